Context: an optimization exercise on an open-source flow, tuned for small area. The choices shown serve that exercise and are no tape-out recipe.
At most, simulation tests tie the RTL to the original design; equivalence was not proved.
Runs are listed by start time; runs that overlapped did not see each other's results, and the first one shown may already differ from the original design.
Not every run is shown, and edits may drop behaviour that the tests do not exercise.
Only the layout flow was run in runs 7, 9, 13, 27 and 28; the RTL was not checked for function there.

## flow/config.mk

```make
export PLATFORM = sky130hd
export DESIGN_NAME = alu
export DESIGN_NICKNAME = alu
export VERILOG_FILES = /design/flow/design.v
export SDC_FILE = /design/flow/constraint.sdc
export NUM_CORES = 4
export LEC_CHECK = 0
export CAP_MARGIN = 20
export CORE_MARGIN = 2
export CORE_UTILIZATION = 40
export SLEW_MARGIN = 20
```

## flow/constraint.sdc

```tcl
create_clock -name core_clock -period 12.0 [get_ports {i_clk}]
set_input_delay 2.4000 -clock core_clock [delete_from_list [all_inputs] [get_ports {i_clk}]]
set_output_delay 2.4000 -clock core_clock [all_outputs]
set_load 0.01 [all_outputs]
```

## flow/design.v

```verilog
module alu #(
	parameter DATA_WIDTH = 32,
	parameter INST_WIDTH = 4
)(
	input                   i_clk,
	input                   i_rst_n,
	input  [DATA_WIDTH-1:0] i_data_a,
	input  [DATA_WIDTH-1:0] i_data_b,
	input  [INST_WIDTH-1:0] i_inst,
	input                   i_valid,
	output [DATA_WIDTH-1:0] o_data,
	output                  o_overflow,
	output                  o_valid
);
	reg [DATA_WIDTH - 1:0] o_data_r, o_data_w;
	reg o_overflow_r, o_overflow_w;
	reg o_valid_r, o_valid_w;
	reg [2 * DATA_WIDTH - 1:0] o_mul_temp;
	integer i;
	assign o_data = o_data_r;
	assign o_overflow = o_overflow_r;
	assign o_valid = o_valid_r;
	always @(*) begin
		if (i_valid) begin
			case (i_inst)
				4'd0: begin
					o_data_w = i_data_a + i_data_b;
					if (i_data_a[DATA_WIDTH - 1] && i_data_b[DATA_WIDTH - 1] && ~o_data_w[DATA_WIDTH - 1]) begin
						o_overflow_w = 1;
					end
					else if (~i_data_a[DATA_WIDTH - 1] && ~i_data_b[DATA_WIDTH - 1] && o_data_w[DATA_WIDTH - 1]) begin
						o_overflow_w = 1;
					end
					else begin
						o_overflow_w = 0;
					end
					o_valid_w = 1;
				end
				4'd1: begin
					o_data_w = i_data_a - i_data_b;
					if (~i_data_a[DATA_WIDTH - 1] && i_data_b[DATA_WIDTH - 1] && o_data_w[DATA_WIDTH - 1]) begin
						o_overflow_w = 1;
					end
					else if (i_data_a[DATA_WIDTH - 1] && ~i_data_b[DATA_WIDTH - 1] && ~o_data_w[DATA_WIDTH - 1]) begin
						o_overflow_w = 1;
					end
					else begin
						o_overflow_w = 0;
					end
					o_valid_w = 1;
				end
				4'd2: begin
					o_data_w = i_data_a * i_data_b;
					if ((i_data_a[DATA_WIDTH - 1] == i_data_b[DATA_WIDTH - 1]) && o_data_w[DATA_WIDTH - 1]) begin
						o_overflow_w = 1;
					end
					else if ((i_data_a[DATA_WIDTH - 1] != i_data_b[DATA_WIDTH - 1]) && ~o_data_w[DATA_WIDTH - 1]) begin
						o_overflow_w = 1;
					end
					else begin
						o_overflow_w = 0;
					end
					o_valid_w = 1;
				end
				4'd3: begin
					if (~i_data_a[DATA_WIDTH - 1] && i_data_b[DATA_WIDTH - 1]) begin
						o_data_w = i_data_a;
					end
					else if (i_data_a[DATA_WIDTH - 1] && ~i_data_b[DATA_WIDTH - 1]) begin
						o_data_w = i_data_b;
					end
					else if (i_data_a > i_data_b) begin
						o_data_w = i_data_a;
					end
					else begin
						o_data_w = i_data_b;
					end
					o_overflow_w = 0;
					o_valid_w = 1;
				end
				4'd4: begin
					if (~i_data_a[DATA_WIDTH - 1] && i_data_b[DATA_WIDTH - 1]) begin
						o_data_w = i_data_b;
					end
					else if (i_data_a[DATA_WIDTH - 1] && ~i_data_b[DATA_WIDTH - 1]) begin
						o_data_w = i_data_a;
					end
					else if (i_data_a < i_data_b) begin
						o_data_w = i_data_a;
					end
					else begin
						o_data_w = i_data_b;
					end
					o_overflow_w = 0;
					o_valid_w = 1;
				end
				4'd5: begin
					{o_overflow_w, o_data_w} = i_data_a + i_data_b;
					o_valid_w = 1;
				end
				4'd6: begin
					o_data_w = i_data_a - i_data_b;
					if (i_data_a < i_data_b) begin
						o_overflow_w = 1;
					end
					else begin
						o_overflow_w = 0;
					end
					o_valid_w = 1;
				end
				4'd7: begin
					o_mul_temp = i_data_a * i_data_b;
					o_overflow_w = 0;
					for (i = DATA_WIDTH; i < 2 * DATA_WIDTH; i = i + 1) begin
						if (o_mul_temp[i]) begin
							o_overflow_w = 1;
						end
					end
					o_data_w = o_mul_temp[DATA_WIDTH - 1:0];
					o_valid_w = 1;
				end
				4'd8: begin
					if (i_data_a > i_data_b) begin
						o_data_w = i_data_a;
					end
					else begin
						o_data_w = i_data_b;
					end
					o_overflow_w = 0;
					o_valid_w = 1;
				end
				4'd9: begin
					if (i_data_a < i_data_b) begin
						o_data_w = i_data_a;
					end
					else begin
						o_data_w = i_data_b;
					end
					o_overflow_w = 0;
					o_valid_w = 1;
				end
				4'd10: begin
					o_data_w = i_data_a & i_data_b;
					o_overflow_w = 0;
					o_valid_w = 1;
				end
				4'd11: begin
					o_data_w = i_data_a | i_data_b;
					o_overflow_w = 0;
					o_valid_w = 1;
				end
				4'd12: begin
					o_data_w = (i_data_a & ~i_data_b) | (~i_data_a & i_data_b);
					o_overflow_w = 0;
					o_valid_w = 1;
				end
				4'd13: begin
					o_data_w = ~i_data_a;
					o_overflow_w = 0;
					o_valid_w = 1;
				end
				4'd14: begin
					for (i = 0; i < DATA_WIDTH; i = i + 1) begin
						o_data_w[i] = i_data_a[DATA_WIDTH - 1 - i];
					end
					o_overflow_w = 0;
					o_valid_w = 1;
				end
				default: begin
					o_overflow_w = 0;
					o_data_w = 0;
					o_valid_w = 1;
				end
			endcase
		end
		else begin
			o_overflow_w = 0;
			o_data_w = 0;
			o_valid_w = 0;
		end
	end
	always @(posedge i_clk or negedge i_rst_n) begin
		if (~i_rst_n) begin
			o_data_r <= 0;
			o_overflow_r <= 0;
			o_valid_r <= 0;
		end
		else begin
			o_data_r <= o_data_w;
			o_overflow_r <= o_overflow_w;
			o_valid_r <= o_valid_w;
		end
	end
endmodule
```

## flow/run.sh

```bash
#!/bin/bash
# synth_recipe.tcl (not shown) runs the flow's synth.tcl, then flattens the netlist and writes it again
# the make line also repeats each setting of config.mk as NAME=value (left out here)
make -C /OpenROAD-flow-scripts/flow DESIGN_CONFIG=/design/flow/config.mk WORK_HOME=/design/flow/orfs CLKGATE_MAP_FILE= SYNTH_SCRIPT=/design/flow/synth_recipe.tcl finish
```

==> results of run 1 <==
cell families after synthesis:
family / after synthesis / share of synthesized area [%]
flip-flops: 34 / 2.12
multiplexers: 10 / 0.256
AO/OA/AOI/OAI: 770 / 12.5
adder cells (fa/ha/maj): 1259 / 56.1
buffers and inverters: 1312 / 12.3
XOR/XNOR: 63 / 1.38
AND/OR/NAND/NOR: 1513 / 15.3
final timing paths:
check,startpoint,endpoint
worst max-delay path,i_data_b[20],o_overflow_r
max in group asynchronous,i_rst_n,o_data_r[20]
min in group core_clock,i_valid,o_valid_r
worst min-delay path,i_rst_n,o_data_r[31]
critical path: stages:
cell,delay [ns]
sky130_fd_sc_hd__clkdlybuf4s50_1,0.74
sky130_fd_sc_hd__inv_1,0.34
sky130_fd_sc_hd__buf_4,0.37
sky130_fd_sc_hd__nor2_1,0.13
sky130_fd_sc_hd__fa_1,0.55
sky130_fd_sc_hd__inv_1,0.05
sky130_fd_sc_hd__fa_1,0.46
sky130_fd_sc_hd__fa_1,0.51
sky130_fd_sc_hd__fa_1,0.57
sky130_fd_sc_hd__fa_1,0.46
sky130_fd_sc_hd__fa_1,0.52
sky130_fd_sc_hd__fa_1,0.43
sky130_fd_sc_hd__fa_1,0.49
sky130_fd_sc_hd__inv_1,0.05
sky130_fd_sc_hd__ha_1,0.40
sky130_fd_sc_hd__a21oi_1,0.30
sky130_fd_sc_hd__o21ai_0,0.32
sky130_fd_sc_hd__a21boi_1,0.55
sky130_fd_sc_hd__nor4_1,0.11
sky130_fd_sc_hd__nor3_1,0.16
sky130_fd_sc_hd__o211ai_1,0.14
sky130_fd_sc_hd__a41oi_1,0.20
sky130_fd_sc_hd__o2111ai_1,0.15
sky130_fd_sc_hd__or4_1,0.43
sky130_fd_sc_hd__nor4_1,0.27
sky130_fd_sc_hd__and4_1,0.23
sky130_fd_sc_hd__and4_1,0.29
sky130_fd_sc_hd__o22ai_1,0.11
stage by stage:
step	instances	util, %	hold slack [ns]
3_5_place_dp	6273	43.7	2.83
5_1_grt	6281	43.9	2.58
4_1_cts	6281	43.9	2.54
3_3_place_gp	6273	43.7	2.83
6_report	6285	43.9	2.53
2_1_floorplan	4961	-	2.10
timing repair:
action | CTS | global route
endpoints found under the hold margin | 0 | 0
endpoints found under the setup margin | 0 | 1
resized for setup | 0 | 1
hold buffers | 0 | 0
cell type report:
type | count | area share [%]
inverters | 994 | 8.53
well taps | 1298 | 3.71
repair buffers | 332 | 6.86
clock inverters | 3 | 0.157
clock buffers | 5 | 0.286
diodes | 4 | 0.0229
multi-input cells | 3615 | 78.5
flip-flops and latches | 34 | 1.94
sequential cells by signal, summed over array words and instances (netlist names):
| name | cells |
|---|---|
| o_data_r | 32 |
| o_overflow_r | 1 |
| o_valid_r | 1 |
cells in the mapped netlist, types with 30 or more instances:
master	instances	area share (%)
sky130_fd_sc_hd__inv_1	967	9.1
sky130_fd_sc_hd__nor2_1	929	8.7
sky130_fd_sc_hd__fa_1	898	45
sky130_fd_sc_hd__nand2_1	390	3.7
sky130_fd_sc_hd__ha_1	361	11
sky130_fd_sc_hd__clkbuf_1	249	2.3
sky130_fd_sc_hd__a21oi_1	222	2.8
sky130_fd_sc_hd__o21ai_0	159	2.0
sky130_fd_sc_hd__buf_1	61	0.57
sky130_fd_sc_hd__o221ai_1	43	0.94
sky130_fd_sc_hd__xnor2_1	39	0.85
sky130_fd_sc_hd__nor3_1	36	0.45
sky130_fd_sc_hd__dfrtp_1	34	2.1
sky130_fd_sc_hd__a31oi_1	30	0.47
metal layers:
metal / global-route usage [%] / up-vias / share of wire, %
li1: - / 15435 / -
met1: 41.1 / 18525 / 39
met2: 49.6 / 1945 / 45
met3: 6.66 / 430 / 9.9
met4: 15.7 / 2 / 6.3
met5: 0.284 / - / 0.011
layout by cell type, fill, tap and decap left out, types with 27 or more instances in the layout:
cell type                         Yosys  layout
sky130_fd_sc_hd__nand2_1            390     390
sky130_fd_sc_hd__xnor2_1             39      39
sky130_fd_sc_hd__o221ai_1            43      43
sky130_fd_sc_hd__buf_4                0     208
sky130_fd_sc_hd__nor2_1             929     927
sky130_fd_sc_hd__a21o_1              28      28
sky130_fd_sc_hd__o31ai_1             27      27
sky130_fd_sc_hd__clkdlybuf4s50_1      0     104
sky130_fd_sc_hd__fa_1               898     898
sky130_fd_sc_hd__a21oi_1            222     222
sky130_fd_sc_hd__inv_1              967     967
sky130_fd_sc_hd__ha_1               361     360
sky130_fd_sc_hd__nand4_1             28      28
sky130_fd_sc_hd__a31oi_1             30      30
sky130_fd_sc_hd__o21ai_0            159     158
sky130_fd_sc_hd__nor3_1              36      33
sky130_fd_sc_hd__a211oi_1            29      29
sky130_fd_sc_hd__dfrtp_1             34      34
sky130_fd_sc_hd__o22ai_1             29      29
==> flow_results.xml, run 1 <==
<?xml version="1.0" encoding="UTF-8"?>
<metrics>
  <group name="outcome">
    <metric name="outcome" unit="">finished clean</metric>
  </group>
  <group name="clocking">
    <metric name="clk_transition_reported_paths" unit="ns">0.05</metric>
    <metric name="cts_tree" unit="">done</metric>
    <metric name="cts_sinks" unit="">34</metric>
    <metric name="cts.htree.levels" unit="">2</metric>
    <metric name="cts_setup_buffers" unit="">0</metric>
    <metric name="cts-root-buf" unit="">sky130_fd_sc_hd__clkbuf_16</metric>
    <metric name="numCtsBuffers" unit="">5</metric>
    <metric name="cts_buffer_depth" unit="">2</metric>
  </group>
  <group name="timing">
    <metric name="final.min_clock_period" unit="ns">11.61</metric>
    <metric name="fmaxAchievable" unit="MHz">86.1</metric>
    <metric name="setup_ws" unit="ns">0.391</metric>
    <metric name="final.setup.tns" unit="ns">0</metric>
    <metric name="rsz0062_at_grt" unit="">no</metric>
    <metric name="setup_violations" unit="">0</metric>
    <metric name="timing.max_slew.rel_slack" unit="%">21.1</metric>
    <metric name="finalMaxSlewViolations" unit="">0</metric>
    <metric name="worst-slew-pin-transition" unit="ns">1.15</metric>
    <metric name="min_period_over_period" unit="%">96.7</metric>
    <metric name="finalHoldViolations" unit="">0</metric>
  </group>
  <group name="floorplanning">
    <metric name="floorplan_die_area" unit="sq um">103000</metric>
    <metric name="die-height" unit="um">321</metric>
    <metric name="ioPinCount" unit="">105</metric>
    <metric name="placeable_area" unit="sq um">99700</metric>
    <metric name="floorplan.die.width" unit="um">321</metric>
    <metric name="floorplan.initialDensity" unit="%">40.2</metric>
    <metric name="num_rows" unit="">116</metric>
  </group>
  <group name="finish">
    <metric name="multiInputGateArea" unit="sq um">34300</metric>
    <metric name="share_of_cells_above_drive_strength_1" unit="%">5.58</metric>
    <metric name="fill_count" unit="">10100</metric>
    <metric name="flow.area_growth_from_synthesis" unit="%">9.11</metric>
    <metric name="finalNetCount" unit="">6312</metric>
    <metric name="seq_area" unit="sq um">851</metric>
    <metric name="stdcell_area" unit="sq um">43800</metric>
  </group>
  <group name="global_routing">
    <metric name="grt_pass1_wl" unit="um">242000</metric>
    <metric name="grt_overflow_total" unit="">0</metric>
    <metric name="grt_pass1_vias" unit="">37654</metric>
    <metric name="grt_max_degree" unit="">63</metric>
    <metric name="grt.total_usage" unit="%">31.5</metric>
    <metric name="initial_antenna_violation_count" unit="">5</metric>
  </group>
  <group name="drt">
    <metric name="drt-total-wl" unit="um">160000</metric>
    <metric name="viasPerCell" unit="">5.78</metric>
    <metric name="drt_pass1_iterations" unit="">6</metric>
    <metric name="routed-via-count" unit="">36337</metric>
    <metric name="antenna_left" unit="">0</metric>
    <metric name="wire_per_inst" unit="um">25.5</metric>
    <metric name="drc_violation_count_after_routing" unit="">0</metric>
    <metric name="drt_iter0_markers" unit="">4192</metric>
  </group>
  <group name="placed_design">
    <metric name="io_buffer_count" unit="">104</metric>
    <metric name="place_hpwl" unit="um">129000</metric>
    <metric name="area_post_placement" unit="sq um">43600</metric>
    <metric name="place_congestion" unit="">1.07</metric>
    <metric name="preCtsSetupSlack" unit="ns">0.116</metric>
  </group>
  <group name="synthesis">
    <metric name="synth_cells" unit="">4961</metric>
    <metric name="mean_instance_size_in_the_synthesized_netlist" unit="sq um">8.08</metric>
    <metric name="netlist_area_pre_place" unit="sq um">40100</metric>
    <metric name="number_of_synthesized_flops_with_an_enable_pin" unit="">0</metric>
    <metric name="synth-seq-area-share" unit="%">2.12</metric>
    <metric name="syn_nets" unit="">6291</metric>
    <metric name="ys_seq_elements" unit="">34</metric>
    <metric name="postSynth.topFlopCell" unit="">sky130_fd_sc_hd__dfrtp_1</metric>
    <metric name="yosys_warnings" unit="">1</metric>
    <metric name="post_synth_num_cell_types" unit="">79</metric>
    <metric name="asyncSetResetFlopFracSynth" unit="%">100</metric>
  </group>
  <group name="setup_path">
    <metric name="crit_arrival" unit="ns">11.76</metric>
    <metric name="path_max_fanout" unit="">15</metric>
    <metric name="criticalPathCategory" unit="">in2reg</metric>
    <metric name="cp-end-kind" unit="">flip-flop</metric>
    <metric name="startpoint_type" unit="">primary input</metric>
    <metric name="timing.critical_path.required" unit="ns">12.15</metric>
  </group>
  <group name="min_path">
    <metric name="hold_class" unit="">in2async</metric>
  </group>
  <group name="run">
    <metric name="max-cap-violations" unit="">0</metric>
  </group>
</metrics>
Power of run 1 is not shown: default switching activity piles up to over one toggle a cycle in this logic, so the estimate is an artifact.
==> inputs of run 2 (changes only) <==
==> flow/design.v (replaced) <==
module alu #(
	parameter DATA_WIDTH = 32,
	parameter INST_WIDTH = 4
)(
	input                   i_clk,
	input                   i_rst_n,
	input  [DATA_WIDTH-1:0] i_data_a,
	input  [DATA_WIDTH-1:0] i_data_b,
	input  [INST_WIDTH-1:0] i_inst,
	input                   i_valid,
	output [DATA_WIDTH-1:0] o_data,
	output                  o_overflow,
	output                  o_valid
);
	wire [31:0] a = i_data_a;
	wire [31:0] b = i_data_b;
	wire [3:0]  op = i_inst;
	wire        sub = (op == 4'd1) | (op == 4'd3) | (op == 4'd4) | (op == 4'd6) | (op == 4'd8) | (op == 4'd9);
	wire [32:0] s   = {1'b0, a} + {1'b0, b ^ {32{sub}}} + {32'd0, sub};
	wire [31:0] sum = s[31:0];
	wire        cout = s[32];
	wire        bx   = b[31] ^ sub;
	wire        sovf = (a[31] == bx) & (sum[31] != a[31]);
	wire        lt_u = ~cout;               
	wire        lt_s = sum[31] ^ sovf;      
	wire [32:0] p = {1'b0, a} * {1'b0, b};
	wire [31:0] bsuf;   
	assign bsuf[31] = b[31];
	genvar k;
	generate
		for (k = 30; k >= 0; k = k - 1) begin : g_suf
			assign bsuf[k] = bsuf[k+1] | b[k];
		end
	endgenerate
	wire [30:0] big_t;
	generate
		for (k = 1; k < 32; k = k + 1) begin : g_big
			assign big_t[k-1] = a[k] & bsuf[32-k];
		end
	endgenerate
	wire umul_ov = p[32] | (|big_t);
	wire smul_ov = p[31] ^ a[31] ^ b[31];
	wire [31:0] rev;
	generate
		for (k = 0; k < 32; k = k + 1) begin : g_rev
			assign rev[k] = a[31-k];
		end
	endgenerate
	reg [31:0] d_w;
	reg        ov_w;
	always @(*) begin
		case (op)
			4'd0:  begin d_w = sum;          ov_w = sovf;    end
			4'd1:  begin d_w = sum;          ov_w = sovf;    end
			4'd2:  begin d_w = p[31:0];      ov_w = smul_ov; end
			4'd3:  begin d_w = lt_s ? b : a; ov_w = 1'b0;    end
			4'd4:  begin d_w = lt_s ? a : b; ov_w = 1'b0;    end
			4'd5:  begin d_w = sum;          ov_w = cout;    end
			4'd6:  begin d_w = sum;          ov_w = lt_u;    end
			4'd7:  begin d_w = p[31:0];      ov_w = umul_ov; end
			4'd8:  begin d_w = lt_u ? b : a; ov_w = 1'b0;    end
			4'd9:  begin d_w = lt_u ? a : b; ov_w = 1'b0;    end
			4'd10: begin d_w = a & b;        ov_w = 1'b0;    end
			4'd11: begin d_w = a | b;        ov_w = 1'b0;    end
			4'd12: begin d_w = a ^ b;        ov_w = 1'b0;    end
			4'd13: begin d_w = ~a;           ov_w = 1'b0;    end
			4'd14: begin d_w = rev;          ov_w = 1'b0;    end
			default: begin d_w = 32'd0;      ov_w = 1'b0;    end
		endcase
	end
	reg [31:0] o_data_r;
	reg        o_overflow_r;
	reg        o_valid_r;
	assign o_data = o_data_r;
	assign o_overflow = o_overflow_r;
	assign o_valid = o_valid_r;
	always @(posedge i_clk or negedge i_rst_n) begin
		if (~i_rst_n) begin
			o_data_r <= 32'd0;
			o_overflow_r <= 1'b0;
			o_valid_r <= 1'b0;
		end
		else begin
			o_data_r <= i_valid ? d_w : 32'd0;
			o_overflow_r <= i_valid & ov_w;
			o_valid_r <= i_valid;
		end
	end
endmodule
==> run 2 against run 1 <==
Still clean; non-clock buffer count down 135; routed wire length decreased by 37%; maximum frequency is 6.4% higher; clock-buffer cell count up 2; sequential share of layout area rose by 1.5 points; area after synthesis fell by 43%; final cell count shrank 43%; first-iteration DRC count decreased by 37%; critical path depth shrank 5; via count is 42% lower; critical endpoint unchanged.
==> flow_results.xml, run 2 <==
<?xml version="1.0" encoding="UTF-8"?>
<metrics>
  <group name="synthesis">
    <metric name="synthTopCellsByCount" unit="">sky130_fd_sc_hd__inv_1, sky130_fd_sc_hd__fa_1, sky130_fd_sc_hd__nand2_1</metric>
    <metric name="synth-seq-area-share" unit="%">3.74</metric>
    <metric name="synth_cells" unit="">2784</metric>
    <metric name="post_synth_main_area_contributors" unit="">sky130_fd_sc_hd__fa_1, sky130_fd_sc_hd__ha_1, sky130_fd_sc_hd__inv_1</metric>
    <metric name="postSynth.topFlopCell" unit="">sky130_fd_sc_hd__dfrtp_1</metric>
    <metric name="post-synth-top-area-cell" unit="">sky130_fd_sc_hd__fa_1</metric>
    <metric name="asyncSetResetFlopFracSynth" unit="%">100</metric>
    <metric name="post_synth_num_cell_types" unit="">77</metric>
    <metric name="number_of_synthesized_flops_with_an_enable_pin" unit="">0</metric>
    <metric name="yosys_warnings" unit="">1</metric>
    <metric name="netlist_area_pre_place" unit="sq um">22800</metric>
    <metric name="yosysMostFrequentCell" unit="">sky130_fd_sc_hd__inv_1</metric>
    <metric name="syn_nets" unit="">3513</metric>
    <metric name="yosys.area.top_type_share" unit="%">38.6</metric>
    <metric name="ys_seq_elements" unit="">34</metric>
    <metric name="mean_instance_size_in_the_synthesized_netlist" unit="sq um">8.18</metric>
  </group>
  <group name="timing">
    <metric name="finalHoldViolations" unit="">0</metric>
    <metric name="worst-slew-pin-transition" unit="ns">1.16</metric>
    <metric name="final.setup.tns" unit="ns">0</metric>
    <metric name="setup_ws" unit="ns">1.09</metric>
    <metric name="finalMaxSlewViolations" unit="">0</metric>
    <metric name="min_period_over_period" unit="%">90.9</metric>
    <metric name="final.min_clock_period" unit="ns">10.91</metric>
    <metric name="rsz0062_at_grt" unit="">no</metric>
    <metric name="fmaxAchievable" unit="MHz">91.7</metric>
    <metric name="setup_violations" unit="">0</metric>
    <metric name="timing.max_slew.rel_slack" unit="%">22.3</metric>
  </group>
  <group name="setup_path">
    <metric name="crit_path_cell_trace" unit="">clkdlybuf4s50_1 &gt; inv_1 &gt; buf_4 &gt; nor2_1 &gt; fa_1 &gt; inv_1 &gt; fa_1 &gt; fa_1 &gt; inv_1 &gt; fa_1 &gt; fa_1 &gt; fa_1 &gt; fa_1 &gt; ha_1 &gt; nand2_1 &gt; nor2_1 &gt; nand4_1 &gt; a21oi_1 &gt; a21oi_1 &gt; a211oi_1 &gt; nor3_1 &gt; nor4b_1 &gt; o22ai_1</metric>
    <metric name="critical_path.slowest_cell" unit="">sky130_fd_sc_hd__inv_1</metric>
    <metric name="worst-path-buf-inv" unit="">5</metric>
    <metric name="startpoint_type" unit="">primary input</metric>
    <metric name="criticalPathCategory" unit="">in2reg</metric>
    <metric name="cp-end-kind" unit="">flip-flop</metric>
    <metric name="crit_arrival" unit="ns">11.06</metric>
    <metric name="cpMostUsedCell" unit="">sky130_fd_sc_hd__fa_1</metric>
    <metric name="path_max_fanout" unit="">18</metric>
    <metric name="timing.critical_path.required" unit="ns">12.16</metric>
    <metric name="slowest_delay" unit="ns">0.79</metric>
    <metric name="crit_family" unit="">adder cells</metric>
  </group>
  <group name="clocking">
    <metric name="cts_tree" unit="">done</metric>
    <metric name="cts_setup_buffers" unit="">0</metric>
    <metric name="cts_hold_buf" unit="">0</metric>
    <metric name="cts_resized" unit="">0</metric>
    <metric name="cts_sinks" unit="">34</metric>
    <metric name="numCtsBuffers" unit="">5</metric>
    <metric name="cts-root-buf" unit="">sky130_fd_sc_hd__clkbuf_16</metric>
    <metric name="cts.htree.levels" unit="">2</metric>
    <metric name="clk_transition_reported_paths" unit="ns">0.06</metric>
    <metric name="cts_buffer_depth" unit="">2</metric>
  </group>
  <group name="global_routing">
    <metric name="grt_overflow_total" unit="">0</metric>
    <metric name="grt_pass1_vias" unit="">21961</metric>
    <metric name="grt_pass1_wl" unit="um">148000</metric>
    <metric name="grt_max_degree" unit="">35</metric>
    <metric name="grt.total_usage" unit="%">34.5</metric>
    <metric name="initial_antenna_violation_count" unit="">1</metric>
  </group>
  <group name="placed_design">
    <metric name="preCtsSetupSlack" unit="ns">1.04</metric>
    <metric name="place_congestion" unit="">1.03</metric>
    <metric name="place_hpwl" unit="um">78500</metric>
    <metric name="io_buffer_count" unit="">104</metric>
  </group>
  <group name="drt">
    <metric name="drt_iter0_markers" unit="">2637</metric>
    <metric name="wire_per_inst" unit="um">28.1</metric>
    <metric name="drc_violation_count_after_routing" unit="">0</metric>
    <metric name="viasPerCell" unit="">5.89</metric>
    <metric name="drt-total-wl" unit="um">101000</metric>
    <metric name="antenna_left" unit="">0</metric>
    <metric name="routed-via-count" unit="">21139</metric>
    <metric name="drt_pass1_iterations" unit="">7</metric>
  </group>
  <group name="floorplanning">
    <metric name="floorplan.initialDensity" unit="%">40.4</metric>
    <metric name="ioPinCount" unit="">105</metric>
    <metric name="floorplan_die_area" unit="sq um">58800</metric>
    <metric name="floorplan.die.width" unit="um">243</metric>
    <metric name="die-height" unit="um">243</metric>
    <metric name="num_rows" unit="">87</metric>
    <metric name="placeable_area" unit="sq um">56400</metric>
  </group>
  <group name="finish">
    <metric name="max_flop_register" unit="">o_data_r</metric>
    <metric name="share_of_cells_above_drive_strength_1" unit="%">4.56</metric>
    <metric name="commonest_non_fill_non_tap_cell_in_the_layout" unit="">sky130_fd_sc_hd__inv_1</metric>
    <metric name="flow.area_growth_from_synthesis" unit="%">10.1</metric>
    <metric name="finalNetCount" unit="">3557</metric>
    <metric name="reg_top3" unit="">o_data_r x32, o_overflow_r x1, o_valid_r x1</metric>
    <metric name="mostFrequentLayoutCells" unit="">sky130_fd_sc_hd__inv_1, sky130_fd_sc_hd__fa_1, sky130_fd_sc_hd__nand2_1</metric>
    <metric name="largest_register_ff_count" unit="">32</metric>
  </group>
  <group name="run">
    <metric name="max-cap-violations" unit="">0</metric>
  </group>
  <group name="outcome">
    <metric name="outcome" unit="">finished clean</metric>
  </group>
  <group name="min_path">
    <metric name="hold_class" unit="">in2async</metric>
  </group>
</metrics>
==> run 2: cell types whose count changed after synthesis, moves of 74 or more <==
cell / previous run / this run
sky130_fd_sc_hd__nor2_1: 929 / 285
sky130_fd_sc_hd__fa_1: 898 / 439
sky130_fd_sc_hd__inv_1: 967 / 534
sky130_fd_sc_hd__ha_1: 361 / 219
sky130_fd_sc_hd__a21oi_1: 222 / 92
sky130_fd_sc_hd__clkbuf_1: 249 / 125
sky130_fd_sc_hd__o21ai_0: 159 / 58
sky130_fd_sc_hd__xnor2_1: 39 / 113
==> run 2: routing by layer <==
metal	part of all wire, %	global-route usage (%)	vias up
met5	0	0	-
met4	6.2	17.4	0
met1	40	46.6	10745
li1	-	-	8803
met3	10	5.59	297
met2	44	53.5	1294
==> run 2: kinds of logic after synthesis <==
logic type | after synthesis | synth area share, %
simple gates | 825 | 15.2
flops | 34 | 3.74
mux | 24 | 1.09
compound gates | 399 | 12.3
fa+ha+maj | 658 | 50.6
xor+xnor | 135 | 5.25
buf+inv | 709 | 11.8
==> run 2: per-stage QoR <==
step / instance area, sq um / cells / utilization [%] / hold WS (ns)
6_report: 25100 / 3586 / 44.5 / 2.27
5_1_grt: 25100 / 3585 / 44.4 / 2.33
4_1_cts: 25100 / 3585 / 44.4 / 2.29
3_5_place_dp: 24900 / 3577 / 44.2 / 2.61
3_3_place_gp: 24900 / 3576 / 44.1 / 2.59
2_1_floorplan: 22800 / 2784 / - / 2.10
==> run 2: how the worst max path moves through the flow <==
| stage | startpoint | end | cells after the start |
|---|---|---|---|
| 3_5_place_dp | i_data_b[1] | o_overflow_r | 23 |
| 5_1_grt | i_data_a[8] | o_overflow_r | 26 |
| 2_1_floorplan | i_data_b[2] | o_overflow_r | 27 |
| 4_1_cts | i_data_b[1] | o_overflow_r | 23 |
| 3_3_place_gp | i_data_a[8] | o_overflow_r | 26 |
| 6_report | i_data_b[1] | o_overflow_r | 23 |
==> run 2: final cells by class <==
type / count / area [sq um]
Timing Repair Buffer: 197 / 1780
Clock buffer: 7 / 143
Multi-Input combinational cell: 2041 / 19300
Clock inverter: 1 / 5.00
Sequential cell: 34 / 851
Inverter: 549 / 2060
Antenna cell: 1 / 2.50
Tap cell: 756 / 946
Fill cell: 5750 / 31300
Power of run 2 is left out for the same reason.
==> run 3: too many edits to list; what changed since run 2 <==
flow/design.v: 89 -> 1639 lines; modules unchanged: 0
  alu: edited, 89 -> 90 lines
  mul33: new, 1549 lines, shown in part
==> module alu, changes in run 3 <==
@@ -25,3 +25,4 @@
 	wire        lt_s = sum[31] ^ sovf;      
-	wire [32:0] p = {1'b0, a} * {1'b0, b};
+	wire [32:0] p;
+	mul33 u_mul (.a(a), .b(b), .p(p));
 	wire [31:0] bsuf;   
==> module mul33 as of run 3, first 60 of 1549 lines <==
module mul33 (input [31:0] a, input [31:0] b, output [32:0] p);
	wire pp_0_0 = a[0] & b[0];
	wire pp_0_1 = a[0] & b[1];
	wire pp_0_2 = a[0] & b[2];
	wire pp_0_3 = a[0] & b[3];
	wire pp_0_4 = a[0] & b[4];
	wire pp_0_5 = a[0] & b[5];
	wire pp_0_6 = a[0] & b[6];
	wire pp_0_7 = a[0] & b[7];
	wire pp_0_8 = a[0] & b[8];
	wire pp_0_9 = a[0] & b[9];
	wire pp_0_10 = a[0] & b[10];
	wire pp_0_11 = a[0] & b[11];
	wire pp_0_12 = a[0] & b[12];
	wire pp_0_13 = a[0] & b[13];
	wire pp_0_14 = a[0] & b[14];
	wire pp_0_15 = a[0] & b[15];
	wire pp_0_16 = a[0] & b[16];
	wire pp_0_17 = a[0] & b[17];
	wire pp_0_18 = a[0] & b[18];
	wire pp_0_19 = a[0] & b[19];
	wire pp_0_20 = a[0] & b[20];
	wire pp_0_21 = a[0] & b[21];
	wire pp_0_22 = a[0] & b[22];
	wire pp_0_23 = a[0] & b[23];
	wire pp_0_24 = a[0] & b[24];
	wire pp_0_25 = a[0] & b[25];
	wire pp_0_26 = a[0] & b[26];
	wire pp_0_27 = a[0] & b[27];
	wire pp_0_28 = a[0] & b[28];
	wire pp_0_29 = a[0] & b[29];
	wire pp_0_30 = a[0] & b[30];
	wire pp_0_31 = a[0] & b[31];
	wire pp_1_0 = a[1] & b[0];
	wire pp_1_1 = a[1] & b[1];
	wire pp_1_2 = a[1] & b[2];
	wire pp_1_3 = a[1] & b[3];
	wire pp_1_4 = a[1] & b[4];
	wire pp_1_5 = a[1] & b[5];
	wire pp_1_6 = a[1] & b[6];
	wire pp_1_7 = a[1] & b[7];
	wire pp_1_8 = a[1] & b[8];
	wire pp_1_9 = a[1] & b[9];
	wire pp_1_10 = a[1] & b[10];
	wire pp_1_11 = a[1] & b[11];
	wire pp_1_12 = a[1] & b[12];
	wire pp_1_13 = a[1] & b[13];
	wire pp_1_14 = a[1] & b[14];
	wire pp_1_15 = a[1] & b[15];
	wire pp_1_16 = a[1] & b[16];
	wire pp_1_17 = a[1] & b[17];
	wire pp_1_18 = a[1] & b[18];
	wire pp_1_19 = a[1] & b[19];
	wire pp_1_20 = a[1] & b[20];
	wire pp_1_21 = a[1] & b[21];
	wire pp_1_22 = a[1] & b[22];
	wire pp_1_23 = a[1] & b[23];
	wire pp_1_24 = a[1] & b[24];
	wire pp_1_25 = a[1] & b[25];
	wire pp_1_26 = a[1] & b[26];
==> run 3 against run 2 <==
Highest routed layer is now met5; still clean; first-iteration DRC count down 14%; critical path type unchanged; area after synthesis down 7.3%; via count down 6.5%; critical endpoint unchanged; maximum frequency up 2.4%; critical path depth up 2.
==> flow_results.xml, run 3 <==
<?xml version="1.0" encoding="UTF-8"?>
<metrics>
  <group name="global_routing">
    <metric name="grt.total_usage" unit="%">34.9</metric>
    <metric name="grt_pass1_vias" unit="">20764</metric>
    <metric name="initial_antenna_violation_count" unit="">4</metric>
    <metric name="grt_pass1_wl" unit="um">137000</metric>
    <metric name="grt_max_degree" unit="">35</metric>
    <metric name="grt_overflow_total" unit="">0</metric>
  </group>
  <group name="synthesis">
    <metric name="number_of_synthesized_flops_with_an_enable_pin" unit="">0</metric>
    <metric name="synth_cells" unit="">2572</metric>
    <metric name="synthTopCellsByCount" unit="">sky130_fd_sc_hd__inv_1, sky130_fd_sc_hd__nor2_1, sky130_fd_sc_hd__fa_1</metric>
    <metric name="ys_seq_elements" unit="">34</metric>
    <metric name="yosys_warnings" unit="">1</metric>
    <metric name="synth-seq-area-share" unit="%">4.03</metric>
    <metric name="post-synth-top-area-cell" unit="">sky130_fd_sc_hd__fa_1</metric>
    <metric name="yosysMostFrequentCell" unit="">sky130_fd_sc_hd__inv_1</metric>
    <metric name="syn_nets" unit="">3236</metric>
    <metric name="mean_instance_size_in_the_synthesized_netlist" unit="sq um">8.20</metric>
    <metric name="postSynth.topFlopCell" unit="">sky130_fd_sc_hd__dfrtp_1</metric>
    <metric name="netlist_area_pre_place" unit="sq um">21100</metric>
    <metric name="asyncSetResetFlopFracSynth" unit="%">100</metric>
    <metric name="yosys.area.top_type_share" unit="%">42.5</metric>
    <metric name="post_synth_num_cell_types" unit="">71</metric>
    <metric name="post_synth_main_area_contributors" unit="">sky130_fd_sc_hd__fa_1, sky130_fd_sc_hd__inv_1, sky130_fd_sc_hd__ha_1</metric>
  </group>
  <group name="floorplanning">
    <metric name="num_rows" unit="">84</metric>
    <metric name="floorplan_die_area" unit="sq um">54600</metric>
    <metric name="floorplan.die.width" unit="um">234</metric>
    <metric name="die-height" unit="um">234</metric>
    <metric name="ioPinCount" unit="">105</metric>
    <metric name="floorplan.initialDensity" unit="%">40.3</metric>
    <metric name="placeable_area" unit="sq um">52300</metric>
  </group>
  <group name="placed_design">
    <metric name="io_buffer_count" unit="">104</metric>
    <metric name="place_congestion" unit="">1.01</metric>
    <metric name="place_hpwl" unit="um">71000</metric>
    <metric name="preCtsSetupSlack" unit="ns">1.19</metric>
    <metric name="area_post_placement" unit="sq um">23000</metric>
  </group>
  <group name="finish">
    <metric name="finalNetCount" unit="">3276</metric>
    <metric name="share_of_cells_above_drive_strength_1" unit="%">4.25</metric>
    <metric name="multiInputGateArea" unit="sq um">17700</metric>
    <metric name="reg_top3" unit="">o_data_r x32, o_overflow_r x1, o_valid_r x1</metric>
    <metric name="commonest_non_fill_non_tap_cell_in_the_layout" unit="">sky130_fd_sc_hd__inv_1</metric>
    <metric name="seq_area" unit="sq um">851</metric>
    <metric name="stdcell_area" unit="sq um">23200</metric>
    <metric name="max_flop_register" unit="">o_data_r</metric>
    <metric name="fill_count" unit="">5236</metric>
    <metric name="largest_register_ff_count" unit="">32</metric>
    <metric name="flow.area_growth_from_synthesis" unit="%">9.92</metric>
    <metric name="mostFrequentLayoutCells" unit="">sky130_fd_sc_hd__inv_1, sky130_fd_sc_hd__nor2_1, sky130_fd_sc_hd__fa_1</metric>
  </group>
  <group name="setup_path">
    <metric name="cpMostUsedCell" unit="">sky130_fd_sc_hd__fa_1</metric>
    <metric name="path_max_fanout" unit="">10</metric>
    <metric name="critical_path.slowest_cell" unit="">sky130_fd_sc_hd__clkdlybuf4s50_1</metric>
    <metric name="cp-end-kind" unit="">flip-flop</metric>
    <metric name="crit_start" unit="">i_data_b[3]</metric>
    <metric name="crit_arrival" unit="ns">10.82</metric>
    <metric name="slowest_delay" unit="ns">0.77</metric>
    <metric name="startpoint_type" unit="">primary input</metric>
    <metric name="criticalPathCategory" unit="">in2reg</metric>
    <metric name="timing.critical_path.required" unit="ns">12.18</metric>
    <metric name="crit_path_end" unit="">o_overflow_r</metric>
  </group>
  <group name="clocking">
    <metric name="cts-root-buf" unit="">sky130_fd_sc_hd__clkbuf_16</metric>
    <metric name="cts_sinks" unit="">34</metric>
    <metric name="cts_resized" unit="">0</metric>
    <metric name="numCtsBuffers" unit="">5</metric>
    <metric name="clk_transition_reported_paths" unit="ns">0.06</metric>
    <metric name="cts.htree.levels" unit="">2</metric>
    <metric name="cts_setup_buffers" unit="">0</metric>
    <metric name="cts_buffer_depth" unit="">2</metric>
    <metric name="cts_tree" unit="">done</metric>
    <metric name="cts_hold_buf" unit="">0</metric>
  </group>
  <group name="timing">
    <metric name="timing.max_slew.rel_slack" unit="%">26.0</metric>
    <metric name="fin_hold_ws" unit="ns">2.54</metric>
    <metric name="final.setup.tns" unit="ns">0</metric>
    <metric name="setup_violations" unit="">0</metric>
    <metric name="finalHoldViolations" unit="">0</metric>
    <metric name="worst-slew-pin-transition" unit="ns">1.10</metric>
    <metric name="final.min_clock_period" unit="ns">10.65</metric>
    <metric name="finalMaxSlewViolations" unit="">0</metric>
    <metric name="rsz0062_at_grt" unit="">no</metric>
    <metric name="setup_ws" unit="ns">1.35</metric>
    <metric name="fmaxAchievable" unit="MHz">93.9</metric>
    <metric name="min_period_over_period" unit="%">88.7</metric>
  </group>
  <group name="outcome">
    <metric name="outcome" unit="">finished clean</metric>
  </group>
  <group name="run">
    <metric name="max-cap-violations" unit="">0</metric>
  </group>
  <group name="drt">
    <metric name="drt_iter0_markers" unit="">2262</metric>
    <metric name="antenna_left" unit="">0</metric>
    <metric name="wire_per_inst" unit="um">28.3</metric>
    <metric name="viasPerCell" unit="">5.98</metric>
    <metric name="drt_pass1_iterations" unit="">8</metric>
    <metric name="drc_violation_count_after_routing" unit="">0</metric>
    <metric name="routed-via-count" unit="">19756</metric>
    <metric name="drt-total-wl" unit="um">93400</metric>
  </group>
  <group name="min_path">
    <metric name="hold_class" unit="">in2async</metric>
  </group>
</metrics>
## run 3: cell types whose count changed in the layout (fill, tap and decap cells not counted), moves of 14 or more
cell                       before  now
sky130_fd_sc_hd__nand2_1      405  173
sky130_fd_sc_hd__nor2_1       285  477
sky130_fd_sc_hd__ha_1         219  145
sky130_fd_sc_hd__inv_1        534  514
sky130_fd_sc_hd__a21oi_1       92   74
sky130_fd_sc_hd__a22oi_1       15   32
sky130_fd_sc_hd__buf_4         90   76
sky130_fd_sc_hd__o21ai_0       57   71
sky130_fd_sc_hd__o221ai_1      18    4
## run 3: cell families after synthesis
| family | share of synthesized area (%) |
|---|---|
| buffers and inverters | 12.3 |
| adder cells (fa/ha/maj) | 51.1 |
| XOR/XNOR | 5.52 |
| AND/OR/NAND/NOR | 14.6 |
| AO/OA/AOI/OAI | 11.8 |
| flip-flops | 4.03 |
| multiplexers | 0.617 |
## run 3: worst min path at each step
stage,start,end,slack (ns),cells past startpoint
6_report,i_rst_n,o_data_r[6],2.54,2
2_1_floorplan,i_rst_n,o_data_r[0],2.10,0
3_5_place_dp,i_rst_n,o_data_r[31],2.86,2
5_1_grt,i_rst_n,o_data_r[12],2.58,2
3_3_place_gp,i_rst_n,o_data_r[31],2.85,2
4_1_cts,i_rst_n,o_data_r[31],2.56,2
## run 3: per-layer routing
metal	share of wire, %	track usage, %	vias to the layer above	wire (um)
li1	-	-	7989	-
met1	38	44.9	9975	35100
met2	44	53.6	1389	40700
met3	12	7.89	397	10800
met4	7.3	20.9	6	6800
met5	0.044	0	-	41
## run 3: worst max-delay path, delay by kind of cell
kind / cells / cell delay [ns]
AND/OR/NAND/NOR: 2 / 0.26
XOR/XNOR: 1 / 0.19
AO/OA/AOI/OAI: 7 / 2.44
buffers and inverters: 3 / 1.24
adder cells (fa/ha/maj): 12 / 4.30
## run 3: cell type report
class	count	area share [%]
antenna	1	0.0108
clock buffer	7	0.615
clock inverter	1	0.0216
inverter	542	8.77
multi-input combinational	1849	76.2
sequential	34	3.67
tap	688	3.71
timing repair buffer	180	6.95
## run 3: metrics by stage
stage          utilization, %  instances
5_1_grt                  44.3       3301
3_3_place_gp             44.0       3293
6_report                 44.3       3302
2_1_floorplan               -       2572
4_1_cts                  44.3       3301
3_5_place_dp             44.0       3293
Power of run 3 is left out for the same reason.
==> inputs of run 4 (changes only) <==
==> flow/flow/run.sh (new file) <==
#!/bin/bash
# Standard synthesis, then a polarity clean-up of the synthesized netlist
# (flow/fixpol.py: removes the inverters Yosys's full-adder extraction leaves
# between full adders), then the standard layout from floorplan on.
set -euo pipefail
R=orfs/results/sky130hd/alu/base
bash standard.sh synth > synth.log 2>&1
cp $R/1_2_yosys.v 1_2_yosys.standard.v
python3 flow/fixpol.py 1_2_yosys.standard.v $R/1_2_yosys.v > fixpol.log 2>&1
rm -f $R/1_synth.odb $R/1_synth.sdc
bash standard.sh finish > layout.log 2>&1
==> flow/flow/fixpol.py (new file) <==
#!/usr/bin/env python3
"""Polarity clean-up of a flat Yosys netlist of sky130_fd_sc_hd cells.

Yosys's extract_fa picks the polarity of each full adder it finds on its own,
so a multiplier tree comes out with an inverter between many pairs of full
adders.  A full adder is self-dual (inverting all three inputs inverts both
outputs), and many simple gates have a De Morgan dual (nand2 <-> nor2 with
inverted inputs, a21oi <-> o21ai, xor2 <-> xnor2, ...).  This script removes
the inverters, chooses for every such cell whether to use it as is or as its
dual so as to need as few inverters as possible, and puts back one inverter
per net whose opposite polarity is still needed.  Registers, ports and every
other cell are kept as they are.

usage: fixpol.py IN.v OUT.v [LIB]
"""
import re
import sys
import random
import collections

P = "sky130_fd_sc_hd__"
OUT_PINS = {"X", "Y", "SUM", "COUT", "Q", "Q_N", "HI", "LO"}

# dual bases: flipping the cell inverts its outputs; inv_in says whether its
# inputs must be inverted too
DUAL = {}
def _pair(a, b, inv_in=True):
    DUAL[a] = (b, inv_in)
    DUAL[b] = (a, inv_in)
for a, b in [("nand2", "nor2"), ("nand3", "nor3"), ("nand4", "nor4"),
             ("and2", "or2"), ("and3", "or3"),
             ("a21oi", "o21ai"), ("a21o", "o21a"), ("a22oi", "o22ai"),
             ("a22o", "o22a"), ("a211oi", "o211ai"), ("a31oi", "o31ai"),
             ("a221oi", "o221ai"), ("a2111oi", "o2111ai"), ("a311oi", "o311ai"),
             ("a41oi", "o41ai"), ("a32oi", "o32ai")]:
    _pair(a, b)
_pair("xor2", "xnor2", inv_in=False)
DUAL["fa"] = ("fa", True)
DUAL["maj3"] = ("maj3", True)


def lib_cells(lib):
    txt = open(lib).read()
    return set(re.findall(r'cell \("' + P + r'(\w+)"\)', txt))


def split_type(t):
    m = re.fullmatch(P + r"(\w+?)_(\d+)", t)
    return (m.group(1), int(m.group(2))) if m else (None, None)


def main():
    src, dst = sys.argv[1], sys.argv[2]
    lib = sys.argv[3] if len(sys.argv) > 3 else \
        "/OpenROAD-flow-scripts/flow/platforms/sky130hd/lib/sky130_fd_sc_hd__tt_025C_1v80.lib"
    have = lib_cells(lib)
    txt = open(src).read()
    if re.search(r"^\s*assign\b", txt, re.M):
        sys.exit("fixpol: netlist has assign statements, not handled")
    mods = re.findall(r"^module\b", txt, re.M)
    if len(mods) != 1:
        sys.exit("fixpol: expected one module")
    head_end = None
    cell_re = re.compile(r"^  (" + P + r"\w+)\s+(\S+)\s*\((.*?)\);\n", re.S | re.M)
    cells = []
    spans = []
    for m in cell_re.finditer(txt):
        pins = [(p, n.strip()) for p, n in re.findall(r"\.(\w+)\(([^()]*)\)", m.group(3))]
        cells.append([m.group(1), m.group(2), pins])
        spans.append((m.start(), m.end()))
    # everything that is not a cell stays (header, wire declarations, endmodule)
    first, last = spans[0][0], spans[-1][1]
    between = txt[first:last]
    rest = cell_re.sub("", between)
    if rest.strip():
        sys.exit("fixpol: unexpected text between cells: " + rest.strip()[:200])
    head, tail = txt[:first], txt[last:]
    ports = set()
    for m in re.finditer(r"^\s*(input|output)\s+(\[\d+:\d+\]\s+)?(\S+);", head, re.M):
        rng, name = m.group(2), m.group(3)
        if rng:
            hi, lo = map(int, re.findall(r"\d+", rng))
            for i in range(min(hi, lo), max(hi, lo) + 1):
                ports.add(f"{name}[{i}]")
        ports.add(name)

    # inverters that can go
    inv_of = {}
    removed = set()
    for i, (t, n, pins) in enumerate(cells):
        base, _ = split_type(t)
        if base in ("inv", "clkinv"):
            d = dict(pins)
            if d["Y"] not in ports:
                inv_of[d["Y"]] = d["A"]
                removed.add(i)
    def root(net):
        k = 0
        seen = 0
        while net in inv_of:
            net = inv_of[net]
            k ^= 1
            seen += 1
            assert seen < 1000
        return net, k

    driver = {}
    for i, (t, n, pins) in enumerate(cells):
        if i in removed:
            continue
        for p, net in pins:
            if p in OUT_PINS:
                driver[net] = i
    flippable = {}
    for i, (t, n, pins) in enumerate(cells):
        if i in removed:
            continue
        base, drive = split_type(t)
        if base in DUAL:
            dual = DUAL[base][0]
            ok = any(f"{dual}_{d}" in have for d in (drive, 1, 2, 0, 4))
            if ok and not any(p in OUT_PINS and net in ports for p, net in pins):
                flippable[i] = DUAL[base][1]
    # consumers: list of (cell, pin index, root, k)
    cons = []
    cons_of_root = collections.defaultdict(list)
    cons_of_cell = collections.defaultdict(list)
    for i, (t, n, pins) in enumerate(cells):
        if i in removed:
            continue
        for j, (p, net) in enumerate(pins):
            if p in OUT_PINS:
                continue
            if not re.fullmatch(r"[\\A-Za-z_][^ ]*|\\\S+", net):
                continue  # constant
            r, k = root(net)
            ci = len(cons)
            cons.append((i, j, r, k))
            cons_of_root[r].append(ci)
            cons_of_cell[i].append(ci)
    flip = collections.defaultdict(int)

    def need(ci):
        i, j, r, k = cons[ci]
        want = k ^ (flip[i] if flippable.get(i, False) else 0)
        d = driver.get(r)
        have_p = flip[d] if d is not None and d in flippable else 0
        return want ^ have_p

    def root_cost(r):
        return 1 if any(need(ci) for ci in cons_of_root[r]) else 0

    def out_roots(i):
        return [net for p, net in cells[i][2] if p in OUT_PINS]

    def affected(i):
        rs = set(out_roots(i))
        if flippable.get(i, False):
            rs.update(cons[ci][2] for ci in cons_of_cell[i])
        return rs

    roots = set(cons[ci][2] for ci in range(len(cons)))
    total = sum(root_cost(r) for r in roots)
    print(f"fixpol: {len(cells)} cells, {len(removed)} inverters removed, "
          f"{len(flippable)} flippable, inverters needed before: {total}")
    rng = random.Random(1)
    order = list(flippable)
    improved = True
    passes = 0
    while improved and passes < 50:
        improved = False
        passes += 1
        rng.shuffle(order)
        for i in order:
            rs = affected(i)
            before = sum(root_cost(r) for r in rs)
            flip[i] ^= 1
            after = sum(root_cost(r) for r in rs)
            if after < before:
                total += after - before
                improved = True
            else:
                flip[i] ^= 1
    total = sum(root_cost(r) for r in roots)
    nflip = sum(1 for i in flippable if flip[i])
    print(f"fixpol: {passes} passes, {nflip} cells flipped, inverters needed after: {total}")

    # emit
    invnet = {}
    newcells = []
    for i, (t, n, pins) in enumerate(cells):
        if i in removed:
            continue
        if flip[i] and i in flippable:
            base, drive = split_type(t)
            dual = DUAL[base][0]
            for d in (drive, 1, 2, 0, 4):
                if f"{dual}_{d}" in have:
                    t = f"{P}{dual}_{d}"
                    break
        newpins = []
        for j, (p, net) in enumerate(pins):
            if p not in OUT_PINS and re.fullmatch(r"[\\A-Za-z_][^ ]*|\\\S+", net):
                r, k = root(net)
                want = k ^ (flip[i] if flippable.get(i, False) else 0)
                d = driver.get(r)
                hp = flip[d] if d is not None and d in flippable else 0
                if want ^ hp:
                    if r not in invnet:
                        invnet[r] = f"_pinv{len(invnet)}_"
                    net = invnet[r]
                else:
                    net = r
            newpins.append((p, net))
        newcells.append((t, n, newpins))
    for r, w in invnet.items():
        newcells.append((P + "inv_1", f"{w}i", [("A", r), ("Y", w)]))
    # drop declarations of nets no longer used
    used = set()
    for t, n, pins in newcells:
        used.update(net for p, net in pins)
    def keep_decl(m):
        name = m.group(1)
        return m.group(0) if (name in used or name in ports or "[" in m.group(0)) else ""
    head2 = re.sub(r"^  wire (\S+);\n", keep_decl, head, flags=re.M)
    head2 += "".join(f"  wire {w};\n" for w in invnet.values())
    body = []
    for t, n, pins in newcells:
        esc = lambda x: x + " " if x.startswith("\\") else x
        body.append(f"  {t} {esc(n)} (\n" + ",\n".join(f"    .{p}({esc(net)})" for p, net in pins) + "\n  );\n")
    open(dst, "w").write(head2 + "".join(body) + tail)
    print(f"fixpol: wrote {dst}: {len(newcells)} cells")


if __name__ == "__main__":
    main()
==> flow/standard.sh (new file) <==
#!/bin/bash
# synth_recipe.tcl (not shown) runs the flow's synth.tcl, then flattens the netlist and writes it again
# the make line also repeats each setting of config.mk as NAME=value (left out here)
make -C /OpenROAD-flow-scripts/flow DESIGN_CONFIG=/design/flow/config.mk WORK_HOME=/design/flow/orfs CLKGATE_MAP_FILE= SYNTH_SCRIPT=/design/flow/synth_recipe.tcl "${@:-finish}"
removed: flow/run.sh
==> run 4 against run 3 <==
Clock-buffer cell count unchanged; routed wire length down 2.8%; final cell count down 12%; first-iteration DRC count up 6.5%; synthesized cell count down 15%; core utilization up 0.28 points; sequential share of layout area up 0.25 points; non-clock buffer count up 1; critical path type unchanged; critical endpoint unchanged; cell area down 6.3%; via count down 7.7%; area after synthesis down 6.8%.
==> flow_results.xml, run 4 <==
<?xml version="1.0" encoding="UTF-8"?>
<metrics>
  <group name="finish">
    <metric name="finalNonFillerCells" unit="">2898</metric>
    <metric name="largest_register_ff_count" unit="">32</metric>
    <metric name="reg_top3" unit="">o_data_r x32, o_overflow_r x1, o_valid_r x1</metric>
    <metric name="commonest_non_fill_non_tap_cell_in_the_layout" unit="">sky130_fd_sc_hd__nor2_1</metric>
    <metric name="max_flop_register" unit="">o_data_r</metric>
    <metric name="share_of_cells_above_drive_strength_1" unit="%">4.88</metric>
    <metric name="finalNetCount" unit="">2896</metric>
    <metric name="flow.area_growth_from_synthesis" unit="%">10.5</metric>
    <metric name="mostFrequentLayoutCells" unit="">sky130_fd_sc_hd__nor2_1, sky130_fd_sc_hd__fa_1, sky130_fd_sc_hd__nand2_1</metric>
  </group>
  <group name="drt">
    <metric name="drt-total-wl" unit="um">90800</metric>
    <metric name="drt_iter0_markers" unit="">2408</metric>
    <metric name="viasPerCell" unit="">6.29</metric>
    <metric name="drt_pass1_iterations" unit="">7</metric>
    <metric name="antenna_left" unit="">0</metric>
    <metric name="routed-via-count" unit="">18226</metric>
    <metric name="wire_per_inst" unit="um">31.3</metric>
    <metric name="drc_violation_count_after_routing" unit="">0</metric>
  </group>
  <group name="timing">
    <metric name="fmaxAchievable" unit="MHz">94.8</metric>
    <metric name="timing.max_slew.rel_slack" unit="%">22.5</metric>
    <metric name="final.setup.tns" unit="ns">0</metric>
    <metric name="finalHoldViolations" unit="">0</metric>
    <metric name="finalMaxSlewViolations" unit="">0</metric>
    <metric name="final.min_clock_period" unit="ns">10.55</metric>
    <metric name="fin_hold_ws" unit="ns">2.28</metric>
    <metric name="rsz0062_at_grt" unit="">no</metric>
    <metric name="worst-slew-pin-transition" unit="ns">1.16</metric>
    <metric name="setup_violations" unit="">0</metric>
    <metric name="setup_ws" unit="ns">1.45</metric>
    <metric name="min_period_over_period" unit="%">87.9</metric>
  </group>
  <group name="clocking">
    <metric name="cts_sinks" unit="">34</metric>
    <metric name="cts_setup_buffers" unit="">0</metric>
    <metric name="cts.htree.levels" unit="">2</metric>
    <metric name="cts_hold_buf" unit="">0</metric>
    <metric name="cts_resized" unit="">0</metric>
    <metric name="cts-root-buf" unit="">sky130_fd_sc_hd__clkbuf_16</metric>
    <metric name="cts_buffer_depth" unit="">2</metric>
    <metric name="cts_tree" unit="">done</metric>
    <metric name="clk_transition_reported_paths" unit="ns">0.06</metric>
    <metric name="numCtsBuffers" unit="">5</metric>
  </group>
  <group name="setup_path">
    <metric name="crit_path_end" unit="">o_overflow_r</metric>
    <metric name="crit_arrival" unit="ns">10.73</metric>
    <metric name="path_max_fanout" unit="">19</metric>
    <metric name="crit_start" unit="">i_data_a[1]</metric>
    <metric name="timing.critical_path.required" unit="ns">12.19</metric>
    <metric name="startpoint_type" unit="">primary input</metric>
    <metric name="criticalPathCategory" unit="">in2reg</metric>
    <metric name="cp-end-kind" unit="">flip-flop</metric>
  </group>
  <group name="placed_design">
    <metric name="place_congestion" unit="">1.01</metric>
    <metric name="place_hpwl" unit="um">69100</metric>
    <metric name="dpl.cell_count" unit="">2889</metric>
    <metric name="preCtsSetupSlack" unit="ns">1.29</metric>
    <metric name="io_buffer_count" unit="">104</metric>
  </group>
  <group name="synthesis">
    <metric name="mean_instance_size_in_the_synthesized_netlist" unit="sq um">8.98</metric>
    <metric name="netlist_area_pre_place" unit="sq um">19700</metric>
    <metric name="syn_nets" unit="">2855</metric>
    <metric name="synth_cells" unit="">2191</metric>
    <metric name="yosys_warnings" unit="">1</metric>
  </group>
  <group name="global_routing">
    <metric name="grt_max_degree" unit="">35</metric>
    <metric name="grt_pass1_vias" unit="">19396</metric>
    <metric name="grt.total_usage" unit="%">36.7</metric>
    <metric name="grt_pass1_wl" unit="um">133000</metric>
    <metric name="initial_antenna_violation_count" unit="">1</metric>
    <metric name="grt_overflow_total" unit="">0</metric>
  </group>
  <group name="run">
    <metric name="max-cap-violations" unit="">0</metric>
  </group>
  <group name="min_path">
    <metric name="hold_class" unit="">in2async</metric>
  </group>
  <group name="outcome">
    <metric name="outcome" unit="">finished clean</metric>
  </group>
  <group name="floorplanning">
    <metric name="num_rows" unit="">81</metric>
    <metric name="placeable_area" unit="sq um">48700</metric>
    <metric name="floorplan_die_area" unit="sq um">51000</metric>
    <metric name="die-height" unit="um">226</metric>
    <metric name="ioPinCount" unit="">105</metric>
    <metric name="floorplan.initialDensity" unit="%">40.3</metric>
    <metric name="floorplan.die.width" unit="um">226</metric>
  </group>
</metrics>
run 4: worst min-delay path by stage:
stage	slack (ns)	endpoint	depth (start not counted)	startpoint
3_5_place_dp	2.61	o_data_r[0]	1	i_rst_n
6_report	2.28	o_data_r[3]	1	i_rst_n
2_1_floorplan	2.10	o_data_r[0]	0	i_rst_n
3_3_place_gp	2.59	o_data_r[0]	1	i_rst_n
4_1_cts	2.29	o_data_r[30]	1	i_rst_n
5_1_grt	2.33	o_data_r[4]	1	i_rst_n
run 4: layout make-up:
type	instances	area [sq um]
antenna	1	2.50
sequential	34	851
multi-input combinational	1849	17700
fill	4790	27000
clock buffer	7	143
inverter	161	604
timing repair buffer	181	1610
clock inverter	1	5.00
tap	664	831
run 4: layer usage:
metal	vias up	share of wire (%)	global-route usage, %
met5	-	0.014	0
met4	2	7.7	22.8
met3	374	11	7.81
met2	1379	44	55.6
met1	9252	37	47.9
li1	7219	-	-
run 4: worst max-delay path: stages:
cell and delay, ns:
sky130_fd_sc_hd__clkdlybuf4s50_1 0.40, sky130_fd_sc_hd__buf_4 0.19, sky130_fd_sc_hd__inv_1 0.54, sky130_fd_sc_hd__buf_4 0.34, sky130_fd_sc_hd__nor2_1 0.07, sky130_fd_sc_hd__ha_1 0.22
sky130_fd_sc_hd__fa_1 0.39, sky130_fd_sc_hd__fa_1 0.41, sky130_fd_sc_hd__fa_1 0.40, sky130_fd_sc_hd__fa_1 0.43, sky130_fd_sc_hd__fa_1 0.40, sky130_fd_sc_hd__fa_1 0.40
sky130_fd_sc_hd__fa_1 0.40, sky130_fd_sc_hd__fa_1 0.39, sky130_fd_sc_hd__fa_1 0.38, sky130_fd_sc_hd__inv_1 0.08, sky130_fd_sc_hd__fa_1 0.18, sky130_fd_sc_hd__fa_1 0.21
sky130_fd_sc_hd__nor2b_1 0.07, sky130_fd_sc_hd__o31ai_1 0.36, sky130_fd_sc_hd__a21o_1 0.22, sky130_fd_sc_hd__o21bai_1 0.15, sky130_fd_sc_hd__o221a_2 0.32, sky130_fd_sc_hd__a211oi_1 0.58
sky130_fd_sc_hd__xnor2_1 0.17, sky130_fd_sc_hd__a311o_1 0.39, sky130_fd_sc_hd__a41o_1 0.24
run 4: through the flow:
| step | cell area [sq um] | util, % |
|---|---|---|
| 3_5_place_dp | 21600 | 44.3 |
| 4_1_cts | 21700 | 44.6 |
| 3_3_place_gp | 21600 | 44.3 |
| 5_1_grt | 21700 | 44.6 |
| 2_1_floorplan | 19700 | - |
| 6_report | 21700 | 44.6 |
Power of run 4 is not shown: the default activity estimate is doubtful for this run.
==> inputs of run 5 (changes only) <==
--- a/flow/flow/fixpol.py
+++ b/flow/flow/fixpol.py
@@ -94,3 +94,8 @@
             if d["Y"] not in ports:
-                inv_of[d["Y"]] = d["A"]
+                inv_of[d["Y"]] = (d["A"], 1)
+                removed.add(i)
+        elif base in ("buf", "clkbuf"):
+            d = dict(pins)
+            if d["X"] not in ports:
+                inv_of[d["X"]] = (d["A"], 0)
                 removed.add(i)
@@ -100,4 +105,4 @@
         while net in inv_of:
-            net = inv_of[net]
-            k ^= 1
+            net, kk = inv_of[net]
+            k ^= kk
             seen += 1
@@ -167,9 +172,25 @@
     order = list(flippable)
-    improved = True
-    passes = 0
-    while improved and passes < 50:
-        improved = False
-        passes += 1
-        rng.shuffle(order)
-        for i in order:
+
+    def greedy():
+        passes = 0
+        improved = True
+        while improved and passes < 50:
+            improved = False
+            passes += 1
+            rng.shuffle(order)
+            for i in order:
+                rs = affected(i)
+                before = sum(root_cost(r) for r in rs)
+                flip[i] ^= 1
+                after = sum(root_cost(r) for r in rs)
+                if after < before:
+                    improved = True
+                else:
+                    flip[i] ^= 1
+
+    def anneal(steps, t0):
+        cur = sum(root_cost(r) for r in roots)
+        for s in range(steps):
+            t = t0 * (1 - s / steps) + 1e-3
+            i = order[rng.randrange(len(order))]
             rs = affected(i)
@@ -178,10 +199,26 @@
             after = sum(root_cost(r) for r in rs)
-            if after < before:
-                total += after - before
-                improved = True
+            d = after - before
+            if d <= 0 or rng.random() < pow(2.718, -d / t):
+                cur += d
             else:
                 flip[i] ^= 1
+
+    starts = {"none": lambda i: 0, "all": lambda i: 1,
+              "fa": lambda i: 1 if split_type(cells[i][0])[0] == "fa" else 0}
+    best = None
+    for name, f0 in starts.items():
+        for i in flippable:
+            flip[i] = f0(i)
+        greedy()
+        anneal(40 * len(order), 1.0)
+        greedy()
+        c = sum(root_cost(r) for r in roots)
+        print(f"fixpol: start {name}: {c} inverters")
+        if best is None or c < best[0]:
+            best = (c, {i: flip[i] for i in flippable})
+    for i in flippable:
+        flip[i] = best[1][i]
     total = sum(root_cost(r) for r in roots)
     nflip = sum(1 for i in flippable if flip[i])
-    print(f"fixpol: {passes} passes, {nflip} cells flipped, inverters needed after: {total}")
+    print(f"fixpol: {nflip} cells flipped, inverters needed after: {total}")
 
==> run 5 against run 4 <==
Critical path depth is the same; synthesized cell count shrank 9.6%; core utilization grew 1.5 points; area after synthesis shrank 4.1%; sequential share of layout area is essentially flat; setup slack lost 0.18 ns; clock-buffer cell count is the same; die area shrank 4.0%; non-clock buffer count grew 3; critical endpoint unchanged; largest cell class unchanged.
==> flow_results.xml, run 5 <==
<?xml version="1.0" encoding="UTF-8"?>
<metrics>
  <group name="finish">
    <metric name="share_of_cells_above_drive_strength_1" unit="%">5.11</metric>
    <metric name="max_flop_register" unit="">o_data_r</metric>
    <metric name="largest_register_ff_count" unit="">32</metric>
    <metric name="reg_top3" unit="">o_data_r x32, o_overflow_r x1, o_valid_r x1</metric>
    <metric name="final_core_utilization" unit="%">46.1</metric>
    <metric name="finalNonFillerCells" unit="">2780</metric>
    <metric name="mostFrequentLayoutCells" unit="">sky130_fd_sc_hd__nor2_1, sky130_fd_sc_hd__fa_1, sky130_fd_sc_hd__ha_1</metric>
    <metric name="commonest_non_fill_non_tap_cell_in_the_layout" unit="">sky130_fd_sc_hd__nor2_1</metric>
    <metric name="flow.area_growth_from_synthesis" unit="%">13.8</metric>
    <metric name="fill_count" unit="">4530</metric>
    <metric name="finalNetCount" unit="">2835</metric>
  </group>
  <group name="clocking">
    <metric name="cts_tree" unit="">done</metric>
    <metric name="numCtsBuffers" unit="">5</metric>
    <metric name="cts_resized" unit="">0</metric>
    <metric name="cts_buffer_depth" unit="">2</metric>
    <metric name="cts_sinks" unit="">34</metric>
    <metric name="cts_setup_buffers" unit="">0</metric>
    <metric name="cts.htree.levels" unit="">2</metric>
    <metric name="cts_hold_buf" unit="">0</metric>
    <metric name="clk_transition_reported_paths" unit="ns">0.07</metric>
    <metric name="cts-root-buf" unit="">sky130_fd_sc_hd__clkbuf_16</metric>
  </group>
  <group name="placed_design">
    <metric name="io_buffer_count" unit="">104</metric>
    <metric name="dpl.cell_count" unit="">2769</metric>
    <metric name="place_congestion" unit="">0.992</metric>
    <metric name="place_hpwl" unit="um">66100</metric>
  </group>
  <group name="setup_path">
    <metric name="timing.critical_path.required" unit="ns">12.20</metric>
    <metric name="cp-end-kind" unit="">flip-flop</metric>
    <metric name="criticalPathCategory" unit="">in2reg</metric>
    <metric name="crit_cells" unit="">27</metric>
    <metric name="cpMostUsedCell" unit="">sky130_fd_sc_hd__fa_1</metric>
    <metric name="startpoint_type" unit="">primary input</metric>
    <metric name="crit_family" unit="">adder cells</metric>
    <metric name="critical_path.slowest_cell" unit="">sky130_fd_sc_hd__clkdlybuf4s50_1</metric>
    <metric name="worst-path-buf-inv" unit="">4</metric>
    <metric name="path_max_fanout" unit="">14</metric>
    <metric name="crit_arrival" unit="ns">10.92</metric>
    <metric name="slowest_delay" unit="ns">0.52</metric>
  </group>
  <group name="floorplanning">
    <metric name="ioPinCount" unit="">105</metric>
    <metric name="num_rows" unit="">79</metric>
    <metric name="floorplan_die_area" unit="sq um">48900</metric>
    <metric name="floorplan.initialDensity" unit="%">40.5</metric>
    <metric name="floorplan.die.width" unit="um">221</metric>
    <metric name="die-height" unit="um">221</metric>
    <metric name="placeable_area" unit="sq um">46600</metric>
  </group>
  <group name="run">
    <metric name="max-cap-violations" unit="">0</metric>
  </group>
  <group name="timing">
    <metric name="timing.max_slew.rel_slack" unit="%">28.1</metric>
    <metric name="setup_violations" unit="">0</metric>
    <metric name="worst-slew-pin-transition" unit="ns">1.08</metric>
    <metric name="final.setup.tns" unit="ns">0</metric>
    <metric name="final.min_clock_period" unit="ns">10.73</metric>
    <metric name="rsz0062_at_grt" unit="">no</metric>
    <metric name="fmaxAchievable" unit="MHz">93.2</metric>
    <metric name="fin_hold_ws" unit="ns">2.26</metric>
    <metric name="min_period_over_period" unit="%">89.4</metric>
    <metric name="finalHoldViolations" unit="">0</metric>
    <metric name="finalMaxSlewViolations" unit="">0</metric>
  </group>
  <group name="synthesis">
    <metric name="syn_nets" unit="">2644</metric>
    <metric name="mean_instance_size_in_the_synthesized_netlist" unit="sq um">9.53</metric>
    <metric name="synth_cells" unit="">1980</metric>
    <metric name="yosys_warnings" unit="">1</metric>
    <metric name="netlist_area_pre_place" unit="sq um">18900</metric>
  </group>
  <group name="drt">
    <metric name="drt_pass1_iterations" unit="">6</metric>
    <metric name="wire_per_inst" unit="um">30.8</metric>
    <metric name="antenna_left" unit="">0</metric>
    <metric name="viasPerCell" unit="">6.32</metric>
    <metric name="drt_iter0_markers" unit="">1992</metric>
    <metric name="drc_violation_count_after_routing" unit="">0</metric>
    <metric name="routed-via-count" unit="">17578</metric>
    <metric name="drt-total-wl" unit="um">85600</metric>
  </group>
  <group name="global_routing">
    <metric name="grt_pass1_vias" unit="">18591</metric>
    <metric name="grt_overflow_total" unit="">0</metric>
    <metric name="grt_pass1_wl" unit="um">126000</metric>
    <metric name="grt.total_usage" unit="%">35.3</metric>
    <metric name="grt_max_degree" unit="">35</metric>
    <metric name="initial_antenna_violation_count" unit="">2</metric>
  </group>
  <group name="outcome">
    <metric name="outcome" unit="">finished clean</metric>
  </group>
  <group name="min_path">
    <metric name="hold_class" unit="">in2async</metric>
  </group>
</metrics>
[run 5: layout make-up]
cell class	instances	area, sq um	share of cell area [%]
multi-input cells	1849	17700	82.4
flip-flops and latches	34	851	3.96
diodes	1	2.50	0.0117
clock inverters	1	5.00	0.0233
clock buffers	7	143	0.664
repair buffers	184	1660	7.75
inverters	97	364	1.70
well taps	607	759	3.54
[run 5: routing by layer]
metal	part of all wire, %	track usage, %	up-vias
li1	-	-	7098
met1	38	45.3	9024
met2	44	54.4	1183
met3	12	10.3	269
met4	6.3	17.7	4
met5	0.022	0	-
[run 5: worst max-delay path by stage]
stage | slack, ns | start | endpoint
after detailed placement | 1.01 | i_data_b[0] | o_overflow_r
after floorplan | 2.25 | i_data_a[0] | o_overflow_r
after CTS | 1.33 | i_data_b[0] | o_overflow_r
after global routing | 0.82 | i_data_b[0] | o_overflow_r
final | 1.27 | i_data_b[0] | o_overflow_r
after global placement | 1.07 | i_data_b[0] | o_overflow_r
[run 5: per-stage QoR]
stage          instance area [sq um]  worst slack [ns]
2_1_floorplan                  18900              2.25
3_3_place_gp                   21300              1.07
3_5_place_dp                   21300              1.01
4_1_cts                        21400              1.33
5_1_grt                        21500             0.824
6_report                       21500              1.27
Power of run 5 is not shown: the default activity estimate is doubtful for this run.
==> inputs of run 6 (changes only) <==
--- a/flow/flow/run.sh
+++ b/flow/flow/run.sh
@@ -3,3 +3,5 @@
 # (flow/fixpol.py: removes the inverters Yosys's full-adder extraction leaves
-# between full adders), then the standard layout from floorplan on.
+# between full adders, choosing De Morgan duals of gates where that needs
+# fewer inverters), then the standard layout from floorplan on, with the
+# port buffers made of the smallest buffer.
 set -euo pipefail
@@ -10,2 +12,3 @@
 rm -f $R/1_synth.odb $R/1_synth.sdc
+export BUFFER_PORTS_ARGS="-buffer_cell sky130_fd_sc_hd__buf_1"
 bash standard.sh finish > layout.log 2>&1
--- a/flow/flow/fixpol.py
+++ b/flow/flow/fixpol.py
@@ -37,2 +37,4 @@
 _pair("xor2", "xnor2", inv_in=False)
+XORS = {"xor2", "xnor2"}
+OUTPIN = {"xor2": "X", "xnor2": "Y"}   # inputs take either polarity; the type absorbs it
 DUAL["fa"] = ("fa", True)
@@ -43,3 +45,15 @@
     txt = open(lib).read()
-    return set(re.findall(r'cell \("' + P + r'(\w+)"\)', txt))
+    area = {}
+    for m in re.finditer(r'cell \("' + P + r'(\w+)"\)\s*\{(.*?)\n\s*area\s*:\s*([\d.]+)', txt, re.S):
+        area[m.group(1)] = float(m.group(3))
+    return area
+
+
+def dual_type(t, have):
+    base, drive = split_type(t)
+    dual = DUAL[base][0]
+    for d in (drive, 1, 2, 0, 4):
+        if f"{dual}_{d}" in have:
+            return f"{P}{dual}_{d}"
+    return None
 
@@ -147,4 +161,8 @@
 
+    isxor = {i for i in flippable if split_type(cells[i][0])[0] in XORS}
+
     def need(ci):
         i, j, r, k = cons[ci]
+        if i in isxor:
+            return 0
         want = k ^ (flip[i] if flippable.get(i, False) else 0)
@@ -173,2 +191,11 @@
 
+    INV_AREA = have["inv_1"]
+    adelta = {}
+    for i in flippable:
+        t = cells[i][0]
+        adelta[i] = 0.0 if i in isxor else have[dual_type(t, have)[len(P):]] - have[t[len(P):]]
+
+    def cellcost(i):
+        return adelta[i] if flip[i] else 0.0
+
     def greedy():
@@ -181,25 +208,42 @@
             for i in order:
-                rs = affected(i)
-                before = sum(root_cost(r) for r in rs)
-                flip[i] ^= 1
-                after = sum(root_cost(r) for r in rs)
-                if after < before:
+                if try_move([i], 0):
                     improved = True
-                else:
-                    flip[i] ^= 1
+
+    # group moves: all flippable consumers of one root, flipped together
+    groups = []
+    for r in roots:
+        g = sorted(set(cons[ci][0] for ci in cons_of_root[r] if flippable.get(cons[ci][0], False)))
+        if len(g) > 1:
+            groups.append(g)
+
+    def try_move(cellset, t):
+        rs = set()
+        for i in cellset:
+            rs |= affected(i)
+        before = INV_AREA * sum(root_cost(r) for r in rs) + sum(cellcost(i) for i in cellset)
+        for i in cellset:
+            flip[i] ^= 1
+        after = INV_AREA * sum(root_cost(r) for r in rs) + sum(cellcost(i) for i in cellset)
+        d = after - before
+        if d < -1e-6 or (t > 0 and rng.random() < pow(2.718, -d / t)):
+            return True
+        for i in cellset:
+            flip[i] ^= 1
+        return False
 
     def anneal(steps, t0):
-        cur = sum(root_cost(r) for r in roots)
         for s in range(steps):
             t = t0 * (1 - s / steps) + 1e-3
-            i = order[rng.randrange(len(order))]
-            rs = affected(i)
-            before = sum(root_cost(r) for r in rs)
-            flip[i] ^= 1
-            after = sum(root_cost(r) for r in rs)
-            d = after - before
-            if d <= 0 or rng.random() < pow(2.718, -d / t):
-                cur += d
+            if groups and rng.random() < 0.3:
+                try_move(groups[rng.randrange(len(groups))], t)
             else:
-                flip[i] ^= 1
+                try_move([order[rng.randrange(len(order))]], t)
+
+    def greedy_groups():
+        improved = True
+        while improved:
+            improved = False
+            for g in groups:
+                if try_move(g, 0):
+                    improved = True
 
@@ -212,6 +256,9 @@
         greedy()
-        anneal(40 * len(order), 1.0)
+        greedy_groups()
+        anneal(40 * len(order), 4.0)
         greedy()
-        c = sum(root_cost(r) for r in roots)
-        print(f"fixpol: start {name}: {c} inverters")
+        greedy_groups()
+        greedy()
+        c = INV_AREA * sum(root_cost(r) for r in roots) + sum(cellcost(i) for i in flippable)
+        print(f"fixpol: start {name}: {sum(root_cost(r) for r in roots)} inverters, cost {c:.1f}")
         if best is None or c < best[0]:
@@ -230,9 +277,17 @@
             continue
-        if flip[i] and i in flippable:
-            base, drive = split_type(t)
-            dual = DUAL[base][0]
-            for d in (drive, 1, 2, 0, 4):
-                if f"{dual}_{d}" in have:
-                    t = f"{P}{dual}_{d}"
-                    break
+        tog = flip[i] if i in flippable else 0
+        if i in isxor:
+            for j, (p, net) in enumerate(pins):
+                if p not in OUT_PINS and re.fullmatch(r"[\\A-Za-z_][^ ]*|\\\S+", net):
+                    r, k = root(net)
+                    d = driver.get(r)
+                    hp = flip[d] if d is not None and d in flippable else 0
+                    tog ^= k ^ hp
+        if tog and i in flippable:
+            t0 = t
+            t = dual_type(t, have)
+            # xor2 drives X, xnor2 drives Y
+            po, pn = OUTPIN.get(split_type(t0)[0]), OUTPIN.get(split_type(t)[0])
+            if po != pn:
+                pins = [(pn if p == po else p, net) for p, net in pins]
         newpins = []
@@ -244,3 +299,3 @@
                 hp = flip[d] if d is not None and d in flippable else 0
-                if want ^ hp:
+                if (want ^ hp) and i not in isxor:
                     if r not in invnet:
==> run 6 against run 5 <==
Clock-buffer cell count decreased by 2; global-route usage decreased by 1.8 points; non-clock buffer count decreased by 18; largest cell class unchanged; highest routed layer unchanged.
==> flow_results.xml, run 6 <==
<?xml version="1.0" encoding="UTF-8"?>
<metrics>
  <group name="outcome">
    <metric name="outcome" unit="">finished clean</metric>
  </group>
  <group name="synthesis">
    <metric name="synth_cells" unit="">1969</metric>
    <metric name="mean_instance_size_in_the_synthesized_netlist" unit="sq um">9.56</metric>
    <metric name="syn_nets" unit="">2633</metric>
    <metric name="yosys_warnings" unit="">1</metric>
    <metric name="netlist_area_pre_place" unit="sq um">18800</metric>
  </group>
  <group name="finish">
    <metric name="finalNetCount" unit="">2806</metric>
    <metric name="max_flop_register" unit="">o_data_r</metric>
    <metric name="fill_count" unit="">4523</metric>
    <metric name="final_core_utilization" unit="%">44.4</metric>
    <metric name="insertedDiodeCount" unit="">0</metric>
    <metric name="share_of_cells_above_drive_strength_1" unit="%">4.34</metric>
    <metric name="commonest_non_fill_non_tap_cell_in_the_layout" unit="">sky130_fd_sc_hd__nor2_1</metric>
    <metric name="mostFrequentLayoutCells" unit="">sky130_fd_sc_hd__nor2_1, sky130_fd_sc_hd__fa_1, sky130_fd_sc_hd__ha_1</metric>
    <metric name="flow.area_growth_from_synthesis" unit="%">9.65</metric>
    <metric name="reg_top3" unit="">o_data_r x32, o_overflow_r x1, o_valid_r x1</metric>
    <metric name="largest_register_ff_count" unit="">32</metric>
  </group>
  <group name="clocking">
    <metric name="cts_hold_buf" unit="">0</metric>
    <metric name="numCtsBuffers" unit="">5</metric>
    <metric name="cts_buffer_depth" unit="">2</metric>
    <metric name="cts_sinks" unit="">34</metric>
    <metric name="cts_setup_buffers" unit="">0</metric>
    <metric name="cts_resized" unit="">0</metric>
    <metric name="cts.htree.levels" unit="">2</metric>
    <metric name="clk_transition_reported_paths" unit="ns">0.07</metric>
    <metric name="cts_tree" unit="">done</metric>
    <metric name="cts-root-buf" unit="">sky130_fd_sc_hd__clkbuf_16</metric>
  </group>
  <group name="setup_path">
    <metric name="timing.critical_path.required" unit="ns">12.20</metric>
    <metric name="crit_start" unit="">i_data_b[3]</metric>
    <metric name="cp-end-kind" unit="">flip-flop</metric>
    <metric name="crit_path_end" unit="">o_overflow_r</metric>
    <metric name="criticalPathCategory" unit="">in2reg</metric>
    <metric name="path_max_fanout" unit="">18</metric>
    <metric name="crit_arrival" unit="ns">10.92</metric>
    <metric name="startpoint_type" unit="">primary input</metric>
  </group>
  <group name="drt">
    <metric name="antenna_left" unit="">0</metric>
    <metric name="wire_per_inst" unit="um">29.6</metric>
    <metric name="viasPerCell" unit="">6.33</metric>
    <metric name="drt_pass1_iterations" unit="">8</metric>
    <metric name="drc_violation_count_after_routing" unit="">0</metric>
    <metric name="drt_iter0_markers" unit="">2236</metric>
    <metric name="routed-via-count" unit="">17408</metric>
    <metric name="drt-total-wl" unit="um">81400</metric>
  </group>
  <group name="floorplanning">
    <metric name="num_rows" unit="">79</metric>
    <metric name="placeable_area" unit="sq um">46500</metric>
    <metric name="floorplan_die_area" unit="sq um">48800</metric>
    <metric name="ioPinCount" unit="">105</metric>
    <metric name="floorplan.die.width" unit="um">221</metric>
    <metric name="die-height" unit="um">221</metric>
    <metric name="floorplan.initialDensity" unit="%">40.5</metric>
  </group>
  <group name="timing">
    <metric name="finalMaxSlewViolations" unit="">0</metric>
    <metric name="final.min_clock_period" unit="ns">10.72</metric>
    <metric name="timing.max_slew.rel_slack" unit="%">25.2</metric>
    <metric name="final.setup.tns" unit="ns">0</metric>
    <metric name="setup_violations" unit="">0</metric>
    <metric name="worst-slew-pin-transition" unit="ns">1.12</metric>
    <metric name="min_period_over_period" unit="%">89.3</metric>
    <metric name="fmaxAchievable" unit="MHz">93.3</metric>
    <metric name="setup_ws" unit="ns">1.28</metric>
    <metric name="finalHoldViolations" unit="">0</metric>
    <metric name="rsz0062_at_grt" unit="">no</metric>
    <metric name="fin_hold_ws" unit="ns">2.24</metric>
  </group>
  <group name="run">
    <metric name="max-cap-violations" unit="">0</metric>
  </group>
  <group name="placed_design">
    <metric name="preCtsSetupSlack" unit="ns">1.14</metric>
    <metric name="place_congestion" unit="">1.00</metric>
    <metric name="io_buffer_count" unit="">104</metric>
    <metric name="place_hpwl" unit="um">62200</metric>
  </group>
  <group name="global_routing">
    <metric name="grt_overflow_total" unit="">0</metric>
    <metric name="grt_max_degree" unit="">35</metric>
    <metric name="initial_antenna_violation_count" unit="">1</metric>
    <metric name="grt_pass1_wl" unit="um">121000</metric>
    <metric name="grt_pass1_vias" unit="">18263</metric>
    <metric name="grt.total_usage" unit="%">33.5</metric>
  </group>
  <group name="min_path">
    <metric name="hold_class" unit="">in2async</metric>
  </group>
</metrics>
run 6: final cells by class:
cell class	count	area (sq um)	share of cell area [%]
clock buffer	5	125	0.606
sequential	34	851	4.12
clock inverter	3	45.0	0.218
multi-input combinational	1849	17700	85.7
inverter	86	323	1.56
timing repair buffer	166	857	4.15
tap	607	759	3.68
run 6: through the flow:
stage / area [sq um] / cells
floorplan: 18800 / 1969
global placement: 20500 / 2742
detailed placement: 20500 / 2742
CTS: 20600 / 2750
global route: 20600 / 2750
finish: 20600 / 2750
run 6: per-layer routing:
| layer | GRT usage (%) | vias up | share of wire [%] |
|---|---|---|---|
| met5 | 0 | - | 0.026 |
| met4 | 17.4 | 2 | 6.6 |
| met3 | 9.99 | 299 | 13 |
| met2 | 50.6 | 1287 | 43 |
| met1 | 43.5 | 8770 | 37 |
| li1 | - | 7050 | - |
run 6: worst max-delay path, stage by stage:
cell and delay [ns]:
sky130_fd_sc_hd__buf_1 0.19, sky130_fd_sc_hd__inv_1 0.47, sky130_fd_sc_hd__buf_4 0.38, sky130_fd_sc_hd__nor2_1 0.09, sky130_fd_sc_hd__fa_1 0.52, sky130_fd_sc_hd__fa_1 0.44
sky130_fd_sc_hd__fa_1 0.48, sky130_fd_sc_hd__fa_1 0.45, sky130_fd_sc_hd__fa_1 0.41, sky130_fd_sc_hd__fa_1 0.43, sky130_fd_sc_hd__fa_1 0.41, sky130_fd_sc_hd__fa_1 0.42
sky130_fd_sc_hd__fa_1 0.40, sky130_fd_sc_hd__fa_1 0.40, sky130_fd_sc_hd__fa_1 0.43, sky130_fd_sc_hd__fa_1 0.42, sky130_fd_sc_hd__inv_1 0.08, sky130_fd_sc_hd__nor2b_1 0.05
sky130_fd_sc_hd__o2111ai_1 0.23, sky130_fd_sc_hd__a31oi_1 0.24, sky130_fd_sc_hd__o21ai_1 0.29, sky130_fd_sc_hd__a31oi_1 0.16, sky130_fd_sc_hd__a21o_1 0.21, sky130_fd_sc_hd__a21oi_1 0.29
sky130_fd_sc_hd__xor2_1 0.11, sky130_fd_sc_hd__o41a_1 0.32, sky130_fd_sc_hd__a41o_1 0.21
run 6: worst min-delay path by stage:
| stage | endpoint | cells past startpoint | startpoint | slack (ns) |
|---|---|---|---|---|
| floorplan | o_data_r[0] | 0 | i_rst_n | 2.10 |
| global placement | o_data_r[17] | 1 | i_rst_n | 2.62 |
| detailed placement | o_data_r[17] | 1 | i_rst_n | 2.64 |
| CTS | o_data_r[2] | 1 | i_rst_n | 2.33 |
| global route | o_data_r[5] | 1 | i_rst_n | 2.31 |
| finish | o_data_r[2] | 1 | i_rst_n | 2.24 |
Power of run 6 is not shown: the default activity estimate is doubtful for this run.
==> inputs of run 7 (changes only) <==
==> flow/design.v (replaced) <==
module alu #(
	parameter DATA_WIDTH = 32,
	parameter INST_WIDTH = 4
)(
	input                   i_clk,
	input                   i_rst_n,
	input  [DATA_WIDTH-1:0] i_data_a,
	input  [DATA_WIDTH-1:0] i_data_b,
	input  [INST_WIDTH-1:0] i_inst,
	input                   i_valid,
	output [DATA_WIDTH-1:0] o_data,
	output                  o_overflow,
	output                  o_valid
);
	wire [31:0] a = i_data_a;
	wire [31:0] b = i_data_b;
	wire [3:0]  op = i_inst;
	wire        sub = (op == 4'd1) | (op == 4'd3) | (op == 4'd4) | (op == 4'd6) | (op == 4'd8) | (op == 4'd9);
	wire [31:0] bxx = b ^ {32{sub}};
	wire rs0 = a[0] ^ bxx[0] ^ sub;
	wire rc0 = (a[0] & bxx[0]) | (a[0] & sub) | (bxx[0] & sub);
	wire rs1 = a[1] ^ bxx[1] ^ rc0;
	wire rc1 = (a[1] & bxx[1]) | (a[1] & rc0) | (bxx[1] & rc0);
	wire rs2 = a[2] ^ bxx[2] ^ rc1;
	wire rc2 = (a[2] & bxx[2]) | (a[2] & rc1) | (bxx[2] & rc1);
	wire rs3 = a[3] ^ bxx[3] ^ rc2;
	wire rc3 = (a[3] & bxx[3]) | (a[3] & rc2) | (bxx[3] & rc2);
	wire rs4 = a[4] ^ bxx[4] ^ rc3;
	wire rc4 = (a[4] & bxx[4]) | (a[4] & rc3) | (bxx[4] & rc3);
	wire rs5 = a[5] ^ bxx[5] ^ rc4;
	wire rc5 = (a[5] & bxx[5]) | (a[5] & rc4) | (bxx[5] & rc4);
	wire rs6 = a[6] ^ bxx[6] ^ rc5;
	wire rc6 = (a[6] & bxx[6]) | (a[6] & rc5) | (bxx[6] & rc5);
	wire rs7 = a[7] ^ bxx[7] ^ rc6;
	wire rc7 = (a[7] & bxx[7]) | (a[7] & rc6) | (bxx[7] & rc6);
	wire [24:0] rhi = {1'b0, a[31:8]} + {1'b0, bxx[31:8]} + rc7;
	wire [32:0] s = {rhi, rs7, rs6, rs5, rs4, rs3, rs2, rs1, rs0};
	wire [31:0] sum = s[31:0];
	wire        cout = s[32];
	wire        bx   = b[31] ^ sub;
	wire        sovf = (a[31] == bx) & (sum[31] != a[31]);
	wire        lt_u = ~cout;               
	wire        lt_s = sum[31] ^ sovf;      
	wire [32:0] p;
	mul33 u_mul (.a(a), .b(b), .p(p));
	wire [31:0] bsuf;   
	assign bsuf[31] = b[31];
	genvar k;
	generate
		for (k = 30; k >= 0; k = k - 1) begin : g_suf
			assign bsuf[k] = bsuf[k+1] | b[k];
		end
	endgenerate
	wire [30:0] big_t;
	generate
		for (k = 1; k < 32; k = k + 1) begin : g_big
			assign big_t[k-1] = a[k] & bsuf[32-k];
		end
	endgenerate
	wire umul_ov = p[32] | (|big_t);
	wire smul_ov = p[31] ^ a[31] ^ b[31];
	wire [31:0] rev;
	generate
		for (k = 0; k < 32; k = k + 1) begin : g_rev
			assign rev[k] = a[31-k];
		end
	endgenerate
	reg [31:0] d_w;
	reg        ov_w;
	always @(*) begin
		case (op)
			4'd0:  begin d_w = sum;          ov_w = sovf;    end
			4'd1:  begin d_w = sum;          ov_w = sovf;    end
			4'd2:  begin d_w = p[31:0];      ov_w = smul_ov; end
			4'd3:  begin d_w = lt_s ? b : a; ov_w = 1'b0;    end
			4'd4:  begin d_w = lt_s ? a : b; ov_w = 1'b0;    end
			4'd5:  begin d_w = sum;          ov_w = cout;    end
			4'd6:  begin d_w = sum;          ov_w = lt_u;    end
			4'd7:  begin d_w = p[31:0];      ov_w = umul_ov; end
			4'd8:  begin d_w = lt_u ? b : a; ov_w = 1'b0;    end
			4'd9:  begin d_w = lt_u ? a : b; ov_w = 1'b0;    end
			4'd10: begin d_w = a & b;        ov_w = 1'b0;    end
			4'd11: begin d_w = a | b;        ov_w = 1'b0;    end
			4'd12: begin d_w = a ^ b;        ov_w = 1'b0;    end
			4'd13: begin d_w = ~a;           ov_w = 1'b0;    end
			4'd14: begin d_w = rev;          ov_w = 1'b0;    end
			default: begin d_w = 32'd0;      ov_w = 1'b0;    end
		endcase
	end
	reg [31:0] o_data_r;
	reg        o_overflow_r;
	reg        o_valid_r;
	assign o_data = o_data_r;
	assign o_overflow = o_overflow_r;
	assign o_valid = o_valid_r;
	always @(posedge i_clk or negedge i_rst_n) begin
		if (~i_rst_n) begin
			o_data_r <= 32'd0;
			o_overflow_r <= 1'b0;
			o_valid_r <= 1'b0;
		end
		else begin
			o_data_r <= i_valid ? d_w : 32'd0;
			o_overflow_r <= i_valid & ov_w;
			o_valid_r <= i_valid;
		end
	end
endmodule
module mul33 (input [31:0] a, input [31:0] b, output [32:0] p);
	wire bo0 = b[0] ^ 1'b0;
	wire bt0 = (b[1] & ~b[0] & ~1'b0) | (~b[1] & b[0] & 1'b0);
	wire bn0 = b[1];
	wire pp_0_0 = ((bo0 & a[0])) ^ bn0;
	wire pp_0_1;
	bpp u_pp_0_1 (.one(bo0), .two(bt0), .neg(bn0), .aj(a[1]), .aj1(a[0]), .y(pp_0_1));
	wire pp_0_2;
	bpp u_pp_0_2 (.one(bo0), .two(bt0), .neg(bn0), .aj(a[2]), .aj1(a[1]), .y(pp_0_2));
	wire pp_0_3;
	bpp u_pp_0_3 (.one(bo0), .two(bt0), .neg(bn0), .aj(a[3]), .aj1(a[2]), .y(pp_0_3));
	wire pp_0_4;
	bpp u_pp_0_4 (.one(bo0), .two(bt0), .neg(bn0), .aj(a[4]), .aj1(a[3]), .y(pp_0_4));
	wire pp_0_5;
	bpp u_pp_0_5 (.one(bo0), .two(bt0), .neg(bn0), .aj(a[5]), .aj1(a[4]), .y(pp_0_5));
	wire pp_0_6;
	bpp u_pp_0_6 (.one(bo0), .two(bt0), .neg(bn0), .aj(a[6]), .aj1(a[5]), .y(pp_0_6));
	wire pp_0_7;
	bpp u_pp_0_7 (.one(bo0), .two(bt0), .neg(bn0), .aj(a[7]), .aj1(a[6]), .y(pp_0_7));
	wire pp_0_8;
	bpp u_pp_0_8 (.one(bo0), .two(bt0), .neg(bn0), .aj(a[8]), .aj1(a[7]), .y(pp_0_8));
	wire pp_0_9;
	bpp u_pp_0_9 (.one(bo0), .two(bt0), .neg(bn0), .aj(a[9]), .aj1(a[8]), .y(pp_0_9));
	wire pp_0_10;
	bpp u_pp_0_10 (.one(bo0), .two(bt0), .neg(bn0), .aj(a[10]), .aj1(a[9]), .y(pp_0_10));
	wire pp_0_11;
	bpp u_pp_0_11 (.one(bo0), .two(bt0), .neg(bn0), .aj(a[11]), .aj1(a[10]), .y(pp_0_11));
	wire pp_0_12;
	bpp u_pp_0_12 (.one(bo0), .two(bt0), .neg(bn0), .aj(a[12]), .aj1(a[11]), .y(pp_0_12));
	wire pp_0_13;
	bpp u_pp_0_13 (.one(bo0), .two(bt0), .neg(bn0), .aj(a[13]), .aj1(a[12]), .y(pp_0_13));
	wire pp_0_14;
	bpp u_pp_0_14 (.one(bo0), .two(bt0), .neg(bn0), .aj(a[14]), .aj1(a[13]), .y(pp_0_14));
	wire pp_0_15;
	bpp u_pp_0_15 (.one(bo0), .two(bt0), .neg(bn0), .aj(a[15]), .aj1(a[14]), .y(pp_0_15));
	wire pp_0_16;
	bpp u_pp_0_16 (.one(bo0), .two(bt0), .neg(bn0), .aj(a[16]), .aj1(a[15]), .y(pp_0_16));
	wire pp_0_17;
	bpp u_pp_0_17 (.one(bo0), .two(bt0), .neg(bn0), .aj(a[17]), .aj1(a[16]), .y(pp_0_17));
	wire pp_0_18;
	bpp u_pp_0_18 (.one(bo0), .two(bt0), .neg(bn0), .aj(a[18]), .aj1(a[17]), .y(pp_0_18));
	wire pp_0_19;
	bpp u_pp_0_19 (.one(bo0), .two(bt0), .neg(bn0), .aj(a[19]), .aj1(a[18]), .y(pp_0_19));
	wire pp_0_20;
	bpp u_pp_0_20 (.one(bo0), .two(bt0), .neg(bn0), .aj(a[20]), .aj1(a[19]), .y(pp_0_20));
	wire pp_0_21;
	bpp u_pp_0_21 (.one(bo0), .two(bt0), .neg(bn0), .aj(a[21]), .aj1(a[20]), .y(pp_0_21));
	wire pp_0_22;
	bpp u_pp_0_22 (.one(bo0), .two(bt0), .neg(bn0), .aj(a[22]), .aj1(a[21]), .y(pp_0_22));
	wire pp_0_23;
	bpp u_pp_0_23 (.one(bo0), .two(bt0), .neg(bn0), .aj(a[23]), .aj1(a[22]), .y(pp_0_23));
	wire pp_0_24;
	bpp u_pp_0_24 (.one(bo0), .two(bt0), .neg(bn0), .aj(a[24]), .aj1(a[23]), .y(pp_0_24));
	wire pp_0_25;
	bpp u_pp_0_25 (.one(bo0), .two(bt0), .neg(bn0), .aj(a[25]), .aj1(a[24]), .y(pp_0_25));
	wire pp_0_26;
	bpp u_pp_0_26 (.one(bo0), .two(bt0), .neg(bn0), .aj(a[26]), .aj1(a[25]), .y(pp_0_26));
	wire pp_0_27;
	bpp u_pp_0_27 (.one(bo0), .two(bt0), .neg(bn0), .aj(a[27]), .aj1(a[26]), .y(pp_0_27));
	wire pp_0_28;
	bpp u_pp_0_28 (.one(bo0), .two(bt0), .neg(bn0), .aj(a[28]), .aj1(a[27]), .y(pp_0_28));
	wire pp_0_29;
	bpp u_pp_0_29 (.one(bo0), .two(bt0), .neg(bn0), .aj(a[29]), .aj1(a[28]), .y(pp_0_29));
	wire pp_0_30;
	bpp u_pp_0_30 (.one(bo0), .two(bt0), .neg(bn0), .aj(a[30]), .aj1(a[29]), .y(pp_0_30));
	wire pp_0_31;
	bpp u_pp_0_31 (.one(bo0), .two(bt0), .neg(bn0), .aj(a[31]), .aj1(a[30]), .y(pp_0_31));
	wire pp_0_32 = ((bt0 & a[31])) ^ bn0;
	wire bo1 = b[2] ^ b[1];
	wire bt1 = (b[3] & ~b[2] & ~b[1]) | (~b[3] & b[2] & b[1]);
	wire bn1 = b[3];
	wire pp_1_0 = ((bo1 & a[0])) ^ bn1;
	wire pp_1_1;
	bpp u_pp_1_1 (.one(bo1), .two(bt1), .neg(bn1), .aj(a[1]), .aj1(a[0]), .y(pp_1_1));
	wire pp_1_2;
	bpp u_pp_1_2 (.one(bo1), .two(bt1), .neg(bn1), .aj(a[2]), .aj1(a[1]), .y(pp_1_2));
	wire pp_1_3;
	bpp u_pp_1_3 (.one(bo1), .two(bt1), .neg(bn1), .aj(a[3]), .aj1(a[2]), .y(pp_1_3));
	wire pp_1_4;
	bpp u_pp_1_4 (.one(bo1), .two(bt1), .neg(bn1), .aj(a[4]), .aj1(a[3]), .y(pp_1_4));
	wire pp_1_5;
	bpp u_pp_1_5 (.one(bo1), .two(bt1), .neg(bn1), .aj(a[5]), .aj1(a[4]), .y(pp_1_5));
	wire pp_1_6;
	bpp u_pp_1_6 (.one(bo1), .two(bt1), .neg(bn1), .aj(a[6]), .aj1(a[5]), .y(pp_1_6));
	wire pp_1_7;
	bpp u_pp_1_7 (.one(bo1), .two(bt1), .neg(bn1), .aj(a[7]), .aj1(a[6]), .y(pp_1_7));
	wire pp_1_8;
	bpp u_pp_1_8 (.one(bo1), .two(bt1), .neg(bn1), .aj(a[8]), .aj1(a[7]), .y(pp_1_8));
	wire pp_1_9;
	bpp u_pp_1_9 (.one(bo1), .two(bt1), .neg(bn1), .aj(a[9]), .aj1(a[8]), .y(pp_1_9));
	wire pp_1_10;
	bpp u_pp_1_10 (.one(bo1), .two(bt1), .neg(bn1), .aj(a[10]), .aj1(a[9]), .y(pp_1_10));
	wire pp_1_11;
	bpp u_pp_1_11 (.one(bo1), .two(bt1), .neg(bn1), .aj(a[11]), .aj1(a[10]), .y(pp_1_11));
	wire pp_1_12;
	bpp u_pp_1_12 (.one(bo1), .two(bt1), .neg(bn1), .aj(a[12]), .aj1(a[11]), .y(pp_1_12));
	wire pp_1_13;
	bpp u_pp_1_13 (.one(bo1), .two(bt1), .neg(bn1), .aj(a[13]), .aj1(a[12]), .y(pp_1_13));
	wire pp_1_14;
	bpp u_pp_1_14 (.one(bo1), .two(bt1), .neg(bn1), .aj(a[14]), .aj1(a[13]), .y(pp_1_14));
	wire pp_1_15;
	bpp u_pp_1_15 (.one(bo1), .two(bt1), .neg(bn1), .aj(a[15]), .aj1(a[14]), .y(pp_1_15));
	wire pp_1_16;
	bpp u_pp_1_16 (.one(bo1), .two(bt1), .neg(bn1), .aj(a[16]), .aj1(a[15]), .y(pp_1_16));
	wire pp_1_17;
	bpp u_pp_1_17 (.one(bo1), .two(bt1), .neg(bn1), .aj(a[17]), .aj1(a[16]), .y(pp_1_17));
	wire pp_1_18;
	bpp u_pp_1_18 (.one(bo1), .two(bt1), .neg(bn1), .aj(a[18]), .aj1(a[17]), .y(pp_1_18));
	wire pp_1_19;
	bpp u_pp_1_19 (.one(bo1), .two(bt1), .neg(bn1), .aj(a[19]), .aj1(a[18]), .y(pp_1_19));
	wire pp_1_20;
	bpp u_pp_1_20 (.one(bo1), .two(bt1), .neg(bn1), .aj(a[20]), .aj1(a[19]), .y(pp_1_20));
	wire pp_1_21;
	bpp u_pp_1_21 (.one(bo1), .two(bt1), .neg(bn1), .aj(a[21]), .aj1(a[20]), .y(pp_1_21));
	wire pp_1_22;
	bpp u_pp_1_22 (.one(bo1), .two(bt1), .neg(bn1), .aj(a[22]), .aj1(a[21]), .y(pp_1_22));
	wire pp_1_23;
	bpp u_pp_1_23 (.one(bo1), .two(bt1), .neg(bn1), .aj(a[23]), .aj1(a[22]), .y(pp_1_23));
	wire pp_1_24;
	bpp u_pp_1_24 (.one(bo1), .two(bt1), .neg(bn1), .aj(a[24]), .aj1(a[23]), .y(pp_1_24));
	wire pp_1_25;
	bpp u_pp_1_25 (.one(bo1), .two(bt1), .neg(bn1), .aj(a[25]), .aj1(a[24]), .y(pp_1_25));
	wire pp_1_26;
	bpp u_pp_1_26 (.one(bo1), .two(bt1), .neg(bn1), .aj(a[26]), .aj1(a[25]), .y(pp_1_26));
	wire pp_1_27;
	bpp u_pp_1_27 (.one(bo1), .two(bt1), .neg(bn1), .aj(a[27]), .aj1(a[26]), .y(pp_1_27));
	wire pp_1_28;
	bpp u_pp_1_28 (.one(bo1), .two(bt1), .neg(bn1), .aj(a[28]), .aj1(a[27]), .y(pp_1_28));
	wire pp_1_29;
	bpp u_pp_1_29 (.one(bo1), .two(bt1), .neg(bn1), .aj(a[29]), .aj1(a[28]), .y(pp_1_29));
	wire pp_1_30;
	bpp u_pp_1_30 (.one(bo1), .two(bt1), .neg(bn1), .aj(a[30]), .aj1(a[29]), .y(pp_1_30));
	wire bo2 = b[4] ^ b[3];
	wire bt2 = (b[5] & ~b[4] & ~b[3]) | (~b[5] & b[4] & b[3]);
	wire bn2 = b[5];
	wire pp_2_0 = ((bo2 & a[0])) ^ bn2;
	wire pp_2_1;
	bpp u_pp_2_1 (.one(bo2), .two(bt2), .neg(bn2), .aj(a[1]), .aj1(a[0]), .y(pp_2_1));
	wire pp_2_2;
	bpp u_pp_2_2 (.one(bo2), .two(bt2), .neg(bn2), .aj(a[2]), .aj1(a[1]), .y(pp_2_2));
	wire pp_2_3;
	bpp u_pp_2_3 (.one(bo2), .two(bt2), .neg(bn2), .aj(a[3]), .aj1(a[2]), .y(pp_2_3));
	wire pp_2_4;
	bpp u_pp_2_4 (.one(bo2), .two(bt2), .neg(bn2), .aj(a[4]), .aj1(a[3]), .y(pp_2_4));
	wire pp_2_5;
	bpp u_pp_2_5 (.one(bo2), .two(bt2), .neg(bn2), .aj(a[5]), .aj1(a[4]), .y(pp_2_5));
	wire pp_2_6;
	bpp u_pp_2_6 (.one(bo2), .two(bt2), .neg(bn2), .aj(a[6]), .aj1(a[5]), .y(pp_2_6));
	wire pp_2_7;
	bpp u_pp_2_7 (.one(bo2), .two(bt2), .neg(bn2), .aj(a[7]), .aj1(a[6]), .y(pp_2_7));
	wire pp_2_8;
	bpp u_pp_2_8 (.one(bo2), .two(bt2), .neg(bn2), .aj(a[8]), .aj1(a[7]), .y(pp_2_8));
	wire pp_2_9;
	bpp u_pp_2_9 (.one(bo2), .two(bt2), .neg(bn2), .aj(a[9]), .aj1(a[8]), .y(pp_2_9));
	wire pp_2_10;
	bpp u_pp_2_10 (.one(bo2), .two(bt2), .neg(bn2), .aj(a[10]), .aj1(a[9]), .y(pp_2_10));
	wire pp_2_11;
	bpp u_pp_2_11 (.one(bo2), .two(bt2), .neg(bn2), .aj(a[11]), .aj1(a[10]), .y(pp_2_11));
	wire pp_2_12;
	bpp u_pp_2_12 (.one(bo2), .two(bt2), .neg(bn2), .aj(a[12]), .aj1(a[11]), .y(pp_2_12));
	wire pp_2_13;
	bpp u_pp_2_13 (.one(bo2), .two(bt2), .neg(bn2), .aj(a[13]), .aj1(a[12]), .y(pp_2_13));
	wire pp_2_14;
	bpp u_pp_2_14 (.one(bo2), .two(bt2), .neg(bn2), .aj(a[14]), .aj1(a[13]), .y(pp_2_14));
	wire pp_2_15;
	bpp u_pp_2_15 (.one(bo2), .two(bt2), .neg(bn2), .aj(a[15]), .aj1(a[14]), .y(pp_2_15));
	wire pp_2_16;
	bpp u_pp_2_16 (.one(bo2), .two(bt2), .neg(bn2), .aj(a[16]), .aj1(a[15]), .y(pp_2_16));
	wire pp_2_17;
	bpp u_pp_2_17 (.one(bo2), .two(bt2), .neg(bn2), .aj(a[17]), .aj1(a[16]), .y(pp_2_17));
	wire pp_2_18;
	bpp u_pp_2_18 (.one(bo2), .two(bt2), .neg(bn2), .aj(a[18]), .aj1(a[17]), .y(pp_2_18));
	wire pp_2_19;
	bpp u_pp_2_19 (.one(bo2), .two(bt2), .neg(bn2), .aj(a[19]), .aj1(a[18]), .y(pp_2_19));
	wire pp_2_20;
	bpp u_pp_2_20 (.one(bo2), .two(bt2), .neg(bn2), .aj(a[20]), .aj1(a[19]), .y(pp_2_20));
	wire pp_2_21;
	bpp u_pp_2_21 (.one(bo2), .two(bt2), .neg(bn2), .aj(a[21]), .aj1(a[20]), .y(pp_2_21));
	wire pp_2_22;
	bpp u_pp_2_22 (.one(bo2), .two(bt2), .neg(bn2), .aj(a[22]), .aj1(a[21]), .y(pp_2_22));
	wire pp_2_23;
	bpp u_pp_2_23 (.one(bo2), .two(bt2), .neg(bn2), .aj(a[23]), .aj1(a[22]), .y(pp_2_23));
	wire pp_2_24;
	bpp u_pp_2_24 (.one(bo2), .two(bt2), .neg(bn2), .aj(a[24]), .aj1(a[23]), .y(pp_2_24));
	wire pp_2_25;
	bpp u_pp_2_25 (.one(bo2), .two(bt2), .neg(bn2), .aj(a[25]), .aj1(a[24]), .y(pp_2_25));
	wire pp_2_26;
	bpp u_pp_2_26 (.one(bo2), .two(bt2), .neg(bn2), .aj(a[26]), .aj1(a[25]), .y(pp_2_26));
	wire pp_2_27;
	bpp u_pp_2_27 (.one(bo2), .two(bt2), .neg(bn2), .aj(a[27]), .aj1(a[26]), .y(pp_2_27));
	wire pp_2_28;
	bpp u_pp_2_28 (.one(bo2), .two(bt2), .neg(bn2), .aj(a[28]), .aj1(a[27]), .y(pp_2_28));
	wire bo3 = b[6] ^ b[5];
	wire bt3 = (b[7] & ~b[6] & ~b[5]) | (~b[7] & b[6] & b[5]);
	wire bn3 = b[7];
	wire pp_3_0 = ((bo3 & a[0])) ^ bn3;
	wire pp_3_1;
	bpp u_pp_3_1 (.one(bo3), .two(bt3), .neg(bn3), .aj(a[1]), .aj1(a[0]), .y(pp_3_1));
	wire pp_3_2;
	bpp u_pp_3_2 (.one(bo3), .two(bt3), .neg(bn3), .aj(a[2]), .aj1(a[1]), .y(pp_3_2));
	wire pp_3_3;
	bpp u_pp_3_3 (.one(bo3), .two(bt3), .neg(bn3), .aj(a[3]), .aj1(a[2]), .y(pp_3_3));
	wire pp_3_4;
	bpp u_pp_3_4 (.one(bo3), .two(bt3), .neg(bn3), .aj(a[4]), .aj1(a[3]), .y(pp_3_4));
	wire pp_3_5;
	bpp u_pp_3_5 (.one(bo3), .two(bt3), .neg(bn3), .aj(a[5]), .aj1(a[4]), .y(pp_3_5));
	wire pp_3_6;
	bpp u_pp_3_6 (.one(bo3), .two(bt3), .neg(bn3), .aj(a[6]), .aj1(a[5]), .y(pp_3_6));
	wire pp_3_7;
	bpp u_pp_3_7 (.one(bo3), .two(bt3), .neg(bn3), .aj(a[7]), .aj1(a[6]), .y(pp_3_7));
	wire pp_3_8;
	bpp u_pp_3_8 (.one(bo3), .two(bt3), .neg(bn3), .aj(a[8]), .aj1(a[7]), .y(pp_3_8));
	wire pp_3_9;
	bpp u_pp_3_9 (.one(bo3), .two(bt3), .neg(bn3), .aj(a[9]), .aj1(a[8]), .y(pp_3_9));
	wire pp_3_10;
	bpp u_pp_3_10 (.one(bo3), .two(bt3), .neg(bn3), .aj(a[10]), .aj1(a[9]), .y(pp_3_10));
	wire pp_3_11;
	bpp u_pp_3_11 (.one(bo3), .two(bt3), .neg(bn3), .aj(a[11]), .aj1(a[10]), .y(pp_3_11));
	wire pp_3_12;
	bpp u_pp_3_12 (.one(bo3), .two(bt3), .neg(bn3), .aj(a[12]), .aj1(a[11]), .y(pp_3_12));
	wire pp_3_13;
	bpp u_pp_3_13 (.one(bo3), .two(bt3), .neg(bn3), .aj(a[13]), .aj1(a[12]), .y(pp_3_13));
	wire pp_3_14;
	bpp u_pp_3_14 (.one(bo3), .two(bt3), .neg(bn3), .aj(a[14]), .aj1(a[13]), .y(pp_3_14));
	wire pp_3_15;
	bpp u_pp_3_15 (.one(bo3), .two(bt3), .neg(bn3), .aj(a[15]), .aj1(a[14]), .y(pp_3_15));
	wire pp_3_16;
	bpp u_pp_3_16 (.one(bo3), .two(bt3), .neg(bn3), .aj(a[16]), .aj1(a[15]), .y(pp_3_16));
	wire pp_3_17;
	bpp u_pp_3_17 (.one(bo3), .two(bt3), .neg(bn3), .aj(a[17]), .aj1(a[16]), .y(pp_3_17));
	wire pp_3_18;
	bpp u_pp_3_18 (.one(bo3), .two(bt3), .neg(bn3), .aj(a[18]), .aj1(a[17]), .y(pp_3_18));
	wire pp_3_19;
	bpp u_pp_3_19 (.one(bo3), .two(bt3), .neg(bn3), .aj(a[19]), .aj1(a[18]), .y(pp_3_19));
	wire pp_3_20;
	bpp u_pp_3_20 (.one(bo3), .two(bt3), .neg(bn3), .aj(a[20]), .aj1(a[19]), .y(pp_3_20));
	wire pp_3_21;
	bpp u_pp_3_21 (.one(bo3), .two(bt3), .neg(bn3), .aj(a[21]), .aj1(a[20]), .y(pp_3_21));
	wire pp_3_22;
	bpp u_pp_3_22 (.one(bo3), .two(bt3), .neg(bn3), .aj(a[22]), .aj1(a[21]), .y(pp_3_22));
	wire pp_3_23;
	bpp u_pp_3_23 (.one(bo3), .two(bt3), .neg(bn3), .aj(a[23]), .aj1(a[22]), .y(pp_3_23));
	wire pp_3_24;
	bpp u_pp_3_24 (.one(bo3), .two(bt3), .neg(bn3), .aj(a[24]), .aj1(a[23]), .y(pp_3_24));
	wire pp_3_25;
	bpp u_pp_3_25 (.one(bo3), .two(bt3), .neg(bn3), .aj(a[25]), .aj1(a[24]), .y(pp_3_25));
	wire pp_3_26;
	bpp u_pp_3_26 (.one(bo3), .two(bt3), .neg(bn3), .aj(a[26]), .aj1(a[25]), .y(pp_3_26));
	wire bo4 = b[8] ^ b[7];
	wire bt4 = (b[9] & ~b[8] & ~b[7]) | (~b[9] & b[8] & b[7]);
	wire bn4 = b[9];
	wire pp_4_0 = ((bo4 & a[0])) ^ bn4;
	wire pp_4_1;
	bpp u_pp_4_1 (.one(bo4), .two(bt4), .neg(bn4), .aj(a[1]), .aj1(a[0]), .y(pp_4_1));
	wire pp_4_2;
	bpp u_pp_4_2 (.one(bo4), .two(bt4), .neg(bn4), .aj(a[2]), .aj1(a[1]), .y(pp_4_2));
	wire pp_4_3;
	bpp u_pp_4_3 (.one(bo4), .two(bt4), .neg(bn4), .aj(a[3]), .aj1(a[2]), .y(pp_4_3));
	wire pp_4_4;
	bpp u_pp_4_4 (.one(bo4), .two(bt4), .neg(bn4), .aj(a[4]), .aj1(a[3]), .y(pp_4_4));
	wire pp_4_5;
	bpp u_pp_4_5 (.one(bo4), .two(bt4), .neg(bn4), .aj(a[5]), .aj1(a[4]), .y(pp_4_5));
	wire pp_4_6;
	bpp u_pp_4_6 (.one(bo4), .two(bt4), .neg(bn4), .aj(a[6]), .aj1(a[5]), .y(pp_4_6));
	wire pp_4_7;
	bpp u_pp_4_7 (.one(bo4), .two(bt4), .neg(bn4), .aj(a[7]), .aj1(a[6]), .y(pp_4_7));
	wire pp_4_8;
	bpp u_pp_4_8 (.one(bo4), .two(bt4), .neg(bn4), .aj(a[8]), .aj1(a[7]), .y(pp_4_8));
	wire pp_4_9;
	bpp u_pp_4_9 (.one(bo4), .two(bt4), .neg(bn4), .aj(a[9]), .aj1(a[8]), .y(pp_4_9));
	wire pp_4_10;
	bpp u_pp_4_10 (.one(bo4), .two(bt4), .neg(bn4), .aj(a[10]), .aj1(a[9]), .y(pp_4_10));
	wire pp_4_11;
	bpp u_pp_4_11 (.one(bo4), .two(bt4), .neg(bn4), .aj(a[11]), .aj1(a[10]), .y(pp_4_11));
	wire pp_4_12;
	bpp u_pp_4_12 (.one(bo4), .two(bt4), .neg(bn4), .aj(a[12]), .aj1(a[11]), .y(pp_4_12));
	wire pp_4_13;
	bpp u_pp_4_13 (.one(bo4), .two(bt4), .neg(bn4), .aj(a[13]), .aj1(a[12]), .y(pp_4_13));
	wire pp_4_14;
	bpp u_pp_4_14 (.one(bo4), .two(bt4), .neg(bn4), .aj(a[14]), .aj1(a[13]), .y(pp_4_14));
	wire pp_4_15;
	bpp u_pp_4_15 (.one(bo4), .two(bt4), .neg(bn4), .aj(a[15]), .aj1(a[14]), .y(pp_4_15));
	wire pp_4_16;
	bpp u_pp_4_16 (.one(bo4), .two(bt4), .neg(bn4), .aj(a[16]), .aj1(a[15]), .y(pp_4_16));
	wire pp_4_17;
	bpp u_pp_4_17 (.one(bo4), .two(bt4), .neg(bn4), .aj(a[17]), .aj1(a[16]), .y(pp_4_17));
	wire pp_4_18;
	bpp u_pp_4_18 (.one(bo4), .two(bt4), .neg(bn4), .aj(a[18]), .aj1(a[17]), .y(pp_4_18));
	wire pp_4_19;
	bpp u_pp_4_19 (.one(bo4), .two(bt4), .neg(bn4), .aj(a[19]), .aj1(a[18]), .y(pp_4_19));
	wire pp_4_20;
	bpp u_pp_4_20 (.one(bo4), .two(bt4), .neg(bn4), .aj(a[20]), .aj1(a[19]), .y(pp_4_20));
	wire pp_4_21;
	bpp u_pp_4_21 (.one(bo4), .two(bt4), .neg(bn4), .aj(a[21]), .aj1(a[20]), .y(pp_4_21));
	wire pp_4_22;
	bpp u_pp_4_22 (.one(bo4), .two(bt4), .neg(bn4), .aj(a[22]), .aj1(a[21]), .y(pp_4_22));
	wire pp_4_23;
	bpp u_pp_4_23 (.one(bo4), .two(bt4), .neg(bn4), .aj(a[23]), .aj1(a[22]), .y(pp_4_23));
	wire pp_4_24;
	bpp u_pp_4_24 (.one(bo4), .two(bt4), .neg(bn4), .aj(a[24]), .aj1(a[23]), .y(pp_4_24));
	wire bo5 = b[10] ^ b[9];
	wire bt5 = (b[11] & ~b[10] & ~b[9]) | (~b[11] & b[10] & b[9]);
	wire bn5 = b[11];
	wire pp_5_0 = ((bo5 & a[0])) ^ bn5;
	wire pp_5_1;
	bpp u_pp_5_1 (.one(bo5), .two(bt5), .neg(bn5), .aj(a[1]), .aj1(a[0]), .y(pp_5_1));
	wire pp_5_2;
	bpp u_pp_5_2 (.one(bo5), .two(bt5), .neg(bn5), .aj(a[2]), .aj1(a[1]), .y(pp_5_2));
	wire pp_5_3;
	bpp u_pp_5_3 (.one(bo5), .two(bt5), .neg(bn5), .aj(a[3]), .aj1(a[2]), .y(pp_5_3));
	wire pp_5_4;
	bpp u_pp_5_4 (.one(bo5), .two(bt5), .neg(bn5), .aj(a[4]), .aj1(a[3]), .y(pp_5_4));
	wire pp_5_5;
	bpp u_pp_5_5 (.one(bo5), .two(bt5), .neg(bn5), .aj(a[5]), .aj1(a[4]), .y(pp_5_5));
	wire pp_5_6;
	bpp u_pp_5_6 (.one(bo5), .two(bt5), .neg(bn5), .aj(a[6]), .aj1(a[5]), .y(pp_5_6));
	wire pp_5_7;
	bpp u_pp_5_7 (.one(bo5), .two(bt5), .neg(bn5), .aj(a[7]), .aj1(a[6]), .y(pp_5_7));
	wire pp_5_8;
	bpp u_pp_5_8 (.one(bo5), .two(bt5), .neg(bn5), .aj(a[8]), .aj1(a[7]), .y(pp_5_8));
	wire pp_5_9;
	bpp u_pp_5_9 (.one(bo5), .two(bt5), .neg(bn5), .aj(a[9]), .aj1(a[8]), .y(pp_5_9));
	wire pp_5_10;
	bpp u_pp_5_10 (.one(bo5), .two(bt5), .neg(bn5), .aj(a[10]), .aj1(a[9]), .y(pp_5_10));
	wire pp_5_11;
	bpp u_pp_5_11 (.one(bo5), .two(bt5), .neg(bn5), .aj(a[11]), .aj1(a[10]), .y(pp_5_11));
	wire pp_5_12;
	bpp u_pp_5_12 (.one(bo5), .two(bt5), .neg(bn5), .aj(a[12]), .aj1(a[11]), .y(pp_5_12));
	wire pp_5_13;
	bpp u_pp_5_13 (.one(bo5), .two(bt5), .neg(bn5), .aj(a[13]), .aj1(a[12]), .y(pp_5_13));
	wire pp_5_14;
	bpp u_pp_5_14 (.one(bo5), .two(bt5), .neg(bn5), .aj(a[14]), .aj1(a[13]), .y(pp_5_14));
	wire pp_5_15;
	bpp u_pp_5_15 (.one(bo5), .two(bt5), .neg(bn5), .aj(a[15]), .aj1(a[14]), .y(pp_5_15));
	wire pp_5_16;
	bpp u_pp_5_16 (.one(bo5), .two(bt5), .neg(bn5), .aj(a[16]), .aj1(a[15]), .y(pp_5_16));
	wire pp_5_17;
	bpp u_pp_5_17 (.one(bo5), .two(bt5), .neg(bn5), .aj(a[17]), .aj1(a[16]), .y(pp_5_17));
	wire pp_5_18;
	bpp u_pp_5_18 (.one(bo5), .two(bt5), .neg(bn5), .aj(a[18]), .aj1(a[17]), .y(pp_5_18));
	wire pp_5_19;
	bpp u_pp_5_19 (.one(bo5), .two(bt5), .neg(bn5), .aj(a[19]), .aj1(a[18]), .y(pp_5_19));
	wire pp_5_20;
	bpp u_pp_5_20 (.one(bo5), .two(bt5), .neg(bn5), .aj(a[20]), .aj1(a[19]), .y(pp_5_20));
	wire pp_5_21;
	bpp u_pp_5_21 (.one(bo5), .two(bt5), .neg(bn5), .aj(a[21]), .aj1(a[20]), .y(pp_5_21));
	wire pp_5_22;
	bpp u_pp_5_22 (.one(bo5), .two(bt5), .neg(bn5), .aj(a[22]), .aj1(a[21]), .y(pp_5_22));
	wire bo6 = b[12] ^ b[11];
	wire bt6 = (b[13] & ~b[12] & ~b[11]) | (~b[13] & b[12] & b[11]);
	wire bn6 = b[13];
	wire pp_6_0 = ((bo6 & a[0])) ^ bn6;
	wire pp_6_1;
	bpp u_pp_6_1 (.one(bo6), .two(bt6), .neg(bn6), .aj(a[1]), .aj1(a[0]), .y(pp_6_1));
	wire pp_6_2;
	bpp u_pp_6_2 (.one(bo6), .two(bt6), .neg(bn6), .aj(a[2]), .aj1(a[1]), .y(pp_6_2));
	wire pp_6_3;
	bpp u_pp_6_3 (.one(bo6), .two(bt6), .neg(bn6), .aj(a[3]), .aj1(a[2]), .y(pp_6_3));
	wire pp_6_4;
	bpp u_pp_6_4 (.one(bo6), .two(bt6), .neg(bn6), .aj(a[4]), .aj1(a[3]), .y(pp_6_4));
	wire pp_6_5;
	bpp u_pp_6_5 (.one(bo6), .two(bt6), .neg(bn6), .aj(a[5]), .aj1(a[4]), .y(pp_6_5));
	wire pp_6_6;
	bpp u_pp_6_6 (.one(bo6), .two(bt6), .neg(bn6), .aj(a[6]), .aj1(a[5]), .y(pp_6_6));
	wire pp_6_7;
	bpp u_pp_6_7 (.one(bo6), .two(bt6), .neg(bn6), .aj(a[7]), .aj1(a[6]), .y(pp_6_7));
	wire pp_6_8;
	bpp u_pp_6_8 (.one(bo6), .two(bt6), .neg(bn6), .aj(a[8]), .aj1(a[7]), .y(pp_6_8));
	wire pp_6_9;
	bpp u_pp_6_9 (.one(bo6), .two(bt6), .neg(bn6), .aj(a[9]), .aj1(a[8]), .y(pp_6_9));
	wire pp_6_10;
	bpp u_pp_6_10 (.one(bo6), .two(bt6), .neg(bn6), .aj(a[10]), .aj1(a[9]), .y(pp_6_10));
	wire pp_6_11;
	bpp u_pp_6_11 (.one(bo6), .two(bt6), .neg(bn6), .aj(a[11]), .aj1(a[10]), .y(pp_6_11));
	wire pp_6_12;
	bpp u_pp_6_12 (.one(bo6), .two(bt6), .neg(bn6), .aj(a[12]), .aj1(a[11]), .y(pp_6_12));
	wire pp_6_13;
	bpp u_pp_6_13 (.one(bo6), .two(bt6), .neg(bn6), .aj(a[13]), .aj1(a[12]), .y(pp_6_13));
	wire pp_6_14;
	bpp u_pp_6_14 (.one(bo6), .two(bt6), .neg(bn6), .aj(a[14]), .aj1(a[13]), .y(pp_6_14));
	wire pp_6_15;
	bpp u_pp_6_15 (.one(bo6), .two(bt6), .neg(bn6), .aj(a[15]), .aj1(a[14]), .y(pp_6_15));
	wire pp_6_16;
	bpp u_pp_6_16 (.one(bo6), .two(bt6), .neg(bn6), .aj(a[16]), .aj1(a[15]), .y(pp_6_16));
	wire pp_6_17;
	bpp u_pp_6_17 (.one(bo6), .two(bt6), .neg(bn6), .aj(a[17]), .aj1(a[16]), .y(pp_6_17));
	wire pp_6_18;
	bpp u_pp_6_18 (.one(bo6), .two(bt6), .neg(bn6), .aj(a[18]), .aj1(a[17]), .y(pp_6_18));
	wire pp_6_19;
	bpp u_pp_6_19 (.one(bo6), .two(bt6), .neg(bn6), .aj(a[19]), .aj1(a[18]), .y(pp_6_19));
	wire pp_6_20;
	bpp u_pp_6_20 (.one(bo6), .two(bt6), .neg(bn6), .aj(a[20]), .aj1(a[19]), .y(pp_6_20));
	wire bo7 = b[14] ^ b[13];
	wire bt7 = (b[15] & ~b[14] & ~b[13]) | (~b[15] & b[14] & b[13]);
	wire bn7 = b[15];
	wire pp_7_0 = ((bo7 & a[0])) ^ bn7;
	wire pp_7_1;
	bpp u_pp_7_1 (.one(bo7), .two(bt7), .neg(bn7), .aj(a[1]), .aj1(a[0]), .y(pp_7_1));
	wire pp_7_2;
	bpp u_pp_7_2 (.one(bo7), .two(bt7), .neg(bn7), .aj(a[2]), .aj1(a[1]), .y(pp_7_2));
	wire pp_7_3;
	bpp u_pp_7_3 (.one(bo7), .two(bt7), .neg(bn7), .aj(a[3]), .aj1(a[2]), .y(pp_7_3));
	wire pp_7_4;
	bpp u_pp_7_4 (.one(bo7), .two(bt7), .neg(bn7), .aj(a[4]), .aj1(a[3]), .y(pp_7_4));
	wire pp_7_5;
	bpp u_pp_7_5 (.one(bo7), .two(bt7), .neg(bn7), .aj(a[5]), .aj1(a[4]), .y(pp_7_5));
	wire pp_7_6;
	bpp u_pp_7_6 (.one(bo7), .two(bt7), .neg(bn7), .aj(a[6]), .aj1(a[5]), .y(pp_7_6));
	wire pp_7_7;
	bpp u_pp_7_7 (.one(bo7), .two(bt7), .neg(bn7), .aj(a[7]), .aj1(a[6]), .y(pp_7_7));
	wire pp_7_8;
	bpp u_pp_7_8 (.one(bo7), .two(bt7), .neg(bn7), .aj(a[8]), .aj1(a[7]), .y(pp_7_8));
	wire pp_7_9;
	bpp u_pp_7_9 (.one(bo7), .two(bt7), .neg(bn7), .aj(a[9]), .aj1(a[8]), .y(pp_7_9));
	wire pp_7_10;
	bpp u_pp_7_10 (.one(bo7), .two(bt7), .neg(bn7), .aj(a[10]), .aj1(a[9]), .y(pp_7_10));
	wire pp_7_11;
	bpp u_pp_7_11 (.one(bo7), .two(bt7), .neg(bn7), .aj(a[11]), .aj1(a[10]), .y(pp_7_11));
	wire pp_7_12;
	bpp u_pp_7_12 (.one(bo7), .two(bt7), .neg(bn7), .aj(a[12]), .aj1(a[11]), .y(pp_7_12));
	wire pp_7_13;
	bpp u_pp_7_13 (.one(bo7), .two(bt7), .neg(bn7), .aj(a[13]), .aj1(a[12]), .y(pp_7_13));
	wire pp_7_14;
	bpp u_pp_7_14 (.one(bo7), .two(bt7), .neg(bn7), .aj(a[14]), .aj1(a[13]), .y(pp_7_14));
	wire pp_7_15;
	bpp u_pp_7_15 (.one(bo7), .two(bt7), .neg(bn7), .aj(a[15]), .aj1(a[14]), .y(pp_7_15));
	wire pp_7_16;
	bpp u_pp_7_16 (.one(bo7), .two(bt7), .neg(bn7), .aj(a[16]), .aj1(a[15]), .y(pp_7_16));
	wire pp_7_17;
	bpp u_pp_7_17 (.one(bo7), .two(bt7), .neg(bn7), .aj(a[17]), .aj1(a[16]), .y(pp_7_17));
	wire pp_7_18;
	bpp u_pp_7_18 (.one(bo7), .two(bt7), .neg(bn7), .aj(a[18]), .aj1(a[17]), .y(pp_7_18));
	wire bo8 = b[16] ^ b[15];
	wire bt8 = (b[17] & ~b[16] & ~b[15]) | (~b[17] & b[16] & b[15]);
	wire bn8 = b[17];
	wire pp_8_0 = ((bo8 & a[0])) ^ bn8;
	wire pp_8_1;
	bpp u_pp_8_1 (.one(bo8), .two(bt8), .neg(bn8), .aj(a[1]), .aj1(a[0]), .y(pp_8_1));
	wire pp_8_2;
	bpp u_pp_8_2 (.one(bo8), .two(bt8), .neg(bn8), .aj(a[2]), .aj1(a[1]), .y(pp_8_2));
	wire pp_8_3;
	bpp u_pp_8_3 (.one(bo8), .two(bt8), .neg(bn8), .aj(a[3]), .aj1(a[2]), .y(pp_8_3));
	wire pp_8_4;
	bpp u_pp_8_4 (.one(bo8), .two(bt8), .neg(bn8), .aj(a[4]), .aj1(a[3]), .y(pp_8_4));
	wire pp_8_5;
	bpp u_pp_8_5 (.one(bo8), .two(bt8), .neg(bn8), .aj(a[5]), .aj1(a[4]), .y(pp_8_5));
	wire pp_8_6;
	bpp u_pp_8_6 (.one(bo8), .two(bt8), .neg(bn8), .aj(a[6]), .aj1(a[5]), .y(pp_8_6));
	wire pp_8_7;
	bpp u_pp_8_7 (.one(bo8), .two(bt8), .neg(bn8), .aj(a[7]), .aj1(a[6]), .y(pp_8_7));
	wire pp_8_8;
	bpp u_pp_8_8 (.one(bo8), .two(bt8), .neg(bn8), .aj(a[8]), .aj1(a[7]), .y(pp_8_8));
	wire pp_8_9;
	bpp u_pp_8_9 (.one(bo8), .two(bt8), .neg(bn8), .aj(a[9]), .aj1(a[8]), .y(pp_8_9));
	wire pp_8_10;
	bpp u_pp_8_10 (.one(bo8), .two(bt8), .neg(bn8), .aj(a[10]), .aj1(a[9]), .y(pp_8_10));
	wire pp_8_11;
	bpp u_pp_8_11 (.one(bo8), .two(bt8), .neg(bn8), .aj(a[11]), .aj1(a[10]), .y(pp_8_11));
	wire pp_8_12;
	bpp u_pp_8_12 (.one(bo8), .two(bt8), .neg(bn8), .aj(a[12]), .aj1(a[11]), .y(pp_8_12));
	wire pp_8_13;
	bpp u_pp_8_13 (.one(bo8), .two(bt8), .neg(bn8), .aj(a[13]), .aj1(a[12]), .y(pp_8_13));
	wire pp_8_14;
	bpp u_pp_8_14 (.one(bo8), .two(bt8), .neg(bn8), .aj(a[14]), .aj1(a[13]), .y(pp_8_14));
	wire pp_8_15;
	bpp u_pp_8_15 (.one(bo8), .two(bt8), .neg(bn8), .aj(a[15]), .aj1(a[14]), .y(pp_8_15));
	wire pp_8_16;
	bpp u_pp_8_16 (.one(bo8), .two(bt8), .neg(bn8), .aj(a[16]), .aj1(a[15]), .y(pp_8_16));
	wire bo9 = b[18] ^ b[17];
	wire bt9 = (b[19] & ~b[18] & ~b[17]) | (~b[19] & b[18] & b[17]);
	wire bn9 = b[19];
	wire pp_9_0 = ((bo9 & a[0])) ^ bn9;
	wire pp_9_1;
	bpp u_pp_9_1 (.one(bo9), .two(bt9), .neg(bn9), .aj(a[1]), .aj1(a[0]), .y(pp_9_1));
	wire pp_9_2;
	bpp u_pp_9_2 (.one(bo9), .two(bt9), .neg(bn9), .aj(a[2]), .aj1(a[1]), .y(pp_9_2));
	wire pp_9_3;
	bpp u_pp_9_3 (.one(bo9), .two(bt9), .neg(bn9), .aj(a[3]), .aj1(a[2]), .y(pp_9_3));
	wire pp_9_4;
	bpp u_pp_9_4 (.one(bo9), .two(bt9), .neg(bn9), .aj(a[4]), .aj1(a[3]), .y(pp_9_4));
	wire pp_9_5;
	bpp u_pp_9_5 (.one(bo9), .two(bt9), .neg(bn9), .aj(a[5]), .aj1(a[4]), .y(pp_9_5));
	wire pp_9_6;
	bpp u_pp_9_6 (.one(bo9), .two(bt9), .neg(bn9), .aj(a[6]), .aj1(a[5]), .y(pp_9_6));
	wire pp_9_7;
	bpp u_pp_9_7 (.one(bo9), .two(bt9), .neg(bn9), .aj(a[7]), .aj1(a[6]), .y(pp_9_7));
	wire pp_9_8;
	bpp u_pp_9_8 (.one(bo9), .two(bt9), .neg(bn9), .aj(a[8]), .aj1(a[7]), .y(pp_9_8));
	wire pp_9_9;
	bpp u_pp_9_9 (.one(bo9), .two(bt9), .neg(bn9), .aj(a[9]), .aj1(a[8]), .y(pp_9_9));
	wire pp_9_10;
	bpp u_pp_9_10 (.one(bo9), .two(bt9), .neg(bn9), .aj(a[10]), .aj1(a[9]), .y(pp_9_10));
	wire pp_9_11;
	bpp u_pp_9_11 (.one(bo9), .two(bt9), .neg(bn9), .aj(a[11]), .aj1(a[10]), .y(pp_9_11));
	wire pp_9_12;
	bpp u_pp_9_12 (.one(bo9), .two(bt9), .neg(bn9), .aj(a[12]), .aj1(a[11]), .y(pp_9_12));
	wire pp_9_13;
	bpp u_pp_9_13 (.one(bo9), .two(bt9), .neg(bn9), .aj(a[13]), .aj1(a[12]), .y(pp_9_13));
	wire pp_9_14;
	bpp u_pp_9_14 (.one(bo9), .two(bt9), .neg(bn9), .aj(a[14]), .aj1(a[13]), .y(pp_9_14));
	wire bo10 = b[20] ^ b[19];
	wire bt10 = (b[21] & ~b[20] & ~b[19]) | (~b[21] & b[20] & b[19]);
	wire bn10 = b[21];
	wire pp_10_0 = ((bo10 & a[0])) ^ bn10;
	wire pp_10_1;
	bpp u_pp_10_1 (.one(bo10), .two(bt10), .neg(bn10), .aj(a[1]), .aj1(a[0]), .y(pp_10_1));
	wire pp_10_2;
	bpp u_pp_10_2 (.one(bo10), .two(bt10), .neg(bn10), .aj(a[2]), .aj1(a[1]), .y(pp_10_2));
	wire pp_10_3;
	bpp u_pp_10_3 (.one(bo10), .two(bt10), .neg(bn10), .aj(a[3]), .aj1(a[2]), .y(pp_10_3));
	wire pp_10_4;
	bpp u_pp_10_4 (.one(bo10), .two(bt10), .neg(bn10), .aj(a[4]), .aj1(a[3]), .y(pp_10_4));
	wire pp_10_5;
	bpp u_pp_10_5 (.one(bo10), .two(bt10), .neg(bn10), .aj(a[5]), .aj1(a[4]), .y(pp_10_5));
	wire pp_10_6;
	bpp u_pp_10_6 (.one(bo10), .two(bt10), .neg(bn10), .aj(a[6]), .aj1(a[5]), .y(pp_10_6));
	wire pp_10_7;
	bpp u_pp_10_7 (.one(bo10), .two(bt10), .neg(bn10), .aj(a[7]), .aj1(a[6]), .y(pp_10_7));
	wire pp_10_8;
	bpp u_pp_10_8 (.one(bo10), .two(bt10), .neg(bn10), .aj(a[8]), .aj1(a[7]), .y(pp_10_8));
	wire pp_10_9;
	bpp u_pp_10_9 (.one(bo10), .two(bt10), .neg(bn10), .aj(a[9]), .aj1(a[8]), .y(pp_10_9));
	wire pp_10_10;
	bpp u_pp_10_10 (.one(bo10), .two(bt10), .neg(bn10), .aj(a[10]), .aj1(a[9]), .y(pp_10_10));
	wire pp_10_11;
	bpp u_pp_10_11 (.one(bo10), .two(bt10), .neg(bn10), .aj(a[11]), .aj1(a[10]), .y(pp_10_11));
	wire pp_10_12;
	bpp u_pp_10_12 (.one(bo10), .two(bt10), .neg(bn10), .aj(a[12]), .aj1(a[11]), .y(pp_10_12));
	wire bo11 = b[22] ^ b[21];
	wire bt11 = (b[23] & ~b[22] & ~b[21]) | (~b[23] & b[22] & b[21]);
	wire bn11 = b[23];
	wire pp_11_0 = ((bo11 & a[0])) ^ bn11;
	wire pp_11_1;
	bpp u_pp_11_1 (.one(bo11), .two(bt11), .neg(bn11), .aj(a[1]), .aj1(a[0]), .y(pp_11_1));
	wire pp_11_2;
	bpp u_pp_11_2 (.one(bo11), .two(bt11), .neg(bn11), .aj(a[2]), .aj1(a[1]), .y(pp_11_2));
	wire pp_11_3;
	bpp u_pp_11_3 (.one(bo11), .two(bt11), .neg(bn11), .aj(a[3]), .aj1(a[2]), .y(pp_11_3));
	wire pp_11_4;
	bpp u_pp_11_4 (.one(bo11), .two(bt11), .neg(bn11), .aj(a[4]), .aj1(a[3]), .y(pp_11_4));
	wire pp_11_5;
	bpp u_pp_11_5 (.one(bo11), .two(bt11), .neg(bn11), .aj(a[5]), .aj1(a[4]), .y(pp_11_5));
	wire pp_11_6;
	bpp u_pp_11_6 (.one(bo11), .two(bt11), .neg(bn11), .aj(a[6]), .aj1(a[5]), .y(pp_11_6));
	wire pp_11_7;
	bpp u_pp_11_7 (.one(bo11), .two(bt11), .neg(bn11), .aj(a[7]), .aj1(a[6]), .y(pp_11_7));
	wire pp_11_8;
	bpp u_pp_11_8 (.one(bo11), .two(bt11), .neg(bn11), .aj(a[8]), .aj1(a[7]), .y(pp_11_8));
	wire pp_11_9;
	bpp u_pp_11_9 (.one(bo11), .two(bt11), .neg(bn11), .aj(a[9]), .aj1(a[8]), .y(pp_11_9));
	wire pp_11_10;
	bpp u_pp_11_10 (.one(bo11), .two(bt11), .neg(bn11), .aj(a[10]), .aj1(a[9]), .y(pp_11_10));
	wire bo12 = b[24] ^ b[23];
	wire bt12 = (b[25] & ~b[24] & ~b[23]) | (~b[25] & b[24] & b[23]);
	wire bn12 = b[25];
	wire pp_12_0 = ((bo12 & a[0])) ^ bn12;
	wire pp_12_1;
	bpp u_pp_12_1 (.one(bo12), .two(bt12), .neg(bn12), .aj(a[1]), .aj1(a[0]), .y(pp_12_1));
	wire pp_12_2;
	bpp u_pp_12_2 (.one(bo12), .two(bt12), .neg(bn12), .aj(a[2]), .aj1(a[1]), .y(pp_12_2));
	wire pp_12_3;
	bpp u_pp_12_3 (.one(bo12), .two(bt12), .neg(bn12), .aj(a[3]), .aj1(a[2]), .y(pp_12_3));
	wire pp_12_4;
	bpp u_pp_12_4 (.one(bo12), .two(bt12), .neg(bn12), .aj(a[4]), .aj1(a[3]), .y(pp_12_4));
	wire pp_12_5;
	bpp u_pp_12_5 (.one(bo12), .two(bt12), .neg(bn12), .aj(a[5]), .aj1(a[4]), .y(pp_12_5));
	wire pp_12_6;
	bpp u_pp_12_6 (.one(bo12), .two(bt12), .neg(bn12), .aj(a[6]), .aj1(a[5]), .y(pp_12_6));
	wire pp_12_7;
	bpp u_pp_12_7 (.one(bo12), .two(bt12), .neg(bn12), .aj(a[7]), .aj1(a[6]), .y(pp_12_7));
	wire pp_12_8;
	bpp u_pp_12_8 (.one(bo12), .two(bt12), .neg(bn12), .aj(a[8]), .aj1(a[7]), .y(pp_12_8));
	wire bo13 = b[26] ^ b[25];
	wire bt13 = (b[27] & ~b[26] & ~b[25]) | (~b[27] & b[26] & b[25]);
	wire bn13 = b[27];
	wire pp_13_0 = ((bo13 & a[0])) ^ bn13;
	wire pp_13_1;
	bpp u_pp_13_1 (.one(bo13), .two(bt13), .neg(bn13), .aj(a[1]), .aj1(a[0]), .y(pp_13_1));
	wire pp_13_2;
	bpp u_pp_13_2 (.one(bo13), .two(bt13), .neg(bn13), .aj(a[2]), .aj1(a[1]), .y(pp_13_2));
	wire pp_13_3;
	bpp u_pp_13_3 (.one(bo13), .two(bt13), .neg(bn13), .aj(a[3]), .aj1(a[2]), .y(pp_13_3));
	wire pp_13_4;
	bpp u_pp_13_4 (.one(bo13), .two(bt13), .neg(bn13), .aj(a[4]), .aj1(a[3]), .y(pp_13_4));
	wire pp_13_5;
	bpp u_pp_13_5 (.one(bo13), .two(bt13), .neg(bn13), .aj(a[5]), .aj1(a[4]), .y(pp_13_5));
	wire pp_13_6;
	bpp u_pp_13_6 (.one(bo13), .two(bt13), .neg(bn13), .aj(a[6]), .aj1(a[5]), .y(pp_13_6));
	wire bo14 = b[28] ^ b[27];
	wire bt14 = (b[29] & ~b[28] & ~b[27]) | (~b[29] & b[28] & b[27]);
	wire bn14 = b[29];
	wire pp_14_0 = ((bo14 & a[0])) ^ bn14;
	wire pp_14_1;
	bpp u_pp_14_1 (.one(bo14), .two(bt14), .neg(bn14), .aj(a[1]), .aj1(a[0]), .y(pp_14_1));
	wire pp_14_2;
	bpp u_pp_14_2 (.one(bo14), .two(bt14), .neg(bn14), .aj(a[2]), .aj1(a[1]), .y(pp_14_2));
	wire pp_14_3;
	bpp u_pp_14_3 (.one(bo14), .two(bt14), .neg(bn14), .aj(a[3]), .aj1(a[2]), .y(pp_14_3));
	wire pp_14_4;
	bpp u_pp_14_4 (.one(bo14), .two(bt14), .neg(bn14), .aj(a[4]), .aj1(a[3]), .y(pp_14_4));
	wire bo15 = b[30] ^ b[29];
	wire bt15 = (b[31] & ~b[30] & ~b[29]) | (~b[31] & b[30] & b[29]);
	wire bn15 = b[31];
	wire pp_15_0 = ((bo15 & a[0])) ^ bn15;
	wire pp_15_1;
	bpp u_pp_15_1 (.one(bo15), .two(bt15), .neg(bn15), .aj(a[1]), .aj1(a[0]), .y(pp_15_1));
	wire pp_15_2;
	bpp u_pp_15_2 (.one(bo15), .two(bt15), .neg(bn15), .aj(a[2]), .aj1(a[1]), .y(pp_15_2));
	wire bo16 = 1'b0 ^ b[31];
	wire bt16 = (1'b0 & ~1'b0 & ~b[31]) | (~1'b0 & 1'b0 & b[31]);
	wire bn16 = 1'b0;
	wire pp_16_0 = ((bo16 & a[0])) ^ bn16;
	wire hs1 = pp_0_24 ^ pp_1_22;
	wire hc2 = pp_0_24 & pp_1_22;
	wire hs3 = pp_0_25 ^ pp_1_23;
	wire hc4 = pp_0_25 & pp_1_23;
	wire fs5 = pp_0_26 ^ pp_1_24 ^ pp_2_22;
	wire fc6 = (pp_0_26 & pp_1_24) | (pp_0_26 & pp_2_22) | (pp_1_24 & pp_2_22);
	wire hs7 = pp_3_20 ^ pp_4_18;
	wire hc8 = pp_3_20 & pp_4_18;
	wire fs9 = pp_0_27 ^ pp_1_25 ^ pp_2_23;
	wire fc10 = (pp_0_27 & pp_1_25) | (pp_0_27 & pp_2_23) | (pp_1_25 & pp_2_23);
	wire hs11 = pp_3_21 ^ pp_4_19;
	wire hc12 = pp_3_21 & pp_4_19;
	wire fs13 = pp_0_28 ^ pp_1_26 ^ pp_2_24;
	wire fc14 = (pp_0_28 & pp_1_26) | (pp_0_28 & pp_2_24) | (pp_1_26 & pp_2_24);
	wire fs15 = pp_3_22 ^ pp_4_20 ^ pp_5_18;
	wire fc16 = (pp_3_22 & pp_4_20) | (pp_3_22 & pp_5_18) | (pp_4_20 & pp_5_18);
	wire hs17 = pp_6_16 ^ pp_7_14;
	wire hc18 = pp_6_16 & pp_7_14;
	wire fs19 = pp_0_29 ^ pp_1_27 ^ pp_2_25;
	wire fc20 = (pp_0_29 & pp_1_27) | (pp_0_29 & pp_2_25) | (pp_1_27 & pp_2_25);
	wire fs21 = pp_3_23 ^ pp_4_21 ^ pp_5_19;
	wire fc22 = (pp_3_23 & pp_4_21) | (pp_3_23 & pp_5_19) | (pp_4_21 & pp_5_19);
	wire hs23 = pp_6_17 ^ pp_7_15;
	wire hc24 = pp_6_17 & pp_7_15;
	wire fs25 = pp_0_30 ^ pp_1_28 ^ pp_2_26;
	wire fc26 = (pp_0_30 & pp_1_28) | (pp_0_30 & pp_2_26) | (pp_1_28 & pp_2_26);
	wire fs27 = pp_3_24 ^ pp_4_22 ^ pp_5_20;
	wire fc28 = (pp_3_24 & pp_4_22) | (pp_3_24 & pp_5_20) | (pp_4_22 & pp_5_20);
	wire fs29 = pp_6_18 ^ pp_7_16 ^ pp_8_14;
	wire fc30 = (pp_6_18 & pp_7_16) | (pp_6_18 & pp_8_14) | (pp_7_16 & pp_8_14);
	wire hs31 = pp_9_12 ^ pp_10_10;
	wire hc32 = pp_9_12 & pp_10_10;
	wire fs33 = pp_0_31 ^ pp_1_29 ^ pp_2_27;
	wire fc34 = (pp_0_31 & pp_1_29) | (pp_0_31 & pp_2_27) | (pp_1_29 & pp_2_27);
	wire fs35 = pp_3_25 ^ pp_4_23 ^ pp_5_21;
	wire fc36 = (pp_3_25 & pp_4_23) | (pp_3_25 & pp_5_21) | (pp_4_23 & pp_5_21);
	wire fs37 = pp_6_19 ^ pp_7_17 ^ pp_8_15;
	wire fc38 = (pp_6_19 & pp_7_17) | (pp_6_19 & pp_8_15) | (pp_7_17 & pp_8_15);
	wire hs39 = pp_9_13 ^ pp_10_11;
	wire hc40 = pp_9_13 & pp_10_11;
	wire hs41 = pp_0_16 ^ pp_1_14;
	wire hc42 = pp_0_16 & pp_1_14;
	wire hs43 = pp_0_17 ^ pp_1_15;
	wire hc44 = pp_0_17 & pp_1_15;
	wire fs45 = pp_0_18 ^ pp_1_16 ^ pp_2_14;
	wire fc46 = (pp_0_18 & pp_1_16) | (pp_0_18 & pp_2_14) | (pp_1_16 & pp_2_14);
	wire hs47 = pp_3_12 ^ pp_4_10;
	wire hc48 = pp_3_12 & pp_4_10;
	wire fs49 = pp_0_19 ^ pp_1_17 ^ pp_2_15;
	wire fc50 = (pp_0_19 & pp_1_17) | (pp_0_19 & pp_2_15) | (pp_1_17 & pp_2_15);
	wire hs51 = pp_3_13 ^ pp_4_11;
	wire hc52 = pp_3_13 & pp_4_11;
	wire fs53 = pp_0_20 ^ pp_1_18 ^ pp_2_16;
	wire fc54 = (pp_0_20 & pp_1_18) | (pp_0_20 & pp_2_16) | (pp_1_18 & pp_2_16);
	wire fs55 = pp_3_14 ^ pp_4_12 ^ pp_5_10;
	wire fc56 = (pp_3_14 & pp_4_12) | (pp_3_14 & pp_5_10) | (pp_4_12 & pp_5_10);
	wire hs57 = pp_6_8 ^ pp_7_6;
	wire hc58 = pp_6_8 & pp_7_6;
	wire fs59 = pp_0_21 ^ pp_1_19 ^ pp_2_17;
	wire fc60 = (pp_0_21 & pp_1_19) | (pp_0_21 & pp_2_17) | (pp_1_19 & pp_2_17);
	wire fs61 = pp_3_15 ^ pp_4_13 ^ pp_5_11;
	wire fc62 = (pp_3_15 & pp_4_13) | (pp_3_15 & pp_5_11) | (pp_4_13 & pp_5_11);
	wire hs63 = pp_6_9 ^ pp_7_7;
	wire hc64 = pp_6_9 & pp_7_7;
	wire fs65 = pp_0_22 ^ pp_1_20 ^ pp_2_18;
	wire fc66 = (pp_0_22 & pp_1_20) | (pp_0_22 & pp_2_18) | (pp_1_20 & pp_2_18);
	wire fs67 = pp_3_16 ^ pp_4_14 ^ pp_5_12;
	wire fc68 = (pp_3_16 & pp_4_14) | (pp_3_16 & pp_5_12) | (pp_4_14 & pp_5_12);
	wire fs69 = pp_6_10 ^ pp_7_8 ^ pp_8_6;
	wire fc70 = (pp_6_10 & pp_7_8) | (pp_6_10 & pp_8_6) | (pp_7_8 & pp_8_6);
	wire hs71 = pp_9_4 ^ pp_10_2;
	wire hc72 = pp_9_4 & pp_10_2;
	wire fs73 = pp_0_23 ^ pp_1_21 ^ pp_2_19;
	wire fc74 = (pp_0_23 & pp_1_21) | (pp_0_23 & pp_2_19) | (pp_1_21 & pp_2_19);
	wire fs75 = pp_3_17 ^ pp_4_15 ^ pp_5_13;
	wire fc76 = (pp_3_17 & pp_4_15) | (pp_3_17 & pp_5_13) | (pp_4_15 & pp_5_13);
	wire fs77 = pp_6_11 ^ pp_7_9 ^ pp_8_7;
	wire fc78 = (pp_6_11 & pp_7_9) | (pp_6_11 & pp_8_7) | (pp_7_9 & pp_8_7);
	wire hs79 = pp_9_5 ^ pp_10_3;
	wire hc80 = pp_9_5 & pp_10_3;
	wire fs81 = pp_2_20 ^ pp_3_18 ^ pp_4_16;
	wire fc82 = (pp_2_20 & pp_3_18) | (pp_2_20 & pp_4_16) | (pp_3_18 & pp_4_16);
	wire fs83 = pp_5_14 ^ pp_6_12 ^ pp_7_10;
	wire fc84 = (pp_5_14 & pp_6_12) | (pp_5_14 & pp_7_10) | (pp_6_12 & pp_7_10);
	wire fs85 = pp_8_8 ^ pp_9_6 ^ pp_10_4;
	wire fc86 = (pp_8_8 & pp_9_6) | (pp_8_8 & pp_10_4) | (pp_9_6 & pp_10_4);
	wire fs87 = pp_11_2 ^ pp_12_0 ^ bn12;
	wire fc88 = (pp_11_2 & pp_12_0) | (pp_11_2 & bn12) | (pp_12_0 & bn12);
	wire fs89 = pp_2_21 ^ pp_3_19 ^ pp_4_17;
	wire fc90 = (pp_2_21 & pp_3_19) | (pp_2_21 & pp_4_17) | (pp_3_19 & pp_4_17);
	wire fs91 = pp_5_15 ^ pp_6_13 ^ pp_7_11;
	wire fc92 = (pp_5_15 & pp_6_13) | (pp_5_15 & pp_7_11) | (pp_6_13 & pp_7_11);
	wire fs93 = pp_8_9 ^ pp_9_7 ^ pp_10_5;
	wire fc94 = (pp_8_9 & pp_9_7) | (pp_8_9 & pp_10_5) | (pp_9_7 & pp_10_5);
	wire fs95 = pp_11_3 ^ pp_12_1 ^ hc2;
	wire fc96 = (pp_11_3 & pp_12_1) | (pp_11_3 & hc2) | (pp_12_1 & hc2);
	wire fs97 = pp_5_16 ^ pp_6_14 ^ pp_7_12;
	wire fc98 = (pp_5_16 & pp_6_14) | (pp_5_16 & pp_7_12) | (pp_6_14 & pp_7_12);
	wire fs99 = pp_8_10 ^ pp_9_8 ^ pp_10_6;
	wire fc100 = (pp_8_10 & pp_9_8) | (pp_8_10 & pp_10_6) | (pp_9_8 & pp_10_6);
	wire fs101 = pp_11_4 ^ pp_12_2 ^ pp_13_0;
	wire fc102 = (pp_11_4 & pp_12_2) | (pp_11_4 & pp_13_0) | (pp_12_2 & pp_13_0);
	wire fs103 = bn13 ^ hc4 ^ fs5;
	wire fc104 = (bn13 & hc4) | (bn13 & fs5) | (hc4 & fs5);
	wire fs105 = pp_5_17 ^ pp_6_15 ^ pp_7_13;
	wire fc106 = (pp_5_17 & pp_6_15) | (pp_5_17 & pp_7_13) | (pp_6_15 & pp_7_13);
	wire fs107 = pp_8_11 ^ pp_9_9 ^ pp_10_7;
	wire fc108 = (pp_8_11 & pp_9_9) | (pp_8_11 & pp_10_7) | (pp_9_9 & pp_10_7);
	wire fs109 = pp_11_5 ^ pp_12_3 ^ pp_13_1;
	wire fc110 = (pp_11_5 & pp_12_3) | (pp_11_5 & pp_13_1) | (pp_12_3 & pp_13_1);
	wire fs111 = fc6 ^ hc8 ^ fs9;
	wire fc112 = (fc6 & hc8) | (fc6 & fs9) | (hc8 & fs9);
	wire fs113 = pp_8_12 ^ pp_9_10 ^ pp_10_8;
	wire fc114 = (pp_8_12 & pp_9_10) | (pp_8_12 & pp_10_8) | (pp_9_10 & pp_10_8);
	wire fs115 = pp_11_6 ^ pp_12_4 ^ pp_13_2;
	wire fc116 = (pp_11_6 & pp_12_4) | (pp_11_6 & pp_13_2) | (pp_12_4 & pp_13_2);
	wire fs117 = pp_14_0 ^ bn14 ^ fc10;
	wire fc118 = (pp_14_0 & bn14) | (pp_14_0 & fc10) | (bn14 & fc10);
	wire fs119 = hc12 ^ fs13 ^ fs15;
	wire fc120 = (hc12 & fs13) | (hc12 & fs15) | (fs13 & fs15);
	wire fs121 = pp_8_13 ^ pp_9_11 ^ pp_10_9;
	wire fc122 = (pp_8_13 & pp_9_11) | (pp_8_13 & pp_10_9) | (pp_9_11 & pp_10_9);
	wire fs123 = pp_11_7 ^ pp_12_5 ^ pp_13_3;
	wire fc124 = (pp_11_7 & pp_12_5) | (pp_11_7 & pp_13_3) | (pp_12_5 & pp_13_3);
	wire fs125 = pp_14_1 ^ fc14 ^ fc16;
	wire fc126 = (pp_14_1 & fc14) | (pp_14_1 & fc16) | (fc14 & fc16);
	wire fs127 = hc18 ^ fs19 ^ fs21;
	wire fc128 = (hc18 & fs19) | (hc18 & fs21) | (fs19 & fs21);
	wire fs129 = pp_11_8 ^ pp_12_6 ^ pp_13_4;
	wire fc130 = (pp_11_8 & pp_12_6) | (pp_11_8 & pp_13_4) | (pp_12_6 & pp_13_4);
	wire fs131 = pp_14_2 ^ pp_15_0 ^ bn15;
	wire fc132 = (pp_14_2 & pp_15_0) | (pp_14_2 & bn15) | (pp_15_0 & bn15);
	wire fs133 = fc20 ^ fc22 ^ hc24;
	wire fc134 = (fc20 & fc22) | (fc20 & hc24) | (fc22 & hc24);
	wire fs135 = fs25 ^ fs27 ^ fs29;
	wire fc136 = (fs25 & fs27) | (fs25 & fs29) | (fs27 & fs29);
	wire fs137 = pp_11_9 ^ pp_12_7 ^ pp_13_5;
	wire fc138 = (pp_11_9 & pp_12_7) | (pp_11_9 & pp_13_5) | (pp_12_7 & pp_13_5);
	wire fs139 = pp_14_3 ^ pp_15_1 ^ fc26;
	wire fc140 = (pp_14_3 & pp_15_1) | (pp_14_3 & fc26) | (pp_15_1 & fc26);
	wire fs141 = fc28 ^ fc30 ^ hc32;
	wire fc142 = (fc28 & fc30) | (fc28 & hc32) | (fc30 & hc32);
	wire fs143 = fs33 ^ fs35 ^ fs37;
	wire fc144 = (fs33 & fs35) | (fs33 & fs37) | (fs35 & fs37);
	wire hs145 = pp_0_10 ^ pp_1_8;
	wire hc146 = pp_0_10 & pp_1_8;
	wire hs147 = pp_0_11 ^ pp_1_9;
	wire hc148 = pp_0_11 & pp_1_9;
	wire fs149 = pp_0_12 ^ pp_1_10 ^ pp_2_8;
	wire fc150 = (pp_0_12 & pp_1_10) | (pp_0_12 & pp_2_8) | (pp_1_10 & pp_2_8);
	wire hs151 = pp_3_6 ^ pp_4_4;
	wire hc152 = pp_3_6 & pp_4_4;
	wire fs153 = pp_0_13 ^ pp_1_11 ^ pp_2_9;
	wire fc154 = (pp_0_13 & pp_1_11) | (pp_0_13 & pp_2_9) | (pp_1_11 & pp_2_9);
	wire hs155 = pp_3_7 ^ pp_4_5;
	wire hc156 = pp_3_7 & pp_4_5;
	wire fs157 = pp_0_14 ^ pp_1_12 ^ pp_2_10;
	wire fc158 = (pp_0_14 & pp_1_12) | (pp_0_14 & pp_2_10) | (pp_1_12 & pp_2_10);
	wire fs159 = pp_3_8 ^ pp_4_6 ^ pp_5_4;
	wire fc160 = (pp_3_8 & pp_4_6) | (pp_3_8 & pp_5_4) | (pp_4_6 & pp_5_4);
	wire hs161 = pp_6_2 ^ pp_7_0;
	wire hc162 = pp_6_2 & pp_7_0;
	wire fs163 = pp_0_15 ^ pp_1_13 ^ pp_2_11;
	wire fc164 = (pp_0_15 & pp_1_13) | (pp_0_15 & pp_2_11) | (pp_1_13 & pp_2_11);
	wire fs165 = pp_3_9 ^ pp_4_7 ^ pp_5_5;
	wire fc166 = (pp_3_9 & pp_4_7) | (pp_3_9 & pp_5_5) | (pp_4_7 & pp_5_5);
	wire hs167 = pp_6_3 ^ pp_7_1;
	wire hc168 = pp_6_3 & pp_7_1;
	wire fs169 = pp_2_12 ^ pp_3_10 ^ pp_4_8;
	wire fc170 = (pp_2_12 & pp_3_10) | (pp_2_12 & pp_4_8) | (pp_3_10 & pp_4_8);
	wire fs171 = pp_5_6 ^ pp_6_4 ^ pp_7_2;
	wire fc172 = (pp_5_6 & pp_6_4) | (pp_5_6 & pp_7_2) | (pp_6_4 & pp_7_2);
	wire fs173 = pp_8_0 ^ bn8 ^ hs41;
	wire fc174 = (pp_8_0 & bn8) | (pp_8_0 & hs41) | (bn8 & hs41);
	wire fs175 = pp_2_13 ^ pp_3_11 ^ pp_4_9;
	wire fc176 = (pp_2_13 & pp_3_11) | (pp_2_13 & pp_4_9) | (pp_3_11 & pp_4_9);
	wire fs177 = pp_5_7 ^ pp_6_5 ^ pp_7_3;
	wire fc178 = (pp_5_7 & pp_6_5) | (pp_5_7 & pp_7_3) | (pp_6_5 & pp_7_3);
	wire fs179 = pp_8_1 ^ hc42 ^ hs43;
	wire fc180 = (pp_8_1 & hc42) | (pp_8_1 & hs43) | (hc42 & hs43);
	wire fs181 = pp_5_8 ^ pp_6_6 ^ pp_7_4;
	wire fc182 = (pp_5_8 & pp_6_6) | (pp_5_8 & pp_7_4) | (pp_6_6 & pp_7_4);
	wire fs183 = pp_8_2 ^ pp_9_0 ^ bn9;
	wire fc184 = (pp_8_2 & pp_9_0) | (pp_8_2 & bn9) | (pp_9_0 & bn9);
	wire fs185 = hc44 ^ fs45 ^ hs47;
	wire fc186 = (hc44 & fs45) | (hc44 & hs47) | (fs45 & hs47);
	wire fs187 = pp_5_9 ^ pp_6_7 ^ pp_7_5;
	wire fc188 = (pp_5_9 & pp_6_7) | (pp_5_9 & pp_7_5) | (pp_6_7 & pp_7_5);
	wire fs189 = pp_8_3 ^ pp_9_1 ^ fc46;
	wire fc190 = (pp_8_3 & pp_9_1) | (pp_8_3 & fc46) | (pp_9_1 & fc46);
	wire fs191 = hc48 ^ fs49 ^ hs51;
	wire fc192 = (hc48 & fs49) | (hc48 & hs51) | (fs49 & hs51);
	wire fs193 = pp_8_4 ^ pp_9_2 ^ pp_10_0;
	wire fc194 = (pp_8_4 & pp_9_2) | (pp_8_4 & pp_10_0) | (pp_9_2 & pp_10_0);
	wire fs195 = bn10 ^ fc50 ^ hc52;
	wire fc196 = (bn10 & fc50) | (bn10 & hc52) | (fc50 & hc52);
	wire fs197 = fs53 ^ fs55 ^ hs57;
	wire fc198 = (fs53 & fs55) | (fs53 & hs57) | (fs55 & hs57);
	wire fs199 = pp_8_5 ^ pp_9_3 ^ pp_10_1;
	wire fc200 = (pp_8_5 & pp_9_3) | (pp_8_5 & pp_10_1) | (pp_9_3 & pp_10_1);
	wire fs201 = fc54 ^ fc56 ^ hc58;
	wire fc202 = (fc54 & fc56) | (fc54 & hc58) | (fc56 & hc58);
	wire fs203 = fs59 ^ fs61 ^ hs63;
	wire fc204 = (fs59 & fs61) | (fs59 & hs63) | (fs61 & hs63);
	wire fs205 = pp_11_0 ^ bn11 ^ fc60;
	wire fc206 = (pp_11_0 & bn11) | (pp_11_0 & fc60) | (bn11 & fc60);
	wire fs207 = fc62 ^ hc64 ^ fs65;
	wire fc208 = (fc62 & hc64) | (fc62 & fs65) | (hc64 & fs65);
	wire fs209 = fs67 ^ fs69 ^ hs71;
	wire fc210 = (fs67 & fs69) | (fs67 & hs71) | (fs69 & hs71);
	wire fs211 = pp_11_1 ^ fc66 ^ fc68;
	wire fc212 = (pp_11_1 & fc66) | (pp_11_1 & fc68) | (fc66 & fc68);
	wire fs213 = fc70 ^ hc72 ^ fs73;
	wire fc214 = (fc70 & hc72) | (fc70 & fs73) | (hc72 & fs73);
	wire fs215 = fs75 ^ fs77 ^ hs79;
	wire fc216 = (fs75 & fs77) | (fs75 & hs79) | (fs77 & hs79);
	wire fs217 = hs1 ^ fc74 ^ fc76;
	wire fc218 = (hs1 & fc74) | (hs1 & fc76) | (fc74 & fc76);
	wire fs219 = fc78 ^ hc80 ^ fs81;
	wire fc220 = (fc78 & hc80) | (fc78 & fs81) | (hc80 & fs81);
	wire fs221 = fs83 ^ fs85 ^ fs87;
	wire fc222 = (fs83 & fs85) | (fs83 & fs87) | (fs85 & fs87);
	wire fs223 = hs3 ^ fc82 ^ fc84;
	wire fc224 = (hs3 & fc82) | (hs3 & fc84) | (fc82 & fc84);
	wire fs225 = fc86 ^ fc88 ^ fs89;
	wire fc226 = (fc86 & fc88) | (fc86 & fs89) | (fc88 & fs89);
	wire fs227 = fs91 ^ fs93 ^ fs95;
	wire fc228 = (fs91 & fs93) | (fs91 & fs95) | (fs93 & fs95);
	wire fs229 = hs7 ^ fc90 ^ fc92;
	wire fc230 = (hs7 & fc90) | (hs7 & fc92) | (fc90 & fc92);
	wire fs231 = fc94 ^ fc96 ^ fs97;
	wire fc232 = (fc94 & fc96) | (fc94 & fs97) | (fc96 & fs97);
	wire fs233 = fs99 ^ fs101 ^ fs103;
	wire fc234 = (fs99 & fs101) | (fs99 & fs103) | (fs101 & fs103);
	wire fs235 = hs11 ^ fc98 ^ fc100;
	wire fc236 = (hs11 & fc98) | (hs11 & fc100) | (fc98 & fc100);
	wire fs237 = fc102 ^ fc104 ^ fs105;
	wire fc238 = (fc102 & fc104) | (fc102 & fs105) | (fc104 & fs105);
	wire fs239 = fs107 ^ fs109 ^ fs111;
	wire fc240 = (fs107 & fs109) | (fs107 & fs111) | (fs109 & fs111);
	wire fs241 = hs17 ^ fc106 ^ fc108;
	wire fc242 = (hs17 & fc106) | (hs17 & fc108) | (fc106 & fc108);
	wire fs243 = fc110 ^ fc112 ^ fs113;
	wire fc244 = (fc110 & fc112) | (fc110 & fs113) | (fc112 & fs113);
	wire fs245 = fs115 ^ fs117 ^ fs119;
	wire fc246 = (fs115 & fs117) | (fs115 & fs119) | (fs117 & fs119);
	wire fs247 = hs23 ^ fc114 ^ fc116;
	wire fc248 = (hs23 & fc114) | (hs23 & fc116) | (fc114 & fc116);
	wire fs249 = fc118 ^ fc120 ^ fs121;
	wire fc250 = (fc118 & fc120) | (fc118 & fs121) | (fc120 & fs121);
	wire fs251 = fs123 ^ fs125 ^ fs127;
	wire fc252 = (fs123 & fs125) | (fs123 & fs127) | (fs125 & fs127);
	wire fs253 = hs31 ^ fc122 ^ fc124;
	wire fc254 = (hs31 & fc122) | (hs31 & fc124) | (fc122 & fc124);
	wire fs255 = fc126 ^ fc128 ^ fs129;
	wire fc256 = (fc126 & fc128) | (fc126 & fs129) | (fc128 & fs129);
	wire fs257 = fs131 ^ fs133 ^ fs135;
	wire fc258 = (fs131 & fs133) | (fs131 & fs135) | (fs133 & fs135);
	wire fs259 = hs39 ^ fc130 ^ fc132;
	wire fc260 = (hs39 & fc130) | (hs39 & fc132) | (fc130 & fc132);
	wire fs261 = fc134 ^ fc136 ^ fs137;
	wire fc262 = (fc134 & fc136) | (fc134 & fs137) | (fc136 & fs137);
	wire fs263 = fs139 ^ fs141 ^ fs143;
	wire fc264 = (fs139 & fs141) | (fs139 & fs143) | (fs141 & fs143);
	wire hs265 = pp_0_6 ^ pp_1_4;
	wire hc266 = pp_0_6 & pp_1_4;
	wire hs267 = pp_0_7 ^ pp_1_5;
	wire hc268 = pp_0_7 & pp_1_5;
	wire fs269 = pp_0_8 ^ pp_1_6 ^ pp_2_4;
	wire fc270 = (pp_0_8 & pp_1_6) | (pp_0_8 & pp_2_4) | (pp_1_6 & pp_2_4);
	wire hs271 = pp_3_2 ^ pp_4_0;
	wire hc272 = pp_3_2 & pp_4_0;
	wire fs273 = pp_0_9 ^ pp_1_7 ^ pp_2_5;
	wire fc274 = (pp_0_9 & pp_1_7) | (pp_0_9 & pp_2_5) | (pp_1_7 & pp_2_5);
	wire hs275 = pp_3_3 ^ pp_4_1;
	wire hc276 = pp_3_3 & pp_4_1;
	wire fs277 = pp_2_6 ^ pp_3_4 ^ pp_4_2;
	wire fc278 = (pp_2_6 & pp_3_4) | (pp_2_6 & pp_4_2) | (pp_3_4 & pp_4_2);
	wire fs279 = pp_5_0 ^ bn5 ^ hs145;
	wire fc280 = (pp_5_0 & bn5) | (pp_5_0 & hs145) | (bn5 & hs145);
	wire fs281 = pp_2_7 ^ pp_3_5 ^ pp_4_3;
	wire fc282 = (pp_2_7 & pp_3_5) | (pp_2_7 & pp_4_3) | (pp_3_5 & pp_4_3);
	wire fs283 = pp_5_1 ^ hc146 ^ hs147;
	wire fc284 = (pp_5_1 & hc146) | (pp_5_1 & hs147) | (hc146 & hs147);
	wire fs285 = pp_5_2 ^ pp_6_0 ^ bn6;
	wire fc286 = (pp_5_2 & pp_6_0) | (pp_5_2 & bn6) | (pp_6_0 & bn6);
	wire fs287 = hc148 ^ fs149 ^ hs151;
	wire fc288 = (hc148 & fs149) | (hc148 & hs151) | (fs149 & hs151);
	wire fs289 = pp_5_3 ^ pp_6_1 ^ fc150;
	wire fc290 = (pp_5_3 & pp_6_1) | (pp_5_3 & fc150) | (pp_6_1 & fc150);
	wire fs291 = hc152 ^ fs153 ^ hs155;
	wire fc292 = (hc152 & fs153) | (hc152 & hs155) | (fs153 & hs155);
	wire fs293 = bn7 ^ fc154 ^ hc156;
	wire fc294 = (bn7 & fc154) | (bn7 & hc156) | (fc154 & hc156);
	wire fs295 = fs157 ^ fs159 ^ hs161;
	wire fc296 = (fs157 & fs159) | (fs157 & hs161) | (fs159 & hs161);
	wire fs297 = fc158 ^ fc160 ^ hc162;
	wire fc298 = (fc158 & fc160) | (fc158 & hc162) | (fc160 & hc162);
	wire fs299 = fs163 ^ fs165 ^ hs167;
	wire fc300 = (fs163 & fs165) | (fs163 & hs167) | (fs165 & hs167);
	wire fs301 = fc164 ^ fc166 ^ hc168;
	wire fc302 = (fc164 & fc166) | (fc164 & hc168) | (fc166 & hc168);
	wire fs303 = fs169 ^ fs171 ^ fs173;
	wire fc304 = (fs169 & fs171) | (fs169 & fs173) | (fs171 & fs173);
	wire fs305 = fc170 ^ fc172 ^ fc174;
	wire fc306 = (fc170 & fc172) | (fc170 & fc174) | (fc172 & fc174);
	wire fs307 = fs175 ^ fs177 ^ fs179;
	wire fc308 = (fs175 & fs177) | (fs175 & fs179) | (fs177 & fs179);
	wire fs309 = fc176 ^ fc178 ^ fc180;
	wire fc310 = (fc176 & fc178) | (fc176 & fc180) | (fc178 & fc180);
	wire fs311 = fs181 ^ fs183 ^ fs185;
	wire fc312 = (fs181 & fs183) | (fs181 & fs185) | (fs183 & fs185);
	wire fs313 = fc182 ^ fc184 ^ fc186;
	wire fc314 = (fc182 & fc184) | (fc182 & fc186) | (fc184 & fc186);
	wire fs315 = fs187 ^ fs189 ^ fs191;
	wire fc316 = (fs187 & fs189) | (fs187 & fs191) | (fs189 & fs191);
	wire fs317 = fc188 ^ fc190 ^ fc192;
	wire fc318 = (fc188 & fc190) | (fc188 & fc192) | (fc190 & fc192);
	wire fs319 = fs193 ^ fs195 ^ fs197;
	wire fc320 = (fs193 & fs195) | (fs193 & fs197) | (fs195 & fs197);
	wire fs321 = fc194 ^ fc196 ^ fc198;
	wire fc322 = (fc194 & fc196) | (fc194 & fc198) | (fc196 & fc198);
	wire fs323 = fs199 ^ fs201 ^ fs203;
	wire fc324 = (fs199 & fs201) | (fs199 & fs203) | (fs201 & fs203);
	wire fs325 = fc200 ^ fc202 ^ fc204;
	wire fc326 = (fc200 & fc202) | (fc200 & fc204) | (fc202 & fc204);
	wire fs327 = fs205 ^ fs207 ^ fs209;
	wire fc328 = (fs205 & fs207) | (fs205 & fs209) | (fs207 & fs209);
	wire fs329 = fc206 ^ fc208 ^ fc210;
	wire fc330 = (fc206 & fc208) | (fc206 & fc210) | (fc208 & fc210);
	wire fs331 = fs211 ^ fs213 ^ fs215;
	wire fc332 = (fs211 & fs213) | (fs211 & fs215) | (fs213 & fs215);
	wire fs333 = fc212 ^ fc214 ^ fc216;
	wire fc334 = (fc212 & fc214) | (fc212 & fc216) | (fc214 & fc216);
	wire fs335 = fs217 ^ fs219 ^ fs221;
	wire fc336 = (fs217 & fs219) | (fs217 & fs221) | (fs219 & fs221);
	wire fs337 = fc218 ^ fc220 ^ fc222;
	wire fc338 = (fc218 & fc220) | (fc218 & fc222) | (fc220 & fc222);
	wire fs339 = fs223 ^ fs225 ^ fs227;
	wire fc340 = (fs223 & fs225) | (fs223 & fs227) | (fs225 & fs227);
	wire fs341 = fc224 ^ fc226 ^ fc228;
	wire fc342 = (fc224 & fc226) | (fc224 & fc228) | (fc226 & fc228);
	wire fs343 = fs229 ^ fs231 ^ fs233;
	wire fc344 = (fs229 & fs231) | (fs229 & fs233) | (fs231 & fs233);
	wire fs345 = fc230 ^ fc232 ^ fc234;
	wire fc346 = (fc230 & fc232) | (fc230 & fc234) | (fc232 & fc234);
	wire fs347 = fs235 ^ fs237 ^ fs239;
	wire fc348 = (fs235 & fs237) | (fs235 & fs239) | (fs237 & fs239);
	wire fs349 = fc236 ^ fc238 ^ fc240;
	wire fc350 = (fc236 & fc238) | (fc236 & fc240) | (fc238 & fc240);
	wire fs351 = fs241 ^ fs243 ^ fs245;
	wire fc352 = (fs241 & fs243) | (fs241 & fs245) | (fs243 & fs245);
	wire fs353 = fc242 ^ fc244 ^ fc246;
	wire fc354 = (fc242 & fc244) | (fc242 & fc246) | (fc244 & fc246);
	wire fs355 = fs247 ^ fs249 ^ fs251;
	wire fc356 = (fs247 & fs249) | (fs247 & fs251) | (fs249 & fs251);
	wire fs357 = fc248 ^ fc250 ^ fc252;
	wire fc358 = (fc248 & fc250) | (fc248 & fc252) | (fc250 & fc252);
	wire fs359 = fs253 ^ fs255 ^ fs257;
	wire fc360 = (fs253 & fs255) | (fs253 & fs257) | (fs255 & fs257);
	wire fs361 = fc254 ^ fc256 ^ fc258;
	wire fc362 = (fc254 & fc256) | (fc254 & fc258) | (fc256 & fc258);
	wire fs363 = fs259 ^ fs261 ^ fs263;
	wire fc364 = (fs259 & fs261) | (fs259 & fs263) | (fs261 & fs263);
	wire hs365 = pp_0_4 ^ pp_1_2;
	wire hc366 = pp_0_4 & pp_1_2;
	wire hs367 = pp_0_5 ^ pp_1_3;
	wire hc368 = pp_0_5 & pp_1_3;
	wire fs369 = pp_2_2 ^ pp_3_0 ^ bn3;
	wire fc370 = (pp_2_2 & pp_3_0) | (pp_2_2 & bn3) | (pp_3_0 & bn3);
	wire fs371 = pp_2_3 ^ pp_3_1 ^ hc266;
	wire fc372 = (pp_2_3 & pp_3_1) | (pp_2_3 & hc266) | (pp_3_1 & hc266);
	wire fs373 = bn4 ^ hc268 ^ fs269;
	wire fc374 = (bn4 & hc268) | (bn4 & fs269) | (hc268 & fs269);
	wire fs375 = fc270 ^ hc272 ^ fs273;
	wire fc376 = (fc270 & hc272) | (fc270 & fs273) | (hc272 & fs273);
	wire fs377 = fc274 ^ hc276 ^ fs277;
	wire fc378 = (fc274 & hc276) | (fc274 & fs277) | (hc276 & fs277);
	wire fs379 = fc278 ^ fc280 ^ fs281;
	wire fc380 = (fc278 & fc280) | (fc278 & fs281) | (fc280 & fs281);
	wire fs381 = fc282 ^ fc284 ^ fs285;
	wire fc382 = (fc282 & fc284) | (fc282 & fs285) | (fc284 & fs285);
	wire fs383 = fc286 ^ fc288 ^ fs289;
	wire fc384 = (fc286 & fc288) | (fc286 & fs289) | (fc288 & fs289);
	wire fs385 = fc290 ^ fc292 ^ fs293;
	wire fc386 = (fc290 & fc292) | (fc290 & fs293) | (fc292 & fs293);
	wire fs387 = fc294 ^ fc296 ^ fs297;
	wire fc388 = (fc294 & fc296) | (fc294 & fs297) | (fc296 & fs297);
	wire fs389 = fc298 ^ fc300 ^ fs301;
	wire fc390 = (fc298 & fc300) | (fc298 & fs301) | (fc300 & fs301);
	wire fs391 = fc302 ^ fc304 ^ fs305;
	wire fc392 = (fc302 & fc304) | (fc302 & fs305) | (fc304 & fs305);
	wire fs393 = fc306 ^ fc308 ^ fs309;
	wire fc394 = (fc306 & fc308) | (fc306 & fs309) | (fc308 & fs309);
	wire fs395 = fc310 ^ fc312 ^ fs313;
	wire fc396 = (fc310 & fc312) | (fc310 & fs313) | (fc312 & fs313);
	wire fs397 = fc314 ^ fc316 ^ fs317;
	wire fc398 = (fc314 & fc316) | (fc314 & fs317) | (fc316 & fs317);
	wire fs399 = fc318 ^ fc320 ^ fs321;
	wire fc400 = (fc318 & fc320) | (fc318 & fs321) | (fc320 & fs321);
	wire fs401 = fc322 ^ fc324 ^ fs325;
	wire fc402 = (fc322 & fc324) | (fc322 & fs325) | (fc324 & fs325);
	wire fs403 = fc326 ^ fc328 ^ fs329;
	wire fc404 = (fc326 & fc328) | (fc326 & fs329) | (fc328 & fs329);
	wire fs405 = fc330 ^ fc332 ^ fs333;
	wire fc406 = (fc330 & fc332) | (fc330 & fs333) | (fc332 & fs333);
	wire fs407 = fc334 ^ fc336 ^ fs337;
	wire fc408 = (fc334 & fc336) | (fc334 & fs337) | (fc336 & fs337);
	wire fs409 = fc338 ^ fc340 ^ fs341;
	wire fc410 = (fc338 & fc340) | (fc338 & fs341) | (fc340 & fs341);
	wire fs411 = fc342 ^ fc344 ^ fs345;
	wire fc412 = (fc342 & fc344) | (fc342 & fs345) | (fc344 & fs345);
	wire fs413 = fc346 ^ fc348 ^ fs349;
	wire fc414 = (fc346 & fc348) | (fc346 & fs349) | (fc348 & fs349);
	wire fs415 = fc350 ^ fc352 ^ fs353;
	wire fc416 = (fc350 & fc352) | (fc350 & fs353) | (fc352 & fs353);
	wire fs417 = fc354 ^ fc356 ^ fs357;
	wire fc418 = (fc354 & fc356) | (fc354 & fs357) | (fc356 & fs357);
	wire fs419 = fc358 ^ fc360 ^ fs361;
	wire fc420 = (fc358 & fc360) | (fc358 & fs361) | (fc360 & fs361);
	wire hs421 = pp_0_2 ^ pp_1_0;
	wire hc422 = pp_0_2 & pp_1_0;
	wire hs423 = pp_0_3 ^ pp_1_1;
	wire hc424 = pp_0_3 & pp_1_1;
	wire fs425 = pp_2_0 ^ bn2 ^ hs365;
	wire fc426 = (pp_2_0 & bn2) | (pp_2_0 & hs365) | (bn2 & hs365);
	wire fs427 = pp_2_1 ^ hc366 ^ hs367;
	wire fc428 = (pp_2_1 & hc366) | (pp_2_1 & hs367) | (hc366 & hs367);
	wire fs429 = hs265 ^ hc368 ^ fs369;
	wire fc430 = (hs265 & hc368) | (hs265 & fs369) | (hc368 & fs369);
	wire fs431 = hs267 ^ fc370 ^ fs371;
	wire fc432 = (hs267 & fc370) | (hs267 & fs371) | (fc370 & fs371);
	wire fs433 = hs271 ^ fc372 ^ fs373;
	wire fc434 = (hs271 & fc372) | (hs271 & fs373) | (fc372 & fs373);
	wire fs435 = hs275 ^ fc374 ^ fs375;
	wire fc436 = (hs275 & fc374) | (hs275 & fs375) | (fc374 & fs375);
	wire fs437 = fs279 ^ fc376 ^ fs377;
	wire fc438 = (fs279 & fc376) | (fs279 & fs377) | (fc376 & fs377);
	wire fs439 = fs283 ^ fc378 ^ fs379;
	wire fc440 = (fs283 & fc378) | (fs283 & fs379) | (fc378 & fs379);
	wire fs441 = fs287 ^ fc380 ^ fs381;
	wire fc442 = (fs287 & fc380) | (fs287 & fs381) | (fc380 & fs381);
	wire fs443 = fs291 ^ fc382 ^ fs383;
	wire fc444 = (fs291 & fc382) | (fs291 & fs383) | (fc382 & fs383);
	wire fs445 = fs295 ^ fc384 ^ fs385;
	wire fc446 = (fs295 & fc384) | (fs295 & fs385) | (fc384 & fs385);
	wire fs447 = fs299 ^ fc386 ^ fs387;
	wire fc448 = (fs299 & fc386) | (fs299 & fs387) | (fc386 & fs387);
	wire fs449 = fs303 ^ fc388 ^ fs389;
	wire fc450 = (fs303 & fc388) | (fs303 & fs389) | (fc388 & fs389);
	wire fs451 = fs307 ^ fc390 ^ fs391;
	wire fc452 = (fs307 & fc390) | (fs307 & fs391) | (fc390 & fs391);
	wire fs453 = fs311 ^ fc392 ^ fs393;
	wire fc454 = (fs311 & fc392) | (fs311 & fs393) | (fc392 & fs393);
	wire fs455 = fs315 ^ fc394 ^ fs395;
	wire fc456 = (fs315 & fc394) | (fs315 & fs395) | (fc394 & fs395);
	wire fs457 = fs319 ^ fc396 ^ fs397;
	wire fc458 = (fs319 & fc396) | (fs319 & fs397) | (fc396 & fs397);
	wire fs459 = fs323 ^ fc398 ^ fs399;
	wire fc460 = (fs323 & fc398) | (fs323 & fs399) | (fc398 & fs399);
	wire fs461 = fs327 ^ fc400 ^ fs401;
	wire fc462 = (fs327 & fc400) | (fs327 & fs401) | (fc400 & fs401);
	wire fs463 = fs331 ^ fc402 ^ fs403;
	wire fc464 = (fs331 & fc402) | (fs331 & fs403) | (fc402 & fs403);
	wire fs465 = fs335 ^ fc404 ^ fs405;
	wire fc466 = (fs335 & fc404) | (fs335 & fs405) | (fc404 & fs405);
	wire fs467 = fs339 ^ fc406 ^ fs407;
	wire fc468 = (fs339 & fc406) | (fs339 & fs407) | (fc406 & fs407);
	wire fs469 = fs343 ^ fc408 ^ fs409;
	wire fc470 = (fs343 & fc408) | (fs343 & fs409) | (fc408 & fs409);
	wire fs471 = fs347 ^ fc410 ^ fs411;
	wire fc472 = (fs347 & fc410) | (fs347 & fs411) | (fc410 & fs411);
	wire fs473 = fs351 ^ fc412 ^ fs413;
	wire fc474 = (fs351 & fc412) | (fs351 & fs413) | (fc412 & fs413);
	wire fs475 = fs355 ^ fc414 ^ fs415;
	wire fc476 = (fs355 & fc414) | (fs355 & fs415) | (fc414 & fs415);
	wire fs477 = fs359 ^ fc416 ^ fs417;
	wire fc478 = (fs359 & fc416) | (fs359 & fs417) | (fc416 & fs417);
	wire fs479 = fs363 ^ fc418 ^ fs419;
	wire fc480 = (fs363 & fc418) | (fs363 & fs419) | (fc418 & fs419);
	wire hs481 = pp_0_0 ^ bn0;
	wire hc482 = pp_0_0 & bn0;
	wire hs483 = pp_0_1 ^ hc482;
	wire hc484 = pp_0_1 & hc482;
	wire fs485 = bn1 ^ hs421 ^ hc484;
	wire fc486 = (bn1 & hs421) | (bn1 & hc484) | (hs421 & hc484);
	wire fs487 = hc422 ^ hs423 ^ fc486;
	wire fc488 = (hc422 & hs423) | (hc422 & fc486) | (hs423 & fc486);
	wire fs489 = hc424 ^ fs425 ^ fc488;
	wire fc490 = (hc424 & fs425) | (hc424 & fc488) | (fs425 & fc488);
	wire fs491 = fc426 ^ fs427 ^ fc490;
	wire fc492 = (fc426 & fs427) | (fc426 & fc490) | (fs427 & fc490);
	wire fs493 = fc428 ^ fs429 ^ fc492;
	wire fc494 = (fc428 & fs429) | (fc428 & fc492) | (fs429 & fc492);
	wire fs495 = fc430 ^ fs431 ^ fc494;
	wire fc496 = (fc430 & fs431) | (fc430 & fc494) | (fs431 & fc494);
	wire fs497 = fc432 ^ fs433 ^ fc496;
	wire fc498 = (fc432 & fs433) | (fc432 & fc496) | (fs433 & fc496);
	wire fs499 = fc434 ^ fs435 ^ fc498;
	wire fc500 = (fc434 & fs435) | (fc434 & fc498) | (fs435 & fc498);
	wire fs501 = fc436 ^ fs437 ^ fc500;
	wire fc502 = (fc436 & fs437) | (fc436 & fc500) | (fs437 & fc500);
	wire fs503 = fc438 ^ fs439 ^ fc502;
	wire fc504 = (fc438 & fs439) | (fc438 & fc502) | (fs439 & fc502);
	wire [19:0] fx = {fc478, fc476, fc474, fc472, fc470, fc468, fc466, fc464, fc462, fc460, fc458, fc456, fc454, fc452, fc450, fc448, fc446, fc444, fc442, fc440};
	wire [19:0] fy = {fs479, fs477, fs475, fs473, fs471, fs469, fs467, fs465, fs463, fs461, fs459, fs457, fs455, fs453, fs451, fs449, fs447, fs445, fs443, fs441};
	wire [20:0] fsum = fx + fy + fc504;
	assign p[0] = hs481;
	assign p[1] = hs483;
	assign p[2] = fs485;
	assign p[3] = fs487;
	assign p[4] = fs489;
	assign p[5] = fs491;
	assign p[6] = fs493;
	assign p[7] = fs495;
	assign p[8] = fs497;
	assign p[9] = fs499;
	assign p[10] = fs501;
	assign p[11] = fs503;
	assign p[12] = fsum[0];
	assign p[13] = fsum[1];
	assign p[14] = fsum[2];
	assign p[15] = fsum[3];
	assign p[16] = fsum[4];
	assign p[17] = fsum[5];
	assign p[18] = fsum[6];
	assign p[19] = fsum[7];
	assign p[20] = fsum[8];
	assign p[21] = fsum[9];
	assign p[22] = fsum[10];
	assign p[23] = fsum[11];
	assign p[24] = fsum[12];
	assign p[25] = fsum[13];
	assign p[26] = fsum[14];
	assign p[27] = fsum[15];
	assign p[28] = fsum[16];
	assign p[29] = fsum[17];
	assign p[30] = fsum[18];
	assign p[31] = fsum[19];
	assign p[32] = (pp_0_32 ^ pp_1_30 ^ pp_2_28 ^ pp_3_26 ^ pp_4_24 ^ pp_5_22 ^ pp_6_20 ^ pp_7_18 ^ pp_8_16 ^ pp_9_14 ^ pp_10_12 ^ pp_11_10 ^ pp_12_8 ^ pp_13_6 ^ pp_14_4 ^ pp_15_2 ^ pp_16_0 ^ bn16 ^ fc34 ^ fc36 ^ fc38 ^ hc40 ^ fc138 ^ fc140 ^ fc142 ^ fc144 ^ fc260 ^ fc262 ^ fc264 ^ fc362 ^ fc364 ^ fc420 ^ fc480 ^ fsum[20]);
endmodule
module bpp (input one, input two, input neg, input aj, input aj1, output y);
	assign y = ((one & aj) | (two & aj1)) ^ neg;
endmodule
--- a/flow/flow/run.sh
+++ b/flow/flow/run.sh
@@ -4,3 +4,4 @@
 # between full adders, choosing De Morgan duals of gates where that needs
-# fewer inverters), then the standard layout from floorplan on, with the
+# fewer inverters, and setting every gate to its smallest drive, which the
+# resizer sizes up where timing needs it), then the standard layout from floorplan on, with the
 # port buffers made of the smallest buffer.
@@ -10,3 +11,3 @@
 cp $R/1_2_yosys.v 1_2_yosys.standard.v
-python3 flow/fixpol.py 1_2_yosys.standard.v $R/1_2_yosys.v > fixpol.log 2>&1
+python3 flow/fixpol.py 1_2_yosys.standard.v $R/1_2_yosys.v --downsize > fixpol.log 2>&1
 rm -f $R/1_synth.odb $R/1_synth.sdc
--- a/flow/flow/fixpol.py
+++ b/flow/flow/fixpol.py
@@ -67,3 +67,4 @@
     src, dst = sys.argv[1], sys.argv[2]
-    lib = sys.argv[3] if len(sys.argv) > 3 else \
+    args = [a for a in sys.argv[3:] if not a.startswith("--")]
+    lib = args[0] if args else \
         "/OpenROAD-flow-scripts/flow/platforms/sky130hd/lib/sky130_fd_sc_hd__tt_025C_1v80.lib"
@@ -184,3 +185,3 @@
 
-    roots = set(cons[ci][2] for ci in range(len(cons)))
+    roots = sorted(set(cons[ci][2] for ci in range(len(cons))))
     total = sum(root_cost(r) for r in roots)
@@ -189,3 +190,3 @@
     rng = random.Random(1)
-    order = list(flippable)
+    order = sorted(flippable)
 
@@ -307,2 +308,22 @@
         newcells.append((t, n, newpins))
+    if "--downsize" in sys.argv:
+        # smallest drive of each combinational cell; the resizer sizes up where timing needs it
+        small = {}
+        for name in have:
+            m = re.fullmatch(r"(\w+?)_(\d+)", name)
+            if m:
+                b, d = m.group(1), int(m.group(2))
+                if b not in small or d < small[b]:
+                    small[b] = d
+        out = []
+        nd = 0
+        for t, n, pins in newcells:
+            base, drive = split_type(t)
+            if base and not base.startswith(("df", "conb", "tap", "fill", "decap", "clk", "dly", "lpflow", "probe")) \
+                    and small.get(base, drive) < drive:
+                t = f"{P}{base}_{small[base]}"
+                nd += 1
+            out.append((t, n, pins))
+        newcells = out
+        print(f"fixpol: {nd} cells set to their smallest drive")
     for r, w in invnet.items():
--- a/flow/config.mk
+++ b/flow/config.mk
@@ -11 +11,3 @@
 export SLEW_MARGIN = 20
+export SYNTH_HIERARCHICAL = 1
+export SYNTH_MINIMUM_KEEP_SIZE = 0
==> run 7 against run 6 <==
Via count is 1.5% lower; first-iteration DRC count is 8.2% higher; die area is 12% lower; critical endpoint unchanged; still clean; clock-buffer cell count is 3 higher; global-route usage is 2.2 points higher; non-clock buffer count is 54 higher.
==> flow_results.xml, run 7 <==
<?xml version="1.0" encoding="UTF-8"?>
<metrics>
  <group name="outcome">
    <metric name="outcome" unit="">finished clean</metric>
  </group>
  <group name="timing">
    <metric name="setup_ws" unit="ns">0.393</metric>
    <metric name="fmaxAchievable" unit="MHz">86.2</metric>
    <metric name="finalHoldViolations" unit="">0</metric>
    <metric name="final.min_clock_period" unit="ns">11.61</metric>
    <metric name="finalMaxSlewViolations" unit="">0</metric>
    <metric name="min_period_over_period" unit="%">96.7</metric>
    <metric name="worst-slew-pin-transition" unit="ns">0.945</metric>
    <metric name="setup_violations" unit="">0</metric>
    <metric name="timing.max_slew.rel_slack" unit="%">36.5</metric>
  </group>
  <group name="global_routing">
    <metric name="initial_antenna_violation_count" unit="">2</metric>
    <metric name="grt.total_usage" unit="%">35.7</metric>
    <metric name="grt_max_degree" unit="">36</metric>
    <metric name="grt_overflow_total" unit="">0</metric>
    <metric name="grt_pass1_vias" unit="">17075</metric>
    <metric name="grt_pass1_wl" unit="um">111000</metric>
  </group>
  <group name="finish">
    <metric name="max_flop_register" unit="">o_data_r</metric>
    <metric name="fill_count" unit="">3961</metric>
    <metric name="finalNetCount" unit="">2432</metric>
    <metric name="flow.area_growth_from_synthesis" unit="%">13.3</metric>
    <metric name="final_core_utilization" unit="%">45.8</metric>
    <metric name="mostFrequentLayoutCells" unit="">sky130_fd_sc_hd__fa_1, sky130_fd_sc_hd__xnor2_1, sky130_fd_sc_hd__xor2_1</metric>
    <metric name="commonest_non_fill_non_tap_cell_in_the_layout" unit="">sky130_fd_sc_hd__fa_1</metric>
    <metric name="multiInputGateArea" unit="sq um">15200</metric>
    <metric name="reg_top3" unit="">o_data_r x32, o_overflow_r x1, o_valid_r x1</metric>
    <metric name="largest_register_ff_count" unit="">32</metric>
    <metric name="seq_area" unit="sq um">851</metric>
    <metric name="share_of_cells_above_drive_strength_1" unit="%">7.34</metric>
  </group>
  <group name="clocking">
    <metric name="cts_tree" unit="">done</metric>
    <metric name="cts.htree.levels" unit="">2</metric>
    <metric name="numCtsBuffers" unit="">5</metric>
    <metric name="cts_buffer_depth" unit="">2</metric>
    <metric name="cts_sinks" unit="">34</metric>
    <metric name="cts-root-buf" unit="">sky130_fd_sc_hd__clkbuf_16</metric>
    <metric name="clk_transition_reported_paths" unit="ns">0.06</metric>
  </group>
  <group name="drt">
    <metric name="drc_violation_count_after_routing" unit="">0</metric>
    <metric name="drt-total-wl" unit="um">76600</metric>
    <metric name="viasPerCell" unit="">6.76</metric>
    <metric name="drt_pass1_iterations" unit="">9</metric>
    <metric name="drt_iter0_markers" unit="">2419</metric>
    <metric name="antenna_left" unit="">0</metric>
    <metric name="routed-via-count" unit="">17151</metric>
    <metric name="wire_per_inst" unit="um">30.2</metric>
  </group>
  <group name="setup_path">
    <metric name="worst-path-buf-inv" unit="">4</metric>
    <metric name="timing.critical_path.required" unit="ns">12.17</metric>
    <metric name="criticalPathCategory" unit="">in2reg</metric>
    <metric name="startpoint_type" unit="">primary input</metric>
    <metric name="cp-end-kind" unit="">flip-flop</metric>
    <metric name="crit_family" unit="">adder cells</metric>
    <metric name="critical_path.slowest_cell" unit="">sky130_fd_sc_hd__fa_1</metric>
    <metric name="cpMostUsedCell" unit="">sky130_fd_sc_hd__fa_1</metric>
    <metric name="slowest_delay" unit="ns">0.51</metric>
    <metric name="path_max_fanout" unit="">10</metric>
    <metric name="crit_arrival" unit="ns">11.78</metric>
  </group>
  <group name="run">
    <metric name="max-cap-violations" unit="">0</metric>
  </group>
  <group name="floorplanning">
    <metric name="ioPinCount" unit="">105</metric>
    <metric name="placeable_area" unit="sq um">40600</metric>
    <metric name="floorplan.die.width" unit="um">207</metric>
    <metric name="floorplan_die_area" unit="sq um">42700</metric>
    <metric name="floorplan.initialDensity" unit="%">40.4</metric>
    <metric name="die-height" unit="um">207</metric>
    <metric name="num_rows" unit="">74</metric>
  </group>
  <group name="placed_design">
    <metric name="place_congestion" unit="">1.03</metric>
    <metric name="place_hpwl" unit="um">57400</metric>
    <metric name="io_buffer_count" unit="">104</metric>
    <metric name="preCtsSetupSlack" unit="ns">0.156</metric>
  </group>
  <group name="min_path">
    <metric name="hold_class" unit="">in2async</metric>
  </group>
  <group name="synthesis">
    <metric name="syn_nets" unit="">2205</metric>
    <metric name="synth_cells" unit="">1775</metric>
    <metric name="yosys_warnings" unit="">7</metric>
    <metric name="mean_instance_size_in_the_synthesized_netlist" unit="sq um">9.26</metric>
    <metric name="netlist_area_pre_place" unit="sq um">16400</metric>
  </group>
</metrics>
==> run 7: per-stage QoR <==
step / instance area (sq um) / setup TNS (ns) / hold slack (ns) / instances
2_1_floorplan: 16400 / 0 / 2.10 / 1775
3_3_place_gp: 18400 / 0 / 2.56 / 2527
3_5_place_dp: 18400 / 0 / 2.57 / 2527
4_1_cts: 18600 / 0 / 2.28 / 2535
5_1_grt: 18600 / -0.0343 / 2.33 / 2535
6_report: 18600 / 0 / 2.24 / 2538
==> run 7: final timing paths <==
kind / startpoint / cells after the start / end
max: i_data_b[1] / 34 / o_overflow_r
min in group core_clock: i_valid / 1 / o_valid_r
max in group asynchronous: i_rst_n / 1 / o_data_r[0]
min: i_rst_n / 1 / o_data_r[19]
==> run 7: repair_timing <==
item / in CTS / in global routing
gates resized for setup: 0 / 2
hold buffers: 0 / 0
setup endpoints to repair: 0 / 1
setup buffers: 0 / 0
==> run 7: cell type report <==
| type | instances | share of cell area, % |
|---|---|---|
| Multi-Input combinational cell | 1638 | 81.9 |
| Inverter | 103 | 2.08 |
| Timing Repair Buffer | 220 | 6.92 |
| Clock buffer | 8 | 0.894 |
| Antenna cell | 3 | 0.0403 |
| Sequential cell | 34 | 4.57 |
| Tap cell | 532 | 3.58 |
==> run 7: layer usage <==
| metal | track usage (%) | up-vias | part of all wire, % |
|---|---|---|---|
| li1 | - | 7092 | - |
| met1 | 46.7 | 8398 | 38 |
| met2 | 53.9 | 1356 | 43 |
| met3 | 8.82 | 303 | 12 |
| met4 | 19.9 | 2 | 6.3 |
| met5 | 0 | - | 0.023 |
Power of run 7 is not shown: default switching activity piles up to over one toggle a cycle in this logic, so the estimate is an artifact.
==> inputs of run 8 (changes only) <==
--- a/flow/design.v
+++ b/flow/design.v
@@ -18,21 +18,3 @@
 	wire        sub = (op == 4'd1) | (op == 4'd3) | (op == 4'd4) | (op == 4'd6) | (op == 4'd8) | (op == 4'd9);
-	wire [31:0] bxx = b ^ {32{sub}};
-	wire rs0 = a[0] ^ bxx[0] ^ sub;
-	wire rc0 = (a[0] & bxx[0]) | (a[0] & sub) | (bxx[0] & sub);
-	wire rs1 = a[1] ^ bxx[1] ^ rc0;
-	wire rc1 = (a[1] & bxx[1]) | (a[1] & rc0) | (bxx[1] & rc0);
-	wire rs2 = a[2] ^ bxx[2] ^ rc1;
-	wire rc2 = (a[2] & bxx[2]) | (a[2] & rc1) | (bxx[2] & rc1);
-	wire rs3 = a[3] ^ bxx[3] ^ rc2;
-	wire rc3 = (a[3] & bxx[3]) | (a[3] & rc2) | (bxx[3] & rc2);
-	wire rs4 = a[4] ^ bxx[4] ^ rc3;
-	wire rc4 = (a[4] & bxx[4]) | (a[4] & rc3) | (bxx[4] & rc3);
-	wire rs5 = a[5] ^ bxx[5] ^ rc4;
-	wire rc5 = (a[5] & bxx[5]) | (a[5] & rc4) | (bxx[5] & rc4);
-	wire rs6 = a[6] ^ bxx[6] ^ rc5;
-	wire rc6 = (a[6] & bxx[6]) | (a[6] & rc5) | (bxx[6] & rc5);
-	wire rs7 = a[7] ^ bxx[7] ^ rc6;
-	wire rc7 = (a[7] & bxx[7]) | (a[7] & rc6) | (bxx[7] & rc6);
-	wire [24:0] rhi = {1'b0, a[31:8]} + {1'b0, bxx[31:8]} + rc7;
-	wire [32:0] s = {rhi, rs7, rs6, rs5, rs4, rs3, rs2, rs1, rs0};
+	wire [32:0] s   = {1'b0, a} + {1'b0, b ^ {32{sub}}} + {32'd0, sub};
 	wire [31:0] sum = s[31:0];
==> run 8 against run 7 <==
Critical path depth did not move; non-clock buffer count fell by 10; hold slack improved by 0.014 ns.
==> flow_results.xml, run 8 <==
<?xml version="1.0" encoding="UTF-8"?>
<metrics>
  <group name="timing">
    <metric name="fmaxAchievable" unit="MHz">85.6</metric>
    <metric name="final.min_clock_period" unit="ns">11.69</metric>
    <metric name="fin_hold_ws" unit="ns">2.26</metric>
    <metric name="timing.max_slew.rel_slack" unit="%">16.4</metric>
    <metric name="setup_violations" unit="">0</metric>
    <metric name="finalMaxSlewViolations" unit="">0</metric>
    <metric name="worst-slew-pin-transition" unit="ns">1.25</metric>
    <metric name="finalHoldViolations" unit="">0</metric>
    <metric name="min_period_over_period" unit="%">97.4</metric>
  </group>
  <group name="setup_path">
    <metric name="cp-end-kind" unit="">flip-flop</metric>
    <metric name="critical_path.slowest_cell" unit="">sky130_fd_sc_hd__fa_1</metric>
    <metric name="startpoint_type" unit="">primary input</metric>
    <metric name="slowest_delay" unit="ns">0.48</metric>
    <metric name="criticalPathCategory" unit="">in2reg</metric>
    <metric name="cpMostUsedCell" unit="">sky130_fd_sc_hd__fa_1</metric>
    <metric name="crit_arrival" unit="ns">11.87</metric>
    <metric name="timing.critical_path.required" unit="ns">12.18</metric>
    <metric name="path_max_fanout" unit="">7</metric>
  </group>
  <group name="clocking">
    <metric name="cts_hold_buf" unit="">0</metric>
    <metric name="cts.htree.levels" unit="">2</metric>
    <metric name="cts_sinks" unit="">34</metric>
    <metric name="cts_buffer_depth" unit="">2</metric>
    <metric name="cts-root-buf" unit="">sky130_fd_sc_hd__clkbuf_16</metric>
    <metric name="cts_tree" unit="">done</metric>
    <metric name="numCtsBuffers" unit="">5</metric>
    <metric name="clk_transition_reported_paths" unit="ns">0.06</metric>
  </group>
  <group name="finish">
    <metric name="stdcell_area" unit="sq um">18800</metric>
    <metric name="reg_top3" unit="">o_data_r x32, o_overflow_r x1, o_valid_r x1</metric>
    <metric name="flow.area_growth_from_synthesis" unit="%">12.3</metric>
    <metric name="largest_register_ff_count" unit="">32</metric>
    <metric name="finalNonFillerCells" unit="">2591</metric>
    <metric name="max_flop_register" unit="">o_data_r</metric>
    <metric name="fill_count" unit="">4230</metric>
    <metric name="commonest_non_fill_non_tap_cell_in_the_layout" unit="">sky130_fd_sc_hd__xnor2_1</metric>
    <metric name="finalNetCount" unit="">2480</metric>
    <metric name="mostFrequentLayoutCells" unit="">sky130_fd_sc_hd__xnor2_1, sky130_fd_sc_hd__fa_1, sky130_fd_sc_hd__xor2_1</metric>
    <metric name="final_core_utilization" unit="%">45.2</metric>
    <metric name="share_of_cells_above_drive_strength_1" unit="%">6.58</metric>
  </group>
  <group name="global_routing">
    <metric name="grt_max_degree" unit="">35</metric>
    <metric name="initial_antenna_violation_count" unit="">2</metric>
    <metric name="grt_pass1_vias" unit="">17439</metric>
    <metric name="grt.total_usage" unit="%">35.9</metric>
    <metric name="grt_overflow_total" unit="">0</metric>
    <metric name="grt_pass1_wl" unit="um">116000</metric>
  </group>
  <group name="synthesis">
    <metric name="syn_nets" unit="">2263</metric>
    <metric name="synth_cells" unit="">1833</metric>
    <metric name="yosys_warnings" unit="">7</metric>
    <metric name="netlist_area_pre_place" unit="sq um">16800</metric>
    <metric name="mean_instance_size_in_the_synthesized_netlist" unit="sq um">9.15</metric>
  </group>
  <group name="drt">
    <metric name="antenna_left" unit="">0</metric>
    <metric name="drt-total-wl" unit="um">79900</metric>
    <metric name="routed-via-count" unit="">17517</metric>
    <metric name="drt_pass1_iterations" unit="">19</metric>
    <metric name="drt_iter0_markers" unit="">2521</metric>
    <metric name="viasPerCell" unit="">6.76</metric>
    <metric name="drc_violation_count_after_routing" unit="">0</metric>
    <metric name="wire_per_inst" unit="um">30.9</metric>
  </group>
  <group name="placed_design">
    <metric name="place_hpwl" unit="um">59800</metric>
    <metric name="io_buffer_count" unit="">104</metric>
    <metric name="dpl.cell_count" unit="">2580</metric>
    <metric name="area_post_placement" unit="sq um">18700</metric>
    <metric name="place_congestion" unit="">1.01</metric>
  </group>
  <group name="outcome">
    <metric name="outcome" unit="">finished clean</metric>
  </group>
  <group name="min_path">
    <metric name="hold_class" unit="">in2async</metric>
  </group>
  <group name="floorplanning">
    <metric name="die-height" unit="um">209</metric>
    <metric name="floorplan.die.width" unit="um">209</metric>
    <metric name="placeable_area" unit="sq um">41700</metric>
    <metric name="floorplan.initialDensity" unit="%">40.2</metric>
    <metric name="ioPinCount" unit="">105</metric>
    <metric name="floorplan_die_area" unit="sq um">43600</metric>
    <metric name="num_rows" unit="">75</metric>
  </group>
  <group name="run">
    <metric name="max-cap-violations" unit="">0</metric>
  </group>
</metrics>
[run 8: cell count changes in the layout (fill, tap and decap cells not counted), sizes merged, moves of 15 or more]
cell	delta
a221o	-17
nor2	+16
a22oi	+41
a21oi	-15
a221oi	+32
o22ai	-38
[run 8: worst max path at each step]
stage | startpoint | to | slack [ns]
floorplan | i_data_b[2] | o_overflow_r | 0.01
global placement | i_data_b[1] | o_overflow_r | 0.11
detailed placement | i_data_b[2] | o_overflow_r | -0.02
CTS | i_data_b[2] | o_overflow_r | 0.25
global route | i_data_b[2] | o_overflow_r | -0.002
finish | i_data_b[2] | o_overflow_r | 0.31
[run 8: per-layer routing]
layer	global-route usage, %	vias to the layer above	share of wire (%)
li1	-	7279	-
met5	0	-	0
met1	46.8	8605	38
met4	18.2	0	6.0
met3	11.6	314	14
met2	53.4	1319	42
[run 8: worst max-delay path: cells and delay by family]
| kind | cells | cell delay [ns] |
|---|---|---|
| buf+inv | 3 | 0.39 |
| fa+ha+maj | 12 | 5.40 |
| compound gates | 12 | 2.43 |
| simple gates | 5 | 0.90 |
| xor+xnor | 2 | 0.36 |
[run 8: timing repair]
item                                    in CTS  in global routing
setup buffers                                0                  2
endpoints found under the setup margin       0                  1
resized for setup                            0                  4
[run 8: per-stage QoR]
stage,setup WS [ns],TNS (ns)
after floorplan,0.0149,0
after global placement,0.115,0
after detailed placement,-0.0185,-0.0185
after CTS,0.251,0
after global routing,-0.00181,-0.00181
final,0.313,0
[run 8: cell type report]
class / count / area (sq um) / share of cell area (%)
flip-flops and latches: 34 / 851 / 4.52
well taps: 539 / 674 / 3.58
repair buffers: 210 / 1200 / 6.38
diodes: 1 / 2.50 / 0.0133
multi-input cells: 1695 / 15600 / 82.7
clock buffers: 7 / 143 / 0.757
clock inverters: 1 / 5.00 / 0.0266
inverters: 104 / 390 / 2.07
Power of run 8 is left out for the same reason.
==> inputs of run 9 (changes only) <==
--- a/flow/design.v
+++ b/flow/design.v
@@ -18,3 +18,21 @@
 	wire        sub = (op == 4'd1) | (op == 4'd3) | (op == 4'd4) | (op == 4'd6) | (op == 4'd8) | (op == 4'd9);
-	wire [32:0] s   = {1'b0, a} + {1'b0, b ^ {32{sub}}} + {32'd0, sub};
+	wire [31:0] bxx = b ^ {32{sub}};
+	wire rs0 = a[0] ^ bxx[0] ^ sub;
+	wire rc0 = (a[0] & bxx[0]) | (a[0] & sub) | (bxx[0] & sub);
+	wire rs1 = a[1] ^ bxx[1] ^ rc0;
+	wire rc1 = (a[1] & bxx[1]) | (a[1] & rc0) | (bxx[1] & rc0);
+	wire rs2 = a[2] ^ bxx[2] ^ rc1;
+	wire rc2 = (a[2] & bxx[2]) | (a[2] & rc1) | (bxx[2] & rc1);
+	wire rs3 = a[3] ^ bxx[3] ^ rc2;
+	wire rc3 = (a[3] & bxx[3]) | (a[3] & rc2) | (bxx[3] & rc2);
+	wire rs4 = a[4] ^ bxx[4] ^ rc3;
+	wire rc4 = (a[4] & bxx[4]) | (a[4] & rc3) | (bxx[4] & rc3);
+	wire rs5 = a[5] ^ bxx[5] ^ rc4;
+	wire rc5 = (a[5] & bxx[5]) | (a[5] & rc4) | (bxx[5] & rc4);
+	wire rs6 = a[6] ^ bxx[6] ^ rc5;
+	wire rc6 = (a[6] & bxx[6]) | (a[6] & rc5) | (bxx[6] & rc5);
+	wire rs7 = a[7] ^ bxx[7] ^ rc6;
+	wire rc7 = (a[7] & bxx[7]) | (a[7] & rc6) | (bxx[7] & rc6);
+	wire [24:0] rhi = {1'b0, a[31:8]} + {1'b0, bxx[31:8]} + rc7;
+	wire [32:0] s = {rhi, rs7, rs6, rs5, rs4, rs3, rs2, rs1, rs0};
 	wire [31:0] sum = s[31:0];
--- a/flow/config.mk
+++ b/flow/config.mk
@@ -10,2 +10,4 @@
 export CORE_UTILIZATION = 40
+export CTS_BUF_LIST = sky130_fd_sc_hd__clkbuf_4
+export GPL_TIMING_DRIVEN = 0
 export SLEW_MARGIN = 20
==> run 9 against run 8 <==
Largest cell class unchanged; routed wire length decreased by 9.4%; still clean; core utilization up 0.75 points; final cell count decreased by 4.4%; maximum frequency about the same; first-iteration DRC count is 9.7% lower; hold slack worse by 0.16 ns; setup slack better by 0.0081 ns; flip-flop and latch count did not move; non-clock buffer count fell by 52; sequential share of layout area is essentially flat; global-route usage is 2.0 points lower; cell area decreased by 0.84%.
==> flow_results.xml, run 9 <==
<?xml version="1.0" encoding="UTF-8"?>
<metrics>
  <group name="finish">
    <metric name="fill_count" unit="">3947</metric>
    <metric name="max_flop_register" unit="">o_data_r</metric>
    <metric name="seq_area" unit="sq um">851</metric>
    <metric name="mostFrequentLayoutCells" unit="">sky130_fd_sc_hd__fa_1, sky130_fd_sc_hd__xnor2_1, sky130_fd_sc_hd__xor2_1</metric>
    <metric name="share_of_cells_above_drive_strength_1" unit="%">7.16</metric>
    <metric name="finalNetCount" unit="">2372</metric>
    <metric name="commonest_non_fill_non_tap_cell_in_the_layout" unit="">sky130_fd_sc_hd__fa_1</metric>
    <metric name="reg_top3" unit="">o_data_r x32, o_overflow_r x1, o_valid_r x1</metric>
    <metric name="largest_register_ff_count" unit="">32</metric>
    <metric name="multiInputGateArea" unit="sq um">15400</metric>
    <metric name="flow.area_growth_from_synthesis" unit="%">13.7</metric>
  </group>
  <group name="synthesis">
    <metric name="yosys_warnings" unit="">7</metric>
    <metric name="syn_nets" unit="">2205</metric>
    <metric name="mean_instance_size_in_the_synthesized_netlist" unit="sq um">9.26</metric>
    <metric name="synth_cells" unit="">1775</metric>
    <metric name="netlist_area_pre_place" unit="sq um">16400</metric>
  </group>
  <group name="timing">
    <metric name="final.min_clock_period" unit="ns">11.68</metric>
    <metric name="finalHoldViolations" unit="">0</metric>
    <metric name="setup_violations" unit="">0</metric>
    <metric name="timing.max_slew.rel_slack" unit="%">17.2</metric>
    <metric name="fmaxAchievable" unit="MHz">85.6</metric>
    <metric name="final.setup.tns" unit="ns">0</metric>
    <metric name="worst-slew-pin-transition" unit="ns">1.24</metric>
    <metric name="min_period_over_period" unit="%">97.3</metric>
    <metric name="finalMaxSlewViolations" unit="">0</metric>
    <metric name="rsz0062_at_grt" unit="">no</metric>
  </group>
  <group name="drt">
    <metric name="drt_pass1_iterations" unit="">9</metric>
    <metric name="drt-total-wl" unit="um">72500</metric>
    <metric name="drc_violation_count_after_routing" unit="">0</metric>
    <metric name="viasPerCell" unit="">6.79</metric>
    <metric name="wire_per_inst" unit="um">29.3</metric>
    <metric name="drt_iter0_markers" unit="">2276</metric>
    <metric name="antenna_left" unit="">0</metric>
    <metric name="routed-via-count" unit="">16818</metric>
  </group>
  <group name="global_routing">
    <metric name="initial_antenna_violation_count" unit="">3</metric>
    <metric name="grt_pass1_vias" unit="">17073</metric>
    <metric name="grt_max_degree" unit="">35</metric>
    <metric name="grt_overflow_total" unit="">0</metric>
    <metric name="grt_pass1_wl" unit="um">108000</metric>
    <metric name="grt.total_usage" unit="%">34.0</metric>
  </group>
  <group name="floorplanning">
    <metric name="placeable_area" unit="sq um">40600</metric>
    <metric name="floorplan.die.width" unit="um">207</metric>
    <metric name="die-height" unit="um">207</metric>
    <metric name="num_rows" unit="">74</metric>
    <metric name="floorplan_die_area" unit="sq um">42700</metric>
    <metric name="ioPinCount" unit="">105</metric>
    <metric name="floorplan.initialDensity" unit="%">40.4</metric>
  </group>
  <group name="clocking">
    <metric name="cts_tree" unit="">done</metric>
    <metric name="clk_transition_reported_paths" unit="ns">0.12</metric>
    <metric name="cts-root-buf" unit="">sky130_fd_sc_hd__clkbuf_4</metric>
    <metric name="cts_hold_buf" unit="">0</metric>
    <metric name="numCtsBuffers" unit="">5</metric>
    <metric name="cts_sinks" unit="">34</metric>
    <metric name="cts.htree.levels" unit="">2</metric>
    <metric name="cts_buffer_depth" unit="">2</metric>
  </group>
  <group name="placed_design">
    <metric name="io_buffer_count" unit="">104</metric>
    <metric name="place_hpwl" unit="um">53300</metric>
    <metric name="place_congestion" unit="">0.947</metric>
  </group>
  <group name="setup_path">
    <metric name="path_max_fanout" unit="">23</metric>
    <metric name="cpMostUsedCell" unit="">sky130_fd_sc_hd__fa_1</metric>
    <metric name="critical_path.slowest_cell" unit="">sky130_fd_sc_hd__fa_1</metric>
    <metric name="criticalPathCategory" unit="">in2reg</metric>
    <metric name="timing.critical_path.required" unit="ns">12.26</metric>
    <metric name="startpoint_type" unit="">primary input</metric>
    <metric name="crit_arrival" unit="ns">11.94</metric>
    <metric name="slowest_delay" unit="ns">0.50</metric>
    <metric name="cp-end-kind" unit="">flip-flop</metric>
  </group>
  <group name="outcome">
    <metric name="outcome" unit="">finished clean</metric>
  </group>
  <group name="min_path">
    <metric name="hold_class" unit="">in2async</metric>
  </group>
  <group name="run">
    <metric name="max-cap-violations" unit="">0</metric>
  </group>
</metrics>
==> run 9: worst paths after layout <==
| check | startpoint | depth (start not counted) | slack (ns) | to |
|---|---|---|---|---|
| setup / recovery | i_data_b[1] | 33 | 0.32 | o_overflow_r |
| hold / removal | i_rst_n | 1 | 2.10 | o_data_r[24] |
| max in group asynchronous | i_rst_n | 1 | 9.40 | o_data_r[23] |
| min in group core_clock | i_valid | 1 | 2.26 | o_valid_r |
==> run 9: final cells by class <==
cell class              instances  area share [%]
diodes                          3          0.0402
clock buffers                   5           0.201
clock inverters                 2          0.0536
inverters                     103            2.29
multi-input cells            1638            82.7
flip-flops and latches         34            4.55
well taps                     532            3.56
repair buffers                158            6.57
repair inverters                2          0.0536
==> run 9: what timing repair did <==
action	in CTS	in global routing
cloned	2	0
pin swaps	2	3
setup buffers	18	0
resized for setup	37	9
setup endpoints to repair	12	1
==> run 9: layer usage <==
metal	vias to the layer above	part of all wire (%)	track usage (%)	routed length (um)
li1	6979	-	-	-
met1	8258	38	43.5	27400
met2	1280	44	53.1	31700
met3	301	12	7.46	8610
met4	0	6.6	18.9	4760
met5	-	0	0	0
==> run 9: worst max-delay path: cells and delay by family <==
kind	cells	cell delay (ns)
buf+inv	3	0.52
compound gates	9	1.77
fa+ha+maj	13	5.77
simple gates	6	1.07
xor+xnor	2	0.38
==> run 9: through the flow <==
step / std cells / hold WS (ns) / area, sq um / utilization (%) / worst slack (ns)
final: 2477 / 2.10 / 18700 / 46.0 / 0.321
after global routing: 2476 / 2.14 / 18700 / 46.0 / 0.0243
after CTS: 2474 / 2.11 / 18600 / 45.8 / 0.0355
after detailed placement: 2447 / 2.51 / 18300 / 45.0 / -2.21
after global placement: 2411 / 2.59 / 17500 / 43.0 / -5.18
after floorplan: 1775 / 2.10 / 16400 / - / 0.281
Power of run 9 is left out for the same reason.
==> inputs of run 10 (changes only) <==
--- a/flow/design.v
+++ b/flow/design.v
@@ -67,24 +67,27 @@
 	endgenerate
-	reg [31:0] d_w;
-	reg        ov_w;
-	always @(*) begin
-		case (op)
-			4'd0:  begin d_w = sum;          ov_w = sovf;    end
-			4'd1:  begin d_w = sum;          ov_w = sovf;    end
-			4'd2:  begin d_w = p[31:0];      ov_w = smul_ov; end
-			4'd3:  begin d_w = lt_s ? b : a; ov_w = 1'b0;    end
-			4'd4:  begin d_w = lt_s ? a : b; ov_w = 1'b0;    end
-			4'd5:  begin d_w = sum;          ov_w = cout;    end
-			4'd6:  begin d_w = sum;          ov_w = lt_u;    end
-			4'd7:  begin d_w = p[31:0];      ov_w = umul_ov; end
-			4'd8:  begin d_w = lt_u ? b : a; ov_w = 1'b0;    end
-			4'd9:  begin d_w = lt_u ? a : b; ov_w = 1'b0;    end
-			4'd10: begin d_w = a & b;        ov_w = 1'b0;    end
-			4'd11: begin d_w = a | b;        ov_w = 1'b0;    end
-			4'd12: begin d_w = a ^ b;        ov_w = 1'b0;    end
-			4'd13: begin d_w = ~a;           ov_w = 1'b0;    end
-			4'd14: begin d_w = rev;          ov_w = 1'b0;    end
-			default: begin d_w = 32'd0;      ov_w = 1'b0;    end
-		endcase
-	end
+	wire is_max_min = (op == 4'd3) | (op == 4'd4) | (op == 4'd8) | (op == 4'd9);
+	wire pick_b = ((op == 4'd3) & lt_s) | ((op == 4'd4) & ~lt_s) |
+	              ((op == 4'd8) & lt_u) | ((op == 4'd9) & ~lt_u);
+	wire pick_a = is_max_min & ~pick_b;
+	wire op_and = (op == 4'd10);
+	wire op_or  = (op == 4'd11);
+	wire op_xor = (op == 4'd12);
+	wire op_not = (op == 4'd13);
+	wire [3:0] lut;    
+	assign lut[0] = i_valid & op_not;
+	assign lut[1] = i_valid & (pick_b | op_or | op_xor | op_not);
+	assign lut[2] = i_valid & (pick_a | op_or | op_xor);
+	assign lut[3] = i_valid & (pick_a | pick_b | op_and | op_or);
+	wire sel_sum = i_valid & ((op == 4'd0) | (op == 4'd1) | (op == 4'd5) | (op == 4'd6));
+	wire sel_mul = i_valid & ((op == 4'd2) | (op == 4'd7));
+	wire sel_rev = i_valid & (op == 4'd14);
+	wire [31:0] d_w;
+	generate
+		for (k = 0; k < 32; k = k + 1) begin : g_out
+			assign d_w[k] = lut[{a[k], b[k]}] | (sel_sum & sum[k]) | (sel_mul & p[k]) | (sel_rev & a[31-k]);
+		end
+	endgenerate
+	wire ov_w = i_valid & (((op == 4'd0) | (op == 4'd1)) & sovf |
+	                      (op == 4'd5) & cout | (op == 4'd6) & lt_u |
+	                      (op == 4'd2) & smul_ov | (op == 4'd7) & umul_ov);
 	reg [31:0] o_data_r;
@@ -102,4 +105,4 @@
 		else begin
-			o_data_r <= i_valid ? d_w : 32'd0;
-			o_overflow_r <= i_valid & ov_w;
+			o_data_r <= d_w;
+			o_overflow_r <= ov_w;
 			o_valid_r <= i_valid;
--- a/flow/config.mk
+++ b/flow/config.mk
@@ -10,4 +10,2 @@
 export CORE_UTILIZATION = 40
-export CTS_BUF_LIST = sky130_fd_sc_hd__clkbuf_4
-export GPL_TIMING_DRIVEN = 0
 export SLEW_MARGIN = 20
==> run 10 against run 9 <==
Still clean on timing, DRC and antenna; final cell count fell by 2.9%; routed wire length fell by 3.1%; core utilization rose by 0.11 points; cell area fell by 6.9%; sequential share of layout area rose by 0.34 points; non-clock buffer count rose by 47; global-route usage rose by 1.6 points; critical path depth rose by 1; highest routed layer unchanged.
==> flow_results.xml, run 10 <==
<?xml version="1.0" encoding="UTF-8"?>
<metrics>
  <group name="setup_path">
    <metric name="path_max_fanout" unit="">5</metric>
    <metric name="cpMostUsedCell" unit="">sky130_fd_sc_hd__fa_1</metric>
    <metric name="crit_start" unit="">i_data_b[1]</metric>
    <metric name="critical_path.slowest_cell" unit="">sky130_fd_sc_hd__fa_1</metric>
    <metric name="timing.critical_path.required" unit="ns">12.17</metric>
    <metric name="crit_path_end" unit="">o_overflow_r</metric>
    <metric name="slowest_delay" unit="ns">0.49</metric>
    <metric name="criticalPathCategory" unit="">in2reg</metric>
    <metric name="crit_arrival" unit="ns">11.53</metric>
    <metric name="startpoint_type" unit="">primary input</metric>
    <metric name="cp-end-kind" unit="">flip-flop</metric>
  </group>
  <group name="global_routing">
    <metric name="grt.total_usage" unit="%">35.5</metric>
    <metric name="grt_overflow_total" unit="">0</metric>
    <metric name="grt_max_degree" unit="">35</metric>
    <metric name="initial_antenna_violation_count" unit="">0</metric>
    <metric name="grt_pass1_wl" unit="um">103000</metric>
    <metric name="grt_pass1_vias" unit="">15761</metric>
  </group>
  <group name="finish">
    <metric name="fill_count" unit="">3724</metric>
    <metric name="stdcell_area" unit="sq um">17400</metric>
    <metric name="reg_top3" unit="">o_data_r x32, o_overflow_r x1, o_valid_r x1</metric>
    <metric name="finalNetCount" unit="">2259</metric>
    <metric name="largest_register_ff_count" unit="">32</metric>
    <metric name="commonest_non_fill_non_tap_cell_in_the_layout" unit="">sky130_fd_sc_hd__fa_1</metric>
    <metric name="share_of_cells_above_drive_strength_1" unit="%">6.97</metric>
    <metric name="final_core_utilization" unit="%">46.1</metric>
    <metric name="max_flop_register" unit="">o_data_r</metric>
    <metric name="mostFrequentLayoutCells" unit="">sky130_fd_sc_hd__fa_1, sky130_fd_sc_hd__xnor2_1, sky130_fd_sc_hd__xor2_1</metric>
    <metric name="flow.area_growth_from_synthesis" unit="%">13.1</metric>
  </group>
  <group name="drt">
    <metric name="antenna_left" unit="">0</metric>
    <metric name="routed-via-count" unit="">15659</metric>
    <metric name="viasPerCell" unit="">6.51</metric>
    <metric name="drc_violation_count_after_routing" unit="">0</metric>
    <metric name="drt_pass1_iterations" unit="">8</metric>
    <metric name="wire_per_inst" unit="um">29.2</metric>
    <metric name="drt-total-wl" unit="um">70200</metric>
    <metric name="drt_iter0_markers" unit="">1903</metric>
  </group>
  <group name="timing">
    <metric name="rsz0062_at_grt" unit="">no</metric>
    <metric name="worst-slew-pin-transition" unit="ns">0.979</metric>
    <metric name="timing.max_slew.rel_slack" unit="%">34.8</metric>
    <metric name="setup_violations" unit="">0</metric>
    <metric name="finalMaxSlewViolations" unit="">0</metric>
    <metric name="fmaxAchievable" unit="MHz">88.0</metric>
    <metric name="final.min_clock_period" unit="ns">11.36</metric>
    <metric name="min_period_over_period" unit="%">94.6</metric>
    <metric name="finalHoldViolations" unit="">0</metric>
    <metric name="final.setup.tns" unit="ns">0</metric>
  </group>
  <group name="min_path">
    <metric name="hold_class" unit="">in2async</metric>
  </group>
  <group name="placed_design">
    <metric name="area_post_placement" unit="sq um">17200</metric>
    <metric name="io_buffer_count" unit="">104</metric>
    <metric name="place_hpwl" unit="um">53200</metric>
    <metric name="place_congestion" unit="">0.965</metric>
  </group>
  <group name="floorplanning">
    <metric name="ioPinCount" unit="">105</metric>
    <metric name="num_rows" unit="">71</metric>
    <metric name="floorplan.die.width" unit="um">200</metric>
    <metric name="floorplan_die_area" unit="sq um">40000</metric>
    <metric name="floorplan.initialDensity" unit="%">40.7</metric>
    <metric name="die-height" unit="um">200</metric>
    <metric name="placeable_area" unit="sq um">37800</metric>
  </group>
  <group name="synthesis">
    <metric name="syn_nets" unit="">2047</metric>
    <metric name="synth_cells" unit="">1681</metric>
    <metric name="mean_instance_size_in_the_synthesized_netlist" unit="sq um">9.15</metric>
    <metric name="netlist_area_pre_place" unit="sq um">15400</metric>
    <metric name="yosys_warnings" unit="">7</metric>
  </group>
  <group name="clocking">
    <metric name="cts.htree.levels" unit="">2</metric>
    <metric name="cts_tree" unit="">done</metric>
    <metric name="cts_sinks" unit="">34</metric>
    <metric name="cts-root-buf" unit="">sky130_fd_sc_hd__clkbuf_16</metric>
    <metric name="cts_buffer_depth" unit="">2</metric>
    <metric name="cts_setup_buffers" unit="">0</metric>
    <metric name="numCtsBuffers" unit="">5</metric>
    <metric name="clk_transition_reported_paths" unit="ns">0.06</metric>
  </group>
  <group name="outcome">
    <metric name="outcome" unit="">finished clean</metric>
  </group>
  <group name="run">
    <metric name="max-cap-violations" unit="">0</metric>
  </group>
</metrics>
==> run 10: cell types whose count changed in the layout (fill, tap and decap cells not counted), moves of 25 or more <==
cell / previous run / this run
sky130_fd_sc_hd__o21ai_0: 41 / 70
sky130_fd_sc_hd__o22ai_1: 166 / 126
sky130_fd_sc_hd__a21oi_1: 84 / 53
sky130_fd_sc_hd__ha_1: 138 / 74
sky130_fd_sc_hd__nor2_1: 71 / 46
sky130_fd_sc_hd__a22oi_1: 131 / 157
sky130_fd_sc_hd__buf_4: 27 / 101
==> run 10: repair_timing <==
| action | in CTS | in global routing |
|---|---|---|
| hold buffers | 0 | 0 |
| gates resized for setup | 0 | 8 |
| endpoints found under the setup margin | 0 | 1 |
==> run 10: critical path: cells and delay by family <==
| family | cells | cell delay (ns) |
|---|---|---|
| buf+inv | 3 | 0.28 |
| xor+xnor | 2 | 0.36 |
| compound gates | 11 | 1.89 |
| fa+ha+maj | 13 | 5.75 |
| simple gates | 5 | 0.84 |
==> run 10: cell type report <==
| class | instances | area (sq um) | share of cell area, % |
|---|---|---|---|
| Clock buffer | 7 | 143 | 0.820 |
| Sequential cell | 34 | 851 | 4.89 |
| Antenna cell | 1 | 2.50 | 0.0144 |
| Clock inverter | 1 | 5.00 | 0.0288 |
| Inverter | 96 | 360 | 2.07 |
| Multi-Input combinational cell | 1551 | 14200 | 81.8 |
| Tap cell | 511 | 639 | 3.68 |
| Timing Repair Buffer | 205 | 1160 | 6.69 |
==> run 10: worst min-delay path by stage <==
| stage | to | slack (ns) | cells past startpoint |
|---|---|---|---|
| final | o_data_r[30] | 2.23 | 1 |
| after floorplan | o_data_r[0] | 2.10 | 0 |
| after global placement | o_data_r[30] | 2.55 | 1 |
| after global routing | o_data_r[30] | 2.31 | 1 |
| after detailed placement | o_data_r[30] | 2.57 | 1 |
| after CTS | o_data_r[30] | 2.26 | 1 |
==> run 10: metrics by stage <==
stage	hold slack [ns]	worst slack, ns	std cells
finish	2.23	0.642	2406
global route	2.31	0.0796	2405
CTS	2.26	0.299	2405
detailed placement	2.57	0.0408	2397
global placement	2.55	0.112	2397
floorplan	2.10	0.0943	1681
==> run 10: layer usage <==
metal | part of all wire [%] | vias to the layer above | global-route usage (%)
met2 | 45 | 1012 | 57.2
met3 | 9.6 | 197 | 5.58
met5 | 0 | - | 0
met4 | 5.0 | 0 | 15.9
met1 | 40 | 7807 | 47.2
li1 | - | 6643 | -
Power of run 10 is left out for the same reason.
==> inputs of run 11 (changes only) <==
--- a/flow/flow/run.sh
+++ b/flow/flow/run.sh
@@ -4,4 +4,3 @@
 # between full adders, choosing De Morgan duals of gates where that needs
-# fewer inverters, and setting every gate to its smallest drive, which the
-# resizer sizes up where timing needs it), then the standard layout from floorplan on, with the
+# fewer inverters), then the standard layout from floorplan on, with the
 # port buffers made of the smallest buffer.
@@ -11,3 +10,3 @@
 cp $R/1_2_yosys.v 1_2_yosys.standard.v
-python3 flow/fixpol.py 1_2_yosys.standard.v $R/1_2_yosys.v --downsize > fixpol.log 2>&1
+python3 flow/fixpol.py 1_2_yosys.standard.v $R/1_2_yosys.v > fixpol.log 2>&1
 rm -f $R/1_synth.odb $R/1_synth.sdc
==> run 11 against run 10 <==
First-iteration DRC count shrank 3.6%; core utilization shrank 0.36 points; global-route usage shrank 4.0 points; area after synthesis grew 11%; non-clock buffer count grew 3; cell area grew 10%; routed wire length is essentially flat; setup slack lost 0.10 ns; critical path depth is the same; via count grew 0.33%; critical path type unchanged; largest cell class unchanged; highest routed layer unchanged.
==> flow_results.xml, run 11 <==
<?xml version="1.0" encoding="UTF-8"?>
<metrics>
  <group name="finish">
    <metric name="share_of_cells_above_drive_strength_1" unit="%">24.5</metric>
    <metric name="commonest_non_fill_non_tap_cell_in_the_layout" unit="">sky130_fd_sc_hd__fa_1</metric>
    <metric name="mostFrequentLayoutCells" unit="">sky130_fd_sc_hd__fa_1, sky130_fd_sc_hd__xnor2_1, sky130_fd_sc_hd__xor2_1</metric>
    <metric name="flow.area_growth_from_synthesis" unit="%">12.4</metric>
    <metric name="largest_register_ff_count" unit="">32</metric>
    <metric name="reg_top3" unit="">o_data_r x32, o_overflow_r x1, o_valid_r x1</metric>
    <metric name="finalNetCount" unit="">2262</metric>
    <metric name="insertedDiodeCount" unit="">0</metric>
    <metric name="final_core_utilization" unit="%">45.7</metric>
    <metric name="max_flop_register" unit="">o_data_r</metric>
  </group>
  <group name="synthesis">
    <metric name="synth_cells" unit="">1681</metric>
    <metric name="mean_instance_size_in_the_synthesized_netlist" unit="sq um">10.2</metric>
    <metric name="syn_nets" unit="">2047</metric>
    <metric name="yosys_warnings" unit="">7</metric>
    <metric name="netlist_area_pre_place" unit="sq um">17100</metric>
  </group>
  <group name="placed_design">
    <metric name="preCtsSetupSlack" unit="ns">0.0889</metric>
    <metric name="place_congestion" unit="">0.970</metric>
    <metric name="io_buffer_count" unit="">104</metric>
    <metric name="place_hpwl" unit="um">53700</metric>
  </group>
  <group name="floorplanning">
    <metric name="floorplan.initialDensity" unit="%">40.7</metric>
    <metric name="floorplan_die_area" unit="sq um">44400</metric>
    <metric name="ioPinCount" unit="">105</metric>
    <metric name="num_rows" unit="">75</metric>
    <metric name="floorplan.die.width" unit="um">211</metric>
    <metric name="placeable_area" unit="sq um">42000</metric>
    <metric name="die-height" unit="um">211</metric>
  </group>
  <group name="drt">
    <metric name="wire_per_inst" unit="um">28.8</metric>
    <metric name="drc_violation_count_after_routing" unit="">0</metric>
    <metric name="viasPerCell" unit="">6.45</metric>
    <metric name="routed-via-count" unit="">15711</metric>
    <metric name="drt_iter0_markers" unit="">1834</metric>
    <metric name="antenna_left" unit="">0</metric>
    <metric name="drt-total-wl" unit="um">70200</metric>
    <metric name="drt_pass1_iterations" unit="">7</metric>
  </group>
  <group name="timing">
    <metric name="worst-slew-pin-transition" unit="ns">1.14</metric>
    <metric name="setup_violations" unit="">0</metric>
    <metric name="setup_ws" unit="ns">0.542</metric>
    <metric name="rsz0062_at_grt" unit="">no</metric>
    <metric name="timing.max_slew.rel_slack" unit="%">23.7</metric>
    <metric name="final.min_clock_period" unit="ns">11.46</metric>
    <metric name="min_period_over_period" unit="%">95.5</metric>
    <metric name="finalHoldViolations" unit="">0</metric>
    <metric name="finalMaxSlewViolations" unit="">0</metric>
    <metric name="final.setup.tns" unit="ns">0</metric>
    <metric name="fmaxAchievable" unit="MHz">87.3</metric>
  </group>
  <group name="setup_path">
    <metric name="crit_path_end" unit="">o_overflow_r</metric>
    <metric name="path_max_fanout" unit="">5</metric>
    <metric name="timing.critical_path.required" unit="ns">12.16</metric>
    <metric name="crit_start" unit="">i_data_b[1]</metric>
    <metric name="critical_path.slowest_cell" unit="">sky130_fd_sc_hd__fa_1</metric>
    <metric name="slowest_delay" unit="ns">0.50</metric>
    <metric name="startpoint_type" unit="">primary input</metric>
    <metric name="criticalPathCategory" unit="">in2reg</metric>
    <metric name="cpMostUsedCell" unit="">sky130_fd_sc_hd__fa_1</metric>
    <metric name="cp-end-kind" unit="">flip-flop</metric>
    <metric name="crit_arrival" unit="ns">11.62</metric>
  </group>
  <group name="clocking">
    <metric name="cts-root-buf" unit="">sky130_fd_sc_hd__clkbuf_16</metric>
    <metric name="cts_tree" unit="">done</metric>
    <metric name="cts.htree.levels" unit="">2</metric>
    <metric name="cts_hold_buf" unit="">0</metric>
    <metric name="clk_transition_reported_paths" unit="ns">0.06</metric>
    <metric name="cts_sinks" unit="">34</metric>
    <metric name="numCtsBuffers" unit="">5</metric>
    <metric name="cts_setup_buffers" unit="">0</metric>
    <metric name="cts_buffer_depth" unit="">2</metric>
    <metric name="cts_resized" unit="">0</metric>
  </group>
  <group name="min_path">
    <metric name="hold_class" unit="">in2async</metric>
  </group>
  <group name="global_routing">
    <metric name="grt_pass1_vias" unit="">15837</metric>
    <metric name="grt_max_degree" unit="">35</metric>
    <metric name="grt.total_usage" unit="%">31.5</metric>
    <metric name="initial_antenna_violation_count" unit="">2</metric>
    <metric name="grt_pass1_wl" unit="um">104000</metric>
    <metric name="grt_overflow_total" unit="">0</metric>
  </group>
  <group name="outcome">
    <metric name="outcome" unit="">finished clean</metric>
  </group>
  <group name="run">
    <metric name="max-cap-violations" unit="">0</metric>
  </group>
</metrics>
[run 11: worst max-delay path: cells and delay by family]
| kind | cells | cell delay (ns) |
|---|---|---|
| buf+inv | 3 | 0.34 |
| compound gates | 11 | 1.81 |
| simple gates | 5 | 0.74 |
| xor+xnor | 2 | 0.36 |
| fa+ha+maj | 13 | 5.96 |
[run 11: metrics by stage]
stage | cells | hold WS [ns] | area [sq um]
finish | 2436 | 2.24 | 19200
global route | 2436 | 2.31 | 19200
CTS | 2436 | 2.27 | 19200
detailed placement | 2428 | 2.57 | 19100
global placement | 2428 | 2.56 | 19100
floorplan | 1681 | 2.10 | 17100
[run 11: per-layer routing]
metal,GRT usage [%],up-vias,part of all wire (%)
met3,5.47,190,9.4
met5,0,-,0
met1,42.6,7921,41
met2,50.5,943,45
met4,12.0,0,4.4
li1,-,6657,-
[run 11: worst min path at each step]
stage              endpoint  startpoint  depth (start not counted)
3_5_place_dp   o_data_r[27]     i_rst_n                          1
4_1_cts        o_data_r[25]     i_rst_n                          1
3_3_place_gp   o_data_r[30]     i_rst_n                          1
6_report       o_data_r[25]     i_rst_n                          1
2_1_floorplan   o_data_r[0]     i_rst_n                          0
5_1_grt        o_data_r[25]     i_rst_n                          1
[run 11: area by class of cell]
| cell class | count | area (sq um) |
|---|---|---|
| fillers | 4071 | 22800 |
| inverters | 96 | 360 |
| flip-flops and latches | 34 | 851 |
| clock buffers | 6 | 139 |
| repair buffers | 208 | 1200 |
| multi-input cells | 1551 | 16000 |
| well taps | 539 | 674 |
| clock inverters | 2 | 12.5 |
Power of run 11 is left out for the same reason.
==> inputs of run 12 (changes only) <==
--- a/flow/flow/run.sh
+++ b/flow/flow/run.sh
@@ -4,3 +4,4 @@
 # between full adders, choosing De Morgan duals of gates where that needs
-# fewer inverters), then the standard layout from floorplan on, with the
+# fewer inverters, and setting every gate to its smallest drive, which the
+# resizer sizes up where timing needs it), then the standard layout from floorplan on, with the
 # port buffers made of the smallest buffer.
@@ -10,3 +11,3 @@
 cp $R/1_2_yosys.v 1_2_yosys.standard.v
-python3 flow/fixpol.py 1_2_yosys.standard.v $R/1_2_yosys.v > fixpol.log 2>&1
+python3 flow/fixpol.py 1_2_yosys.standard.v $R/1_2_yosys.v --downsize > fixpol.log 2>&1
 rm -f $R/1_synth.odb $R/1_synth.sdc
--- a/flow/config.mk
+++ b/flow/config.mk
@@ -7,6 +7,6 @@
 export LEC_CHECK = 0
-export CAP_MARGIN = 20
+export CAP_MARGIN = 0
 export CORE_MARGIN = 2
 export CORE_UTILIZATION = 40
-export SLEW_MARGIN = 20
+export SLEW_MARGIN = 0
 export SYNTH_HIERARCHICAL = 1
==> run 12 against run 11 <==
Still clean; hold slack lost 0.0026 ns; sequential share of layout area grew 0.46 points; cell area shrank 9.5%; maximum frequency grew 0.88%.
==> flow_results.xml, run 12 <==
<?xml version="1.0" encoding="UTF-8"?>
<metrics>
  <group name="floorplanning">
    <metric name="die-height" unit="um">200</metric>
    <metric name="floorplan_die_area" unit="sq um">40000</metric>
    <metric name="floorplan.die.width" unit="um">200</metric>
    <metric name="num_rows" unit="">71</metric>
    <metric name="floorplan.initialDensity" unit="%">40.7</metric>
    <metric name="placeable_area" unit="sq um">37800</metric>
    <metric name="ioPinCount" unit="">105</metric>
  </group>
  <group name="timing">
    <metric name="finalHoldViolations" unit="">0</metric>
    <metric name="min_period_over_period" unit="%">94.6</metric>
    <metric name="timing.max_slew.rel_slack" unit="%">34.8</metric>
    <metric name="finalMaxSlewViolations" unit="">0</metric>
    <metric name="worst-slew-pin-transition" unit="ns">0.979</metric>
    <metric name="rsz0062_at_grt" unit="">no</metric>
    <metric name="setup_violations" unit="">0</metric>
    <metric name="final.setup.tns" unit="ns">0</metric>
    <metric name="final.min_clock_period" unit="ns">11.36</metric>
    <metric name="fmaxAchievable" unit="MHz">88.0</metric>
  </group>
  <group name="synthesis">
    <metric name="mean_instance_size_in_the_synthesized_netlist" unit="sq um">9.15</metric>
    <metric name="synth_cells" unit="">1681</metric>
    <metric name="yosys_warnings" unit="">7</metric>
    <metric name="netlist_area_pre_place" unit="sq um">15400</metric>
    <metric name="syn_nets" unit="">2047</metric>
  </group>
  <group name="setup_path">
    <metric name="cp-end-kind" unit="">flip-flop</metric>
    <metric name="path_max_fanout" unit="">5</metric>
    <metric name="timing.critical_path.required" unit="ns">12.17</metric>
    <metric name="startpoint_type" unit="">primary input</metric>
    <metric name="slowest_delay" unit="ns">0.49</metric>
    <metric name="critical_path.slowest_cell" unit="">sky130_fd_sc_hd__fa_1</metric>
    <metric name="crit_arrival" unit="ns">11.53</metric>
    <metric name="criticalPathCategory" unit="">in2reg</metric>
    <metric name="cpMostUsedCell" unit="">sky130_fd_sc_hd__fa_1</metric>
  </group>
  <group name="drt">
    <metric name="drc_violation_count_after_routing" unit="">0</metric>
    <metric name="viasPerCell" unit="">6.51</metric>
    <metric name="drt-total-wl" unit="um">70200</metric>
    <metric name="drt_pass1_iterations" unit="">8</metric>
    <metric name="antenna_left" unit="">0</metric>
    <metric name="wire_per_inst" unit="um">29.2</metric>
    <metric name="routed-via-count" unit="">15659</metric>
    <metric name="drt_iter0_markers" unit="">1903</metric>
  </group>
  <group name="global_routing">
    <metric name="grt.met3_usage" unit="%">5.58</metric>
    <metric name="grt_pass1_wl" unit="um">103000</metric>
    <metric name="grt_overflow_total" unit="">0</metric>
    <metric name="grt_pass1_vias" unit="">15761</metric>
    <metric name="met1_usage" unit="%">47.2</metric>
    <metric name="global_route.usage.met2" unit="%">57.2</metric>
    <metric name="grt_max_degree" unit="">35</metric>
    <metric name="initial_antenna_violation_count" unit="">0</metric>
    <metric name="most_utilized_layer_in_the_global_route_result" unit="">met2</metric>
    <metric name="grt.total_usage" unit="%">35.5</metric>
  </group>
  <group name="clocking">
    <metric name="cts.htree.levels" unit="">2</metric>
    <metric name="cts_hold_buf" unit="">0</metric>
    <metric name="cts_tree" unit="">done</metric>
    <metric name="cts_setup_buffers" unit="">0</metric>
    <metric name="numCtsBuffers" unit="">5</metric>
    <metric name="cts_buffer_depth" unit="">2</metric>
    <metric name="clk_transition_reported_paths" unit="ns">0.06</metric>
    <metric name="cts-root-buf" unit="">sky130_fd_sc_hd__clkbuf_16</metric>
    <metric name="cts_sinks" unit="">34</metric>
  </group>
  <group name="finish">
    <metric name="reg_top3" unit="">o_data_r x32, o_overflow_r x1, o_valid_r x1</metric>
    <metric name="largest_register_ff_count" unit="">32</metric>
    <metric name="mostFrequentLayoutCells" unit="">sky130_fd_sc_hd__fa_1, sky130_fd_sc_hd__xnor2_1, sky130_fd_sc_hd__xor2_1</metric>
    <metric name="finalNetCount" unit="">2259</metric>
    <metric name="max_flop_register" unit="">o_data_r</metric>
    <metric name="flow.area_growth_from_synthesis" unit="%">13.1</metric>
    <metric name="share_of_cells_above_drive_strength_1" unit="%">6.97</metric>
    <metric name="commonest_non_fill_non_tap_cell_in_the_layout" unit="">sky130_fd_sc_hd__fa_1</metric>
  </group>
  <group name="placed_design">
    <metric name="place_congestion" unit="">0.965</metric>
    <metric name="place_hpwl" unit="um">53200</metric>
    <metric name="io_buffer_count" unit="">104</metric>
  </group>
  <group name="outcome">
    <metric name="outcome" unit="">finished clean</metric>
  </group>
  <group name="min_path">
    <metric name="hold_class" unit="">in2async</metric>
  </group>
  <group name="run">
    <metric name="max-cap-violations" unit="">0</metric>
  </group>
</metrics>
## run 12: final cells by class
| cell class | count | area, sq um |
|---|---|---|
| Inverter | 96 | 360 |
| Sequential cell | 34 | 851 |
| Multi-Input combinational cell | 1551 | 14200 |
| Tap cell | 511 | 639 |
| Antenna cell | 1 | 2.50 |
| Timing Repair Buffer | 205 | 1160 |
| Clock buffer | 7 | 143 |
| Clock inverter | 1 | 5.00 |
| Fill cell | 3724 | 20400 |
## run 12: timing repair
item	4_1_cts	5_1_grt
setup endpoints to repair	0	1
hold endpoints to repair	0	0
gates resized for setup	0	8
## run 12: path summary, 6_finish.rpt
path / startpoint / to / slack, ns / cells after the start
worst min-delay path: i_rst_n / o_data_r[30] / 2.23 / 1
max in group asynchronous: i_rst_n / o_data_r[15] / 9.18 / 1
min in group core_clock: i_valid / o_valid_r / 2.36 / 1
worst max-delay path: i_data_b[1] / o_overflow_r / 0.64 / 34
## run 12: worst max-delay path: cells and delay by family
kind,cells,cell delay [ns]
adder cells (fa/ha/maj),13,5.75
XOR/XNOR,2,0.36
AND/OR/NAND/NOR,5,0.84
AO/OA/AOI/OAI,11,1.89
buffers and inverters,3,0.28
## run 12: per-layer routing
layer | wire [um] | part of all wire, %
met5 | 0 | 0
met4 | 3510 | 5.0
met3 | 6760 | 9.6
met2 | 31800 | 45
met1 | 28200 | 40
## run 12: stage by stage
step,hold WS [ns],setup WS [ns],util [%],cells,instance area [sq um]
after floorplan,2.10,0.0943,-,1681,15400
after global placement,2.55,0.112,45.6,2397,17200
after detailed placement,2.57,0.0408,45.6,2397,17200
after CTS,2.26,0.299,46.0,2405,17400
after global routing,2.31,0.0796,46.1,2405,17400
final,2.23,0.642,46.1,2406,17400
Power of run 12 is left out for the same reason.
==> inputs of run 13 (changes only) <==
--- a/flow/design.v
+++ b/flow/design.v
@@ -35,4 +35,159 @@
 	wire rc7 = (a[7] & bxx[7]) | (a[7] & rc6) | (bxx[7] & rc6);
-	wire [24:0] rhi = {1'b0, a[31:8]} + {1'b0, bxx[31:8]} + rc7;
-	wire [32:0] s = {rhi, rs7, rs6, rs5, rs4, rs3, rs2, rs1, rs0};
+	wire akg0 = a[8] & bxx[8];
+	wire akp0 = a[8] ^ bxx[8];
+	wire akg1 = a[9] & bxx[9];
+	wire akp1 = a[9] ^ bxx[9];
+	wire akg2 = a[10] & bxx[10];
+	wire akp2 = a[10] ^ bxx[10];
+	wire akg3 = a[11] & bxx[11];
+	wire akp3 = a[11] ^ bxx[11];
+	wire akg4 = a[12] & bxx[12];
+	wire akp4 = a[12] ^ bxx[12];
+	wire akg5 = a[13] & bxx[13];
+	wire akp5 = a[13] ^ bxx[13];
+	wire akg6 = a[14] & bxx[14];
+	wire akp6 = a[14] ^ bxx[14];
+	wire akg7 = a[15] & bxx[15];
+	wire akp7 = a[15] ^ bxx[15];
+	wire akg8 = a[16] & bxx[16];
+	wire akp8 = a[16] ^ bxx[16];
+	wire akg9 = a[17] & bxx[17];
+	wire akp9 = a[17] ^ bxx[17];
+	wire akg10 = a[18] & bxx[18];
+	wire akp10 = a[18] ^ bxx[18];
+	wire akg11 = a[19] & bxx[19];
+	wire akp11 = a[19] ^ bxx[19];
+	wire akg12 = a[20] & bxx[20];
+	wire akp12 = a[20] ^ bxx[20];
+	wire akg13 = a[21] & bxx[21];
+	wire akp13 = a[21] ^ bxx[21];
+	wire akg14 = a[22] & bxx[22];
+	wire akp14 = a[22] ^ bxx[22];
+	wire akg15 = a[23] & bxx[23];
+	wire akp15 = a[23] ^ bxx[23];
+	wire akg16 = a[24] & bxx[24];
+	wire akp16 = a[24] ^ bxx[24];
+	wire akg17 = a[25] & bxx[25];
+	wire akp17 = a[25] ^ bxx[25];
+	wire akg18 = a[26] & bxx[26];
+	wire akp18 = a[26] ^ bxx[26];
+	wire akg19 = a[27] & bxx[27];
+	wire akp19 = a[27] ^ bxx[27];
+	wire akg20 = a[28] & bxx[28];
+	wire akp20 = a[28] ^ bxx[28];
+	wire akg21 = a[29] & bxx[29];
+	wire akp21 = a[29] ^ bxx[29];
+	wire akg22 = a[30] & bxx[30];
+	wire akp22 = a[30] ^ bxx[30];
+	wire akg23 = a[31] & bxx[31];
+	wire akp23 = a[31] ^ bxx[31];
+	wire akG1 = akg0 | (akp0 & rc7);
+	wire akP1 = akp0 & 1'b0;
+	wire akG2 = akg2 | (akp2 & akg1);
+	wire akP2 = akp2 & akp1;
+	wire akG3 = akg4 | (akp4 & akg3);
+	wire akP3 = akp4 & akp3;
+	wire akG4 = akg6 | (akp6 & akg5);
+	wire akP4 = akp6 & akp5;
+	wire akG5 = akg8 | (akp8 & akg7);
+	wire akP5 = akp8 & akp7;
+	wire akG6 = akg10 | (akp10 & akg9);
+	wire akP6 = akp10 & akp9;
+	wire akG7 = akg12 | (akp12 & akg11);
+	wire akP7 = akp12 & akp11;
+	wire akG8 = akg14 | (akp14 & akg13);
+	wire akP8 = akp14 & akp13;
+	wire akG9 = akg16 | (akp16 & akg15);
+	wire akP9 = akp16 & akp15;
+	wire akG10 = akg18 | (akp18 & akg17);
+	wire akP10 = akp18 & akp17;
+	wire akG11 = akg20 | (akp20 & akg19);
+	wire akP11 = akp20 & akp19;
+	wire akG12 = akg22 | (akp22 & akg21);
+	wire akP12 = akp22 & akp21;
+	wire akG13 = akG2 | (akP2 & akG1);
+	wire akP13 = akP2 & akP1;
+	wire akG14 = akG4 | (akP4 & akG3);
+	wire akP14 = akP4 & akP3;
+	wire akG15 = akG6 | (akP6 & akG5);
+	wire akP15 = akP6 & akP5;
+	wire akG16 = akG8 | (akP8 & akG7);
+	wire akP16 = akP8 & akP7;
+	wire akG17 = akG10 | (akP10 & akG9);
+	wire akP17 = akP10 & akP9;
+	wire akG18 = akG12 | (akP12 & akG11);
+	wire akP18 = akP12 & akP11;
+	wire akG19 = akG14 | (akP14 & akG13);
+	wire akP19 = akP14 & akP13;
+	wire akG20 = akG16 | (akP16 & akG15);
+	wire akP20 = akP16 & akP15;
+	wire akG21 = akG18 | (akP18 & akG17);
+	wire akP21 = akP18 & akP17;
+	wire akG22 = akG20 | (akP20 & akG19);
+	wire akP22 = akP20 & akP19;
+	wire akG23 = akG21 | (akP21 & akG22);
+	wire akP23 = akP21 & akP22;
+	wire akG24 = akG15 | (akP15 & akG19);
+	wire akP24 = akP15 & akP19;
+	wire akG25 = akG17 | (akP17 & akG22);
+	wire akP25 = akP17 & akP22;
+	wire akG26 = akG3 | (akP3 & akG13);
+	wire akP26 = akP3 & akP13;
+	wire akG27 = akG5 | (akP5 & akG19);
+	wire akP27 = akP5 & akP19;
+	wire akG28 = akG7 | (akP7 & akG24);
+	wire akP28 = akP7 & akP24;
+	wire akG29 = akG9 | (akP9 & akG22);
+	wire akP29 = akP9 & akP22;
+	wire akG30 = akG11 | (akP11 & akG25);
+	wire akP30 = akP11 & akP25;
+	wire akG31 = akg1 | (akp1 & akG1);
+	wire akP31 = akp1 & akP1;
+	wire akG32 = akg3 | (akp3 & akG13);
+	wire akP32 = akp3 & akP13;
+	wire akG33 = akg5 | (akp5 & akG26);
+	wire akP33 = akp5 & akP26;
+	wire akG34 = akg7 | (akp7 & akG19);
+	wire akP34 = akp7 & akP19;
+	wire akG35 = akg9 | (akp9 & akG27);
+	wire akP35 = akp9 & akP27;
+	wire akG36 = akg11 | (akp11 & akG24);
+	wire akP36 = akp11 & akP24;
+	wire akG37 = akg13 | (akp13 & akG28);
+	wire akP37 = akp13 & akP28;
+	wire akG38 = akg15 | (akp15 & akG22);
+	wire akP38 = akp15 & akP22;
+	wire akG39 = akg17 | (akp17 & akG29);
+	wire akP39 = akp17 & akP29;
+	wire akG40 = akg19 | (akp19 & akG25);
+	wire akP40 = akp19 & akP25;
+	wire akG41 = akg21 | (akp21 & akG30);
+	wire akP41 = akp21 & akP30;
+	wire akG42 = akg23 | (akp23 & akG23);
+	wire akP42 = akp23 & akP23;
+	wire aks0 = akp0 ^ rc7;
+	wire aks1 = akp1 ^ akG1;
+	wire aks2 = akp2 ^ akG31;
+	wire aks3 = akp3 ^ akG13;
+	wire aks4 = akp4 ^ akG32;
+	wire aks5 = akp5 ^ akG26;
+	wire aks6 = akp6 ^ akG33;
+	wire aks7 = akp7 ^ akG19;
+	wire aks8 = akp8 ^ akG34;
+	wire aks9 = akp9 ^ akG27;
+	wire aks10 = akp10 ^ akG35;
+	wire aks11 = akp11 ^ akG24;
+	wire aks12 = akp12 ^ akG36;
+	wire aks13 = akp13 ^ akG28;
+	wire aks14 = akp14 ^ akG37;
+	wire aks15 = akp15 ^ akG22;
+	wire aks16 = akp16 ^ akG38;
+	wire aks17 = akp17 ^ akG29;
+	wire aks18 = akp18 ^ akG39;
+	wire aks19 = akp19 ^ akG25;
+	wire aks20 = akp20 ^ akG40;
+	wire aks21 = akp21 ^ akG30;
+	wire aks22 = akp22 ^ akG41;
+	wire aks23 = akp23 ^ akG23;
+	wire [32:0] s = {akG42, aks23, aks22, aks21, aks20, aks19, aks18, aks17, aks16, aks15, aks14, aks13, aks12, aks11, aks10, aks9, aks8, aks7, aks6, aks5, aks4, aks3, aks2, aks1, aks0, rs7, rs6, rs5, rs4, rs3, rs2, rs1, rs0};
 	wire [31:0] sum = s[31:0];
@@ -1229,3 +1384,131 @@
 	wire [19:0] fy = {fs479, fs477, fs475, fs473, fs471, fs469, fs467, fs465, fs463, fs461, fs459, fs457, fs455, fs453, fs451, fs449, fs447, fs445, fs443, fs441};
-	wire [20:0] fsum = fx + fy + fc504;
+	wire mkg0 = fc440 & fs441;
+	wire mkp0 = fc440 ^ fs441;
+	wire mkg1 = fc442 & fs443;
+	wire mkp1 = fc442 ^ fs443;
+	wire mkg2 = fc444 & fs445;
+	wire mkp2 = fc444 ^ fs445;
+	wire mkg3 = fc446 & fs447;
+	wire mkp3 = fc446 ^ fs447;
+	wire mkg4 = fc448 & fs449;
+	wire mkp4 = fc448 ^ fs449;
+	wire mkg5 = fc450 & fs451;
+	wire mkp5 = fc450 ^ fs451;
+	wire mkg6 = fc452 & fs453;
+	wire mkp6 = fc452 ^ fs453;
+	wire mkg7 = fc454 & fs455;
+	wire mkp7 = fc454 ^ fs455;
+	wire mkg8 = fc456 & fs457;
+	wire mkp8 = fc456 ^ fs457;
+	wire mkg9 = fc458 & fs459;
+	wire mkp9 = fc458 ^ fs459;
+	wire mkg10 = fc460 & fs461;
+	wire mkp10 = fc460 ^ fs461;
+	wire mkg11 = fc462 & fs463;
+	wire mkp11 = fc462 ^ fs463;
+	wire mkg12 = fc464 & fs465;
+	wire mkp12 = fc464 ^ fs465;
+	wire mkg13 = fc466 & fs467;
+	wire mkp13 = fc466 ^ fs467;
+	wire mkg14 = fc468 & fs469;
+	wire mkp14 = fc468 ^ fs469;
+	wire mkg15 = fc470 & fs471;
+	wire mkp15 = fc470 ^ fs471;
+	wire mkg16 = fc472 & fs473;
+	wire mkp16 = fc472 ^ fs473;
+	wire mkg17 = fc474 & fs475;
+	wire mkp17 = fc474 ^ fs475;
+	wire mkg18 = fc476 & fs477;
+	wire mkp18 = fc476 ^ fs477;
+	wire mkg19 = fc478 & fs479;
+	wire mkp19 = fc478 ^ fs479;
+	wire mkG1 = mkg0 | (mkp0 & fc504);
+	wire mkP1 = mkp0 & 1'b0;
+	wire mkG2 = mkg2 | (mkp2 & mkg1);
+	wire mkP2 = mkp2 & mkp1;
+	wire mkG3 = mkg4 | (mkp4 & mkg3);
+	wire mkP3 = mkp4 & mkp3;
+	wire mkG4 = mkg6 | (mkp6 & mkg5);
+	wire mkP4 = mkp6 & mkp5;
+	wire mkG5 = mkg8 | (mkp8 & mkg7);
+	wire mkP5 = mkp8 & mkp7;
+	wire mkG6 = mkg10 | (mkp10 & mkg9);
+	wire mkP6 = mkp10 & mkp9;
+	wire mkG7 = mkg12 | (mkp12 & mkg11);
+	wire mkP7 = mkp12 & mkp11;
+	wire mkG8 = mkg14 | (mkp14 & mkg13);
+	wire mkP8 = mkp14 & mkp13;
+	wire mkG9 = mkg16 | (mkp16 & mkg15);
+	wire mkP9 = mkp16 & mkp15;
+	wire mkG10 = mkg18 | (mkp18 & mkg17);
+	wire mkP10 = mkp18 & mkp17;
+	wire mkG11 = mkG2 | (mkP2 & mkG1);
+	wire mkP11 = mkP2 & mkP1;
+	wire mkG12 = mkG4 | (mkP4 & mkG3);
+	wire mkP12 = mkP4 & mkP3;
+	wire mkG13 = mkG6 | (mkP6 & mkG5);
+	wire mkP13 = mkP6 & mkP5;
+	wire mkG14 = mkG8 | (mkP8 & mkG7);
+	wire mkP14 = mkP8 & mkP7;
+	wire mkG15 = mkG10 | (mkP10 & mkG9);
+	wire mkP15 = mkP10 & mkP9;
+	wire mkG16 = mkG12 | (mkP12 & mkG11);
+	wire mkP16 = mkP12 & mkP11;
+	wire mkG17 = mkG14 | (mkP14 & mkG13);
+	wire mkP17 = mkP14 & mkP13;
+	wire mkG18 = mkG17 | (mkP17 & mkG16);
+	wire mkP18 = mkP17 & mkP16;
+	wire mkG19 = mkG13 | (mkP13 & mkG16);
+	wire mkP19 = mkP13 & mkP16;
+	wire mkG20 = mkG15 | (mkP15 & mkG18);
+	wire mkP20 = mkP15 & mkP18;
+	wire mkG21 = mkG3 | (mkP3 & mkG11);
+	wire mkP21 = mkP3 & mkP11;
+	wire mkG22 = mkG5 | (mkP5 & mkG16);
+	wire mkP22 = mkP5 & mkP16;
+	wire mkG23 = mkG7 | (mkP7 & mkG19);
+	wire mkP23 = mkP7 & mkP19;
+	wire mkG24 = mkG9 | (mkP9 & mkG18);
+	wire mkP24 = mkP9 & mkP18;
+	wire mkG25 = mkg1 | (mkp1 & mkG1);
+	wire mkP25 = mkp1 & mkP1;
+	wire mkG26 = mkg3 | (mkp3 & mkG11);
+	wire mkP26 = mkp3 & mkP11;
+	wire mkG27 = mkg5 | (mkp5 & mkG21);
+	wire mkP27 = mkp5 & mkP21;
+	wire mkG28 = mkg7 | (mkp7 & mkG16);
+	wire mkP28 = mkp7 & mkP16;
+	wire mkG29 = mkg9 | (mkp9 & mkG22);
+	wire mkP29 = mkp9 & mkP22;
+	wire mkG30 = mkg11 | (mkp11 & mkG19);
+	wire mkP30 = mkp11 & mkP19;
+	wire mkG31 = mkg13 | (mkp13 & mkG23);
+	wire mkP31 = mkp13 & mkP23;
+	wire mkG32 = mkg15 | (mkp15 & mkG18);
+	wire mkP32 = mkp15 & mkP18;
+	wire mkG33 = mkg17 | (mkp17 & mkG24);
+	wire mkP33 = mkp17 & mkP24;
+	wire mkG34 = mkg19 | (mkp19 & mkG20);
+	wire mkP34 = mkp19 & mkP20;
+	wire mks0 = mkp0 ^ fc504;
+	wire mks1 = mkp1 ^ mkG1;
+	wire mks2 = mkp2 ^ mkG25;
+	wire mks3 = mkp3 ^ mkG11;
+	wire mks4 = mkp4 ^ mkG26;
+	wire mks5 = mkp5 ^ mkG21;
+	wire mks6 = mkp6 ^ mkG27;
+	wire mks7 = mkp7 ^ mkG16;
+	wire mks8 = mkp8 ^ mkG28;
+	wire mks9 = mkp9 ^ mkG22;
+	wire mks10 = mkp10 ^ mkG29;
+	wire mks11 = mkp11 ^ mkG19;
+	wire mks12 = mkp12 ^ mkG30;
+	wire mks13 = mkp13 ^ mkG23;
+	wire mks14 = mkp14 ^ mkG31;
+	wire mks15 = mkp15 ^ mkG18;
+	wire mks16 = mkp16 ^ mkG32;
+	wire mks17 = mkp17 ^ mkG24;
+	wire mks18 = mkp18 ^ mkG33;
+	wire mks19 = mkp19 ^ mkG20;
+	wire [20:0] fsum = {mkG34, mks19, mks18, mks17, mks16, mks15, mks14, mks13, mks12, mks11, mks10, mks9, mks8, mks7, mks6, mks5, mks4, mks3, mks2, mks1, mks0};
 	assign p[0] = hs481;
--- a/flow/config.mk
+++ b/flow/config.mk
@@ -7,6 +7,6 @@
 export LEC_CHECK = 0
-export CAP_MARGIN = 0
+export CAP_MARGIN = 20
 export CORE_MARGIN = 2
 export CORE_UTILIZATION = 40
-export SLEW_MARGIN = 0
+export SLEW_MARGIN = 20
 export SYNTH_HIERARCHICAL = 1
==> run 13 against run 12 <==
Routed wire length fell by 0.48%; sequential share of layout area hardly changed; final cell count fell by 0.75%; die area decreased by 1.6%; still clean; clock-buffer cell count unchanged; critical path type unchanged.
==> flow_results.xml, run 13 <==
<?xml version="1.0" encoding="UTF-8"?>
<metrics>
  <group name="finish">
    <metric name="stdcell_area" unit="sq um">17600</metric>
    <metric name="flow.area_growth_from_synthesis" unit="%">16.0</metric>
    <metric name="commonest_non_fill_non_tap_cell_in_the_layout" unit="">sky130_fd_sc_hd__fa_1</metric>
    <metric name="reg_top3" unit="">o_data_r x32, o_overflow_r x1, o_valid_r x1</metric>
    <metric name="insertedDiodeCount" unit="">0</metric>
    <metric name="finalNetCount" unit="">2262</metric>
    <metric name="max_flop_register" unit="">o_data_r</metric>
    <metric name="mostFrequentLayoutCells" unit="">sky130_fd_sc_hd__fa_1, sky130_fd_sc_hd__xor2_1, sky130_fd_sc_hd__xnor2_1</metric>
    <metric name="share_of_cells_above_drive_strength_1" unit="%">10.2</metric>
    <metric name="largest_register_ff_count" unit="">32</metric>
  </group>
  <group name="clocking">
    <metric name="cts_sinks" unit="">34</metric>
    <metric name="numCtsBuffers" unit="">5</metric>
    <metric name="cts-root-buf" unit="">sky130_fd_sc_hd__clkbuf_16</metric>
    <metric name="cts_buffer_depth" unit="">2</metric>
    <metric name="cts_hold_buf" unit="">0</metric>
    <metric name="cts_tree" unit="">done</metric>
    <metric name="cts.htree.levels" unit="">2</metric>
    <metric name="clk_transition_reported_paths" unit="ns">0.06</metric>
  </group>
  <group name="drt">
    <metric name="drt_pass1_iterations" unit="">6</metric>
    <metric name="wire_per_inst" unit="um">29.3</metric>
    <metric name="drt_iter0_markers" unit="">1994</metric>
    <metric name="routed-via-count" unit="">15438</metric>
    <metric name="viasPerCell" unit="">6.46</metric>
    <metric name="antenna_left" unit="">0</metric>
    <metric name="drc_violation_count_after_routing" unit="">0</metric>
    <metric name="drt-total-wl" unit="um">69900</metric>
  </group>
  <group name="setup_path">
    <metric name="slowest_delay" unit="ns">0.42</metric>
    <metric name="crit_arrival" unit="ns">11.79</metric>
    <metric name="crit_cells" unit="">40</metric>
    <metric name="cpMostUsedCell" unit="">sky130_fd_sc_hd__fa_2</metric>
    <metric name="timing.critical_path.required" unit="ns">12.17</metric>
    <metric name="critical_path.slowest_cell" unit="">sky130_fd_sc_hd__fa_2</metric>
    <metric name="startpoint_type" unit="">primary input</metric>
    <metric name="worst-path-buf-inv" unit="">4</metric>
    <metric name="crit_family" unit="">adder cells</metric>
    <metric name="cp-end-kind" unit="">flip-flop</metric>
    <metric name="criticalPathCategory" unit="">in2reg</metric>
    <metric name="path_max_fanout" unit="">8</metric>
  </group>
  <group name="timing">
    <metric name="min_period_over_period" unit="%">96.8</metric>
    <metric name="final.min_clock_period" unit="ns">11.62</metric>
    <metric name="rsz0062_at_grt" unit="">no</metric>
    <metric name="setup_violations" unit="">0</metric>
    <metric name="timing.max_slew.rel_slack" unit="%">12.1</metric>
    <metric name="final.setup.tns" unit="ns">0</metric>
    <metric name="worst-slew-pin-transition" unit="ns">1.31</metric>
    <metric name="finalHoldViolations" unit="">0</metric>
    <metric name="finalMaxSlewViolations" unit="">0</metric>
    <metric name="fmaxAchievable" unit="MHz">86.1</metric>
  </group>
  <group name="global_routing">
    <metric name="grt_max_degree" unit="">35</metric>
    <metric name="grt_overflow_total" unit="">0</metric>
    <metric name="initial_antenna_violation_count" unit="">1</metric>
    <metric name="grt_pass1_wl" unit="um">103000</metric>
    <metric name="grt_pass1_vias" unit="">15443</metric>
    <metric name="grt.total_usage" unit="%">36.0</metric>
  </group>
  <group name="placed_design">
    <metric name="place_hpwl" unit="um">53600</metric>
    <metric name="place_congestion" unit="">1.05</metric>
    <metric name="area_post_placement" unit="sq um">17300</metric>
    <metric name="io_buffer_count" unit="">104</metric>
  </group>
  <group name="floorplanning">
    <metric name="die-height" unit="um">199</metric>
    <metric name="ioPinCount" unit="">105</metric>
    <metric name="placeable_area" unit="sq um">37500</metric>
    <metric name="floorplan.initialDensity" unit="%">40.4</metric>
    <metric name="floorplan_die_area" unit="sq um">39400</metric>
    <metric name="floorplan.die.width" unit="um">199</metric>
    <metric name="num_rows" unit="">71</metric>
  </group>
  <group name="min_path">
    <metric name="hold_class" unit="">in2async</metric>
  </group>
  <group name="synthesis">
    <metric name="yosys_warnings" unit="">7</metric>
    <metric name="netlist_area_pre_place" unit="sq um">15100</metric>
    <metric name="synth_cells" unit="">1624</metric>
    <metric name="syn_nets" unit="">2009</metric>
    <metric name="mean_instance_size_in_the_synthesized_netlist" unit="sq um">9.32</metric>
  </group>
  <group name="run">
    <metric name="max-cap-violations" unit="">0</metric>
  </group>
  <group name="outcome">
    <metric name="outcome" unit="">finished clean</metric>
  </group>
</metrics>
==> run 13: timing repair <==
action / in CTS / in global routing
buffers inserted: 0 / 2
gates resized for setup: 11 / 10
pin swaps: 2 / 9
cloned: 0 / 0
setup endpoints to repair: 1 / 1
==> run 13: metal layers <==
| metal | routed length, um | global-route usage, % | vias up |
|---|---|---|---|
| met3 | 8370 | 7.71 | 241 |
| met1 | 27400 | 48.7 | 7666 |
| met4 | 4180 | 19.5 | 0 |
| met2 | 29900 | 53.8 | 1119 |
| met5 | 0 | 0 | - |
| li1 | - | - | 6412 |
==> run 13: metrics by stage <==
step	setup WS, ns	hold WS, ns	util [%]	instances
5_1_grt	0.0260	2.30	46.8	2388
3_5_place_dp	-0.736	2.57	46.2	2379
4_1_cts	0.0365	2.25	46.7	2386
3_3_place_gp	-0.720	2.56	46.2	2379
6_report	0.380	2.21	46.8	2388
2_1_floorplan	0.0398	2.10	-	1624
==> run 13: how the worst max path moves through the flow <==
stage,from,to,slack (ns)
finish,i_data_b[2],o_overflow_r,0.38
global route,i_data_b[2],o_overflow_r,0.03
CTS,i_data_b[1],o_overflow_r,0.04
detailed placement,i_data_b[2],o_overflow_r,-0.74
global placement,i_data_b[2],o_overflow_r,-0.72
floorplan,i_data_b[2],o_overflow_r,0.04
==> run 13: area by class of cell <==
cell class	instances	area [sq um]
clock buffers	7	133
fillers	3735	19900
inverters	116	438
multi-input cells	1474	14000
flip-flops and latches	34	851
well taps	511	639
repair buffers	246	1500
Power of run 13 is left out for the same reason.
==> inputs of run 14 (changes only) <==
==> flow/design.v: back to that of run 10 <==
--- a/flow/config.mk
+++ b/flow/config.mk
@@ -7,6 +7,7 @@
 export LEC_CHECK = 0
-export CAP_MARGIN = 20
+export CAP_MARGIN = 0
 export CORE_MARGIN = 2
 export CORE_UTILIZATION = 40
-export SLEW_MARGIN = 20
+export GPL_TIMING_DRIVEN = 0
+export SLEW_MARGIN = 0
 export SYNTH_HIERARCHICAL = 1
==> run 14 against run 13 <==
Core utilization decreased by 0.68 points; via count increased by 1.9%; die area increased by 1.6%; setup slack got worse by 0.052 ns; critical endpoint unchanged; area after synthesis increased by 1.6%; highest routed layer is now met5; now fails the layout checks on capacitance limit, slew limit; final cell count decreased by 1.7%.
==> flow_results.xml, run 14 <==
<?xml version="1.0" encoding="UTF-8"?>
<metrics>
  <group name="outcome">
    <metric name="outcome" unit="">failed layout checks</metric>
    <metric name="violations" unit="">capacitance limit, slew limit</metric>
  </group>
  <group name="setup_path">
    <metric name="cpMostUsedCell" unit="">sky130_fd_sc_hd__fa_2</metric>
    <metric name="slowest_delay" unit="ns">0.77</metric>
    <metric name="crit_family" unit="">adder cells</metric>
    <metric name="critical_path.slowest_cell" unit="">sky130_fd_sc_hd__o21ai_2</metric>
    <metric name="cp-end-kind" unit="">flip-flop</metric>
    <metric name="startpoint_type" unit="">primary input</metric>
    <metric name="timing.critical_path.required" unit="ns">12.15</metric>
    <metric name="worst-path-buf-inv" unit="">4</metric>
    <metric name="criticalPathCategory" unit="">in2reg</metric>
    <metric name="crit_arrival" unit="ns">11.83</metric>
    <metric name="path_max_fanout" unit="">31</metric>
    <metric name="crit_start" unit="">i_data_b[5]</metric>
  </group>
  <group name="synthesis">
    <metric name="syn_nets" unit="">2047</metric>
    <metric name="netlist_area_pre_place" unit="sq um">15400</metric>
    <metric name="synth_cells" unit="">1681</metric>
    <metric name="mean_instance_size_in_the_synthesized_netlist" unit="sq um">9.15</metric>
    <metric name="yosys_warnings" unit="">7</metric>
  </group>
  <group name="floorplanning">
    <metric name="floorplan.die.width" unit="um">200</metric>
    <metric name="floorplan.initialDensity" unit="%">40.7</metric>
    <metric name="die-height" unit="um">200</metric>
    <metric name="placeable_area" unit="sq um">37800</metric>
    <metric name="floorplan_die_area" unit="sq um">40000</metric>
    <metric name="num_rows" unit="">71</metric>
    <metric name="ioPinCount" unit="">105</metric>
  </group>
  <group name="finish">
    <metric name="final_core_utilization" unit="%">46.2</metric>
    <metric name="flow.area_growth_from_synthesis" unit="%">13.3</metric>
    <metric name="max_flop_register" unit="">o_data_r</metric>
    <metric name="share_of_cells_above_drive_strength_1" unit="%">6.32</metric>
    <metric name="mostFrequentLayoutCells" unit="">sky130_fd_sc_hd__fa_1, sky130_fd_sc_hd__xnor2_1, sky130_fd_sc_hd__xor2_1</metric>
    <metric name="commonest_non_fill_non_tap_cell_in_the_layout" unit="">sky130_fd_sc_hd__fa_1</metric>
    <metric name="reg_top3" unit="">o_data_r x32, o_overflow_r x1, o_valid_r x1</metric>
    <metric name="finalNetCount" unit="">2201</metric>
    <metric name="largest_register_ff_count" unit="">32</metric>
  </group>
  <group name="drt">
    <metric name="viasPerCell" unit="">6.70</metric>
    <metric name="antenna_left" unit="">0</metric>
    <metric name="drt-total-wl" unit="um">66600</metric>
    <metric name="wire_per_inst" unit="um">28.4</metric>
    <metric name="drt_pass1_iterations" unit="">6</metric>
    <metric name="routed-via-count" unit="">15736</metric>
    <metric name="drc_violation_count_after_routing" unit="">0</metric>
    <metric name="drt_iter0_markers" unit="">1979</metric>
  </group>
  <group name="min_path">
    <metric name="hold_class" unit="">in2async</metric>
  </group>
  <group name="clocking">
    <metric name="numCtsBuffers" unit="">5</metric>
    <metric name="cts_sinks" unit="">34</metric>
    <metric name="cts_hold_buf" unit="">0</metric>
    <metric name="clk_transition_reported_paths" unit="ns">0.06</metric>
    <metric name="cts_tree" unit="">done</metric>
    <metric name="cts.htree.levels" unit="">2</metric>
    <metric name="cts_buffer_depth" unit="">2</metric>
    <metric name="cts-root-buf" unit="">sky130_fd_sc_hd__clkbuf_16</metric>
  </group>
  <group name="timing">
    <metric name="timing.max_slew.rel_slack" unit="%">-3.50</metric>
    <metric name="fmaxAchievable" unit="MHz">85.7</metric>
    <metric name="worst-slew-pin-transition" unit="ns">1.55</metric>
    <metric name="rsz0062_at_grt" unit="">no</metric>
    <metric name="fin_hold_ws" unit="ns">2.18</metric>
    <metric name="final.min_clock_period" unit="ns">11.67</metric>
    <metric name="finalHoldViolations" unit="">0</metric>
    <metric name="finalMaxSlewViolations" unit="">12</metric>
    <metric name="setup_violations" unit="">0</metric>
    <metric name="min_period_over_period" unit="%">97.3</metric>
    <metric name="final.setup.tns" unit="ns">0</metric>
  </group>
  <group name="global_routing">
    <metric name="grt_pass1_vias" unit="">15946</metric>
    <metric name="grt_max_degree" unit="">35</metric>
    <metric name="grt_overflow_total" unit="">0</metric>
    <metric name="grt_pass1_wl" unit="um">99400</metric>
    <metric name="initial_antenna_violation_count" unit="">2</metric>
    <metric name="grt.total_usage" unit="%">33.6</metric>
  </group>
  <group name="placed_design">
    <metric name="place_congestion" unit="">0.950</metric>
    <metric name="io_buffer_count" unit="">104</metric>
    <metric name="place_hpwl" unit="um">47800</metric>
  </group>
  <group name="run">
    <metric name="max-cap-violations" unit="">1</metric>
  </group>
</metrics>
[run 14: cell types whose count changed in the layout (fill, tap and decap cells not counted), sizes merged, moves of 12 or more]
cell,change
fa,-20
o211ai,-17
o21ai,-12
a22oi,+12
xnor2,+26
nand3b,+20
inv,-28
nor2,+14
nand3,+13
buf,-94
xor2,-13
o31ai,+12
[run 14: worst max path at each step]
stage	end	slack, ns	cells after the start
2_1_floorplan	o_overflow_r	0.09	33
3_3_place_gp	o_overflow_r	-5.02	35
3_5_place_dp	o_overflow_r	-2.98	34
4_1_cts	o_overflow_r	0.04	37
5_1_grt	o_overflow_r	0.004	37
6_report	o_overflow_r	0.33	32
[run 14: what timing repair did]
| action | 4_1_cts | 5_1_grt |
|---|---|---|
| pin swaps | 6 | 5 |
| buffers inserted | 18 | 1 |
| endpoints found under the setup margin | 15 | 1 |
| cloned | 3 | 0 |
| gates resized for setup | 51 | 4 |
[run 14: layout make-up]
cell class | instances | area [sq um]
Tap cell | 511 | 639
Timing Repair inverter | 2 | 10.0
Clock inverter | 1 | 5.00
Multi-Input combinational cell | 1551 | 14400
Inverter | 96 | 390
Clock buffer | 7 | 143
Timing Repair Buffer | 145 | 982
Sequential cell | 34 | 851
Fill cell | 3732 | 20300
Antenna cell | 1 | 2.50
[run 14: per-stage QoR]
step | cells | setup WS [ns] | area [sq um]
after floorplan | 1681 | 0.0943 | 15400
after global placement | 2296 | -5.02 | 16400
after detailed placement | 2317 | -2.98 | 16900
after CTS | 2346 | 0.0435 | 17400
after global routing | 2347 | 0.00404 | 17400
final | 2348 | 0.329 | 17400
[run 14: routing by layer]
| metal | track usage [%] | up-vias | routed length [um] |
|---|---|---|---|
| met4 | 16.9 | 2 | 3580 |
| met1 | 43.9 | 7802 | 25800 |
| met3 | 7.34 | 259 | 7830 |
| met5 | 0 | - | 13 |
| li1 | - | 6555 | - |
| met2 | 52.5 | 1118 | 29400 |
Power of run 14 is left out for the same reason.
==> inputs of run 15 (changes only) <==
--- a/flow/flow/run.sh
+++ b/flow/flow/run.sh
@@ -14,2 +14,4 @@
 export BUFFER_PORTS_ARGS="-buffer_cell sky130_fd_sc_hd__buf_1"
+# the resizer buffers high-fanout nets with the smaller buffers
+export DONT_USE_CELLS="sky130_fd_sc_hd__buf_4 sky130_fd_sc_hd__buf_6 sky130_fd_sc_hd__buf_8 sky130_fd_sc_hd__buf_12 sky130_fd_sc_hd__buf_16"
 bash standard.sh finish > layout.log 2>&1
--- a/flow/config.mk
+++ b/flow/config.mk
@@ -7,7 +7,6 @@
 export LEC_CHECK = 0
-export CAP_MARGIN = 0
+export CAP_MARGIN = 20
 export CORE_MARGIN = 2
 export CORE_UTILIZATION = 40
-export GPL_TIMING_DRIVEN = 0
-export SLEW_MARGIN = 0
+export SLEW_MARGIN = 20
 export SYNTH_HIERARCHICAL = 1
==> run 15 against run 14 <==
The run now finishes clean; via count is 0.49% lower; hold slack better by 0.051 ns; routed wire length is 5.4% higher; flip-flop and latch count stayed put; core utilization is 0.079 points lower; clock-buffer cell count stayed put; first-iteration DRC count is 3.8% lower; final cell count is 2.5% higher; synthesized cell count stayed put; critical path depth is 2 higher.
==> flow_results.xml, run 15 <==
<?xml version="1.0" encoding="UTF-8"?>
<metrics>
  <group name="timing">
    <metric name="min_period_over_period" unit="%">94.6</metric>
    <metric name="fmaxAchievable" unit="MHz">88.0</metric>
    <metric name="timing.max_slew.rel_slack" unit="%">34.8</metric>
    <metric name="rsz0062_at_grt" unit="">no</metric>
    <metric name="final.setup.tns" unit="ns">0</metric>
    <metric name="finalMaxSlewViolations" unit="">0</metric>
    <metric name="final.min_clock_period" unit="ns">11.36</metric>
    <metric name="finalHoldViolations" unit="">0</metric>
    <metric name="setup_violations" unit="">0</metric>
    <metric name="worst-slew-pin-transition" unit="ns">0.979</metric>
  </group>
  <group name="placed_design">
    <metric name="place_hpwl" unit="um">53200</metric>
    <metric name="place_congestion" unit="">0.965</metric>
    <metric name="io_buffer_count" unit="">104</metric>
  </group>
  <group name="setup_path">
    <metric name="cp-end-kind" unit="">flip-flop</metric>
    <metric name="crit_arrival" unit="ns">11.53</metric>
    <metric name="criticalPathCategory" unit="">in2reg</metric>
    <metric name="path_max_fanout" unit="">5</metric>
    <metric name="startpoint_type" unit="">primary input</metric>
    <metric name="timing.critical_path.required" unit="ns">12.17</metric>
    <metric name="critical_path.slowest_cell" unit="">sky130_fd_sc_hd__fa_1</metric>
    <metric name="slowest_delay" unit="ns">0.49</metric>
    <metric name="cpMostUsedCell" unit="">sky130_fd_sc_hd__fa_1</metric>
  </group>
  <group name="clocking">
    <metric name="clk_transition_reported_paths" unit="ns">0.06</metric>
    <metric name="cts_hold_buf" unit="">0</metric>
    <metric name="cts_setup_buffers" unit="">0</metric>
    <metric name="numCtsBuffers" unit="">5</metric>
    <metric name="cts_sinks" unit="">34</metric>
    <metric name="cts_tree" unit="">done</metric>
    <metric name="cts_buffer_depth" unit="">2</metric>
    <metric name="cts_resized" unit="">0</metric>
    <metric name="cts-root-buf" unit="">sky130_fd_sc_hd__clkbuf_16</metric>
    <metric name="cts.htree.levels" unit="">2</metric>
  </group>
  <group name="drt">
    <metric name="antenna_left" unit="">0</metric>
    <metric name="drc_violation_count_after_routing" unit="">0</metric>
    <metric name="drt_pass1_iterations" unit="">8</metric>
    <metric name="drt_iter0_markers" unit="">1903</metric>
    <metric name="viasPerCell" unit="">6.51</metric>
    <metric name="drt-total-wl" unit="um">70200</metric>
    <metric name="wire_per_inst" unit="um">29.2</metric>
    <metric name="routed-via-count" unit="">15659</metric>
  </group>
  <group name="finish">
    <metric name="max_flop_register" unit="">o_data_r</metric>
    <metric name="mostFrequentLayoutCells" unit="">sky130_fd_sc_hd__fa_1, sky130_fd_sc_hd__xnor2_1, sky130_fd_sc_hd__xor2_1</metric>
    <metric name="share_of_cells_above_drive_strength_1" unit="%">6.97</metric>
    <metric name="flow.area_growth_from_synthesis" unit="%">13.1</metric>
    <metric name="reg_top3" unit="">o_data_r x32, o_overflow_r x1, o_valid_r x1</metric>
    <metric name="commonest_non_fill_non_tap_cell_in_the_layout" unit="">sky130_fd_sc_hd__fa_1</metric>
    <metric name="fill_count" unit="">3724</metric>
    <metric name="largest_register_ff_count" unit="">32</metric>
    <metric name="finalNetCount" unit="">2259</metric>
  </group>
  <group name="global_routing">
    <metric name="initial_antenna_violation_count" unit="">0</metric>
    <metric name="grt_pass1_wl" unit="um">103000</metric>
    <metric name="grt_max_degree" unit="">35</metric>
    <metric name="grt_pass1_vias" unit="">15761</metric>
    <metric name="grt_overflow_total" unit="">0</metric>
    <metric name="grt.total_usage" unit="%">35.5</metric>
  </group>
  <group name="run">
    <metric name="max-cap-violations" unit="">0</metric>
  </group>
  <group name="floorplanning">
    <metric name="floorplan.initialDensity" unit="%">40.7</metric>
    <metric name="floorplan_die_area" unit="sq um">40000</metric>
    <metric name="placeable_area" unit="sq um">37800</metric>
    <metric name="die-height" unit="um">200</metric>
    <metric name="num_rows" unit="">71</metric>
    <metric name="floorplan.die.width" unit="um">200</metric>
    <metric name="ioPinCount" unit="">105</metric>
  </group>
  <group name="synthesis">
    <metric name="yosys_warnings" unit="">7</metric>
    <metric name="syn_nets" unit="">2047</metric>
    <metric name="mean_instance_size_in_the_synthesized_netlist" unit="sq um">9.15</metric>
    <metric name="synth_cells" unit="">1681</metric>
    <metric name="netlist_area_pre_place" unit="sq um">15400</metric>
  </group>
  <group name="outcome">
    <metric name="outcome" unit="">finished clean</metric>
  </group>
  <group name="min_path">
    <metric name="hold_class" unit="">in2async</metric>
  </group>
</metrics>
==> run 15: routing by layer <==
layer	vias up	global-route usage (%)	routed length (um)
met2	1012	57.2	31800
met3	197	5.58	6760
met5	-	0	0
li1	6643	-	-
met4	0	15.9	3510
met1	7807	47.2	28200
==> run 15: path summary, 6_finish.rpt <==
| kind | endpoint | from | cells past startpoint | slack, ns |
|---|---|---|---|---|
| worst max-delay path | o_overflow_r | i_data_b[1] | 34 | 0.64 |
| worst min-delay path | o_data_r[30] | i_rst_n | 1 | 2.23 |
| max in group asynchronous | o_data_r[15] | i_rst_n | 1 | 9.18 |
| min in group core_clock | o_valid_r | i_valid | 1 | 2.36 |
==> run 15: final cells by class <==
type / instances / area [sq um] / area share [%]
Inverter: 96 / 360 / 2.07
Clock buffer: 7 / 143 / 0.820
Clock inverter: 1 / 5.00 / 0.0288
Multi-Input combinational cell: 1551 / 14200 / 81.8
Tap cell: 511 / 639 / 3.68
Timing Repair Buffer: 205 / 1160 / 6.69
Antenna cell: 1 / 2.50 / 0.0144
Sequential cell: 34 / 851 / 4.89
==> run 15: stage by stage <==
step	instances	util (%)	setup WS, ns	hold slack, ns	area (sq um)
final	2406	46.1	0.642	2.23	17400
after global routing	2405	46.1	0.0796	2.31	17400
after CTS	2405	46.0	0.299	2.26	17400
after detailed placement	2397	45.6	0.0408	2.57	17200
after global placement	2397	45.6	0.112	2.55	17200
after floorplan	1681	-	0.0943	2.10	15400
==> run 15: worst max-delay path: cells and delay by family <==
family,cells,cell delay [ns]
adder cells (fa/ha/maj),13,5.75
AO/OA/AOI/OAI,11,1.89
AND/OR/NAND/NOR,5,0.84
XOR/XNOR,2,0.36
buffers and inverters,3,0.28
Power of run 15 is left out for the same reason.
==> inputs of run 16 (changes only) <==
--- a/flow/flow/run.sh
+++ b/flow/flow/run.sh
@@ -14,4 +14,2 @@
 export BUFFER_PORTS_ARGS="-buffer_cell sky130_fd_sc_hd__buf_1"
-# the resizer buffers high-fanout nets with the smaller buffers
-export DONT_USE_CELLS="sky130_fd_sc_hd__buf_4 sky130_fd_sc_hd__buf_6 sky130_fd_sc_hd__buf_8 sky130_fd_sc_hd__buf_12 sky130_fd_sc_hd__buf_16"
 bash standard.sh finish > layout.log 2>&1
--- a/flow/flow/fixpol.py
+++ b/flow/flow/fixpol.py
@@ -249,2 +249,12 @@
                     improved = True
+            # every cell of one kind (as it currently stands) flipped together
+            kinds = collections.defaultdict(list)
+            for i in order:
+                base = split_type(cells[i][0])[0]
+                if flip[i]:
+                    base = DUAL[base][0]
+                kinds[base].append(i)
+            for base in sorted(kinds):
+                if len(kinds[base]) > 1 and try_move(kinds[base], 0):
+                    improved = True
 
@@ -317,2 +327,11 @@
                     small[b] = d
+        fo_lim = 10 ** 9
+        for a in sys.argv:
+            if a.startswith("--downsize-fo="):
+                fo_lim = int(a.split("=")[1])
+        fanout = collections.Counter()
+        for t, n, pins in newcells:
+            for p, net in pins:
+                if p not in OUT_PINS:
+                    fanout[net] += 1
         out = []
@@ -321,2 +340,5 @@
             base, drive = split_type(t)
+            if any(p in OUT_PINS and fanout[net] >= fo_lim for p, net in pins):
+                out.append((t, n, pins))
+                continue
             if base and not base.startswith(("df", "conb", "tap", "fill", "decap", "clk", "dly", "lpflow", "probe")) \
==> run 16 against run 15 <==
Still clean; routed wire length is 6.8% lower; setup slack worse by 0.071 ns; final cell count is 2.3% lower; via count decreased by 2.1%; core utilization barely moved; global-route usage shrank 2.4 points; non-clock buffer count unchanged; hold slack got worse by 0.021 ns; critical path type unchanged; critical endpoint unchanged; largest cell class unchanged.
==> flow_results.xml, run 16 <==
<?xml version="1.0" encoding="UTF-8"?>
<metrics>
  <group name="drt">
    <metric name="antenna_left" unit="">0</metric>
    <metric name="top_layer" unit="">met5</metric>
    <metric name="drt-total-wl" unit="um">65400</metric>
    <metric name="detailroute.wirelength.met2" unit="um">29800</metric>
    <metric name="drt_iter0_markers" unit="">1789</metric>
    <metric name="met3_wirelength" unit="um">7120</metric>
    <metric name="routed-via-count" unit="">15324</metric>
    <metric name="viasPerCell" unit="">6.52</metric>
    <metric name="wirelength_met1" unit="um">25700</metric>
    <metric name="drc_violation_count_after_routing" unit="">0</metric>
    <metric name="wire_per_inst" unit="um">27.8</metric>
    <metric name="drt_pass1_iterations" unit="">6</metric>
  </group>
  <group name="clocking">
    <metric name="numCtsBuffers" unit="">5</metric>
    <metric name="clk_transition_reported_paths" unit="ns">0.06</metric>
    <metric name="cts_sinks" unit="">34</metric>
    <metric name="cts.htree.levels" unit="">2</metric>
    <metric name="cts_tree" unit="">done</metric>
    <metric name="cts_setup_buffers" unit="">0</metric>
    <metric name="cts_buffer_depth" unit="">2</metric>
    <metric name="cts-root-buf" unit="">sky130_fd_sc_hd__clkbuf_16</metric>
  </group>
  <group name="outcome">
    <metric name="outcome" unit="">finished clean</metric>
  </group>
  <group name="timing">
    <metric name="setup_violations" unit="">0</metric>
    <metric name="fmaxAchievable" unit="MHz">87.5</metric>
    <metric name="worst-slew-pin-transition" unit="ns">1.16</metric>
    <metric name="rsz0062_at_grt" unit="">no</metric>
    <metric name="min_period_over_period" unit="%">95.2</metric>
    <metric name="finalHoldViolations" unit="">0</metric>
    <metric name="finalMaxSlewViolations" unit="">0</metric>
    <metric name="final.min_clock_period" unit="ns">11.43</metric>
    <metric name="final.setup.tns" unit="ns">0</metric>
    <metric name="timing.max_slew.rel_slack" unit="%">22.8</metric>
  </group>
  <group name="placed_design">
    <metric name="place_congestion" unit="">0.928</metric>
    <metric name="io_buffer_count" unit="">104</metric>
    <metric name="place_hpwl" unit="um">48500</metric>
  </group>
  <group name="finish">
    <metric name="finalNetCount" unit="">2207</metric>
    <metric name="insertedDiodeCount" unit="">0</metric>
    <metric name="mostFrequentLayoutCells" unit="">sky130_fd_sc_hd__xnor2_1, sky130_fd_sc_hd__a22oi_1, sky130_fd_sc_hd__fa_1</metric>
    <metric name="share_of_cells_above_drive_strength_1" unit="%">7.88</metric>
    <metric name="flow.area_growth_from_synthesis" unit="%">13.4</metric>
    <metric name="commonest_non_fill_non_tap_cell_in_the_layout" unit="">sky130_fd_sc_hd__xnor2_1</metric>
    <metric name="max_flop_register" unit="">o_data_r</metric>
    <metric name="largest_register_ff_count" unit="">32</metric>
    <metric name="reg_top3" unit="">o_data_r x32, o_overflow_r x1, o_valid_r x1</metric>
  </group>
  <group name="setup_path">
    <metric name="worst-path-buf-inv" unit="">1</metric>
    <metric name="critical_path.slowest_cell" unit="">sky130_fd_sc_hd__fa_1</metric>
    <metric name="slowest_delay" unit="ns">0.50</metric>
    <metric name="path_max_fanout" unit="">5</metric>
    <metric name="cpMostUsedCell" unit="">sky130_fd_sc_hd__fa_1</metric>
    <metric name="crit_family" unit="">adder cells</metric>
    <metric name="criticalPathCategory" unit="">in2reg</metric>
    <metric name="crit_arrival" unit="ns">11.61</metric>
    <metric name="cp-end-kind" unit="">flip-flop</metric>
    <metric name="startpoint_type" unit="">primary input</metric>
    <metric name="timing.critical_path.required" unit="ns">12.19</metric>
  </group>
  <group name="min_path">
    <metric name="hold_class" unit="">in2async</metric>
  </group>
  <group name="floorplanning">
    <metric name="floorplan.die.width" unit="um">200</metric>
    <metric name="placeable_area" unit="sq um">37800</metric>
    <metric name="floorplan_die_area" unit="sq um">39900</metric>
    <metric name="floorplan.initialDensity" unit="%">40.6</metric>
    <metric name="ioPinCount" unit="">105</metric>
    <metric name="die-height" unit="um">200</metric>
    <metric name="num_rows" unit="">71</metric>
  </group>
  <group name="synthesis">
    <metric name="synth_cells" unit="">1629</metric>
    <metric name="syn_nets" unit="">1995</metric>
    <metric name="netlist_area_pre_place" unit="sq um">15300</metric>
    <metric name="yosys_warnings" unit="">7</metric>
    <metric name="mean_instance_size_in_the_synthesized_netlist" unit="sq um">9.42</metric>
  </group>
  <group name="global_routing">
    <metric name="grt_max_degree" unit="">35</metric>
    <metric name="grt_overflow_total" unit="">0</metric>
    <metric name="grt_pass1_vias" unit="">15360</metric>
    <metric name="grt.total_usage" unit="%">33.1</metric>
    <metric name="initial_antenna_violation_count" unit="">3</metric>
    <metric name="grt_pass1_wl" unit="um">97500</metric>
  </group>
  <group name="run">
    <metric name="max-cap-violations" unit="">0</metric>
  </group>
</metrics>
[run 16: layout make-up]
class,instances,area [sq um]
Timing Repair Buffer,205,1180
Fill cell,3736,20400
Multi-Input combinational cell,1551,14400
Inverter,44,165
Sequential cell,34,851
Clock buffer,6,139
Tap cell,511,639
[run 16: worst max path at each step]
stage / startpoint / to / cells after the start
2_1_floorplan: i_data_b[3] / o_overflow_r / 32
3_3_place_gp: i_data_b[1] / o_overflow_r / 32
3_5_place_dp: i_data_b[1] / o_overflow_r / 32
4_1_cts: i_data_b[1] / o_overflow_r / 32
5_1_grt: i_data_b[1] / o_overflow_r / 32
6_report: i_data_b[1] / o_overflow_r / 32
[run 16: what timing repair did]
action / CTS / global route
hold buffers: 0 / 0
resized for setup: 0 / 3
setup endpoints to repair: 0 / 1
endpoints found under the hold margin: 0 / 0
[run 16: per-stage QoR]
stage	instance area [sq um]	hold slack [ns]	cells	setup slack (ns)	utilization [%]
finish	17400	2.21	2351	0.571	46.1
global route	17400	2.29	2351	0.103	46.1
CTS	17400	2.25	2351	0.326	46.0
detailed placement	17200	2.58	2345	0.00987	45.7
global placement	17200	2.57	2345	0.0689	45.7
floorplan	15400	2.10	1629	0.341	-
[run 16: layer usage]
layer	vias up	GRT usage [%]
met1	7611	44.1
met3	181	6.62
met4	6	13.8
met5	-	0
met2	996	52.7
li1	6530	-
Power of run 16 is left out for the same reason.
==> inputs of run 17 (changes only) <==
--- a/flow/config.mk
+++ b/flow/config.mk
@@ -10,2 +10,5 @@
 export CORE_UTILIZATION = 40
+export CTS_BUF_LIST = sky130_fd_sc_hd__clkbuf_8
+export CTS_CLUSTER_DIAMETER = 300
+export CTS_CLUSTER_SIZE = 40
 export SLEW_MARGIN = 20
==> run 17 against run 16 <==
Critical endpoint unchanged; still clean on timing, DRC and antenna; setup slack lost 0.16 ns; core utilization decreased by 0.18 points; cell area shrank 0.38%; critical path type unchanged; first-iteration DRC count up 1.3%; global-route usage is essentially flat; non-clock buffer count unchanged.
==> flow_results.xml, run 17 <==
<?xml version="1.0" encoding="UTF-8"?>
<metrics>
  <group name="floorplanning">
    <metric name="die-height" unit="um">200</metric>
    <metric name="num_rows" unit="">71</metric>
    <metric name="ioPinCount" unit="">105</metric>
    <metric name="floorplan.die.width" unit="um">200</metric>
    <metric name="floorplan.initialDensity" unit="%">40.6</metric>
    <metric name="floorplan_die_area" unit="sq um">39900</metric>
    <metric name="placeable_area" unit="sq um">37800</metric>
  </group>
  <group name="finish">
    <metric name="flow.area_growth_from_synthesis" unit="%">12.9</metric>
    <metric name="insertedDiodeCount" unit="">0</metric>
    <metric name="stdcell_area" unit="sq um">17300</metric>
    <metric name="final_core_utilization" unit="%">45.9</metric>
    <metric name="share_of_cells_above_drive_strength_1" unit="%">7.83</metric>
    <metric name="max_flop_register" unit="">o_data_r</metric>
    <metric name="fill_count" unit="">3748</metric>
    <metric name="commonest_non_fill_non_tap_cell_in_the_layout" unit="">sky130_fd_sc_hd__xnor2_1</metric>
    <metric name="mostFrequentLayoutCells" unit="">sky130_fd_sc_hd__xnor2_1, sky130_fd_sc_hd__a22oi_1, sky130_fd_sc_hd__fa_1</metric>
    <metric name="finalNetCount" unit="">2207</metric>
    <metric name="largest_register_ff_count" unit="">32</metric>
    <metric name="reg_top3" unit="">o_data_r x32, o_overflow_r x1, o_valid_r x1</metric>
  </group>
  <group name="setup_path">
    <metric name="cpMostUsedCell" unit="">sky130_fd_sc_hd__fa_1</metric>
    <metric name="critical_path.slowest_cell" unit="">sky130_fd_sc_hd__fa_1</metric>
    <metric name="path_max_fanout" unit="">5</metric>
    <metric name="crit_cells" unit="">32</metric>
    <metric name="timing.critical_path.required" unit="ns">12.21</metric>
    <metric name="startpoint_type" unit="">primary input</metric>
    <metric name="worst-path-buf-inv" unit="">1</metric>
    <metric name="cp-end-kind" unit="">flip-flop</metric>
    <metric name="crit_arrival" unit="ns">11.80</metric>
    <metric name="criticalPathCategory" unit="">in2reg</metric>
    <metric name="slowest_delay" unit="ns">0.50</metric>
    <metric name="crit_family" unit="">adder cells</metric>
  </group>
  <group name="timing">
    <metric name="worst-slew-pin-transition" unit="ns">1.16</metric>
    <metric name="setup_violations" unit="">0</metric>
    <metric name="final.min_clock_period" unit="ns">11.59</metric>
    <metric name="rsz0062_at_grt" unit="">no</metric>
    <metric name="fmaxAchievable" unit="MHz">86.3</metric>
    <metric name="finalHoldViolations" unit="">0</metric>
    <metric name="min_period_over_period" unit="%">96.6</metric>
    <metric name="finalMaxSlewViolations" unit="">0</metric>
    <metric name="final.setup.tns" unit="ns">0</metric>
    <metric name="timing.max_slew.rel_slack" unit="%">22.8</metric>
  </group>
  <group name="drt">
    <metric name="drt_pass1_iterations" unit="">8</metric>
    <metric name="routed-via-count" unit="">15313</metric>
    <metric name="viasPerCell" unit="">6.51</metric>
    <metric name="antenna_left" unit="">0</metric>
    <metric name="drt_iter0_markers" unit="">1813</metric>
    <metric name="drt-total-wl" unit="um">65500</metric>
    <metric name="drc_violation_count_after_routing" unit="">0</metric>
    <metric name="wire_per_inst" unit="um">27.9</metric>
  </group>
  <group name="outcome">
    <metric name="outcome" unit="">finished clean</metric>
  </group>
  <group name="synthesis">
    <metric name="yosys_warnings" unit="">7</metric>
    <metric name="synth_cells" unit="">1629</metric>
    <metric name="mean_instance_size_in_the_synthesized_netlist" unit="sq um">9.42</metric>
    <metric name="syn_nets" unit="">1995</metric>
    <metric name="netlist_area_pre_place" unit="sq um">15300</metric>
  </group>
  <group name="run">
    <metric name="max-cap-violations" unit="">0</metric>
  </group>
  <group name="global_routing">
    <metric name="grt.total_usage" unit="%">33.1</metric>
    <metric name="grt_pass1_wl" unit="um">97500</metric>
    <metric name="grt_overflow_total" unit="">0</metric>
    <metric name="grt_max_degree" unit="">35</metric>
    <metric name="initial_antenna_violation_count" unit="">3</metric>
    <metric name="grt_pass1_vias" unit="">15365</metric>
  </group>
  <group name="clocking">
    <metric name="cts_hold_buf" unit="">0</metric>
    <metric name="clk_transition_reported_paths" unit="ns">0.07</metric>
    <metric name="cts.htree.levels" unit="">2</metric>
    <metric name="cts-root-buf" unit="">sky130_fd_sc_hd__clkbuf_8</metric>
    <metric name="numCtsBuffers" unit="">5</metric>
    <metric name="cts_sinks" unit="">34</metric>
    <metric name="cts_buffer_depth" unit="">2</metric>
    <metric name="cts_tree" unit="">done</metric>
  </group>
  <group name="placed_design">
    <metric name="io_buffer_count" unit="">104</metric>
    <metric name="place_congestion" unit="">0.928</metric>
    <metric name="place_hpwl" unit="um">48500</metric>
    <metric name="area_post_placement" unit="sq um">17200</metric>
  </group>
  <group name="min_path">
    <metric name="hold_class" unit="">in2async</metric>
  </group>
</metrics>
run 17: cell types whose count changed in the layout (fill, tap and decap cells not counted):
cell and delta:
sky130_fd_sc_hd__buf_4 +1, sky130_fd_sc_hd__buf_6 -1, sky130_fd_sc_hd__clkbuf_16 -5, sky130_fd_sc_hd__clkbuf_8 +5, sky130_fd_sc_hd__o221ai_1 +1, sky130_fd_sc_hd__o221ai_2 -1
run 17: cell type report:
class,count,area [sq um],share of cell area (%)
Clock buffer,6,82.6,0.477
Sequential cell,34,851,4.91
Inverter,44,165,0.953
Multi-Input combinational cell,1551,14400,83.2
Tap cell,511,639,3.69
Timing Repair Buffer,205,1180,6.80
run 17: worst paths after layout:
kind	slack (ns)	from	endpoint
worst max-delay path	0.41	i_data_b[1]	o_overflow_r
max in group asynchronous	9.22	i_rst_n	o_data_r[12]
worst min-delay path	2.18	i_rst_n	o_data_r[27]
min in group core_clock	2.30	i_valid	o_valid_r
run 17: metal layers:
metal | global-route usage (%) | part of all wire (%) | vias to the layer above
met5 | 0 | 0.056 | -
met4 | 14.0 | 4.5 | 6
met3 | 6.79 | 11 | 201
met2 | 52.7 | 45 | 999
met1 | 44.0 | 39 | 7574
li1 | - | - | 6533
run 17: repair_timing:
item | 4_1_cts | 5_1_grt
endpoints found under the setup margin | 0 | 1
hold endpoints to repair | 0 | 0
setup buffers | 0 | 0
resized for setup | 0 | 1
run 17: stage by stage:
step	instances	setup slack (ns)	hold WS (ns)
detailed placement	2345	0.00987	2.58
floorplan	1629	0.341	2.10
global route	2351	0.00256	2.25
CTS	2351	0.361	2.22
finish	2351	0.412	2.18
global placement	2345	0.0689	2.57
Power of run 17 is left out for the same reason.
==> inputs of run 18 (changes only) <==
--- a/flow/flow/run.sh
+++ b/flow/flow/run.sh
@@ -6,3 +6,3 @@
 # resizer sizes up where timing needs it), then the standard layout from floorplan on, with the
-# port buffers made of the smallest buffer.
+# port buffers made of buf_4.
 set -euo pipefail
@@ -13,3 +13,3 @@
 rm -f $R/1_synth.odb $R/1_synth.sdc
-export BUFFER_PORTS_ARGS="-buffer_cell sky130_fd_sc_hd__buf_1"
+export BUFFER_PORTS_ARGS="-buffer_cell sky130_fd_sc_hd__buf_4"
 bash standard.sh finish > layout.log 2>&1
==> run 18 against run 17 <==
Largest cell class unchanged; global-route usage down 0.32 points; hold slack got worse by 0.16 ns; non-clock buffer count shrank 39; critical path type unchanged; cell area increased by 0.55%; area after synthesis did not move; first-iteration DRC count fell by 5.1%; routed wire length is 1.1% lower; via count fell by 1.0%; still clean on timing, DRC and antenna; setup slack improved by 0.076 ns; final cell count decreased by 1.6%.
==> flow_results.xml, run 18 <==
<?xml version="1.0" encoding="UTF-8"?>
<metrics>
  <group name="outcome">
    <metric name="outcome" unit="">finished clean</metric>
  </group>
  <group name="global_routing">
    <metric name="grt.total_usage" unit="%">32.8</metric>
    <metric name="grt_overflow_total" unit="">0</metric>
    <metric name="initial_antenna_violation_count" unit="">5</metric>
    <metric name="grt_pass1_wl" unit="um">97100</metric>
    <metric name="grt_pass1_vias" unit="">15346</metric>
    <metric name="grt_max_degree" unit="">38</metric>
  </group>
  <group name="setup_path">
    <metric name="slowest_delay" unit="ns">0.50</metric>
    <metric name="timing.critical_path.required" unit="ns">12.21</metric>
    <metric name="cpMostUsedCell" unit="">sky130_fd_sc_hd__fa_1</metric>
    <metric name="critical_path.slowest_cell" unit="">sky130_fd_sc_hd__fa_1</metric>
    <metric name="startpoint_type" unit="">primary input</metric>
    <metric name="criticalPathCategory" unit="">in2reg</metric>
    <metric name="worst-path-buf-inv" unit="">1</metric>
    <metric name="crit_family" unit="">adder cells</metric>
    <metric name="crit_arrival" unit="ns">11.72</metric>
    <metric name="path_max_fanout" unit="">5</metric>
    <metric name="cp-end-kind" unit="">flip-flop</metric>
  </group>
  <group name="clocking">
    <metric name="numCtsBuffers" unit="">5</metric>
    <metric name="cts-root-buf" unit="">sky130_fd_sc_hd__clkbuf_8</metric>
    <metric name="cts_buffer_depth" unit="">2</metric>
    <metric name="cts_sinks" unit="">34</metric>
    <metric name="clk_transition_reported_paths" unit="ns">0.07</metric>
    <metric name="cts_hold_buf" unit="">0</metric>
    <metric name="cts.htree.levels" unit="">2</metric>
    <metric name="cts_setup_buffers" unit="">0</metric>
    <metric name="cts_tree" unit="">done</metric>
  </group>
  <group name="floorplanning">
    <metric name="floorplan_die_area" unit="sq um">39900</metric>
    <metric name="die-height" unit="um">200</metric>
    <metric name="ioPinCount" unit="">105</metric>
    <metric name="num_rows" unit="">71</metric>
    <metric name="floorplan.die.width" unit="um">200</metric>
    <metric name="placeable_area" unit="sq um">37800</metric>
    <metric name="floorplan.initialDensity" unit="%">40.6</metric>
  </group>
  <group name="synthesis">
    <metric name="syn_nets" unit="">1995</metric>
    <metric name="synth_cells" unit="">1629</metric>
    <metric name="netlist_area_pre_place" unit="sq um">15300</metric>
    <metric name="yosys_warnings" unit="">7</metric>
    <metric name="mean_instance_size_in_the_synthesized_netlist" unit="sq um">9.42</metric>
  </group>
  <group name="timing">
    <metric name="min_period_over_period" unit="%">95.9</metric>
    <metric name="worst-slew-pin-transition" unit="ns">1.24</metric>
    <metric name="final.setup.tns" unit="ns">0</metric>
    <metric name="fin_hold_ws" unit="ns">2.01</metric>
    <metric name="rsz0062_at_grt" unit="">no</metric>
    <metric name="setup_ws" unit="ns">0.487</metric>
    <metric name="fmaxAchievable" unit="MHz">86.9</metric>
    <metric name="setup_violations" unit="">0</metric>
    <metric name="timing.max_slew.rel_slack" unit="%">16.8</metric>
    <metric name="finalMaxSlewViolations" unit="">0</metric>
    <metric name="final.min_clock_period" unit="ns">11.51</metric>
    <metric name="finalHoldViolations" unit="">0</metric>
  </group>
  <group name="drt">
    <metric name="drt_pass1_iterations" unit="">6</metric>
    <metric name="routed-via-count" unit="">15160</metric>
    <metric name="drt-total-wl" unit="um">64800</metric>
    <metric name="viasPerCell" unit="">6.55</metric>
    <metric name="drt_iter0_markers" unit="">1720</metric>
    <metric name="drc_violation_count_after_routing" unit="">0</metric>
    <metric name="antenna_left" unit="">0</metric>
    <metric name="wire_per_inst" unit="um">28.0</metric>
  </group>
  <group name="finish">
    <metric name="max_flop_register" unit="">o_data_r</metric>
    <metric name="largest_register_ff_count" unit="">32</metric>
    <metric name="finalNonFillerCells" unit="">2314</metric>
    <metric name="mostFrequentLayoutCells" unit="">sky130_fd_sc_hd__xnor2_1, sky130_fd_sc_hd__a22oi_1, sky130_fd_sc_hd__fa_1</metric>
    <metric name="commonest_non_fill_non_tap_cell_in_the_layout" unit="">sky130_fd_sc_hd__xnor2_1</metric>
    <metric name="share_of_cells_above_drive_strength_1" unit="%">10.5</metric>
    <metric name="finalNetCount" unit="">2168</metric>
    <metric name="flow.area_growth_from_synthesis" unit="%">13.6</metric>
    <metric name="reg_top3" unit="">o_data_r x32, o_overflow_r x1, o_valid_r x1</metric>
  </group>
  <group name="run">
    <metric name="max-cap-violations" unit="">0</metric>
  </group>
  <group name="placed_design">
    <metric name="io_buffer_count" unit="">104</metric>
    <metric name="dpl.cell_count" unit="">2306</metric>
    <metric name="preCtsSetupSlack" unit="ns">0.0220</metric>
    <metric name="place_hpwl" unit="um">46400</metric>
    <metric name="place_congestion" unit="">0.922</metric>
  </group>
  <group name="min_path">
    <metric name="hold_class" unit="">in2async</metric>
  </group>
</metrics>
[run 18: layout make-up]
class,count,area [sq um]
Inverter,44,165
Antenna cell,2,5.00
Multi-Input combinational cell,1551,14400
Tap cell,511,639
Timing Repair Buffer,166,1250
Fill cell,3635,20300
Sequential cell,34,851
Clock buffer,6,82.6
[run 18: layer usage]
layer  vias up  GRT usage [%]  share of wire (%)
met5         -              0              0.068
met1      7559           43.4                 40
met4         8           14.8                4.6
met3       182           6.54                 10
li1       6468              -                  -
met2       943           52.0                 45
[run 18: what timing repair did]
action / CTS / global route
resized for setup: 0 / 2
hold endpoints to repair: 0 / 0
setup endpoints to repair: 0 / 1
[run 18: how the worst max path moves through the flow]
stage                     start            to  slack (ns)  cells past startpoint
CTS                 i_data_b[1]  o_overflow_r        0.32                     32
floorplan           i_data_b[3]  o_overflow_r        0.34                     32
global placement    i_data_b[1]  o_overflow_r        0.08                     32
finish              i_data_b[1]  o_overflow_r        0.49                     32
detailed placement  i_data_b[1]  o_overflow_r        0.02                     32
global route        i_data_b[1]  o_overflow_r        0.09                     32
[run 18: per-stage QoR]
| stage | utilization [%] | area, sq um |
|---|---|---|
| finish | 46.1 | 17400 |
| global route | 46.1 | 17400 |
| global placement | 45.9 | 17300 |
| floorplan | - | 15400 |
| detailed placement | 45.9 | 17300 |
| CTS | 46.1 | 17400 |
Power of run 18 is left out for the same reason.
==> inputs of run 19 (changes only) <==
--- a/flow/flow/run.sh
+++ b/flow/flow/run.sh
@@ -6,3 +6,3 @@
 # resizer sizes up where timing needs it), then the standard layout from floorplan on, with the
-# port buffers made of buf_4.
+# port buffers made of buf_2.
 set -euo pipefail
@@ -13,3 +13,3 @@
 rm -f $R/1_synth.odb $R/1_synth.sdc
-export BUFFER_PORTS_ARGS="-buffer_cell sky130_fd_sc_hd__buf_4"
+export BUFFER_PORTS_ARGS="-buffer_cell sky130_fd_sc_hd__buf_2"
 bash standard.sh finish > layout.log 2>&1
==> run 19 against run 18 <==
Area after synthesis unchanged; global-route usage up 0.068 points; first-iteration DRC count up 3.1%; routed wire length up 0.84%.
==> flow_results.xml, run 19 <==
<?xml version="1.0" encoding="UTF-8"?>
<metrics>
  <group name="finish">
    <metric name="reg_top3" unit="">o_data_r x32, o_overflow_r x1, o_valid_r x1</metric>
    <metric name="largest_register_ff_count" unit="">32</metric>
    <metric name="multiInputGateArea" unit="sq um">14400</metric>
    <metric name="flow.area_growth_from_synthesis" unit="%">12.6</metric>
    <metric name="max_flop_register" unit="">o_data_r</metric>
    <metric name="fill_count" unit="">3673</metric>
    <metric name="mostFrequentLayoutCells" unit="">sky130_fd_sc_hd__xnor2_1, sky130_fd_sc_hd__a22oi_1, sky130_fd_sc_hd__fa_1</metric>
    <metric name="seq_area" unit="sq um">851</metric>
    <metric name="commonest_non_fill_non_tap_cell_in_the_layout" unit="">sky130_fd_sc_hd__xnor2_1</metric>
    <metric name="share_of_cells_above_drive_strength_1" unit="%">11.2</metric>
    <metric name="finalNetCount" unit="">2183</metric>
  </group>
  <group name="timing">
    <metric name="final.setup.tns" unit="ns">0</metric>
    <metric name="finalMaxSlewViolations" unit="">0</metric>
    <metric name="timing.max_slew.rel_slack" unit="%">24.9</metric>
    <metric name="finalHoldViolations" unit="">0</metric>
    <metric name="setup_violations" unit="">0</metric>
    <metric name="rsz0062_at_grt" unit="">no</metric>
    <metric name="final.min_clock_period" unit="ns">11.55</metric>
    <metric name="min_period_over_period" unit="%">96.3</metric>
    <metric name="worst-slew-pin-transition" unit="ns">1.12</metric>
    <metric name="fmaxAchievable" unit="MHz">86.6</metric>
  </group>
  <group name="drt">
    <metric name="wire_per_inst" unit="um">28.0</metric>
    <metric name="routed-via-count" unit="">15275</metric>
    <metric name="antenna_left" unit="">0</metric>
    <metric name="drt-total-wl" unit="um">65300</metric>
    <metric name="drt_iter0_markers" unit="">1774</metric>
    <metric name="drc_violation_count_after_routing" unit="">0</metric>
    <metric name="drt_pass1_iterations" unit="">8</metric>
    <metric name="viasPerCell" unit="">6.55</metric>
  </group>
  <group name="global_routing">
    <metric name="grt.total_usage" unit="%">32.9</metric>
    <metric name="grt_overflow_total" unit="">0</metric>
    <metric name="grt_pass1_wl" unit="um">97100</metric>
    <metric name="initial_antenna_violation_count" unit="">5</metric>
    <metric name="grt_max_degree" unit="">36</metric>
    <metric name="grt_pass1_vias" unit="">15167</metric>
  </group>
  <group name="setup_path">
    <metric name="crit_arrival" unit="ns">11.74</metric>
    <metric name="crit_family" unit="">adder cells</metric>
    <metric name="cpMostUsedCell" unit="">sky130_fd_sc_hd__fa_1</metric>
    <metric name="path_max_fanout" unit="">5</metric>
    <metric name="worst-path-buf-inv" unit="">2</metric>
    <metric name="cp-end-kind" unit="">flip-flop</metric>
    <metric name="slowest_delay" unit="ns">0.48</metric>
    <metric name="critical_path.slowest_cell" unit="">sky130_fd_sc_hd__fa_1</metric>
    <metric name="startpoint_type" unit="">primary input</metric>
    <metric name="timing.critical_path.required" unit="ns">12.18</metric>
    <metric name="criticalPathCategory" unit="">in2reg</metric>
  </group>
  <group name="placed_design">
    <metric name="io_buffer_count" unit="">104</metric>
    <metric name="place_hpwl" unit="um">48200</metric>
    <metric name="place_congestion" unit="">0.939</metric>
  </group>
  <group name="floorplanning">
    <metric name="die-height" unit="um">200</metric>
    <metric name="floorplan.initialDensity" unit="%">40.6</metric>
    <metric name="floorplan_die_area" unit="sq um">39900</metric>
    <metric name="ioPinCount" unit="">105</metric>
    <metric name="num_rows" unit="">71</metric>
    <metric name="floorplan.die.width" unit="um">200</metric>
    <metric name="placeable_area" unit="sq um">37800</metric>
  </group>
  <group name="clocking">
    <metric name="cts.htree.levels" unit="">2</metric>
    <metric name="cts_tree" unit="">done</metric>
    <metric name="cts_sinks" unit="">34</metric>
    <metric name="clk_transition_reported_paths" unit="ns">0.09</metric>
    <metric name="cts_buffer_depth" unit="">2</metric>
    <metric name="cts_hold_buf" unit="">0</metric>
    <metric name="cts-root-buf" unit="">sky130_fd_sc_hd__clkbuf_8</metric>
    <metric name="numCtsBuffers" unit="">5</metric>
  </group>
  <group name="synthesis">
    <metric name="mean_instance_size_in_the_synthesized_netlist" unit="sq um">9.42</metric>
    <metric name="synth_cells" unit="">1629</metric>
    <metric name="syn_nets" unit="">1995</metric>
    <metric name="netlist_area_pre_place" unit="sq um">15300</metric>
    <metric name="yosys_warnings" unit="">7</metric>
  </group>
  <group name="outcome">
    <metric name="outcome" unit="">finished clean</metric>
  </group>
  <group name="run">
    <metric name="max-cap-violations" unit="">0</metric>
  </group>
  <group name="min_path">
    <metric name="hold_class" unit="">in2async</metric>
  </group>
</metrics>
run 19: final timing paths:
check,depth (start not counted),start,to
min in group core_clock,1,i_valid,o_valid_r
max in group asynchronous,1,i_rst_n,o_data_r[17]
max,33,i_data_b[1],o_overflow_r
min,1,i_rst_n,o_data_r[27]
run 19: final cells by class:
| type | instances | share of cell area [%] |
|---|---|---|
| inverters | 44 | 0.956 |
| clock buffers | 6 | 0.478 |
| repair buffers | 181 | 6.36 |
| flip-flops and latches | 34 | 4.93 |
| multi-input cells | 1551 | 83.5 |
| clock inverters | 2 | 0.0724 |
| well taps | 511 | 3.70 |
| diodes | 3 | 0.0435 |
run 19: metal layers:
metal / part of all wire, % / wire length, um / vias to the layer above / GRT usage [%]
li1: - / - / 6500 / -
met1: 40 / 26400 / 7624 / 44.4
met2: 45 / 29200 / 965 / 51.3
met3: 11 / 7040 / 180 / 6.70
met4: 4.2 / 2750 / 6 / 14.1
met5: 0.052 / 34 / - / 0
run 19: what timing repair did:
action	in CTS	in global routing
endpoints found under the hold margin	0	0
setup buffers	0	0
setup endpoints to repair	0	1
resized for setup	0	2
run 19: metrics by stage:
step	cell area (sq um)	hold slack, ns	setup slack (ns)	instances	utilization, %
3_5_place_dp	17200	2.55	0.174	2321	45.5
6_report	17300	2.15	0.446	2332	45.7
3_3_place_gp	17200	2.53	0.189	2321	45.5
4_1_cts	17300	2.20	0.489	2329	45.7
2_1_floorplan	15400	2.10	0.341	1629	-
5_1_grt	17300	2.22	0.111	2330	45.7
Power of run 19 is left out for the same reason.
==> inputs of run 20 (changes only) <==
--- a/flow/config.mk
+++ b/flow/config.mk
@@ -13,2 +13,3 @@
 export CTS_CLUSTER_SIZE = 40
+export PLACE_DENSITY = 0.85
 export SLEW_MARGIN = 20
==> run 20 against run 19 <==
Still clean on timing, DRC and antenna; global-route usage down 1.4 points; clock-buffer cell count unchanged; final cell count down 0.69%; hold slack better by 0.027 ns; die area unchanged; core utilization down 0.30 points; routed wire length down 4.1%; critical path depth down 1; area after synthesis unchanged; maximum frequency down 0.22%; non-clock buffer count down 15; critical endpoint unchanged.
==> flow_results.xml, run 20 <==
<?xml version="1.0" encoding="UTF-8"?>
<metrics>
  <group name="timing">
    <metric name="setup_violations" unit="">0</metric>
    <metric name="setup_ws" unit="ns">0.421</metric>
    <metric name="final.min_clock_period" unit="ns">11.58</metric>
    <metric name="worst-slew-pin-transition" unit="ns">1.15</metric>
    <metric name="finalMaxSlewViolations" unit="">0</metric>
    <metric name="fmaxAchievable" unit="MHz">86.4</metric>
    <metric name="timing.max_slew.rel_slack" unit="%">22.9</metric>
    <metric name="finalHoldViolations" unit="">0</metric>
    <metric name="min_period_over_period" unit="%">96.5</metric>
  </group>
  <group name="global_routing">
    <metric name="initial_antenna_violation_count" unit="">5</metric>
    <metric name="grt_max_degree" unit="">35</metric>
    <metric name="grt.total_usage" unit="%">31.5</metric>
    <metric name="grt_pass1_vias" unit="">15694</metric>
    <metric name="grt_pass1_wl" unit="um">94800</metric>
    <metric name="grt_overflow_total" unit="">0</metric>
  </group>
  <group name="floorplanning">
    <metric name="ioPinCount" unit="">105</metric>
    <metric name="floorplan.die.width" unit="um">200</metric>
    <metric name="floorplan_die_area" unit="sq um">39900</metric>
    <metric name="die-height" unit="um">200</metric>
    <metric name="num_rows" unit="">71</metric>
    <metric name="floorplan.initialDensity" unit="%">40.6</metric>
    <metric name="placeable_area" unit="sq um">37800</metric>
  </group>
  <group name="drt">
    <metric name="wire_per_inst" unit="um">27.1</metric>
    <metric name="antenna_left" unit="">0</metric>
    <metric name="drt_iter0_markers" unit="">2295</metric>
    <metric name="drt_pass1_iterations" unit="">11</metric>
    <metric name="drt-total-wl" unit="um">62700</metric>
    <metric name="routed-via-count" unit="">15810</metric>
    <metric name="drc_violation_count_after_routing" unit="">0</metric>
    <metric name="viasPerCell" unit="">6.83</metric>
  </group>
  <group name="finish">
    <metric name="largest_register_ff_count" unit="">32</metric>
    <metric name="share_of_cells_above_drive_strength_1" unit="%">10.5</metric>
    <metric name="finalNonFillerCells" unit="">2316</metric>
    <metric name="finalNetCount" unit="">2168</metric>
    <metric name="commonest_non_fill_non_tap_cell_in_the_layout" unit="">sky130_fd_sc_hd__xnor2_1</metric>
    <metric name="flow.area_growth_from_synthesis" unit="%">11.9</metric>
    <metric name="reg_top3" unit="">o_data_r x32, o_overflow_r x1, o_valid_r x1</metric>
    <metric name="mostFrequentLayoutCells" unit="">sky130_fd_sc_hd__xnor2_1, sky130_fd_sc_hd__a22oi_1, sky130_fd_sc_hd__fa_1</metric>
    <metric name="stdcell_area" unit="sq um">17200</metric>
    <metric name="max_flop_register" unit="">o_data_r</metric>
  </group>
  <group name="clocking">
    <metric name="numCtsBuffers" unit="">5</metric>
    <metric name="cts_tree" unit="">done</metric>
    <metric name="clk_transition_reported_paths" unit="ns">0.09</metric>
    <metric name="cts.htree.levels" unit="">2</metric>
    <metric name="cts_setup_buffers" unit="">0</metric>
    <metric name="cts_sinks" unit="">34</metric>
    <metric name="cts_buffer_depth" unit="">2</metric>
    <metric name="cts-root-buf" unit="">sky130_fd_sc_hd__clkbuf_8</metric>
  </group>
  <group name="synthesis">
    <metric name="synth_cells" unit="">1629</metric>
    <metric name="yosys_warnings" unit="">7</metric>
    <metric name="syn_nets" unit="">1995</metric>
    <metric name="netlist_area_pre_place" unit="sq um">15300</metric>
    <metric name="mean_instance_size_in_the_synthesized_netlist" unit="sq um">9.42</metric>
  </group>
  <group name="run">
    <metric name="max-cap-violations" unit="">0</metric>
  </group>
  <group name="setup_path">
    <metric name="crit_arrival" unit="ns">11.76</metric>
    <metric name="crit_path_end" unit="">o_overflow_r</metric>
    <metric name="worst-path-buf-inv" unit="">1</metric>
    <metric name="startpoint_type" unit="">primary input</metric>
    <metric name="crit_family" unit="">adder cells</metric>
    <metric name="path_max_fanout" unit="">5</metric>
    <metric name="criticalPathCategory" unit="">in2reg</metric>
    <metric name="cpMostUsedCell" unit="">sky130_fd_sc_hd__fa_1</metric>
    <metric name="crit_cells" unit="">32</metric>
    <metric name="cp-end-kind" unit="">flip-flop</metric>
    <metric name="timing.critical_path.required" unit="ns">12.18</metric>
    <metric name="crit_start" unit="">i_data_b[1]</metric>
    <metric name="critical_path.slowest_cell" unit="">sky130_fd_sc_hd__fa_1</metric>
    <metric name="slowest_delay" unit="ns">0.49</metric>
  </group>
  <group name="placed_design">
    <metric name="dpl.cell_count" unit="">2306</metric>
    <metric name="preCtsSetupSlack" unit="ns">0.137</metric>
    <metric name="place_congestion" unit="">1.04</metric>
    <metric name="place_hpwl" unit="um">45700</metric>
    <metric name="area_post_placement" unit="sq um">17000</metric>
    <metric name="io_buffer_count" unit="">104</metric>
  </group>
  <group name="min_path">
    <metric name="hold_class" unit="">in2async</metric>
  </group>
  <group name="outcome">
    <metric name="outcome" unit="">finished clean</metric>
  </group>
</metrics>
-- run 20: worst min-delay path by stage --
stage	slack [ns]	from	depth (start not counted)	to
final	2.18	i_rst_n	1	o_data_r[27]
after global routing	2.25	i_rst_n	1	o_data_r[27]
after CTS	2.22	i_rst_n	1	o_data_r[27]
after detailed placement	2.55	i_rst_n	1	o_data_r[27]
after global placement	2.54	i_rst_n	1	o_data_r[27]
after floorplan	2.10	i_rst_n	0	o_data_r[0]
-- run 20: cell type report --
type,instances,area [sq um]
sequential,34,851
tap,511,639
clock buffer,6,82.6
clock inverter,2,8.76
timing repair buffer,166,986
multi-input combinational,1551,14400
inverter,44,165
antenna,2,5.00
fill,3584,20600
-- run 20: metrics by stage --
step           hold WS [ns]  TNS (ns)  util, %
4_1_cts                2.22         0     45.4
6_report               2.18         0     45.5
5_1_grt                2.25   -0.0614     45.4
2_1_floorplan          2.10         0        -
3_3_place_gp           2.54         0     45.1
3_5_place_dp           2.55         0     45.1
-- run 20: per-layer routing --
layer | global-route usage, % | vias to the layer above | share of wire (%)
met1 | 40.6 | 7607 | 36
li1 | - | 6462 | -
met4 | 15.9 | 8 | 5.8
met3 | 9.12 | 342 | 15
met2 | 48.1 | 1391 | 44
met5 | 0 | - | 0.075
-- run 20: what timing repair did --
| item | 4_1_cts | 5_1_grt |
|---|---|---|
| endpoints found under the setup margin | 0 | 1 |
| hold endpoints to repair | 0 | 0 |
| hold buffers | 0 | 0 |
| gates resized for setup | 0 | 3 |
Power of run 20 is left out for the same reason.
==> inputs of run 21 (changes only) <==
--- a/flow/config.mk
+++ b/flow/config.mk
@@ -13,3 +13,3 @@
 export CTS_CLUSTER_SIZE = 40
-export PLACE_DENSITY = 0.85
+export PLACE_DENSITY = 0.75
 export SLEW_MARGIN = 20
==> run 21 against run 20 <==
Area after synthesis is the same; core utilization up 0.060 points; largest cell class unchanged; final cell count is 0.22% higher; critical path depth increased by 2.
==> flow_results.xml, run 21 <==
<?xml version="1.0" encoding="UTF-8"?>
<metrics>
  <group name="drt">
    <metric name="drc_violation_count_after_routing" unit="">0</metric>
    <metric name="drt_pass1_iterations" unit="">9</metric>
    <metric name="routed-via-count" unit="">15544</metric>
    <metric name="drt_iter0_markers" unit="">2222</metric>
    <metric name="antenna_left" unit="">0</metric>
    <metric name="wire_per_inst" unit="um">27.1</metric>
    <metric name="drt-total-wl" unit="um">62900</metric>
    <metric name="viasPerCell" unit="">6.70</metric>
  </group>
  <group name="timing">
    <metric name="timing.max_slew.rel_slack" unit="%">23.7</metric>
    <metric name="worst-slew-pin-transition" unit="ns">1.14</metric>
    <metric name="min_period_over_period" unit="%">94.6</metric>
    <metric name="setup_violations" unit="">0</metric>
    <metric name="finalHoldViolations" unit="">0</metric>
    <metric name="final.min_clock_period" unit="ns">11.35</metric>
    <metric name="finalMaxSlewViolations" unit="">0</metric>
    <metric name="fmaxAchievable" unit="MHz">88.1</metric>
    <metric name="setup_ws" unit="ns">0.653</metric>
    <metric name="rsz0062_at_grt" unit="">no</metric>
    <metric name="final.setup.tns" unit="ns">0</metric>
  </group>
  <group name="placed_design">
    <metric name="place_congestion" unit="">0.976</metric>
    <metric name="io_buffer_count" unit="">104</metric>
    <metric name="place_hpwl" unit="um">46000</metric>
    <metric name="dpl.cell_count" unit="">2309</metric>
    <metric name="preCtsSetupSlack" unit="ns">0.148</metric>
  </group>
  <group name="finish">
    <metric name="mostFrequentLayoutCells" unit="">sky130_fd_sc_hd__xnor2_1, sky130_fd_sc_hd__a22oi_1, sky130_fd_sc_hd__fa_1</metric>
    <metric name="finalNetCount" unit="">2171</metric>
    <metric name="largest_register_ff_count" unit="">32</metric>
    <metric name="commonest_non_fill_non_tap_cell_in_the_layout" unit="">sky130_fd_sc_hd__xnor2_1</metric>
    <metric name="seq_area" unit="sq um">851</metric>
    <metric name="fill_count" unit="">3666</metric>
    <metric name="multiInputGateArea" unit="sq um">14400</metric>
    <metric name="reg_top3" unit="">o_data_r x32, o_overflow_r x1, o_valid_r x1</metric>
    <metric name="flow.area_growth_from_synthesis" unit="%">12.0</metric>
    <metric name="finalNonFillerCells" unit="">2321</metric>
    <metric name="share_of_cells_above_drive_strength_1" unit="%">10.6</metric>
    <metric name="max_flop_register" unit="">o_data_r</metric>
  </group>
  <group name="min_path">
    <metric name="hold_class" unit="">in2async</metric>
  </group>
  <group name="run">
    <metric name="max-cap-violations" unit="">0</metric>
  </group>
  <group name="clocking">
    <metric name="numCtsBuffers" unit="">5</metric>
    <metric name="clk_transition_reported_paths" unit="ns">0.08</metric>
    <metric name="cts_buffer_depth" unit="">2</metric>
    <metric name="cts_resized" unit="">0</metric>
    <metric name="cts_tree" unit="">done</metric>
    <metric name="cts.htree.levels" unit="">2</metric>
    <metric name="cts_setup_buffers" unit="">0</metric>
    <metric name="cts_hold_buf" unit="">0</metric>
    <metric name="cts-root-buf" unit="">sky130_fd_sc_hd__clkbuf_8</metric>
    <metric name="cts_sinks" unit="">34</metric>
  </group>
  <group name="setup_path">
    <metric name="cpMostUsedCell" unit="">sky130_fd_sc_hd__fa_1</metric>
    <metric name="slowest_delay" unit="ns">0.48</metric>
    <metric name="path_max_fanout" unit="">29</metric>
    <metric name="worst-path-buf-inv" unit="">3</metric>
    <metric name="crit_family" unit="">adder cells</metric>
    <metric name="startpoint_type" unit="">primary input</metric>
    <metric name="cp-end-kind" unit="">flip-flop</metric>
    <metric name="criticalPathCategory" unit="">in2reg</metric>
    <metric name="critical_path.slowest_cell" unit="">sky130_fd_sc_hd__fa_1</metric>
    <metric name="crit_arrival" unit="ns">11.53</metric>
    <metric name="timing.critical_path.required" unit="ns">12.18</metric>
  </group>
  <group name="global_routing">
    <metric name="grt_overflow_total" unit="">0</metric>
    <metric name="grt_pass1_wl" unit="um">95000</metric>
    <metric name="initial_antenna_violation_count" unit="">5</metric>
    <metric name="grt_pass1_vias" unit="">15613</metric>
    <metric name="grt.total_usage" unit="%">31.6</metric>
    <metric name="grt_max_degree" unit="">37</metric>
  </group>
  <group name="floorplanning">
    <metric name="floorplan_die_area" unit="sq um">39900</metric>
    <metric name="floorplan.die.width" unit="um">200</metric>
    <metric name="ioPinCount" unit="">105</metric>
    <metric name="floorplan.initialDensity" unit="%">40.6</metric>
    <metric name="die-height" unit="um">200</metric>
    <metric name="num_rows" unit="">71</metric>
    <metric name="placeable_area" unit="sq um">37800</metric>
  </group>
  <group name="outcome">
    <metric name="outcome" unit="">finished clean</metric>
  </group>
  <group name="synthesis">
    <metric name="mean_instance_size_in_the_synthesized_netlist" unit="sq um">9.42</metric>
    <metric name="netlist_area_pre_place" unit="sq um">15300</metric>
    <metric name="yosys_warnings" unit="">7</metric>
    <metric name="synth_cells" unit="">1629</metric>
    <metric name="syn_nets" unit="">1995</metric>
  </group>
</metrics>
run 21: cell type report:
class | count | area share [%]
Clock buffer | 6 | 0.481
Multi-Input combinational cell | 1551 | 83.9
Timing Repair Buffer | 169 | 5.87
Clock inverter | 2 | 0.0510
Antenna cell | 4 | 0.0583
Inverter | 44 | 0.961
Tap cell | 511 | 3.72
Sequential cell | 34 | 4.95
run 21: final timing paths:
kind                             start      endpoint  slack, ns  cells past startpoint
setup / recovery           i_data_b[1]  o_overflow_r       0.65                     34
hold / removal                 i_rst_n  o_data_r[27]       2.17                      1
max in group asynchronous      i_rst_n  o_data_r[11]       9.28                      1
min in group core_clock        i_valid     o_valid_r       2.30                      1
run 21: metrics by stage:
step / utilization (%) / hold WS, ns / cell area [sq um]
6_report: 45.5 / 2.17 / 17200
5_1_grt: 45.5 / 2.23 / 17200
4_1_cts: 45.5 / 2.20 / 17200
3_5_place_dp: 45.2 / 2.53 / 17100
3_3_place_gp: 45.2 / 2.52 / 17100
2_1_floorplan: - / 2.10 / 15400
run 21: per-layer routing:
layer	up-vias	GRT usage, %	share of wire (%)
met5	-	0	0.067
met4	8	14.3	4.7
met3	247	8.27	13
met2	1154	49.5	45
met1	7666	41.0	37
li1	6469	-	-
Power of run 21 is left out for the same reason.
==> inputs of run 22 (changes only) <==
--- a/flow/flow/fixpol.py
+++ b/flow/flow/fixpol.py
@@ -319,3 +319,2 @@
     if "--downsize" in sys.argv:
-        # smallest drive of each combinational cell; the resizer sizes up where timing needs it
         small = {}
@@ -325,3 +324,3 @@
                 b, d = m.group(1), int(m.group(2))
-                if b not in small or d < small[b]:
+                if b not in small or (have[name], -d) < (have[f"{b}_{small[b]}"], -small[b]):
                     small[b] = d
@@ -344,3 +343,3 @@
             if base and not base.startswith(("df", "conb", "tap", "fill", "decap", "clk", "dly", "lpflow", "probe")) \
-                    and small.get(base, drive) < drive:
+                    and small.get(base, drive) != drive and have[f"{base}_{small[base]}"] <= have[f"{base}_{drive}"]:
                 t = f"{P}{base}_{small[base]}"
@@ -351,3 +350,3 @@
     for r, w in invnet.items():
-        newcells.append((P + "inv_1", f"{w}i", [("A", r), ("Y", w)]))
+        newcells.append((P + ("inv_2" if "--downsize" in sys.argv else "inv_1"), f"{w}i", [("A", r), ("Y", w)]))
     # drop declarations of nets no longer used
--- a/flow/config.mk
+++ b/flow/config.mk
@@ -13,3 +13,3 @@
 export CTS_CLUSTER_SIZE = 40
-export PLACE_DENSITY = 0.75
+export PLACE_DENSITY = 0.85
 export SLEW_MARGIN = 20
==> run 22 against run 21 <==
Via count rose by 0.83%; global-route usage shrank 0.54 points; clock-buffer cell count is 1 lower; setup slack got worse by 0.18 ns; routed wire length decreased by 0.96%; sequential share of layout area about the same; area after synthesis unchanged; final cell count hardly changed; critical path type unchanged.
==> flow_results.xml, run 22 <==
<?xml version="1.0" encoding="UTF-8"?>
<metrics>
  <group name="floorplanning">
    <metric name="num_rows" unit="">71</metric>
    <metric name="die-height" unit="um">200</metric>
    <metric name="floorplan_die_area" unit="sq um">39900</metric>
    <metric name="ioPinCount" unit="">105</metric>
    <metric name="placeable_area" unit="sq um">37800</metric>
    <metric name="floorplan.initialDensity" unit="%">40.6</metric>
    <metric name="floorplan.die.width" unit="um">200</metric>
  </group>
  <group name="clocking">
    <metric name="cts-root-buf" unit="">sky130_fd_sc_hd__clkbuf_8</metric>
    <metric name="clk_transition_reported_paths" unit="ns">0.09</metric>
    <metric name="numCtsBuffers" unit="">5</metric>
    <metric name="cts_sinks" unit="">34</metric>
    <metric name="cts_tree" unit="">done</metric>
    <metric name="cts.htree.levels" unit="">2</metric>
    <metric name="cts_buffer_depth" unit="">2</metric>
    <metric name="cts_setup_buffers" unit="">0</metric>
    <metric name="cts_hold_buf" unit="">0</metric>
  </group>
  <group name="timing">
    <metric name="finalHoldViolations" unit="">0</metric>
    <metric name="final.setup.tns" unit="ns">0</metric>
    <metric name="worst-slew-pin-transition" unit="ns">1.10</metric>
    <metric name="finalMaxSlewViolations" unit="">0</metric>
    <metric name="min_period_over_period" unit="%">96.1</metric>
    <metric name="timing.max_slew.rel_slack" unit="%">26.7</metric>
    <metric name="final.min_clock_period" unit="ns">11.53</metric>
    <metric name="fmaxAchievable" unit="MHz">86.7</metric>
    <metric name="setup_violations" unit="">0</metric>
  </group>
  <group name="setup_path">
    <metric name="criticalPathCategory" unit="">in2reg</metric>
    <metric name="timing.critical_path.required" unit="ns">12.18</metric>
    <metric name="cpMostUsedCell" unit="">sky130_fd_sc_hd__fa_1</metric>
    <metric name="path_max_fanout" unit="">30</metric>
    <metric name="critical_path.slowest_cell" unit="">sky130_fd_sc_hd__fa_1</metric>
    <metric name="cp-end-kind" unit="">flip-flop</metric>
    <metric name="worst-path-buf-inv" unit="">2</metric>
    <metric name="slowest_delay" unit="ns">0.49</metric>
    <metric name="crit_arrival" unit="ns">11.71</metric>
    <metric name="crit_family" unit="">adder cells</metric>
    <metric name="startpoint_type" unit="">primary input</metric>
    <metric name="crit_cells" unit="">32</metric>
  </group>
  <group name="drt">
    <metric name="routed-via-count" unit="">15673</metric>
    <metric name="drt_pass1_iterations" unit="">7</metric>
    <metric name="drc_violation_count_after_routing" unit="">0</metric>
    <metric name="drt_iter0_markers" unit="">2286</metric>
    <metric name="viasPerCell" unit="">6.75</metric>
    <metric name="antenna_left" unit="">0</metric>
    <metric name="wire_per_inst" unit="um">26.8</metric>
    <metric name="drt-total-wl" unit="um">62300</metric>
  </group>
  <group name="synthesis">
    <metric name="synth_cells" unit="">1629</metric>
    <metric name="netlist_area_pre_place" unit="sq um">15300</metric>
    <metric name="yosys_warnings" unit="">7</metric>
    <metric name="syn_nets" unit="">1995</metric>
    <metric name="mean_instance_size_in_the_synthesized_netlist" unit="sq um">9.42</metric>
  </group>
  <group name="placed_design">
    <metric name="io_buffer_count" unit="">104</metric>
    <metric name="place_hpwl" unit="um">45500</metric>
    <metric name="place_congestion" unit="">1.00</metric>
  </group>
  <group name="global_routing">
    <metric name="initial_antenna_violation_count" unit="">8</metric>
    <metric name="grt_pass1_vias" unit="">15837</metric>
    <metric name="grt_overflow_total" unit="">0</metric>
    <metric name="grt_max_degree" unit="">37</metric>
    <metric name="grt_pass1_wl" unit="um">93800</metric>
    <metric name="grt.total_usage" unit="%">31.0</metric>
  </group>
  <group name="finish">
    <metric name="largest_register_ff_count" unit="">32</metric>
    <metric name="max_flop_register" unit="">o_data_r</metric>
    <metric name="flow.area_growth_from_synthesis" unit="%">12.2</metric>
    <metric name="finalNetCount" unit="">2169</metric>
    <metric name="mostFrequentLayoutCells" unit="">sky130_fd_sc_hd__xnor2_1, sky130_fd_sc_hd__a22oi_1, sky130_fd_sc_hd__fa_1</metric>
    <metric name="reg_top3" unit="">o_data_r x32, o_overflow_r x1, o_valid_r x1</metric>
    <metric name="share_of_cells_above_drive_strength_1" unit="%">13.7</metric>
    <metric name="commonest_non_fill_non_tap_cell_in_the_layout" unit="">sky130_fd_sc_hd__xnor2_1</metric>
  </group>
  <group name="run">
    <metric name="max-cap-violations" unit="">0</metric>
  </group>
  <group name="outcome">
    <metric name="outcome" unit="">finished clean</metric>
  </group>
  <group name="min_path">
    <metric name="hold_class" unit="">in2async</metric>
  </group>
</metrics>
run 22: final timing paths:
path	from	endpoint
max	i_data_b[2]	o_overflow_r
min	i_rst_n	o_data_r[22]
max in group asynchronous	i_rst_n	o_data_r[19]
min in group core_clock	i_valid	o_valid_r
run 22: per-stage QoR:
stage | instances | setup slack, ns | area, sq um | hold WS (ns) | util, %
2_1_floorplan | 1629 | 0.0254 | 15300 | 2.10 | -
3_3_place_gp | 2307 | 0.289 | 17100 | 2.53 | 45.2
3_5_place_dp | 2307 | 0.230 | 17100 | 2.54 | 45.2
4_1_cts | 2315 | 0.515 | 17200 | 2.21 | 45.5
5_1_grt | 2316 | -0.0213 | 17200 | 2.24 | 45.6
6_report | 2322 | 0.470 | 17200 | 2.18 | 45.6
run 22: cell type report:
type	instances	area [sq um]
fill	3591	20500
multi-input combinational	1551	14400
timing repair buffer	167	993
sequential	34	851
tap	511	639
inverter	44	165
clock buffer	5	68.8
clock inverter	3	68.8
antenna	7	17.5
run 22: layer usage:
| metal | wire length, um | part of all wire (%) | vias up | track usage (%) |
|---|---|---|---|---|
| met5 | 0 | 0 | - | 0 |
| met4 | 3020 | 4.9 | 0 | 13.8 |
| met3 | 10000 | 16 | 271 | 10.6 |
| met2 | 27100 | 43 | 1386 | 47.2 |
| met1 | 22200 | 36 | 7533 | 40.0 |
| li1 | - | - | 6483 | - |
run 22: what timing repair did:
action	4_1_cts	5_1_grt
resized for setup	0	1
endpoints found under the hold margin	0	0
setup endpoints to repair	0	1
Power of run 22 is left out for the same reason.
==> inputs of run 23 (changes only) <==
--- a/flow/config.mk
+++ b/flow/config.mk
@@ -13,3 +13,3 @@
 export CTS_CLUSTER_SIZE = 40
-export PLACE_DENSITY = 0.85
+export PLACE_DENSITY = 0.75
 export SLEW_MARGIN = 20
==> run 23 against run 22 <==
Hold slack improved by 0.0051 ns; synthesized cell count unchanged; still clean; critical path depth unchanged; via count decreased by 0.94%; final cell count decreased by 0.17%; critical endpoint unchanged; cell area decreased by 0.35%; area after synthesis unchanged.
==> flow_results.xml, run 23 <==
<?xml version="1.0" encoding="UTF-8"?>
<metrics>
  <group name="run">
    <metric name="max-cap-violations" unit="">0</metric>
  </group>
  <group name="finish">
    <metric name="finalNetCount" unit="">2169</metric>
    <metric name="reg_top3" unit="">o_data_r x32, o_overflow_r x1, o_valid_r x1</metric>
    <metric name="commonest_non_fill_non_tap_cell_in_the_layout" unit="">sky130_fd_sc_hd__xnor2_1</metric>
    <metric name="share_of_cells_above_drive_strength_1" unit="%">13.7</metric>
    <metric name="mostFrequentLayoutCells" unit="">sky130_fd_sc_hd__xnor2_1, sky130_fd_sc_hd__a22oi_1, sky130_fd_sc_hd__fa_1</metric>
    <metric name="max_flop_register" unit="">o_data_r</metric>
    <metric name="multiInputGateArea" unit="sq um">14400</metric>
    <metric name="largest_register_ff_count" unit="">32</metric>
    <metric name="flow.area_growth_from_synthesis" unit="%">11.8</metric>
    <metric name="seq_area" unit="sq um">851</metric>
    <metric name="fill_count" unit="">3627</metric>
  </group>
  <group name="floorplanning">
    <metric name="floorplan.die.width" unit="um">200</metric>
    <metric name="floorplan_die_area" unit="sq um">39900</metric>
    <metric name="ioPinCount" unit="">105</metric>
    <metric name="die-height" unit="um">200</metric>
    <metric name="floorplan.initialDensity" unit="%">40.6</metric>
    <metric name="placeable_area" unit="sq um">37800</metric>
    <metric name="num_rows" unit="">71</metric>
  </group>
  <group name="setup_path">
    <metric name="cp-end-kind" unit="">flip-flop</metric>
    <metric name="timing.critical_path.required" unit="ns">12.18</metric>
    <metric name="crit_family" unit="">adder cells</metric>
    <metric name="critical_path.slowest_cell" unit="">sky130_fd_sc_hd__fa_1</metric>
    <metric name="startpoint_type" unit="">primary input</metric>
    <metric name="slowest_delay" unit="ns">0.50</metric>
    <metric name="crit_arrival" unit="ns">11.63</metric>
    <metric name="worst-path-buf-inv" unit="">1</metric>
    <metric name="path_max_fanout" unit="">7</metric>
    <metric name="cpMostUsedCell" unit="">sky130_fd_sc_hd__fa_1</metric>
    <metric name="criticalPathCategory" unit="">in2reg</metric>
  </group>
  <group name="timing">
    <metric name="finalHoldViolations" unit="">0</metric>
    <metric name="final.setup.tns" unit="ns">0</metric>
    <metric name="fin_hold_ws" unit="ns">2.19</metric>
    <metric name="rsz0062_at_grt" unit="">no</metric>
    <metric name="final.min_clock_period" unit="ns">11.44</metric>
    <metric name="worst-slew-pin-transition" unit="ns">1.13</metric>
    <metric name="finalMaxSlewViolations" unit="">0</metric>
    <metric name="timing.max_slew.rel_slack" unit="%">24.8</metric>
    <metric name="min_period_over_period" unit="%">95.4</metric>
    <metric name="fmaxAchievable" unit="MHz">87.4</metric>
    <metric name="setup_violations" unit="">0</metric>
  </group>
  <group name="global_routing">
    <metric name="grt.total_usage" unit="%">31.3</metric>
    <metric name="grt_overflow_total" unit="">0</metric>
    <metric name="grt_max_degree" unit="">38</metric>
    <metric name="grt_pass1_vias" unit="">15511</metric>
    <metric name="initial_antenna_violation_count" unit="">6</metric>
    <metric name="grt_pass1_wl" unit="um">94200</metric>
  </group>
  <group name="drt">
    <metric name="drc_violation_count_after_routing" unit="">0</metric>
    <metric name="met3_wirelength" unit="um">8520</metric>
    <metric name="wirelength_met1" unit="um">23800</metric>
    <metric name="drt_iter0_markers" unit="">2247</metric>
    <metric name="drt_pass1_iterations" unit="">9</metric>
    <metric name="drt-total-wl" unit="um">62400</metric>
    <metric name="detailroute.wirelength.met2" unit="um">27400</metric>
    <metric name="antenna_left" unit="">0</metric>
    <metric name="wire_per_inst" unit="um">26.9</metric>
    <metric name="top_layer" unit="">met5</metric>
    <metric name="routed-via-count" unit="">15525</metric>
    <metric name="viasPerCell" unit="">6.70</metric>
  </group>
  <group name="synthesis">
    <metric name="netlist_area_pre_place" unit="sq um">15300</metric>
    <metric name="mean_instance_size_in_the_synthesized_netlist" unit="sq um">9.42</metric>
    <metric name="yosys_warnings" unit="">7</metric>
    <metric name="synth_cells" unit="">1629</metric>
    <metric name="syn_nets" unit="">1995</metric>
  </group>
  <group name="min_path">
    <metric name="hold_class" unit="">in2async</metric>
  </group>
  <group name="clocking">
    <metric name="cts_sinks" unit="">34</metric>
    <metric name="numCtsBuffers" unit="">5</metric>
    <metric name="cts_tree" unit="">done</metric>
    <metric name="clk_transition_reported_paths" unit="ns">0.08</metric>
    <metric name="cts-root-buf" unit="">sky130_fd_sc_hd__clkbuf_8</metric>
    <metric name="cts_hold_buf" unit="">0</metric>
    <metric name="cts_buffer_depth" unit="">2</metric>
    <metric name="cts_setup_buffers" unit="">0</metric>
    <metric name="cts.htree.levels" unit="">2</metric>
  </group>
  <group name="placed_design">
    <metric name="io_buffer_count" unit="">104</metric>
    <metric name="place_congestion" unit="">0.970</metric>
    <metric name="place_hpwl" unit="um">46200</metric>
  </group>
  <group name="outcome">
    <metric name="outcome" unit="">finished clean</metric>
  </group>
</metrics>
-- run 23: worst max-delay path by stage --
stage,depth (start not counted),slack (ns),endpoint,startpoint
2_1_floorplan,31,0.03,o_overflow_r,i_data_b[2]
3_3_place_gp,32,0.18,o_overflow_r,i_data_b[2]
3_5_place_dp,32,0.19,o_overflow_r,i_data_b[2]
4_1_cts,32,0.48,o_overflow_r,i_data_b[2]
5_1_grt,32,0.08,o_overflow_r,i_data_b[2]
6_report,32,0.56,o_overflow_r,i_data_b[2]
-- run 23: per-layer routing --
metal	GRT usage [%]	vias up
li1	-	6479
met1	43.0	7623
met2	48.6	1189
met3	6.30	232
met4	12.0	2
met5	0	-
-- run 23: per-stage QoR --
step / setup slack [ns] / utilization, % / std cells / instance area, sq um
after detailed placement: 0.191 / 45.2 / 2307 / 17100
final: 0.558 / 45.4 / 2318 / 17200
after global routing: 0.0817 / 45.4 / 2315 / 17200
after CTS: 0.482 / 45.4 / 2315 / 17100
after floorplan: 0.0254 / - / 1629 / 15300
after global placement: 0.179 / 45.2 / 2307 / 17100
-- run 23: repair_timing --
item                                    CTS  global route
endpoints found under the setup margin    0             1
hold endpoints to repair                  0             0
gates resized for setup                   0             2
-- run 23: final cells by class --
type	instances	area share (%)
multi-input cells	1551	84.0
inverters	44	0.963
repair buffers	167	5.79
flip-flops and latches	34	4.96
diodes	3	0.0438
clock inverters	3	0.102
clock buffers	5	0.401
well taps	511	3.73
Power of run 23 is left out for the same reason.
==> inputs of run 24 (changes only) <==
--- a/flow/config.mk
+++ b/flow/config.mk
@@ -9,3 +9,3 @@
 export CORE_MARGIN = 2
-export CORE_UTILIZATION = 40
+export CORE_UTILIZATION = 55
 export CTS_BUF_LIST = sky130_fd_sc_hd__clkbuf_8
==> run 24 against run 23 <==
Core utilization rose by 16 points; final cell count is 5.7% lower; cell area down 0.74%; synthesized cell count unchanged; maximum frequency fell by 0.62%; routed wire length is essentially flat; die area decreased by 27%; setup slack lost 0.072 ns; clock-buffer cell count grew 1; sequential share of layout area about the same; hold slack better by 0.00075 ns; global-route usage up 12 points; highest routed layer unchanged.
==> flow_results.xml, run 24 <==
<?xml version="1.0" encoding="UTF-8"?>
<metrics>
  <group name="run">
    <metric name="max-cap-violations" unit="">0</metric>
  </group>
  <group name="finish">
    <metric name="flow.area_growth_from_synthesis" unit="%">11.0</metric>
    <metric name="finalNetCount" unit="">2171</metric>
    <metric name="multiInputGateArea" unit="sq um">14400</metric>
    <metric name="mostFrequentLayoutCells" unit="">sky130_fd_sc_hd__xnor2_1, sky130_fd_sc_hd__a22oi_1, sky130_fd_sc_hd__fa_1</metric>
    <metric name="share_of_cells_above_drive_strength_1" unit="%">14.0</metric>
    <metric name="largest_register_ff_count" unit="">32</metric>
    <metric name="reg_top3" unit="">o_data_r x32, o_overflow_r x1, o_valid_r x1</metric>
    <metric name="seq_area" unit="sq um">851</metric>
    <metric name="max_flop_register" unit="">o_data_r</metric>
    <metric name="fill_count" unit="">2458</metric>
    <metric name="commonest_non_fill_non_tap_cell_in_the_layout" unit="">sky130_fd_sc_hd__xnor2_1</metric>
    <metric name="finalNonFillerCells" unit="">2185</metric>
  </group>
  <group name="timing">
    <metric name="finalHoldViolations" unit="">0</metric>
    <metric name="min_period_over_period" unit="%">95.9</metric>
    <metric name="worst-slew-pin-transition" unit="ns">1.13</metric>
    <metric name="fmaxAchievable" unit="MHz">86.9</metric>
    <metric name="timing.max_slew.rel_slack" unit="%">24.7</metric>
    <metric name="finalMaxSlewViolations" unit="">0</metric>
    <metric name="final.min_clock_period" unit="ns">11.51</metric>
    <metric name="setup_violations" unit="">0</metric>
  </group>
  <group name="synthesis">
    <metric name="synth_cells" unit="">1629</metric>
    <metric name="yosys_warnings" unit="">7</metric>
    <metric name="syn_nets" unit="">1995</metric>
    <metric name="mean_instance_size_in_the_synthesized_netlist" unit="sq um">9.42</metric>
    <metric name="netlist_area_pre_place" unit="sq um">15300</metric>
  </group>
  <group name="global_routing">
    <metric name="grt_pass1_wl" unit="um">94300</metric>
    <metric name="grt_max_degree" unit="">37</metric>
    <metric name="grt_overflow_total" unit="">0</metric>
    <metric name="initial_antenna_violation_count" unit="">3</metric>
    <metric name="grt.total_usage" unit="%">43.2</metric>
    <metric name="grt_pass1_vias" unit="">15708</metric>
  </group>
  <group name="setup_path">
    <metric name="cp-end-kind" unit="">flip-flop</metric>
    <metric name="cpMostUsedCell" unit="">sky130_fd_sc_hd__fa_1</metric>
    <metric name="slowest_delay" unit="ns">0.49</metric>
    <metric name="path_max_fanout" unit="">7</metric>
    <metric name="startpoint_type" unit="">primary input</metric>
    <metric name="crit_start" unit="">i_data_b[2]</metric>
    <metric name="timing.critical_path.required" unit="ns">12.20</metric>
    <metric name="crit_arrival" unit="ns">11.71</metric>
    <metric name="criticalPathCategory" unit="">in2reg</metric>
    <metric name="critical_path.slowest_cell" unit="">sky130_fd_sc_hd__fa_1</metric>
    <metric name="crit_path_end" unit="">o_overflow_r</metric>
  </group>
  <group name="drt">
    <metric name="routed-via-count" unit="">15619</metric>
    <metric name="drt_pass1_iterations" unit="">9</metric>
    <metric name="viasPerCell" unit="">7.15</metric>
    <metric name="drc_violation_count_after_routing" unit="">0</metric>
    <metric name="antenna_left" unit="">0</metric>
    <metric name="drt-total-wl" unit="um">62400</metric>
    <metric name="wire_per_inst" unit="um">28.6</metric>
    <metric name="drt_iter0_markers" unit="">2269</metric>
  </group>
  <group name="placed_design">
    <metric name="place_congestion" unit="">1.01</metric>
    <metric name="io_buffer_count" unit="">104</metric>
    <metric name="place_hpwl" unit="um">44500</metric>
    <metric name="dpl.cell_count" unit="">2176</metric>
  </group>
  <group name="clocking">
    <metric name="cts_buffer_depth" unit="">2</metric>
    <metric name="cts.htree.levels" unit="">2</metric>
    <metric name="cts_tree" unit="">done</metric>
    <metric name="cts-root-buf" unit="">sky130_fd_sc_hd__clkbuf_8</metric>
    <metric name="cts_resized" unit="">0</metric>
    <metric name="cts_hold_buf" unit="">0</metric>
    <metric name="numCtsBuffers" unit="">5</metric>
    <metric name="clk_transition_reported_paths" unit="ns">0.08</metric>
    <metric name="cts_setup_buffers" unit="">0</metric>
    <metric name="cts_sinks" unit="">34</metric>
  </group>
  <group name="floorplanning">
    <metric name="floorplan_die_area" unit="sq um">29200</metric>
    <metric name="floorplan.die.width" unit="um">171</metric>
    <metric name="num_rows" unit="">61</metric>
    <metric name="ioPinCount" unit="">105</metric>
    <metric name="placeable_area" unit="sq um">27600</metric>
    <metric name="floorplan.initialDensity" unit="%">55.5</metric>
    <metric name="die-height" unit="um">171</metric>
  </group>
  <group name="min_path">
    <metric name="hold_class" unit="">in2async</metric>
  </group>
  <group name="outcome">
    <metric name="outcome" unit="">finished clean</metric>
  </group>
</metrics>
[run 24: critical path: cells and delay by family]
family | cells | cell delay (ns)
fa+ha+maj | 13 | 5.96
compound gates | 10 | 1.93
simple gates | 5 | 0.64
xor+xnor | 3 | 0.56
buf+inv | 1 | 0.21
[run 24: worst min path at each step]
| stage | startpoint | endpoint | slack (ns) | depth (start not counted) |
|---|---|---|---|---|
| floorplan | i_rst_n | o_data_r[0] | 2.10 | 0 |
| finish | i_rst_n | o_data_r[31] | 2.19 | 1 |
| global placement | i_rst_n | o_data_r[31] | 2.55 | 1 |
| CTS | i_rst_n | o_data_r[31] | 2.21 | 1 |
| detailed placement | i_rst_n | o_data_r[0] | 2.55 | 1 |
| global route | i_rst_n | o_data_r[3] | 2.24 | 1 |
[run 24: metrics by stage]
stage | util [%] | hold slack (ns) | cell area [sq um] | setup WS, ns | TNS (ns)
2_1_floorplan | - | 2.10 | 15300 | 0.0254 | 0
5_1_grt | 61.6 | 2.24 | 17000 | -0.0718 | -0.0718
4_1_cts | 61.6 | 2.21 | 17000 | 0.325 | 0
3_5_place_dp | 61.2 | 2.55 | 16900 | 0.0177 | 0
6_report | 61.6 | 2.19 | 17000 | 0.486 | 0
3_3_place_gp | 61.2 | 2.55 | 16900 | 0.0499 | 0
[run 24: metal layers]
layer  GRT usage (%)  share of wire (%)  vias up
met2            66.0                 44     1278
met5               0              0.045        -
met1            55.9                 36     7550
met3            10.2                 14      310
met4            25.6                6.7        4
li1                -                  -     6477
[run 24: area by class of cell]
class	count	share of cell area, %
tap	378	2.78
timing repair buffer	169	5.92
antenna	1	0.0147
clock buffer	6	0.485
sequential	34	5.00
clock inverter	2	0.0514
inverter	44	0.970
multi-input combinational	1551	84.8
Power of run 24 is left out for the same reason.
==> inputs of run 25 (changes only) <==
--- a/flow/flow/run.sh
+++ b/flow/flow/run.sh
@@ -1,3 +1,3 @@
 #!/bin/bash
-# Standard synthesis, then a polarity clean-up of the synthesized netlist
+# Standard synthesis (adders mapped as Brent-Kung), then a polarity clean-up of the synthesized netlist
 # (flow/fixpol.py: removes the inverters Yosys's full-adder extraction leaves
@@ -9,3 +9,5 @@
 R=orfs/results/sky130hd/alu/base
-bash standard.sh synth > synth.log 2>&1
+# SYNTH_OPERATIONS_ARGS set (to a no-op) keeps ORFS from adding its Kogge-Stone
+# carry-lookahead map, so Yosys's own Brent-Kung map builds the adders
+bash standard.sh 'SYNTH_OPERATIONS_ARGS=-top alu' synth > synth.log 2>&1
 cp $R/1_2_yosys.v 1_2_yosys.standard.v
--- a/flow/config.mk
+++ b/flow/config.mk
@@ -9,3 +9,3 @@
 export CORE_MARGIN = 2
-export CORE_UTILIZATION = 55
+export CORE_UTILIZATION = 40
 export CTS_BUF_LIST = sky130_fd_sc_hd__clkbuf_8
==> run 25 against run 24 <==
Still clean on timing, DRC and antenna; synthesized cell count decreased by 5.1%; clock-buffer cell count decreased by 1; area after synthesis decreased by 1.4%; critical path type unchanged; largest cell class unchanged.
==> flow_results.xml, run 25 <==
<?xml version="1.0" encoding="UTF-8"?>
<metrics>
  <group name="setup_path">
    <metric name="criticalPathCategory" unit="">in2reg</metric>
    <metric name="crit_arrival" unit="ns">11.89</metric>
    <metric name="critical_path.slowest_cell" unit="">sky130_fd_sc_hd__or4b_2</metric>
    <metric name="path_max_fanout" unit="">6</metric>
    <metric name="slowest_delay" unit="ns">0.66</metric>
    <metric name="cp-end-kind" unit="">flip-flop</metric>
    <metric name="cpMostUsedCell" unit="">sky130_fd_sc_hd__fa_1</metric>
    <metric name="crit_family" unit="">adder cells</metric>
    <metric name="worst-path-buf-inv" unit="">1</metric>
    <metric name="startpoint_type" unit="">primary input</metric>
    <metric name="timing.critical_path.required" unit="ns">12.26</metric>
  </group>
  <group name="drt">
    <metric name="wire_per_inst" unit="um">28.1</metric>
    <metric name="drt_iter0_markers" unit="">2201</metric>
    <metric name="drt_pass1_iterations" unit="">7</metric>
    <metric name="drt-total-wl" unit="um">62700</metric>
    <metric name="routed-via-count" unit="">15202</metric>
    <metric name="viasPerCell" unit="">6.82</metric>
    <metric name="antenna_left" unit="">0</metric>
    <metric name="drc_violation_count_after_routing" unit="">0</metric>
  </group>
  <group name="timing">
    <metric name="rsz0062_at_grt" unit="">no</metric>
    <metric name="final.min_clock_period" unit="ns">11.63</metric>
    <metric name="finalMaxSlewViolations" unit="">0</metric>
    <metric name="finalHoldViolations" unit="">0</metric>
    <metric name="fmaxAchievable" unit="MHz">86.0</metric>
    <metric name="setup_violations" unit="">0</metric>
    <metric name="final.setup.tns" unit="ns">0</metric>
    <metric name="worst-slew-pin-transition" unit="ns">1.07</metric>
    <metric name="min_period_over_period" unit="%">96.9</metric>
    <metric name="timing.max_slew.rel_slack" unit="%">27.9</metric>
  </group>
  <group name="placed_design">
    <metric name="io_buffer_count" unit="">104</metric>
    <metric name="place_congestion" unit="">1.02</metric>
    <metric name="place_hpwl" unit="um">44600</metric>
  </group>
  <group name="finish">
    <metric name="finalNetCount" unit="">2100</metric>
    <metric name="fill_count" unit="">3608</metric>
    <metric name="share_of_cells_above_drive_strength_1" unit="%">15.3</metric>
    <metric name="largest_register_ff_count" unit="">32</metric>
    <metric name="commonest_non_fill_non_tap_cell_in_the_layout" unit="">sky130_fd_sc_hd__xnor2_1</metric>
    <metric name="reg_top3" unit="">o_data_r x32, o_overflow_r x1, o_valid_r x1</metric>
    <metric name="multiInputGateArea" unit="sq um">14100</metric>
    <metric name="mostFrequentLayoutCells" unit="">sky130_fd_sc_hd__xnor2_1, sky130_fd_sc_hd__fa_1, sky130_fd_sc_hd__a22oi_1</metric>
    <metric name="flow.area_growth_from_synthesis" unit="%">11.9</metric>
    <metric name="seq_area" unit="sq um">851</metric>
    <metric name="max_flop_register" unit="">o_data_r</metric>
  </group>
  <group name="clocking">
    <metric name="cts_hold_buf" unit="">0</metric>
    <metric name="clk_transition_reported_paths" unit="ns">0.09</metric>
    <metric name="numCtsBuffers" unit="">5</metric>
    <metric name="cts_setup_buffers" unit="">0</metric>
    <metric name="cts_sinks" unit="">34</metric>
    <metric name="cts-root-buf" unit="">sky130_fd_sc_hd__clkbuf_8</metric>
    <metric name="cts_buffer_depth" unit="">2</metric>
    <metric name="cts.htree.levels" unit="">2</metric>
    <metric name="cts_tree" unit="">done</metric>
    <metric name="cts_resized" unit="">0</metric>
  </group>
  <group name="floorplanning">
    <metric name="placeable_area" unit="sq um">37500</metric>
    <metric name="floorplan.die.width" unit="um">198</metric>
    <metric name="num_rows" unit="">71</metric>
    <metric name="floorplan_die_area" unit="sq um">39400</metric>
    <metric name="ioPinCount" unit="">105</metric>
    <metric name="floorplan.initialDensity" unit="%">40.4</metric>
    <metric name="die-height" unit="um">198</metric>
  </group>
  <group name="global_routing">
    <metric name="grt_pass1_vias" unit="">15564</metric>
    <metric name="grt_pass1_wl" unit="um">94000</metric>
    <metric name="grt.total_usage" unit="%">31.9</metric>
    <metric name="initial_antenna_violation_count" unit="">4</metric>
    <metric name="grt_max_degree" unit="">35</metric>
    <metric name="grt_overflow_total" unit="">0</metric>
  </group>
  <group name="synthesis">
    <metric name="synth_cells" unit="">1546</metric>
    <metric name="netlist_area_pre_place" unit="sq um">15100</metric>
    <metric name="mean_instance_size_in_the_synthesized_netlist" unit="sq um">9.79</metric>
    <metric name="yosys_warnings" unit="">7</metric>
    <metric name="syn_nets" unit="">1930</metric>
  </group>
  <group name="outcome">
    <metric name="outcome" unit="">finished clean</metric>
  </group>
  <group name="min_path">
    <metric name="hold_class" unit="">in2async</metric>
  </group>
  <group name="run">
    <metric name="max-cap-violations" unit="">0</metric>
  </group>
</metrics>
[run 25: cell types whose count changed in the layout (fill, tap and decap cells not counted), moves of 19 or more]
cell                       change
sky130_fd_sc_hd__a22oi_1      -46
sky130_fd_sc_hd__o22ai_1      +39
sky130_fd_sc_hd__o311ai_1     +28
sky130_fd_sc_hd__nand2_1      -25
sky130_fd_sc_hd__o21ai_1      -25
sky130_fd_sc_hd__inv_2        +24
sky130_fd_sc_hd__a221o_1      +21
sky130_fd_sc_hd__a31oi_1      -20
sky130_fd_sc_hd__fa_1         +20
sky130_fd_sc_hd__nand3b_1     -19
[run 25: routing by layer]
| layer | track usage, % | part of all wire (%) | routed length [um] | up-vias |
|---|---|---|---|---|
| met5 | 0 | 0.041 | 26 | - |
| met4 | 20.1 | 7.0 | 4400 | 4 |
| met3 | 8.66 | 14 | 8770 | 317 |
| met2 | 48.6 | 44 | 27500 | 1281 |
| met1 | 40.0 | 35 | 22000 | 7448 |
| li1 | - | - | - | 6152 |
[run 25: stage by stage]
step | hold slack, ns | area [sq um] | utilization (%) | instances | setup slack (ns)
after floorplan | 2.10 | 15100 | - | 1546 | 0.208
after global placement | 2.57 | 16800 | 44.8 | 2220 | 0.182
after detailed placement | 2.58 | 16800 | 44.8 | 2220 | 0.0459
after CTS | 2.25 | 16900 | 45.1 | 2228 | 0.350
after global routing | 2.27 | 16900 | 45.2 | 2230 | 0.0737
final | 2.22 | 16900 | 45.2 | 2230 | 0.371
[run 25: final cells by class]
class                   count  area share [%]
flip-flops and latches     34            5.03
inverters                  68            1.51
repair buffers            163            5.69
diodes                      2          0.0296
clock inverters             3           0.244
multi-input cells        1444            83.3
well taps                 511            3.78
clock buffers               5           0.407
[run 25: worst paths after layout]
| check | startpoint | endpoint | slack, ns | cells after the start |
|---|---|---|---|---|
| hold / removal | i_rst_n | o_data_r[28] | 2.22 | 1 |
| max in group asynchronous | i_rst_n | o_data_r[7] | 9.16 | 1 |
| setup / recovery | i_data_b[0] | o_overflow_r | 0.37 | 28 |
| min in group core_clock | i_valid | o_valid_r | 2.32 | 1 |
Power of run 25 is left out for the same reason.
==> inputs of run 26 (changes only) <==
--- a/flow/design.v
+++ b/flow/design.v
@@ -1219,13 +1219,5 @@
 	wire fc496 = (fc430 & fs431) | (fc430 & fc494) | (fs431 & fc494);
-	wire fs497 = fc432 ^ fs433 ^ fc496;
-	wire fc498 = (fc432 & fs433) | (fc432 & fc496) | (fs433 & fc496);
-	wire fs499 = fc434 ^ fs435 ^ fc498;
-	wire fc500 = (fc434 & fs435) | (fc434 & fc498) | (fs435 & fc498);
-	wire fs501 = fc436 ^ fs437 ^ fc500;
-	wire fc502 = (fc436 & fs437) | (fc436 & fc500) | (fs437 & fc500);
-	wire fs503 = fc438 ^ fs439 ^ fc502;
-	wire fc504 = (fc438 & fs439) | (fc438 & fc502) | (fs439 & fc502);
-	wire [19:0] fx = {fc478, fc476, fc474, fc472, fc470, fc468, fc466, fc464, fc462, fc460, fc458, fc456, fc454, fc452, fc450, fc448, fc446, fc444, fc442, fc440};
-	wire [19:0] fy = {fs479, fs477, fs475, fs473, fs471, fs469, fs467, fs465, fs463, fs461, fs459, fs457, fs455, fs453, fs451, fs449, fs447, fs445, fs443, fs441};
-	wire [20:0] fsum = fx + fy + fc504;
+	wire [23:0] fx = {fc478, fc476, fc474, fc472, fc470, fc468, fc466, fc464, fc462, fc460, fc458, fc456, fc454, fc452, fc450, fc448, fc446, fc444, fc442, fc440, fc438, fc436, fc434, fc432};
+	wire [23:0] fy = {fs479, fs477, fs475, fs473, fs471, fs469, fs467, fs465, fs463, fs461, fs459, fs457, fs455, fs453, fs451, fs449, fs447, fs445, fs443, fs441, fs439, fs437, fs435, fs433};
+	wire [24:0] fsum = fx + fy + fc496;
 	assign p[0] = hs481;
@@ -1238,27 +1230,27 @@
 	assign p[7] = fs495;
-	assign p[8] = fs497;
-	assign p[9] = fs499;
-	assign p[10] = fs501;
-	assign p[11] = fs503;
-	assign p[12] = fsum[0];
-	assign p[13] = fsum[1];
-	assign p[14] = fsum[2];
-	assign p[15] = fsum[3];
-	assign p[16] = fsum[4];
-	assign p[17] = fsum[5];
-	assign p[18] = fsum[6];
-	assign p[19] = fsum[7];
-	assign p[20] = fsum[8];
-	assign p[21] = fsum[9];
-	assign p[22] = fsum[10];
-	assign p[23] = fsum[11];
-	assign p[24] = fsum[12];
-	assign p[25] = fsum[13];
-	assign p[26] = fsum[14];
-	assign p[27] = fsum[15];
-	assign p[28] = fsum[16];
-	assign p[29] = fsum[17];
-	assign p[30] = fsum[18];
-	assign p[31] = fsum[19];
-	assign p[32] = (pp_0_32 ^ pp_1_30 ^ pp_2_28 ^ pp_3_26 ^ pp_4_24 ^ pp_5_22 ^ pp_6_20 ^ pp_7_18 ^ pp_8_16 ^ pp_9_14 ^ pp_10_12 ^ pp_11_10 ^ pp_12_8 ^ pp_13_6 ^ pp_14_4 ^ pp_15_2 ^ pp_16_0 ^ bn16 ^ fc34 ^ fc36 ^ fc38 ^ hc40 ^ fc138 ^ fc140 ^ fc142 ^ fc144 ^ fc260 ^ fc262 ^ fc264 ^ fc362 ^ fc364 ^ fc420 ^ fc480 ^ fsum[20]);
+	assign p[8] = fsum[0];
+	assign p[9] = fsum[1];
+	assign p[10] = fsum[2];
+	assign p[11] = fsum[3];
+	assign p[12] = fsum[4];
+	assign p[13] = fsum[5];
+	assign p[14] = fsum[6];
+	assign p[15] = fsum[7];
+	assign p[16] = fsum[8];
+	assign p[17] = fsum[9];
+	assign p[18] = fsum[10];
+	assign p[19] = fsum[11];
+	assign p[20] = fsum[12];
+	assign p[21] = fsum[13];
+	assign p[22] = fsum[14];
+	assign p[23] = fsum[15];
+	assign p[24] = fsum[16];
+	assign p[25] = fsum[17];
+	assign p[26] = fsum[18];
+	assign p[27] = fsum[19];
+	assign p[28] = fsum[20];
+	assign p[29] = fsum[21];
+	assign p[30] = fsum[22];
+	assign p[31] = fsum[23];
+	assign p[32] = (pp_0_32 ^ pp_1_30 ^ pp_2_28 ^ pp_3_26 ^ pp_4_24 ^ pp_5_22 ^ pp_6_20 ^ pp_7_18 ^ pp_8_16 ^ pp_9_14 ^ pp_10_12 ^ pp_11_10 ^ pp_12_8 ^ pp_13_6 ^ pp_14_4 ^ pp_15_2 ^ pp_16_0 ^ bn16 ^ fc34 ^ fc36 ^ fc38 ^ hc40 ^ fc138 ^ fc140 ^ fc142 ^ fc144 ^ fc260 ^ fc262 ^ fc264 ^ fc362 ^ fc364 ^ fc420 ^ fc480 ^ fsum[24]);
 endmodule
==> run 26 against run 25 <==
Still clean; final cell count fell by 0.31%; hold slack got worse by 0.00065 ns; synthesized cell count rose by 0.13%; non-clock buffer count fell by 7; routed wire length fell by 3.0%; area after synthesis rose by 0.30%; maximum frequency rose by 6.4%; sequential share of layout area barely moved; via count fell by 2.8%; critical path type unchanged; global-route usage fell by 0.80 points; cell area fell by 0.17%; flip-flop and latch count did not move.
==> flow_results.xml, run 26 <==
<?xml version="1.0" encoding="UTF-8"?>
<metrics>
  <group name="setup_path">
    <metric name="worst-path-buf-inv" unit="">2</metric>
    <metric name="startpoint_type" unit="">primary input</metric>
    <metric name="cp-end-kind" unit="">flip-flop</metric>
    <metric name="criticalPathCategory" unit="">in2reg</metric>
    <metric name="slowest_delay" unit="ns">0.82</metric>
    <metric name="cpMostUsedCell" unit="">sky130_fd_sc_hd__fa_1</metric>
    <metric name="crit_arrival" unit="ns">11.14</metric>
    <metric name="crit_family" unit="">adder cells</metric>
    <metric name="critical_path.slowest_cell" unit="">sky130_fd_sc_hd__mux2_2</metric>
    <metric name="path_max_fanout" unit="">32</metric>
    <metric name="timing.critical_path.required" unit="ns">12.22</metric>
  </group>
  <group name="placed_design">
    <metric name="place_congestion" unit="">0.966</metric>
    <metric name="dpl.cell_count" unit="">2215</metric>
    <metric name="place_hpwl" unit="um">44000</metric>
    <metric name="area_post_placement" unit="sq um">16800</metric>
    <metric name="io_buffer_count" unit="">104</metric>
  </group>
  <group name="clocking">
    <metric name="numCtsBuffers" unit="">5</metric>
    <metric name="cts_hold_buf" unit="">0</metric>
    <metric name="cts_setup_buffers" unit="">0</metric>
    <metric name="clk_transition_reported_paths" unit="ns">0.08</metric>
    <metric name="cts_buffer_depth" unit="">2</metric>
    <metric name="cts_tree" unit="">done</metric>
    <metric name="cts.htree.levels" unit="">2</metric>
    <metric name="cts_resized" unit="">0</metric>
    <metric name="cts_sinks" unit="">34</metric>
    <metric name="cts-root-buf" unit="">sky130_fd_sc_hd__clkbuf_8</metric>
  </group>
  <group name="timing">
    <metric name="fin_hold_ws" unit="ns">2.22</metric>
    <metric name="final.min_clock_period" unit="ns">10.93</metric>
    <metric name="setup_violations" unit="">0</metric>
    <metric name="finalMaxSlewViolations" unit="">0</metric>
    <metric name="timing.max_slew.rel_slack" unit="%">31.8</metric>
    <metric name="rsz0062_at_grt" unit="">no</metric>
    <metric name="worst-slew-pin-transition" unit="ns">1.02</metric>
    <metric name="min_period_over_period" unit="%">91.0</metric>
    <metric name="fmaxAchievable" unit="MHz">91.5</metric>
    <metric name="final.setup.tns" unit="ns">0</metric>
    <metric name="finalHoldViolations" unit="">0</metric>
  </group>
  <group name="floorplanning">
    <metric name="die-height" unit="um">199</metric>
    <metric name="placeable_area" unit="sq um">37500</metric>
    <metric name="ioPinCount" unit="">105</metric>
    <metric name="floorplan.die.width" unit="um">199</metric>
    <metric name="floorplan_die_area" unit="sq um">39500</metric>
    <metric name="num_rows" unit="">71</metric>
    <metric name="floorplan.initialDensity" unit="%">40.5</metric>
  </group>
  <group name="global_routing">
    <metric name="grt.total_usage" unit="%">31.1</metric>
    <metric name="most_utilized_layer_in_the_global_route_result" unit="">met2</metric>
    <metric name="grt_pass1_vias" unit="">15122</metric>
    <metric name="grt.met3_usage" unit="%">8.51</metric>
    <metric name="grt_pass1_wl" unit="um">92400</metric>
    <metric name="grt_max_degree" unit="">42</metric>
    <metric name="initial_antenna_violation_count" unit="">1</metric>
    <metric name="grt_overflow_total" unit="">0</metric>
    <metric name="global_route.usage.met2" unit="%">48.4</metric>
    <metric name="met1_usage" unit="%">39.3</metric>
  </group>
  <group name="drt">
    <metric name="viasPerCell" unit="">6.65</metric>
    <metric name="wire_per_inst" unit="um">27.4</metric>
    <metric name="drt_pass1_iterations" unit="">6</metric>
    <metric name="routed-via-count" unit="">14774</metric>
    <metric name="antenna_left" unit="">0</metric>
    <metric name="drt-total-wl" unit="um">60800</metric>
    <metric name="drt_iter0_markers" unit="">1810</metric>
    <metric name="drc_violation_count_after_routing" unit="">0</metric>
  </group>
  <group name="finish">
    <metric name="share_of_cells_above_drive_strength_1" unit="%">14.4</metric>
    <metric name="multiInputGateArea" unit="sq um">14200</metric>
    <metric name="finalNonFillerCells" unit="">2223</metric>
    <metric name="seq_area" unit="sq um">851</metric>
    <metric name="fill_count" unit="">3637</metric>
    <metric name="stdcell_area" unit="sq um">16900</metric>
    <metric name="commonest_non_fill_non_tap_cell_in_the_layout" unit="">sky130_fd_sc_hd__xnor2_1</metric>
    <metric name="flow.area_growth_from_synthesis" unit="%">11.4</metric>
    <metric name="finalNetCount" unit="">2097</metric>
    <metric name="mostFrequentLayoutCells" unit="">sky130_fd_sc_hd__xnor2_1, sky130_fd_sc_hd__a22oi_1, sky130_fd_sc_hd__fa_1</metric>
    <metric name="max_flop_register" unit="">o_data_r</metric>
    <metric name="largest_register_ff_count" unit="">32</metric>
    <metric name="reg_top3" unit="">o_data_r x32, o_overflow_r x1, o_valid_r x1</metric>
  </group>
  <group name="outcome">
    <metric name="outcome" unit="">finished clean</metric>
  </group>
  <group name="run">
    <metric name="max-cap-violations" unit="">0</metric>
  </group>
  <group name="synthesis">
    <metric name="syn_nets" unit="">1934</metric>
    <metric name="synth_cells" unit="">1548</metric>
    <metric name="netlist_area_pre_place" unit="sq um">15200</metric>
    <metric name="yosys_warnings" unit="">7</metric>
    <metric name="mean_instance_size_in_the_synthesized_netlist" unit="sq um">9.80</metric>
  </group>
  <group name="min_path">
    <metric name="hold_class" unit="">in2async</metric>
  </group>
</metrics>
run 26: final cells by class:
type	count	area share [%]
Multi-Input combinational cell	1452	83.9
Timing Repair Buffer	156	5.39
Sequential cell	34	5.03
Tap cell	511	3.78
Inverter	62	1.38
Clock buffer	5	0.407
Clock inverter	2	0.0444
Antenna cell	1	0.0148
run 26: metrics by stage:
step,setup WS [ns],utilization (%)
final,1.07,45.1
after global routing,0.663,45.1
after CTS,1.15,45.1
after detailed placement,0.831,44.8
after global placement,0.915,44.8
after floorplan,0.961,-
run 26: final timing paths:
| check | from | cells past startpoint | slack, ns | to |
|---|---|---|---|---|
| setup / recovery | i_inst[3] | 29 | 1.07 | o_data_r[0] |
| hold / removal | i_rst_n | 1 | 2.22 | o_data_r[31] |
| min in group core_clock | i_valid | 1 | 2.32 | o_valid_r |
| max in group asynchronous | i_rst_n | 1 | 9.19 | o_data_r[6] |
run 26: metal layers:
layer  wire length (um)  share of wire, %
met5                 13             0.021
met4               3300               5.4
met3               7070                12
met2              27700                46
met1              22700                37
Power of run 26 is left out for the same reason.
==> inputs of run 27 (changes only) <==
--- a/flow/design.v
+++ b/flow/design.v
@@ -35,4 +35,12 @@
 	wire rc7 = (a[7] & bxx[7]) | (a[7] & rc6) | (bxx[7] & rc6);
-	wire [24:0] rhi = {1'b0, a[31:8]} + {1'b0, bxx[31:8]} + rc7;
-	wire [32:0] s = {rhi, rs7, rs6, rs5, rs4, rs3, rs2, rs1, rs0};
+	wire rs8 = a[8] ^ bxx[8] ^ rc7;
+	wire rc8 = (a[8] & bxx[8]) | (a[8] & rc7) | (bxx[8] & rc7);
+	wire rs9 = a[9] ^ bxx[9] ^ rc8;
+	wire rc9 = (a[9] & bxx[9]) | (a[9] & rc8) | (bxx[9] & rc8);
+	wire rs10 = a[10] ^ bxx[10] ^ rc9;
+	wire rc10 = (a[10] & bxx[10]) | (a[10] & rc9) | (bxx[10] & rc9);
+	wire rs11 = a[11] ^ bxx[11] ^ rc10;
+	wire rc11 = (a[11] & bxx[11]) | (a[11] & rc10) | (bxx[11] & rc10);
+	wire [20:0] rhi = {1'b0, a[31:12]} + {1'b0, bxx[31:12]} + rc11;
+	wire [32:0] s = {rhi, rs11, rs10, rs9, rs8, rs7, rs6, rs5, rs4, rs3, rs2, rs1, rs0};
 	wire [31:0] sum = s[31:0];
==> run 27 against run 26 <==
Still clean on timing, DRC and antenna; sequential share of layout area fell by 0.11 points; routed wire length increased by 2.0%; critical path depth is 4 higher; flip-flop and latch count is the same; clock-buffer cell count unchanged; non-clock buffer count rose by 16; first-iteration DRC count rose by 22%; global-route usage is 0.74 points lower; setup slack got worse by 0.75 ns; die area grew 1.5%.
==> flow_results.xml, run 27 <==
<?xml version="1.0" encoding="UTF-8"?>
<metrics>
  <group name="outcome">
    <metric name="outcome" unit="">finished clean</metric>
  </group>
  <group name="clocking">
    <metric name="cts_sinks" unit="">34</metric>
    <metric name="cts_buffer_depth" unit="">2</metric>
    <metric name="cts_tree" unit="">done</metric>
    <metric name="cts_resized" unit="">0</metric>
    <metric name="cts-root-buf" unit="">sky130_fd_sc_hd__clkbuf_8</metric>
    <metric name="numCtsBuffers" unit="">5</metric>
    <metric name="cts.htree.levels" unit="">2</metric>
    <metric name="cts_setup_buffers" unit="">0</metric>
    <metric name="cts_hold_buf" unit="">0</metric>
    <metric name="clk_transition_reported_paths" unit="ns">0.09</metric>
  </group>
  <group name="placed_design">
    <metric name="place_congestion" unit="">0.984</metric>
    <metric name="dpl.cell_count" unit="">2273</metric>
    <metric name="area_post_placement" unit="sq um">17200</metric>
    <metric name="io_buffer_count" unit="">104</metric>
    <metric name="place_hpwl" unit="um">45200</metric>
  </group>
  <group name="run">
    <metric name="max-cap-violations" unit="">0</metric>
  </group>
  <group name="finish">
    <metric name="share_of_cells_above_drive_strength_1" unit="%">15.0</metric>
    <metric name="insertedDiodeCount" unit="">0</metric>
    <metric name="reg_top3" unit="">o_data_r x32, o_overflow_r x1, o_valid_r x1</metric>
    <metric name="finalNetCount" unit="">2153</metric>
    <metric name="stdcell_area" unit="sq um">17300</metric>
    <metric name="largest_register_ff_count" unit="">32</metric>
    <metric name="commonest_non_fill_non_tap_cell_in_the_layout" unit="">sky130_fd_sc_hd__xnor2_1</metric>
    <metric name="mostFrequentLayoutCells" unit="">sky130_fd_sc_hd__xnor2_1, sky130_fd_sc_hd__a22oi_1, sky130_fd_sc_hd__fa_1</metric>
    <metric name="max_flop_register" unit="">o_data_r</metric>
    <metric name="flow.area_growth_from_synthesis" unit="%">12.1</metric>
    <metric name="finalNonFillerCells" unit="">2280</metric>
  </group>
  <group name="timing">
    <metric name="worst-slew-pin-transition" unit="ns">1.16</metric>
    <metric name="final.setup.tns" unit="ns">0</metric>
    <metric name="finalHoldViolations" unit="">0</metric>
    <metric name="fin_hold_ws" unit="ns">2.23</metric>
    <metric name="fmaxAchievable" unit="MHz">85.6</metric>
    <metric name="finalMaxSlewViolations" unit="">0</metric>
    <metric name="rsz0062_at_grt" unit="">no</metric>
    <metric name="setup_violations" unit="">0</metric>
    <metric name="timing.max_slew.rel_slack" unit="%">22.7</metric>
    <metric name="min_period_over_period" unit="%">97.3</metric>
    <metric name="final.min_clock_period" unit="ns">11.68</metric>
  </group>
  <group name="synthesis">
    <metric name="yosys_warnings" unit="">7</metric>
    <metric name="synth_cells" unit="">1590</metric>
    <metric name="syn_nets" unit="">1974</metric>
    <metric name="mean_instance_size_in_the_synthesized_netlist" unit="sq um">9.69</metric>
    <metric name="netlist_area_pre_place" unit="sq um">15400</metric>
  </group>
  <group name="drt">
    <metric name="drc_violation_count_after_routing" unit="">0</metric>
    <metric name="drt-total-wl" unit="um">62000</metric>
    <metric name="drt_pass1_iterations" unit="">6</metric>
    <metric name="viasPerCell" unit="">6.84</metric>
    <metric name="wire_per_inst" unit="um">27.2</metric>
    <metric name="drt_iter0_markers" unit="">2205</metric>
    <metric name="antenna_left" unit="">0</metric>
    <metric name="routed-via-count" unit="">15598</metric>
  </group>
  <group name="setup_path">
    <metric name="startpoint_type" unit="">primary input</metric>
    <metric name="critical_path.slowest_cell" unit="">sky130_fd_sc_hd__fa_1</metric>
    <metric name="cp-end-kind" unit="">flip-flop</metric>
    <metric name="crit_start" unit="">i_inst[3]</metric>
    <metric name="slowest_delay" unit="ns">0.42</metric>
    <metric name="crit_path_end" unit="">o_data_r[16]</metric>
    <metric name="cpMostUsedCell" unit="">sky130_fd_sc_hd__fa_1</metric>
    <metric name="criticalPathCategory" unit="">in2reg</metric>
    <metric name="path_max_fanout" unit="">32</metric>
    <metric name="crit_arrival" unit="ns">11.86</metric>
    <metric name="timing.critical_path.required" unit="ns">12.18</metric>
  </group>
  <group name="floorplanning">
    <metric name="die-height" unit="um">200</metric>
    <metric name="ioPinCount" unit="">105</metric>
    <metric name="num_rows" unit="">71</metric>
    <metric name="floorplan.die.width" unit="um">200</metric>
    <metric name="floorplan_die_area" unit="sq um">40100</metric>
    <metric name="floorplan.initialDensity" unit="%">40.8</metric>
    <metric name="placeable_area" unit="sq um">37800</metric>
  </group>
  <group name="global_routing">
    <metric name="initial_antenna_violation_count" unit="">3</metric>
    <metric name="grt_max_degree" unit="">35</metric>
    <metric name="grt_pass1_vias" unit="">15958</metric>
    <metric name="grt_pass1_wl" unit="um">94500</metric>
    <metric name="grt.total_usage" unit="%">30.3</metric>
    <metric name="grt_overflow_total" unit="">0</metric>
  </group>
  <group name="min_path">
    <metric name="hold_class" unit="">in2async</metric>
  </group>
</metrics>
-- run 27: worst min-delay path by stage --
stage | from | endpoint | slack [ns] | depth (start not counted)
after floorplan | i_rst_n | o_data_r[0] | 2.10 | 0
after global placement | i_rst_n | o_overflow_r | 2.56 | 1
after detailed placement | i_rst_n | o_data_r[28] | 2.57 | 1
after CTS | i_rst_n | o_data_r[24] | 2.25 | 1
after global routing | i_rst_n | o_data_r[24] | 2.27 | 1
final | i_rst_n | o_valid_r | 2.23 | 1
-- run 27: critical path: cells and delay by family --
family	cells	cell delay, ns
xor gates and xnor gates	1	0.17
buffers and inverters	3	0.56
AOI/OAI and AO/OA	11	2.38
and+or+nand+nor	4	0.72
adders and majority gates	14	5.61
-- run 27: layout make-up --
class | count | area (sq um)
Clock buffer | 5 | 68.8
Multi-Input combinational cell | 1505 | 14500
Clock inverter | 2 | 11.3
Timing Repair Buffer | 172 | 1040
Inverter | 51 | 191
Fill cell | 3589 | 20500
Sequential cell | 34 | 851
Tap cell | 511 | 639
-- run 27: routing by layer --
layer / GRT usage (%) / share of wire (%)
met3: 7.44 / 13
met2: 46.6 / 44
met4: 15.6 / 5.9
met5: 0 / 0.064
met1: 39.6 / 37
-- run 27: metrics by stage --
stage	util (%)	worst slack (ns)
3_5_place_dp	45.5	0.113
5_1_grt	45.7	0.0286
6_report	45.7	0.320
3_3_place_gp	45.5	0.247
2_1_floorplan	-	0.00867
4_1_cts	45.7	0.405
Power of run 27 is left out for the same reason.
==> inputs of run 28 (changes only) <==
--- a/flow/design.v
+++ b/flow/design.v
@@ -35,12 +35,4 @@
 	wire rc7 = (a[7] & bxx[7]) | (a[7] & rc6) | (bxx[7] & rc6);
-	wire rs8 = a[8] ^ bxx[8] ^ rc7;
-	wire rc8 = (a[8] & bxx[8]) | (a[8] & rc7) | (bxx[8] & rc7);
-	wire rs9 = a[9] ^ bxx[9] ^ rc8;
-	wire rc9 = (a[9] & bxx[9]) | (a[9] & rc8) | (bxx[9] & rc8);
-	wire rs10 = a[10] ^ bxx[10] ^ rc9;
-	wire rc10 = (a[10] & bxx[10]) | (a[10] & rc9) | (bxx[10] & rc9);
-	wire rs11 = a[11] ^ bxx[11] ^ rc10;
-	wire rc11 = (a[11] & bxx[11]) | (a[11] & rc10) | (bxx[11] & rc10);
-	wire [20:0] rhi = {1'b0, a[31:12]} + {1'b0, bxx[31:12]} + rc11;
-	wire [32:0] s = {rhi, rs11, rs10, rs9, rs8, rs7, rs6, rs5, rs4, rs3, rs2, rs1, rs0};
+	wire [24:0] rhi = {1'b0, a[31:8]} + {1'b0, bxx[31:8]} + rc7;
+	wire [32:0] s = {rhi, rs7, rs6, rs5, rs4, rs3, rs2, rs1, rs0};
 	wire [31:0] sum = s[31:0];
@@ -1219,13 +1211,5 @@
 	wire fc488 = (hc422 & hs423) | (hc422 & fc486) | (hs423 & fc486);
-	wire fs489 = hc424 ^ fs425 ^ fc488;
-	wire fc490 = (hc424 & fs425) | (hc424 & fc488) | (fs425 & fc488);
-	wire fs491 = fc426 ^ fs427 ^ fc490;
-	wire fc492 = (fc426 & fs427) | (fc426 & fc490) | (fs427 & fc490);
-	wire fs493 = fc428 ^ fs429 ^ fc492;
-	wire fc494 = (fc428 & fs429) | (fc428 & fc492) | (fs429 & fc492);
-	wire fs495 = fc430 ^ fs431 ^ fc494;
-	wire fc496 = (fc430 & fs431) | (fc430 & fc494) | (fs431 & fc494);
-	wire [23:0] fx = {fc478, fc476, fc474, fc472, fc470, fc468, fc466, fc464, fc462, fc460, fc458, fc456, fc454, fc452, fc450, fc448, fc446, fc444, fc442, fc440, fc438, fc436, fc434, fc432};
-	wire [23:0] fy = {fs479, fs477, fs475, fs473, fs471, fs469, fs467, fs465, fs463, fs461, fs459, fs457, fs455, fs453, fs451, fs449, fs447, fs445, fs443, fs441, fs439, fs437, fs435, fs433};
-	wire [24:0] fsum = fx + fy + fc496;
+	wire [27:0] fx = {fc478, fc476, fc474, fc472, fc470, fc468, fc466, fc464, fc462, fc460, fc458, fc456, fc454, fc452, fc450, fc448, fc446, fc444, fc442, fc440, fc438, fc436, fc434, fc432, fc430, fc428, fc426, hc424};
+	wire [27:0] fy = {fs479, fs477, fs475, fs473, fs471, fs469, fs467, fs465, fs463, fs461, fs459, fs457, fs455, fs453, fs451, fs449, fs447, fs445, fs443, fs441, fs439, fs437, fs435, fs433, fs431, fs429, fs427, fs425};
+	wire [28:0] fsum = fx + fy + fc488;
 	assign p[0] = hs481;
@@ -1234,31 +1218,31 @@
 	assign p[3] = fs487;
-	assign p[4] = fs489;
-	assign p[5] = fs491;
-	assign p[6] = fs493;
-	assign p[7] = fs495;
-	assign p[8] = fsum[0];
-	assign p[9] = fsum[1];
-	assign p[10] = fsum[2];
-	assign p[11] = fsum[3];
-	assign p[12] = fsum[4];
-	assign p[13] = fsum[5];
-	assign p[14] = fsum[6];
-	assign p[15] = fsum[7];
-	assign p[16] = fsum[8];
-	assign p[17] = fsum[9];
-	assign p[18] = fsum[10];
-	assign p[19] = fsum[11];
-	assign p[20] = fsum[12];
-	assign p[21] = fsum[13];
-	assign p[22] = fsum[14];
-	assign p[23] = fsum[15];
-	assign p[24] = fsum[16];
-	assign p[25] = fsum[17];
-	assign p[26] = fsum[18];
-	assign p[27] = fsum[19];
-	assign p[28] = fsum[20];
-	assign p[29] = fsum[21];
-	assign p[30] = fsum[22];
-	assign p[31] = fsum[23];
-	assign p[32] = (pp_0_32 ^ pp_1_30 ^ pp_2_28 ^ pp_3_26 ^ pp_4_24 ^ pp_5_22 ^ pp_6_20 ^ pp_7_18 ^ pp_8_16 ^ pp_9_14 ^ pp_10_12 ^ pp_11_10 ^ pp_12_8 ^ pp_13_6 ^ pp_14_4 ^ pp_15_2 ^ pp_16_0 ^ bn16 ^ fc34 ^ fc36 ^ fc38 ^ hc40 ^ fc138 ^ fc140 ^ fc142 ^ fc144 ^ fc260 ^ fc262 ^ fc264 ^ fc362 ^ fc364 ^ fc420 ^ fc480 ^ fsum[24]);
+	assign p[4] = fsum[0];
+	assign p[5] = fsum[1];
+	assign p[6] = fsum[2];
+	assign p[7] = fsum[3];
+	assign p[8] = fsum[4];
+	assign p[9] = fsum[5];
+	assign p[10] = fsum[6];
+	assign p[11] = fsum[7];
+	assign p[12] = fsum[8];
+	assign p[13] = fsum[9];
+	assign p[14] = fsum[10];
+	assign p[15] = fsum[11];
+	assign p[16] = fsum[12];
+	assign p[17] = fsum[13];
+	assign p[18] = fsum[14];
+	assign p[19] = fsum[15];
+	assign p[20] = fsum[16];
+	assign p[21] = fsum[17];
+	assign p[22] = fsum[18];
+	assign p[23] = fsum[19];
+	assign p[24] = fsum[20];
+	assign p[25] = fsum[21];
+	assign p[26] = fsum[22];
+	assign p[27] = fsum[23];
+	assign p[28] = fsum[24];
+	assign p[29] = fsum[25];
+	assign p[30] = fsum[26];
+	assign p[31] = fsum[27];
+	assign p[32] = (pp_0_32 ^ pp_1_30 ^ pp_2_28 ^ pp_3_26 ^ pp_4_24 ^ pp_5_22 ^ pp_6_20 ^ pp_7_18 ^ pp_8_16 ^ pp_9_14 ^ pp_10_12 ^ pp_11_10 ^ pp_12_8 ^ pp_13_6 ^ pp_14_4 ^ pp_15_2 ^ pp_16_0 ^ bn16 ^ fc34 ^ fc36 ^ fc38 ^ hc40 ^ fc138 ^ fc140 ^ fc142 ^ fc144 ^ fc260 ^ fc262 ^ fc264 ^ fc362 ^ fc364 ^ fc420 ^ fc480 ^ fsum[28]);
 endmodule
==> run 28 against run 27 <==
Flip-flop and latch count unchanged; cell area down 1.4%; non-clock buffer count down 17; global-route usage up 0.32 points; first-iteration DRC count down 2.8%; clock-buffer cell count unchanged; core utilization down 0.52 points; setup slack better by 1.1 ns; maximum frequency up 11%; final cell count down 1.8%.
==> flow_results.xml, run 28 <==
<?xml version="1.0" encoding="UTF-8"?>
<metrics>
  <group name="setup_path">
    <metric name="critical_path.slowest_cell" unit="">sky130_fd_sc_hd__mux2_2</metric>
    <metric name="timing.critical_path.required" unit="ns">12.22</metric>
    <metric name="crit_start" unit="">i_inst[3]</metric>
    <metric name="criticalPathCategory" unit="">in2reg</metric>
    <metric name="crit_arrival" unit="ns">10.76</metric>
    <metric name="cpMostUsedCell" unit="">sky130_fd_sc_hd__fa_1</metric>
    <metric name="worst-path-buf-inv" unit="">1</metric>
    <metric name="cp-end-kind" unit="">flip-flop</metric>
    <metric name="path_max_fanout" unit="">32</metric>
    <metric name="startpoint_type" unit="">primary input</metric>
    <metric name="slowest_delay" unit="ns">0.70</metric>
    <metric name="crit_family" unit="">adder cells</metric>
  </group>
  <group name="clocking">
    <metric name="cts.htree.levels" unit="">2</metric>
    <metric name="cts_resized" unit="">0</metric>
    <metric name="cts-root-buf" unit="">sky130_fd_sc_hd__clkbuf_8</metric>
    <metric name="cts_sinks" unit="">34</metric>
    <metric name="numCtsBuffers" unit="">5</metric>
    <metric name="clk_transition_reported_paths" unit="ns">0.09</metric>
    <metric name="cts_tree" unit="">done</metric>
    <metric name="cts_buffer_depth" unit="">2</metric>
    <metric name="cts_setup_buffers" unit="">0</metric>
    <metric name="cts_hold_buf" unit="">0</metric>
  </group>
  <group name="global_routing">
    <metric name="grt_pass1_wl" unit="um">92600</metric>
    <metric name="grt.total_usage" unit="%">30.6</metric>
    <metric name="grt_overflow_total" unit="">0</metric>
    <metric name="grt_pass1_vias" unit="">15676</metric>
    <metric name="initial_antenna_violation_count" unit="">4</metric>
    <metric name="grt_max_degree" unit="">39</metric>
  </group>
  <group name="timing">
    <metric name="finalHoldViolations" unit="">0</metric>
    <metric name="worst-slew-pin-transition" unit="ns">1.20</metric>
    <metric name="final.setup.tns" unit="ns">0</metric>
    <metric name="final.min_clock_period" unit="ns">10.54</metric>
    <metric name="setup_violations" unit="">0</metric>
    <metric name="timing.max_slew.rel_slack" unit="%">19.6</metric>
    <metric name="min_period_over_period" unit="%">87.9</metric>
    <metric name="rsz0062_at_grt" unit="">no</metric>
    <metric name="finalMaxSlewViolations" unit="">0</metric>
    <metric name="fmaxAchievable" unit="MHz">94.9</metric>
  </group>
  <group name="placed_design">
    <metric name="place_hpwl" unit="um">43000</metric>
    <metric name="io_buffer_count" unit="">104</metric>
    <metric name="area_post_placement" unit="sq um">16900</metric>
    <metric name="place_congestion" unit="">0.931</metric>
  </group>
  <group name="drt">
    <metric name="antenna_left" unit="">0</metric>
    <metric name="viasPerCell" unit="">6.67</metric>
    <metric name="drt_pass1_iterations" unit="">8</metric>
    <metric name="met3_wirelength" unit="um">7300</metric>
    <metric name="drt_iter0_markers" unit="">2144</metric>
    <metric name="routed-via-count" unit="">14923</metric>
    <metric name="drt-total-wl" unit="um">60000</metric>
    <metric name="wirelength_met1" unit="um">22800</metric>
    <metric name="detailroute.wirelength.met2" unit="um">26700</metric>
    <metric name="drc_violation_count_after_routing" unit="">0</metric>
    <metric name="top_layer" unit="">met5</metric>
    <metric name="wire_per_inst" unit="um">26.8</metric>
  </group>
  <group name="min_path">
    <metric name="hold_class" unit="">in2async</metric>
  </group>
  <group name="synthesis">
    <metric name="synth_cells" unit="">1562</metric>
    <metric name="syn_nets" unit="">1950</metric>
    <metric name="mean_instance_size_in_the_synthesized_netlist" unit="sq um">9.80</metric>
    <metric name="netlist_area_pre_place" unit="sq um">15300</metric>
    <metric name="yosys_warnings" unit="">7</metric>
  </group>
  <group name="floorplanning">
    <metric name="num_rows" unit="">71</metric>
    <metric name="placeable_area" unit="sq um">37700</metric>
    <metric name="floorplan_die_area" unit="sq um">39900</metric>
    <metric name="floorplan.die.width" unit="um">200</metric>
    <metric name="ioPinCount" unit="">105</metric>
    <metric name="floorplan.initialDensity" unit="%">40.6</metric>
    <metric name="die-height" unit="um">200</metric>
  </group>
  <group name="finish">
    <metric name="largest_register_ff_count" unit="">32</metric>
    <metric name="final_core_utilization" unit="%">45.2</metric>
    <metric name="mostFrequentLayoutCells" unit="">sky130_fd_sc_hd__xnor2_1, sky130_fd_sc_hd__a22oi_1, sky130_fd_sc_hd__fa_1</metric>
    <metric name="share_of_cells_above_drive_strength_1" unit="%">14.2</metric>
    <metric name="flow.area_growth_from_synthesis" unit="%">11.2</metric>
    <metric name="finalNetCount" unit="">2112</metric>
    <metric name="max_flop_register" unit="">o_data_r</metric>
    <metric name="commonest_non_fill_non_tap_cell_in_the_layout" unit="">sky130_fd_sc_hd__xnor2_1</metric>
    <metric name="stdcell_area" unit="sq um">17000</metric>
    <metric name="reg_top3" unit="">o_data_r x32, o_overflow_r x1, o_valid_r x1</metric>
  </group>
  <group name="outcome">
    <metric name="outcome" unit="">finished clean</metric>
  </group>
  <group name="run">
    <metric name="max-cap-violations" unit="">0</metric>
  </group>
</metrics>
[run 28: worst paths after layout]
path,to,slack [ns],depth (start not counted)
worst max-delay path,o_data_r[0],1.46,29
worst min-delay path,o_data_r[30],2.19,1
max in group asynchronous,o_data_r[1],9.17,1
min in group core_clock,o_valid_r,2.33,1
[run 28: stage by stage]
step | hold WS (ns) | worst slack (ns) | instances
global route | 2.24 | 1.00 | 2238
global placement | 2.57 | 1.36 | 2228
CTS | 2.22 | 1.50 | 2236
finish | 2.19 | 1.46 | 2239
detailed placement | 2.58 | 1.21 | 2228
floorplan | 2.10 | 0.959 | 1562
[run 28: metal layers]
metal / global-route usage, % / vias to the layer above
met1: 40.5 / 7340
met3: 6.78 / 245
met4: 15.4 / 2
met5: 0 / -
li1: - / 6188
met2: 47.2 / 1148
[run 28: final cells by class]
type | count | area (sq um)
Timing Repair Buffer | 155 | 903
Inverter | 59 | 221
Clock inverter | 3 | 17.5
Tap cell | 511 | 639
Fill cell | 3645 | 20600
Multi-Input combinational cell | 1469 | 14300
Sequential cell | 34 | 851
Clock buffer | 5 | 68.8
Antenna cell | 3 | 7.51
Power of run 28 is left out for the same reason.

-- afterwards: timing with drivers on the ports --
How much do the figures lean on ideal ports? The routed layouts below were timed once more, with nothing changed but the port constraints.
Step 1 assumes that a clkbuf_16 drives the clock port and a buf_2 every other input.
Step 2 also shifts input and output timing later by t, the mid clock arrival at the registers, as if the neighbouring blocks saw the same clock.
a / b / c = ideal / step 1 / step 2; a / b = the first two.
run | t, ns | setup WS [ns] | worst setup path after step 2 | worst data-port slew with drivers (ns) | cell pins on the clock port's net
run 1 | 0.308 | 0.391 / 0.367 / 0.059 | input to register | 0.12 | 1
run 2 | 0.347 | 1.094 / 1.113 / 0.766 | input to register | 0.09 | 1
run 3 | 0.324 | 1.351 / 1.366 / 1.043 | input to register | 0.05 | 1
run 4 | 0.337 | 1.451 / 1.470 / 1.134 | input to register | 0.04 | 1
run 5 | 0.341 | 1.274 / 1.286 / 0.945 | input to register | 0.05 | 1
run 6 | 0.345 | 1.282 / 1.304 / 0.959 | input to register | 0.05 | 1
run 7 | 0.321 | 0.393 / 0.398 / 0.077 | input to register | 0.09 | 1
run 8 | 0.352 | 0.313 / 0.337 / -0.014 | input to register | 0.09 | 1
run 9 | 0.374 | 0.321 / 0.276 / -0.099 | input to register | 0.08 | 1
run 10 | 0.334 | 0.642 / 0.655 / 0.321 | input to register | 0.08 | 1
run 11 | 0.322 | 0.542 / 0.546 / 0.225 | input to register | 0.05 | 1
run 12 | 0.334 | 0.642 / 0.655 / 0.321 | input to register | 0.08 | 1
run 13 | 0.351 | 0.380 / 0.398 / 0.047 | input to register | 0.06 | 1
run 14 | 0.322 | 0.329 / 0.346 / 0.024 | input to register | 0.06 | 1
run 15 | 0.334 | 0.642 / 0.655 / 0.321 | input to register | 0.08 | 1
run 16 | 0.352 | 0.571 / 0.546 / 0.194 | input to register | 0.18 | 1
run 17 | 0.368 | 0.412 / 0.390 / 0.021 | input to register | 0.19 | 1
run 18 | 0.363 | 0.487 / 0.433 / 0.070 | input to register | 0.13 | 1
run 19 | 0.357 | 0.446 / 0.460 / 0.103 | input to register | 0.14 | 1
run 20 | 0.342 | 0.421 / 0.439 / 0.097 | input to register | 0.12 | 1
run 21 | 0.340 | 0.653 / 0.619 / 0.279 | input to register | 0.11 | 1
run 22 | 0.336 | 0.470 / 0.451 / 0.115 | input to register | 0.16 | 1
run 23 | 0.330 | 0.558 / 0.557 / 0.227 | input to register | 0.14 | 1
run 24 | 0.345 | 0.486 / 0.466 / 0.121 | input to register | 0.11 | 1
run 25 | 0.347 | 0.371 / 0.307 / -0.039 | input to register | 0.15 | 1
run 26 | 0.356 | 1.075 / 1.089 / 0.733 | input to register | 0.08 | 1
run 27 | 0.335 | 0.320 / 0.343 / 0.008 | input to register | 0.13 | 1
run 28 | 0.357 | 1.457 / 1.465 / 1.108 | input to register | 0.08 | 1
With both steps, setup timing fails in run 8, run 9 and run 25, where it was met with ideal ports. For run 9, which loses most, drivers alone change the setup slack by -0.045 ns; drivers and shift together by -0.420 ns.
